Source: an optimization exercise on an open RTL-to-GDS flow (aim: small area, a short achievable clock period and few clock cycles). Production flows keep margins and buffers that such runs may drop.
Where RTL was checked, it was by simulation tests only, not by an equivalence proof against the original.
Order is by start time. A run may have started before the one above it ended, and the first run may already hold edits.
Not every run is shown, and edits may drop behaviour that the tests do not exercise.
Function not checked in run 3: the RTL went through the layout flow alone.
No activity file was given, so power comes from the tool's default toggle rates.

`flow/design.v`:
```
module lenet (
    input wire clk,
    input wire rst_n,
    input wire compute_start,
    output reg compute_finish,
    input wire [31:0] scale_CONV1,
    input wire [31:0] scale_CONV2,
    input wire [31:0] scale_CONV3,
    input wire [31:0] scale_FC1,
    input wire [31:0] scale_FC2,
    output reg [ 3:0] sram_weight_wea0,
    output reg [15:0] sram_weight_addr0,
    output reg [31:0] sram_weight_wdata0,
    input wire [31:0] sram_weight_rdata0,
    output reg [ 3:0] sram_weight_wea1,
    output reg [15:0] sram_weight_addr1,
    output reg [31:0] sram_weight_wdata1,
    input wire [31:0] sram_weight_rdata1,
    output reg [ 3:0] sram_act_wea0,
    output reg [15:0] sram_act_addr0,
    output reg [31:0] sram_act_wdata0,
    input wire [31:0] sram_act_rdata0,
    output reg [ 3:0] sram_act_wea1,
    output reg [15:0] sram_act_addr1,
    output reg [31:0] sram_act_wdata1,
    input wire [31:0] sram_act_rdata1
);
    reg [2:0] state, next_state;
    wire load_done, layer_done, do_store;
    wire [8*8-1:0] in_act;  
    wire [10*8-1:0] weight;  
    wire [8*8-1:0] out_act;  
    reg [9:0] scale;
    wire [7:0] wea;
    wire [9:0] load_act_addr0, load_act_addr1, store_act_addr0, store_act_addr1;
    reg in_rst_n;
    reg in_compute_start;
    reg out_compute_finish;
    reg [9:0] in_scale_CONV1, in_scale_CONV2, in_scale_CONV3, in_scale_FC1;
    wire [13:0] out_sram_weight_addr0, out_sram_weight_addr1;
    reg [31:0] in_sram_weight_rdata0, in_sram_weight_rdata1;
    wire [3:0] out_sram_act_wea0, out_sram_act_wea1;
    reg [9:0] out_sram_act_addr0, out_sram_act_addr1;
    wire [31:0] out_sram_act_wdata0, out_sram_act_wdata1;
    reg [31:0] in_sram_act_rdata0, in_sram_act_rdata1;
    always @(posedge clk) begin
        in_rst_n <= rst_n;
        in_compute_start <= compute_start;
        in_scale_CONV1 <= scale_CONV1;
        in_scale_CONV2 <= scale_CONV2;
        in_scale_CONV3 <= scale_CONV3;
        in_scale_FC1 <= scale_FC1;
        in_sram_weight_rdata0 <= sram_weight_rdata0;
        in_sram_weight_rdata1 <= sram_weight_rdata1;
        in_sram_act_rdata0 <= sram_act_rdata0;
        in_sram_act_rdata1 <= sram_act_rdata1;
        compute_finish <= out_compute_finish;
        sram_weight_wea0 <= 1'b0;  
        sram_weight_addr0 <= out_sram_weight_addr0;
        sram_weight_wdata0 <= 1'b0;  
        sram_weight_wea1 <= 1'b0;  
        sram_weight_addr1 <= out_sram_weight_addr1;
        sram_weight_wdata1 <= 1'b0;  
        sram_act_wea0 <= out_sram_act_wea0;
        sram_act_addr0 <= out_sram_act_addr0;
        sram_act_wdata0 <= out_sram_act_wdata0;
        sram_act_wea1 <= out_sram_act_wea1;
        sram_act_addr1 <= out_sram_act_addr1;
        sram_act_wdata1 <= out_sram_act_wdata1;
    end  
    reg [6*3-1:0] state_delay;  
    reg [5:0] do_store_delay;  
    reg [2:0] layer_done_delay;  
    always @(posedge clk) begin
        if(!in_rst_n) begin
            state_delay <= 1'b0;
            do_store_delay <= 1'b0;
            layer_done_delay <= 1'b0;
        end
        else begin
            state_delay <= {state_delay[14:0], state[2:0]};
            do_store_delay <= {do_store_delay[4:0], do_store};
            layer_done_delay <= {layer_done_delay[1:0], layer_done};
        end
    end
    load_act lda(
        .clk(clk),
        .rst_n(in_rst_n),
        .state(state),
        .stop(do_store_delay[0]),
        .in_act(in_act),
        .load_done(load_done),
        .sram_act_addr0(load_act_addr0), .sram_act_addr1(load_act_addr1),
        .sram_act_rdata0(in_sram_act_rdata0), .sram_act_rdata1(in_sram_act_rdata1)     
    );
    load_weight ldw(
        .clk(clk),
        .rst_n(in_rst_n),
        .state(state),
        .stop(do_store_delay[0]),
        .weight(weight),
        .sram_weight_addr0(out_sram_weight_addr0), .sram_weight_addr1(out_sram_weight_addr1),
        .sram_weight_rdata0(in_sram_weight_rdata0), .sram_weight_rdata1(in_sram_weight_rdata1)    
    );
    layer ly(
        .clk(clk),
        .rst_n(in_rst_n),
        .state(state_delay[17:12]),
        .stop(do_store_delay[5:4]),
        .weight(weight),
        .in_act(in_act),
        .scale(scale),
        .out_act(out_act),
        .wea(wea),
        .do_store(do_store),
        .layer_done(layer_done)
    );
    store sd(
        .clk(clk),
        .rst_n(in_rst_n),
        .state(state_delay[17:15]),
        .do_store(do_store),
        .out_act(out_act),
        .wea(wea),
        .sram_act_wea0(out_sram_act_wea0), .sram_act_wea1(out_sram_act_wea1),
        .sram_act_addr0(store_act_addr0), .sram_act_addr1(store_act_addr1),
        .sram_act_wdata0(out_sram_act_wdata0), .sram_act_wdata1(out_sram_act_wdata1)    
    );
    always @(posedge clk) begin
        if(!in_rst_n) state <= 3'd0;       
        else state <= next_state;        
    end
    always @(*) begin    
        if(do_store_delay[0]) begin  
            out_sram_act_addr0 = store_act_addr0;
            out_sram_act_addr1 = store_act_addr1;
        end
        else begin  
            out_sram_act_addr0 = load_act_addr0;
            out_sram_act_addr1 = load_act_addr1;
        end
        case(state)
            3'd0: begin
                next_state = in_compute_start ? 3'd1 : 3'd0;
                scale = 0;          
            end
            3'd1: begin
                next_state = load_done? 3'd2: 3'd1;   
                scale = in_scale_CONV1;
            end      
            3'd2: begin
                next_state = load_done? 3'd3: 3'd2;  
                scale = in_scale_CONV2;
            end  
            3'd3: begin
                next_state = load_done? 3'd4: 3'd3;   
                scale = in_scale_CONV3;
            end  
            3'd4: begin
                next_state = load_done? 3'd5: 3'd4;    
                scale = in_scale_FC1;
            end  
            3'd5: begin
                next_state = load_done? 3'd7: 3'd5;     
                scale = in_scale_FC1;  
            end  
            default: begin  
                next_state = layer_done_delay[2]? 3'd0: 3'd7;
                scale = 0;
            end
        endcase
        case(state)
            3'd7: out_compute_finish = layer_done_delay[2];
            default: out_compute_finish = 1'b0;    
        endcase
    end
endmodule
module load_act(
    input wire clk,
    input wire rst_n,
    input wire [2:0] state,
    input wire stop,
    output reg [8*8-1:0] in_act,  
    output reg load_done,
    output reg [9:0] sram_act_addr0, sram_act_addr1,
    input wire [31:0] sram_act_rdata0, sram_act_rdata1
);
    reg [3:0] cnt_unit1, next_cnt_unit1;
    reg [6:0] cnt_unit2, next_cnt_unit2;
    reg [9:0] cnt_unit3, next_cnt_unit3;
    reg [13:0] cnt_unit4, next_cnt_unit4;
    reg unit1_bound, unit2_bound, unit3_bound, unit4_bound;
    reg [9:0] act_idx, next_act_idx;
    reg [8*8-1:0] next_in_act;
    reg [9:0] next_act_addr0, next_act_addr1;
    reg next_load_done;
    always @(posedge clk) begin
        if (!rst_n) begin
            cnt_unit1 <= 1'b0;
            cnt_unit2 <= 1'b0;
            cnt_unit3 <= 1'b0;
            cnt_unit4 <= 1'b0;
            act_idx <= 1'b0;
            in_act <= 1'b0;
            sram_act_addr0 <= 16'b0;
            sram_act_addr1 <= 16'b1;
            load_done <= 1'b0;
        end
        else begin
            cnt_unit1 <= next_cnt_unit1;
            cnt_unit2 <= next_cnt_unit2;
            cnt_unit3 <= next_cnt_unit3;
            cnt_unit4 <= next_cnt_unit4;
            act_idx <= next_act_idx;
            in_act <= next_in_act;
            sram_act_addr0 <= next_act_addr0;
            sram_act_addr1 <= next_act_addr1;  
            load_done <= next_load_done; 
        end
    end
    always @(*) begin
        if(!stop) begin
            case(state)
                3'd1: begin
                    unit1_bound = (cnt_unit1 == 4'd6-1);
                    unit2_bound = (cnt_unit2 == 7'd42-1); 
                    unit3_bound = (cnt_unit3 == 10'd588-1); 
                    unit4_bound = (cnt_unit4 == 14'd3528-1); 
                    next_cnt_unit1 = unit1_bound? 1'b0: (cnt_unit1 + 1'b1);
                    next_cnt_unit2 = unit2_bound? 1'b0: (cnt_unit2 + 1'b1);
                    next_cnt_unit3 = unit3_bound? 1'b0: (cnt_unit3 + 1'b1);
                    next_cnt_unit4 = unit4_bound? 1'b0: (cnt_unit4 + 1'b1);
                    if(unit4_bound)
                        next_act_idx = 10'd256;  
                    else begin
                        if(unit3_bound)
                            next_act_idx = 1'b0;  
                        else begin
                            if(unit2_bound)
                                next_act_idx = act_idx + 10'd10;  
                            else
                                next_act_idx = unit1_bound? (act_idx + 1'b1): act_idx;  
                        end        
                    end   
                    next_act_addr0 = act_idx + cnt_unit1*8;  
                    next_act_addr1 = act_idx + cnt_unit1*8 + 1'b1;              
                    next_in_act = {sram_act_rdata1, sram_act_rdata0};   
                    next_load_done = unit4_bound;
                end
                3'd2: begin
                    unit1_bound = (cnt_unit1 == 4'd6-1);
                    unit2_bound = (cnt_unit2 == 7'd108-1);
                    unit3_bound = (cnt_unit3 == 10'd540-1);
                    unit4_bound = (cnt_unit4 == 14'd8640-1);
                    next_cnt_unit1 = unit1_bound? 1'b0: (cnt_unit1 + 1'b1);
                    next_cnt_unit2 = unit2_bound? 1'b0: (cnt_unit2 + 1'b1);
                    next_cnt_unit3 = unit3_bound? 1'b0: (cnt_unit3 + 1'b1);
                    next_cnt_unit4 = unit4_bound? 1'b0: (cnt_unit4 + 1'b1);
                    if(unit4_bound)
                        next_act_idx = 10'd592;  
                    else begin
                        if(unit3_bound) 
                            next_act_idx = 10'd256;  
                        else begin
                            case(cnt_unit2)
                                7'd36-1, 7'd72-1: next_act_idx = act_idx - 10'd280 + 1'b1;  
                                7'd108-1: next_act_idx = act_idx - 10'd280 + 10'd6;  
                                default: next_act_idx = unit1_bound? (act_idx + 10'd56): act_idx;  
                            endcase  
                        end   
                    end
                    next_act_addr0 = act_idx + cnt_unit1*4;  
                    next_act_addr1 = act_idx + cnt_unit1*4 + 1'b1;  
                    next_in_act = {sram_act_rdata1, sram_act_rdata0}; 
                    next_load_done = unit4_bound;
                end
                3'd3: begin
                    unit1_bound = (cnt_unit1 == 4'd5-1);  
                    unit2_bound = (cnt_unit2 == 7'd5-1);  
                    unit3_bound = (cnt_unit3 == 10'd50-1); 
                    unit4_bound = (cnt_unit4 == 14'd6000-1); 
                    next_cnt_unit1 = unit1_bound? 1'b0: (cnt_unit1 + 1'b1);
                    next_cnt_unit2 = unit2_bound? 1'b0: (cnt_unit2 + 1'b1);
                    next_cnt_unit3 = unit3_bound? 1'b0: (cnt_unit3 + 1'b1); 
                    next_cnt_unit4 = unit4_bound? 1'b0: (cnt_unit4 + 1'b1);
                    next_act_idx = unit4_bound? 10'd692: act_idx;  
                    next_act_addr0 = act_idx + cnt_unit3*2;
                    next_act_addr1 = act_idx + cnt_unit3*2 + 1'b1;  
                    next_in_act = {sram_act_rdata1, sram_act_rdata0}; 
                    next_load_done = unit4_bound;
                end
                3'd4: begin
                    unit1_bound = (cnt_unit1 == 4'd15-1);  
                    unit2_bound = (cnt_unit2 == 7'd15-1);  
                    unit3_bound = (cnt_unit3 == 10'd15-1); 
                    unit4_bound = (cnt_unit4 == 14'd1260-1);
                    next_cnt_unit1 = unit1_bound? 1'b0: (cnt_unit1 + 1'b1);
                    next_cnt_unit2 = unit2_bound? 1'b0: (cnt_unit2 + 1'b1);
                    next_cnt_unit3 = unit3_bound? 1'b0: (cnt_unit3 + 1'b1); 
                    next_cnt_unit4 = unit4_bound? 1'b0: (cnt_unit4 + 1'b1);
                    next_act_idx =  unit4_bound? 10'd722: act_idx;  
                    next_act_addr0 = act_idx + cnt_unit3*2;
                    next_act_addr1 = act_idx + cnt_unit3*2 + 1'b1;  
                    next_in_act = {sram_act_rdata1, sram_act_rdata0}; 
                    next_load_done = unit4_bound;
                end
                3'd5: begin
                    unit1_bound = (cnt_unit1 == 4'd11-1);  
                    unit2_bound = (cnt_unit2 == 7'd11-1);  
                    unit3_bound = (cnt_unit3 == 10'd11-1); 
                    unit4_bound = (cnt_unit4 == 14'd110-1);
                    next_cnt_unit1 = unit1_bound? 1'b0: (cnt_unit1 + 1'b1);
                    next_cnt_unit2 = unit2_bound? 1'b0: (cnt_unit2 + 1'b1);
                    next_cnt_unit3 = unit3_bound? 1'b0: (cnt_unit3 + 1'b1); 
                    next_cnt_unit4 = unit4_bound? 1'b0: (cnt_unit4 + 1'b1);
                    next_act_idx = act_idx;
                    next_act_addr0 = act_idx + cnt_unit3*2;
                    next_act_addr1 = act_idx + cnt_unit3*2 + 1'b1;  
                    next_in_act = {sram_act_rdata1, sram_act_rdata0}; 
                    next_load_done = unit4_bound;
                end
                default: begin
                    unit1_bound = 1'b0;
                    unit2_bound = 1'b0;
                    unit3_bound = 1'b0;
                    unit4_bound = 1'b0;
                    next_cnt_unit1 = cnt_unit1;
                    next_cnt_unit2 = cnt_unit2;
                    next_cnt_unit3 = cnt_unit3;
                    next_cnt_unit4 = cnt_unit4;
                    next_act_idx = act_idx;
                    next_act_addr0 = sram_act_addr0;
                    next_act_addr1 = sram_act_addr1;
                    next_in_act = {sram_act_rdata1, sram_act_rdata0};
                    next_load_done = load_done;
                end
            endcase
        end
        else begin
            unit1_bound = 1'b0;
            unit2_bound = 1'b0;
            unit3_bound = 1'b0;
            unit4_bound = 1'b0;
            next_cnt_unit1 = cnt_unit1;
            next_cnt_unit2 = cnt_unit2;
            next_cnt_unit3 = cnt_unit3;
            next_cnt_unit4 = cnt_unit4;
            next_act_idx = act_idx;
            next_act_addr0 = sram_act_addr0;
            next_act_addr1 = sram_act_addr1;
            next_in_act = {sram_act_rdata1, sram_act_rdata0};
            next_load_done = load_done;
        end
    end
endmodule
module load_weight (
    input wire clk,
    input wire rst_n,
    input wire [2:0] state,
    input wire stop,
    output reg [10*8-1:0] weight,  
    output reg [13:0] sram_weight_addr0, sram_weight_addr1,
    input wire [31:0] sram_weight_rdata0, sram_weight_rdata1
);
    reg [3:0] cnt_unit1, next_cnt_unit1;
    reg [5:0] cnt_unit2, next_cnt_unit2;
    reg [12:0] cnt_unit3, next_cnt_unit3;
    reg unit1_bound, unit2_bound, unit3_bound;
    reg [13:0] weight_idx, next_weight_idx;
    reg [10*8-1:0] next_weight;
    reg [13:0] next_weight_addr0, next_weight_addr1;
    always @(posedge clk) begin
        if (!rst_n) begin
            cnt_unit1 <= 1'b0;
            cnt_unit2 <= 1'b0;
            cnt_unit3 <= 1'b0;
            weight_idx <= 1'b0;
            weight <= 1'b0;
            sram_weight_addr0 <= 16'b0;
            sram_weight_addr1 <= 16'b1;
        end
        else begin
            cnt_unit1 <= next_cnt_unit1;
            cnt_unit2 <= next_cnt_unit2;
            cnt_unit3 <= next_cnt_unit3;
            weight_idx <= next_weight_idx;
            weight <= next_weight;
            sram_weight_addr0 <= next_weight_addr0;
            sram_weight_addr1 <= next_weight_addr1;   
        end
    end
    always @(*) begin
        if(!stop) begin
            case(state)
                3'd1: begin
                    unit1_bound = (cnt_unit1 == 4'd6-1);
                    unit2_bound = (cnt_unit2 == 6'd6-1);  
                    unit3_bound = (cnt_unit3 == 13'd588-1); 
                    next_cnt_unit1 = unit1_bound? 1'b0: (cnt_unit1 + 1'b1);
                    next_cnt_unit2 = unit2_bound? 1'b0: (cnt_unit2 + 1'b1);
                    next_cnt_unit3 = unit3_bound? 1'b0: (cnt_unit3 + 1'b1);
                    next_weight_idx = unit3_bound? (weight_idx + 10'd10): weight_idx;  
                    next_weight_addr0 = unit1_bound? sram_weight_addr0: (weight_idx + cnt_unit1*2);  
                    next_weight_addr1 = unit1_bound? sram_weight_addr1: (weight_idx + cnt_unit1*2 + 1'b1);                       
                end 
                3'd2: begin
                    unit1_bound = (cnt_unit1 == 4'd6-1);
                    unit2_bound = (cnt_unit2 == 6'd36-1);
                    unit3_bound = (cnt_unit3 == 13'd540-1);
                    next_cnt_unit1 = unit1_bound? 1'b0: (cnt_unit1 + 1'b1);
                    next_cnt_unit2 = unit2_bound? 1'b0: (cnt_unit2 + 1'b1);
                    next_cnt_unit3 = unit3_bound? 1'b0: (cnt_unit3 + 1'b1);
                    if(unit3_bound)
                        next_weight_idx = weight_idx + 10'd10;  
                    else begin
                        if(unit2_bound)
                            next_weight_idx = weight_idx - 10'd50;  
                        else
                            next_weight_idx = unit1_bound? (weight_idx + 10'd10): weight_idx;  
                    end
                    next_weight_addr0 = unit1_bound? sram_weight_addr0: (weight_idx + cnt_unit1*2);  
                    next_weight_addr1 = unit1_bound? sram_weight_addr1: (weight_idx + cnt_unit1*2 + 1'b1);                           
                end
                3'd3: begin
                    unit1_bound = (cnt_unit1 == 4'd6-1);  
                    unit2_bound = (cnt_unit2 == 6'd6-1);  
                    unit3_bound = (cnt_unit3 == 13'd6000-1);
                    next_cnt_unit1 = unit1_bound? 1'b0: (cnt_unit1 + 1'b1);
                    next_cnt_unit2 = unit2_bound? 1'b0: (cnt_unit2 + 1'b1);
                    next_cnt_unit3 = unit3_bound? 1'b0: (cnt_unit3 + 1'b1);
                    next_weight_idx = unit3_bound? 16'd13020: weight_idx;  
                    next_weight_addr0 = weight_idx + cnt_unit3*2;
                    next_weight_addr1 = weight_idx + cnt_unit3*2 + 1'b1;                           
                end
                3'd4: begin
                    unit1_bound = (cnt_unit1 == 4'd6-1);  
                    unit2_bound = (cnt_unit2 == 6'd6-1);  
                    unit3_bound = (cnt_unit3 == 13'd1260-1);
                    next_cnt_unit1 = unit1_bound? 1'b0: (cnt_unit1 + 1'b1);
                    next_cnt_unit2 = 1'b0;
                    next_cnt_unit3 = unit3_bound? 1'b0: (cnt_unit3 + 1'b1);
                    next_weight_idx = unit3_bound? 16'd15540: weight_idx;  
                    next_weight_addr0 = weight_idx + cnt_unit3*2;
                    next_weight_addr1 = weight_idx + cnt_unit3*2 + 1'b1;                           
                end
                3'd5: begin
                    unit1_bound = (cnt_unit1 == 4'd11-1);
                    unit2_bound = (cnt_unit2 == 6'd1-1);
                    unit3_bound = (cnt_unit3 == 13'd110-1);  
                    next_cnt_unit1 = unit1_bound? 1'b0: (cnt_unit1 + 1'b1);
                    next_cnt_unit2 = unit1_bound? (cnt_unit2 + 1'b1): cnt_unit2;
                    next_cnt_unit3 = unit3_bound? 1'b0: (cnt_unit3 + 1'b1);
                    next_weight_idx = unit1_bound? (weight_idx + 16'd21): weight_idx;
                    next_weight_addr0 = weight_idx + cnt_unit1*2;
                    next_weight_addr1 = unit1_bound? (16'd15750 + cnt_unit2): (weight_idx + cnt_unit1*2 + 1'b1);  
                end
                default: begin
                    unit1_bound = 1'b0;
                    unit2_bound = 1'b0;
                    unit3_bound = 1'b0;
                    next_cnt_unit1 = cnt_unit1;
                    next_cnt_unit2 = cnt_unit2;
                    next_cnt_unit3 = cnt_unit3;
                    next_weight_idx = weight_idx;
                    next_weight_addr0 = sram_weight_addr0;
                    next_weight_addr1 = sram_weight_addr1;
                end
            endcase
        end
        else begin
            unit1_bound = 1'b0;
            unit2_bound = 1'b0;
            unit3_bound = 1'b0;
            next_cnt_unit1 = cnt_unit1;
            next_cnt_unit2 = cnt_unit2;
            next_cnt_unit3 = cnt_unit3;
            next_weight_idx = weight_idx;
            next_weight_addr0 = sram_weight_addr0;
            next_weight_addr1 = sram_weight_addr1;
        end
        case(state)
            3'd1, 3'd2: next_weight = {weight[39:0], sram_weight_rdata1[7:0], sram_weight_rdata0};
            3'd3, 3'd4, 3'd5, 3'd7: next_weight = {16'b0, sram_weight_rdata1, sram_weight_rdata0};
            default: next_weight = weight;
        endcase
    end
endmodule
module layer (
    input wire clk,
    input wire rst_n,
    input wire [5:0] state,  
    input wire [1:0] stop,  
    input wire [10*8-1:0] weight,  
    input wire [8*8-1:0] in_act,  
    input wire [9:0] scale,
    output reg [8*8-1:0] out_act,  
    output reg [7:0] wea,
    output reg do_store,
    output reg layer_done
);
    reg [8:0] cnt_unit1, next_cnt_unit1;
    reg [13:0] cnt_unit2, next_cnt_unit2;
    reg [8*32-1:0] psum;  
    wire [8*32-1:0] next_psum;  
    wire [2*32-1:0] max;  
    wire [2*8-1:0] cur_out_act;  
    reg [8*8-1:0] next_out_act;  
    reg [7:0] next_wea;
    reg next_layer_done, next_do_store;
    mul_iw mul1(  
        .clk(clk),
        .rst_n(rst_n),
        .state(state[2:0]),  
        .stop(stop[0]),
        .psum(psum),  
        .weight(weight),
        .in_act(in_act),
        .next_psum(next_psum)  
    );
    comparator cmp1(  
        .in({psum[191:128], psum[63:0]}),  
        .max(max[31:0])  
    ); 
    comparator cmp2(  
        .in({psum[255:192], psum[127:64]}),  
        .max(max[63:32])  
    );  
    rqc r1(  
        .in(max[31:0]),  
        .scale(scale),
        .out(cur_out_act[7:0])  
    );
    rqc r2(  
        .in(max[63:32]),  
        .scale(scale),
        .out(cur_out_act[15:8])  
    );
    always @(posedge clk) begin
        if(!rst_n) begin
            cnt_unit1 <= 1'b0;
            cnt_unit2 <= 1'b0;
            psum <= 1'b0;
            out_act <= 1'b0;
            wea <= 1'b0;
            do_store <= 1'b0;
            layer_done <= 1'b0;
        end
        else begin
            cnt_unit1 <= next_cnt_unit1;
            cnt_unit2 <= next_cnt_unit2;
            psum <= next_psum;
            out_act <= next_out_act;
            wea <= next_wea;
            do_store <= next_do_store;
            layer_done <= next_layer_done;
        end
    end
    always @(*) begin
        next_out_act = out_act;
        if(!stop[1]) begin
            case(state[5:3])  
                3'd1: begin 
                    next_cnt_unit1 = (cnt_unit1 == 9'd42-1)? 1'b0: (cnt_unit1 + 1'b1);
                    next_cnt_unit2 = (cnt_unit2 == 14'd3528-1)? 1'b0: (cnt_unit2 + 1'b1);
                    case(cnt_unit1)
                        9'd6-1, 9'd30-1: next_out_act = {48'b0, cur_out_act};
                        9'd12-1, 9'd36-1: next_out_act[31:16] = cur_out_act;
                        9'd18-1, 9'd42-1: next_out_act[47:32] = cur_out_act;
                        9'd24-1: next_out_act[63:48] = cur_out_act;
                    endcase
                    next_do_store = (cnt_unit1 == 9'd24-1) | (cnt_unit1 == 9'd42-1);
                    next_layer_done = (cnt_unit2 == 14'd3528-1);
                    next_wea = 8'b1111_1111;
                end
                3'd2: begin
                    next_cnt_unit1 = (cnt_unit1 == 9'd432-1)? 1'b0: (cnt_unit1 + 1'b1);
                    next_cnt_unit2 = (cnt_unit2 == 14'd8640-1)? 1'b0: (cnt_unit2 + 1'b1);
                    case(cnt_unit1)
                        9'd36-1: next_out_act = {48'b0, cur_out_act};
                        9'd72-1: next_out_act[31:16] = cur_out_act;
                        9'd108-1: next_out_act[39:32] = cur_out_act[7:0];
                        9'd144-1: next_out_act = {40'b0, cur_out_act, 8'b0};
                        9'd180-1: next_out_act[39:24] = cur_out_act;
                        9'd216-1: next_out_act[47:40] = cur_out_act[7:0];
                        9'd252-1: next_out_act = {32'b0, cur_out_act, 16'b0};
                        9'd288-1: next_out_act[47:32] = cur_out_act;
                        9'd324-1: next_out_act[55:48] = cur_out_act[7:0];
                        9'd360-1: next_out_act = {24'b0, cur_out_act, 24'b0};
                        9'd396-1: next_out_act[55:40] = cur_out_act;
                        9'd432-1: next_out_act[63:56] = cur_out_act[7:0];
                    endcase
                    case(cnt_unit1)
                        9'd108-1: next_wea = 8'b0001_1111;
                        9'd216-1: next_wea = 8'b0011_1110;
                        9'd324-1: next_wea = 8'b0111_1100;
                        9'd432-1: next_wea = 8'b1111_1000;
                        default: next_wea = 8'b0000_0000;
                    endcase
                    next_do_store = (cnt_unit1 == 9'd108-1) | (cnt_unit1 == 9'd216-1) | (cnt_unit1 == 9'd324-1) | (cnt_unit1 == 9'd432-1);
                    next_layer_done = (cnt_unit2 == 14'd8640-1);
                end
                3'd3: begin
                    next_cnt_unit1 = (cnt_unit1 == 9'd400-1)? 1'b0: (cnt_unit1 + 1'b1);
                    next_cnt_unit2 = (cnt_unit2 == 14'd6000-1)? 1'b0: (cnt_unit2 + 1'b1);
                    case(cnt_unit1)
                        9'd50-1: next_out_act[7:0] = cur_out_act[7:0];
                        9'd100-1: next_out_act[15:8] = cur_out_act[7:0];
                        9'd150-1: next_out_act[23:16] = cur_out_act[7:0];
                        9'd200-1: next_out_act[31:24] = cur_out_act[7:0];
                        9'd250-1: next_out_act[39:32] = cur_out_act[7:0];
                        9'd300-1: next_out_act[47:40] = cur_out_act[7:0];
                        9'd350-1: next_out_act[55:48] = cur_out_act[7:0];
                        9'd400-1: next_out_act[63:56] = cur_out_act[7:0];
                    endcase
                    next_wea = 8'b1111_1111;
                    next_do_store = (cnt_unit1 == 9'd400-1);
                    next_layer_done = (cnt_unit2 == 14'd6000-1);
                end
                3'd4: begin
                    next_cnt_unit1 = ((cnt_unit1 == 9'd120-1) | (cnt_unit2 == 14'd1260-1))? 1'b0: (cnt_unit1 + 1'b1);
                    next_cnt_unit2 = (cnt_unit2 == 14'd1260-1)? 1'b0: (cnt_unit2 + 1'b1);
                    case(cnt_unit1)
                        9'd15-1: next_out_act[7:0] = cur_out_act[7:0];
                        9'd30-1: next_out_act[15:8] = cur_out_act[7:0];
                        9'd45-1: next_out_act[23:16] = cur_out_act[7:0];
                        9'd60-1: next_out_act[31:24] = cur_out_act[7:0];
                        9'd75-1: next_out_act[39:32] = cur_out_act[7:0];
                        9'd90-1: next_out_act[47:40] = cur_out_act[7:0];
                        9'd105-1: next_out_act[55:48] = cur_out_act[7:0];
                        9'd120-1: next_out_act[63:56] = cur_out_act[7:0];
                    endcase
                    next_wea = (cnt_unit2 == 14'd1260-1)? 8'b0000_1111: 8'b1111_1111;
                    next_do_store = (cnt_unit1 == 9'd120-1) | (cnt_unit2 == 14'd1260-1);
                    next_layer_done = (cnt_unit2 == 14'd1260-1);
                end
                3'd5: begin
                    next_cnt_unit1 = (cnt_unit1 == 9'd22-1)? 1'b0: (cnt_unit1 + 1'b1);
                    next_cnt_unit2 = (cnt_unit2 == 14'd110-1)? 1'b0: (cnt_unit2 + 1'b1);
                    case(cnt_unit1)
                        9'd11-2: next_out_act[31:0] = next_psum[31:0];
                        9'd22-2: next_out_act[63:32] = next_psum[31:0];
                    endcase
                    next_wea = 8'b1111_1111;
                    next_do_store = (cnt_unit1 == 9'd22-2);
                    next_layer_done = (cnt_unit2 == 14'd110-2);
                end
                default: begin
                    next_cnt_unit1 = cnt_unit1;
                    next_cnt_unit2 = cnt_unit2;
                    next_do_store = do_store;
                    next_layer_done = layer_done;
                    next_wea = wea;
                end
            endcase
        end
        else begin
            next_cnt_unit1 = cnt_unit1;
            next_cnt_unit2 = cnt_unit2;
            next_do_store = do_store;
            next_layer_done = layer_done;
            next_wea = wea;
        end
    end
endmodule
module mul_iw(
    input wire clk,
    input wire rst_n,
    input wire [2:0] state,
    input wire stop,
    input wire [8*32-1:0] psum,  
    input wire [10*8-1:0] weight,  
    input wire [8*8-1:0] in_act,  
    output reg [8*32-1:0] next_psum  
);
    integer i;
    reg [5:0] cnt_unit1, next_cnt_unit1;
    always @(posedge clk) begin
        if(!rst_n) begin
            cnt_unit1 <= 1'b0;
        end
        else begin
            cnt_unit1 <= next_cnt_unit1;
        end
    end
    always @(*) begin
        if(!stop) begin
            case(state)
                3'd1: next_cnt_unit1 = (cnt_unit1 == 6'd6-1)? 1'b0: (cnt_unit1 + 1'b1);
                3'd2: next_cnt_unit1 = (cnt_unit1 == 6'd36-1)? 1'b0: (cnt_unit1 + 1'b1);
                3'd3: next_cnt_unit1 = (cnt_unit1 == 6'd50-1)? 1'b0: (cnt_unit1 + 1'b1);
                3'd4: next_cnt_unit1 = (cnt_unit1 == 6'd15-1)? 1'b0: (cnt_unit1 + 1'b1);
                3'd5: next_cnt_unit1 = (cnt_unit1 == 6'd11-1)? 1'b0: (cnt_unit1 + 1'b1);
                default: next_cnt_unit1 = cnt_unit1;
            endcase
            case(state)
                3'd1, 3'd2: begin
                    case(cnt_unit1)
                        6'd0: begin
                            for(i = 0; i < 4; i = i+1) begin
                                next_psum[i*32 +: 32] = ($signed(in_act[i*8 +: 8])*$signed(weight[7:0]) + $signed(in_act[(i+1)*8 +: 8])*$signed(weight[15:8])) + 
                                                        ($signed(in_act[(i+2)*8 +: 8])*$signed(weight[23:16]) + $signed(in_act[(i+3)*8 +: 8])*$signed(weight[31:24])) + 
                                                        $signed(in_act[(i+4)*8 +: 8])*$signed(weight[39:32]);
                            end
                            next_psum[32*8-1:32*4] = 1'b0;
                        end
                        6'd6, 6'd12, 6'd18, 6'd24, 6'd30: begin
                            for(i = 0; i < 4; i = i+1) begin
                                next_psum[i*32 +: 32] = ($signed(in_act[i*8 +: 8])*$signed(weight[7:0]) + $signed(in_act[(i+1)*8 +: 8])*$signed(weight[15:8])) + 
                                                        ($signed(in_act[(i+2)*8 +: 8])*$signed(weight[23:16]) + $signed(in_act[(i+3)*8 +: 8])*$signed(weight[31:24])) + 
                                                        $signed(in_act[(i+4)*8 +: 8])*$signed(weight[39:32]) + $signed(psum[i*32 +: 32]);
                            end
                            next_psum[32*8-1:32*4] = psum[32*8-1:32*4];
                        end
                        6'd5, 6'd11, 6'd17, 6'd23, 6'd29, 6'd35: begin
                            next_psum[32*4-1:0] = psum[32*4-1:0];
                            for(i = 0; i < 4; i = i+1) begin
                                next_psum[(i+4)*32 +: 32] = ($signed(in_act[i*8 +: 8])*$signed(weight[47:40]) + $signed(in_act[(i+1)*8 +: 8])*$signed(weight[55:48])) + 
                                                            ($signed(in_act[(i+2)*8 +: 8])*$signed(weight[63:56]) + $signed(in_act[(i+3)*8 +: 8])*$signed(weight[71:64])) + 
                                                            $signed(in_act[(i+4)*8 +: 8])*$signed(weight[79:72]) + $signed(psum[(i+4)*32 +: 32]);
                            end
                        end
                        default: begin
                            for(i = 0; i < 4; i = i+1) begin
                                next_psum[i*32 +: 32] = ($signed(in_act[i*8 +: 8])*$signed(weight[7:0]) + $signed(in_act[(i+1)*8 +: 8])*$signed(weight[15:8])) + 
                                                        ($signed(in_act[(i+2)*8 +: 8])*$signed(weight[23:16]) + $signed(in_act[(i+3)*8 +: 8])*$signed(weight[31:24])) + 
                                                        $signed(in_act[(i+4)*8 +: 8])*$signed(weight[39:32]) + $signed(psum[i*32 +: 32]);
                            end
                            for(i = 0; i < 4; i = i+1) begin
                                next_psum[(i+4)*32 +: 32] = ($signed(in_act[i*8 +: 8])*$signed(weight[47:40]) + $signed(in_act[(i+1)*8 +: 8])*$signed(weight[55:48])) + 
                                                            ($signed(in_act[(i+2)*8 +: 8])*$signed(weight[63:56]) + $signed(in_act[(i+3)*8 +: 8])*$signed(weight[71:64])) + 
                                                            $signed(in_act[(i+4)*8 +: 8])*$signed(weight[79:72]) + $signed(psum[(i+4)*32 +: 32]);
                            end
                        end
                    endcase
                end
                3'd3, 3'd4: begin
                    next_psum[255:32] = 1'b0;
                    case(cnt_unit1)
                        6'd0: begin
                            next_psum[31:0] = (($signed(in_act[7:0])*$signed(weight[7:0]) + $signed(in_act[15:8])*$signed(weight[15:8])) +
                                            ($signed(in_act[23:16])*$signed(weight[23:16]) + $signed(in_act[31:24])*$signed(weight[31:24]))) + 
                                            (($signed(in_act[39:32])*$signed(weight[39:32]) + $signed(in_act[47:40])*$signed(weight[47:40])) + 
                                            ($signed(in_act[55:48])*$signed(weight[55:48]) + $signed(in_act[63:56])*$signed(weight[63:56])));
                        end
                        default: begin
                            next_psum[31:0] = (($signed(in_act[7:0])*$signed(weight[7:0]) + $signed(in_act[15:8])*$signed(weight[15:8])) +
                                            ($signed(in_act[23:16])*$signed(weight[23:16]) + $signed(in_act[31:24])*$signed(weight[31:24]))) + 
                                            (($signed(in_act[39:32])*$signed(weight[39:32]) + $signed(in_act[47:40])*$signed(weight[47:40])) + 
                                            ($signed(in_act[55:48])*$signed(weight[55:48]) + $signed(in_act[63:56])*$signed(weight[63:56]))) +
                                            $signed(psum[31:0]);
                        end
                    endcase
                end
                3'd5: begin
                    next_psum[255:32] = 1'b0;
                    case(cnt_unit1)
                        6'd0: begin
                            next_psum[31:0] = (($signed(in_act[7:0])*$signed(weight[7:0]) + $signed(in_act[15:8])*$signed(weight[15:8])) +
                                            ($signed(in_act[23:16])*$signed(weight[23:16]) + $signed(in_act[31:24])*$signed(weight[31:24]))) + 
                                            (($signed(in_act[39:32])*$signed(weight[39:32]) + $signed(in_act[47:40])*$signed(weight[47:40])) + 
                                            ($signed(in_act[55:48])*$signed(weight[55:48]) + $signed(in_act[63:56])*$signed(weight[63:56])));
                        end
                        6'd11-1: begin  
                            next_psum[31:0] = (($signed(in_act[7:0])*$signed(weight[7:0]) + $signed(in_act[15:8])*$signed(weight[15:8])) +
                                            ($signed(in_act[23:16])*$signed(weight[23:16]) + $signed(in_act[31:24])*$signed(weight[31:24]))) +
                                            $signed(psum[31:0]) + $signed(weight[63:32]);
                        end
                        default: begin
                            next_psum[31:0] = (($signed(in_act[7:0])*$signed(weight[7:0]) + $signed(in_act[15:8])*$signed(weight[15:8])) +
                                            ($signed(in_act[23:16])*$signed(weight[23:16]) + $signed(in_act[31:24])*$signed(weight[31:24]))) + 
                                            (($signed(in_act[39:32])*$signed(weight[39:32]) + $signed(in_act[47:40])*$signed(weight[47:40])) + 
                                            ($signed(in_act[55:48])*$signed(weight[55:48]) + $signed(in_act[63:56])*$signed(weight[63:56]))) +
                                            $signed(psum[31:0]);
                        end
                    endcase
                end
                default: next_psum = psum;
            endcase
        end
        else begin
            next_psum = psum;
            next_cnt_unit1 = cnt_unit1;
        end
    end
endmodule
module comparator(  
    input wire [4*32-1:0] in,  
    output reg [31:0] max  
);  
    always @(*) begin
        if($signed(in[31:0]) > $signed(in[63:32])) begin
            if($signed(in[95:64]) > $signed(in[127:96]))
                max = ($signed(in[31:0]) > $signed(in[95:64]))? $signed(in[31:0]): $signed(in[95:64]);
            else
                max = ($signed(in[31:0]) > $signed(in[127:96]))? $signed(in[31:0]): $signed(in[127:96]);
        end
        else begin
            if($signed(in[95:64]) > $signed(in[127:96]))
                max = ($signed(in[63:32]) > $signed(in[95:64]))? $signed(in[63:32]): $signed(in[95:64]);
            else
                max = ($signed(in[63:32]) > $signed(in[127:96]))? $signed(in[63:32]): $signed(in[127:96]);
        end
    end
endmodule
module rqc(  
    input wire [31:0] in,  
    input [9:0] scale,
    output reg [7:0] out  
);
    reg [31:0] quant;
    always @(*) begin
        if($signed(in) > 0) begin  
            quant = ($signed(scale) * $signed(in)) >>> 16;  
            out = (quant > 32'h7f)? 8'h7f: quant[7:0];  
        end
        else begin
            quant = 32'b0;
            out = 8'b0;
        end
    end
endmodule
module store(
    input wire clk,
    input wire rst_n,
    input wire [2:0] state,
    input wire do_store,
    input wire [8*8-1:0] out_act,  
    input wire [7:0] wea,
    output reg [3:0] sram_act_wea0, sram_act_wea1,
    output reg [9:0] sram_act_addr0, sram_act_addr1,
    output reg [31:0] sram_act_wdata0, sram_act_wdata1
);
    reg [3:0] next_act_wea0, next_act_wea1;
    reg [9:0] next_act_addr0, next_act_addr1;
    reg [31:0] next_sram_act_wdata0, next_sram_act_wdata1;
    always @(posedge clk) begin
        if(!rst_n) begin
            sram_act_wea0 <= 4'b0;
            sram_act_wea1 <= 4'b0;
            sram_act_addr0 <= 16'd0; 
            sram_act_addr1 <= 16'd0;
            sram_act_wdata0 <= 32'b0;
            sram_act_wdata1 <= 32'b0;
        end
        else begin
            sram_act_wea0 <= next_act_wea0;
            sram_act_wea1 <= next_act_wea1;
            sram_act_addr0 <= next_act_addr0; 
            sram_act_addr1 <= next_act_addr1; 
            sram_act_wdata0 <= next_sram_act_wdata0;
            sram_act_wdata1 <= next_sram_act_wdata1;
        end
    end
    always @(*) begin
        if(do_store) begin
            next_act_wea0 = wea[3:0];
            next_act_wea1 = wea[7:4]; 
            next_sram_act_wdata0 = out_act[31:0];
            next_sram_act_wdata1 = out_act[63:32];
            case(state)
                3'd1, 3'd3, 3'd4: begin                 
                    next_act_addr0 = sram_act_addr0 + 2'd2;
                    next_act_addr1 = sram_act_addr1 + 2'd2;      
                end
                3'd2: begin
                    case(wea) 
                        8'b0001_1111: begin
                            next_act_addr0 = sram_act_addr0 + 2'd2;
                            next_act_addr1 = sram_act_addr1 + 2'd2; 
                        end
                        default: begin
                            next_act_addr0 = sram_act_addr0 + 2'd1;
                            next_act_addr1 = sram_act_addr1 + 2'd1; 
                        end
                    endcase                   
                end
                3'd5: begin
                    if(sram_act_addr0 == 16'd742) begin  
                        next_act_addr0 = sram_act_addr0 + 2'd1;
                        next_act_addr1 = sram_act_addr1 + 2'd1; 
                    end
                    else begin
                        next_act_addr0 = sram_act_addr0 + 2'd2;
                        next_act_addr1 = sram_act_addr1 + 2'd2; 
                    end
                end
                default: begin                   
                    next_act_addr0 = sram_act_addr0;
                    next_act_addr1 = sram_act_addr1; 
                end
            endcase
        end
        else begin
            next_act_wea0 = 4'b0;
            next_act_wea1 = 4'b0;
            next_sram_act_wdata0 = 1'b0;
            next_sram_act_wdata1 = 1'b0;
            next_act_addr0 = (state == 3'd0)? 16'd256-2: sram_act_addr0;
            next_act_addr1 = (state == 3'd0)? 16'd257-2: sram_act_addr1;
        end
    end
endmodule
```
`flow/run.sh`:
```
#!/bin/bash
# synth_recipe.tcl (not shown) runs the flow's synth.tcl, then flattens the netlist and writes it again
# the make line also repeats each setting of config.mk as NAME=value (left out here)
make -C /OpenROAD-flow-scripts/flow DESIGN_CONFIG=/design/flow/config.mk WORK_HOME=/design/flow/orfs CLKGATE_MAP_FILE= SYNTH_SCRIPT=/design/flow/synth_recipe.tcl finish
```
`flow/config.mk`:
```
export PLATFORM = sky130hd
export DESIGN_NAME = lenet
export DESIGN_NICKNAME = lenet
export VERILOG_FILES = /design/flow/design.v
export SDC_FILE = /design/flow/constraint.sdc
export NUM_CORES = 4
export LEC_CHECK = 0
export CAP_MARGIN = 20
export CORE_MARGIN = 2
export CORE_UTILIZATION = 40
export SLEW_MARGIN = 20
```
`flow/constraint.sdc`:
```
create_clock -name core_clock -period 14.0 [get_ports {clk}]
set_input_delay 2.8000 -clock core_clock [delete_from_list [all_inputs] [get_ports {clk}]]
set_output_delay 2.8000 -clock core_clock [all_outputs]
set_load 0.01 [all_outputs]
```
==> results of run 1 <==
## critical path: cells and delay by family, from the launching register on
kind	cells	cell delay, ns
AO/OA/AOI/OAI	21	3.53
XOR/XNOR	3	0.56
adder cells (fa/ha/maj)	14	5.90
buffers and inverters	14	1.94
flip-flops	1	0.41
AND/OR/NAND/NOR	5	0.97
## final timing paths
kind	start	endpoint	slack, ns	cells past startpoint
max reg2reg	lda.in_act[11]	ly.out_act[62]	0.57	57
min	sd.sram_act_wdata0[28]	sram_act_wdata0[28]	0.32	0
min reg2reg	sd.sram_act_wdata0[28]	sram_act_wdata0[28]	0.32	0
max	lda.in_act[11]	ly.out_act[62]	0.57	57
## state kept, by name, indices dropped and copies added, names as in the netlist, 13 cells and up
register and flops:
sram_act_wdata0 32, ldw.cnt_unit3 13, lda.cnt_unit4 14, ldw.weight_idx 14, sd.sram_act_wdata1 32, ly.cnt_unit2 14
ly.out_act 64, ldw.weight 80, state_delay 18, in_sram_act_rdata0 32, sd.sram_act_wdata0 32, sram_weight_addr0 14
sram_act_wdata1 32, in_sram_act_rdata1 32, ldw.sram_weight_addr0 14, in_sram_weight_rdata0 32, ldw.sram_weight_addr1 14, ly.psum 256
lda.in_act 64, sram_weight_addr1 14, in_sram_weight_rdata1 32
## repair_timing
| action | CTS | global route |
|---|---|---|
| setup endpoints to repair | 4 | 24 |
| setup buffers | 0 | 2 |
| pin swaps | 0 | 23 |
| endpoints found under the hold margin | 0 | 0 |
| cloned | 0 | 0 |
| gates resized for setup | 3 | 73 |
## synth_stat cells (103+ instances only)
master | count | share of area (%)
nand3_1 | 222 | 0.54
nand2b_1 | 327 | 0.99
nor2_1 | 1229 | 2.2
and3_1 | 141 | 0.42
xnor2_1 | 695 | 2.9
fa_1 | 3855 | 37
o21ai_0 | 677 | 1.6
nor2b_1 | 103 | 0.31
a21oi_1 | 969 | 2.3
nor3_1 | 239 | 0.58
and2_1 | 1530 | 4.6
a21o_1 | 221 | 0.80
dfxtp_1 | 1047 | 10
a211oi_1 | 103 | 0.37
xor2_1 | 253 | 1.1
clkbuf_1 | 940 | 1.7
o21bai_1 | 149 | 0.54
inv_1 | 4602 | 8.3
nand4_1 | 125 | 0.38
a22oi_1 | 186 | 0.67
nand2_1 | 2187 | 4.0
ha_1 | 2113 | 13
## layout make-up
class / count / area [µm²] / share of cell area, %
Multi-Input combinational cell: 16707 / 166100 / 73.49
Sequential cell: 1047 / 21150 / 9.362
Inverter: 4607 / 17300 / 7.657
Tap cell: 6916 / 8653 / 3.830
Timing Repair Buffer: 929 / 7925 / 3.507
Clock buffer: 188 / 4023 / 1.780
Clock inverter: 64 / 783.3 / 0.3466
Antenna cell: 25 / 62.56 / 0.02769
## cell families after synthesis
kind of cell / after synthesis / synth area share, %
flops: 1047 / 10.09
buf+inv: 5698 / 10.49
simple gates: 6368 / 14.91
mux: 100 / 0.5164
xor+xnor: 960 / 4.125
fa+ha+maj: 5968 / 49.89
other cells: 1 / 0.001806
compound gates: 3223 / 9.971
## through the flow
| step | utilization [%] | hold slack, ns |
|---|---|---|
| after CTS | 43.62 | 0.3200 |
| after global routing | 43.70 | 0.3285 |
| after detailed placement | 42.68 | 0.3121 |
| final | 43.71 | 0.3237 |
| after global placement | 42.68 | 0.3122 |
| after floorplan | - | 0.3096 |
## metal layers
metal	vias up	global-route usage, %
met5	-	0
met3	1282	6.716
met4	24	13.75
met2	6818	41.88
li1	73195	-
met1	82156	37.72
==> run summary, run 1 <==
# TYPE chip_impl_metric gauge
chip_impl_info{name="run_status",value="timing/DRC/antenna clean"} 1
chip_impl_metric{name="worst_ep_required_time",unit="ns"} 14.80
chip_impl_info{name="final_common_cell",value="inv_1"} 1
chip_impl_metric{name="vias_per_cell",unit=""} 5.363
chip_impl_metric{name="synth_area",unit="µm²"} 207700
chip_impl_info{name="holdCritPathClass",value="reg2reg"} 1
chip_impl_info{name="cts_tree",value="yes"} 1
chip_impl_metric{name="layout.filler_cells",unit=""} 50560
chip_impl_metric{name="clk_path_buf_depth",unit=""} 4
chip_impl_info{name="cp-start-kind",value="flip-flop"} 1
chip_impl_metric{name="grt_pass1_wl",unit="mm"} 1099
chip_impl_metric{name="io_buffers",unit=""} 291
chip_impl_metric{name="grt_antenna_before_repair",unit=""} 42
chip_impl_metric{name="fin_crit",unit="ns"} 13.43
chip_impl_metric{name="final_cells",unit=""} 30483
chip_impl_metric{name="drt-pass1-iter-count",unit=""} 10
chip_impl_metric{name="ys_warn_count",unit=""} 8
chip_impl_metric{name="grt_overflow_total",unit=""} 0
chip_impl_metric{name="met3_length",unit="mm"} 69.59
chip_impl_metric{name="die_height",unit="µm"} 724.5
chip_impl_metric{name="detail_route.drc_violations",unit=""} 0
chip_impl_metric{name="critical_path_peak_fanout",unit=""} 26
chip_impl_info{name="maxUsedRoutingLayer",value="met5"} 1
chip_impl_metric{name="worst_path_largest_cell_delay",unit="ns"} 0.55
chip_impl_metric{name="initial_utilization",unit="%"} 40.17
chip_impl_info{name="layout_common_cells",value="inv_1 (4,602), fa_1 (3,854), nand2_1 (2,182)"} 1
chip_impl_metric{name="areaGrowthSynthToFinish",unit="%"} 8.809
chip_impl_metric{name="max_cap_violations",unit=""} 0
chip_impl_metric{name="finalHoldViolations",unit=""} 0
chip_impl_metric{name="synth_async_sr_flop_share",unit="%"} 0
chip_impl_info{name="timing.critical_path.mode_cell",value="fa_1"} 1
chip_impl_metric{name="ios",unit=""} 500
chip_impl_metric{name="number_of_register_bits_inferred_by_synthesis",unit=""} 1047
chip_impl_metric{name="detail-route-antenna-nets",unit=""} 0
chip_impl_metric{name="placedInstanceArea",unit="µm²"} 220700
chip_impl_metric{name="timing.setup.tns",unit="ns"} 0
chip_impl_metric{name="worstSkewPairLatency",unit="ns"} 0.93
chip_impl_metric{name="worst_slew_margin_rel",unit="%"} 8.470
chip_impl_metric{name="post_place_setup_slack",unit="ns"} -0.1986
chip_impl_info{name="dominantRegCellSynth",value="dfxtp_1"} 1
chip_impl_metric{name="fmax",unit="GHz"} 0.07448
chip_impl_metric{name="globalplace.congestion",unit=""} 0.9736
chip_impl_metric{name="worst_ep_arrival_time",unit="ns"} 14.22
chip_impl_metric{name="final-setup-viol-count",unit=""} 0
chip_impl_metric{name="detailedRoute.firstIterationViolations",unit=""} 13867
chip_impl_metric{name="die_footprint",unit="µm²"} 524900
chip_impl_info{name="worst-setup-path-type",value="reg2reg"} 1
chip_impl_metric{name="cts_max_level",unit=""} 4
chip_impl_metric{name="synthesis.instances",unit=""} 23365
chip_impl_metric{name="final_min_period_over_clock_period",unit="%"} 95.90
chip_impl_metric{name="num_rows",unit=""} 264
chip_impl_metric{name="core_region_area",unit="µm²"} 516900
chip_impl_metric{name="track_usage",unit="%"} 27.92
chip_impl_metric{name="clk_pin_slew",unit="ns"} 0.06
chip_impl_info{name="clockRootBuffer",value="clkbuf_16"} 1
chip_impl_metric{name="chipWidth",unit="µm"} 724.5
chip_impl_metric{name="post_route_skew",unit="ns"} 0.1176
chip_impl_metric{name="grt_max_degree",unit=""} 89
chip_impl_metric{name="worstMarginPinSlew",unit="ns"} 1.373
chip_impl_metric{name="cts_buffers",unit=""} 144
chip_impl_metric{name="synth_sequential_area_ratio",unit="%"} 10.09
chip_impl_metric{name="via_count",unit=""} 163475
chip_impl_metric{name="wl_met1",unit="mm"} 308.7
chip_impl_metric{name="routed_wirelength",unit="mm"} 733.8
chip_impl_metric{name="wire_length_on_met2",unit="mm"} 310.4
chip_impl_metric{name="cts_hold_buffers",unit=""} 0
chip_impl_metric{name="synth.distinct_cells",unit=""} 105
chip_impl_metric{name="synth_enable_flop_cells",unit=""} 0
chip_impl_metric{name="finalNetCount",unit=""} 29695
chip_impl_info{name="timing.critical_path.to_type",value="flip-flop"} 1
chip_impl_metric{name="postSynthAreaPerCell",unit="µm²"} 8.888
chip_impl_metric{name="place.detailed.instances",unit=""} 30203
chip_impl_metric{name="clock_sink_count",unit=""} 1047
chip_impl_info{name="cp_slowest_cell",value="fa_1"} 1
chip_impl_metric{name="wl_per_cell",unit="µm"} 24.07
chip_impl_metric{name="final_max_slew_viol_count",unit=""} 0
chip_impl_metric{name="first_global_vias",unit=""} 167405
chip_impl_metric{name="final_layout_size_suffix_gt1_share",unit="%"} 5.203
chip_impl_metric{name="timing.final.ws_setup",unit="ns"} 0.5739
chip_impl_metric{name="detail_placement_hpwl",unit="mm"} 589.3
chip_impl_metric{name="postLayoutCellArea",unit="µm²"} 226000
Testbench counts, summed over its fixed seeds: cycles 475,968.
Power of run 1 is not shown: the default activity estimate is doubtful for this run.
==> run 2, diff against run 1 <==
==> flow/design.v (replaced) <==
module lenet (
    input wire clk,
    input wire rst_n,
    input wire compute_start,
    output reg compute_finish,
    input wire [31:0] scale_CONV1,
    input wire [31:0] scale_CONV2,
    input wire [31:0] scale_CONV3,
    input wire [31:0] scale_FC1,
    input wire [31:0] scale_FC2,
    output wire [ 3:0] sram_weight_wea0,
    output wire [15:0] sram_weight_addr0,
    output wire [31:0] sram_weight_wdata0,
    input wire [31:0] sram_weight_rdata0,
    output wire [ 3:0] sram_weight_wea1,
    output wire [15:0] sram_weight_addr1,
    output wire [31:0] sram_weight_wdata1,
    input wire [31:0] sram_weight_rdata1,
    output reg [ 3:0] sram_act_wea0,
    output wire [15:0] sram_act_addr0,
    output wire [31:0] sram_act_wdata0,
    input wire [31:0] sram_act_rdata0,
    output reg [ 3:0] sram_act_wea1,
    output wire [15:0] sram_act_addr1,
    output wire [31:0] sram_act_wdata1,
    input wire [31:0] sram_act_rdata1
);
    reg rst_q, start_q;
    always @(posedge clk) begin
        rst_q <= rst_n;
        start_q <= compute_start;
    end
    reg s_idle, s_c1, s_c2, s_c3, s_f1, s_f2, s_done;
    wire conv = s_c1 | s_c2;
    wire dense = s_c3 | s_f1 | s_f2;
    reg running;            
    reg wr_req;             
    wire issue = running & ~wr_req;
    reg [2:0] r;  reg r_e;        
    reg [2:0] c;  reg c_e;        
    reg dy;                       
    reg [2:0] j;  reg j_e;        
    reg [3:0] py; reg py_e;       
    reg [3:0] f;  reg f_e;        
    reg [5:0] k;  reg k_e;        
    reg [6:0] n;  reg n_e;        
    reg k_e1;                     
    wire grp_e = r_e & c_e;                   
    wire conv_last = grp_e & dy & j_e & py_e & f_e;
    wire at_last = conv ? conv_last : (k_e & n_e);
    reg [9:0] ap, ap1;      
    reg [9:0] rb;           
    reg [13:0] wa0, wa1;    
    reg [13:0] wb, wb1;     
    reg [13:0] bpa;         
    reg [9:0] aa0, aa1;     
    reg q_n;                
    reg t1v, t1f, t1l, t1d, t1g, t1q, t1a, t1b;
    reg t2v, t2f, t2l, t2d, t2g, t2q, t2a, t2b;
    reg t3v, t3f, t3l, t3d, t3g, t3a;
    reg t4v, t4f, t4l, t4d, t4g;
    reg t5v, t5d, t5g;
    reg go;                 
    reg [3:0] rq_cnt;
    wire pipe_empty = ~(t1v | t2v | t3v | t4v | t5v | go | (rq_cnt != 4'd0) | wr_req);
    reg [11:0] wptr, wptr1;
    reg rq_g;               
    wire [2:0] r_n = r_e ? 3'd0 : r + 3'd1;
    wire [2:0] c_n = c_e ? 3'd0 : c + 3'd1;
    wire [2:0] j_n = j_e ? 3'd0 : j + 3'd1;
    wire [3:0] py_n = py_e ? 4'd0 : py + 4'd1;
    wire [5:0] k_n = k_e ? 6'd0 : k + 6'd1;
    reg [5:0] k_last;
    always @(*) begin
        if (s_c3) k_last = 6'd49;
        else if (s_f1) k_last = 6'd14;
        else k_last = 6'd10;
    end
    always @(posedge clk) begin
        if (!rst_q) begin
            {s_c1, s_c2, s_c3, s_f1, s_f2, s_done} <= 6'd0;
            s_idle <= 1'b1;
            running <= 1'b0;
            compute_finish <= 1'b0;
            t1v <= 1'b0;
        end else begin
            t1v <= 1'b0;
            if (issue & at_last) running <= 1'b0;
            if (issue & ~at_last) begin
                t1v <= 1'b1;
                t1a <= 1'b0;
                t1b <= 1'b0;
                t1q <= 1'b0;
                if (conv) begin
                    r <= r_n;
                    r_e <= (r_n == 3'd4);
                    t1f <= grp_e;
                    t1l <= (r == 3'd3) & c_e;
                    wa0 <= wa0 + 14'd2;
                    wa1 <= wa1 + 14'd2;
                    if (!r_e) begin
                        ap <= ap + (s_c1 ? 10'd8 : 10'd4); aa0 <= ap + (s_c1 ? 10'd8 : 10'd4);
                        ap1 <= ap1 + (s_c1 ? 10'd8 : 10'd4); aa1 <= ap1 + (s_c1 ? 10'd8 : 10'd4);
                        if (q_n) begin
                            t1q <= 1'b1;
                            if (r == 3'd1) wa1 <= wa1 + 14'd4;
                            if (r == 3'd3) wa1 <= wa1;
                        end
                    end else if (!c_e) begin
                        c <= c_n;
                        c_e <= (c_n == 3'd5);
                        ap <= ap + 10'd40; aa0 <= ap + 10'd40;
                        ap1 <= ap1 + 10'd40; aa1 <= ap1 + 10'd40;
                    end else begin
                        c <= 3'd0;
                        c_e <= s_c1;
                        dy <= ~dy;
                        wa0 <= wb;
                        wa1 <= wb1;
                        if (!dy) begin
                            ap <= rb + (s_c1 ? 10'd8 : 10'd4); aa0 <= rb + (s_c1 ? 10'd8 : 10'd4);
                            ap1 <= rb + (s_c1 ? 10'd9 : 10'd5); aa1 <= rb + (s_c1 ? 10'd9 : 10'd5);
                        end else begin
                            j <= j_n;
                            j_e <= s_c1 ? (j_n == 3'd6) : (j_n == 3'd2);
                            if (!j_e) begin
                                rb <= rb + 10'd1;
                                ap <= rb + 10'd1; aa0 <= rb + 10'd1;
                                ap1 <= rb + 10'd2; aa1 <= rb + 10'd2;
                            end else begin
                                py <= py_n;
                                py_e <= s_c1 ? (py_n == 4'd13) : (py_n == 4'd4);
                                if (!py_e) begin
                                    rb <= rb + (s_c1 ? 10'd10 : 10'd6);
                                    ap <= rb + (s_c1 ? 10'd10 : 10'd6); aa0 <= rb + (s_c1 ? 10'd10 : 10'd6);
                                    ap1 <= rb + (s_c1 ? 10'd11 : 10'd7); aa1 <= rb + (s_c1 ? 10'd11 : 10'd7);
                                end else begin
                                    rb <= s_c1 ? 10'd0 : 10'd256;
                                    ap <= s_c1 ? 10'd0 : 10'd256; aa0 <= s_c1 ? 10'd0 : 10'd256;
                                    ap1 <= s_c1 ? 10'd1 : 10'd257; aa1 <= s_c1 ? 10'd1 : 10'd257;
                                    f <= f + 4'd1;
                                    f_e <= s_c1 ? (f == 4'd4) : (f == 4'd14);
                                    wa0 <= wa0 + 14'd2;
                                    wa1 <= wa1 + 14'd2;
                                    wb <= wa0 + 14'd2;
                                    wb1 <= wa1 + 14'd2;
                                end
                            end
                        end
                    end
                    q_n <= s_c2 & f_e & py_e & j_e & dy & c_e & ((r_n == 3'd1) | (r_n == 3'd2) | (r_n == 3'd3));
                end else begin
                    k <= k_n;
                    k_e <= k_e1;
                    k_e1 <= (k_n == k_last - 6'd1);
                    t1f <= k_e;
                    t1l <= k_e1;
                    wa0 <= wa0 + 14'd2;
                    wa1 <= wa1 + 14'd2;
                    ap <= ap + 10'd2; aa0 <= ap + 10'd2;
                    ap1 <= ap1 + 10'd2; aa1 <= ap1 + 10'd2;
                    if (k_e1 & s_f2) begin
                        wa1 <= bpa;
                        bpa <= bpa + 14'd1;
                        t1a <= 1'b1;
                        t1b <= 1'b1;
                    end
                    if (k_e) begin
                        n <= n + 7'd1;
                        n_e <= s_c3 ? (n == 7'd118) : s_f1 ? (n == 7'd82) : (n == 7'd8);
                        ap <= s_c3 ? 10'd592 : s_f1 ? 10'd692 : 10'd722; aa0 <= s_c3 ? 10'd592 : s_f1 ? 10'd692 : 10'd722;
                        ap1 <= s_c3 ? 10'd593 : s_f1 ? 10'd693 : 10'd723; aa1 <= s_c3 ? 10'd593 : s_f1 ? 10'd693 : 10'd723;
                        if (s_f2) begin
                            wa0 <= wa0 + 14'd1;
                            wa1 <= wa0 + 14'd2;
                        end
                    end
                end
                t1d <= conv & (grp_e ? ~dy : dy);
                t1g <= conv & (grp_e & dy ? (s_c1 ? (j_n == 3'd6) : (j_n == 3'd2)) : j_e);
            end
            if (wr_req) begin
                aa0 <= wptr[11:2];
                aa1 <= s_c1 ? wptr[11:2] : wptr1[11:2];
            end
            if (!running && pipe_empty && !s_done) begin
                if (s_idle & ~start_q) begin
                end else if (s_f2) begin
                    s_f2 <= 1'b0;
                    s_done <= 1'b1;
                    compute_finish <= 1'b1;
                end else begin
                    {s_c1, s_c2, s_c3, s_f1, s_f2} <= {s_idle, s_c1, s_c2, s_c3, s_f1};
                    s_idle <= 1'b0;
                    running <= 1'b1;
                    r <= 3'd0; r_e <= 1'b0;
                    c <= 3'd0; c_e <= s_idle;
                    dy <= 1'b0;
                    j <= 3'd0; j_e <= 1'b0;
                    py <= 4'd0; py_e <= 1'b0;
                    f <= 4'd0; f_e <= 1'b0;
                    k <= 6'd0; k_e <= 1'b0;
                    k_e1 <= 1'b0;
                    n <= 7'd0; n_e <= 1'b0;
                    q_n <= 1'b0;
                    bpa <= 14'd15750;
                    if (s_idle) begin
                        wa0 <= 14'd0; wa1 <= 14'd1; wb <= 14'd0; wb1 <= 14'd1;
                    end else begin
                        wa0 <= wa0 + 14'd2; wa1 <= wa0 + 14'd3;
                        wb <= wa0 + 14'd2; wb1 <= wa0 + 14'd3;
                    end
                    if (s_idle) begin ap <= 10'd0; aa0 <= 10'd0; ap1 <= 10'd1; aa1 <= 10'd1; rb <= 10'd0; end
                    else if (s_c1) begin ap <= 10'd256; aa0 <= 10'd256; ap1 <= 10'd257; aa1 <= 10'd257; rb <= 10'd256; end
                    else if (s_c2) begin ap <= 10'd592; aa0 <= 10'd592; ap1 <= 10'd593; aa1 <= 10'd593; end
                    else if (s_c3) begin ap <= 10'd692; aa0 <= 10'd692; ap1 <= 10'd693; aa1 <= 10'd693; end
                    else begin ap <= 10'd722; aa0 <= 10'd722; ap1 <= 10'd723; aa1 <= 10'd723; end
                    t1v <= 1'b1;
                    t1f <= 1'b1;
                    t1l <= 1'b0;
                    t1d <= 1'b0;
                    t1g <= 1'b0;
                    t1q <= 1'b0;
                    t1a <= 1'b0;
                    t1b <= s_c2;             
                end
            end
        end
    end
    reg conv1_w, conv2_w, fc2_w;
    always @(posedge clk) begin
        if (!rst_q) begin
            sram_act_wea0 <= 4'd0;
            sram_act_wea1 <= 4'd0;
        end else begin
            sram_act_wea0 <= 4'd0;
            sram_act_wea1 <= 4'd0;
            if (wr_req) begin
                if (s_c1) begin
                    sram_act_wea0 <= wptr[1] ? 4'b1100 : 4'b0011;
                    sram_act_wea1 <= rq_g ? 4'b1100 : 4'b0000;
                end else if (s_f2) begin
                    sram_act_wea0 <= 4'b1111;
                end else begin
                    sram_act_wea0 <= 4'b0001 << wptr[1:0];
                    sram_act_wea1 <= (s_c2 & ~rq_g) ? (4'b0001 << wptr1[1:0]) : 4'b0000;
                end
            end
        end
    end
    assign sram_weight_wea0 = 4'd0;
    assign sram_weight_wea1 = 4'd0;
    assign sram_weight_wdata0 = 32'd0;
    assign sram_weight_wdata1 = 32'd0;
    assign sram_weight_addr0 = {2'b00, wa0};
    assign sram_weight_addr1 = {2'b00, wa1};
    assign sram_act_addr0 = {6'd0, aa0};
    assign sram_act_addr1 = {6'd0, aa1};
    reg [7:0] A0, A1, A2, A3, A4, A5, A6, A7;   
    reg [7:0] W0, W1, W2, W3, W4;               
    reg [7:0] V2, V3, V4;                       
    reg lane3_zero;                             
    wire [63:0] ab = {sram_act_rdata1, sram_act_rdata0};
    wire [63:0] wbt = {sram_weight_rdata1, sram_weight_rdata0};
    always @(posedge clk) begin
        t2v <= t1v & rst_q; t2f <= t1f; t2l <= t1l; t2d <= t1d; t2g <= t1g;
        t2q <= t1q; t2a <= t1a; t2b <= t1b;
        t3v <= t2v & rst_q; t3f <= t2f; t3l <= t2l; t3d <= t2d; t3g <= t2g; t3a <= t2a;
        t4v <= t3v & rst_q; t4f <= t3f; t4l <= t3l; t4d <= t3d; t4g <= t3g;
        A0 <= ab[7:0];
        A1 <= ab[15:8];
        A2 <= ab[23:16];
        A3 <= ab[31:24];
        A4 <= t2a ? 8'd0 : ab[39:32];
        A5 <= t2b ? 8'd0 : ab[47:40];
        A6 <= t2b ? 8'd0 : ab[55:48];
        A7 <= t2b ? 8'd0 : ab[63:56];
        W0 <= t2q ? wbt[47:40] : wbt[7:0];
        W1 <= t2q ? wbt[55:48] : wbt[15:8];
        W2 <= t2q ? wbt[63:56] : wbt[23:16];
        W3 <= t2q ? 8'd0 : wbt[31:24];
        W4 <= t2q ? 8'd0 : wbt[39:32];
        V2 <= dense ? wbt[47:40] : t2q ? wbt[63:56] : wbt[23:16];
        V3 <= dense ? wbt[55:48] : t2q ? 8'd0 : wbt[31:24];
        V4 <= dense ? wbt[63:56] : t2q ? 8'd0 : wbt[39:32];
        lane3_zero <= dense;
    end
    wire [7:0] V0 = lane3_zero ? 8'd0 : W0;
    wire [7:0] V1 = lane3_zero ? 8'd0 : W1;
    wire [23:0] p0r0, p0r1, p0r2, p0r3, p1r0, p1r1, p1r2, p1r3;
    wire [23:0] p2r0, p2r1, p2r2, p2r3, p3r0, p3r1, p3r2, p3r3;
    csa5 m0 (.a0(A0), .w0(W0), .a1(A1), .w1(W1), .a2(A2), .w2(W2), .a3(A3), .w3(W3), .a4(A4), .w4(W4),
             .r0(p0r0), .r1(p0r1), .r2(p0r2), .r3(p0r3));
    csa5 m1 (.a0(A1), .w0(W0), .a1(A2), .w1(W1), .a2(A3), .w2(W2), .a3(A4), .w3(W3), .a4(A5), .w4(W4),
             .r0(p1r0), .r1(p1r1), .r2(p1r2), .r3(p1r3));
    csa5 m2 (.a0(A2), .w0(W0), .a1(A3), .w1(W1), .a2(A4), .w2(W2), .a3(A5), .w3(W3), .a4(A6), .w4(W4),
             .r0(p2r0), .r1(p2r1), .r2(p2r2), .r3(p2r3));
    csa5 m3 (.a0(A3), .w0(V0), .a1(A4), .w1(V1), .a2(A5), .w2(V2), .a3(A6), .w3(V3), .a4(A7), .w4(V4),
             .r0(p3r0), .r1(p3r1), .r2(p3r2), .r3(p3r3));
    reg [23:0] R00, R01, R02, R03, R10, R11, R12, R13, R20, R21, R22, R23, R30, R31, R32, R33;
    always @(posedge clk) begin
        R00 <= p0r0; R01 <= p0r1; R02 <= p0r2; R03 <= p0r3;
        R10 <= p1r0; R11 <= p1r1; R12 <= p1r2; R13 <= p1r3;
        R20 <= p2r0; R21 <= p2r1; R22 <= p2r2; R23 <= p2r3;
        R30 <= p3r0; R31 <= p3r1; R32 <= p3r2; R33 <= p3r3;
    end
    reg signed [23:0] acc0, acc1, acc2, acc3;
    wire [23:0] ai0 = t4f ? 24'd0 : acc0;
    wire [23:0] ai1 = t4f ? 24'd0 : acc1;
    wire [23:0] ai2 = t4f ? 24'd0 : acc2;
    wire [23:0] ai3 = t4f ? 24'd0 : acc3;
    wire [23:0] s0, c0, s1, c1, s2, c2, s3, c3;
    csa_acc x0 (.acc(ai0), .r0(R00), .r1(R01), .r2(R02), .r3(R03), .s(s0), .c(c0));
    csa_acc x1 (.acc(ai1), .r0(R10), .r1(R11), .r2(R12), .r3(R13), .s(s1), .c(c1));
    csa_acc x2 (.acc(ai2), .r0(R20), .r1(R21), .r2(R22), .r3(R23), .s(s2), .c(c2));
    csa_acc x3 (.acc(ai3), .r0(R30), .r1(R31), .r2(R32), .r3(R33), .s(s3), .c(c3));
    always @(posedge clk) begin
        t5v <= t4v & t4l & rst_q;
        t5d <= t4d;
        t5g <= t4g;
        if (t4v) begin
            acc0 <= s0 + c0;
            acc1 <= s1 + c1;
            acc2 <= s2 + c2;
            acc3 <= s3 + c3;
        end
    end
    reg signed [23:0] pp0, pp1, m1r, rq_m;
    wire signed [23:0] h0 = (acc0 > acc1) ? acc0 : acc1;
    wire signed [23:0] h1 = (acc2 > acc3) ? acc2 : acc3;
    wire signed [23:0] v0 = (pp0 > h0) ? pp0 : h0;
    wire signed [23:0] v1 = (pp1 > h1) ? pp1 : h1;
    wire signed [23:0] dsum = acc0 + acc3;
    wire signed [23:0] mv0 = conv ? v0 : dsum;
    wire mv0_pos = ~mv0[23] & (|mv0[22:0]);
    wire mv1_pos = ~v1[23] & (|v1[22:0]);
    wire [23:0] m0_new = (s_f2 | mv0_pos) ? mv0 : 24'sd0;
    always @(posedge clk) begin
        go <= 1'b0;
        if (t5v) begin
            if (conv & ~t5d) begin
                pp0 <= h0;
                pp1 <= h1;
            end else begin
                go <= rst_q;
                rq_g <= t5g;
                m1r <= mv1_pos ? v1 : 24'sd0;
            end
        end
    end
    reg [9:0] scale;
    wire scale_next = (wptr == 12'd2364) | (wptr == 12'd2767) | (wptr == 12'd2887);
    always @(posedge clk) begin
        if (s_c1 & ~scale_next) scale <= scale_CONV1[9:0];
        else if ((s_c1 & scale_next) | (s_c2 & ~scale_next)) scale <= scale_CONV2[9:0];
        else if ((s_c2 & scale_next) | (s_c3 & ~scale_next)) scale <= scale_CONV3[9:0];
        else scale <= scale_FC1[9:0];
    end
    reg [31:0] rq_acc;
    reg [12:0] sh;          
    reg [7:0] q0;
    reg [31:0] wd0;
    reg [7:0] wd1;
    wire [31:0] M = {{8{rq_m[23]}}, rq_m};
    function [32:0] bsel;   
        input [2:0] d;
        input [31:0] x;
        reg neg, two, one;
        begin
            neg = d[2] & ~(d[1] & d[0]);
            two = (d == 3'b011) | (d == 3'b100);
            one = d[1] ^ d[0];
            bsel = {neg, (two ? {x[30:0], 1'b0} : one ? x : 32'd0) ^ {32{neg}}};
        end
    endfunction
    wire [32:0] bh = bsel(sh[12:10], M);
    wire [32:0] bl = bsel(sh[10:8], M);
    wire first_step = (rq_cnt == 4'd1) | (rq_cnt == 4'd5);
    wire [31:0] rq_base = s_f2 ? rq_acc : first_step ? 32'd0 : {rq_acc[27:0], 4'd0};
    wire [31:0] rq_x1 = s_f2 ? M : {bh[29:0], 2'b00};
    wire [31:0] rq_x2 = s_f2 ? 32'd0 : bl[31:0];
    wire [31:0] rq_ci = s_f2 ? 32'd0 : {29'd0, bh[32], 1'b0, bl[32]};
    wire [31:0] rq_sum = rq_base + rq_x1 + rq_x2 + rq_ci;
    wire [7:0] qbyte = (rq_acc[31:23] != 9'd0) ? 8'h7f : {1'b0, rq_acc[22:16]};
    always @(posedge clk) begin
        if (!rst_q) begin
            rq_cnt <= 4'd0;
            wr_req <= 1'b0;
        end else begin
            if (wr_req) wr_req <= 1'b0;
            if (t3a) rq_acc <= {V4, V3, V2, W4};
            if (t5v & ~(conv & ~t5d)) rq_m <= m0_new;
            if (go) begin
                sh <= {scale[9], scale[9], scale, 1'b0};
                if (s_f2) rq_cnt <= 4'd9;
                else rq_cnt <= 4'd1;
            end else if (rq_cnt != 4'd0) begin
                rq_cnt <= rq_cnt + 4'd1;
                sh <= {sh[8:0], 4'd0};
                rq_acc <= rq_sum;
                if (rq_cnt == 4'd4) begin
                    q0 <= qbyte;
                    wd0 <= {4{qbyte}};
                    if (conv) begin
                        rq_m <= m1r;
                        sh <= {scale[9], scale[9], scale, 1'b0};
                    end else begin
                        rq_cnt <= 4'd0;
                        wr_req <= 1'b1;
                    end
                end
                if (rq_cnt == 4'd8) begin
                    rq_cnt <= 4'd0;
                    wr_req <= 1'b1;
                    if (s_c1) wd0 <= {qbyte, q0, qbyte, q0};
                end
                if (rq_cnt == 4'd9) rq_cnt <= 4'd10;
                if (rq_cnt == 4'd10) begin
                    wd0 <= rq_acc;
                    rq_cnt <= 4'd0;
                    wr_req <= 1'b1;
                end
            end
        end
    end
    always @(posedge clk) if (rq_cnt == 4'd8) wd1 <= s_c1 ? 8'd0 : qbyte;
    assign sram_act_wdata0 = wd0;
    assign sram_act_wdata1 = {4{wd1}};
    always @(posedge clk) begin
        if (!rst_q) begin
            wptr <= 12'd1024;
            wptr1 <= 12'd1025;
        end else if (wr_req) begin
            if (s_c1) begin
                wptr <= wptr + (rq_g ? 12'd4 : 12'd2);
                wptr1 <= wptr1 + (rq_g ? 12'd4 : 12'd2);
            end else if (s_c2 & ~rq_g) begin
                wptr <= wptr + 12'd2;
                wptr1 <= wptr1 + 12'd2;
            end else if (s_f2) begin
                wptr <= wptr + 12'd4;
                wptr1 <= wptr1 + 12'd4;
            end else begin
                wptr <= wptr + 12'd1;
                wptr1 <= wptr1 + 12'd1;
            end
        end
    end
endmodule
module csa5 (
    input wire [7:0] a0, w0, a1, w1, a2, w2, a3, w3, a4, w4,
    output wire [23:0] r0, r1, r2, r3
);
    wire p1 = (a0[0] & w0[0]) ^ (a1[0] & w1[0]) ^ (a2[0] & w2[0]);
    wire p2 = ((a0[0] & w0[0]) & (a1[0] & w1[0])) | ((a0[0] & w0[0]) & (a2[0] & w2[0])) | ((a1[0] & w1[0]) & (a2[0] & w2[0]));
    wire p3 = (a0[0] & w0[1]) ^ (a0[1] & w0[0]) ^ (a1[0] & w1[1]);
    wire p4 = ((a0[0] & w0[1]) & (a0[1] & w0[0])) | ((a0[0] & w0[1]) & (a1[0] & w1[1])) | ((a0[1] & w0[0]) & (a1[0] & w1[1]));
    wire p5 = (a1[1] & w1[0]) ^ (a2[0] & w2[1]) ^ (a2[1] & w2[0]);
    wire p6 = ((a1[1] & w1[0]) & (a2[0] & w2[1])) | ((a1[1] & w1[0]) & (a2[1] & w2[0])) | ((a2[0] & w2[1]) & (a2[1] & w2[0]));
    wire p7 = (a3[0] & w3[1]) ^ (a3[1] & w3[0]) ^ (a4[0] & w4[1]);
    wire p8 = ((a3[0] & w3[1]) & (a3[1] & w3[0])) | ((a3[0] & w3[1]) & (a4[0] & w4[1])) | ((a3[1] & w3[0]) & (a4[0] & w4[1]));
    wire p9 = (a0[0] & w0[2]) ^ (a0[1] & w0[1]) ^ (a0[2] & w0[0]);
    wire p10 = ((a0[0] & w0[2]) & (a0[1] & w0[1])) | ((a0[0] & w0[2]) & (a0[2] & w0[0])) | ((a0[1] & w0[1]) & (a0[2] & w0[0]));
    wire p11 = (a1[0] & w1[2]) ^ (a1[1] & w1[1]) ^ (a1[2] & w1[0]);
    wire p12 = ((a1[0] & w1[2]) & (a1[1] & w1[1])) | ((a1[0] & w1[2]) & (a1[2] & w1[0])) | ((a1[1] & w1[1]) & (a1[2] & w1[0]));
    wire p13 = (a2[0] & w2[2]) ^ (a2[1] & w2[1]) ^ (a2[2] & w2[0]);
    wire p14 = ((a2[0] & w2[2]) & (a2[1] & w2[1])) | ((a2[0] & w2[2]) & (a2[2] & w2[0])) | ((a2[1] & w2[1]) & (a2[2] & w2[0]));
    wire p15 = (a3[0] & w3[2]) ^ (a3[1] & w3[1]) ^ (a3[2] & w3[0]);
    wire p16 = ((a3[0] & w3[2]) & (a3[1] & w3[1])) | ((a3[0] & w3[2]) & (a3[2] & w3[0])) | ((a3[1] & w3[1]) & (a3[2] & w3[0]));
    wire p17 = (a4[0] & w4[2]) ^ (a4[1] & w4[1]) ^ (a4[2] & w4[0]);
    wire p18 = ((a4[0] & w4[2]) & (a4[1] & w4[1])) | ((a4[0] & w4[2]) & (a4[2] & w4[0])) | ((a4[1] & w4[1]) & (a4[2] & w4[0]));
    wire p19 = (a0[0] & w0[3]) ^ (a0[1] & w0[2]) ^ (a0[2] & w0[1]);
    wire p20 = ((a0[0] & w0[3]) & (a0[1] & w0[2])) | ((a0[0] & w0[3]) & (a0[2] & w0[1])) | ((a0[1] & w0[2]) & (a0[2] & w0[1]));
    wire p21 = (a0[3] & w0[0]) ^ (a1[0] & w1[3]) ^ (a1[1] & w1[2]);
    wire p22 = ((a0[3] & w0[0]) & (a1[0] & w1[3])) | ((a0[3] & w0[0]) & (a1[1] & w1[2])) | ((a1[0] & w1[3]) & (a1[1] & w1[2]));
    wire p23 = (a1[2] & w1[1]) ^ (a1[3] & w1[0]) ^ (a2[0] & w2[3]);
    wire p24 = ((a1[2] & w1[1]) & (a1[3] & w1[0])) | ((a1[2] & w1[1]) & (a2[0] & w2[3])) | ((a1[3] & w1[0]) & (a2[0] & w2[3]));
    wire p25 = (a2[1] & w2[2]) ^ (a2[2] & w2[1]) ^ (a2[3] & w2[0]);
    wire p26 = ((a2[1] & w2[2]) & (a2[2] & w2[1])) | ((a2[1] & w2[2]) & (a2[3] & w2[0])) | ((a2[2] & w2[1]) & (a2[3] & w2[0]));
    wire p27 = (a3[0] & w3[3]) ^ (a3[1] & w3[2]) ^ (a3[2] & w3[1]);
    wire p28 = ((a3[0] & w3[3]) & (a3[1] & w3[2])) | ((a3[0] & w3[3]) & (a3[2] & w3[1])) | ((a3[1] & w3[2]) & (a3[2] & w3[1]));
    wire p29 = (a3[3] & w3[0]) ^ (a4[0] & w4[3]) ^ (a4[1] & w4[2]);
    wire p30 = ((a3[3] & w3[0]) & (a4[0] & w4[3])) | ((a3[3] & w3[0]) & (a4[1] & w4[2])) | ((a4[0] & w4[3]) & (a4[1] & w4[2]));
    wire p31 = (a4[2] & w4[1]) ^ (a4[3] & w4[0]);
    wire p32 = (a4[2] & w4[1]) & (a4[3] & w4[0]);
    wire p33 = (a0[0] & w0[4]) ^ (a0[1] & w0[3]) ^ (a0[2] & w0[2]);
    wire p34 = ((a0[0] & w0[4]) & (a0[1] & w0[3])) | ((a0[0] & w0[4]) & (a0[2] & w0[2])) | ((a0[1] & w0[3]) & (a0[2] & w0[2]));
    wire p35 = (a0[3] & w0[1]) ^ (a0[4] & w0[0]) ^ (a1[0] & w1[4]);
    wire p36 = ((a0[3] & w0[1]) & (a0[4] & w0[0])) | ((a0[3] & w0[1]) & (a1[0] & w1[4])) | ((a0[4] & w0[0]) & (a1[0] & w1[4]));
    wire p37 = (a1[1] & w1[3]) ^ (a1[2] & w1[2]) ^ (a1[3] & w1[1]);
    wire p38 = ((a1[1] & w1[3]) & (a1[2] & w1[2])) | ((a1[1] & w1[3]) & (a1[3] & w1[1])) | ((a1[2] & w1[2]) & (a1[3] & w1[1]));
    wire p39 = (a1[4] & w1[0]) ^ (a2[0] & w2[4]) ^ (a2[1] & w2[3]);
    wire p40 = ((a1[4] & w1[0]) & (a2[0] & w2[4])) | ((a1[4] & w1[0]) & (a2[1] & w2[3])) | ((a2[0] & w2[4]) & (a2[1] & w2[3]));
    wire p41 = (a2[2] & w2[2]) ^ (a2[3] & w2[1]) ^ (a2[4] & w2[0]);
    wire p42 = ((a2[2] & w2[2]) & (a2[3] & w2[1])) | ((a2[2] & w2[2]) & (a2[4] & w2[0])) | ((a2[3] & w2[1]) & (a2[4] & w2[0]));
    wire p43 = (a3[0] & w3[4]) ^ (a3[1] & w3[3]) ^ (a3[2] & w3[2]);
    wire p44 = ((a3[0] & w3[4]) & (a3[1] & w3[3])) | ((a3[0] & w3[4]) & (a3[2] & w3[2])) | ((a3[1] & w3[3]) & (a3[2] & w3[2]));
    wire p45 = (a3[3] & w3[1]) ^ (a3[4] & w3[0]) ^ (a4[0] & w4[4]);
    wire p46 = ((a3[3] & w3[1]) & (a3[4] & w3[0])) | ((a3[3] & w3[1]) & (a4[0] & w4[4])) | ((a3[4] & w3[0]) & (a4[0] & w4[4]));
    wire p47 = (a4[1] & w4[3]) ^ (a4[2] & w4[2]) ^ (a4[3] & w4[1]);
    wire p48 = ((a4[1] & w4[3]) & (a4[2] & w4[2])) | ((a4[1] & w4[3]) & (a4[3] & w4[1])) | ((a4[2] & w4[2]) & (a4[3] & w4[1]));
    wire p49 = (a0[0] & w0[5]) ^ (a0[1] & w0[4]) ^ (a0[2] & w0[3]);
    wire p50 = ((a0[0] & w0[5]) & (a0[1] & w0[4])) | ((a0[0] & w0[5]) & (a0[2] & w0[3])) | ((a0[1] & w0[4]) & (a0[2] & w0[3]));
    wire p51 = (a0[3] & w0[2]) ^ (a0[4] & w0[1]) ^ (a0[5] & w0[0]);
    wire p52 = ((a0[3] & w0[2]) & (a0[4] & w0[1])) | ((a0[3] & w0[2]) & (a0[5] & w0[0])) | ((a0[4] & w0[1]) & (a0[5] & w0[0]));
    wire p53 = (a1[0] & w1[5]) ^ (a1[1] & w1[4]) ^ (a1[2] & w1[3]);
    wire p54 = ((a1[0] & w1[5]) & (a1[1] & w1[4])) | ((a1[0] & w1[5]) & (a1[2] & w1[3])) | ((a1[1] & w1[4]) & (a1[2] & w1[3]));
    wire p55 = (a1[3] & w1[2]) ^ (a1[4] & w1[1]) ^ (a1[5] & w1[0]);
    wire p56 = ((a1[3] & w1[2]) & (a1[4] & w1[1])) | ((a1[3] & w1[2]) & (a1[5] & w1[0])) | ((a1[4] & w1[1]) & (a1[5] & w1[0]));
    wire p57 = (a2[0] & w2[5]) ^ (a2[1] & w2[4]) ^ (a2[2] & w2[3]);
    wire p58 = ((a2[0] & w2[5]) & (a2[1] & w2[4])) | ((a2[0] & w2[5]) & (a2[2] & w2[3])) | ((a2[1] & w2[4]) & (a2[2] & w2[3]));
    wire p59 = (a2[3] & w2[2]) ^ (a2[4] & w2[1]) ^ (a2[5] & w2[0]);
    wire p60 = ((a2[3] & w2[2]) & (a2[4] & w2[1])) | ((a2[3] & w2[2]) & (a2[5] & w2[0])) | ((a2[4] & w2[1]) & (a2[5] & w2[0]));
    wire p61 = (a3[0] & w3[5]) ^ (a3[1] & w3[4]) ^ (a3[2] & w3[3]);
    wire p62 = ((a3[0] & w3[5]) & (a3[1] & w3[4])) | ((a3[0] & w3[5]) & (a3[2] & w3[3])) | ((a3[1] & w3[4]) & (a3[2] & w3[3]));
    wire p63 = (a3[3] & w3[2]) ^ (a3[4] & w3[1]) ^ (a3[5] & w3[0]);
    wire p64 = ((a3[3] & w3[2]) & (a3[4] & w3[1])) | ((a3[3] & w3[2]) & (a3[5] & w3[0])) | ((a3[4] & w3[1]) & (a3[5] & w3[0]));
    wire p65 = (a4[0] & w4[5]) ^ (a4[1] & w4[4]) ^ (a4[2] & w4[3]);
    wire p66 = ((a4[0] & w4[5]) & (a4[1] & w4[4])) | ((a4[0] & w4[5]) & (a4[2] & w4[3])) | ((a4[1] & w4[4]) & (a4[2] & w4[3]));
    wire p67 = (a4[3] & w4[2]) ^ (a4[4] & w4[1]) ^ (a4[5] & w4[0]);
    wire p68 = ((a4[3] & w4[2]) & (a4[4] & w4[1])) | ((a4[3] & w4[2]) & (a4[5] & w4[0])) | ((a4[4] & w4[1]) & (a4[5] & w4[0]));
    wire p69 = (a0[0] & w0[6]) ^ (a0[1] & w0[5]) ^ (a0[2] & w0[4]);
    wire p70 = ((a0[0] & w0[6]) & (a0[1] & w0[5])) | ((a0[0] & w0[6]) & (a0[2] & w0[4])) | ((a0[1] & w0[5]) & (a0[2] & w0[4]));
    wire p71 = (a0[3] & w0[3]) ^ (a0[4] & w0[2]) ^ (a0[5] & w0[1]);
    wire p72 = ((a0[3] & w0[3]) & (a0[4] & w0[2])) | ((a0[3] & w0[3]) & (a0[5] & w0[1])) | ((a0[4] & w0[2]) & (a0[5] & w0[1]));
    wire p73 = (a0[6] & w0[0]) ^ (a1[0] & w1[6]) ^ (a1[1] & w1[5]);
    wire p74 = ((a0[6] & w0[0]) & (a1[0] & w1[6])) | ((a0[6] & w0[0]) & (a1[1] & w1[5])) | ((a1[0] & w1[6]) & (a1[1] & w1[5]));
    wire p75 = (a1[2] & w1[4]) ^ (a1[3] & w1[3]) ^ (a1[4] & w1[2]);
    wire p76 = ((a1[2] & w1[4]) & (a1[3] & w1[3])) | ((a1[2] & w1[4]) & (a1[4] & w1[2])) | ((a1[3] & w1[3]) & (a1[4] & w1[2]));
    wire p77 = (a1[5] & w1[1]) ^ (a1[6] & w1[0]) ^ (a2[0] & w2[6]);
    wire p78 = ((a1[5] & w1[1]) & (a1[6] & w1[0])) | ((a1[5] & w1[1]) & (a2[0] & w2[6])) | ((a1[6] & w1[0]) & (a2[0] & w2[6]));
    wire p79 = (a2[1] & w2[5]) ^ (a2[2] & w2[4]) ^ (a2[3] & w2[3]);
    wire p80 = ((a2[1] & w2[5]) & (a2[2] & w2[4])) | ((a2[1] & w2[5]) & (a2[3] & w2[3])) | ((a2[2] & w2[4]) & (a2[3] & w2[3]));
    wire p81 = (a2[4] & w2[2]) ^ (a2[5] & w2[1]) ^ (a2[6] & w2[0]);
    wire p82 = ((a2[4] & w2[2]) & (a2[5] & w2[1])) | ((a2[4] & w2[2]) & (a2[6] & w2[0])) | ((a2[5] & w2[1]) & (a2[6] & w2[0]));
    wire p83 = (a3[0] & w3[6]) ^ (a3[1] & w3[5]) ^ (a3[2] & w3[4]);
    wire p84 = ((a3[0] & w3[6]) & (a3[1] & w3[5])) | ((a3[0] & w3[6]) & (a3[2] & w3[4])) | ((a3[1] & w3[5]) & (a3[2] & w3[4]));
    wire p85 = (a3[3] & w3[3]) ^ (a3[4] & w3[2]) ^ (a3[5] & w3[1]);
    wire p86 = ((a3[3] & w3[3]) & (a3[4] & w3[2])) | ((a3[3] & w3[3]) & (a3[5] & w3[1])) | ((a3[4] & w3[2]) & (a3[5] & w3[1]));
    wire p87 = (a3[6] & w3[0]) ^ (a4[0] & w4[6]) ^ (a4[1] & w4[5]);
    wire p88 = ((a3[6] & w3[0]) & (a4[0] & w4[6])) | ((a3[6] & w3[0]) & (a4[1] & w4[5])) | ((a4[0] & w4[6]) & (a4[1] & w4[5]));
    wire p89 = (a4[2] & w4[4]) ^ (a4[3] & w4[3]) ^ (a4[4] & w4[2]);
    wire p90 = ((a4[2] & w4[4]) & (a4[3] & w4[3])) | ((a4[2] & w4[4]) & (a4[4] & w4[2])) | ((a4[3] & w4[3]) & (a4[4] & w4[2]));
    wire p91 = (a4[5] & w4[1]) ^ (a4[6] & w4[0]);
    wire p92 = (a4[5] & w4[1]) & (a4[6] & w4[0]);
    wire p93 = (a0[1] & w0[6]) ^ (a0[2] & w0[5]) ^ (a0[3] & w0[4]);
    wire p94 = ((a0[1] & w0[6]) & (a0[2] & w0[5])) | ((a0[1] & w0[6]) & (a0[3] & w0[4])) | ((a0[2] & w0[5]) & (a0[3] & w0[4]));
    wire p95 = (a0[4] & w0[3]) ^ (a0[5] & w0[2]) ^ (a0[6] & w0[1]);
    wire p96 = ((a0[4] & w0[3]) & (a0[5] & w0[2])) | ((a0[4] & w0[3]) & (a0[6] & w0[1])) | ((a0[5] & w0[2]) & (a0[6] & w0[1]));
    wire p97 = (a1[1] & w1[6]) ^ (a1[2] & w1[5]) ^ (a1[3] & w1[4]);
    wire p98 = ((a1[1] & w1[6]) & (a1[2] & w1[5])) | ((a1[1] & w1[6]) & (a1[3] & w1[4])) | ((a1[2] & w1[5]) & (a1[3] & w1[4]));
    wire p99 = (a1[4] & w1[3]) ^ (a1[5] & w1[2]) ^ (a1[6] & w1[1]);
    wire p100 = ((a1[4] & w1[3]) & (a1[5] & w1[2])) | ((a1[4] & w1[3]) & (a1[6] & w1[1])) | ((a1[5] & w1[2]) & (a1[6] & w1[1]));
    wire p101 = (a2[1] & w2[6]) ^ (a2[2] & w2[5]) ^ (a2[3] & w2[4]);
    wire p102 = ((a2[1] & w2[6]) & (a2[2] & w2[5])) | ((a2[1] & w2[6]) & (a2[3] & w2[4])) | ((a2[2] & w2[5]) & (a2[3] & w2[4]));
    wire p103 = (a2[4] & w2[3]) ^ (a2[5] & w2[2]) ^ (a2[6] & w2[1]);
    wire p104 = ((a2[4] & w2[3]) & (a2[5] & w2[2])) | ((a2[4] & w2[3]) & (a2[6] & w2[1])) | ((a2[5] & w2[2]) & (a2[6] & w2[1]));
    wire p105 = (a3[1] & w3[6]) ^ (a3[2] & w3[5]) ^ (a3[3] & w3[4]);
    wire p106 = ((a3[1] & w3[6]) & (a3[2] & w3[5])) | ((a3[1] & w3[6]) & (a3[3] & w3[4])) | ((a3[2] & w3[5]) & (a3[3] & w3[4]));
    wire p107 = (a3[4] & w3[3]) ^ (a3[5] & w3[2]) ^ (a3[6] & w3[1]);
    wire p108 = ((a3[4] & w3[3]) & (a3[5] & w3[2])) | ((a3[4] & w3[3]) & (a3[6] & w3[1])) | ((a3[5] & w3[2]) & (a3[6] & w3[1]));
    wire p109 = (a4[1] & w4[6]) ^ (a4[2] & w4[5]) ^ (a4[3] & w4[4]);
    wire p110 = ((a4[1] & w4[6]) & (a4[2] & w4[5])) | ((a4[1] & w4[6]) & (a4[3] & w4[4])) | ((a4[2] & w4[5]) & (a4[3] & w4[4]));
    wire p111 = (a4[4] & w4[3]) ^ (a4[5] & w4[2]) ^ (a4[6] & w4[1]);
    wire p112 = ((a4[4] & w4[3]) & (a4[5] & w4[2])) | ((a4[4] & w4[3]) & (a4[6] & w4[1])) | ((a4[5] & w4[2]) & (a4[6] & w4[1]));
    wire p113 = ~(a0[0] & w0[7]) ^ ~(a0[7] & w0[0]) ^ ~(a1[0] & w1[7]);
    wire p114 = (~(a0[0] & w0[7]) & ~(a0[7] & w0[0])) | (~(a0[0] & w0[7]) & ~(a1[0] & w1[7])) | (~(a0[7] & w0[0]) & ~(a1[0] & w1[7]));
    wire p115 = ~(a1[7] & w1[0]) ^ ~(a2[0] & w2[7]) ^ ~(a2[7] & w2[0]);
    wire p116 = (~(a1[7] & w1[0]) & ~(a2[0] & w2[7])) | (~(a1[7] & w1[0]) & ~(a2[7] & w2[0])) | (~(a2[0] & w2[7]) & ~(a2[7] & w2[0]));
    wire p117 = ~(a3[0] & w3[7]) ^ ~(a3[7] & w3[0]) ^ ~(a4[0] & w4[7]);
    wire p118 = (~(a3[0] & w3[7]) & ~(a3[7] & w3[0])) | (~(a3[0] & w3[7]) & ~(a4[0] & w4[7])) | (~(a3[7] & w3[0]) & ~(a4[0] & w4[7]));
    wire p119 = 1'b1 ^ (a0[2] & w0[6]) ^ (a0[3] & w0[5]);
    wire p120 = (1'b1 & (a0[2] & w0[6])) | (1'b1 & (a0[3] & w0[5])) | ((a0[2] & w0[6]) & (a0[3] & w0[5]));
    wire p121 = (a0[4] & w0[4]) ^ (a0[5] & w0[3]) ^ (a0[6] & w0[2]);
    wire p122 = ((a0[4] & w0[4]) & (a0[5] & w0[3])) | ((a0[4] & w0[4]) & (a0[6] & w0[2])) | ((a0[5] & w0[3]) & (a0[6] & w0[2]));
    wire p123 = (a1[2] & w1[6]) ^ (a1[3] & w1[5]) ^ (a1[4] & w1[4]);
    wire p124 = ((a1[2] & w1[6]) & (a1[3] & w1[5])) | ((a1[2] & w1[6]) & (a1[4] & w1[4])) | ((a1[3] & w1[5]) & (a1[4] & w1[4]));
    wire p125 = (a1[5] & w1[3]) ^ (a1[6] & w1[2]) ^ (a2[2] & w2[6]);
    wire p126 = ((a1[5] & w1[3]) & (a1[6] & w1[2])) | ((a1[5] & w1[3]) & (a2[2] & w2[6])) | ((a1[6] & w1[2]) & (a2[2] & w2[6]));
    wire p127 = (a2[3] & w2[5]) ^ (a2[4] & w2[4]) ^ (a2[5] & w2[3]);
    wire p128 = ((a2[3] & w2[5]) & (a2[4] & w2[4])) | ((a2[3] & w2[5]) & (a2[5] & w2[3])) | ((a2[4] & w2[4]) & (a2[5] & w2[3]));
    wire p129 = (a2[6] & w2[2]) ^ (a3[2] & w3[6]) ^ (a3[3] & w3[5]);
    wire p130 = ((a2[6] & w2[2]) & (a3[2] & w3[6])) | ((a2[6] & w2[2]) & (a3[3] & w3[5])) | ((a3[2] & w3[6]) & (a3[3] & w3[5]));
    wire p131 = (a3[4] & w3[4]) ^ (a3[5] & w3[3]) ^ (a3[6] & w3[2]);
    wire p132 = ((a3[4] & w3[4]) & (a3[5] & w3[3])) | ((a3[4] & w3[4]) & (a3[6] & w3[2])) | ((a3[5] & w3[3]) & (a3[6] & w3[2]));
    wire p133 = (a4[2] & w4[6]) ^ (a4[3] & w4[5]) ^ (a4[4] & w4[4]);
    wire p134 = ((a4[2] & w4[6]) & (a4[3] & w4[5])) | ((a4[2] & w4[6]) & (a4[4] & w4[4])) | ((a4[3] & w4[5]) & (a4[4] & w4[4]));
    wire p135 = (a4[5] & w4[3]) ^ (a4[6] & w4[2]) ^ ~(a0[1] & w0[7]);
    wire p136 = ((a4[5] & w4[3]) & (a4[6] & w4[2])) | ((a4[5] & w4[3]) & ~(a0[1] & w0[7])) | ((a4[6] & w4[2]) & ~(a0[1] & w0[7]));
    wire p137 = ~(a0[7] & w0[1]) ^ ~(a1[1] & w1[7]) ^ ~(a1[7] & w1[1]);
    wire p138 = (~(a0[7] & w0[1]) & ~(a1[1] & w1[7])) | (~(a0[7] & w0[1]) & ~(a1[7] & w1[1])) | (~(a1[1] & w1[7]) & ~(a1[7] & w1[1]));
    wire p139 = ~(a2[1] & w2[7]) ^ ~(a2[7] & w2[1]) ^ ~(a3[1] & w3[7]);
    wire p140 = (~(a2[1] & w2[7]) & ~(a2[7] & w2[1])) | (~(a2[1] & w2[7]) & ~(a3[1] & w3[7])) | (~(a2[7] & w2[1]) & ~(a3[1] & w3[7]));
    wire p141 = ~(a3[7] & w3[1]) ^ ~(a4[1] & w4[7]) ^ ~(a4[7] & w4[1]);
    wire p142 = (~(a3[7] & w3[1]) & ~(a4[1] & w4[7])) | (~(a3[7] & w3[1]) & ~(a4[7] & w4[1])) | (~(a4[1] & w4[7]) & ~(a4[7] & w4[1]));
    wire p143 = (a0[3] & w0[6]) ^ (a0[4] & w0[5]) ^ (a0[5] & w0[4]);
    wire p144 = ((a0[3] & w0[6]) & (a0[4] & w0[5])) | ((a0[3] & w0[6]) & (a0[5] & w0[4])) | ((a0[4] & w0[5]) & (a0[5] & w0[4]));
    wire p145 = (a0[6] & w0[3]) ^ (a1[3] & w1[6]) ^ (a1[4] & w1[5]);
    wire p146 = ((a0[6] & w0[3]) & (a1[3] & w1[6])) | ((a0[6] & w0[3]) & (a1[4] & w1[5])) | ((a1[3] & w1[6]) & (a1[4] & w1[5]));
    wire p147 = (a1[5] & w1[4]) ^ (a1[6] & w1[3]) ^ (a2[3] & w2[6]);
    wire p148 = ((a1[5] & w1[4]) & (a1[6] & w1[3])) | ((a1[5] & w1[4]) & (a2[3] & w2[6])) | ((a1[6] & w1[3]) & (a2[3] & w2[6]));
    wire p149 = (a2[4] & w2[5]) ^ (a2[5] & w2[4]) ^ (a2[6] & w2[3]);
    wire p150 = ((a2[4] & w2[5]) & (a2[5] & w2[4])) | ((a2[4] & w2[5]) & (a2[6] & w2[3])) | ((a2[5] & w2[4]) & (a2[6] & w2[3]));
    wire p151 = (a3[3] & w3[6]) ^ (a3[4] & w3[5]) ^ (a3[5] & w3[4]);
    wire p152 = ((a3[3] & w3[6]) & (a3[4] & w3[5])) | ((a3[3] & w3[6]) & (a3[5] & w3[4])) | ((a3[4] & w3[5]) & (a3[5] & w3[4]));
    wire p153 = (a3[6] & w3[3]) ^ (a4[3] & w4[6]) ^ (a4[4] & w4[5]);
    wire p154 = ((a3[6] & w3[3]) & (a4[3] & w4[6])) | ((a3[6] & w3[3]) & (a4[4] & w4[5])) | ((a4[3] & w4[6]) & (a4[4] & w4[5]));
    wire p155 = (a4[5] & w4[4]) ^ (a4[6] & w4[3]) ^ ~(a0[2] & w0[7]);
    wire p156 = ((a4[5] & w4[4]) & (a4[6] & w4[3])) | ((a4[5] & w4[4]) & ~(a0[2] & w0[7])) | ((a4[6] & w4[3]) & ~(a0[2] & w0[7]));
    wire p157 = ~(a0[7] & w0[2]) ^ ~(a1[2] & w1[7]) ^ ~(a1[7] & w1[2]);
    wire p158 = (~(a0[7] & w0[2]) & ~(a1[2] & w1[7])) | (~(a0[7] & w0[2]) & ~(a1[7] & w1[2])) | (~(a1[2] & w1[7]) & ~(a1[7] & w1[2]));
    wire p159 = ~(a2[2] & w2[7]) ^ ~(a2[7] & w2[2]) ^ ~(a3[2] & w3[7]);
    wire p160 = (~(a2[2] & w2[7]) & ~(a2[7] & w2[2])) | (~(a2[2] & w2[7]) & ~(a3[2] & w3[7])) | (~(a2[7] & w2[2]) & ~(a3[2] & w3[7]));
    wire p161 = ~(a3[7] & w3[2]) ^ ~(a4[2] & w4[7]) ^ ~(a4[7] & w4[2]);
    wire p162 = (~(a3[7] & w3[2]) & ~(a4[2] & w4[7])) | (~(a3[7] & w3[2]) & ~(a4[7] & w4[2])) | (~(a4[2] & w4[7]) & ~(a4[7] & w4[2]));
    wire p163 = 1'b1 ^ (a0[4] & w0[6]) ^ (a0[5] & w0[5]);
    wire p164 = (1'b1 & (a0[4] & w0[6])) | (1'b1 & (a0[5] & w0[5])) | ((a0[4] & w0[6]) & (a0[5] & w0[5]));
    wire p165 = (a0[6] & w0[4]) ^ (a1[4] & w1[6]) ^ (a1[5] & w1[5]);
    wire p166 = ((a0[6] & w0[4]) & (a1[4] & w1[6])) | ((a0[6] & w0[4]) & (a1[5] & w1[5])) | ((a1[4] & w1[6]) & (a1[5] & w1[5]));
    wire p167 = (a1[6] & w1[4]) ^ (a2[4] & w2[6]) ^ (a2[5] & w2[5]);
    wire p168 = ((a1[6] & w1[4]) & (a2[4] & w2[6])) | ((a1[6] & w1[4]) & (a2[5] & w2[5])) | ((a2[4] & w2[6]) & (a2[5] & w2[5]));
    wire p169 = (a2[6] & w2[4]) ^ (a3[4] & w3[6]) ^ (a3[5] & w3[5]);
    wire p170 = ((a2[6] & w2[4]) & (a3[4] & w3[6])) | ((a2[6] & w2[4]) & (a3[5] & w3[5])) | ((a3[4] & w3[6]) & (a3[5] & w3[5]));
    wire p171 = (a3[6] & w3[4]) ^ (a4[4] & w4[6]) ^ (a4[5] & w4[5]);
    wire p172 = ((a3[6] & w3[4]) & (a4[4] & w4[6])) | ((a3[6] & w3[4]) & (a4[5] & w4[5])) | ((a4[4] & w4[6]) & (a4[5] & w4[5]));
    wire p173 = (a4[6] & w4[4]) ^ ~(a0[3] & w0[7]) ^ ~(a0[7] & w0[3]);
    wire p174 = ((a4[6] & w4[4]) & ~(a0[3] & w0[7])) | ((a4[6] & w4[4]) & ~(a0[7] & w0[3])) | (~(a0[3] & w0[7]) & ~(a0[7] & w0[3]));
    wire p175 = ~(a1[3] & w1[7]) ^ ~(a1[7] & w1[3]) ^ ~(a2[3] & w2[7]);
    wire p176 = (~(a1[3] & w1[7]) & ~(a1[7] & w1[3])) | (~(a1[3] & w1[7]) & ~(a2[3] & w2[7])) | (~(a1[7] & w1[3]) & ~(a2[3] & w2[7]));
    wire p177 = ~(a2[7] & w2[3]) ^ ~(a3[3] & w3[7]) ^ ~(a3[7] & w3[3]);
    wire p178 = (~(a2[7] & w2[3]) & ~(a3[3] & w3[7])) | (~(a2[7] & w2[3]) & ~(a3[7] & w3[3])) | (~(a3[3] & w3[7]) & ~(a3[7] & w3[3]));
    wire p179 = ~(a4[3] & w4[7]) ^ ~(a4[7] & w4[3]);
    wire p180 = ~(a4[3] & w4[7]) & ~(a4[7] & w4[3]);
    wire p181 = (a0[5] & w0[6]) ^ (a0[6] & w0[5]) ^ (a1[5] & w1[6]);
    wire p182 = ((a0[5] & w0[6]) & (a0[6] & w0[5])) | ((a0[5] & w0[6]) & (a1[5] & w1[6])) | ((a0[6] & w0[5]) & (a1[5] & w1[6]));
    wire p183 = (a1[6] & w1[5]) ^ (a2[5] & w2[6]) ^ (a2[6] & w2[5]);
    wire p184 = ((a1[6] & w1[5]) & (a2[5] & w2[6])) | ((a1[6] & w1[5]) & (a2[6] & w2[5])) | ((a2[5] & w2[6]) & (a2[6] & w2[5]));
    wire p185 = (a3[5] & w3[6]) ^ (a3[6] & w3[5]) ^ (a4[5] & w4[6]);
    wire p186 = ((a3[5] & w3[6]) & (a3[6] & w3[5])) | ((a3[5] & w3[6]) & (a4[5] & w4[6])) | ((a3[6] & w3[5]) & (a4[5] & w4[6]));
    wire p187 = (a4[6] & w4[5]) ^ ~(a0[4] & w0[7]) ^ ~(a0[7] & w0[4]);
    wire p188 = ((a4[6] & w4[5]) & ~(a0[4] & w0[7])) | ((a4[6] & w4[5]) & ~(a0[7] & w0[4])) | (~(a0[4] & w0[7]) & ~(a0[7] & w0[4]));
    wire p189 = ~(a1[4] & w1[7]) ^ ~(a1[7] & w1[4]) ^ ~(a2[4] & w2[7]);
    wire p190 = (~(a1[4] & w1[7]) & ~(a1[7] & w1[4])) | (~(a1[4] & w1[7]) & ~(a2[4] & w2[7])) | (~(a1[7] & w1[4]) & ~(a2[4] & w2[7]));
    wire p191 = ~(a2[7] & w2[4]) ^ ~(a3[4] & w3[7]) ^ ~(a3[7] & w3[4]);
    wire p192 = (~(a2[7] & w2[4]) & ~(a3[4] & w3[7])) | (~(a2[7] & w2[4]) & ~(a3[7] & w3[4])) | (~(a3[4] & w3[7]) & ~(a3[7] & w3[4]));
    wire p193 = ~(a4[4] & w4[7]) ^ ~(a4[7] & w4[4]);
    wire p194 = ~(a4[4] & w4[7]) & ~(a4[7] & w4[4]);
    wire p195 = (a0[6] & w0[6]) ^ (a1[6] & w1[6]) ^ (a2[6] & w2[6]);
    wire p196 = ((a0[6] & w0[6]) & (a1[6] & w1[6])) | ((a0[6] & w0[6]) & (a2[6] & w2[6])) | ((a1[6] & w1[6]) & (a2[6] & w2[6]));
    wire p197 = (a3[6] & w3[6]) ^ (a4[6] & w4[6]) ^ ~(a0[5] & w0[7]);
    wire p198 = ((a3[6] & w3[6]) & (a4[6] & w4[6])) | ((a3[6] & w3[6]) & ~(a0[5] & w0[7])) | ((a4[6] & w4[6]) & ~(a0[5] & w0[7]));
    wire p199 = ~(a0[7] & w0[5]) ^ ~(a1[5] & w1[7]) ^ ~(a1[7] & w1[5]);
    wire p200 = (~(a0[7] & w0[5]) & ~(a1[5] & w1[7])) | (~(a0[7] & w0[5]) & ~(a1[7] & w1[5])) | (~(a1[5] & w1[7]) & ~(a1[7] & w1[5]));
    wire p201 = ~(a2[5] & w2[7]) ^ ~(a2[7] & w2[5]) ^ ~(a3[5] & w3[7]);
    wire p202 = (~(a2[5] & w2[7]) & ~(a2[7] & w2[5])) | (~(a2[5] & w2[7]) & ~(a3[5] & w3[7])) | (~(a2[7] & w2[5]) & ~(a3[5] & w3[7]));
    wire p203 = ~(a3[7] & w3[5]) ^ ~(a4[5] & w4[7]) ^ ~(a4[7] & w4[5]);
    wire p204 = (~(a3[7] & w3[5]) & ~(a4[5] & w4[7])) | (~(a3[7] & w3[5]) & ~(a4[7] & w4[5])) | (~(a4[5] & w4[7]) & ~(a4[7] & w4[5]));
    wire p205 = ~(a0[6] & w0[7]) ^ ~(a0[7] & w0[6]) ^ ~(a1[6] & w1[7]);
    wire p206 = (~(a0[6] & w0[7]) & ~(a0[7] & w0[6])) | (~(a0[6] & w0[7]) & ~(a1[6] & w1[7])) | (~(a0[7] & w0[6]) & ~(a1[6] & w1[7]));
    wire p207 = ~(a1[7] & w1[6]) ^ ~(a2[6] & w2[7]) ^ ~(a2[7] & w2[6]);
    wire p208 = (~(a1[7] & w1[6]) & ~(a2[6] & w2[7])) | (~(a1[7] & w1[6]) & ~(a2[7] & w2[6])) | (~(a2[6] & w2[7]) & ~(a2[7] & w2[6]));
    wire p209 = ~(a3[6] & w3[7]) ^ ~(a3[7] & w3[6]) ^ ~(a4[6] & w4[7]);
    wire p210 = (~(a3[6] & w3[7]) & ~(a3[7] & w3[6])) | (~(a3[6] & w3[7]) & ~(a4[6] & w4[7])) | (~(a3[7] & w3[6]) & ~(a4[6] & w4[7]));
    wire p211 = (a0[7] & w0[7]) ^ (a1[7] & w1[7]) ^ (a2[7] & w2[7]);
    wire p212 = ((a0[7] & w0[7]) & (a1[7] & w1[7])) | ((a0[7] & w0[7]) & (a2[7] & w2[7])) | ((a1[7] & w1[7]) & (a2[7] & w2[7]));
    wire p213 = (a3[7] & w3[7]) ^ (a4[7] & w4[7]);
    wire p214 = (a3[7] & w3[7]) & (a4[7] & w4[7]);
    wire p215 = (a4[1] & w4[0]) ^ p2 ^ p3;
    wire p216 = ((a4[1] & w4[0]) & p2) | ((a4[1] & w4[0]) & p3) | (p2 & p3);
    wire p217 = p4 ^ p6 ^ p8;
    wire p218 = (p4 & p6) | (p4 & p8) | (p6 & p8);
    wire p219 = p11 ^ p13 ^ p15;
    wire p220 = (p11 & p13) | (p11 & p15) | (p13 & p15);
    wire p221 = p17 ^ p9;
    wire p222 = p17 & p9;
    wire p223 = p31 ^ p10 ^ p12;
    wire p224 = (p31 & p10) | (p31 & p12) | (p10 & p12);
    wire p225 = p14 ^ p16 ^ p18;
    wire p226 = (p14 & p16) | (p14 & p18) | (p16 & p18);
    wire p227 = p19 ^ p21 ^ p23;
    wire p228 = (p19 & p21) | (p19 & p23) | (p21 & p23);
    wire p229 = p25 ^ p27 ^ p29;
    wire p230 = (p25 & p27) | (p25 & p29) | (p27 & p29);
    wire p231 = (a4[4] & w4[0]) ^ p32 ^ p20;
    wire p232 = ((a4[4] & w4[0]) & p32) | ((a4[4] & w4[0]) & p20) | (p32 & p20);
    wire p233 = p22 ^ p24 ^ p26;
    wire p234 = (p22 & p24) | (p22 & p26) | (p24 & p26);
    wire p235 = p28 ^ p30 ^ p33;
    wire p236 = (p28 & p30) | (p28 & p33) | (p30 & p33);
    wire p237 = p35 ^ p37 ^ p39;
    wire p238 = (p35 & p37) | (p35 & p39) | (p37 & p39);
    wire p239 = p41 ^ p43 ^ p45;
    wire p240 = (p41 & p43) | (p41 & p45) | (p43 & p45);
    wire p241 = p34 ^ p36 ^ p38;
    wire p242 = (p34 & p36) | (p34 & p38) | (p36 & p38);
    wire p243 = p40 ^ p42 ^ p44;
    wire p244 = (p40 & p42) | (p40 & p44) | (p42 & p44);
    wire p245 = p46 ^ p48 ^ p49;
    wire p246 = (p46 & p48) | (p46 & p49) | (p48 & p49);
    wire p247 = p51 ^ p53 ^ p55;
    wire p248 = (p51 & p53) | (p51 & p55) | (p53 & p55);
    wire p249 = p57 ^ p59 ^ p61;
    wire p250 = (p57 & p59) | (p57 & p61) | (p59 & p61);
    wire p251 = p63 ^ p65 ^ p67;
    wire p252 = (p63 & p65) | (p63 & p67) | (p65 & p67);
    wire p253 = p91 ^ p50 ^ p52;
    wire p254 = (p91 & p50) | (p91 & p52) | (p50 & p52);
    wire p255 = p54 ^ p56 ^ p58;
    wire p256 = (p54 & p56) | (p54 & p58) | (p56 & p58);
    wire p257 = p60 ^ p62 ^ p64;
    wire p258 = (p60 & p62) | (p60 & p64) | (p62 & p64);
    wire p259 = p66 ^ p68 ^ p69;
    wire p260 = (p66 & p68) | (p66 & p69) | (p68 & p69);
    wire p261 = p71 ^ p73 ^ p75;
    wire p262 = (p71 & p73) | (p71 & p75) | (p73 & p75);
    wire p263 = p77 ^ p79 ^ p81;
    wire p264 = (p77 & p79) | (p77 & p81) | (p79 & p81);
    wire p265 = p83 ^ p85 ^ p87;
    wire p266 = (p83 & p85) | (p83 & p87) | (p85 & p87);
    wire p267 = ~(a4[7] & w4[0]) ^ p92 ^ p70;
    wire p268 = (~(a4[7] & w4[0]) & p92) | (~(a4[7] & w4[0]) & p70) | (p92 & p70);
    wire p269 = p72 ^ p74 ^ p76;
    wire p270 = (p72 & p74) | (p72 & p76) | (p74 & p76);
    wire p271 = p78 ^ p80 ^ p82;
    wire p272 = (p78 & p80) | (p78 & p82) | (p80 & p82);
    wire p273 = p84 ^ p86 ^ p88;
    wire p274 = (p84 & p86) | (p84 & p88) | (p86 & p88);
    wire p275 = p90 ^ p101 ^ p103;
    wire p276 = (p90 & p101) | (p90 & p103) | (p101 & p103);
    wire p277 = p105 ^ p107 ^ p109;
    wire p278 = (p105 & p107) | (p105 & p109) | (p107 & p109);
    wire p279 = p111 ^ p113 ^ p115;
    wire p280 = (p111 & p113) | (p111 & p115) | (p113 & p115);
    wire p281 = p117 ^ p93 ^ p95;
    wire p282 = (p117 & p93) | (p117 & p95) | (p93 & p95);
    wire p283 = p97 ^ p99;
    wire p284 = p97 & p99;
    wire p285 = p100 ^ p102 ^ p104;
    wire p286 = (p100 & p102) | (p100 & p104) | (p102 & p104);
    wire p287 = p106 ^ p108 ^ p110;
    wire p288 = (p106 & p108) | (p106 & p110) | (p108 & p110);
    wire p289 = p112 ^ p114 ^ p116;
    wire p290 = (p112 & p114) | (p112 & p116) | (p114 & p116);
    wire p291 = p118 ^ p94 ^ p96;
    wire p292 = (p118 & p94) | (p118 & p96) | (p94 & p96);
    wire p293 = p98 ^ p119 ^ p121;
    wire p294 = (p98 & p119) | (p98 & p121) | (p119 & p121);
    wire p295 = p123 ^ p125 ^ p127;
    wire p296 = (p123 & p125) | (p123 & p127) | (p125 & p127);
    wire p297 = p129 ^ p131 ^ p133;
    wire p298 = (p129 & p131) | (p129 & p133) | (p131 & p133);
    wire p299 = p135 ^ p137 ^ p139;
    wire p300 = (p135 & p137) | (p135 & p139) | (p137 & p139);
    wire p301 = p120 ^ p122 ^ p124;
    wire p302 = (p120 & p122) | (p120 & p124) | (p122 & p124);
    wire p303 = p126 ^ p128 ^ p130;
    wire p304 = (p126 & p128) | (p126 & p130) | (p128 & p130);
    wire p305 = p132 ^ p134 ^ p136;
    wire p306 = (p132 & p134) | (p132 & p136) | (p134 & p136);
    wire p307 = p138 ^ p140 ^ p142;
    wire p308 = (p138 & p140) | (p138 & p142) | (p140 & p142);
    wire p309 = p143 ^ p145 ^ p147;
    wire p310 = (p143 & p145) | (p143 & p147) | (p145 & p147);
    wire p311 = p149 ^ p151 ^ p153;
    wire p312 = (p149 & p151) | (p149 & p153) | (p151 & p153);
    wire p313 = p155 ^ p157 ^ p159;
    wire p314 = (p155 & p157) | (p155 & p159) | (p157 & p159);
    wire p315 = p179 ^ p144 ^ p146;
    wire p316 = (p179 & p144) | (p179 & p146) | (p144 & p146);
    wire p317 = p148 ^ p150 ^ p152;
    wire p318 = (p148 & p150) | (p148 & p152) | (p150 & p152);
    wire p319 = p154 ^ p156 ^ p158;
    wire p320 = (p154 & p156) | (p154 & p158) | (p156 & p158);
    wire p321 = p160 ^ p162 ^ p163;
    wire p322 = (p160 & p162) | (p160 & p163) | (p162 & p163);
    wire p323 = p165 ^ p167 ^ p169;
    wire p324 = (p165 & p167) | (p165 & p169) | (p167 & p169);
    wire p325 = p171 ^ p173 ^ p175;
    wire p326 = (p171 & p173) | (p171 & p175) | (p173 & p175);
    wire p327 = p180 ^ p193 ^ p164;
    wire p328 = (p180 & p193) | (p180 & p164) | (p193 & p164);
    wire p329 = p166 ^ p168 ^ p170;
    wire p330 = (p166 & p168) | (p166 & p170) | (p168 & p170);
    wire p331 = p172 ^ p174 ^ p176;
    wire p332 = (p172 & p174) | (p172 & p176) | (p174 & p176);
    wire p333 = p178 ^ p181 ^ p183;
    wire p334 = (p178 & p181) | (p178 & p183) | (p181 & p183);
    wire p335 = p185 ^ p187 ^ p189;
    wire p336 = (p185 & p187) | (p185 & p189) | (p187 & p189);
    wire p337 = p194 ^ p182 ^ p184;
    wire p338 = (p194 & p182) | (p194 & p184) | (p182 & p184);
    wire p339 = p186 ^ p188 ^ p190;
    wire p340 = (p186 & p188) | (p186 & p190) | (p188 & p190);
    wire p341 = p192 ^ p195 ^ p197;
    wire p342 = (p192 & p195) | (p192 & p197) | (p195 & p197);
    wire p343 = p199 ^ p201 ^ p203;
    wire p344 = (p199 & p201) | (p199 & p203) | (p201 & p203);
    wire p345 = ~(a4[7] & w4[6]) ^ p196 ^ p198;
    wire p346 = (~(a4[7] & w4[6]) & p196) | (~(a4[7] & w4[6]) & p198) | (p196 & p198);
    wire p347 = p200 ^ p202 ^ p204;
    wire p348 = (p200 & p202) | (p200 & p204) | (p202 & p204);
    wire p349 = p205 ^ p207 ^ p209;
    wire p350 = (p205 & p207) | (p205 & p209) | (p207 & p209);
    wire p351 = p213 ^ p206 ^ p208;
    wire p352 = (p213 & p206) | (p213 & p208) | (p206 & p208);
    wire p353 = p210 ^ p211;
    wire p354 = p210 & p211;
    wire p355 = 1'b1 ^ p214 ^ p212;
    wire p356 = (1'b1 & p214) | (1'b1 & p212) | (p214 & p212);
    wire p357 = p222 ^ p218 ^ p223;
    wire p358 = (p222 & p218) | (p222 & p223) | (p218 & p223);
    wire p359 = p225 ^ p220 ^ p227;
    wire p360 = (p225 & p220) | (p225 & p227) | (p220 & p227);
    wire p361 = p47 ^ p224 ^ p226;
    wire p362 = (p47 & p224) | (p47 & p226) | (p224 & p226);
    wire p363 = p231 ^ p233 ^ p228;
    wire p364 = (p231 & p233) | (p231 & p228) | (p233 & p228);
    wire p365 = p230 ^ p235 ^ p237;
    wire p366 = (p230 & p235) | (p230 & p237) | (p235 & p237);
    wire p367 = p232 ^ p234 ^ p241;
    wire p368 = (p232 & p234) | (p232 & p241) | (p234 & p241);
    wire p369 = p243 ^ p236 ^ p238;
    wire p370 = (p243 & p236) | (p243 & p238) | (p236 & p238);
    wire p371 = p240 ^ p245 ^ p247;
    wire p372 = (p240 & p245) | (p240 & p247) | (p245 & p247);
    wire p373 = p249 ^ p251;
    wire p374 = p249 & p251;
    wire p375 = p89 ^ p242 ^ p244;
    wire p376 = (p89 & p242) | (p89 & p244) | (p242 & p244);
    wire p377 = p253 ^ p255 ^ p257;
    wire p378 = (p253 & p255) | (p253 & p257) | (p255 & p257);
    wire p379 = p246 ^ p248 ^ p250;
    wire p380 = (p246 & p248) | (p246 & p250) | (p248 & p250);
    wire p381 = p252 ^ p259 ^ p261;
    wire p382 = (p252 & p259) | (p252 & p261) | (p259 & p261);
    wire p383 = p263 ^ p265;
    wire p384 = p263 & p265;
    wire p385 = p283 ^ p254 ^ p256;
    wire p386 = (p283 & p254) | (p283 & p256) | (p254 & p256);
    wire p387 = p258 ^ p267 ^ p269;
    wire p388 = (p258 & p267) | (p258 & p269) | (p267 & p269);
    wire p389 = p271 ^ p273 ^ p260;
    wire p390 = (p271 & p273) | (p271 & p260) | (p273 & p260);
    wire p391 = p262 ^ p264 ^ p266;
    wire p392 = (p262 & p264) | (p262 & p266) | (p264 & p266);
    wire p393 = p275 ^ p277 ^ p279;
    wire p394 = (p275 & p277) | (p275 & p279) | (p277 & p279);
    wire p395 = p141 ^ p284 ^ p268;
    wire p396 = (p141 & p284) | (p141 & p268) | (p284 & p268);
    wire p397 = p270 ^ p272 ^ p274;
    wire p398 = (p270 & p272) | (p270 & p274) | (p272 & p274);
    wire p399 = p285 ^ p287 ^ p289;
    wire p400 = (p285 & p287) | (p285 & p289) | (p287 & p289);
    wire p401 = p291 ^ p276 ^ p278;
    wire p402 = (p291 & p276) | (p291 & p278) | (p276 & p278);
    wire p403 = p280 ^ p282 ^ p293;
    wire p404 = (p280 & p282) | (p280 & p293) | (p282 & p293);
    wire p405 = p295 ^ p297 ^ p299;
    wire p406 = (p295 & p297) | (p295 & p299) | (p297 & p299);
    wire p407 = p161 ^ p286 ^ p288;
    wire p408 = (p161 & p286) | (p161 & p288) | (p286 & p288);
    wire p409 = p290 ^ p292 ^ p301;
    wire p410 = (p290 & p292) | (p290 & p301) | (p292 & p301);
    wire p411 = p303 ^ p305 ^ p307;
    wire p412 = (p303 & p305) | (p303 & p307) | (p305 & p307);
    wire p413 = p294 ^ p296 ^ p298;
    wire p414 = (p294 & p296) | (p294 & p298) | (p296 & p298);
    wire p415 = p300 ^ p309 ^ p311;
    wire p416 = (p300 & p309) | (p300 & p311) | (p309 & p311);
    wire p417 = p177 ^ p302 ^ p304;
    wire p418 = (p177 & p302) | (p177 & p304) | (p302 & p304);
    wire p419 = p306 ^ p308 ^ p315;
    wire p420 = (p306 & p308) | (p306 & p315) | (p308 & p315);
    wire p421 = p317 ^ p319 ^ p310;
    wire p422 = (p317 & p319) | (p317 & p310) | (p319 & p310);
    wire p423 = p312 ^ p314 ^ p321;
    wire p424 = (p312 & p314) | (p312 & p321) | (p314 & p321);
    wire p425 = p323 ^ p325;
    wire p426 = p323 & p325;
    wire p427 = p191 ^ p316 ^ p318;
    wire p428 = (p191 & p316) | (p191 & p318) | (p316 & p318);
    wire p429 = p320 ^ p327 ^ p329;
    wire p430 = (p320 & p327) | (p320 & p329) | (p327 & p329);
    wire p431 = p331 ^ p322 ^ p324;
    wire p432 = (p331 & p322) | (p331 & p324) | (p322 & p324);
    wire p433 = p326 ^ p333 ^ p335;
    wire p434 = (p326 & p333) | (p326 & p335) | (p333 & p335);
    wire p435 = p328 ^ p330 ^ p332;
    wire p436 = (p328 & p330) | (p328 & p332) | (p330 & p332);
    wire p437 = p337 ^ p339 ^ p334;
    wire p438 = (p337 & p339) | (p337 & p334) | (p339 & p334);
    wire p439 = p336 ^ p341 ^ p343;
    wire p440 = (p336 & p341) | (p336 & p343) | (p341 & p343);
    wire p441 = p338 ^ p340 ^ p345;
    wire p442 = (p338 & p340) | (p338 & p345) | (p340 & p345);
    wire p443 = p347 ^ p342 ^ p344;
    wire p444 = (p347 & p342) | (p347 & p344) | (p342 & p344);
    wire p445 = p353 ^ p346 ^ p348;
    wire p446 = (p353 & p346) | (p353 & p348) | (p346 & p348);
    wire p447 = p351 ^ p350;
    wire p448 = p351 & p350;
    wire p449 = p354 ^ p352 ^ p355;
    wire p450 = (p354 & p352) | (p354 & p355) | (p352 & p355);
    wire p451 = p239 ^ p358 ^ p361;
    wire p452 = (p239 & p358) | (p239 & p361) | (p358 & p361);
    wire p453 = p373 ^ p362 ^ p364;
    wire p454 = (p373 & p362) | (p373 & p364) | (p362 & p364);
    wire p455 = p366 ^ p367 ^ p369;
    wire p456 = (p366 & p367) | (p366 & p369) | (p367 & p369);
    wire p457 = p374 ^ p383 ^ p368;
    wire p458 = (p374 & p383) | (p374 & p368) | (p383 & p368);
    wire p459 = p370 ^ p375 ^ p372;
    wire p460 = (p370 & p375) | (p370 & p372) | (p375 & p372);
    wire p461 = p377 ^ p379 ^ p381;
    wire p462 = (p377 & p379) | (p377 & p381) | (p379 & p381);
    wire p463 = p281 ^ p384 ^ p376;
    wire p464 = (p281 & p384) | (p281 & p376) | (p384 & p376);
    wire p465 = p378 ^ p380 ^ p385;
    wire p466 = (p378 & p380) | (p378 & p385) | (p380 & p385);
    wire p467 = p382 ^ p387 ^ p389;
    wire p468 = (p382 & p387) | (p382 & p389) | (p387 & p389);
    wire p469 = p391 ^ p393;
    wire p470 = p391 & p393;
    wire p471 = p386 ^ p388 ^ p390;
    wire p472 = (p386 & p388) | (p386 & p390) | (p388 & p390);
    wire p473 = p392 ^ p395 ^ p397;
    wire p474 = (p392 & p395) | (p392 & p397) | (p395 & p397);
    wire p475 = p394 ^ p399 ^ p401;
    wire p476 = (p394 & p399) | (p394 & p401) | (p399 & p401);
    wire p477 = p403 ^ p405;
    wire p478 = p403 & p405;
    wire p479 = p313 ^ p396 ^ p398;
    wire p480 = (p313 & p396) | (p313 & p398) | (p396 & p398);
    wire p481 = p400 ^ p402 ^ p407;
    wire p482 = (p400 & p402) | (p400 & p407) | (p402 & p407);
    wire p483 = p404 ^ p406 ^ p409;
    wire p484 = (p404 & p406) | (p404 & p409) | (p406 & p409);
    wire p485 = p411 ^ p413 ^ p415;
    wire p486 = (p411 & p413) | (p411 & p415) | (p413 & p415);
    wire p487 = p425 ^ p408 ^ p410;
    wire p488 = (p425 & p408) | (p425 & p410) | (p408 & p410);
    wire p489 = p412 ^ p414 ^ p417;
    wire p490 = (p412 & p414) | (p412 & p417) | (p414 & p417);
    wire p491 = p416 ^ p419 ^ p421;
    wire p492 = (p416 & p419) | (p416 & p421) | (p419 & p421);
    wire p493 = p426 ^ p418 ^ p420;
    wire p494 = (p426 & p418) | (p426 & p420) | (p418 & p420);
    wire p495 = p422 ^ p427 ^ p424;
    wire p496 = (p422 & p427) | (p422 & p424) | (p427 & p424);
    wire p497 = p429 ^ p431 ^ p433;
    wire p498 = (p429 & p431) | (p429 & p433) | (p431 & p433);
    wire p499 = p428 ^ p430 ^ p432;
    wire p500 = (p428 & p430) | (p428 & p432) | (p430 & p432);
    wire p501 = p435 ^ p434 ^ p437;
    wire p502 = (p435 & p434) | (p435 & p437) | (p434 & p437);
    wire p503 = p349 ^ p436 ^ p438;
    wire p504 = (p349 & p436) | (p349 & p438) | (p436 & p438);
    wire p505 = p440 ^ p441 ^ p443;
    wire p506 = (p440 & p441) | (p440 & p443) | (p441 & p443);
    wire p507 = p447 ^ p442 ^ p444;
    wire p508 = (p447 & p442) | (p447 & p444) | (p442 & p444);
    wire p509 = p454 ^ p457 ^ p456;
    wire p510 = (p454 & p457) | (p454 & p456) | (p457 & p456);
    wire p511 = p469 ^ p458 ^ p463;
    wire p512 = (p469 & p458) | (p469 & p463) | (p458 & p463);
    wire p513 = p460 ^ p465 ^ p462;
    wire p514 = (p460 & p465) | (p460 & p462) | (p465 & p462);
    wire p515 = p464 ^ p470 ^ p477;
    wire p516 = (p464 & p470) | (p464 & p477) | (p470 & p477);
    wire p517 = p466 ^ p468 ^ p471;
    wire p518 = (p466 & p468) | (p466 & p471) | (p468 & p471);
    wire p519 = p473 ^ p475;
    wire p520 = p473 & p475;
    wire p521 = p478 ^ p472 ^ p474;
    wire p522 = (p478 & p472) | (p478 & p474) | (p472 & p474);
    wire p523 = p479 ^ p476 ^ p481;
    wire p524 = (p479 & p476) | (p479 & p481) | (p476 & p481);
    wire p525 = p483 ^ p485;
    wire p526 = p483 & p485;
    wire p527 = p423 ^ p480 ^ p482;
    wire p528 = (p423 & p480) | (p423 & p482) | (p480 & p482);
    wire p529 = p484 ^ p487 ^ p489;
    wire p530 = (p484 & p487) | (p484 & p489) | (p487 & p489);
    wire p531 = p486 ^ p491;
    wire p532 = p486 & p491;
    wire p533 = p488 ^ p490 ^ p493;
    wire p534 = (p488 & p490) | (p488 & p493) | (p490 & p493);
    wire p535 = p492 ^ p495 ^ p497;
    wire p536 = (p492 & p495) | (p492 & p497) | (p495 & p497);
    wire p537 = p439 ^ p494 ^ p496;
    wire p538 = (p439 & p494) | (p439 & p496) | (p494 & p496);
    wire p539 = p499 ^ p498 ^ p501;
    wire p540 = (p499 & p498) | (p499 & p501) | (p498 & p501);
    wire p541 = p500 ^ p502 ^ p503;
    wire p542 = (p500 & p502) | (p500 & p503) | (p502 & p503);
    wire p543 = p445 ^ p504 ^ p506;
    wire p544 = (p445 & p504) | (p445 & p506) | (p504 & p506);
    wire p545 = p448 ^ p446 ^ p449;
    wire p546 = (p448 & p446) | (p448 & p449) | (p446 & p449);
    wire p547 = p519 ^ p512 ^ p515;
    wire p548 = (p519 & p512) | (p519 & p515) | (p512 & p515);
    wire p549 = p520 ^ p516 ^ p525;
    wire p550 = (p520 & p516) | (p520 & p525) | (p516 & p525);
    wire p551 = p518 ^ p521 ^ p523;
    wire p552 = (p518 & p521) | (p518 & p523) | (p521 & p523);
    wire p553 = p531 ^ p522 ^ p526;
    wire p554 = (p531 & p522) | (p531 & p526) | (p522 & p526);
    wire p555 = p524 ^ p527 ^ p529;
    wire p556 = (p524 & p527) | (p524 & p529) | (p527 & p529);
    wire p557 = p532 ^ p528 ^ p530;
    wire p558 = (p532 & p528) | (p532 & p530) | (p528 & p530);
    wire p559 = p533 ^ p535;
    wire p560 = p533 & p535;
    wire p561 = p534 ^ p537 ^ p536;
    wire p562 = (p534 & p537) | (p534 & p536) | (p537 & p536);
    wire p563 = p505 ^ p538 ^ p540;
    wire p564 = (p505 & p538) | (p505 & p540) | (p538 & p540);
    assign r0 = {1'b1, 1'b1, 1'b1, 1'b1, 1'b1, 1'b1, 1'b0, 1'b1, p508, p507, p541, p539, p554, p550, p548, p514, p467, p459, p371, p360, p229, p221, p5, (a3[0] & w3[0])};
    assign r1 = {1'b0, 1'b0, 1'b0, 1'b0, 1'b0, 1'b0, 1'b0, p356, p545, p542, p562, p558, p559, p553, p549, p517, p510, p461, p452, p363, p357, p217, p7, (a4[0] & w4[0])};
    assign r2 = {1'b0, 1'b0, 1'b0, 1'b0, 1'b0, 1'b0, 1'b0, p450, p544, p543, p563, p560, p556, p552, p551, p547, p511, p509, p453, p365, p359, p216, p215, p1};
    assign r3 = {1'b0, 1'b0, 1'b0, 1'b0, 1'b0, 1'b0, 1'b0, p546, 1'b0, p564, 1'b0, p561, p557, p555, 1'b0, 1'b0, p513, 1'b0, p455, p451, 1'b0, p219, 1'b0, 1'b0};
endmodule
module csa_acc (
    input wire [23:0] acc, r0, r1, r2, r3,
    output wire [23:0] s, c
);
    wire q1 = r0[0] ^ r1[0] ^ r2[0];
    wire q2 = (r0[0] & r1[0]) | (r0[0] & r2[0]) | (r1[0] & r2[0]);
    wire q3 = r3[0] ^ acc[0];
    wire q4 = r3[0] & acc[0];
    wire q5 = r0[1] ^ r1[1] ^ r2[1];
    wire q6 = (r0[1] & r1[1]) | (r0[1] & r2[1]) | (r1[1] & r2[1]);
    wire q7 = r3[1] ^ acc[1];
    wire q8 = r3[1] & acc[1];
    wire q9 = r0[2] ^ r1[2] ^ r2[2];
    wire q10 = (r0[2] & r1[2]) | (r0[2] & r2[2]) | (r1[2] & r2[2]);
    wire q11 = r3[2] ^ acc[2];
    wire q12 = r3[2] & acc[2];
    wire q13 = r0[3] ^ r1[3] ^ r2[3];
    wire q14 = (r0[3] & r1[3]) | (r0[3] & r2[3]) | (r1[3] & r2[3]);
    wire q15 = r3[3] ^ acc[3];
    wire q16 = r3[3] & acc[3];
    wire q17 = r0[4] ^ r1[4] ^ r2[4];
    wire q18 = (r0[4] & r1[4]) | (r0[4] & r2[4]) | (r1[4] & r2[4]);
    wire q19 = r3[4] ^ acc[4];
    wire q20 = r3[4] & acc[4];
    wire q21 = r0[5] ^ r1[5] ^ r2[5];
    wire q22 = (r0[5] & r1[5]) | (r0[5] & r2[5]) | (r1[5] & r2[5]);
    wire q23 = r3[5] ^ acc[5];
    wire q24 = r3[5] & acc[5];
    wire q25 = r0[6] ^ r1[6] ^ r2[6];
    wire q26 = (r0[6] & r1[6]) | (r0[6] & r2[6]) | (r1[6] & r2[6]);
    wire q27 = r3[6] ^ acc[6];
    wire q28 = r3[6] & acc[6];
    wire q29 = r0[7] ^ r1[7] ^ r2[7];
    wire q30 = (r0[7] & r1[7]) | (r0[7] & r2[7]) | (r1[7] & r2[7]);
    wire q31 = r3[7] ^ acc[7];
    wire q32 = r3[7] & acc[7];
    wire q33 = r0[8] ^ r1[8] ^ r2[8];
    wire q34 = (r0[8] & r1[8]) | (r0[8] & r2[8]) | (r1[8] & r2[8]);
    wire q35 = r3[8] ^ acc[8];
    wire q36 = r3[8] & acc[8];
    wire q37 = r0[9] ^ r1[9] ^ r2[9];
    wire q38 = (r0[9] & r1[9]) | (r0[9] & r2[9]) | (r1[9] & r2[9]);
    wire q39 = r3[9] ^ acc[9];
    wire q40 = r3[9] & acc[9];
    wire q41 = r0[10] ^ r1[10] ^ r2[10];
    wire q42 = (r0[10] & r1[10]) | (r0[10] & r2[10]) | (r1[10] & r2[10]);
    wire q43 = r3[10] ^ acc[10];
    wire q44 = r3[10] & acc[10];
    wire q45 = r0[11] ^ r1[11] ^ r2[11];
    wire q46 = (r0[11] & r1[11]) | (r0[11] & r2[11]) | (r1[11] & r2[11]);
    wire q47 = r3[11] ^ acc[11];
    wire q48 = r3[11] & acc[11];
    wire q49 = r0[12] ^ r1[12] ^ r2[12];
    wire q50 = (r0[12] & r1[12]) | (r0[12] & r2[12]) | (r1[12] & r2[12]);
    wire q51 = r3[12] ^ acc[12];
    wire q52 = r3[12] & acc[12];
    wire q53 = r0[13] ^ r1[13] ^ r2[13];
    wire q54 = (r0[13] & r1[13]) | (r0[13] & r2[13]) | (r1[13] & r2[13]);
    wire q55 = r3[13] ^ acc[13];
    wire q56 = r3[13] & acc[13];
    wire q57 = r0[14] ^ r1[14] ^ r2[14];
    wire q58 = (r0[14] & r1[14]) | (r0[14] & r2[14]) | (r1[14] & r2[14]);
    wire q59 = r3[14] ^ acc[14];
    wire q60 = r3[14] & acc[14];
    wire q61 = r0[15] ^ r1[15] ^ r2[15];
    wire q62 = (r0[15] & r1[15]) | (r0[15] & r2[15]) | (r1[15] & r2[15]);
    wire q63 = r3[15] ^ acc[15];
    wire q64 = r3[15] & acc[15];
    wire q65 = r0[16] ^ r1[16] ^ r2[16];
    wire q66 = (r0[16] & r1[16]) | (r0[16] & r2[16]) | (r1[16] & r2[16]);
    wire q67 = r3[16] ^ acc[16];
    wire q68 = r3[16] & acc[16];
    wire q69 = r0[17] ^ r1[17] ^ r2[17];
    wire q70 = (r0[17] & r1[17]) | (r0[17] & r2[17]) | (r1[17] & r2[17]);
    wire q71 = r3[17] ^ acc[17];
    wire q72 = r3[17] & acc[17];
    wire q73 = r0[18] ^ r1[18] ^ r2[18];
    wire q74 = (r0[18] & r1[18]) | (r0[18] & r2[18]) | (r1[18] & r2[18]);
    wire q75 = r3[18] ^ acc[18];
    wire q76 = r3[18] & acc[18];
    wire q77 = r0[19] ^ r1[19] ^ r2[19];
    wire q78 = (r0[19] & r1[19]) | (r0[19] & r2[19]) | (r1[19] & r2[19]);
    wire q79 = r3[19] ^ acc[19];
    wire q80 = r3[19] & acc[19];
    wire q81 = r0[20] ^ r1[20] ^ r2[20];
    wire q82 = (r0[20] & r1[20]) | (r0[20] & r2[20]) | (r1[20] & r2[20]);
    wire q83 = r3[20] ^ acc[20];
    wire q84 = r3[20] & acc[20];
    wire q85 = r0[21] ^ r1[21] ^ r2[21];
    wire q86 = (r0[21] & r1[21]) | (r0[21] & r2[21]) | (r1[21] & r2[21]);
    wire q87 = r3[21] ^ acc[21];
    wire q88 = r3[21] & acc[21];
    wire q89 = r0[22] ^ r1[22] ^ r2[22];
    wire q90 = (r0[22] & r1[22]) | (r0[22] & r2[22]) | (r1[22] & r2[22]);
    wire q91 = r3[22] ^ acc[22];
    wire q92 = r3[22] & acc[22];
    wire q93 = r0[23] ^ r1[23] ^ r2[23];
    wire q94 = (r0[23] & r1[23]) | (r0[23] & r2[23]) | (r1[23] & r2[23]);
    wire q95 = r3[23] ^ acc[23];
    wire q96 = r3[23] & acc[23];
    wire q97 = q2 ^ q4 ^ q5;
    wire q98 = (q2 & q4) | (q2 & q5) | (q4 & q5);
    wire q99 = q6 ^ q8 ^ q9;
    wire q100 = (q6 & q8) | (q6 & q9) | (q8 & q9);
    wire q101 = q10 ^ q12 ^ q13;
    wire q102 = (q10 & q12) | (q10 & q13) | (q12 & q13);
    wire q103 = q14 ^ q16 ^ q17;
    wire q104 = (q14 & q16) | (q14 & q17) | (q16 & q17);
    wire q105 = q18 ^ q20 ^ q21;
    wire q106 = (q18 & q20) | (q18 & q21) | (q20 & q21);
    wire q107 = q22 ^ q24 ^ q25;
    wire q108 = (q22 & q24) | (q22 & q25) | (q24 & q25);
    wire q109 = q26 ^ q28 ^ q29;
    wire q110 = (q26 & q28) | (q26 & q29) | (q28 & q29);
    wire q111 = q30 ^ q32 ^ q33;
    wire q112 = (q30 & q32) | (q30 & q33) | (q32 & q33);
    wire q113 = q34 ^ q36 ^ q37;
    wire q114 = (q34 & q36) | (q34 & q37) | (q36 & q37);
    wire q115 = q38 ^ q40 ^ q41;
    wire q116 = (q38 & q40) | (q38 & q41) | (q40 & q41);
    wire q117 = q42 ^ q44 ^ q45;
    wire q118 = (q42 & q44) | (q42 & q45) | (q44 & q45);
    wire q119 = q46 ^ q48 ^ q49;
    wire q120 = (q46 & q48) | (q46 & q49) | (q48 & q49);
    wire q121 = q50 ^ q52 ^ q53;
    wire q122 = (q50 & q52) | (q50 & q53) | (q52 & q53);
    wire q123 = q54 ^ q56 ^ q57;
    wire q124 = (q54 & q56) | (q54 & q57) | (q56 & q57);
    wire q125 = q58 ^ q60 ^ q61;
    wire q126 = (q58 & q60) | (q58 & q61) | (q60 & q61);
    wire q127 = q62 ^ q64 ^ q65;
    wire q128 = (q62 & q64) | (q62 & q65) | (q64 & q65);
    wire q129 = q66 ^ q68 ^ q69;
    wire q130 = (q66 & q68) | (q66 & q69) | (q68 & q69);
    wire q131 = q70 ^ q72 ^ q73;
    wire q132 = (q70 & q72) | (q70 & q73) | (q72 & q73);
    wire q133 = q74 ^ q76 ^ q77;
    wire q134 = (q74 & q76) | (q74 & q77) | (q76 & q77);
    wire q135 = q78 ^ q80 ^ q81;
    wire q136 = (q78 & q80) | (q78 & q81) | (q80 & q81);
    wire q137 = q82 ^ q84 ^ q85;
    wire q138 = (q82 & q84) | (q82 & q85) | (q84 & q85);
    wire q139 = q86 ^ q88 ^ q89;
    wire q140 = (q86 & q88) | (q86 & q89) | (q88 & q89);
    wire q141 = q90 ^ q92 ^ q93;
    wire q142 = (q90 & q92) | (q90 & q93) | (q92 & q93);
    wire q143 = q11 ^ q98 ^ q99;
    wire q144 = (q11 & q98) | (q11 & q99) | (q98 & q99);
    wire q145 = q15 ^ q100 ^ q101;
    wire q146 = (q15 & q100) | (q15 & q101) | (q100 & q101);
    wire q147 = q19 ^ q102 ^ q103;
    wire q148 = (q19 & q102) | (q19 & q103) | (q102 & q103);
    wire q149 = q23 ^ q104 ^ q105;
    wire q150 = (q23 & q104) | (q23 & q105) | (q104 & q105);
    wire q151 = q27 ^ q106 ^ q107;
    wire q152 = (q27 & q106) | (q27 & q107) | (q106 & q107);
    wire q153 = q31 ^ q108 ^ q109;
    wire q154 = (q31 & q108) | (q31 & q109) | (q108 & q109);
    wire q155 = q35 ^ q110 ^ q111;
    wire q156 = (q35 & q110) | (q35 & q111) | (q110 & q111);
    wire q157 = q39 ^ q112 ^ q113;
    wire q158 = (q39 & q112) | (q39 & q113) | (q112 & q113);
    wire q159 = q43 ^ q114 ^ q115;
    wire q160 = (q43 & q114) | (q43 & q115) | (q114 & q115);
    wire q161 = q47 ^ q116 ^ q117;
    wire q162 = (q47 & q116) | (q47 & q117) | (q116 & q117);
    wire q163 = q51 ^ q118 ^ q119;
    wire q164 = (q51 & q118) | (q51 & q119) | (q118 & q119);
    wire q165 = q55 ^ q120 ^ q121;
    wire q166 = (q55 & q120) | (q55 & q121) | (q120 & q121);
    wire q167 = q59 ^ q122 ^ q123;
    wire q168 = (q59 & q122) | (q59 & q123) | (q122 & q123);
    wire q169 = q63 ^ q124 ^ q125;
    wire q170 = (q63 & q124) | (q63 & q125) | (q124 & q125);
    wire q171 = q67 ^ q126 ^ q127;
    wire q172 = (q67 & q126) | (q67 & q127) | (q126 & q127);
    wire q173 = q71 ^ q128 ^ q129;
    wire q174 = (q71 & q128) | (q71 & q129) | (q128 & q129);
    wire q175 = q75 ^ q130 ^ q131;
    wire q176 = (q75 & q130) | (q75 & q131) | (q130 & q131);
    wire q177 = q79 ^ q132 ^ q133;
    wire q178 = (q79 & q132) | (q79 & q133) | (q132 & q133);
    wire q179 = q83 ^ q134 ^ q135;
    wire q180 = (q83 & q134) | (q83 & q135) | (q134 & q135);
    wire q181 = q87 ^ q136 ^ q137;
    wire q182 = (q87 & q136) | (q87 & q137) | (q136 & q137);
    wire q183 = q91 ^ q138 ^ q139;
    wire q184 = (q91 & q138) | (q91 & q139) | (q138 & q139);
    wire q185 = q95 ^ q140 ^ q141;
    wire q186 = (q95 & q140) | (q95 & q141) | (q140 & q141);
    assign s = {q184, q182, q180, q178, q176, q174, q172, q170, q168, q166, q164, q162, q160, q158, q156, q154, q152, q150, q148, q146, q144, q143, q7, q1};
    assign c = {q185, q183, q181, q179, q177, q175, q173, q171, q169, q167, q165, q163, q161, q159, q157, q155, q153, q151, q149, q147, q145, 1'b0, q97, q3};
endmodule
==> run 2 against run 1 <==
Synthesized cell count shrank 60%. Worst hold slack gained 0.0024 ns. Design area shrank 56%. Highest routed layer unchanged. First-iteration DRC count shrank 56%. Count of clock-buffer cells in the layout shrank 31. Maximum frequency grew 110%. Die area shrank 57%. Register-to-register slack gained 7.1 ns. Core utilization grew 0.57 points. Via count shrank 59%. Global-route usage shrank 2.7 points. Worst setup slack gained 7.1 ns.
==> run summary, run 2 <==
# TYPE chip_impl_metric gauge
chip_impl_metric{name="ios",unit=""} 500
chip_impl_metric{name="detailedRoute.firstIterationViolations",unit=""} 6052
chip_impl_metric{name="drt-pass1-iter-count",unit=""} 6
chip_impl_metric{name="chipWidth",unit="µm"} 476.3
chip_impl_metric{name="final_min_period_over_clock_period",unit="%"} 45.36
chip_impl_metric{name="final-setup-viol-count",unit=""} 0
chip_impl_metric{name="ff2ff_setup_slack",unit="ns"} 7.65
chip_impl_metric{name="globalplace.congestion",unit=""} 0.9165
chip_impl_info{name="layout_common_cells",value="inv_1 (1,480), fa_1 (1,248), and2_1 (988)"} 1
chip_impl_metric{name="vias_per_cell",unit=""} 5.403
chip_impl_metric{name="post_route_skew",unit="ns"} 0.03520
chip_impl_info{name="registers_with_the_highest_flip_flop_counts",value="rq_acc: 32 flops, wd0: 32 flops"} 1
chip_impl_metric{name="area_of_the_multi_input_gates",unit="µm²"} 59070
chip_impl_metric{name="number_of_register_bits_inferred_by_synthesis",unit=""} 896
chip_impl_metric{name="final_max_slew_viol_count",unit=""} 0
chip_impl_metric{name="synth_sequential_area_ratio",unit="%"} 25.15
chip_impl_metric{name="grt_overflow_total",unit=""} 0
chip_impl_metric{name="ys_warn_count",unit=""} 1
chip_impl_metric{name="fmax",unit="GHz"} 0.1575
chip_impl_metric{name="synth_area",unit="µm²"} 89220
chip_impl_metric{name="final_layout_size_suffix_gt1_share",unit="%"} 5.243
chip_impl_metric{name="first_global_vias",unit=""} 69286
chip_impl_info{name="timing.critical_path.to_type",value="flip-flop"} 1
chip_impl_metric{name="fin_crit",unit="ns"} 6.350
chip_impl_metric{name="cts_setup_buffers",unit=""} 0
chip_impl_info{name="cp_slowest_cell",value="or4_1"} 1
chip_impl_metric{name="timing.setup.tns",unit="ns"} 0
chip_impl_info{name="final_common_cell",value="inv_1"} 1
chip_impl_info{name="post-synth-top-area-cell",value="fa_1"} 1
chip_impl_metric{name="synth_enable_flop_cells",unit=""} 450
chip_impl_metric{name="grt_antenna_before_repair",unit=""} 22
chip_impl_metric{name="yosysTopAreaCellShare",unit="%"} 28.00
chip_impl_metric{name="cts_buffers",unit=""} 107
chip_impl_info{name="cts_tree",value="yes"} 1
chip_impl_metric{name="worst_ep_arrival_time",unit="ns"} 6.84
chip_impl_metric{name="worstMarginPinSlew",unit="ns"} 1.266
chip_impl_metric{name="ctsResizeCount",unit=""} 0
chip_impl_metric{name="cts_max_level",unit=""} 3
chip_impl_info{name="run_status",value="timing/DRC/antenna clean"} 1
chip_impl_info{name="synth_commonest_cells",value="inv_1 (1,481), fa_1 (1,248), and2_1 (988)"} 1
chip_impl_metric{name="grt_max_degree",unit=""} 73
chip_impl_metric{name="areaGrowthSynthToFinish",unit="%"} 10.21
chip_impl_metric{name="die_footprint",unit="µm²"} 226800
chip_impl_metric{name="finalNetCount",unit=""} 11376
chip_impl_metric{name="synthesis.instances",unit=""} 9294
chip_impl_info{name="worst-setup-path-type",value="reg2reg"} 1
chip_impl_metric{name="detail-route-antenna-nets",unit=""} 0
chip_impl_info{name="grt_setup_unrepaired",value="no"} 1
chip_impl_metric{name="track_usage",unit="%"} 25.20
chip_impl_metric{name="layout.filler_cells",unit=""} 21478
chip_impl_metric{name="routed_wirelength",unit="mm"} 288.9
chip_impl_info{name="synth_most_common_cell",value="inv_1"} 1
chip_impl_metric{name="register_area",unit="µm²"} 22500
chip_impl_metric{name="worst_path_largest_cell_delay",unit="ns"} 0.58
chip_impl_metric{name="detail_placement_hpwl",unit="mm"} 205.9
chip_impl_metric{name="critical_path_peak_fanout",unit=""} 29
chip_impl_metric{name="die_height",unit="µm"} 476.3
chip_impl_metric{name="postSynthAreaPerCell",unit="µm²"} 9.600
chip_impl_metric{name="max_cap_violations",unit=""} 0
chip_impl_metric{name="worstSkewPairLatency",unit="ns"} 0.77
chip_impl_metric{name="cts_hold_buffers",unit=""} 0
chip_impl_info{name="clockRootBuffer",value="clkbuf_16"} 1
chip_impl_metric{name="worst_ep_required_time",unit="ns"} 14.49
chip_impl_info{name="netlist_top_cells_area",value="fa_1 (28%), edfxtp_1 (15%), dfxtp_1 (10%)"} 1
chip_impl_metric{name="worst_slew_margin_rel",unit="%"} 15.51
chip_impl_metric{name="synth_async_sr_flop_share",unit="%"} 0
chip_impl_metric{name="clk_pin_slew",unit="ns"} 0.06
chip_impl_info{name="holdCritPathClass",value="reg2reg"} 1
chip_impl_metric{name="core_region_area",unit="µm²"} 222100
chip_impl_metric{name="num_rows",unit=""} 173
chip_impl_info{name="path_cells",value="ha_1 -> nand4_1 -> or4_1 -> nand3_1 -> o31ai_1 -> a21boi_2 -> buf_4 -> nand2_1 -> o21ai_0 -> inv_1 -> ha_1 -> a211oi_1 -> o21ai_1 -> a211oi_1 -> a21oi_1 -> o41ai_2 -> buf_4 -> nand2_1 -> o211ai_1 -> o22ai_1"} 1
chip_impl_metric{name="clk_path_buf_depth",unit=""} 3
chip_impl_metric{name="synth.distinct_cells",unit=""} 103
chip_impl_metric{name="grt_pass1_wl",unit="mm"} 435.7
chip_impl_info{name="cp-start-kind",value="flip-flop"} 1
chip_impl_metric{name="io_buffers",unit=""} 287
chip_impl_metric{name="finalHoldViolations",unit=""} 0
chip_impl_info{name="dominantRegCellSynth",value="edfxtp_1"} 1
chip_impl_metric{name="wl_per_cell",unit="µm"} 23.23
chip_impl_metric{name="detail_route.drc_violations",unit=""} 0
chip_impl_metric{name="initial_utilization",unit="%"} 40.17
chip_impl_metric{name="via_count",unit=""} 67196
chip_impl_metric{name="clock_sink_count",unit=""} 896
run 2: cell types whose count changed in the layout (fill, tap and decap cells not counted), moves of 542 or more:
cell / change
nor2_1: -750
ha_1: -1619
nand2_1: -1498
inv_1: -3122
fa_1: -2606
and2_1: -542
run 2: worst max-delay path: cells and delay by family (launching register included):
kind	cells	cell delay, ns
flops	1	0.55
compound gates	10	2.66
buf+inv	3	0.89
simple gates	5	1.24
fa+ha+maj	2	0.72
run 2: layer usage:
metal / track usage (%) / wire, µm / vias to the layer above / part of all wire (%)
met5: 0 / 25 / - / 0.0087
met4: 10.22 / 13060 / 4 / 4.5
met3: 5.269 / 26130 / 693 / 9.0
met2: 39.06 / 128200 / 3343 / 44
met1: 34.31 / 121500 / 33569 / 42
li1: - / - / 29587 / -
run 2: area by class of cell:
cell class / count / area share (%)
antenna: 21 / 0.05344
clock buffer: 157 / 3.276
clock inverter: 44 / 0.4148
inverter: 1484 / 5.665
multi-input combinational: 6451 / 60.07
sequential: 896 / 22.88
tap: 2975 / 3.785
timing repair buffer: 409 / 3.864
run 2: path summary, 6_finish.rpt:
check / startpoint / to / cells after the start
hold / removal: t2g / t3g / 0
hold reg to reg: t2g / t3g / 0
setup reg to reg: acc0[23] / rq_m[10] / 20
setup / recovery: acc0[23] / rq_m[10] / 20
run 2: stage by stage:
| step | instance area, µm² | hold WS, ns | std cells | setup WS, ns | util [%] |
|---|---|---|---|---|---|
| CTS | 98230 | 0.3268 | 12413 | 7.360 | 44.23 |
| floorplan | 89570 | 0.3096 | 9386 | 6.270 | - |
| finish | 98340 | 0.3261 | 12437 | 7.650 | 44.28 |
| detailed placement | 94600 | 0.3121 | 12212 | 7.330 | 42.60 |
| global placement | 94600 | 0.3132 | 12212 | 7.398 | 42.60 |
| global route | 98300 | 0.3305 | 12421 | 7.243 | 44.26 |
run 2: cell families (layout without fill, tap and decap cells):
kind of cell	after synthesis	count (layout)	synth area share, %
other	1	114	0.004203
AND/OR/NAND/NOR	2848	2848	16.53
flip-flops	896	896	25.15
buffers and inverters	2039	2094	9.150
multiplexers	176	176	2.094
AO/OA/AOI/OAI	1270	1270	9.003
adder cells (fa/ha/maj)	1736	1736	34.85
XOR/XNOR	328	328	3.220
Testbench counts for the RTL of run 2, summed over its fixed seeds: cycles 690,096.
Power of run 2 is not shown: the default activity estimate is doubtful for this run.
==> run 3, diff against run 2 <==
--- a/flow/design.v
+++ b/flow/design.v
@@ -258,10 +258,11 @@
     assign sram_act_addr1 = {6'd0, aa1};
     reg [7:0] A0, A1, A2, A3, A4, A5, A6, A7;   
     reg [7:0] W0, W1, W2, W3, W4;               
-    reg [7:0] V2, V3, V4;                       
-    reg lane3_zero;                             
+    reg [7:0] V0, V1, V2, V3, V4;               
     wire [63:0] ab = {sram_act_rdata1, sram_act_rdata0};
     wire [63:0] wbt = {sram_weight_rdata1, sram_weight_rdata0};
+    wire [7:0] W0_n = t2q ? wbt[47:40] : wbt[7:0];
+    wire [7:0] W1_n = t2q ? wbt[55:48] : wbt[15:8];
     always @(posedge clk) begin
         t2v <= t1v & rst_q; t2f <= t1f; t2l <= t1l; t2d <= t1d; t2g <= t1g;
         t2q <= t1q; t2a <= t1a; t2b <= t1b;
@@ -275,34 +276,33 @@
         A5 <= t2b ? 8'd0 : ab[47:40];
         A6 <= t2b ? 8'd0 : ab[55:48];
         A7 <= t2b ? 8'd0 : ab[63:56];
-        W0 <= t2q ? wbt[47:40] : wbt[7:0];
-        W1 <= t2q ? wbt[55:48] : wbt[15:8];
+        W0 <= W0_n;
+        W1 <= W1_n;
         W2 <= t2q ? wbt[63:56] : wbt[23:16];
         W3 <= t2q ? 8'd0 : wbt[31:24];
         W4 <= t2q ? 8'd0 : wbt[39:32];
         V2 <= dense ? wbt[47:40] : t2q ? wbt[63:56] : wbt[23:16];
         V3 <= dense ? wbt[55:48] : t2q ? 8'd0 : wbt[31:24];
         V4 <= dense ? wbt[63:56] : t2q ? 8'd0 : wbt[39:32];
-        lane3_zero <= dense;
+        V0 <= dense ? 8'd0 : W0_n;
+        V1 <= dense ? 8'd0 : W1_n;
     end
-    wire [7:0] V0 = lane3_zero ? 8'd0 : W0;
-    wire [7:0] V1 = lane3_zero ? 8'd0 : W1;
-    wire [23:0] p0r0, p0r1, p0r2, p0r3, p1r0, p1r1, p1r2, p1r3;
-    wire [23:0] p2r0, p2r1, p2r2, p2r3, p3r0, p3r1, p3r2, p3r3;
+    wire [23:0] p0r0, p0r1, p0r2, p1r0, p1r1, p1r2;
+    wire [23:0] p2r0, p2r1, p2r2, p3r0, p3r1, p3r2;
     csa5 m0 (.a0(A0), .w0(W0), .a1(A1), .w1(W1), .a2(A2), .w2(W2), .a3(A3), .w3(W3), .a4(A4), .w4(W4),
-             .r0(p0r0), .r1(p0r1), .r2(p0r2), .r3(p0r3));
+             .r0(p0r0), .r1(p0r1), .r2(p0r2));
     csa5 m1 (.a0(A1), .w0(W0), .a1(A2), .w1(W1), .a2(A3), .w2(W2), .a3(A4), .w3(W3), .a4(A5), .w4(W4),
-             .r0(p1r0), .r1(p1r1), .r2(p1r2), .r3(p1r3));
+             .r0(p1r0), .r1(p1r1), .r2(p1r2));
     csa5 m2 (.a0(A2), .w0(W0), .a1(A3), .w1(W1), .a2(A4), .w2(W2), .a3(A5), .w3(W3), .a4(A6), .w4(W4),
-             .r0(p2r0), .r1(p2r1), .r2(p2r2), .r3(p2r3));
+             .r0(p2r0), .r1(p2r1), .r2(p2r2));
     csa5 m3 (.a0(A3), .w0(V0), .a1(A4), .w1(V1), .a2(A5), .w2(V2), .a3(A6), .w3(V3), .a4(A7), .w4(V4),
-             .r0(p3r0), .r1(p3r1), .r2(p3r2), .r3(p3r3));
-    reg [23:0] R00, R01, R02, R03, R10, R11, R12, R13, R20, R21, R22, R23, R30, R31, R32, R33;
+             .r0(p3r0), .r1(p3r1), .r2(p3r2));
+    reg [23:0] R00, R01, R02, R10, R11, R12, R20, R21, R22, R30, R31, R32;
     always @(posedge clk) begin
-        R00 <= p0r0; R01 <= p0r1; R02 <= p0r2; R03 <= p0r3;
-        R10 <= p1r0; R11 <= p1r1; R12 <= p1r2; R13 <= p1r3;
-        R20 <= p2r0; R21 <= p2r1; R22 <= p2r2; R23 <= p2r3;
-        R30 <= p3r0; R31 <= p3r1; R32 <= p3r2; R33 <= p3r3;
+        R00 <= p0r0; R01 <= p0r1; R02 <= p0r2;
+        R10 <= p1r0; R11 <= p1r1; R12 <= p1r2;
+        R20 <= p2r0; R21 <= p2r1; R22 <= p2r2;
+        R30 <= p3r0; R31 <= p3r1; R32 <= p3r2;
     end
     reg signed [23:0] acc0, acc1, acc2, acc3;
     wire [23:0] ai0 = t4f ? 24'd0 : acc0;
@@ -310,10 +310,10 @@
     wire [23:0] ai2 = t4f ? 24'd0 : acc2;
     wire [23:0] ai3 = t4f ? 24'd0 : acc3;
     wire [23:0] s0, c0, s1, c1, s2, c2, s3, c3;
-    csa_acc x0 (.acc(ai0), .r0(R00), .r1(R01), .r2(R02), .r3(R03), .s(s0), .c(c0));
-    csa_acc x1 (.acc(ai1), .r0(R10), .r1(R11), .r2(R12), .r3(R13), .s(s1), .c(c1));
-    csa_acc x2 (.acc(ai2), .r0(R20), .r1(R21), .r2(R22), .r3(R23), .s(s2), .c(c2));
-    csa_acc x3 (.acc(ai3), .r0(R30), .r1(R31), .r2(R32), .r3(R33), .s(s3), .c(c3));
+    csa_acc x0 (.acc(ai0), .r0(R00), .r1(R01), .r2(R02), .s(s0), .c(c0));
+    csa_acc x1 (.acc(ai1), .r0(R10), .r1(R11), .r2(R12), .s(s1), .c(c1));
+    csa_acc x2 (.acc(ai2), .r0(R20), .r1(R21), .r2(R22), .s(s2), .c(c2));
+    csa_acc x3 (.acc(ai3), .r0(R30), .r1(R31), .r2(R32), .s(s3), .c(c3));
     always @(posedge clk) begin
         t5v <= t4v & t4l & rst_q;
         t5d <= t4d;
@@ -326,10 +326,12 @@
         end
     end
     reg signed [23:0] pp0, pp1, m1r, rq_m;
-    wire signed [23:0] h0 = (acc0 > acc1) ? acc0 : acc1;
-    wire signed [23:0] h1 = (acc2 > acc3) ? acc2 : acc3;
-    wire signed [23:0] v0 = (pp0 > h0) ? pp0 : h0;
-    wire signed [23:0] v1 = (pp1 > h1) ? pp1 : h1;
+    wire g01 = acc0 > acc1, gp0 = pp0 > acc0, gp1 = pp0 > acc1;
+    wire g23 = acc2 > acc3, gp2 = pp1 > acc2, gp3 = pp1 > acc3;
+    wire signed [23:0] h0 = g01 ? acc0 : acc1;
+    wire signed [23:0] h1 = g23 ? acc2 : acc3;
+    wire signed [23:0] v0 = (gp0 & gp1) ? pp0 : h0;
+    wire signed [23:0] v1 = (gp2 & gp3) ? pp1 : h1;
     wire signed [23:0] dsum = acc0 + acc3;
     wire signed [23:0] mv0 = conv ? v0 : dsum;
     wire mv0_pos = ~mv0[23] & (|mv0[22:0]);
@@ -356,7 +358,7 @@
         else if ((s_c2 & scale_next) | (s_c3 & ~scale_next)) scale <= scale_CONV3[9:0];
         else scale <= scale_FC1[9:0];
     end
-    reg [31:0] rq_acc;
+    reg [31:0] rq_s, rq_c;
     reg [12:0] sh;          
     reg [7:0] q0;
     reg [31:0] wd0;
@@ -375,35 +377,47 @@
     endfunction
     wire [32:0] bh = bsel(sh[12:10], M);
     wire [32:0] bl = bsel(sh[10:8], M);
-    wire first_step = (rq_cnt == 4'd1) | (rq_cnt == 4'd5);
-    wire [31:0] rq_base = s_f2 ? rq_acc : first_step ? 32'd0 : {rq_acc[27:0], 4'd0};
-    wire [31:0] rq_x1 = s_f2 ? M : {bh[29:0], 2'b00};
-    wire [31:0] rq_x2 = s_f2 ? 32'd0 : bl[31:0];
-    wire [31:0] rq_ci = s_f2 ? 32'd0 : {29'd0, bh[32], 1'b0, bl[32]};
-    wire [31:0] rq_sum = rq_base + rq_x1 + rq_x2 + rq_ci;
-    wire [7:0] qbyte = (rq_acc[31:23] != 9'd0) ? 8'h7f : {1'b0, rq_acc[22:16]};
+    wire [31:0] y0 = {rq_s[27:0], 4'd0};
+    wire [31:0] y1 = {rq_c[27:0], 1'b0, bh[32], 1'b0, bl[32]};
+    wire [31:0] y2 = {bh[29:0], 2'b00};
+    wire [31:0] y3 = bl[31:0];
+    wire [31:0] u_s = y0 ^ y1 ^ y2;
+    wire [31:0] u_c = {((y0 & y1) | (y0 & y2) | (y1 & y2)), 1'b0};
+    wire [31:0] v_s = u_s ^ u_c[31:0] ^ y3;
+    wire [31:0] v_c = {((u_s & u_c[31:0]) | (u_s & y3) | (u_c[31:0] & y3)), 1'b0};
+    wire [31:0] prod = rq_s + rq_c;
+    wire [7:0] qbyte = (prod[31:23] != 9'd0) ? 8'h7f : {1'b0, prod[22:16]};
     always @(posedge clk) begin
         if (!rst_q) begin
             rq_cnt <= 4'd0;
             wr_req <= 1'b0;
         end else begin
             if (wr_req) wr_req <= 1'b0;
-            if (t3a) rq_acc <= {V4, V3, V2, W4};
             if (t5v & ~(conv & ~t5d)) rq_m <= m0_new;
+            if (t3a) rq_s <= {V4, V3, V2, W4};
             if (go) begin
                 sh <= {scale[9], scale[9], scale, 1'b0};
-                if (s_f2) rq_cnt <= 4'd9;
-                else rq_cnt <= 4'd1;
+                if (s_f2) begin
+                    rq_c <= M;
+                    rq_cnt <= 4'd9;
+                end else begin
+                    rq_s <= 32'd0;
+                    rq_c <= 32'd0;
+                    rq_cnt <= 4'd1;
+                end
             end else if (rq_cnt != 4'd0) begin
                 rq_cnt <= rq_cnt + 4'd1;
                 sh <= {sh[8:0], 4'd0};
-                rq_acc <= rq_sum;
+                rq_s <= v_s;
+                rq_c <= v_c;
                 if (rq_cnt == 4'd4) begin
                     q0 <= qbyte;
                     wd0 <= {4{qbyte}};
                     if (conv) begin
                         rq_m <= m1r;
                         sh <= {scale[9], scale[9], scale, 1'b0};
+                        rq_s <= 32'd0;
+                        rq_c <= 32'd0;
                     end else begin
                         rq_cnt <= 4'd0;
                         wr_req <= 1'b1;
@@ -414,9 +428,8 @@
                     wr_req <= 1'b1;
                     if (s_c1) wd0 <= {qbyte, q0, qbyte, q0};
                 end
-                if (rq_cnt == 4'd9) rq_cnt <= 4'd10;
-                if (rq_cnt == 4'd10) begin
-                    wd0 <= rq_acc;
+                if (rq_cnt == 4'd9) begin
+                    wd0 <= prod;
                     rq_cnt <= 4'd0;
                     wr_req <= 1'b1;
                 end
@@ -449,7 +462,7 @@
 endmodule
 module csa5 (
     input wire [7:0] a0, w0, a1, w1, a2, w2, a3, w3, a4, w4,
-    output wire [23:0] r0, r1, r2, r3
+    output wire [23:0] r0, r1, r2
 );
     wire p1 = (a0[0] & w0[0]) ^ (a1[0] & w1[0]) ^ (a2[0] & w2[0]);
     wire p2 = ((a0[0] & w0[0]) & (a1[0] & w1[0])) | ((a0[0] & w0[0]) & (a2[0] & w2[0])) | ((a1[0] & w1[0]) & (a2[0] & w2[0]));
@@ -807,409 +820,346 @@
     wire p354 = p210 & p211;
     wire p355 = 1'b1 ^ p214 ^ p212;
     wire p356 = (1'b1 & p214) | (1'b1 & p212) | (p214 & p212);
-    wire p357 = p222 ^ p218 ^ p223;
-    wire p358 = (p222 & p218) | (p222 & p223) | (p218 & p223);
-    wire p359 = p225 ^ p220 ^ p227;
-    wire p360 = (p225 & p220) | (p225 & p227) | (p220 & p227);
-    wire p361 = p47 ^ p224 ^ p226;
-    wire p362 = (p47 & p224) | (p47 & p226) | (p224 & p226);
-    wire p363 = p231 ^ p233 ^ p228;
-    wire p364 = (p231 & p233) | (p231 & p228) | (p233 & p228);
-    wire p365 = p230 ^ p235 ^ p237;
-    wire p366 = (p230 & p235) | (p230 & p237) | (p235 & p237);
-    wire p367 = p232 ^ p234 ^ p241;
-    wire p368 = (p232 & p234) | (p232 & p241) | (p234 & p241);
-    wire p369 = p243 ^ p236 ^ p238;
-    wire p370 = (p243 & p236) | (p243 & p238) | (p236 & p238);
-    wire p371 = p240 ^ p245 ^ p247;
-    wire p372 = (p240 & p245) | (p240 & p247) | (p245 & p247);
-    wire p373 = p249 ^ p251;
-    wire p374 = p249 & p251;
-    wire p375 = p89 ^ p242 ^ p244;
-    wire p376 = (p89 & p242) | (p89 & p244) | (p242 & p244);
-    wire p377 = p253 ^ p255 ^ p257;
-    wire p378 = (p253 & p255) | (p253 & p257) | (p255 & p257);
-    wire p379 = p246 ^ p248 ^ p250;
-    wire p380 = (p246 & p248) | (p246 & p250) | (p248 & p250);
-    wire p381 = p252 ^ p259 ^ p261;
-    wire p382 = (p252 & p259) | (p252 & p261) | (p259 & p261);
-    wire p383 = p263 ^ p265;
-    wire p384 = p263 & p265;
-    wire p385 = p283 ^ p254 ^ p256;
-    wire p386 = (p283 & p254) | (p283 & p256) | (p254 & p256);
-    wire p387 = p258 ^ p267 ^ p269;
-    wire p388 = (p258 & p267) | (p258 & p269) | (p267 & p269);
-    wire p389 = p271 ^ p273 ^ p260;
-    wire p390 = (p271 & p273) | (p271 & p260) | (p273 & p260);
-    wire p391 = p262 ^ p264 ^ p266;
-    wire p392 = (p262 & p264) | (p262 & p266) | (p264 & p266);
-    wire p393 = p275 ^ p277 ^ p279;
-    wire p394 = (p275 & p277) | (p275 & p279) | (p277 & p279);
-    wire p395 = p141 ^ p284 ^ p268;
-    wire p396 = (p141 & p284) | (p141 & p268) | (p284 & p268);
-    wire p397 = p270 ^ p272 ^ p274;
-    wire p398 = (p270 & p272) | (p270 & p274) | (p272 & p274);
-    wire p399 = p285 ^ p287 ^ p289;
-    wire p400 = (p285 & p287) | (p285 & p289) | (p287 & p289);
-    wire p401 = p291 ^ p276 ^ p278;
-    wire p402 = (p291 & p276) | (p291 & p278) | (p276 & p278);
-    wire p403 = p280 ^ p282 ^ p293;
-    wire p404 = (p280 & p282) | (p280 & p293) | (p282 & p293);
-    wire p405 = p295 ^ p297 ^ p299;
-    wire p406 = (p295 & p297) | (p295 & p299) | (p297 & p299);
-    wire p407 = p161 ^ p286 ^ p288;
-    wire p408 = (p161 & p286) | (p161 & p288) | (p286 & p288);
-    wire p409 = p290 ^ p292 ^ p301;
-    wire p410 = (p290 & p292) | (p290 & p301) | (p292 & p301);
-    wire p411 = p303 ^ p305 ^ p307;
-    wire p412 = (p303 & p305) | (p303 & p307) | (p305 & p307);
-    wire p413 = p294 ^ p296 ^ p298;
-    wire p414 = (p294 & p296) | (p294 & p298) | (p296 & p298);
-    wire p415 = p300 ^ p309 ^ p311;
-    wire p416 = (p300 & p309) | (p300 & p311) | (p309 & p311);
-    wire p417 = p177 ^ p302 ^ p304;
-    wire p418 = (p177 & p302) | (p177 & p304) | (p302 & p304);
-    wire p419 = p306 ^ p308 ^ p315;
-    wire p420 = (p306 & p308) | (p306 & p315) | (p308 & p315);
-    wire p421 = p317 ^ p319 ^ p310;
-    wire p422 = (p317 & p319) | (p317 & p310) | (p319 & p310);
-    wire p423 = p312 ^ p314 ^ p321;
-    wire p424 = (p312 & p314) | (p312 & p321) | (p314 & p321);
-    wire p425 = p323 ^ p325;
-    wire p426 = p323 & p325;
-    wire p427 = p191 ^ p316 ^ p318;
-    wire p428 = (p191 & p316) | (p191 & p318) | (p316 & p318);
-    wire p429 = p320 ^ p327 ^ p329;
-    wire p430 = (p320 & p327) | (p320 & p329) | (p327 & p329);
-    wire p431 = p331 ^ p322 ^ p324;
-    wire p432 = (p331 & p322) | (p331 & p324) | (p322 & p324);
-    wire p433 = p326 ^ p333 ^ p335;
-    wire p434 = (p326 & p333) | (p326 & p335) | (p333 & p335);
-    wire p435 = p328 ^ p330 ^ p332;
-    wire p436 = (p328 & p330) | (p328 & p332) | (p330 & p332);
-    wire p437 = p337 ^ p339 ^ p334;
-    wire p438 = (p337 & p339) | (p337 & p334) | (p339 & p334);
-    wire p439 = p336 ^ p341 ^ p343;
-    wire p440 = (p336 & p341) | (p336 & p343) | (p341 & p343);
-    wire p441 = p338 ^ p340 ^ p345;
-    wire p442 = (p338 & p340) | (p338 & p345) | (p340 & p345);
-    wire p443 = p347 ^ p342 ^ p344;
-    wire p444 = (p347 & p342) | (p347 & p344) | (p342 & p344);
-    wire p445 = p353 ^ p346 ^ p348;
-    wire p446 = (p353 & p346) | (p353 & p348) | (p346 & p348);
-    wire p447 = p351 ^ p350;
-    wire p448 = p351 & p350;
-    wire p449 = p354 ^ p352 ^ p355;
-    wire p450 = (p354 & p352) | (p354 & p355) | (p352 & p355);
-    wire p451 = p239 ^ p358 ^ p361;
-    wire p452 = (p239 & p358) | (p239 & p361) | (p358 & p361);
-    wire p453 = p373 ^ p362 ^ p364;
-    wire p454 = (p373 & p362) | (p373 & p364) | (p362 & p364);
-    wire p455 = p366 ^ p367 ^ p369;
-    wire p456 = (p366 & p367) | (p366 & p369) | (p367 & p369);
-    wire p457 = p374 ^ p383 ^ p368;
-    wire p458 = (p374 & p383) | (p374 & p368) | (p383 & p368);
-    wire p459 = p370 ^ p375 ^ p372;
-    wire p460 = (p370 & p375) | (p370 & p372) | (p375 & p372);
-    wire p461 = p377 ^ p379 ^ p381;
-    wire p462 = (p377 & p379) | (p377 & p381) | (p379 & p381);
-    wire p463 = p281 ^ p384 ^ p376;
-    wire p464 = (p281 & p384) | (p281 & p376) | (p384 & p376);
-    wire p465 = p378 ^ p380 ^ p385;
-    wire p466 = (p378 & p380) | (p378 & p385) | (p380 & p385);
-    wire p467 = p382 ^ p387 ^ p389;
-    wire p468 = (p382 & p387) | (p382 & p389) | (p387 & p389);
-    wire p469 = p391 ^ p393;
-    wire p470 = p391 & p393;
-    wire p471 = p386 ^ p388 ^ p390;
-    wire p472 = (p386 & p388) | (p386 & p390) | (p388 & p390);
-    wire p473 = p392 ^ p395 ^ p397;
-    wire p474 = (p392 & p395) | (p392 & p397) | (p395 & p397);
-    wire p475 = p394 ^ p399 ^ p401;
-    wire p476 = (p394 & p399) | (p394 & p401) | (p399 & p401);
-    wire p477 = p403 ^ p405;
-    wire p478 = p403 & p405;
-    wire p479 = p313 ^ p396 ^ p398;
-    wire p480 = (p313 & p396) | (p313 & p398) | (p396 & p398);
-    wire p481 = p400 ^ p402 ^ p407;
-    wire p482 = (p400 & p402) | (p400 & p407) | (p402 & p407);
-    wire p483 = p404 ^ p406 ^ p409;
-    wire p484 = (p404 & p406) | (p404 & p409) | (p406 & p409);
-    wire p485 = p411 ^ p413 ^ p415;
-    wire p486 = (p411 & p413) | (p411 & p415) | (p413 & p415);
-    wire p487 = p425 ^ p408 ^ p410;
-    wire p488 = (p425 & p408) | (p425 & p410) | (p408 & p410);
-    wire p489 = p412 ^ p414 ^ p417;
-    wire p490 = (p412 & p414) | (p412 & p417) | (p414 & p417);
-    wire p491 = p416 ^ p419 ^ p421;
-    wire p492 = (p416 & p419) | (p416 & p421) | (p419 & p421);
-    wire p493 = p426 ^ p418 ^ p420;
-    wire p494 = (p426 & p418) | (p426 & p420) | (p418 & p420);
-    wire p495 = p422 ^ p427 ^ p424;
-    wire p496 = (p422 & p427) | (p422 & p424) | (p427 & p424);
-    wire p497 = p429 ^ p431 ^ p433;
-    wire p498 = (p429 & p431) | (p429 & p433) | (p431 & p433);
-    wire p499 = p428 ^ p430 ^ p432;
-    wire p500 = (p428 & p430) | (p428 & p432) | (p430 & p432);
-    wire p501 = p435 ^ p434 ^ p437;
-    wire p502 = (p435 & p434) | (p435 & p437) | (p434 & p437);
-    wire p503 = p349 ^ p436 ^ p438;
-    wire p504 = (p349 & p436) | (p349 & p438) | (p436 & p438);
-    wire p505 = p440 ^ p441 ^ p443;
-    wire p506 = (p440 & p441) | (p440 & p443) | (p441 & p443);
-    wire p507 = p447 ^ p442 ^ p444;
-    wire p508 = (p447 & p442) | (p447 & p444) | (p442 & p444);
-    wire p509 = p454 ^ p457 ^ p456;
-    wire p510 = (p454 & p457) | (p454 & p456) | (p457 & p456);
-    wire p511 = p469 ^ p458 ^ p463;
-    wire p512 = (p469 & p458) | (p469 & p463) | (p458 & p463);
-    wire p513 = p460 ^ p465 ^ p462;
-    wire p514 = (p460 & p465) | (p460 & p462) | (p465 & p462);
-    wire p515 = p464 ^ p470 ^ p477;
-    wire p516 = (p464 & p470) | (p464 & p477) | (p470 & p477);
-    wire p517 = p466 ^ p468 ^ p471;
-    wire p518 = (p466 & p468) | (p466 & p471) | (p468 & p471);
-    wire p519 = p473 ^ p475;
-    wire p520 = p473 & p475;
-    wire p521 = p478 ^ p472 ^ p474;
-    wire p522 = (p478 & p472) | (p478 & p474) | (p472 & p474);
-    wire p523 = p479 ^ p476 ^ p481;
-    wire p524 = (p479 & p476) | (p479 & p481) | (p476 & p481);
-    wire p525 = p483 ^ p485;
-    wire p526 = p483 & p485;
-    wire p527 = p423 ^ p480 ^ p482;
-    wire p528 = (p423 & p480) | (p423 & p482) | (p480 & p482);
-    wire p529 = p484 ^ p487 ^ p489;
-    wire p530 = (p484 & p487) | (p484 & p489) | (p487 & p489);
-    wire p531 = p486 ^ p491;
-    wire p532 = p486 & p491;
-    wire p533 = p488 ^ p490 ^ p493;
-    wire p534 = (p488 & p490) | (p488 & p493) | (p490 & p493);
-    wire p535 = p492 ^ p495 ^ p497;
-    wire p536 = (p492 & p495) | (p492 & p497) | (p495 & p497);
-    wire p537 = p439 ^ p494 ^ p496;
-    wire p538 = (p439 & p494) | (p439 & p496) | (p494 & p496);
-    wire p539 = p499 ^ p498 ^ p501;
-    wire p540 = (p499 & p498) | (p499 & p501) | (p498 & p501);
-    wire p541 = p500 ^ p502 ^ p503;
-    wire p542 = (p500 & p502) | (p500 & p503) | (p502 & p503);
-    wire p543 = p445 ^ p504 ^ p506;
-    wire p544 = (p445 & p504) | (p445 & p506) | (p504 & p506);
-    wire p545 = p448 ^ p446 ^ p449;
-    wire p546 = (p448 & p446) | (p448 & p449) | (p446 & p449);
-    wire p547 = p519 ^ p512 ^ p515;
-    wire p548 = (p519 & p512) | (p519 & p515) | (p512 & p515);
-    wire p549 = p520 ^ p516 ^ p525;
-    wire p550 = (p520 & p516) | (p520 & p525) | (p516 & p525);
-    wire p551 = p518 ^ p521 ^ p523;
-    wire p552 = (p518 & p521) | (p518 & p523) | (p521 & p523);
-    wire p553 = p531 ^ p522 ^ p526;
-    wire p554 = (p531 & p522) | (p531 & p526) | (p522 & p526);
-    wire p555 = p524 ^ p527 ^ p529;
-    wire p556 = (p524 & p527) | (p524 & p529) | (p527 & p529);
-    wire p557 = p532 ^ p528 ^ p530;
-    wire p558 = (p532 & p528) | (p532 & p530) | (p528 & p530);
-    wire p559 = p533 ^ p535;
-    wire p560 = p533 & p535;
-    wire p561 = p534 ^ p537 ^ p536;
-    wire p562 = (p534 & p537) | (p534 & p536) | (p537 & p536);
-    wire p563 = p505 ^ p538 ^ p540;
-    wire p564 = (p505 & p538) | (p505 & p540) | (p538 & p540);
-    assign r0 = {1'b1, 1'b1, 1'b1, 1'b1, 1'b1, 1'b1, 1'b0, 1'b1, p508, p507, p541, p539, p554, p550, p548, p514, p467, p459, p371, p360, p229, p221, p5, (a3[0] & w3[0])};
-    assign r1 = {1'b0, 1'b0, 1'b0, 1'b0, 1'b0, 1'b0, 1'b0, p356, p545, p542, p562, p558, p559, p553, p549, p517, p510, p461, p452, p363, p357, p217, p7, (a4[0] & w4[0])};
-    assign r2 = {1'b0, 1'b0, 1'b0, 1'b0, 1'b0, 1'b0, 1'b0, p450, p544, p543, p563, p560, p556, p552, p551, p547, p511, p509, p453, p365, p359, p216, p215, p1};
-    assign r3 = {1'b0, 1'b0, 1'b0, 1'b0, 1'b0, 1'b0, 1'b0, p546, 1'b0, p564, 1'b0, p561, p557, p555, 1'b0, 1'b0, p513, 1'b0, p455, p451, 1'b0, p219, 1'b0, 1'b0};
+    wire p357 = p221 ^ p217 ^ p216;
+    wire p358 = (p221 & p217) | (p221 & p216) | (p217 & p216);
+    wire p359 = p222 ^ p218 ^ p223;
+    wire p360 = (p222 & p218) | (p222 & p223) | (p218 & p223);
+    wire p361 = p225 ^ p220 ^ p227;
+    wire p362 = (p225 & p220) | (p225 & p227) | (p220 & p227);
+    wire p363 = p47 ^ p224 ^ p226;
+    wire p364 = (p47 & p224) | (p47 & p226) | (p224 & p226);
+    wire p365 = p231 ^ p233 ^ p228;
+    wire p366 = (p231 & p233) | (p231 & p228) | (p233 & p228);
+    wire p367 = p230 ^ p235 ^ p237;
+    wire p368 = (p230 & p235) | (p230 & p237) | (p235 & p237);
+    wire p369 = p232 ^ p234 ^ p241;
+    wire p370 = (p232 & p234) | (p232 & p241) | (p234 & p241);
+    wire p371 = p243 ^ p236 ^ p238;
+    wire p372 = (p243 & p236) | (p243 & p238) | (p236 & p238);
+    wire p373 = p240 ^ p245 ^ p247;
+    wire p374 = (p240 & p245) | (p240 & p247) | (p245 & p247);
+    wire p375 = p249 ^ p251;
+    wire p376 = p249 & p251;
+    wire p377 = p89 ^ p242 ^ p244;
+    wire p378 = (p89 & p242) | (p89 & p244) | (p242 & p244);
+    wire p379 = p253 ^ p255 ^ p257;
+    wire p380 = (p253 & p255) | (p253 & p257) | (p255 & p257);
+    wire p381 = p246 ^ p248 ^ p250;
+    wire p382 = (p246 & p248) | (p246 & p250) | (p248 & p250);
+    wire p383 = p252 ^ p259 ^ p261;
+    wire p384 = (p252 & p259) | (p252 & p261) | (p259 & p261);
+    wire p385 = p263 ^ p265;
+    wire p386 = p263 & p265;
+    wire p387 = p283 ^ p254 ^ p256;
+    wire p388 = (p283 & p254) | (p283 & p256) | (p254 & p256);
+    wire p389 = p258 ^ p267 ^ p269;
+    wire p390 = (p258 & p267) | (p258 & p269) | (p267 & p269);
+    wire p391 = p271 ^ p273 ^ p260;
+    wire p392 = (p271 & p273) | (p271 & p260) | (p273 & p260);
+    wire p393 = p262 ^ p264 ^ p266;
+    wire p394 = (p262 & p264) | (p262 & p266) | (p264 & p266);
+    wire p395 = p275 ^ p277 ^ p279;
+    wire p396 = (p275 & p277) | (p275 & p279) | (p277 & p279);
+    wire p397 = p141 ^ p284 ^ p268;
+    wire p398 = (p141 & p284) | (p141 & p268) | (p284 & p268);
+    wire p399 = p270 ^ p272 ^ p274;
+    wire p400 = (p270 & p272) | (p270 & p274) | (p272 & p274);
+    wire p401 = p285 ^ p287 ^ p289;
+    wire p402 = (p285 & p287) | (p285 & p289) | (p287 & p289);
+    wire p403 = p291 ^ p276 ^ p278;
+    wire p404 = (p291 & p276) | (p291 & p278) | (p276 & p278);
+    wire p405 = p280 ^ p282 ^ p293;
+    wire p406 = (p280 & p282) | (p280 & p293) | (p282 & p293);
+    wire p407 = p295 ^ p297 ^ p299;
+    wire p408 = (p295 & p297) | (p295 & p299) | (p297 & p299);
+    wire p409 = p161 ^ p286 ^ p288;
+    wire p410 = (p161 & p286) | (p161 & p288) | (p286 & p288);
+    wire p411 = p290 ^ p292 ^ p301;
+    wire p412 = (p290 & p292) | (p290 & p301) | (p292 & p301);
+    wire p413 = p303 ^ p305 ^ p307;
+    wire p414 = (p303 & p305) | (p303 & p307) | (p305 & p307);
+    wire p415 = p294 ^ p296 ^ p298;
+    wire p416 = (p294 & p296) | (p294 & p298) | (p296 & p298);
+    wire p417 = p300 ^ p309 ^ p311;
+    wire p418 = (p300 & p309) | (p300 & p311) | (p309 & p311);
+    wire p419 = p177 ^ p302 ^ p304;
+    wire p420 = (p177 & p302) | (p177 & p304) | (p302 & p304);
+    wire p421 = p306 ^ p308 ^ p315;
+    wire p422 = (p306 & p308) | (p306 & p315) | (p308 & p315);
+    wire p423 = p317 ^ p319 ^ p310;
+    wire p424 = (p317 & p319) | (p317 & p310) | (p319 & p310);
+    wire p425 = p312 ^ p314 ^ p321;
+    wire p426 = (p312 & p314) | (p312 & p321) | (p314 & p321);
+    wire p427 = p323 ^ p325;
+    wire p428 = p323 & p325;
+    wire p429 = p191 ^ p316 ^ p318;
+    wire p430 = (p191 & p316) | (p191 & p318) | (p316 & p318);
+    wire p431 = p320 ^ p327 ^ p329;
+    wire p432 = (p320 & p327) | (p320 & p329) | (p327 & p329);
+    wire p433 = p331 ^ p322 ^ p324;
+    wire p434 = (p331 & p322) | (p331 & p324) | (p322 & p324);
+    wire p435 = p326 ^ p333 ^ p335;
+    wire p436 = (p326 & p333) | (p326 & p335) | (p333 & p335);
+    wire p437 = p328 ^ p330 ^ p332;
+    wire p438 = (p328 & p330) | (p328 & p332) | (p330 & p332);
+    wire p439 = p337 ^ p339 ^ p334;
+    wire p440 = (p337 & p339) | (p337 & p334) | (p339 & p334);
+    wire p441 = p336 ^ p341 ^ p343;
+    wire p442 = (p336 & p341) | (p336 & p343) | (p341 & p343);
+    wire p443 = p338 ^ p340 ^ p345;
+    wire p444 = (p338 & p340) | (p338 & p345) | (p340 & p345);
+    wire p445 = p347 ^ p342 ^ p344;
+    wire p446 = (p347 & p342) | (p347 & p344) | (p342 & p344);
+    wire p447 = p353 ^ p346 ^ p348;
+    wire p448 = (p353 & p346) | (p353 & p348) | (p346 & p348);
+    wire p449 = p351 ^ p350;
+    wire p450 = p351 & p350;
+    wire p451 = p354 ^ p352 ^ p355;
+    wire p452 = (p354 & p352) | (p354 & p355) | (p352 & p355);
+    wire p453 = p229 ^ p358 ^ p359;
+    wire p454 = (p229 & p358) | (p229 & p359) | (p358 & p359);
+    wire p455 = p239 ^ p360 ^ p363;
+    wire p456 = (p239 & p360) | (p239 & p363) | (p360 & p363);
+    wire p457 = p362 ^ p365 ^ p367;
+    wire p458 = (p362 & p365) | (p362 & p367) | (p365 & p367);
+    wire p459 = p375 ^ p364 ^ p366;
+    wire p460 = (p375 & p364) | (p375 & p366) | (p364 & p366);
+    wire p461 = p368 ^ p369 ^ p371;
+    wire p462 = (p368 & p369) | (p368 & p371) | (p369 & p371);
+    wire p463 = p376 ^ p385 ^ p370;
+    wire p464 = (p376 & p385) | (p376 & p370) | (p385 & p370);
+    wire p465 = p372 ^ p377 ^ p374;
+    wire p466 = (p372 & p377) | (p372 & p374) | (p377 & p374);
+    wire p467 = p379 ^ p381 ^ p383;
+    wire p468 = (p379 & p381) | (p379 & p383) | (p381 & p383);
+    wire p469 = p281 ^ p386 ^ p378;
+    wire p470 = (p281 & p386) | (p281 & p378) | (p386 & p378);
+    wire p471 = p380 ^ p382 ^ p387;
+    wire p472 = (p380 & p382) | (p380 & p387) | (p382 & p387);
+    wire p473 = p384 ^ p389 ^ p391;
+    wire p474 = (p384 & p389) | (p384 & p391) | (p389 & p391);
+    wire p475 = p393 ^ p395;
+    wire p476 = p393 & p395;
+    wire p477 = p388 ^ p390 ^ p392;
+    wire p478 = (p388 & p390) | (p388 & p392) | (p390 & p392);
+    wire p479 = p394 ^ p397 ^ p399;
+    wire p480 = (p394 & p397) | (p394 & p399) | (p397 & p399);
+    wire p481 = p396 ^ p401 ^ p403;
+    wire p482 = (p396 & p401) | (p396 & p403) | (p401 & p403);
+    wire p483 = p405 ^ p407;
+    wire p484 = p405 & p407;
+    wire p485 = p313 ^ p398 ^ p400;
+    wire p486 = (p313 & p398) | (p313 & p400) | (p398 & p400);
+    wire p487 = p402 ^ p404 ^ p409;
+    wire p488 = (p402 & p404) | (p402 & p409) | (p404 & p409);
+    wire p489 = p406 ^ p408 ^ p411;
+    wire p490 = (p406 & p408) | (p406 & p411) | (p408 & p411);
+    wire p491 = p413 ^ p415 ^ p417;
+    wire p492 = (p413 & p415) | (p413 & p417) | (p415 & p417);
+    wire p493 = p427 ^ p410 ^ p412;
+    wire p494 = (p427 & p410) | (p427 & p412) | (p410 & p412);
+    wire p495 = p414 ^ p416 ^ p419;
+    wire p496 = (p414 & p416) | (p414 & p419) | (p416 & p419);
+    wire p497 = p418 ^ p421 ^ p423;
+    wire p498 = (p418 & p421) | (p418 & p423) | (p421 & p423);
+    wire p499 = p428 ^ p420 ^ p422;
+    wire p500 = (p428 & p420) | (p428 & p422) | (p420 & p422);
+    wire p501 = p424 ^ p429 ^ p426;
+    wire p502 = (p424 & p429) | (p424 & p426) | (p429 & p426);
+    wire p503 = p431 ^ p433 ^ p435;
+    wire p504 = (p431 & p433) | (p431 & p435) | (p433 & p435);
+    wire p505 = p430 ^ p432 ^ p434;
+    wire p506 = (p430 & p432) | (p430 & p434) | (p432 & p434);
+    wire p507 = p437 ^ p436 ^ p439;
+    wire p508 = (p437 & p436) | (p437 & p439) | (p436 & p439);
+    wire p509 = p349 ^ p438 ^ p440;
+    wire p510 = (p349 & p438) | (p349 & p440) | (p438 & p440);
+    wire p511 = p442 ^ p443 ^ p445;
+    wire p512 = (p442 & p443) | (p442 & p445) | (p443 & p445);
+    wire p513 = p449 ^ p444 ^ p446;
+    wire p514 = (p449 & p444) | (p449 & p446) | (p444 & p446);
+    wire p515 = p450 ^ p448 ^ p451;
+    wire p516 = (p450 & p448) | (p450 & p451) | (p448 & p451);
+    wire p517 = 1'b1 ^ p356 ^ p452;
+    wire p518 = (1'b1 & p356) | (1'b1 & p452) | (p356 & p452);
+    wire p519 = p373 ^ p456 ^ p459;
+    wire p520 = (p373 & p456) | (p373 & p459) | (p456 & p459);
+    wire p521 = p460 ^ p463 ^ p462;
+    wire p522 = (p460 & p463) | (p460 & p462) | (p463 & p462);
+    wire p523 = p465 ^ p467;
+    wire p524 = p465 & p467;
+    wire p525 = p475 ^ p464 ^ p469;
+    wire p526 = (p475 & p464) | (p475 & p469) | (p464 & p469);
+    wire p527 = p466 ^ p471 ^ p468;
+    wire p528 = (p466 & p471) | (p466 & p468) | (p471 & p468);
+    wire p529 = p470 ^ p476 ^ p483;
+    wire p530 = (p470 & p476) | (p470 & p483) | (p476 & p483);
+    wire p531 = p472 ^ p474 ^ p477;
+    wire p532 = (p472 & p474) | (p472 & p477) | (p474 & p477);
+    wire p533 = p479 ^ p481;
+    wire p534 = p479 & p481;
+    wire p535 = p484 ^ p478 ^ p480;
+    wire p536 = (p484 & p478) | (p484 & p480) | (p478 & p480);
+    wire p537 = p485 ^ p482 ^ p487;
+    wire p538 = (p485 & p482) | (p485 & p487) | (p482 & p487);
+    wire p539 = p489 ^ p491;
+    wire p540 = p489 & p491;
+    wire p541 = p425 ^ p486 ^ p488;
+    wire p542 = (p425 & p486) | (p425 & p488) | (p486 & p488);
+    wire p543 = p490 ^ p493 ^ p495;
+    wire p544 = (p490 & p493) | (p490 & p495) | (p493 & p495);
+    wire p545 = p492 ^ p497;
+    wire p546 = p492 & p497;
+    wire p547 = p494 ^ p496 ^ p499;
+    wire p548 = (p494 & p496) | (p494 & p499) | (p496 & p499);
+    wire p549 = p498 ^ p501 ^ p503;
+    wire p550 = (p498 & p501) | (p498 & p503) | (p501 & p503);
+    wire p551 = p441 ^ p500 ^ p502;
+    wire p552 = (p441 & p500) | (p441 & p502) | (p500 & p502);
+    wire p553 = p505 ^ p504 ^ p507;
+    wire p554 = (p505 & p504) | (p505 & p507) | (p504 & p507);
+    wire p555 = p506 ^ p508 ^ p509;
+    wire p556 = (p506 & p508) | (p506 & p509) | (p508 & p509);
+    wire p557 = p447 ^ p510 ^ p512;
+    wire p558 = (p447 & p510) | (p447 & p512) | (p510 & p512);
+    wire p559 = p473 ^ p524 ^ p522;
+    wire p560 = (p473 & p524) | (p473 & p522) | (p524 & p522);
+    wire p561 = p533 ^ p526 ^ p529;
+    wire p562 = (p533 & p526) | (p533 & p529) | (p526 & p529);
+    wire p563 = p528 ^ p531;
+    wire p564 = p528 & p531;
+    wire p565 = p534 ^ p530 ^ p539;
+    wire p566 = (p534 & p530) | (p534 & p539) | (p530 & p539);
+    wire p567 = p532 ^ p535 ^ p537;
+    wire p568 = (p532 & p535) | (p532 & p537) | (p535 & p537);
+    wire p569 = p545 ^ p536 ^ p540;
+    wire p570 = (p545 & p536) | (p545 & p540) | (p536 & p540);
+    wire p571 = p538 ^ p541 ^ p543;
+    wire p572 = (p538 & p541) | (p538 & p543) | (p541 & p543);
+    wire p573 = p546 ^ p542 ^ p544;
+    wire p574 = (p546 & p542) | (p546 & p544) | (p542 & p544);
+    wire p575 = p547 ^ p549;
+    wire p576 = p547 & p549;
+    wire p577 = p548 ^ p551 ^ p550;
+    wire p578 = (p548 & p551) | (p548 & p550) | (p551 & p550);
+    wire p579 = p511 ^ p552 ^ p554;
+    wire p580 = (p511 & p552) | (p511 & p554) | (p552 & p554);
+    wire p581 = p513 ^ p556 ^ p557;
+    wire p582 = (p513 & p556) | (p513 & p557) | (p556 & p557);
+    wire p583 = p514 ^ p515 ^ p558;
+    wire p584 = (p514 & p515) | (p514 & p558) | (p515 & p558);
+    wire p585 = p564 ^ p562 ^ p565;
+    wire p586 = (p564 & p562) | (p564 & p565) | (p562 & p565);
+    wire p587 = p566 ^ p569 ^ p568;
+    wire p588 = (p566 & p569) | (p566 & p568) | (p569 & p568);
+    wire p589 = p570 ^ p575 ^ p572;
+    wire p590 = (p570 & p575) | (p570 & p572) | (p575 & p572);
+    wire p591 = p553 ^ p574 ^ p576;
+    wire p592 = (p553 & p574) | (p553 & p576) | (p574 & p576);
+    wire p593 = p555 ^ p578 ^ p579;
+    wire p594 = (p555 & p578) | (p555 & p579) | (p578 & p579);
+    assign r0 = {1'b1, 1'b1, 1'b1, 1'b1, 1'b1, 1'b1, p518, p516, p582, p580, p592, p577, p573, p571, p567, p563, p525, p523, p458, p454, p361, p219, p5, (a3[0] & w3[0])};
+    assign r1 = {1'b0, 1'b0, 1'b0, 1'b0, 1'b0, 1'b0, 1'b0, p517, p583, p581, p593, p590, p588, p586, p585, p560, p527, p520, p461, p455, p453, p357, p7, (a4[0] & w4[0])};
+    assign r2 = {1'b0, 1'b0, 1'b0, 1'b0, 1'b0, 1'b0, 1'b0, p584, 1'b0, p594, 1'b0, p591, p589, p587, 1'b0, p561, p559, p521, p519, p457, 1'b0, 1'b0, p215, p1};
 endmodule
 module csa_acc (
-    input wire [23:0] acc, r0, r1, r2, r3,
+    input wire [23:0] acc, r0, r1, r2,
     output wire [23:0] s, c
 );
     wire q1 = r0[0] ^ r1[0] ^ r2[0];
     wire q2 = (r0[0] & r1[0]) | (r0[0] & r2[0]) | (r1[0] & r2[0]);
-    wire q3 = r3[0] ^ acc[0];
-    wire q4 = r3[0] & acc[0];
-    wire q5 = r0[1] ^ r1[1] ^ r2[1];
-    wire q6 = (r0[1] & r1[1]) | (r0[1] & r2[1]) | (r1[1] & r2[1]);
-    wire q7 = r3[1] ^ acc[1];
-    wire q8 = r3[1] & acc[1];
-    wire q9 = r0[2] ^ r1[2] ^ r2[2];
-    wire q10 = (r0[2] & r1[2]) | (r0[2] & r2[2]) | (r1[2] & r2[2]);
-    wire q11 = r3[2] ^ acc[2];
-    wire q12 = r3[2] & acc[2];
-    wire q13 = r0[3] ^ r1[3] ^ r2[3];
-    wire q14 = (r0[3] & r1[3]) | (r0[3] & r2[3]) | (r1[3] & r2[3]);
-    wire q15 = r3[3] ^ acc[3];
-    wire q16 = r3[3] & acc[3];
-    wire q17 = r0[4] ^ r1[4] ^ r2[4];
-    wire q18 = (r0[4] & r1[4]) | (r0[4] & r2[4]) | (r1[4] & r2[4]);
-    wire q19 = r3[4] ^ acc[4];
-    wire q20 = r3[4] & acc[4];
-    wire q21 = r0[5] ^ r1[5] ^ r2[5];
-    wire q22 = (r0[5] & r1[5]) | (r0[5] & r2[5]) | (r1[5] & r2[5]);
-    wire q23 = r3[5] ^ acc[5];
-    wire q24 = r3[5] & acc[5];
-    wire q25 = r0[6] ^ r1[6] ^ r2[6];
-    wire q26 = (r0[6] & r1[6]) | (r0[6] & r2[6]) | (r1[6] & r2[6]);
-    wire q27 = r3[6] ^ acc[6];
-    wire q28 = r3[6] & acc[6];
-    wire q29 = r0[7] ^ r1[7] ^ r2[7];
-    wire q30 = (r0[7] & r1[7]) | (r0[7] & r2[7]) | (r1[7] & r2[7]);
-    wire q31 = r3[7] ^ acc[7];
-    wire q32 = r3[7] & acc[7];
-    wire q33 = r0[8] ^ r1[8] ^ r2[8];
-    wire q34 = (r0[8] & r1[8]) | (r0[8] & r2[8]) | (r1[8] & r2[8]);
-    wire q35 = r3[8] ^ acc[8];
-    wire q36 = r3[8] & acc[8];
-    wire q37 = r0[9] ^ r1[9] ^ r2[9];
-    wire q38 = (r0[9] & r1[9]) | (r0[9] & r2[9]) | (r1[9] & r2[9]);
-    wire q39 = r3[9] ^ acc[9];
-    wire q40 = r3[9] & acc[9];
-    wire q41 = r0[10] ^ r1[10] ^ r2[10];
-    wire q42 = (r0[10] & r1[10]) | (r0[10] & r2[10]) | (r1[10] & r2[10]);
-    wire q43 = r3[10] ^ acc[10];
-    wire q44 = r3[10] & acc[10];
-    wire q45 = r0[11] ^ r1[11] ^ r2[11];
-    wire q46 = (r0[11] & r1[11]) | (r0[11] & r2[11]) | (r1[11] & r2[11]);
-    wire q47 = r3[11] ^ acc[11];
-    wire q48 = r3[11] & acc[11];
-    wire q49 = r0[12] ^ r1[12] ^ r2[12];
-    wire q50 = (r0[12] & r1[12]) | (r0[12] & r2[12]) | (r1[12] & r2[12]);
-    wire q51 = r3[12] ^ acc[12];
-    wire q52 = r3[12] & acc[12];
-    wire q53 = r0[13] ^ r1[13] ^ r2[13];
-    wire q54 = (r0[13] & r1[13]) | (r0[13] & r2[13]) | (r1[13] & r2[13]);
-    wire q55 = r3[13] ^ acc[13];
-    wire q56 = r3[13] & acc[13];
-    wire q57 = r0[14] ^ r1[14] ^ r2[14];
-    wire q58 = (r0[14] & r1[14]) | (r0[14] & r2[14]) | (r1[14] & r2[14]);
-    wire q59 = r3[14] ^ acc[14];
-    wire q60 = r3[14] & acc[14];
-    wire q61 = r0[15] ^ r1[15] ^ r2[15];
-    wire q62 = (r0[15] & r1[15]) | (r0[15] & r2[15]) | (r1[15] & r2[15]);
-    wire q63 = r3[15] ^ acc[15];
-    wire q64 = r3[15] & acc[15];
-    wire q65 = r0[16] ^ r1[16] ^ r2[16];
-    wire q66 = (r0[16] & r1[16]) | (r0[16] & r2[16]) | (r1[16] & r2[16]);
-    wire q67 = r3[16] ^ acc[16];
-    wire q68 = r3[16] & acc[16];
-    wire q69 = r0[17] ^ r1[17] ^ r2[17];
-    wire q70 = (r0[17] & r1[17]) | (r0[17] & r2[17]) | (r1[17] & r2[17]);
-    wire q71 = r3[17] ^ acc[17];
-    wire q72 = r3[17] & acc[17];
-    wire q73 = r0[18] ^ r1[18] ^ r2[18];
-    wire q74 = (r0[18] & r1[18]) | (r0[18] & r2[18]) | (r1[18] & r2[18]);
-    wire q75 = r3[18] ^ acc[18];
-    wire q76 = r3[18] & acc[18];
-    wire q77 = r0[19] ^ r1[19] ^ r2[19];
-    wire q78 = (r0[19] & r1[19]) | (r0[19] & r2[19]) | (r1[19] & r2[19]);
-    wire q79 = r3[19] ^ acc[19];
-    wire q80 = r3[19] & acc[19];
-    wire q81 = r0[20] ^ r1[20] ^ r2[20];
-    wire q82 = (r0[20] & r1[20]) | (r0[20] & r2[20]) | (r1[20] & r2[20]);
-    wire q83 = r3[20] ^ acc[20];
-    wire q84 = r3[20] & acc[20];
-    wire q85 = r0[21] ^ r1[21] ^ r2[21];
-    wire q86 = (r0[21] & r1[21]) | (r0[21] & r2[21]) | (r1[21] & r2[21]);
-    wire q87 = r3[21] ^ acc[21];
-    wire q88 = r3[21] & acc[21];
-    wire q89 = r0[22] ^ r1[22] ^ r2[22];
-    wire q90 = (r0[22] & r1[22]) | (r0[22] & r2[22]) | (r1[22] & r2[22]);
-    wire q91 = r3[22] ^ acc[22];
-    wire q92 = r3[22] & acc[22];
-    wire q93 = r0[23] ^ r1[23] ^ r2[23];
-    wire q94 = (r0[23] & r1[23]) | (r0[23] & r2[23]) | (r1[23] & r2[23]);
-    wire q95 = r3[23] ^ acc[23];
-    wire q96 = r3[23] & acc[23];
-    wire q97 = q2 ^ q4 ^ q5;
-    wire q98 = (q2 & q4) | (q2 & q5) | (q4 & q5);
-    wire q99 = q6 ^ q8 ^ q9;
-    wire q100 = (q6 & q8) | (q6 & q9) | (q8 & q9);
-    wire q101 = q10 ^ q12 ^ q13;
-    wire q102 = (q10 & q12) | (q10 & q13) | (q12 & q13);
-    wire q103 = q14 ^ q16 ^ q17;
-    wire q104 = (q14 & q16) | (q14 & q17) | (q16 & q17);
-    wire q105 = q18 ^ q20 ^ q21;
-    wire q106 = (q18 & q20) | (q18 & q21) | (q20 & q21);
-    wire q107 = q22 ^ q24 ^ q25;
-    wire q108 = (q22 & q24) | (q22 & q25) | (q24 & q25);
-    wire q109 = q26 ^ q28 ^ q29;
-    wire q110 = (q26 & q28) | (q26 & q29) | (q28 & q29);
-    wire q111 = q30 ^ q32 ^ q33;
-    wire q112 = (q30 & q32) | (q30 & q33) | (q32 & q33);
-    wire q113 = q34 ^ q36 ^ q37;
-    wire q114 = (q34 & q36) | (q34 & q37) | (q36 & q37);
-    wire q115 = q38 ^ q40 ^ q41;
-    wire q116 = (q38 & q40) | (q38 & q41) | (q40 & q41);
-    wire q117 = q42 ^ q44 ^ q45;
-    wire q118 = (q42 & q44) | (q42 & q45) | (q44 & q45);
-    wire q119 = q46 ^ q48 ^ q49;
-    wire q120 = (q46 & q48) | (q46 & q49) | (q48 & q49);
-    wire q121 = q50 ^ q52 ^ q53;
-    wire q122 = (q50 & q52) | (q50 & q53) | (q52 & q53);
-    wire q123 = q54 ^ q56 ^ q57;
-    wire q124 = (q54 & q56) | (q54 & q57) | (q56 & q57);
-    wire q125 = q58 ^ q60 ^ q61;
-    wire q126 = (q58 & q60) | (q58 & q61) | (q60 & q61);
-    wire q127 = q62 ^ q64 ^ q65;
-    wire q128 = (q62 & q64) | (q62 & q65) | (q64 & q65);
-    wire q129 = q66 ^ q68 ^ q69;
-    wire q130 = (q66 & q68) | (q66 & q69) | (q68 & q69);
-    wire q131 = q70 ^ q72 ^ q73;
-    wire q132 = (q70 & q72) | (q70 & q73) | (q72 & q73);
-    wire q133 = q74 ^ q76 ^ q77;
-    wire q134 = (q74 & q76) | (q74 & q77) | (q76 & q77);
-    wire q135 = q78 ^ q80 ^ q81;
-    wire q136 = (q78 & q80) | (q78 & q81) | (q80 & q81);
-    wire q137 = q82 ^ q84 ^ q85;
-    wire q138 = (q82 & q84) | (q82 & q85) | (q84 & q85);
-    wire q139 = q86 ^ q88 ^ q89;
-    wire q140 = (q86 & q88) | (q86 & q89) | (q88 & q89);
-    wire q141 = q90 ^ q92 ^ q93;
-    wire q142 = (q90 & q92) | (q90 & q93) | (q92 & q93);
-    wire q143 = q11 ^ q98 ^ q99;
-    wire q144 = (q11 & q98) | (q11 & q99) | (q98 & q99);
-    wire q145 = q15 ^ q100 ^ q101;
-    wire q146 = (q15 & q100) | (q15 & q101) | (q100 & q101);
-    wire q147 = q19 ^ q102 ^ q103;
-    wire q148 = (q19 & q102) | (q19 & q103) | (q102 & q103);
-    wire q149 = q23 ^ q104 ^ q105;
-    wire q150 = (q23 & q104) | (q23 & q105) | (q104 & q105);
-    wire q151 = q27 ^ q106 ^ q107;
-    wire q152 = (q27 & q106) | (q27 & q107) | (q106 & q107);
-    wire q153 = q31 ^ q108 ^ q109;
-    wire q154 = (q31 & q108) | (q31 & q109) | (q108 & q109);
-    wire q155 = q35 ^ q110 ^ q111;
-    wire q156 = (q35 & q110) | (q35 & q111) | (q110 & q111);
-    wire q157 = q39 ^ q112 ^ q113;
-    wire q158 = (q39 & q112) | (q39 & q113) | (q112 & q113);
-    wire q159 = q43 ^ q114 ^ q115;
-    wire q160 = (q43 & q114) | (q43 & q115) | (q114 & q115);
-    wire q161 = q47 ^ q116 ^ q117;
-    wire q162 = (q47 & q116) | (q47 & q117) | (q116 & q117);
-    wire q163 = q51 ^ q118 ^ q119;
-    wire q164 = (q51 & q118) | (q51 & q119) | (q118 & q119);
-    wire q165 = q55 ^ q120 ^ q121;
-    wire q166 = (q55 & q120) | (q55 & q121) | (q120 & q121);
-    wire q167 = q59 ^ q122 ^ q123;
-    wire q168 = (q59 & q122) | (q59 & q123) | (q122 & q123);
-    wire q169 = q63 ^ q124 ^ q125;
-    wire q170 = (q63 & q124) | (q63 & q125) | (q124 & q125);
-    wire q171 = q67 ^ q126 ^ q127;
-    wire q172 = (q67 & q126) | (q67 & q127) | (q126 & q127);
-    wire q173 = q71 ^ q128 ^ q129;
-    wire q174 = (q71 & q128) | (q71 & q129) | (q128 & q129);
-    wire q175 = q75 ^ q130 ^ q131;
-    wire q176 = (q75 & q130) | (q75 & q131) | (q130 & q131);
-    wire q177 = q79 ^ q132 ^ q133;
-    wire q178 = (q79 & q132) | (q79 & q133) | (q132 & q133);
-    wire q179 = q83 ^ q134 ^ q135;
-    wire q180 = (q83 & q134) | (q83 & q135) | (q134 & q135);
-    wire q181 = q87 ^ q136 ^ q137;
-    wire q182 = (q87 & q136) | (q87 & q137) | (q136 & q137);
-    wire q183 = q91 ^ q138 ^ q139;
-    wire q184 = (q91 & q138) | (q91 & q139) | (q138 & q139);
-    wire q185 = q95 ^ q140 ^ q141;
-    wire q186 = (q95 & q140) | (q95 & q141) | (q140 & q141);
-    assign s = {q184, q182, q180, q178, q176, q174, q172, q170, q168, q166, q164, q162, q160, q158, q156, q154, q152, q150, q148, q146, q144, q143, q7, q1};
-    assign c = {q185, q183, q181, q179, q177, q175, q173, q171, q169, q167, q165, q163, q161, q159, q157, q155, q153, q151, q149, q147, q145, 1'b0, q97, q3};
+    wire q3 = r0[1] ^ r1[1] ^ r2[1];
+    wire q4 = (r0[1] & r1[1]) | (r0[1] & r2[1]) | (r1[1] & r2[1]);
+    wire q5 = r0[2] ^ r1[2] ^ r2[2];
+    wire q6 = (r0[2] & r1[2]) | (r0[2] & r2[2]) | (r1[2] & r2[2]);
+    wire q7 = r0[3] ^ r1[3] ^ r2[3];
+    wire q8 = (r0[3] & r1[3]) | (r0[3] & r2[3]) | (r1[3] & r2[3]);
+    wire q9 = r0[4] ^ r1[4] ^ r2[4];
+    wire q10 = (r0[4] & r1[4]) | (r0[4] & r2[4]) | (r1[4] & r2[4]);
+    wire q11 = r0[5] ^ r1[5] ^ r2[5];
+    wire q12 = (r0[5] & r1[5]) | (r0[5] & r2[5]) | (r1[5] & r2[5]);
+    wire q13 = r0[6] ^ r1[6] ^ r2[6];
+    wire q14 = (r0[6] & r1[6]) | (r0[6] & r2[6]) | (r1[6] & r2[6]);
+    wire q15 = r0[7] ^ r1[7] ^ r2[7];
+    wire q16 = (r0[7] & r1[7]) | (r0[7] & r2[7]) | (r1[7] & r2[7]);
+    wire q17 = r0[8] ^ r1[8] ^ r2[8];
+    wire q18 = (r0[8] & r1[8]) | (r0[8] & r2[8]) | (r1[8] & r2[8]);
+    wire q19 = r0[9] ^ r1[9] ^ r2[9];
+    wire q20 = (r0[9] & r1[9]) | (r0[9] & r2[9]) | (r1[9] & r2[9]);
+    wire q21 = r0[10] ^ r1[10] ^ r2[10];
+    wire q22 = (r0[10] & r1[10]) | (r0[10] & r2[10]) | (r1[10] & r2[10]);
+    wire q23 = r0[11] ^ r1[11] ^ r2[11];
+    wire q24 = (r0[11] & r1[11]) | (r0[11] & r2[11]) | (r1[11] & r2[11]);
+    wire q25 = r0[12] ^ r1[12] ^ r2[12];
+    wire q26 = (r0[12] & r1[12]) | (r0[12] & r2[12]) | (r1[12] & r2[12]);
+    wire q27 = r0[13] ^ r1[13] ^ r2[13];
+    wire q28 = (r0[13] & r1[13]) | (r0[13] & r2[13]) | (r1[13] & r2[13]);
+    wire q29 = r0[14] ^ r1[14] ^ r2[14];
+    wire q30 = (r0[14] & r1[14]) | (r0[14] & r2[14]) | (r1[14] & r2[14]);
+    wire q31 = r0[15] ^ r1[15] ^ r2[15];
+    wire q32 = (r0[15] & r1[15]) | (r0[15] & r2[15]) | (r1[15] & r2[15]);
+    wire q33 = r0[16] ^ r1[16] ^ r2[16];
+    wire q34 = (r0[16] & r1[16]) | (r0[16] & r2[16]) | (r1[16] & r2[16]);
+    wire q35 = r0[17] ^ r1[17] ^ r2[17];
+    wire q36 = (r0[17] & r1[17]) | (r0[17] & r2[17]) | (r1[17] & r2[17]);
+    wire q37 = r0[18] ^ r1[18] ^ r2[18];
+    wire q38 = (r0[18] & r1[18]) | (r0[18] & r2[18]) | (r1[18] & r2[18]);
+    wire q39 = r0[19] ^ r1[19] ^ r2[19];
+    wire q40 = (r0[19] & r1[19]) | (r0[19] & r2[19]) | (r1[19] & r2[19]);
+    wire q41 = r0[20] ^ r1[20] ^ r2[20];
+    wire q42 = (r0[20] & r1[20]) | (r0[20] & r2[20]) | (r1[20] & r2[20]);
+    wire q43 = r0[21] ^ r1[21] ^ r2[21];
+    wire q44 = (r0[21] & r1[21]) | (r0[21] & r2[21]) | (r1[21] & r2[21]);
+    wire q45 = r0[22] ^ r1[22] ^ r2[22];
+    wire q46 = (r0[22] & r1[22]) | (r0[22] & r2[22]) | (r1[22] & r2[22]);
+    wire q47 = r0[23] ^ r1[23] ^ r2[23];
+    wire q48 = (r0[23] & r1[23]) | (r0[23] & r2[23]) | (r1[23] & r2[23]);
+    wire q49 = q2 ^ q3 ^ acc[1];
+    wire q50 = (q2 & q3) | (q2 & acc[1]) | (q3 & acc[1]);
+    wire q51 = q4 ^ q5 ^ acc[2];
+    wire q52 = (q4 & q5) | (q4 & acc[2]) | (q5 & acc[2]);
+    wire q53 = q6 ^ q7 ^ acc[3];
+    wire q54 = (q6 & q7) | (q6 & acc[3]) | (q7 & acc[3]);
+    wire q55 = q8 ^ q9 ^ acc[4];
+    wire q56 = (q8 & q9) | (q8 & acc[4]) | (q9 & acc[4]);
+    wire q57 = q10 ^ q11 ^ acc[5];
+    wire q58 = (q10 & q11) | (q10 & acc[5]) | (q11 & acc[5]);
+    wire q59 = q12 ^ q13 ^ acc[6];
+    wire q60 = (q12 & q13) | (q12 & acc[6]) | (q13 & acc[6]);
+    wire q61 = q14 ^ q15 ^ acc[7];
+    wire q62 = (q14 & q15) | (q14 & acc[7]) | (q15 & acc[7]);
+    wire q63 = q16 ^ q17 ^ acc[8];
+    wire q64 = (q16 & q17) | (q16 & acc[8]) | (q17 & acc[8]);
+    wire q65 = q18 ^ q19 ^ acc[9];
+    wire q66 = (q18 & q19) | (q18 & acc[9]) | (q19 & acc[9]);
+    wire q67 = q20 ^ q21 ^ acc[10];
+    wire q68 = (q20 & q21) | (q20 & acc[10]) | (q21 & acc[10]);
+    wire q69 = q22 ^ q23 ^ acc[11];
+    wire q70 = (q22 & q23) | (q22 & acc[11]) | (q23 & acc[11]);
+    wire q71 = q24 ^ q25 ^ acc[12];
+    wire q72 = (q24 & q25) | (q24 & acc[12]) | (q25 & acc[12]);
+    wire q73 = q26 ^ q27 ^ acc[13];
+    wire q74 = (q26 & q27) | (q26 & acc[13]) | (q27 & acc[13]);
+    wire q75 = q28 ^ q29 ^ acc[14];
+    wire q76 = (q28 & q29) | (q28 & acc[14]) | (q29 & acc[14]);
+    wire q77 = q30 ^ q31 ^ acc[15];
+    wire q78 = (q30 & q31) | (q30 & acc[15]) | (q31 & acc[15]);
+    wire q79 = q32 ^ q33 ^ acc[16];
+    wire q80 = (q32 & q33) | (q32 & acc[16]) | (q33 & acc[16]);
+    wire q81 = q34 ^ q35 ^ acc[17];
+    wire q82 = (q34 & q35) | (q34 & acc[17]) | (q35 & acc[17]);
+    wire q83 = q36 ^ q37 ^ acc[18];
+    wire q84 = (q36 & q37) | (q36 & acc[18]) | (q37 & acc[18]);
+    wire q85 = q38 ^ q39 ^ acc[19];
+    wire q86 = (q38 & q39) | (q38 & acc[19]) | (q39 & acc[19]);
+    wire q87 = q40 ^ q41 ^ acc[20];
+    wire q88 = (q40 & q41) | (q40 & acc[20]) | (q41 & acc[20]);
+    wire q89 = q42 ^ q43 ^ acc[21];
+    wire q90 = (q42 & q43) | (q42 & acc[21]) | (q43 & acc[21]);
+    wire q91 = q44 ^ q45 ^ acc[22];
+    wire q92 = (q44 & q45) | (q44 & acc[22]) | (q45 & acc[22]);
+    wire q93 = q46 ^ q47 ^ acc[23];
+    wire q94 = (q46 & q47) | (q46 & acc[23]) | (q47 & acc[23]);
+    assign s = {q92, q90, q88, q86, q84, q82, q80, q78, q76, q74, q72, q70, q68, q66, q64, q62, q60, q58, q56, q54, q52, q50, q49, q1};
+    assign c = {q93, q91, q89, q87, q85, q83, q81, q79, q77, q75, q73, q71, q69, q67, q65, q63, q61, q59, q57, q55, q53, q51, 1'b0, acc[0]};
 endmodule
--- a/flow/config.mk
+++ b/flow/config.mk
@@ -5,7 +5,7 @@
 export SDC_FILE = /design/flow/constraint.sdc
 export NUM_CORES = 4
 export LEC_CHECK = 0
-export CAP_MARGIN = 20
+export CAP_MARGIN = 80
 export CORE_MARGIN = 2
 export CORE_UTILIZATION = 40
-export SLEW_MARGIN = 20
+export SLEW_MARGIN = 80
==> run 3 against run 2 <==
Still clean on timing, DRC and antenna. Design area grew 8.1%. Area after synthesis grew 0.56%. Core utilization grew 3.5 points. Critical path type unchanged. Critical endpoint is now acc3[23]. Highest routed layer unchanged.
==> run summary, run 3 <==
# TYPE chip_impl_metric gauge
chip_impl_metric{name="routed_wirelength",unit="mm"} 298.8
chip_impl_info{name="synth_commonest_cells",value="inv_1 (1,417), fa_1 (1,270), and2_1 (1,005)"} 1
chip_impl_metric{name="grt_pass1_wl",unit="mm"} 452.9
chip_impl_metric{name="grt_antenna_before_repair",unit=""} 32
chip_impl_info{name="worst-setup-path-type",value="reg2reg"} 1
chip_impl_metric{name="reg2regPathDepth",unit=""} 21
chip_impl_metric{name="first_global_vias",unit=""} 72710
chip_impl_metric{name="chipWidth",unit="µm"} 477.6
chip_impl_metric{name="gr-usage-met2",unit="%"} 40.82
chip_impl_metric{name="fin_crit",unit="ns"} 5.765
chip_impl_metric{name="initial_utilization",unit="%"} 40.32
chip_impl_metric{name="die_height",unit="µm"} 477.6
chip_impl_metric{name="number_of_register_bits_inferred_by_synthesis",unit=""} 895
chip_impl_info{name="dominantRegCellSynth",value="edfxtp_1"} 1
chip_impl_metric{name="max_cap_violations",unit=""} 0
chip_impl_metric{name="cts_buffers",unit=""} 107
chip_impl_metric{name="post_synth_fa_ha_maj_area_fraction",unit="%"} 34.84
chip_impl_info{name="holdCritPathClass",value="reg2reg"} 1
chip_impl_metric{name="critical_path_peak_fanout",unit=""} 41
chip_impl_metric{name="fmax",unit="GHz"} 0.1734
chip_impl_metric{name="clk_path_buf_depth",unit=""} 3
chip_impl_info{name="cp-start-kind",value="flip-flop"} 1
chip_impl_metric{name="fin_worst_hold_slack",unit="ns"} 0.2902
chip_impl_metric{name="detail-route-antenna-nets",unit=""} 0
chip_impl_metric{name="synth.area.mux_share",unit="%"} 2.103
chip_impl_metric{name="cts_hold_buffers",unit=""} 0
chip_impl_metric{name="cts_setup_buffers",unit=""} 0
chip_impl_info{name="layout_common_cells",value="inv_1 (1,402), fa_1 (1,262), and2_1 (1,004)"} 1
chip_impl_metric{name="worst_ep_arrival_time",unit="ns"} 6.36
chip_impl_metric{name="vias_per_cell",unit=""} 5.423
chip_impl_metric{name="finalNetCount",unit=""} 11730
chip_impl_metric{name="via_count",unit=""} 69336
chip_impl_info{name="global_route.peak_usage_layer",value="met2"} 1
chip_impl_metric{name="synth_async_sr_flop_share",unit="%"} 0
chip_impl_metric{name="grt_max_degree",unit=""} 45
chip_impl_metric{name="wl_per_cell",unit="µm"} 23.37
chip_impl_metric{name="synth_sequential_area_ratio",unit="%"} 25.35
chip_impl_metric{name="worst_hold_path.num_cells",unit=""} 0
chip_impl_metric{name="final_max_slew_viol_count",unit=""} 0
chip_impl_metric{name="synth_simple_gate_area_share",unit="%"} 17.05
chip_impl_metric{name="final-setup-viol-count",unit=""} 0
chip_impl_metric{name="ios",unit=""} 500
chip_impl_metric{name="post_place_setup_slack",unit="ns"} 8.174
chip_impl_info{name="run_status",value="timing/DRC/antenna clean"} 1
chip_impl_metric{name="timing.setup.tns",unit="ns"} 0
chip_impl_metric{name="ff2ff_setup_slack",unit="ns"} 8.23
chip_impl_metric{name="final_layout_size_suffix_gt1_share",unit="%"} 12.33
chip_impl_metric{name="globalplace.congestion",unit=""} 0.9284
chip_impl_metric{name="cts_max_level",unit=""} 3
chip_impl_metric{name="drt-pass1-iter-count",unit=""} 6
chip_impl_metric{name="synthesis.instances",unit=""} 9268
chip_impl_info{name="final_common_cell",value="inv_1"} 1
chip_impl_metric{name="synth_area",unit="µm²"} 89720
chip_impl_info{name="cts_tree",value="yes"} 1
chip_impl_metric{name="yosysTopAreaCellShare",unit="%"} 28.34
chip_impl_metric{name="grt.met1_usage",unit="%"} 35.20
chip_impl_info{name="netlist_top_cells_area",value="fa_1 (28%), edfxtp_1 (16%), dfxtp_1 (9.2%)"} 1
chip_impl_metric{name="num_rows",unit=""} 173
chip_impl_metric{name="ctsResizeCount",unit=""} 0
chip_impl_metric{name="areaGrowthSynthToFinish",unit="%"} 18.50
chip_impl_metric{name="post_route_skew",unit="ns"} 0.07338
chip_impl_metric{name="detail_route.drc_violations",unit=""} 0
chip_impl_metric{name="grt_util_met3",unit="%"} 5.329
chip_impl_metric{name="synth_enable_flop_cells",unit=""} 482
chip_impl_metric{name="track_usage",unit="%"} 26.09
chip_impl_metric{name="detailedRoute.firstIterationViolations",unit=""} 6068
chip_impl_info{name="registers_with_the_highest_flip_flop_counts",value="rq_c: 32 flops, rq_s: 32 flops, wd0: 32 flops"} 1
chip_impl_metric{name="timing.final.ws_setup",unit="ns"} 8.235
chip_impl_metric{name="postSynthAreaPerCell",unit="µm²"} 9.681
chip_impl_metric{name="worst_ep_required_time",unit="ns"} 14.59
chip_impl_metric{name="final_min_period_over_clock_period",unit="%"} 41.18
chip_impl_metric{name="worstSkewPairLatency",unit="ns"} 0.82
chip_impl_info{name="synth_most_common_cell",value="inv_1"} 1
chip_impl_info{name="clockRootBuffer",value="clkbuf_16"} 1
chip_impl_metric{name="synth-xor-area-share",unit="%"} 3.277
chip_impl_metric{name="clock_sink_count",unit=""} 895
chip_impl_metric{name="grt_overflow_total",unit=""} 0
chip_impl_metric{name="detail_placement_hpwl",unit="mm"} 228.5
chip_impl_metric{name="post-route-util",unit="%"} 47.78
chip_impl_metric{name="die_footprint",unit="µm²"} 228100
chip_impl_metric{name="io_buffers",unit=""} 287
chip_impl_metric{name="finalHoldViolations",unit=""} 0
chip_impl_metric{name="core_region_area",unit="µm²"} 222500
chip_impl_info{name="timing.critical_path.to_type",value="flip-flop"} 1
chip_impl_info{name="post-synth-top-area-cell",value="fa_1"} 1
chip_impl_info{name="grt_setup_unrepaired",value="no"} 1
chip_impl_metric{name="synth_compound_gate_area_share",unit="%"} 8.627
chip_impl_info{name="combinational_family_with_the_most_area_after_synthesis",value="adder cells"} 1
chip_impl_metric{name="synth.distinct_cells",unit=""} 102
chip_impl_metric{name="clk_pin_slew",unit="ns"} 0.06
chip_impl_metric{name="ys_warn_count",unit=""} 1
[run 3: final cells by class]
class                   count  area, µm²
diodes                     14      35.03
clock buffers             153       3293
clock inverters            49      444.2
fillers                 20754     116200
inverters                1417       5331
multi-input cells        6494      61750
flip-flops and latches    895      23050
well taps                2975       3722
repair buffers            788       8692
[run 3: logic make-up after synthesis]
kind of cell,count (synthesis)
adders and majority gates,1736
DFF,895
AOI/OAI and AO/OA,1221
muxes,180
xor gates and xnor gates,334
and+or+nand+nor,2930
buffers and inverters,1971
other,1
[run 3: worst paths after layout]
| check | from | endpoint |
|---|---|---|
| setup / recovery | t4f | acc3[23] |
| hold / removal | t3l | t4l |
| hold reg to reg | t3l | t4l |
| setup reg to reg | t4f | acc3[23] |
[run 3: per-stage QoR]
| stage | instance area (µm²) | instances |
|---|---|---|
| floorplan | 90070 | 9360 |
| global placement | 95160 | 12187 |
| detailed placement | 101500 | 12527 |
| CTS | 105200 | 12729 |
| global route | 106300 | 12774 |
| finish | 106300 | 12785 |
[run 3: critical path, cell delays in order (launching register included)]
cell and delay, ns:
dfxtp_2 0.33, buf_8 0.25, buf_8 0.25, buf_16 0.20, nor2_1 0.09, fa_1 0.49, ha_1 0.34, a31oi_2 0.19
nor2b_1 0.08, o21ai_1 0.19, a21oi_1 0.13, nor4_2 0.19, clkdlybuf4s25_1 0.36, o31ai_4 0.11, o41ai_2 0.21, clkdlybuf4s50_1 0.57
clkdlybuf4s50_1 0.52, o21ai_2 0.11, o211a_1 0.24, o21a_1 0.20, o2111a_1 0.24, a211oi_1 0.24
[run 3: routing by layer]
metal | up-vias | routed length (µm)
met1 | 34891 | 124500
met2 | 3240 | 134600
li1 | 30430 | -
met4 | 16 | 14050
met3 | 759 | 25520
met5 | - | 97
Power of run 3 is not shown: the default activity estimate is doubtful for this run.
==> run 4, diff against run 3 <==
--- a/flow/design.v
+++ b/flow/design.v
@@ -48,11 +48,10 @@
     wire grp_e = r_e & c_e;                   
     wire conv_last = grp_e & dy & j_e & py_e & f_e;
     wire at_last = conv ? conv_last : (k_e & n_e);
-    reg [9:0] ap, ap1;      
+    reg [9:0] ap;           
     reg [9:0] rb;           
     reg [13:0] wa0, wa1;    
-    reg [13:0] wb, wb1;     
-    reg [13:0] bpa;         
+    reg [13:0] wb;          
     reg [9:0] aa0, aa1;     
     reg q_n;                
     reg t1v, t1f, t1l, t1d, t1g, t1q, t1a, t1b;
@@ -63,7 +62,7 @@
     reg go;                 
     reg [3:0] rq_cnt;
     wire pipe_empty = ~(t1v | t2v | t3v | t4v | t5v | go | (rq_cnt != 4'd0) | wr_req);
-    reg [11:0] wptr, wptr1;
+    reg [11:0] wptr;
     reg rq_g;               
     wire [2:0] r_n = r_e ? 3'd0 : r + 3'd1;
     wire [2:0] c_n = c_e ? 3'd0 : c + 3'd1;
@@ -76,6 +75,35 @@
         else if (s_f1) k_last = 6'd14;
         else k_last = 6'd10;
     end
+    wire st_r  = conv & ~r_e;                   
+    wire st_c  = conv & r_e & ~c_e;             
+    wire st_g  = conv & grp_e;                  
+    wire st_dy = st_g & ~dy;                    
+    wire st_j  = st_g & dy & ~j_e;              
+    wire st_py = st_g & dy & j_e & ~py_e;       
+    wire st_f  = st_g & dy & j_e & py_e;        
+    wire st_n  = dense & k_e;                   
+    reg [9:0] dlt, dlt1;
+    always @(*) begin
+        if (st_c) begin dlt = 10'd40; dlt1 = 10'd41; end
+        else if (st_j) begin dlt = 10'd1; dlt1 = 10'd2; end
+        else if (st_py) begin dlt = s_c1 ? 10'd10 : 10'd6; dlt1 = s_c1 ? 10'd11 : 10'd7; end
+        else if (conv) begin dlt = s_c1 ? 10'd8 : 10'd4; dlt1 = s_c1 ? 10'd9 : 10'd5; end
+        else begin dlt = 10'd2; dlt1 = 10'd3; end
+    end
+    wire [9:0] apb = (st_dy | st_j | st_py) ? rb : ap;
+    wire [9:0] apsum = apb + dlt;
+    wire [9:0] apsum1 = apb + dlt1;
+    wire [9:0] lbase = s_c3 ? 10'd592 : s_f1 ? 10'd692 : 10'd722;
+    wire [9:0] ap_nx = st_f ? (s_c1 ? 10'd0 : 10'd256) : st_n ? lbase : apsum;
+    wire [9:0] lbase1 = s_c3 ? 10'd593 : s_f1 ? 10'd693 : 10'd723;
+    wire [9:0] ap1_nx = st_f ? (s_c1 ? 10'd1 : 10'd257) : st_n ? lbase1 : apsum1;
+    wire [13:0] wsum = wa0 + ((s_f2 & k_e) ? 14'd1 : 14'd2);
+    wire [13:0] wa0_nx = (st_g & ~st_f) ? wb : wsum;
+    wire q3 = q_n & ((r == 3'd1) | (r == 3'd2));
+    wire fc2_bias = s_f2 & k_e1;
+    wire [13:0] wa1_nx = fc2_bias ? (14'd15750 + {7'd0, n}) : (st_g & ~st_f) ? (wb + 14'd1) : (wa0 + ((s_f2 & k_e) ? 14'd2 : q3 ? 14'd5 : 14'd3));
+    wire [11:0] wptr_p1 = wptr + 12'd1;
     always @(posedge clk) begin
         if (!rst_q) begin
             {s_c1, s_c2, s_c3, s_f1, s_f2, s_done} <= 6'd0;
@@ -83,70 +111,48 @@
             running <= 1'b0;
             compute_finish <= 1'b0;
             t1v <= 1'b0;
+            t1f <= 1'b0;
         end else begin
             t1v <= 1'b0;
+            t1f <= 1'b0;
             if (issue & at_last) running <= 1'b0;
             if (issue & ~at_last) begin
                 t1v <= 1'b1;
-                t1a <= 1'b0;
-                t1b <= 1'b0;
-                t1q <= 1'b0;
+                t1a <= fc2_bias;
+                t1b <= fc2_bias;
+                t1q <= conv & q_n;
+                ap <= ap_nx;
+                aa0 <= ap_nx;
+                aa1 <= ap1_nx;
+                wa0 <= wa0_nx;
+                wa1 <= wa1_nx;
+                if (st_j | st_py | st_f) rb <= ap_nx;
+                if (st_f) wb <= wsum;
                 if (conv) begin
                     r <= r_n;
                     r_e <= (r_n == 3'd4);
                     t1f <= grp_e;
                     t1l <= (r == 3'd3) & c_e;
-                    wa0 <= wa0 + 14'd2;
-                    wa1 <= wa1 + 14'd2;
-                    if (!r_e) begin
-                        ap <= ap + (s_c1 ? 10'd8 : 10'd4); aa0 <= ap + (s_c1 ? 10'd8 : 10'd4);
-                        ap1 <= ap1 + (s_c1 ? 10'd8 : 10'd4); aa1 <= ap1 + (s_c1 ? 10'd8 : 10'd4);
-                        if (q_n) begin
-                            t1q <= 1'b1;
-                            if (r == 3'd1) wa1 <= wa1 + 14'd4;
-                            if (r == 3'd3) wa1 <= wa1;
-                        end
-                    end else if (!c_e) begin
+                    if (st_c) begin
                         c <= c_n;
                         c_e <= (c_n == 3'd5);
-                        ap <= ap + 10'd40; aa0 <= ap + 10'd40;
-                        ap1 <= ap1 + 10'd40; aa1 <= ap1 + 10'd40;
-                    end else begin
+                    end
+                    if (st_g) begin
                         c <= 3'd0;
                         c_e <= s_c1;
                         dy <= ~dy;
-                        wa0 <= wb;
-                        wa1 <= wb1;
-                        if (!dy) begin
-                            ap <= rb + (s_c1 ? 10'd8 : 10'd4); aa0 <= rb + (s_c1 ? 10'd8 : 10'd4);
-                            ap1 <= rb + (s_c1 ? 10'd9 : 10'd5); aa1 <= rb + (s_c1 ? 10'd9 : 10'd5);
-                        end else begin
-                            j <= j_n;
-                            j_e <= s_c1 ? (j_n == 3'd6) : (j_n == 3'd2);
-                            if (!j_e) begin
-                                rb <= rb + 10'd1;
-                                ap <= rb + 10'd1; aa0 <= rb + 10'd1;
-                                ap1 <= rb + 10'd2; aa1 <= rb + 10'd2;
-                            end else begin
-                                py <= py_n;
-                                py_e <= s_c1 ? (py_n == 4'd13) : (py_n == 4'd4);
-                                if (!py_e) begin
-                                    rb <= rb + (s_c1 ? 10'd10 : 10'd6);
-                                    ap <= rb + (s_c1 ? 10'd10 : 10'd6); aa0 <= rb + (s_c1 ? 10'd10 : 10'd6);
-                                    ap1 <= rb + (s_c1 ? 10'd11 : 10'd7); aa1 <= rb + (s_c1 ? 10'd11 : 10'd7);
-                                end else begin
-                                    rb <= s_c1 ? 10'd0 : 10'd256;
-                                    ap <= s_c1 ? 10'd0 : 10'd256; aa0 <= s_c1 ? 10'd0 : 10'd256;
-                                    ap1 <= s_c1 ? 10'd1 : 10'd257; aa1 <= s_c1 ? 10'd1 : 10'd257;
-                                    f <= f + 4'd1;
-                                    f_e <= s_c1 ? (f == 4'd4) : (f == 4'd14);
-                                    wa0 <= wa0 + 14'd2;
-                                    wa1 <= wa1 + 14'd2;
-                                    wb <= wa0 + 14'd2;
-                                    wb1 <= wa1 + 14'd2;
-                                end
-                            end
-                        end
+                    end
+                    if (st_j | st_py | st_f) begin
+                        j <= j_n;
+                        j_e <= s_c1 ? (j_n == 3'd6) : (j_n == 3'd2);
+                    end
+                    if (st_py | st_f) begin
+                        py <= py_n;
+                        py_e <= s_c1 ? (py_n == 4'd13) : (py_n == 4'd4);
+                    end
+                    if (st_f) begin
+                        f <= f + 4'd1;
+                        f_e <= s_c1 ? (f == 4'd4) : (f == 4'd14);
                     end
                     q_n <= s_c2 & f_e & py_e & j_e & dy & c_e & ((r_n == 3'd1) | (r_n == 3'd2) | (r_n == 3'd3));
                 end else begin
@@ -155,25 +161,9 @@
                     k_e1 <= (k_n == k_last - 6'd1);
                     t1f <= k_e;
                     t1l <= k_e1;
-                    wa0 <= wa0 + 14'd2;
-                    wa1 <= wa1 + 14'd2;
-                    ap <= ap + 10'd2; aa0 <= ap + 10'd2;
-                    ap1 <= ap1 + 10'd2; aa1 <= ap1 + 10'd2;
-                    if (k_e1 & s_f2) begin
-                        wa1 <= bpa;
-                        bpa <= bpa + 14'd1;
-                        t1a <= 1'b1;
-                        t1b <= 1'b1;
-                    end
                     if (k_e) begin
                         n <= n + 7'd1;
                         n_e <= s_c3 ? (n == 7'd118) : s_f1 ? (n == 7'd82) : (n == 7'd8);
-                        ap <= s_c3 ? 10'd592 : s_f1 ? 10'd692 : 10'd722; aa0 <= s_c3 ? 10'd592 : s_f1 ? 10'd692 : 10'd722;
-                        ap1 <= s_c3 ? 10'd593 : s_f1 ? 10'd693 : 10'd723; aa1 <= s_c3 ? 10'd593 : s_f1 ? 10'd693 : 10'd723;
-                        if (s_f2) begin
-                            wa0 <= wa0 + 14'd1;
-                            wa1 <= wa0 + 14'd2;
-                        end
                     end
                 end
                 t1d <= conv & (grp_e ? ~dy : dy);
@@ -181,7 +171,7 @@
             end
             if (wr_req) begin
                 aa0 <= wptr[11:2];
-                aa1 <= s_c1 ? wptr[11:2] : wptr1[11:2];
+                aa1 <= s_c1 ? wptr[11:2] : wptr_p1[11:2];
             end
             if (!running && pipe_empty && !s_done) begin
                 if (s_idle & ~start_q) begin
@@ -203,18 +193,14 @@
                     k_e1 <= 1'b0;
                     n <= 7'd0; n_e <= 1'b0;
                     q_n <= 1'b0;
-                    bpa <= 14'd15750;
-                    if (s_idle) begin
-                        wa0 <= 14'd0; wa1 <= 14'd1; wb <= 14'd0; wb1 <= 14'd1;
-                    end else begin
-                        wa0 <= wa0 + 14'd2; wa1 <= wa0 + 14'd3;
-                        wb <= wa0 + 14'd2; wb1 <= wa0 + 14'd3;
-                    end
-                    if (s_idle) begin ap <= 10'd0; aa0 <= 10'd0; ap1 <= 10'd1; aa1 <= 10'd1; rb <= 10'd0; end
-                    else if (s_c1) begin ap <= 10'd256; aa0 <= 10'd256; ap1 <= 10'd257; aa1 <= 10'd257; rb <= 10'd256; end
-                    else if (s_c2) begin ap <= 10'd592; aa0 <= 10'd592; ap1 <= 10'd593; aa1 <= 10'd593; end
-                    else if (s_c3) begin ap <= 10'd692; aa0 <= 10'd692; ap1 <= 10'd693; aa1 <= 10'd693; end
-                    else begin ap <= 10'd722; aa0 <= 10'd722; ap1 <= 10'd723; aa1 <= 10'd723; end
+                    wa0 <= s_idle ? 14'd0 : wsum;
+                    wb <= s_idle ? 14'd0 : wsum;
+                    wa1 <= s_idle ? 14'd1 : wsum + 14'd1;
+                    if (s_idle) begin ap <= 10'd0; aa0 <= 10'd0; aa1 <= 10'd1; rb <= 10'd0; end
+                    else if (s_c1) begin ap <= 10'd256; aa0 <= 10'd256; aa1 <= 10'd257; rb <= 10'd256; end
+                    else if (s_c2) begin ap <= 10'd592; aa0 <= 10'd592; aa1 <= 10'd593; end
+                    else if (s_c3) begin ap <= 10'd692; aa0 <= 10'd692; aa1 <= 10'd693; end
+                    else begin ap <= 10'd722; aa0 <= 10'd722; aa1 <= 10'd723; end
                     t1v <= 1'b1;
                     t1f <= 1'b1;
                     t1l <= 1'b0;
@@ -227,7 +213,6 @@
             end
         end
     end
-    reg conv1_w, conv2_w, fc2_w;
     always @(posedge clk) begin
         if (!rst_q) begin
             sram_act_wea0 <= 4'd0;
@@ -243,7 +228,7 @@
                     sram_act_wea0 <= 4'b1111;
                 end else begin
                     sram_act_wea0 <= 4'b0001 << wptr[1:0];
-                    sram_act_wea1 <= (s_c2 & ~rq_g) ? (4'b0001 << wptr1[1:0]) : 4'b0000;
+                    sram_act_wea1 <= (s_c2 & ~rq_g) ? (4'b0001 << wptr_p1[1:0]) : 4'b0000;
                 end
             end
         end
@@ -268,14 +253,14 @@
         t2q <= t1q; t2a <= t1a; t2b <= t1b;
         t3v <= t2v & rst_q; t3f <= t2f; t3l <= t2l; t3d <= t2d; t3g <= t2g; t3a <= t2a;
         t4v <= t3v & rst_q; t4f <= t3f; t4l <= t3l; t4d <= t3d; t4g <= t3g;
-        A0 <= ab[7:0];
-        A1 <= ab[15:8];
-        A2 <= ab[23:16];
-        A3 <= ab[31:24];
-        A4 <= t2a ? 8'd0 : ab[39:32];
-        A5 <= t2b ? 8'd0 : ab[47:40];
-        A6 <= t2b ? 8'd0 : ab[55:48];
-        A7 <= t2b ? 8'd0 : ab[63:56];
+        A0 <= t2v ? ab[7:0] : 8'd0;
+        A1 <= t2v ? ab[15:8] : 8'd0;
+        A2 <= t2v ? ab[23:16] : 8'd0;
+        A3 <= t2v ? ab[31:24] : 8'd0;
+        A4 <= (t2v & ~t2a) ? ab[39:32] : 8'd0;
+        A5 <= (t2v & ~t2b) ? ab[47:40] : 8'd0;
+        A6 <= (t2v & ~t2b) ? ab[55:48] : 8'd0;
+        A7 <= (t2v & ~t2b) ? ab[63:56] : 8'd0;
         W0 <= W0_n;
         W1 <= W1_n;
         W2 <= t2q ? wbt[63:56] : wbt[23:16];
@@ -318,12 +303,10 @@
         t5v <= t4v & t4l & rst_q;
         t5d <= t4d;
         t5g <= t4g;
-        if (t4v) begin
-            acc0 <= s0 + c0;
-            acc1 <= s1 + c1;
-            acc2 <= s2 + c2;
-            acc3 <= s3 + c3;
-        end
+        acc0 <= s0 + c0;
+        acc1 <= s1 + c1;
+        acc2 <= s2 + c2;
+        acc3 <= s3 + c3;
     end
     reg signed [23:0] pp0, pp1, m1r, rq_m;
     wire g01 = acc0 > acc1, gp0 = pp0 > acc0, gp1 = pp0 > acc1;
@@ -440,24 +423,8 @@
     assign sram_act_wdata0 = wd0;
     assign sram_act_wdata1 = {4{wd1}};
     always @(posedge clk) begin
-        if (!rst_q) begin
-            wptr <= 12'd1024;
-            wptr1 <= 12'd1025;
-        end else if (wr_req) begin
-            if (s_c1) begin
-                wptr <= wptr + (rq_g ? 12'd4 : 12'd2);
-                wptr1 <= wptr1 + (rq_g ? 12'd4 : 12'd2);
-            end else if (s_c2 & ~rq_g) begin
-                wptr <= wptr + 12'd2;
-                wptr1 <= wptr1 + 12'd2;
-            end else if (s_f2) begin
-                wptr <= wptr + 12'd4;
-                wptr1 <= wptr1 + 12'd4;
-            end else begin
-                wptr <= wptr + 12'd1;
-                wptr1 <= wptr1 + 12'd1;
-            end
-        end
+        if (!rst_q) wptr <= 12'd1024;
+        else if (wr_req) wptr <= wptr + ((s_c1 & rq_g) | s_f2 ? 12'd4 : (s_c1 | (s_c2 & ~rq_g)) ? 12'd2 : 12'd1);
     end
 endmodule
 module csa5 (
==> flow/config.mk (replaced) <==
export PLATFORM = sky130hd
export DESIGN_NAME = lenet
export DESIGN_NICKNAME = lenet
export VERILOG_FILES = /design/flow/design.v
export SDC_FILE = /design/flow/constraint.sdc
export NUM_CORES = 4
export LEC_CHECK = 0
export CAP_MARGIN = 20
export CORE_MARGIN = 2
export CORE_UTILIZATION = 65
export PLACE_DENSITY = 0.75
export SLEW_MARGIN = 20
==> run 4 against run 3 <==
Via count decreased by 8.8%. Global-route usage up 13 points. Design area is 14% lower. Synthesized cell count is 6.4% lower. Worst hold slack lost 0.015 ns. Critical path depth shrank 4. Die area is 42% lower. Maximum frequency is 4.5% higher. Area after synthesis shrank 6.3%. Count of clock-buffer cells in the layout is 20 lower. Critical endpoint is now acc1[23]. Non-clock buffer count decreased by 393. Final cell count fell by 17%. Still clean on timing, DRC and antenna.
==> run summary, run 4 <==
# TYPE chip_impl_metric gauge
chip_impl_info{name="run_status",value="timing/DRC/antenna clean"} 1
chip_impl_metric{name="core_region_area",unit="µm²"} 128000
chip_impl_info{name="timing.hold.worst_endpoint",value="t4l"} 1
chip_impl_info{name="post-synth-top-area-cell",value="fa_1"} 1
chip_impl_metric{name="grt_max_degree",unit=""} 163
chip_impl_metric{name="p_clk_share",unit="%"} 13.4
chip_impl_info{name="holdCritPathClass",value="reg2reg"} 1
chip_impl_metric{name="worst_hold_path.num_cells",unit=""} 0
chip_impl_metric{name="worst_ep_arrival_time",unit="ns"} 6.19
chip_impl_metric{name="fmax",unit="GHz"} 0.1812
chip_impl_metric{name="synth.distinct_cells",unit=""} 92
chip_impl_info{name="clockRootBuffer",value="clkbuf_16"} 1
chip_impl_info{name="cts_tree",value="yes"} 1
chip_impl_metric{name="ios",unit=""} 500
chip_impl_metric{name="ctsResizeCount",unit=""} 0
chip_impl_info{name="layout_common_cells",value="inv_1 (1,488), fa_1 (1,269), and2_1 (1,094)"} 1
chip_impl_metric{name="reg2regPathDepth",unit=""} 17
chip_impl_metric{name="detail_route.drc_violations",unit=""} 0
chip_impl_metric{name="vias_per_cell",unit=""} 5.954
chip_impl_metric{name="worst_path_largest_cell_delay",unit="ns"} 0.63
chip_impl_metric{name="cts_hold_buffers",unit=""} 0
chip_impl_info{name="critical_path.top_delay_family",value="compound AO/OA/AOI/OAI gates"} 1
chip_impl_metric{name="track_usage",unit="%"} 38.91
chip_impl_metric{name="power.density",unit="nW/µm²"} 221.0
chip_impl_metric{name="final_min_period_over_clock_period",unit="%"} 39.42
chip_impl_metric{name="final_max_slew_viol_count",unit=""} 0
chip_impl_metric{name="critical_path_buf_inv_count",unit=""} 2
chip_impl_info{name="hp-start",value="t3l"} 1
chip_impl_metric{name="ff2ff_setup_slack",unit="ns"} 8.48
chip_impl_metric{name="areaGrowthSynthToFinish",unit="%"} 9.005
chip_impl_metric{name="power_frac_seq",unit="%"} 22.7
chip_impl_metric{name="post_route_skew",unit="ns"} 0.06134
chip_impl_metric{name="comb_power_share",unit="%"} 64.0
chip_impl_metric{name="synth_enable_flop_cells",unit=""} 347
chip_impl_metric{name="chipWidth",unit="µm"} 363.6
chip_impl_metric{name="clk_pin_slew",unit="ns"} 0.06
chip_impl_metric{name="post-route-util",unit="%"} 71.57
chip_impl_info{name="synth_commonest_cells",value="inv_1 (1,488), fa_1 (1,269), and2_1 (1,094)"} 1
chip_impl_metric{name="detail-route-antenna-nets",unit=""} 0
chip_impl_metric{name="wl_per_cell",unit="µm"} 23.88
chip_impl_metric{name="netSwitchingPower",unit="µW"} 9760
chip_impl_metric{name="p_int",unit="µW"} 10490
chip_impl_metric{name="finalHoldViolations",unit=""} 0
chip_impl_metric{name="synth_area",unit="µm²"} 84040
chip_impl_metric{name="drt-pass1-iter-count",unit=""} 9
chip_impl_metric{name="max_cap_violations",unit=""} 0
chip_impl_metric{name="grt_pass1_wl",unit="mm"} 386.7
chip_impl_info{name="path_cells",value="buf_4 -> buf_4 -> nor2_1 -> fa_1 -> ha_1 -> a31oi_1 -> o21bai_1 -> a211o_1 -> a2111oi_0 -> o31ai_1 -> o211ai_1 -> a311oi_1 -> o21ai_1 -> nand2b_1 -> a21o_1 -> a21oi_1 -> xor2_1"} 1
chip_impl_metric{name="fin_crit",unit="ns"} 5.519
chip_impl_metric{name="detail_placement_hpwl",unit="mm"} 179.6
chip_impl_metric{name="worst_ep_required_time",unit="ns"} 14.67
chip_impl_metric{name="design_power_total",unit="µW"} 20250
chip_impl_metric{name="cts_buffers",unit=""} 97
chip_impl_metric{name="initial_utilization",unit="%"} 65.65
chip_impl_info{name="registers_with_the_highest_flip_flop_counts",value="rq_c: 32 flops, rq_s: 32 flops, wd0: 32 flops"} 1
chip_impl_metric{name="die_footprint",unit="µm²"} 132200
chip_impl_metric{name="clock_sink_count",unit=""} 845
chip_impl_metric{name="timing.setup.tns",unit="ns"} 0
chip_impl_metric{name="finalNetCount",unit=""} 10794
chip_impl_info{name="netlist_top_cells_area",value="fa_1 (30%), edfxtp_1 (12%), dfxtp_1 (12%)"} 1
chip_impl_info{name="timing.critical_path.mode_cell",value="buf_4"} 1
chip_impl_metric{name="synth_async_sr_flop_share",unit="%"} 0
chip_impl_metric{name="synthesis.instances",unit=""} 8678
chip_impl_metric{name="final-setup-viol-count",unit=""} 0
chip_impl_metric{name="final_cells",unit=""} 10616
chip_impl_metric{name="number_of_register_bits_inferred_by_synthesis",unit=""} 845
chip_impl_metric{name="grt_overflow_total",unit=""} 0
chip_impl_info{name="timing.critical_path.to_type",value="flip-flop"} 1
chip_impl_info{name="dominantRegCellSynth",value="dfxtp_1"} 1
chip_impl_info{name="worst-setup-path-type",value="reg2reg"} 1
chip_impl_info{name="grt_setup_unrepaired",value="no"} 1
chip_impl_metric{name="cts_setup_buffers",unit=""} 0
chip_impl_metric{name="synth_sequential_area_ratio",unit="%"} 24.26
chip_impl_metric{name="critical_path_peak_fanout",unit=""} 50
chip_impl_info{name="final_common_cell",value="inv_1"} 1
chip_impl_metric{name="cts_max_level",unit=""} 3
chip_impl_info{name="synth_most_common_cell",value="inv_1"} 1
chip_impl_info{name="cp-start-kind",value="flip-flop"} 1
chip_impl_info{name="crit-reg2reg-launch",value="t4f"} 1
chip_impl_metric{name="first_global_vias",unit=""} 65667
chip_impl_metric{name="peakVddDrop",unit="µV"} 208.1
chip_impl_metric{name="leakagePower",unit="µW"} 0.04140
chip_impl_metric{name="globalplace.congestion",unit=""} 0.9554
chip_impl_metric{name="final_layout_size_suffix_gt1_share",unit="%"} 4.624
chip_impl_metric{name="ys_warn_count",unit=""} 1
chip_impl_metric{name="num_rows",unit=""} 131
chip_impl_metric{name="worstMarginPinSlew",unit="ns"} 1.223
chip_impl_metric{name="yosysTopAreaCellShare",unit="%"} 30.23
chip_impl_metric{name="grt_antenna_before_repair",unit=""} 13
chip_impl_metric{name="postSynthAreaPerCell",unit="µm²"} 9.685
chip_impl_metric{name="worstSkewPairLatency",unit="ns"} 0.75
chip_impl_metric{name="power.share.switching",unit="%"} 48.20
chip_impl_metric{name="detailedRoute.firstIterationViolations",unit=""} 7005
chip_impl_metric{name="routed_wirelength",unit="mm"} 253.5
chip_impl_metric{name="die_height",unit="µm"} 363.6
chip_impl_metric{name="place.detailed.instances",unit=""} 10414
chip_impl_info{name="reg2reg_to",value="acc1[23]"} 1
chip_impl_metric{name="via_count",unit=""} 63204
chip_impl_metric{name="io_buffers",unit=""} 287
chip_impl_info{name="cp_slowest_cell",value="dfxtp_2"} 1
chip_impl_metric{name="worst_slew_margin_rel",unit="%"} 18.47
chip_impl_metric{name="clk_path_buf_depth",unit=""} 3
-- run 4: cell types whose count changed after synthesis, moves of 43 or more --
cell      before   now
edfxtp_1     482   347
nor2_1       473   352
o21ai_0      320   209
nand2_1      713   603
and2_1      1005  1094
dfxtp_1      413   498
nand3_1      168    91
inv_1       1417  1488
clkbuf_1     405   341
o21ai_1        4    47
-- run 4: cells by family (layout without fill, tap and decap cells) --
family	count (synthesis)	count (layout)	share of synthesized area, %
muxes	156	156	1.949
buffers and inverters	1967	2064	9.303
adders and majority gates	1718	1718	36.91
xor gates and xnor gates	265	265	2.762
DFF	845	845	24.26
other	1	113	0.004462
and+or+nand+nor	2669	2669	16.84
AOI/OAI and AO/OA	1057	1057	7.966
-- run 4: power by group through the flow --
| stage | Clock, µW | Sequential (µW) | Combinational [µW] |
|---|---|---|---|
| floorplan | 0 | 4100 | 9260 |
| global placement | 0 | 4570 | 12300 |
| detailed placement | 0 | 4600 | 12700 |
| CTS | 2730 | 4550 | 12800 |
| global route | 2820 | 4630 | 14400 |
| finish | 2700 | 4590 | 13000 |
-- run 4: how the worst max path moves through the flow --
stage	startpoint	endpoint	slack [ns]	depth (start not counted)
after floorplan	rst_q	rq_c[0]	6.39	2
after global placement	t4f	acc1[23]	8.59	17
after detailed placement	t4f	acc1[23]	8.54	17
after CTS	t4f	acc1[23]	8.49	17
after global routing	t4f	acc1[23]	8.04	17
final	t4f	acc1[23]	8.48	17
-- run 4: final cells by class --
cell class	instances	area, µm²
multi-input cells	5958	56290
fillers	9723	36400
flip-flops and latches	845	20430
inverters	1488	5585
repair buffers	395	3704
clock buffers	133	2831
well taps	1729	2163
clock inverters	48	561.8
diodes	20	50.05
-- run 4: routing by layer --
layer  share of wire (%)  global-route usage (%)  vias to the layer above
li1                    -                       -                    27429
met1                  37                   49.82                    31085
met2                  46                   61.15                     3769
met3                  11                   10.07                      919
met4                 5.9                   20.48                        2
met5              0.0051                       0                        -
-- run 4: stage by stage --
stage	area (µm²)	setup slack (ns)	hold WS, ns
after floorplan	84390	6.390	0.3096
after global placement	88130	8.588	0.3130
after detailed placement	88130	8.537	0.3142
after CTS	91530	8.488	0.2699
after global routing	91570	8.038	0.2878
final	91610	8.481	0.2748
Testbench counts for the RTL of run 4, summed over its fixed seeds: cycles 690,072.
==> run 5, diff against run 4 <==
--- a/flow/config.mk
+++ b/flow/config.mk
@@ -5,8 +5,8 @@
 export SDC_FILE = /design/flow/constraint.sdc
 export NUM_CORES = 4
 export LEC_CHECK = 0
-export CAP_MARGIN = 20
+export CAP_MARGIN = 80
 export CORE_MARGIN = 2
 export CORE_UTILIZATION = 65
 export PLACE_DENSITY = 0.75
-export SLEW_MARGIN = 20
+export SLEW_MARGIN = 80
==> run 5 against run 4 <==
Via count grew 2.3%. Combinational power grew 12%. Final cell count is 2.0% higher. Highest routed layer unchanged. Core utilization increased by 4.1 points. Sequential power is 2% lower. Synthesized cell count unchanged. Die area stayed put. Sequential share of layout area is 0.91 points lower. Design area is 5.7% higher. Area after synthesis is the same.
==> run summary, run 5 <==
# TYPE chip_impl_metric gauge
chip_impl_info{name="clockRootBuffer",value="clkbuf_16"} 1
chip_impl_metric{name="drt-pass1-iter-count",unit=""} 6
chip_impl_metric{name="finalNetCount",unit=""} 11003
chip_impl_metric{name="synth_sequential_area_ratio",unit="%"} 24.26
chip_impl_info{name="worst-setup-path-type",value="reg2reg"} 1
chip_impl_metric{name="grt_overflow_total",unit=""} 0
chip_impl_metric{name="netSwitchingPower",unit="µW"} 10450
chip_impl_metric{name="worst_hold_path.num_cells",unit=""} 0
chip_impl_metric{name="globalplace.congestion",unit=""} 0.9554
chip_impl_info{name="hp-start",value="t4d"} 1
chip_impl_metric{name="comb_power_share",unit="%"} 66.7
chip_impl_info{name="run_status",value="timing/DRC/antenna clean"} 1
chip_impl_metric{name="final_max_slew_viol_count",unit=""} 0
chip_impl_metric{name="postSynthAreaPerCell",unit="µm²"} 9.685
chip_impl_info{name="post-synth-top-area-cell",value="fa_1"} 1
chip_impl_info{name="timing.critical_path.to_type",value="flip-flop"} 1
chip_impl_metric{name="layout.filler_cells",unit=""} 8846
chip_impl_metric{name="synthesis.instances",unit=""} 8678
chip_impl_info{name="registers_with_the_highest_flip_flop_counts",value="rq_c: 32 flops, rq_s: 32 flops, wd0: 32 flops"} 1
chip_impl_metric{name="ff2ff_setup_slack",unit="ns"} 8.63
chip_impl_metric{name="detail-route-antenna-nets",unit=""} 0
chip_impl_metric{name="worstSkewPairLatency",unit="ns"} 0.77
chip_impl_metric{name="detailedRoute.firstIterationViolations",unit=""} 6471
chip_impl_metric{name="num_rows",unit=""} 131
chip_impl_metric{name="synth_area",unit="µm²"} 84040
chip_impl_metric{name="reg2regPathDepth",unit=""} 20
chip_impl_info{name="reg2reg_to",value="acc2[20]"} 1
chip_impl_info{name="cts_tree",value="yes"} 1
chip_impl_metric{name="clock_sink_count",unit=""} 845
chip_impl_info{name="grt_setup_unrepaired",value="no"} 1
chip_impl_metric{name="post_route_skew",unit="ns"} 0.05955
chip_impl_metric{name="vias_per_cell",unit=""} 5.976
chip_impl_metric{name="chipWidth",unit="µm"} 363.6
chip_impl_metric{name="register_area",unit="µm²"} 20710
chip_impl_metric{name="track_usage",unit="%"} 39.59
chip_impl_metric{name="timing.setup.tns",unit="ns"} 0
chip_impl_metric{name="final-setup-viol-count",unit=""} 0
chip_impl_metric{name="io_buffers",unit=""} 287
chip_impl_metric{name="area_of_the_multi_input_gates",unit="µm²"} 58150
chip_impl_metric{name="power.share.switching",unit="%"} 48.00
chip_impl_metric{name="yosysTopAreaCellShare",unit="%"} 30.23
chip_impl_metric{name="p_clk_share",unit="%"} 12.6
chip_impl_metric{name="grt_pass1_wl",unit="mm"} 394.0
chip_impl_metric{name="design_power_total",unit="µW"} 21770
chip_impl_info{name="layout_common_cells",value="inv_1 (1,483), fa_1 (1,266), and2_1 (1,091)"} 1
chip_impl_metric{name="ios",unit=""} 500
chip_impl_metric{name="peakVddDrop",unit="µV"} 215.1
chip_impl_metric{name="cts_max_level",unit=""} 3
chip_impl_metric{name="worst_ep_arrival_time",unit="ns"} 5.96
chip_impl_metric{name="fmax",unit="GHz"} 0.1863
chip_impl_metric{name="cts_hold_buffers",unit=""} 0
chip_impl_info{name="crit-reg2reg-launch",value="t4f"} 1
chip_impl_metric{name="initial_utilization",unit="%"} 65.65
chip_impl_metric{name="wl_per_cell",unit="µm"} 24.02
chip_impl_info{name="holdCritPathClass",value="reg2reg"} 1
chip_impl_info{name="dominantRegCellSynth",value="dfxtp_1"} 1
chip_impl_info{name="final_common_cell",value="inv_1"} 1
chip_impl_metric{name="via_count",unit=""} 64686
chip_impl_info{name="synth_commonest_cells",value="inv_1 (1,488), fa_1 (1,269), and2_1 (1,094)"} 1
chip_impl_metric{name="routed_wirelength",unit="mm"} 260.0
chip_impl_metric{name="number_of_register_bits_inferred_by_synthesis",unit=""} 845
chip_impl_metric{name="grt_max_degree",unit=""} 52
chip_impl_metric{name="areaGrowthSynthToFinish",unit="%"} 15.24
chip_impl_metric{name="die_height",unit="µm"} 363.6
chip_impl_metric{name="detail_placement_hpwl",unit="mm"} 191.1
chip_impl_metric{name="ctsResizeCount",unit=""} 0
chip_impl_metric{name="synth.distinct_cells",unit=""} 92
chip_impl_metric{name="detail_route.drc_violations",unit=""} 0
chip_impl_metric{name="die_footprint",unit="µm²"} 132200
chip_impl_metric{name="first_global_vias",unit=""} 67241
chip_impl_metric{name="synth_enable_flop_cells",unit=""} 347
chip_impl_metric{name="leakagePower",unit="µW"} 0.04323
chip_impl_metric{name="worst_ep_required_time",unit="ns"} 14.59
chip_impl_metric{name="max_cap_violations",unit=""} 0
chip_impl_info{name="synth_most_common_cell",value="inv_1"} 1
chip_impl_metric{name="timing.final.ws_setup",unit="ns"} 8.634
chip_impl_metric{name="cts_buffers",unit=""} 98
chip_impl_metric{name="ys_warn_count",unit=""} 1
chip_impl_metric{name="power.density",unit="nW/µm²"} 224.8
chip_impl_metric{name="post_place_setup_slack",unit="ns"} 8.827
chip_impl_metric{name="p_int",unit="µW"} 11320
chip_impl_metric{name="fin_crit",unit="ns"} 5.366
chip_impl_metric{name="synth_async_sr_flop_share",unit="%"} 0
chip_impl_metric{name="grt_antenna_before_repair",unit=""} 12
chip_impl_metric{name="finalHoldViolations",unit=""} 0
chip_impl_metric{name="clk_path_buf_depth",unit=""} 3
chip_impl_metric{name="power_frac_seq",unit="%"} 20.7
chip_impl_info{name="cp-start-kind",value="flip-flop"} 1
chip_impl_info{name="timing.hold.worst_endpoint",value="t5d"} 1
chip_impl_metric{name="cts_setup_buffers",unit=""} 0
chip_impl_metric{name="core_region_area",unit="µm²"} 128000
chip_impl_metric{name="final_min_period_over_clock_period",unit="%"} 38.33
chip_impl_info{name="netlist_top_cells_area",value="fa_1 (30%), edfxtp_1 (12%), dfxtp_1 (12%)"} 1
chip_impl_metric{name="clk_pin_slew",unit="ns"} 0.06
chip_impl_metric{name="final_layout_size_suffix_gt1_share",unit="%"} 10.46
chip_impl_metric{name="critical_path_peak_fanout",unit=""} 30
-- run 5: metrics by stage --
stage	hold slack [ns]	std cells	cell area, µm²	util (%)
after floorplan	0.3096	8770	84390	-
after global placement	0.3130	10414	88130	68.85
after detailed placement	0.3136	10579	92160	72.00
after CTS	0.3272	10765	95580	74.67
after global routing	0.3284	10810	96810	75.63
final	0.3261	10825	96850	75.66
-- run 5: worst max-delay path by stage --
stage / slack (ns) / endpoint / startpoint
after floorplan: 6.39 / rq_c[0] / rst_q
after global placement: 8.59 / acc1[23] / t4f
after detailed placement: 8.83 / acc2[20] / t4f
after CTS: 8.77 / acc2[20] / t4f
after global routing: 8.43 / acc2[20] / t4f
final: 8.63 / acc2[20] / t4f
-- run 5: critical path, cell delays in order, from the launching register on --
cell and delay, ns:
dfxtp_4 0.38, buf_6 0.19, buf_4 0.28, buf_8 0.22, buf_12 0.21, nor2_1 0.09, fa_1 0.47, ha_1 0.34
a21o_1 0.20, a21oi_1 0.22, o21bai_1 0.09, a21oi_1 0.24, o21bai_1 0.14, a41oi_1 0.35, a21oi_2 0.13, a41o_1 0.30
o41ai_2 0.22, clkdlybuf4s50_1 0.60, o21ai_2 0.11, or2_1 0.24, xor2_1 0.15
-- run 5: kinds of logic after synthesis --
kind of cell	synth area share, %
buffers and inverters	9.303
other	0.004462
adders and majority gates	36.91
DFF	24.26
xor gates and xnor gates	2.762
AOI/OAI and AO/OA	7.966
and+or+nand+nor	16.84
muxes	1.949
-- run 5: area by class of cell --
class / instances / area share, %
sequential: 845 / 21.38
clock buffer: 137 / 2.894
antenna: 16 / 0.04134
clock inverter: 49 / 0.6369
inverter: 1488 / 5.772
multi-input combinational: 5958 / 60.04
tap: 1729 / 2.234
timing repair buffer: 603 / 6.998
-- run 5: routing by layer --
layer / GRT usage [%] / wire, µm / vias to the layer above
met4: 21.49 / 16580 / 6
met3: 10.88 / 29410 / 1060
met5: 0.5810 / 131 / -
met1: 49.41 / 94600 / 31868
met2: 62.81 / 119300 / 3900
li1: - / - / 27852
-- run 5: power by group through the flow --
stage / Sequential (µW) / Combinational [µW] / Clock (µW)
detailed placement: 4530 / 13700 / 0
global route: 4550 / 16000 / 2860
CTS: 4480 / 13800 / 2760
floorplan: 4100 / 9260 / 0
finish: 4500 / 14500 / 2740
global placement: 4570 / 12300 / 0
==> run 6, diff against run 5 <==
--- a/flow/design.v
+++ b/flow/design.v
@@ -57,7 +57,8 @@
     reg t1v, t1f, t1l, t1d, t1g, t1q, t1a, t1b;
     reg t2v, t2f, t2l, t2d, t2g, t2q, t2a, t2b;
     reg t3v, t3f, t3l, t3d, t3g, t3a;
-    reg t4v, t4f, t4l, t4d, t4g;
+    reg t4v, t4l, t4d, t4g;
+    reg clr0, clr1, clr2, clr3;   
     reg t5v, t5d, t5g;
     reg go;                 
     reg [3:0] rq_cnt;
@@ -252,7 +253,7 @@
         t2v <= t1v & rst_q; t2f <= t1f; t2l <= t1l; t2d <= t1d; t2g <= t1g;
         t2q <= t1q; t2a <= t1a; t2b <= t1b;
         t3v <= t2v & rst_q; t3f <= t2f; t3l <= t2l; t3d <= t2d; t3g <= t2g; t3a <= t2a;
-        t4v <= t3v & rst_q; t4f <= t3f; t4l <= t3l; t4d <= t3d; t4g <= t3g;
+        t4v <= t3v & rst_q; t4l <= t3l; t4d <= t3d; t4g <= t3g;
         A0 <= t2v ? ab[7:0] : 8'd0;
         A1 <= t2v ? ab[15:8] : 8'd0;
         A2 <= t2v ? ab[23:16] : 8'd0;
@@ -290,10 +291,16 @@
         R30 <= p3r0; R31 <= p3r1; R32 <= p3r2;
     end
     reg signed [23:0] acc0, acc1, acc2, acc3;
-    wire [23:0] ai0 = t4f ? 24'd0 : acc0;
-    wire [23:0] ai1 = t4f ? 24'd0 : acc1;
-    wire [23:0] ai2 = t4f ? 24'd0 : acc2;
-    wire [23:0] ai3 = t4f ? 24'd0 : acc3;
+    always @(posedge clk) begin
+        clr0 <= t3f;
+        clr1 <= t3f | dense;
+        clr2 <= t3f | dense | (s_c2 & t3g);
+        clr3 <= t3f | (s_c2 & t3g);
+    end
+    wire [23:0] ai0 = clr0 ? 24'd0 : acc0;
+    wire [23:0] ai1 = clr1 ? 24'd0 : acc1;
+    wire [23:0] ai2 = clr2 ? 24'd0 : acc2;
+    wire [23:0] ai3 = clr3 ? 24'd0 : acc3;
     wire [23:0] s0, c0, s1, c1, s2, c2, s3, c3;
     csa_acc x0 (.acc(ai0), .r0(R00), .r1(R01), .r2(R02), .s(s0), .c(c0));
     csa_acc x1 (.acc(ai1), .r0(R10), .r1(R11), .r2(R12), .s(s1), .c(c1));
--- a/flow/config.mk
+++ b/flow/config.mk
@@ -5,8 +5,8 @@
 export SDC_FILE = /design/flow/constraint.sdc
 export NUM_CORES = 4
 export LEC_CHECK = 0
-export CAP_MARGIN = 80
+export CAP_MARGIN = 20
 export CORE_MARGIN = 2
 export CORE_UTILIZATION = 65
 export PLACE_DENSITY = 0.75
-export SLEW_MARGIN = 80
+export SLEW_MARGIN = 20
==> run 6 against run 5 <==
Flip-flop and latch count is 3 higher. Still clean. Clock power is 3% higher. Critical endpoint is now R01[9]. Area after synthesis hardly changed. Clock skew is 0.015 ns lower. Largest cell class unchanged.
==> run summary, run 6 <==
# TYPE chip_impl_metric gauge
chip_impl_metric{name="worst_ep_arrival_time",unit="ns"} 5.70
chip_impl_metric{name="io_buffers",unit=""} 287
chip_impl_metric{name="fin_crit",unit="ns"} 5.017
chip_impl_metric{name="worst_ep_required_time",unit="ns"} 14.69
chip_impl_metric{name="track_usage",unit="%"} 38.74
chip_impl_metric{name="cts_hold_buffers",unit=""} 0
chip_impl_metric{name="peakVddDrop",unit="µV"} 194.9
chip_impl_metric{name="p_int",unit="µW"} 10820
chip_impl_info{name="holdCritPathClass",value="reg2reg"} 1
chip_impl_metric{name="netSwitchingPower",unit="µW"} 9993
chip_impl_metric{name="detailedRoute.firstIterationViolations",unit=""} 6185
chip_impl_metric{name="die_height",unit="µm"} 363.5
chip_impl_info{name="hp-start",value="t3d"} 1
chip_impl_metric{name="final-setup-viol-count",unit=""} 0
chip_impl_metric{name="timing.final.ws_setup",unit="ns"} 8.983
chip_impl_info{name="synth_commonest_cells",value="inv_1 (1,465), fa_1 (1,269), and2_1 (1,085)"} 1
chip_impl_metric{name="finalHoldViolations",unit=""} 0
chip_impl_info{name="grt_setup_unrepaired",value="no"} 1
chip_impl_metric{name="synth_area",unit="µm²"} 84010
chip_impl_info{name="final_common_cell",value="inv_1"} 1
chip_impl_metric{name="routed_wirelength",unit="mm"} 252.0
chip_impl_metric{name="ios",unit=""} 500
chip_impl_metric{name="num_rows",unit=""} 131
chip_impl_metric{name="power_frac_seq",unit="%"} 22.8
chip_impl_metric{name="synthesis.instances",unit=""} 8650
chip_impl_info{name="reg2reg_to",value="R01[9]"} 1
chip_impl_info{name="worst-setup-path-type",value="reg2reg"} 1
chip_impl_metric{name="drt-pass1-iter-count",unit=""} 8
chip_impl_metric{name="grt_overflow_total",unit=""} 0
chip_impl_metric{name="place.detailed.instances",unit=""} 10311
chip_impl_metric{name="fin_worst_hold_slack",unit="ns"} 0.3253
chip_impl_metric{name="cts_max_level",unit=""} 3
chip_impl_metric{name="max_cap_violations",unit=""} 0
chip_impl_metric{name="timing.setup.tns",unit="ns"} 0
chip_impl_info{name="netlist_top_cells_area",value="fa_1 (30%), edfxtp_1 (12%), dfxtp_1 (12%)"} 1
chip_impl_metric{name="detail-route-antenna-nets",unit=""} 0
chip_impl_metric{name="synth_enable_flop_cells",unit=""} 347
chip_impl_info{name="post-synth-top-area-cell",value="fa_1"} 1
chip_impl_info{name="timing.hold.worst_endpoint",value="t4d"} 1
chip_impl_metric{name="areaGrowthSynthToFinish",unit="%"} 8.976
chip_impl_metric{name="yosysTopAreaCellShare",unit="%"} 30.24
chip_impl_info{name="registers_with_the_highest_flip_flop_counts",value="rq_c: 32 flops, rq_s: 32 flops, wd0: 32 flops"} 1
chip_impl_metric{name="final_max_slew_viol_count",unit=""} 0
chip_impl_metric{name="postSynthAreaPerCell",unit="µm²"} 9.712
chip_impl_metric{name="reg2regPathDepth",unit=""} 12
chip_impl_metric{name="grt_antenna_before_repair",unit=""} 12
chip_impl_metric{name="ys_warn_count",unit=""} 1
chip_impl_info{name="dominantRegCellSynth",value="dfxtp_1"} 1
chip_impl_metric{name="synth.distinct_cells",unit=""} 87
chip_impl_metric{name="synth_async_sr_flop_share",unit="%"} 0
chip_impl_metric{name="number_of_register_bits_inferred_by_synthesis",unit=""} 848
chip_impl_metric{name="detail_placement_hpwl",unit="mm"} 179.7
chip_impl_metric{name="post_route_skew",unit="ns"} 0.04422
chip_impl_metric{name="final_cells",unit=""} 10510
chip_impl_info{name="run_status",value="timing/DRC/antenna clean"} 1
chip_impl_metric{name="finalNetCount",unit=""} 10759
chip_impl_metric{name="power.density",unit="nW/µm²"} 227.4
chip_impl_metric{name="clk_pin_slew",unit="ns"} 0.06
chip_impl_info{name="timing.critical_path.to_type",value="flip-flop"} 1
chip_impl_metric{name="vias_per_cell",unit=""} 6.004
chip_impl_info{name="cp-start-kind",value="flip-flop"} 1
chip_impl_metric{name="synth_sequential_area_ratio",unit="%"} 24.34
chip_impl_metric{name="wl_per_cell",unit="µm"} 23.98
chip_impl_metric{name="cts_setup_buffers",unit=""} 0
chip_impl_metric{name="die_footprint",unit="µm²"} 132100
chip_impl_metric{name="cts_buffers",unit=""} 98
chip_impl_info{name="cts_tree",value="yes"} 1
chip_impl_metric{name="ff2ff_setup_slack",unit="ns"} 8.98
chip_impl_info{name="layout_common_cells",value="inv_1 (1,465), fa_1 (1,269), and2_1 (1,085)"} 1
chip_impl_info{name="crit-reg2reg-launch",value="A3[5]"} 1
chip_impl_metric{name="comb_power_share",unit="%"} 63.6
chip_impl_metric{name="clk_path_buf_depth",unit=""} 3
chip_impl_metric{name="chipWidth",unit="µm"} 363.5
chip_impl_metric{name="worstSkewPairLatency",unit="ns"} 0.75
chip_impl_metric{name="grt_max_degree",unit=""} 73
chip_impl_metric{name="via_count",unit=""} 63097
chip_impl_metric{name="core_region_area",unit="µm²"} 127800
chip_impl_metric{name="p_clk_share",unit="%"} 13.5
chip_impl_metric{name="power.share.switching",unit="%"} 48.01
chip_impl_metric{name="initial_utilization",unit="%"} 65.71
chip_impl_metric{name="critical_path_peak_fanout",unit=""} 32
chip_impl_metric{name="final_layout_size_suffix_gt1_share",unit="%"} 5.027
chip_impl_metric{name="clock_sink_count",unit=""} 848
chip_impl_metric{name="globalplace.congestion",unit=""} 0.9537
chip_impl_metric{name="layout.filler_cells",unit=""} 9723
chip_impl_metric{name="worstMarginPinSlew",unit="ns"} 1.192
chip_impl_metric{name="post_place_setup_slack",unit="ns"} 9.059
chip_impl_metric{name="worst_slew_margin_rel",unit="%"} 20.56
chip_impl_metric{name="ctsResizeCount",unit=""} 0
chip_impl_info{name="clockRootBuffer",value="clkbuf_16"} 1
chip_impl_metric{name="grt_pass1_wl",unit="mm"} 384.4
chip_impl_metric{name="worst_hold_path.num_cells",unit=""} 0
chip_impl_metric{name="detail_route.drc_violations",unit=""} 0
chip_impl_metric{name="leakagePower",unit="µW"} 0.04157
chip_impl_metric{name="fmax",unit="GHz"} 0.1993
chip_impl_metric{name="first_global_vias",unit=""} 65679
chip_impl_metric{name="final_min_period_over_clock_period",unit="%"} 35.84
chip_impl_info{name="synth_most_common_cell",value="inv_1"} 1
[run 6: cell count changes in the layout (fill, tap and decap cells not counted), sizes merged, moves of 28 or more]
| cell | before | now |
|---|---|---|
| a21oi | 306 | 352 |
| nor2 | 352 | 392 |
| clkbuf | 163 | 133 |
| buf | 267 | 103 |
| inv | 1496 | 1468 |
[run 6: kinds of logic after synthesis]
| logic type | after synthesis | share of synthesized area (%) |
|---|---|---|
| buffers and inverters | 1947 | 9.247 |
| and+or+nand+nor | 2634 | 16.54 |
| muxes | 163 | 2.052 |
| AOI/OAI and AO/OA | 1074 | 8.132 |
| xor gates and xnor gates | 265 | 2.763 |
| other | 1 | 0.004464 |
| adders and majority gates | 1718 | 36.93 |
| DFF | 848 | 24.34 |
[run 6: final cells by class]
| type | count | area, µm² | area share (%) |
|---|---|---|---|
| inverter | 1465 | 5499 | 6.006 |
| tap | 1662 | 2079 | 2.271 |
| sequential | 848 | 20480 | 22.37 |
| timing repair buffer | 390 | 3654 | 3.991 |
| clock buffer | 133 | 2968 | 3.242 |
| multi-input combinational | 5947 | 56260 | 61.45 |
| clock inverter | 50 | 573.1 | 0.6259 |
| antenna | 15 | 37.54 | 0.04100 |
[run 6: through the flow]
stage / util [%] / power, µW / cell area [µm²]
after floorplan: - / 13640 / 84360
after global placement: 68.79 / 17260 / 87940
after detailed placement: 68.79 / 17700 / 87940
after CTS: 71.56 / 20630 / 91480
after global routing: 71.59 / 22550 / 91530
final: 71.61 / 20820 / 91550
[run 6: routing by layer]
layer	up-vias	share of wire (%)	global-route usage (%)
li1	27360	-	-
met1	31109	37	49.47
met2	3706	45	60.79
met3	914	11	9.776
met4	8	6.3	21.24
met5	-	0.019	0
[run 6: critical path, cell delays in order, from the launching register on]
cell     delay, ns
dfxtp_2       1.10
and2_1        0.29
fa_1          0.39
inv_1         0.09
fa_1          0.47
fa_1          0.53
fa_1          0.56
inv_1         0.05
ha_1          0.30
inv_1         0.06
fa_1          0.54
inv_1         0.05
fa_1          0.52
[run 6: power by group through the flow]
stage	Clock, µW	Combinational [µW]	Sequential [µW]
6_report	2820	13200	4750
5_1_grt	2940	14800	4800
4_1_cts	2840	13100	4710
3_5_place_dp	0	13000	4750
3_3_place_gp	0	12500	4730
2_1_floorplan	0	9470	4170
[run 6: worst max path at each step]
stage,from,to,cells after the start
detailed placement,A3[5],R01[9],12
floorplan,rst_q,rq_c[0],2
global placement,A3[5],R01[9],12
CTS,A3[5],R01[9],12
finish,A3[5],R01[9],12
global route,clr3,acc3[22],14
Testbench counts for the RTL of run 6, summed over its fixed seeds: cycles 690,072.
==> run 7, diff against run 6 <==
--- a/flow/config.mk
+++ b/flow/config.mk
@@ -8,5 +8,6 @@
 export CAP_MARGIN = 20
 export CORE_MARGIN = 2
 export CORE_UTILIZATION = 65
+export CTS_BUF_LIST = sky130_fd_sc_hd__clkbuf_8
 export PLACE_DENSITY = 0.75
 export SLEW_MARGIN = 20
==> run 7 against run 6 <==
Die area stayed put. Critical endpoint is now R00[13]. Synthesized cell count did not move. Clock skew increased by 0.040 ns. Via count is essentially flat. Design area down 0.55%. Combinational power is essentially flat. Worst hold slack gained 0.0018 ns.
==> run summary, run 7 <==
# TYPE chip_impl_metric gauge
chip_impl_metric{name="worst_ep_arrival_time",unit="ns"} 5.74
chip_impl_metric{name="synth_async_sr_flop_share",unit="%"} 0
chip_impl_metric{name="synth.distinct_cells",unit=""} 87
chip_impl_metric{name="io_buffers",unit=""} 287
chip_impl_metric{name="power.density",unit="nW/µm²"} 223.6
chip_impl_metric{name="grt_antenna_before_repair",unit=""} 18
chip_impl_metric{name="layout.filler_cells",unit=""} 9859
chip_impl_metric{name="netSwitchingPower",unit="µW"} 9957
chip_impl_info{name="run_status",value="timing/DRC/antenna clean"} 1
chip_impl_metric{name="detail_route.drc_violations",unit=""} 0
chip_impl_metric{name="leakagePower",unit="µW"} 0.04157
chip_impl_info{name="synth_most_common_cell",value="inv_1"} 1
chip_impl_metric{name="fin_crit",unit="ns"} 5.006
chip_impl_metric{name="fin_worst_hold_slack",unit="ns"} 0.3270
chip_impl_metric{name="p_int",unit="µW"} 10400
chip_impl_metric{name="power.share.switching",unit="%"} 48.92
chip_impl_info{name="grt_setup_unrepaired",value="no"} 1
chip_impl_info{name="cts_tree",value="yes"} 1
chip_impl_info{name="timing.critical_path.to_type",value="flip-flop"} 1
chip_impl_metric{name="num_rows",unit=""} 131
chip_impl_metric{name="drt-pass1-iter-count",unit=""} 8
chip_impl_metric{name="core_region_area",unit="µm²"} 127800
chip_impl_metric{name="detail_placement_hpwl",unit="mm"} 179.7
chip_impl_metric{name="initial_utilization",unit="%"} 65.71
chip_impl_metric{name="post_route_skew",unit="ns"} 0.08375
chip_impl_metric{name="power_frac_seq",unit="%"} 23.3
chip_impl_info{name="worst-setup-path-type",value="reg2reg"} 1
chip_impl_metric{name="ctsResizeCount",unit=""} 0
chip_impl_info{name="cp-start-kind",value="flip-flop"} 1
chip_impl_metric{name="synth_area",unit="µm²"} 84010
chip_impl_metric{name="worst_ep_required_time",unit="ns"} 14.73
chip_impl_metric{name="p_clk_share",unit="%"} 11.7
chip_impl_metric{name="final_max_slew_viol_count",unit=""} 0
chip_impl_metric{name="wl_per_cell",unit="µm"} 23.68
chip_impl_metric{name="grt_pass1_wl",unit="mm"} 383.3
chip_impl_metric{name="clk_pin_slew",unit="ns"} 0.06
chip_impl_metric{name="vias_per_cell",unit=""} 5.955
chip_impl_metric{name="postSynthAreaPerCell",unit="µm²"} 9.712
chip_impl_metric{name="detailedRoute.firstIterationViolations",unit=""} 6099
chip_impl_info{name="dominantRegCellSynth",value="dfxtp_1"} 1
chip_impl_metric{name="finalNetCount",unit=""} 10812
chip_impl_metric{name="yosysTopAreaCellShare",unit="%"} 30.24
chip_impl_metric{name="detail-route-antenna-nets",unit=""} 0
chip_impl_metric{name="synthesis.instances",unit=""} 8650
chip_impl_metric{name="critical_path_peak_fanout",unit=""} 16
chip_impl_metric{name="cts_max_level",unit=""} 4
chip_impl_metric{name="routed_wirelength",unit="mm"} 250.9
chip_impl_metric{name="final_layout_size_suffix_gt1_share",unit="%"} 5.580
chip_impl_info{name="registers_with_the_highest_flip_flop_counts",value="rq_c: 32 flops, rq_s: 32 flops, wd0: 32 flops"} 1
chip_impl_metric{name="first_global_vias",unit=""} 65840
chip_impl_info{name="synth_commonest_cells",value="inv_1 (1,465), fa_1 (1,269), and2_1 (1,085)"} 1
chip_impl_info{name="post-synth-top-area-cell",value="fa_1"} 1
chip_impl_metric{name="final-setup-viol-count",unit=""} 0
chip_impl_metric{name="track_usage",unit="%"} 38.69
chip_impl_info{name="layout_common_cells",value="inv_1 (1,508), fa_1 (1,269), and2_1 (1,085)"} 1
chip_impl_metric{name="synth_sequential_area_ratio",unit="%"} 24.34
chip_impl_metric{name="die_height",unit="µm"} 363.5
chip_impl_metric{name="grt_max_degree",unit=""} 73
chip_impl_metric{name="cts_buffers",unit=""} 150
chip_impl_metric{name="max_cap_violations",unit=""} 0
chip_impl_metric{name="ios",unit=""} 500
chip_impl_metric{name="area_of_the_multi_input_gates",unit="µm²"} 56250
chip_impl_info{name="netlist_top_cells_area",value="fa_1 (30%), edfxtp_1 (12%), dfxtp_1 (12%)"} 1
chip_impl_metric{name="ys_warn_count",unit=""} 1
chip_impl_metric{name="cts_hold_buffers",unit=""} 0
chip_impl_metric{name="via_count",unit=""} 63109
chip_impl_metric{name="clk_path_buf_depth",unit=""} 3
chip_impl_metric{name="worstMarginPinSlew",unit="ns"} 1.229
chip_impl_metric{name="register_area",unit="µm²"} 20480
chip_impl_metric{name="cts_setup_buffers",unit=""} 0
chip_impl_metric{name="worst_slew_margin_rel",unit="%"} 18.10
chip_impl_metric{name="fmax",unit="GHz"} 0.1998
chip_impl_metric{name="final_min_period_over_clock_period",unit="%"} 35.76
chip_impl_info{name="final_common_cell",value="inv_1"} 1
chip_impl_info{name="clockRootBuffer",value="clkbuf_8"} 1
chip_impl_metric{name="areaGrowthSynthToFinish",unit="%"} 8.382
chip_impl_info{name="holdCritPathClass",value="reg2reg"} 1
chip_impl_metric{name="grt_overflow_total",unit=""} 0
chip_impl_metric{name="comb_power_share",unit="%"} 64.9
chip_impl_metric{name="die_footprint",unit="µm²"} 132100
chip_impl_metric{name="timing.setup.tns",unit="ns"} 0
chip_impl_metric{name="globalplace.congestion",unit=""} 0.9537
chip_impl_metric{name="finalHoldViolations",unit=""} 0
chip_impl_metric{name="worstSkewPairLatency",unit="ns"} 0.95
chip_impl_metric{name="synth_enable_flop_cells",unit=""} 347
chip_impl_metric{name="chipWidth",unit="µm"} 363.5
chip_impl_metric{name="number_of_register_bits_inferred_by_synthesis",unit=""} 848
chip_impl_metric{name="peakVddDrop",unit="µV"} 196.7
chip_impl_metric{name="clock_sink_count",unit=""} 848
## run 7: changes by cell type in the layout (fill, tap and decap cells not counted), moves of 4 or more
cell / delta
bufinv_16: -6
clkbuf_1: -9
clkbuf_16: -109
clkbuf_8: +166
diode_2: -4
inv_1: +43
inv_6: +4
## run 7: power groups by stage
stage | combinational (µW) | clock [µW] | sequential (µW)
floorplan | 9470 | 0 | 4170
global placement | 12500 | 0 | 4730
detailed placement | 13000 | 0 | 4750
CTS | 13100 | 2420 | 4700
global route | 14800 | 2520 | 4800
finish | 13200 | 2390 | 4750
## run 7: kinds of logic after synthesis
family / Yosys count / synth area share (%)
AO/OA/AOI/OAI: 1074 / 8.132
AND/OR/NAND/NOR: 2634 / 16.54
XOR/XNOR: 265 / 2.763
multiplexers: 163 / 2.052
other: 1 / 0.004464
adder cells (fa/ha/maj): 1718 / 36.93
buffers and inverters: 1947 / 9.247
flip-flops: 848 / 24.34
## run 7: through the flow
| step | util [%] | power [µW] | setup slack (ns) | instances | cell area, µm² |
|---|---|---|---|---|---|
| 2_1_floorplan | - | 13640 | 6.748 | 8742 | 84360 |
| 3_3_place_gp | 68.79 | 17260 | 9.090 | 10311 | 87940 |
| 3_5_place_dp | 68.79 | 17700 | 9.059 | 10311 | 87940 |
| 4_1_cts | 71.17 | 20200 | 9.034 | 10584 | 90990 |
| 5_1_grt | 71.21 | 22120 | 8.866 | 10592 | 91040 |
| 6_report | 71.22 | 20360 | 8.994 | 10597 | 91050 |
## run 7: worst max-delay path, cell delays in order (launching register included)
cell and delay [ns]:
dfxtp_1 1.01, and2_1 0.26, fa_1 0.45, fa_1 0.54, inv_1 0.05, fa_1 0.54, inv_1 0.06, fa_1 0.53
fa_1 0.55, inv_1 0.04, ha_1 0.20, fa_1 0.55
## run 7: worst paths after layout
kind,start,to,slack (ns),cells after the start
max reg2reg,A1[4],R00[13],8.99,11
min reg2reg,t2f,t3f,0.33,0
max,A1[4],R00[13],8.99,11
min,t2f,t3f,0.33,0
## run 7: final cells by class
| cell class | count | share of cell area, % |
|---|---|---|
| flip-flops and latches | 848 | 22.50 |
| clock inverters | 92 | 0.6129 |
| diodes | 11 | 0.03023 |
| multi-input cells | 5947 | 61.78 |
| well taps | 1662 | 2.284 |
| inverters | 1465 | 6.039 |
| repair buffers | 391 | 4.025 |
| clock buffers | 181 | 2.736 |
## run 7: metal layers
metal,routed length (µm),global-route usage (%),up-vias
met5,46,0,-
met4,15710,21.63,6
met1,93950,49.81,31014
met3,28290,9.786,945
met2,112900,60.07,3688
li1,-,-,27456
==> run 8, diff against run 7 <==
==> flow/config.mk (replaced) <==
export PLATFORM = sky130hd
export DESIGN_NAME = lenet
export DESIGN_NICKNAME = lenet
export VERILOG_FILES = /design/flow/design.v
export SDC_FILE = /design/flow/constraint.sdc
export NUM_CORES = 4
export LEC_CHECK = 0
export CAP_MARGIN = 45
export CORE_MARGIN = 2
export CORE_UTILIZATION = 65
export PLACE_DENSITY = 0.75
export SLEW_MARGIN = 45
==> run 8 against run 7 <==
Via count up 0.44%. Core utilization is 0.52 points higher. First-iteration DRC count fell by 1.9%. Largest power group unchanged. Power increased by 2.6%. Sequential share of layout area fell by 0.091 points.
==> run summary, run 8 <==
# TYPE chip_impl_metric gauge
chip_impl_metric{name="drt-pass1-iter-count",unit=""} 6
chip_impl_metric{name="detail_route.drc_violations",unit=""} 0
chip_impl_metric{name="detail-route-antenna-nets",unit=""} 0
chip_impl_metric{name="first_global_vias",unit=""} 65826
chip_impl_info{name="holdCritPathClass",value="reg2reg"} 1
chip_impl_metric{name="chipWidth",unit="µm"} 363.5
chip_impl_info{name="clockRootBuffer",value="clkbuf_16"} 1
chip_impl_metric{name="ys_warn_count",unit=""} 1
chip_impl_metric{name="worstMarginPinSlew",unit="ns"} 0.8597
chip_impl_metric{name="synthesis.instances",unit=""} 8650
chip_impl_metric{name="synth_enable_flop_cells",unit=""} 347
chip_impl_metric{name="final_max_slew_viol_count",unit=""} 0
chip_impl_info{name="layout_common_cells",value="inv_1 (1,464), fa_1 (1,269), and2_1 (1,085)"} 1
chip_impl_metric{name="core_region_area",unit="µm²"} 127800
chip_impl_metric{name="worst_ep_required_time",unit="ns"} 14.60
chip_impl_metric{name="peakVddDrop",unit="µV"} 197.4
chip_impl_metric{name="clock_sink_count",unit=""} 848
chip_impl_metric{name="die_height",unit="µm"} 363.5
chip_impl_info{name="dominantRegCellSynth",value="dfxtp_1"} 1
chip_impl_metric{name="number_of_register_bits_inferred_by_synthesis",unit=""} 848
chip_impl_metric{name="power.density",unit="nW/µm²"} 227.6
chip_impl_metric{name="clk_pin_slew",unit="ns"} 0.06
chip_impl_metric{name="leakagePower",unit="µW"} 0.04162
chip_impl_metric{name="final_layout_size_suffix_gt1_share",unit="%"} 5.430
chip_impl_metric{name="grt_pass1_wl",unit="mm"} 384.4
chip_impl_metric{name="num_rows",unit=""} 131
chip_impl_metric{name="place.detailed.instances",unit=""} 10315
chip_impl_metric{name="yosysTopAreaCellShare",unit="%"} 30.24
chip_impl_metric{name="die_footprint",unit="µm²"} 132100
chip_impl_info{name="cp-start-kind",value="flip-flop"} 1
chip_impl_metric{name="final_min_period_over_clock_period",unit="%"} 34.20
chip_impl_metric{name="design_power_total",unit="µW"} 20880
chip_impl_info{name="post-synth-top-area-cell",value="fa_1"} 1
chip_impl_info{name="grt_setup_unrepaired",value="no"} 1
chip_impl_metric{name="layout.filler_cells",unit=""} 9624
chip_impl_metric{name="grt_antenna_before_repair",unit=""} 11
chip_impl_metric{name="detail_placement_hpwl",unit="mm"} 180.4
chip_impl_metric{name="synth_async_sr_flop_share",unit="%"} 0
chip_impl_metric{name="routed_wirelength",unit="mm"} 252.4
chip_impl_metric{name="worstSkewPairLatency",unit="ns"} 0.74
chip_impl_info{name="worst-setup-path-type",value="reg2reg"} 1
chip_impl_info{name="reg2reg_to",value="R01[9]"} 1
chip_impl_metric{name="timing.setup.tns",unit="ns"} 0
chip_impl_metric{name="vias_per_cell",unit=""} 6.027
chip_impl_metric{name="track_usage",unit="%"} 38.77
chip_impl_info{name="run_status",value="timing/DRC/antenna clean"} 1
chip_impl_metric{name="ff2ff_setup_slack",unit="ns"} 9.21
chip_impl_metric{name="globalplace.congestion",unit=""} 0.9537
chip_impl_metric{name="worst_hold_path.num_cells",unit=""} 0
chip_impl_metric{name="cts_hold_buffers",unit=""} 0
chip_impl_info{name="cts_tree",value="yes"} 1
chip_impl_metric{name="final-setup-viol-count",unit=""} 0
chip_impl_metric{name="register_area",unit="µm²"} 20550
chip_impl_metric{name="io_buffers",unit=""} 287
chip_impl_metric{name="cts_max_level",unit=""} 3
chip_impl_metric{name="finalNetCount",unit=""} 10763
chip_impl_metric{name="detailedRoute.firstIterationViolations",unit=""} 5982
chip_impl_metric{name="ios",unit=""} 500
chip_impl_metric{name="initial_utilization",unit="%"} 65.71
chip_impl_metric{name="fmax",unit="GHz"} 0.2088
chip_impl_metric{name="synth_area",unit="µm²"} 84010
chip_impl_metric{name="cts_setup_buffers",unit=""} 0
chip_impl_metric{name="cts_buffers",unit=""} 99
chip_impl_metric{name="critical_path_peak_fanout",unit=""} 33
chip_impl_metric{name="wl_per_cell",unit="µm"} 23.99
chip_impl_metric{name="synth_sequential_area_ratio",unit="%"} 24.34
chip_impl_metric{name="ctsResizeCount",unit=""} 0
chip_impl_metric{name="worst_ep_arrival_time",unit="ns"} 5.39
chip_impl_metric{name="grt_overflow_total",unit=""} 0
chip_impl_info{name="final_common_cell",value="inv_1"} 1
chip_impl_metric{name="clk_path_buf_depth",unit=""} 3
chip_impl_info{name="synth_most_common_cell",value="inv_1"} 1
chip_impl_metric{name="placedInstanceArea",unit="µm²"} 88100
chip_impl_metric{name="postSynthAreaPerCell",unit="µm²"} 9.712
chip_impl_metric{name="reg2regPathDepth",unit=""} 12
chip_impl_metric{name="grt_max_degree",unit=""} 73
chip_impl_metric{name="final_cells",unit=""} 10517
chip_impl_metric{name="worst_slew_margin_rel",unit="%"} 42.61
chip_impl_metric{name="fin_crit",unit="ns"} 4.789
chip_impl_metric{name="area_of_the_multi_input_gates",unit="µm²"} 56300
chip_impl_info{name="timing.critical_path.to_type",value="flip-flop"} 1
chip_impl_info{name="synth_commonest_cells",value="inv_1 (1,465), fa_1 (1,269), and2_1 (1,085)"} 1
chip_impl_metric{name="areaGrowthSynthToFinish",unit="%"} 9.174
chip_impl_metric{name="finalHoldViolations",unit=""} 0
chip_impl_metric{name="postLayoutCellArea",unit="µm²"} 91720
chip_impl_info{name="netlist_top_cells_area",value="fa_1 (30%), edfxtp_1 (12%), dfxtp_1 (12%)"} 1
chip_impl_info{name="crit-reg2reg-launch",value="A4[4]"} 1
chip_impl_metric{name="via_count",unit=""} 63387
chip_impl_metric{name="synth.distinct_cells",unit=""} 87
chip_impl_info{name="hp-start",value="t3d"} 1
chip_impl_metric{name="max_cap_violations",unit=""} 0
chip_impl_info{name="timing.hold.worst_endpoint",value="t4d"} 1
chip_impl_metric{name="post_route_skew",unit="ns"} 0.03837
chip_impl_info{name="registers_with_the_highest_flip_flop_counts",value="rq_c: 32 flops, rq_s: 32 flops, wd0: 32 flops"} 1
run 8: critical path, cell delays in order, from the launching register on:
cell and delay (ns):
dfxtp_2 0.31, buf_4 0.51, nand2_1 0.17, fa_1 0.53, fa_1 0.55, fa_1 0.53, fa_1 0.56, inv_1 0.05
ha_1 0.29, inv_1 0.06, fa_1 0.53, inv_1 0.05, fa_1 0.45
run 8: through the flow:
step / setup slack [ns] / utilization, % / hold slack (ns)
final: 9.211 / 71.74 / 0.3246
after global routing: 8.873 / 71.71 / 0.3300
after CTS: 9.215 / 71.69 / 0.3253
after detailed placement: 9.235 / 68.91 / 0.3146
after global placement: 9.090 / 68.79 / 0.3122
after floorplan: 6.748 / - / 0.3096
run 8: worst max path at each step:
| stage | end | startpoint | slack (ns) |
|---|---|---|---|
| after global placement | R01[9] | A3[5] | 9.09 |
| after detailed placement | R01[9] | A4[4] | 9.24 |
| after global routing | wd0[26] | rq_s[0] | 8.87 |
| final | R01[9] | A4[4] | 9.21 |
| after CTS | R01[9] | A4[4] | 9.21 |
| after floorplan | rq_c[0] | rst_q | 6.75 |
run 8: cell type report:
type                       count  share of cell area (%)
clock inverter                71                  0.8976
tap                         1662                   2.267
antenna                       15                 0.04092
multi-input combinational   5947                   61.38
sequential                   848                   22.40
timing repair buffer         393                   4.037
clock buffer                 116                   2.978
inverter                    1465                   5.995
run 8: layer usage:
| metal | part of all wire [%] | GRT usage [%] |
|---|---|---|
| met3 | 11 | 9.599 |
| met5 | 0.027 | 0 |
| met2 | 45 | 60.78 |
| met4 | 6.1 | 20.97 |
| met1 | 38 | 49.82 |
run 8: cells by family (layout without fill, tap and decap cells):
| logic type | count (synthesis) | in the layout | share of synthesized area (%) |
|---|---|---|---|
| adders and majority gates | 1718 | 1718 | 36.93 |
| buffers and inverters | 1947 | 2045 | 9.247 |
| other | 1 | 108 | 0.004464 |
| and+or+nand+nor | 2634 | 2634 | 16.54 |
| muxes | 163 | 163 | 2.052 |
| AOI/OAI and AO/OA | 1074 | 1074 | 8.132 |
| xor gates and xnor gates | 265 | 265 | 2.763 |
| DFF | 848 | 848 | 24.34 |
run 8: power by group:
group / switching, µW / leakage, µW / total (µW) / internal (µW)
Clock: 1170 / 0.00175 / 2840 / 1670
Sequential: 1070 / 0.00749 / 4750 / 3680
Combinational: 7800 / 0.0324 / 13300 / 5490
Total: 10000 / 0.0416 / 20900 / 10800
==> run 9, diff against run 8 <==
--- a/flow/config.mk
+++ b/flow/config.mk
@@ -8,5 +8,6 @@
 export CAP_MARGIN = 45
 export CORE_MARGIN = 2
 export CORE_UTILIZATION = 65
+export CTS_BUF_LIST = sky130_fd_sc_hd__clkbuf_8
 export PLACE_DENSITY = 0.75
 export SLEW_MARGIN = 45
==> run 9 against run 8 <==
Area after synthesis stayed put. Count of clock-buffer cells in the layout is 70 higher. Flip-flop and latch count stayed put. Critical path depth is 11 lower. Via count is 0.23% lower. Worst setup slack worse by 0.10 ns. Global-route usage hardly changed. Critical path type is now reg2out. Critical endpoint is now sram_weight_addr0[7]. Largest cell class unchanged. Largest power group unchanged. Highest routed layer unchanged.
==> run summary, run 9 <==
# TYPE chip_impl_metric gauge
chip_impl_metric{name="post_synth_fa_ha_maj_area_fraction",unit="%"} 36.93
chip_impl_metric{name="io_buffers",unit=""} 287
chip_impl_metric{name="post_route_skew",unit="ns"} 0.08425
chip_impl_metric{name="chipWidth",unit="µm"} 363.5
chip_impl_info{name="synth_most_common_cell",value="inv_1"} 1
chip_impl_metric{name="via_count",unit=""} 63242
chip_impl_metric{name="power.density",unit="nW/µm²"} 224.0
chip_impl_metric{name="detailedRoute.firstIterationViolations",unit=""} 5967
chip_impl_info{name="layout_common_cells",value="inv_1 (1,496), fa_1 (1,269), and2_1 (1,085)"} 1
chip_impl_metric{name="fmax",unit="GHz"} 0.2045
chip_impl_metric{name="p_int",unit="µW"} 10460
chip_impl_metric{name="cts_setup_buffers",unit=""} 0
chip_impl_metric{name="detail_placement_hpwl",unit="mm"} 180.4
chip_impl_metric{name="power_frac_seq",unit="%"} 23.2
chip_impl_info{name="worst-setup-path-type",value="reg2out"} 1
chip_impl_info{name="timing.critical_path.to_type",value="output pin"} 1
chip_impl_metric{name="num_rows",unit=""} 131
chip_impl_metric{name="areaGrowthSynthToFinish",unit="%"} 8.697
chip_impl_metric{name="yosysTopAreaCellShare",unit="%"} 30.24
chip_impl_info{name="path_cells",value="clkdlybuf4s50_1"} 1
chip_impl_metric{name="clock_sink_count",unit=""} 848
chip_impl_metric{name="synth-xor-area-share",unit="%"} 2.763
chip_impl_info{name="cp_slowest_cell",value="clkdlybuf4s50_1"} 1
chip_impl_metric{name="finalHoldViolations",unit=""} 0
chip_impl_metric{name="synth.area.mux_share",unit="%"} 2.052
chip_impl_metric{name="worstSkewPairLatency",unit="ns"} 0.95
chip_impl_metric{name="postLayoutCellArea",unit="µm²"} 91320
chip_impl_metric{name="initial_utilization",unit="%"} 65.71
chip_impl_info{name="clockRootBuffer",value="clkbuf_8"} 1
chip_impl_metric{name="timing.final.ws_setup",unit="ns"} 9.109
chip_impl_metric{name="routed_wirelength",unit="mm"} 251.5
chip_impl_metric{name="grt_max_degree",unit=""} 73
chip_impl_info{name="post-synth-top-area-cell",value="fa_1"} 1
chip_impl_metric{name="leakagePower",unit="µW"} 0.04163
chip_impl_info{name="netlist_top_cells_area",value="fa_1 (30%), edfxtp_1 (12%), dfxtp_1 (12%)"} 1
chip_impl_metric{name="critical_path_buf_inv_count",unit=""} 1
chip_impl_metric{name="final_cells",unit=""} 10605
chip_impl_metric{name="ys_warn_count",unit=""} 1
chip_impl_metric{name="final_layout_size_suffix_gt1_share",unit="%"} 6.044
chip_impl_metric{name="cts_buffers",unit=""} 152
chip_impl_info{name="cp-start-kind",value="flip-flop"} 1
chip_impl_metric{name="synth_compound_gate_area_share",unit="%"} 8.132
chip_impl_metric{name="clk_path_buf_depth",unit=""} 3
chip_impl_info{name="combinational_family_with_the_most_area_after_synthesis",value="adder cells"} 1
chip_impl_metric{name="drt-pass1-iter-count",unit=""} 6
chip_impl_metric{name="post_place_setup_slack",unit="ns"} 9.235
chip_impl_info{name="grt_setup_unrepaired",value="no"} 1
chip_impl_metric{name="critical_path_peak_fanout",unit=""} 11
chip_impl_info{name="final_common_cell",value="inv_1"} 1
chip_impl_metric{name="synth_async_sr_flop_share",unit="%"} 0
chip_impl_metric{name="clk_pin_slew",unit="ns"} 0.07
chip_impl_metric{name="ios",unit=""} 500
chip_impl_metric{name="fin_crit",unit="ns"} 4.891
chip_impl_metric{name="timing.setup.tns",unit="ns"} 0
chip_impl_metric{name="detail_route.drc_violations",unit=""} 0
chip_impl_info{name="dominantRegCellSynth",value="dfxtp_1"} 1
chip_impl_metric{name="ctsResizeCount",unit=""} 0
chip_impl_metric{name="power.share.switching",unit="%"} 48.86
chip_impl_metric{name="grt_overflow_total",unit=""} 0
chip_impl_info{name="critical_path.top_delay_family",value="buffers and inverters"} 1
chip_impl_metric{name="grt_pass1_wl",unit="mm"} 383.4
chip_impl_metric{name="die_height",unit="µm"} 363.5
chip_impl_metric{name="synth_area",unit="µm²"} 84010
chip_impl_metric{name="worst_ep_required_time",unit="ns"} 11.20
chip_impl_metric{name="place.detailed.instances",unit=""} 10315
chip_impl_metric{name="final_max_slew_viol_count",unit=""} 0
chip_impl_metric{name="postSynthAreaPerCell",unit="µm²"} 9.712
chip_impl_metric{name="netSwitchingPower",unit="µW"} 9997
chip_impl_metric{name="synth_simple_gate_area_share",unit="%"} 16.54
chip_impl_info{name="holdCritPathClass",value="reg2reg"} 1
chip_impl_metric{name="final_min_period_over_clock_period",unit="%"} 34.93
chip_impl_metric{name="comb_power_share",unit="%"} 64.7
chip_impl_metric{name="final-setup-viol-count",unit=""} 0
chip_impl_metric{name="die_footprint",unit="µm²"} 132100
chip_impl_metric{name="number_of_register_bits_inferred_by_synthesis",unit=""} 848
chip_impl_metric{name="worstMarginPinSlew",unit="ns"} 0.8653
chip_impl_metric{name="wl_per_cell",unit="µm"} 23.71
chip_impl_metric{name="p_clk_share",unit="%"} 12.1
chip_impl_metric{name="placedInstanceArea",unit="µm²"} 88100
chip_impl_metric{name="core_region_area",unit="µm²"} 127800
chip_impl_info{name="run_status",value="timing/DRC/antenna clean"} 1
chip_impl_metric{name="cts_max_level",unit=""} 4
chip_impl_metric{name="grt_antenna_before_repair",unit=""} 10
chip_impl_metric{name="ff2ff_setup_slack",unit="ns"} 9.14
chip_impl_metric{name="vias_per_cell",unit=""} 5.963
chip_impl_metric{name="synthesis.instances",unit=""} 8650
chip_impl_metric{name="globalplace.congestion",unit=""} 0.9537
chip_impl_metric{name="peakVddDrop",unit="µV"} 198.8
chip_impl_metric{name="first_global_vias",unit=""} 65981
chip_impl_metric{name="finalNetCount",unit=""} 10816
chip_impl_info{name="registers_with_the_highest_flip_flop_counts",value="rq_c: 32 flops, rq_s: 32 flops, wd0: 32 flops"} 1
chip_impl_metric{name="design_power_total",unit="µW"} 20460
chip_impl_metric{name="synth_enable_flop_cells",unit=""} 347
chip_impl_metric{name="cts_hold_buffers",unit=""} 0
chip_impl_metric{name="max_cap_violations",unit=""} 0
chip_impl_metric{name="worst_ep_arrival_time",unit="ns"} 2.09
chip_impl_metric{name="track_usage",unit="%"} 38.74
chip_impl_info{name="synth_commonest_cells",value="inv_1 (1,465), fa_1 (1,269), and2_1 (1,085)"} 1
chip_impl_metric{name="worst_path_largest_cell_delay",unit="ns"} 0.61
chip_impl_info{name="cts_tree",value="yes"} 1
chip_impl_metric{name="synth_sequential_area_ratio",unit="%"} 24.34
chip_impl_metric{name="worst_slew_margin_rel",unit="%"} 42.12
chip_impl_metric{name="detail-route-antenna-nets",unit=""} 0
chip_impl_metric{name="synth.distinct_cells",unit=""} 87
run 9: cell counts after synthesis:
Identical to the previous run, type by type.
run 9: final timing paths:
kind / from / end / cells past startpoint
min: t3d / t4d / 0
min reg2reg: t3d / t4d / 0
max reg2reg: A4[4] / R01[9] / 12
max: wa0[7] / sram_weight_addr0[7] / 1
run 9: area by class of cell:
| type | count | area [µm²] |
|---|---|---|
| clock inverter | 95 | 608.1 |
| antenna | 9 | 22.52 |
| timing repair buffer | 393 | 3702 |
| inverter | 1465 | 5499 |
| fill | 9726 | 36530 |
| sequential | 848 | 20550 |
| multi-input combinational | 5947 | 56300 |
| clock buffer | 186 | 2560 |
| tap | 1662 | 2079 |
run 9: power groups by stage:
stage / clock network (µW) / registers, µW / logic [µW]
5_1_grt: 2600 / 4800 / 14800
3_3_place_gp: 0 / 4730 / 12500
3_5_place_dp: 0 / 4750 / 13000
6_report: 2470 / 4760 / 13200
4_1_cts: 2500 / 4710 / 13100
2_1_floorplan: 0 / 4170 / 9470
run 9: per-layer routing:
layer | track usage (%) | share of wire [%] | wire [µm] | vias up
met5 | 0 | 0.0052 | 13 | -
met4 | 21.36 | 6.3 | 15740 | 2
met3 | 10.21 | 11 | 28300 | 946
met2 | 60.27 | 45 | 113100 | 3771
met1 | 49.61 | 38 | 94350 | 31061
li1 | - | - | - | 27462
run 9: cell families after synthesis:
| family | after synthesis |
|---|---|
| simple gates | 2634 |
| buf+inv | 1947 |
| fa+ha+maj | 1718 |
| compound gates | 1074 |
| flops | 848 |
| xor+xnor | 265 |
| mux | 163 |
| other cells | 1 |
run 9: stage by stage:
| stage | utilization (%) | hold slack [ns] |
|---|---|---|
| after global placement | 68.79 | 0.3122 |
| final | 71.43 | 0.3290 |
| after global routing | 71.42 | 0.3313 |
| after detailed placement | 68.91 | 0.3146 |
| after floorplan | - | 0.3096 |
| after CTS | 71.38 | 0.3282 |
==> run 10, diff against run 9 <==
--- a/flow/config.mk
+++ b/flow/config.mk
@@ -10,4 +10,4 @@
 export CORE_UTILIZATION = 65
 export CTS_BUF_LIST = sky130_fd_sc_hd__clkbuf_8
 export PLACE_DENSITY = 0.75
-export SLEW_MARGIN = 45
+export SLEW_MARGIN = 65
==> run 10 against run 9 <==
Critical path depth unchanged. Global-route usage up 0.13 points. Maximum frequency decreased by 0.96%. Largest cell class unchanged. Clock skew fell by 0.017 ns. Largest power group unchanged.
==> run summary, run 10 <==
# TYPE chip_impl_metric gauge
chip_impl_metric{name="place.detailed.instances",unit=""} 10331
chip_impl_metric{name="worst_path_largest_cell_delay",unit="ns"} 0.62
chip_impl_metric{name="worst_ep_arrival_time",unit="ns"} 2.14
chip_impl_metric{name="areaGrowthSynthToFinish",unit="%"} 9.737
chip_impl_metric{name="synth.area.mux_share",unit="%"} 2.052
chip_impl_metric{name="via_count",unit=""} 63446
chip_impl_metric{name="die_footprint",unit="µm²"} 132100
chip_impl_info{name="timing.critical_path.to_type",value="output pin"} 1
chip_impl_metric{name="drt-pass1-iter-count",unit=""} 6
chip_impl_info{name="synth_most_common_cell",value="inv_1"} 1
chip_impl_metric{name="post_place_setup_slack",unit="ns"} 9.287
chip_impl_metric{name="post_synth_fa_ha_maj_area_fraction",unit="%"} 36.93
chip_impl_metric{name="clock_sink_count",unit=""} 848
chip_impl_metric{name="globalplace.congestion",unit=""} 0.9537
chip_impl_metric{name="final_max_slew_viol_count",unit=""} 0
chip_impl_info{name="path_cells",value="clkdlybuf4s50_1"} 1
chip_impl_metric{name="io_buffers",unit=""} 287
chip_impl_info{name="netlist_top_cells_area",value="fa_1 (30%), edfxtp_1 (12%), dfxtp_1 (12%)"} 1
chip_impl_metric{name="first_global_vias",unit=""} 66160
chip_impl_metric{name="wl_per_cell",unit="µm"} 23.68
chip_impl_metric{name="power.density",unit="nW/µm²"} 223.5
chip_impl_metric{name="cts_setup_buffers",unit=""} 0
chip_impl_metric{name="grt_max_degree",unit=""} 73
chip_impl_info{name="post-synth-top-area-cell",value="fa_1"} 1
chip_impl_metric{name="ctsResizeCount",unit=""} 0
chip_impl_metric{name="timing.setup.tns",unit="ns"} 0
chip_impl_metric{name="synth_enable_flop_cells",unit=""} 347
chip_impl_info{name="grt_setup_unrepaired",value="no"} 1
chip_impl_metric{name="max_cap_violations",unit=""} 0
chip_impl_metric{name="ys_warn_count",unit=""} 1
chip_impl_info{name="holdCritPathClass",value="reg2reg"} 1
chip_impl_metric{name="initial_utilization",unit="%"} 65.71
chip_impl_info{name="clockRootBuffer",value="clkbuf_8"} 1
chip_impl_metric{name="vias_per_cell",unit=""} 5.970
chip_impl_metric{name="yosysTopAreaCellShare",unit="%"} 30.24
chip_impl_metric{name="ios",unit=""} 500
chip_impl_info{name="worst-setup-path-type",value="reg2out"} 1
chip_impl_metric{name="final_cells",unit=""} 10628
chip_impl_info{name="synth_commonest_cells",value="inv_1 (1,465), fa_1 (1,269), and2_1 (1,085)"} 1
chip_impl_metric{name="layout.filler_cells",unit=""} 9657
chip_impl_metric{name="synth-xor-area-share",unit="%"} 2.763
chip_impl_metric{name="post_route_skew",unit="ns"} 0.06730
chip_impl_metric{name="synth_area",unit="µm²"} 84010
chip_impl_metric{name="die_height",unit="µm"} 363.5
chip_impl_metric{name="grt_overflow_total",unit=""} 0
chip_impl_metric{name="leakagePower",unit="µW"} 0.04196
chip_impl_metric{name="fin_crit",unit="ns"} 4.938
chip_impl_metric{name="routed_wirelength",unit="mm"} 251.6
chip_impl_metric{name="final_layout_size_suffix_gt1_share",unit="%"} 7.156
chip_impl_metric{name="synth_async_sr_flop_share",unit="%"} 0
chip_impl_info{name="run_status",value="timing/DRC/antenna clean"} 1
chip_impl_metric{name="core_region_area",unit="µm²"} 127800
chip_impl_metric{name="synthesis.instances",unit=""} 8650
chip_impl_metric{name="finalHoldViolations",unit=""} 0
chip_impl_metric{name="cts_max_level",unit=""} 4
chip_impl_metric{name="synth_simple_gate_area_share",unit="%"} 16.54
chip_impl_metric{name="cts_hold_buffers",unit=""} 0
chip_impl_metric{name="critical_path_peak_fanout",unit=""} 11
chip_impl_metric{name="worst_slew_margin_rel",unit="%"} 62.22
chip_impl_metric{name="finalNetCount",unit=""} 10840
chip_impl_metric{name="final_min_period_over_clock_period",unit="%"} 35.27
chip_impl_metric{name="worstSkewPairLatency",unit="ns"} 0.95
chip_impl_metric{name="track_usage",unit="%"} 38.87
chip_impl_metric{name="synth.distinct_cells",unit=""} 87
chip_impl_metric{name="detailedRoute.firstIterationViolations",unit=""} 6112
chip_impl_info{name="cts_tree",value="yes"} 1
chip_impl_metric{name="detail_placement_hpwl",unit="mm"} 182.0
chip_impl_metric{name="detail-route-antenna-nets",unit=""} 0
chip_impl_info{name="final_common_cell",value="inv_1"} 1
chip_impl_metric{name="worstMarginPinSlew",unit="ns"} 0.5668
chip_impl_metric{name="clk_pin_slew",unit="ns"} 0.06
chip_impl_metric{name="ff2ff_setup_slack",unit="ns"} 9.25
chip_impl_metric{name="cts_buffers",unit=""} 154
chip_impl_metric{name="chipWidth",unit="µm"} 363.5
chip_impl_metric{name="num_rows",unit=""} 131
chip_impl_metric{name="timing.final.ws_setup",unit="ns"} 9.062
chip_impl_metric{name="critical_path_buf_inv_count",unit=""} 1
chip_impl_metric{name="number_of_register_bits_inferred_by_synthesis",unit=""} 848
chip_impl_metric{name="final-setup-viol-count",unit=""} 0
chip_impl_metric{name="fmax",unit="GHz"} 0.2025
chip_impl_metric{name="synth_sequential_area_ratio",unit="%"} 24.34
chip_impl_info{name="dominantRegCellSynth",value="dfxtp_1"} 1
chip_impl_info{name="combinational_family_with_the_most_area_after_synthesis",value="adder cells"} 1
chip_impl_metric{name="clk_path_buf_depth",unit=""} 3
chip_impl_metric{name="synth_compound_gate_area_share",unit="%"} 8.132
chip_impl_metric{name="detail_route.drc_violations",unit=""} 0
chip_impl_metric{name="worst_ep_required_time",unit="ns"} 11.20
chip_impl_info{name="cp_slowest_cell",value="clkdlybuf4s50_1"} 1
chip_impl_info{name="layout_common_cells",value="inv_1 (1,513), fa_1 (1,269), and2_1 (1,084)"} 1
chip_impl_info{name="registers_with_the_highest_flip_flop_counts",value="rq_c: 32 flops, rq_s: 32 flops, wd0: 32 flops"} 1
chip_impl_metric{name="postSynthAreaPerCell",unit="µm²"} 9.712
chip_impl_metric{name="grt_pass1_wl",unit="mm"} 384.9
chip_impl_info{name="cp-start-kind",value="flip-flop"} 1
chip_impl_metric{name="peakVddDrop",unit="µV"} 208.2
chip_impl_metric{name="grt_antenna_before_repair",unit=""} 14
chip_impl_info{name="critical_path.top_delay_family",value="buffers and inverters"} 1
-- run 10: changes by cell type in the layout (fill, tap and decap cells not counted), sizes merged --
| cell | delta |
|---|---|
| buf | +21 |
| inv | +16 |
| clkbuf | +3 |
| clkinv | -14 |
| bufinv | -2 |
| clkinvlp | -1 |
-- run 10: stage by stage --
step                total power (µW)  instance area (µm²)  util [%]  hold WS, ns
finish                         20600                92190     72.11       0.3207
floorplan                      13640                84360         -       0.3096
detailed placement             17870                88810     69.46       0.3136
CTS                            20380                91930     71.91       0.3238
global route                   22430                92180     72.10       0.3259
global placement               17260                87940     68.79       0.3122
-- run 10: logic make-up (layout without fill, tap and decap cells) --
| kind of cell | Yosys count | after routing |
|---|---|---|
| AOI/OAI and AO/OA | 1074 | 1074 |
| xor gates and xnor gates | 265 | 265 |
| adders and majority gates | 1718 | 1718 |
| buffers and inverters | 1947 | 2162 |
| DFF | 848 | 848 |
| muxes | 163 | 163 |
| other | 1 | 102 |
| and+or+nand+nor | 2634 | 2634 |
-- run 10: power by group --
group	switching (µW)	internal [µW]	leakage [µW]
Combinational	7890	5590	0.0327
Sequential	1030	3680	0.00750
Clock	1140	1280	0.00179
-- run 10: final cells by class --
cell class	instances	area, µm²	area share [%]
antenna	9	22.52	0.02443
clock buffer	188	2587	2.807
clock inverter	94	536.8	0.5822
timing repair buffer	415	4207	4.563
inverter	1465	5502	5.967
tap	1662	2079	2.256
multi-input combinational	5947	56630	61.43
sequential	848	20630	22.37
-- run 10: layer usage --
metal	vias up	part of all wire, %	GRT usage [%]
li1	27523	-	-
met2	3685	45	60.33
met3	968	11	10.69
met4	4	6.4	21.02
met1	31266	37	49.76
met5	-	0.010	0
-- run 10: path summary, 6_finish.rpt --
path                              from                   end  cells after the start
worst max register to register   W0[4]               R00[13]                     13
worst min-delay path               t4g                   t5g                      0
worst min register to register     t4g                   t5g                      0
worst max-delay path            wa0[7]  sram_weight_addr0[7]                      1
==> run 11, diff against run 10 <==
--- a/flow/design.v
+++ b/flow/design.v
@@ -33,9 +33,7 @@
     reg s_idle, s_c1, s_c2, s_c3, s_f1, s_f2, s_done;
     wire conv = s_c1 | s_c2;
     wire dense = s_c3 | s_f1 | s_f2;
-    reg running;            
     reg wr_req;             
-    wire issue = running & ~wr_req;
     reg [2:0] r;  reg r_e;        
     reg [2:0] c;  reg c_e;        
     reg dy;                       
@@ -48,23 +46,28 @@
     wire grp_e = r_e & c_e;                   
     wire conv_last = grp_e & dy & j_e & py_e & f_e;
     wire at_last = conv ? conv_last : (k_e & n_e);
-    reg [9:0] ap;           
+    reg [9:0] ap, ap1;      
+    reg [13:0] pw0, pw1;    
+    reg nvld;               
+    reg nf, nl, nd, ng, nq, na, nb;
     reg [9:0] rb;           
     reg [13:0] wa0, wa1;    
     reg [13:0] wb;          
     reg [9:0] aa0, aa1;     
     reg q_n;                
-    reg t1v, t1f, t1l, t1d, t1g, t1q, t1a, t1b;
-    reg t2v, t2f, t2l, t2d, t2g, t2q, t2a, t2b;
-    reg t3v, t3f, t3l, t3d, t3g, t3a;
-    reg t4v, t4l, t4d, t4g;
+    reg t1v, t1f, t1l, t1d, t1g, t1q, t1a, t1b, t1z;    
+    reg t2v, t2f, t2l, t2d, t2g, t2q, t2a, t2b, t2z;
+    reg t3v, t3f, t3l, t3d, t3g, t3a, t3z;
+    reg t4v, t4l, t4d, t4g, t4z;
     reg clr0, clr1, clr2, clr3;   
-    reg t5v, t5d, t5g;
+    reg t5v, t5d, t5g, t5z;
     reg go;                 
     reg [3:0] rq_cnt;
-    wire pipe_empty = ~(t1v | t2v | t3v | t4v | t5v | go | (rq_cnt != 4'd0) | wr_req);
+    reg fin;                
+    wire pipe_empty = ~(t1v | t2v | t3v | t4v | t5v | go | (rq_cnt != 4'd0) | fin | wr_req);
     reg [11:0] wptr;
     reg rq_g;               
+    reg rq_z;               
     wire [2:0] r_n = r_e ? 3'd0 : r + 3'd1;
     wire [2:0] c_n = c_e ? 3'd0 : c + 3'd1;
     wire [2:0] j_n = j_e ? 3'd0 : j + 3'd1;
@@ -99,41 +102,48 @@
     wire [9:0] ap_nx = st_f ? (s_c1 ? 10'd0 : 10'd256) : st_n ? lbase : apsum;
     wire [9:0] lbase1 = s_c3 ? 10'd593 : s_f1 ? 10'd693 : 10'd723;
     wire [9:0] ap1_nx = st_f ? (s_c1 ? 10'd1 : 10'd257) : st_n ? lbase1 : apsum1;
-    wire [13:0] wsum = wa0 + ((s_f2 & k_e) ? 14'd1 : 14'd2);
+    wire [13:0] wsum = pw0 + ((s_f2 & k_e) ? 14'd1 : 14'd2);
     wire [13:0] wa0_nx = (st_g & ~st_f) ? wb : wsum;
     wire q3 = q_n & ((r == 3'd1) | (r == 3'd2));
     wire fc2_bias = s_f2 & k_e1;
-    wire [13:0] wa1_nx = fc2_bias ? (14'd15750 + {7'd0, n}) : (st_g & ~st_f) ? (wb + 14'd1) : (wa0 + ((s_f2 & k_e) ? 14'd2 : q3 ? 14'd5 : 14'd3));
+    wire [13:0] wa1_nx = fc2_bias ? (14'd15750 + {7'd0, n}) : (st_g & ~st_f) ? (wb + 14'd1) : (pw0 + ((s_f2 & k_e) ? 14'd2 : q3 ? 14'd5 : 14'd3));
     wire [11:0] wptr_p1 = wptr + 12'd1;
+    wire issue = nvld & ~wr_req;
     always @(posedge clk) begin
         if (!rst_q) begin
             {s_c1, s_c2, s_c3, s_f1, s_f2, s_done} <= 6'd0;
             s_idle <= 1'b1;
-            running <= 1'b0;
+            nvld <= 1'b0;
             compute_finish <= 1'b0;
             t1v <= 1'b0;
             t1f <= 1'b0;
         end else begin
             t1v <= 1'b0;
             t1f <= 1'b0;
-            if (issue & at_last) running <= 1'b0;
-            if (issue & ~at_last) begin
+            wa0 <= pw0;
+            wa1 <= pw1;
+            aa0 <= ap;
+            aa1 <= ap1;
+            if (issue) begin
                 t1v <= 1'b1;
-                t1a <= fc2_bias;
-                t1b <= fc2_bias;
-                t1q <= conv & q_n;
+                t1f <= nf; t1l <= nl; t1d <= nd; t1g <= ng; t1q <= nq; t1a <= na; t1b <= nb; t1z <= at_last;
+            end
+            if (issue & at_last) nvld <= 1'b0;
+            if (issue & ~at_last) begin
+                na <= fc2_bias;
+                nb <= fc2_bias;
+                nq <= conv & q_n;
                 ap <= ap_nx;
-                aa0 <= ap_nx;
-                aa1 <= ap1_nx;
-                wa0 <= wa0_nx;
-                wa1 <= wa1_nx;
+                ap1 <= ap1_nx;
+                pw0 <= wa0_nx;
+                pw1 <= wa1_nx;
                 if (st_j | st_py | st_f) rb <= ap_nx;
                 if (st_f) wb <= wsum;
                 if (conv) begin
                     r <= r_n;
                     r_e <= (r_n == 3'd4);
-                    t1f <= grp_e;
-                    t1l <= (r == 3'd3) & c_e;
+                    nf <= grp_e;
+                    nl <= (r == 3'd3) & c_e;
                     if (st_c) begin
                         c <= c_n;
                         c_e <= (c_n == 3'd5);
@@ -160,21 +170,21 @@
                     k <= k_n;
                     k_e <= k_e1;
                     k_e1 <= (k_n == k_last - 6'd1);
-                    t1f <= k_e;
-                    t1l <= k_e1;
+                    nf <= k_e;
+                    nl <= k_e1;
                     if (k_e) begin
                         n <= n + 7'd1;
                         n_e <= s_c3 ? (n == 7'd118) : s_f1 ? (n == 7'd82) : (n == 7'd8);
                     end
                 end
-                t1d <= conv & (grp_e ? ~dy : dy);
-                t1g <= conv & (grp_e & dy ? (s_c1 ? (j_n == 3'd6) : (j_n == 3'd2)) : j_e);
+                nd <= conv & (grp_e ? ~dy : dy);
+                ng <= conv & (grp_e & dy ? (s_c1 ? (j_n == 3'd6) : (j_n == 3'd2)) : j_e);
             end
             if (wr_req) begin
                 aa0 <= wptr[11:2];
                 aa1 <= s_c1 ? wptr[11:2] : wptr_p1[11:2];
             end
-            if (!running && pipe_empty && !s_done) begin
+            if (!nvld && pipe_empty && !s_done) begin
                 if (s_idle & ~start_q) begin
                 end else if (s_f2) begin
                     s_f2 <= 1'b0;
@@ -183,7 +193,7 @@
                 end else begin
                     {s_c1, s_c2, s_c3, s_f1, s_f2} <= {s_idle, s_c1, s_c2, s_c3, s_f1};
                     s_idle <= 1'b0;
-                    running <= 1'b1;
+                    nvld <= 1'b1;
                     r <= 3'd0; r_e <= 1'b0;
                     c <= 3'd0; c_e <= s_idle;
                     dy <= 1'b0;
@@ -194,22 +204,21 @@
                     k_e1 <= 1'b0;
                     n <= 7'd0; n_e <= 1'b0;
                     q_n <= 1'b0;
-                    wa0 <= s_idle ? 14'd0 : wsum;
-                    wb <= s_idle ? 14'd0 : wsum;
-                    wa1 <= s_idle ? 14'd1 : wsum + 14'd1;
-                    if (s_idle) begin ap <= 10'd0; aa0 <= 10'd0; aa1 <= 10'd1; rb <= 10'd0; end
-                    else if (s_c1) begin ap <= 10'd256; aa0 <= 10'd256; aa1 <= 10'd257; rb <= 10'd256; end
-                    else if (s_c2) begin ap <= 10'd592; aa0 <= 10'd592; aa1 <= 10'd593; end
-                    else if (s_c3) begin ap <= 10'd692; aa0 <= 10'd692; aa1 <= 10'd693; end
-                    else begin ap <= 10'd722; aa0 <= 10'd722; aa1 <= 10'd723; end
-                    t1v <= 1'b1;
-                    t1f <= 1'b1;
-                    t1l <= 1'b0;
-                    t1d <= 1'b0;
-                    t1g <= 1'b0;
-                    t1q <= 1'b0;
-                    t1a <= 1'b0;
-                    t1b <= s_c2;             
+                    pw0 <= s_idle ? 14'd0 : wa0 + 14'd2;
+                    wb <= s_idle ? 14'd0 : wa0 + 14'd2;
+                    pw1 <= s_idle ? 14'd1 : wa0 + 14'd3;
+                    if (s_idle) begin ap <= 10'd0; ap1 <= 10'd1; rb <= 10'd0; end
+                    else if (s_c1) begin ap <= 10'd256; ap1 <= 10'd257; rb <= 10'd256; end
+                    else if (s_c2) begin ap <= 10'd592; ap1 <= 10'd593; end
+                    else if (s_c3) begin ap <= 10'd692; ap1 <= 10'd693; end
+                    else begin ap <= 10'd722; ap1 <= 10'd723; end
+                    nf <= 1'b1;
+                    nl <= 1'b0;
+                    nd <= 1'b0;
+                    ng <= 1'b0;
+                    nq <= 1'b0;
+                    na <= 1'b0;
+                    nb <= s_c2;              
                 end
             end
         end
@@ -245,15 +254,17 @@
     reg [7:0] A0, A1, A2, A3, A4, A5, A6, A7;   
     reg [7:0] W0, W1, W2, W3, W4;               
     reg [7:0] V0, V1, V2, V3, V4;               
+    reg [7:0] B1, B2, B3, B4, B5, B6;           
+    reg [7:0] U0, U1, U2, U3, U4;               
     wire [63:0] ab = {sram_act_rdata1, sram_act_rdata0};
     wire [63:0] wbt = {sram_weight_rdata1, sram_weight_rdata0};
     wire [7:0] W0_n = t2q ? wbt[47:40] : wbt[7:0];
     wire [7:0] W1_n = t2q ? wbt[55:48] : wbt[15:8];
     always @(posedge clk) begin
-        t2v <= t1v & rst_q; t2f <= t1f; t2l <= t1l; t2d <= t1d; t2g <= t1g;
+        t2v <= t1v & rst_q; t2f <= t1f; t2l <= t1l; t2d <= t1d; t2g <= t1g; t2z <= t1z;
         t2q <= t1q; t2a <= t1a; t2b <= t1b;
-        t3v <= t2v & rst_q; t3f <= t2f; t3l <= t2l; t3d <= t2d; t3g <= t2g; t3a <= t2a;
-        t4v <= t3v & rst_q; t4l <= t3l; t4d <= t3d; t4g <= t3g;
+        t3v <= t2v & rst_q; t3f <= t2f; t3l <= t2l; t3d <= t2d; t3g <= t2g; t3a <= t2a; t3z <= t2z;
+        t4v <= t3v & rst_q; t4l <= t3l; t4d <= t3d; t4g <= t3g; t4z <= t3z;
         A0 <= t2v ? ab[7:0] : 8'd0;
         A1 <= t2v ? ab[15:8] : 8'd0;
         A2 <= t2v ? ab[23:16] : 8'd0;
@@ -272,14 +283,25 @@
         V4 <= dense ? wbt[63:56] : t2q ? 8'd0 : wbt[39:32];
         V0 <= dense ? 8'd0 : W0_n;
         V1 <= dense ? 8'd0 : W1_n;
+        B1 <= (t2v & conv) ? ab[15:8] : 8'd0;
+        B2 <= (t2v & conv) ? ab[23:16] : 8'd0;
+        B3 <= (t2v & conv) ? ab[31:24] : 8'd0;
+        B4 <= (t2v & conv) ? ab[39:32] : 8'd0;
+        B5 <= (t2v & conv) ? ab[47:40] : 8'd0;
+        B6 <= (t2v & conv) ? ab[55:48] : 8'd0;
+        U0 <= conv ? W0_n : 8'd0;
+        U1 <= conv ? W1_n : 8'd0;
+        U2 <= conv ? (t2q ? wbt[63:56] : wbt[23:16]) : 8'd0;
+        U3 <= (conv & ~t2q) ? wbt[31:24] : 8'd0;
+        U4 <= (conv & ~t2q) ? wbt[39:32] : 8'd0;
     end
     wire [23:0] p0r0, p0r1, p0r2, p1r0, p1r1, p1r2;
     wire [23:0] p2r0, p2r1, p2r2, p3r0, p3r1, p3r2;
     csa5 m0 (.a0(A0), .w0(W0), .a1(A1), .w1(W1), .a2(A2), .w2(W2), .a3(A3), .w3(W3), .a4(A4), .w4(W4),
              .r0(p0r0), .r1(p0r1), .r2(p0r2));
-    csa5 m1 (.a0(A1), .w0(W0), .a1(A2), .w1(W1), .a2(A3), .w2(W2), .a3(A4), .w3(W3), .a4(A5), .w4(W4),
+    csa5 m1 (.a0(B1), .w0(U0), .a1(B2), .w1(U1), .a2(B3), .w2(U2), .a3(B4), .w3(U3), .a4(B5), .w4(U4),
              .r0(p1r0), .r1(p1r1), .r2(p1r2));
-    csa5 m2 (.a0(A2), .w0(W0), .a1(A3), .w1(W1), .a2(A4), .w2(W2), .a3(A5), .w3(W3), .a4(A6), .w4(W4),
+    csa5 m2 (.a0(B2), .w0(U0), .a1(B3), .w1(U1), .a2(B4), .w2(U2), .a3(B5), .w3(U3), .a4(B6), .w4(U4),
              .r0(p2r0), .r1(p2r1), .r2(p2r2));
     csa5 m3 (.a0(A3), .w0(V0), .a1(A4), .w1(V1), .a2(A5), .w2(V2), .a3(A6), .w3(V3), .a4(A7), .w4(V4),
              .r0(p3r0), .r1(p3r1), .r2(p3r2));
@@ -310,6 +332,7 @@
         t5v <= t4v & t4l & rst_q;
         t5d <= t4d;
         t5g <= t4g;
+        t5z <= t4z;
         acc0 <= s0 + c0;
         acc1 <= s1 + c1;
         acc2 <= s2 + c2;
@@ -336,18 +359,14 @@
             end else begin
                 go <= rst_q;
                 rq_g <= t5g;
+                rq_z <= t5z;
                 m1r <= mv1_pos ? v1 : 24'sd0;
             end
         end
     end
-    reg [9:0] scale;
-    wire scale_next = (wptr == 12'd2364) | (wptr == 12'd2767) | (wptr == 12'd2887);
-    always @(posedge clk) begin
-        if (s_c1 & ~scale_next) scale <= scale_CONV1[9:0];
-        else if ((s_c1 & scale_next) | (s_c2 & ~scale_next)) scale <= scale_CONV2[9:0];
-        else if ((s_c2 & scale_next) | (s_c3 & ~scale_next)) scale <= scale_CONV3[9:0];
-        else scale <= scale_FC1[9:0];
-    end
+    wire [9:0] scale = s_c1 ? (rq_z ? scale_CONV2[9:0] : scale_CONV1[9:0]) :
+                       s_c2 ? (rq_z ? scale_CONV3[9:0] : scale_CONV2[9:0]) :
+                       s_c3 ? (rq_z ? scale_FC1[9:0] : scale_CONV3[9:0]) : scale_FC1[9:0];
     reg [31:0] rq_s, rq_c;
     reg [12:0] sh;          
     reg [7:0] q0;
@@ -376,13 +395,16 @@
     wire [31:0] v_s = u_s ^ u_c[31:0] ^ y3;
     wire [31:0] v_c = {((u_s & u_c[31:0]) | (u_s & y3) | (u_c[31:0] & y3)), 1'b0};
     wire [31:0] prod = rq_s + rq_c;
-    wire [7:0] qbyte = (prod[31:23] != 9'd0) ? 8'h7f : {1'b0, prod[22:16]};
+    reg [31:0] rp;
+    wire [7:0] qc = (rp[31:23] != 9'd0) ? 8'h7f : {1'b0, rp[22:16]};
     always @(posedge clk) begin
         if (!rst_q) begin
             rq_cnt <= 4'd0;
             wr_req <= 1'b0;
+            fin <= 1'b0;
         end else begin
             if (wr_req) wr_req <= 1'b0;
+            fin <= 1'b0;
             if (t5v & ~(conv & ~t5d)) rq_m <= m0_new;
             if (t3a) rq_s <= {V4, V3, V2, W4};
             if (go) begin
@@ -401,8 +423,7 @@
                 rq_s <= v_s;
                 rq_c <= v_c;
                 if (rq_cnt == 4'd4) begin
-                    q0 <= qbyte;
-                    wd0 <= {4{qbyte}};
+                    rp <= prod;
                     if (conv) begin
                         rq_m <= m1r;
                         sh <= {scale[9], scale[9], scale, 1'b0};
@@ -410,23 +431,26 @@
                         rq_c <= 32'd0;
                     end else begin
                         rq_cnt <= 4'd0;
-                        wr_req <= 1'b1;
+                        fin <= 1'b1;
                     end
                 end
-                if (rq_cnt == 4'd8) begin
-                    rq_cnt <= 4'd0;
-                    wr_req <= 1'b1;
-                    if (s_c1) wd0 <= {qbyte, q0, qbyte, q0};
-                end
-                if (rq_cnt == 4'd9) begin
-                    wd0 <= prod;
+                if (rq_cnt == 4'd5) q0 <= qc;
+                if ((rq_cnt == 4'd8) | (rq_cnt == 4'd9)) begin
+                    rp <= prod;
                     rq_cnt <= 4'd0;
-                    wr_req <= 1'b1;
+                    fin <= 1'b1;
                 end
             end
+            if (fin) begin
+                wr_req <= 1'b1;
+                if (s_f2) wd0 <= rp;
+                else if (s_c1) wd0 <= {qc, q0, qc, q0};
+                else if (s_c2) wd0 <= {4{q0}};
+                else wd0 <= {4{qc}};
+                wd1 <= s_c2 ? qc : 8'd0;
+            end
         end
     end
-    always @(posedge clk) if (rq_cnt == 4'd8) wd1 <= s_c1 ? 8'd0 : qbyte;
     assign sram_act_wdata0 = wd0;
     assign sram_act_wdata1 = {4{wd1}};
     always @(posedge clk) begin
--- a/flow/config.mk
+++ b/flow/config.mk
@@ -10,4 +10,4 @@
 export CORE_UTILIZATION = 65
 export CTS_BUF_LIST = sky130_fd_sc_hd__clkbuf_8
 export PLACE_DENSITY = 0.75
-export SLEW_MARGIN = 65
+export SLEW_MARGIN = 45
==> run 11 against run 10 <==
Routed wire length increased by 12%. Global-route usage increased by 1.9 points. Worst setup slack got worse by 0.47 ns. Via count increased by 4.6%. Sequential power increased by 4.7%. Worst hold slack got worse by 0.028 ns. Clock skew decreased by 0.015 ns. Largest cell class unchanged. Highest routed layer unchanged.
==> run summary, run 11 <==
# TYPE chip_impl_metric gauge
chip_impl_info{name="final_common_cell",value="inv_1"} 1
chip_impl_metric{name="fmax",unit="GHz"} 0.1850
chip_impl_metric{name="final_min_period_over_clock_period",unit="%"} 38.61
chip_impl_metric{name="detail_placement_hpwl",unit="mm"} 212.9
chip_impl_info{name="layout_common_cells",value="inv_1 (1,503), fa_1 (1,269), and2_1 (1,100)"} 1
chip_impl_metric{name="post_place_setup_slack",unit="ns"} 8.683
chip_impl_metric{name="worst_slew_margin_rel",unit="%"} 36.63
chip_impl_metric{name="synth_area",unit="µm²"} 88750
chip_impl_metric{name="first_global_vias",unit=""} 68677
chip_impl_metric{name="post_route_skew",unit="ns"} 0.05279
chip_impl_metric{name="final_layout_size_suffix_gt1_share",unit="%"} 6.071
chip_impl_metric{name="finalHoldViolations",unit=""} 0
chip_impl_metric{name="track_usage",unit="%"} 40.73
chip_impl_metric{name="worst_ep_required_time",unit="ns"} 14.67
chip_impl_metric{name="synth.distinct_cells",unit=""} 95
chip_impl_info{name="holdCritPathClass",value="reg2reg"} 1
chip_impl_metric{name="clk_path_buf_depth",unit=""} 3
chip_impl_metric{name="num_rows",unit=""} 135
chip_impl_metric{name="grt_pass1_wl",unit="mm"} 420.8
chip_impl_info{name="synth_most_common_cell",value="inv_1"} 1
chip_impl_metric{name="worst_ep_arrival_time",unit="ns"} 6.07
chip_impl_metric{name="chipWidth",unit="µm"} 373.5
chip_impl_metric{name="wl_per_cell",unit="µm"} 25.45
chip_impl_metric{name="detail-route-antenna-nets",unit=""} 0
chip_impl_metric{name="yosysTopAreaCellShare",unit="%"} 28.63
chip_impl_info{name="post-synth-top-area-cell",value="fa_1"} 1
chip_impl_metric{name="drt-pass1-iter-count",unit=""} 8
chip_impl_metric{name="max_cap_violations",unit=""} 0
chip_impl_metric{name="clk_pin_slew",unit="ns"} 0.06
chip_impl_metric{name="synthesis.instances",unit=""} 8903
chip_impl_metric{name="clock_sink_count",unit=""} 1010
chip_impl_info{name="dominantRegCellSynth",value="dfxtp_1"} 1
chip_impl_metric{name="core_region_area",unit="µm²"} 135500
chip_impl_metric{name="finalNetCount",unit=""} 11139
chip_impl_metric{name="cts_max_level",unit=""} 4
chip_impl_metric{name="place.detailed.instances",unit=""} 10731
chip_impl_metric{name="initial_utilization",unit="%"} 65.51
chip_impl_info{name="cts_tree",value="yes"} 1
chip_impl_info{name="synth_commonest_cells",value="inv_1 (1,449), fa_1 (1,269), and2_1 (1,102)"} 1
chip_impl_metric{name="layout.filler_cells",unit=""} 10251
chip_impl_metric{name="grt_max_degree",unit=""} 75
chip_impl_metric{name="register_area",unit="µm²"} 24600
chip_impl_metric{name="cts_hold_buffers",unit=""} 0
chip_impl_metric{name="ctsResizeCount",unit=""} 0
chip_impl_metric{name="timing.final.ws_setup",unit="ns"} 8.595
chip_impl_info{name="netlist_top_cells_area",value="fa_1 (29%), edfxtp_1 (14%), dfxtp_1 (13%)"} 1
chip_impl_metric{name="die_height",unit="µm"} 373.5
chip_impl_metric{name="detail_route.drc_violations",unit=""} 0
chip_impl_metric{name="fin_crit",unit="ns"} 5.405
chip_impl_info{name="run_status",value="timing/DRC/antenna clean"} 1
chip_impl_metric{name="timing.setup.tns",unit="ns"} 0
chip_impl_metric{name="worstMarginPinSlew",unit="ns"} 0.9461
chip_impl_metric{name="synth_async_sr_flop_share",unit="%"} 0
chip_impl_metric{name="cts_buffers",unit=""} 174
chip_impl_metric{name="synth_sequential_area_ratio",unit="%"} 27.59
chip_impl_metric{name="routed_wirelength",unit="mm"} 281.8
chip_impl_info{name="worst-setup-path-type",value="reg2reg"} 1
chip_impl_info{name="clockRootBuffer",value="clkbuf_8"} 1
chip_impl_metric{name="ios",unit=""} 500
chip_impl_metric{name="postSynthAreaPerCell",unit="µm²"} 9.968
chip_impl_metric{name="grt_overflow_total",unit=""} 0
chip_impl_metric{name="final_max_slew_viol_count",unit=""} 0
chip_impl_metric{name="via_count",unit=""} 66368
chip_impl_info{name="timing.critical_path.to_type",value="flip-flop"} 1
chip_impl_metric{name="fin_worst_hold_slack",unit="ns"} 0.2927
chip_impl_metric{name="peakVddDrop",unit="µV"} 201.2
chip_impl_metric{name="final-setup-viol-count",unit=""} 0
chip_impl_metric{name="design_power_total",unit="µW"} 17070
chip_impl_metric{name="cts_setup_buffers",unit=""} 0
chip_impl_metric{name="grt_antenna_before_repair",unit=""} 27
chip_impl_metric{name="number_of_register_bits_inferred_by_synthesis",unit=""} 1010
chip_impl_metric{name="areaGrowthSynthToFinish",unit="%"} 9.034
chip_impl_metric{name="area_of_the_multi_input_gates",unit="µm²"} 57260
chip_impl_metric{name="vias_per_cell",unit=""} 5.994
chip_impl_metric{name="leakagePower",unit="µW"} 0.04351
chip_impl_metric{name="die_footprint",unit="µm²"} 139500
chip_impl_metric{name="critical_path_peak_fanout",unit=""} 18
chip_impl_info{name="grt_setup_unrepaired",value="no"} 1
chip_impl_metric{name="ys_warn_count",unit=""} 1
chip_impl_metric{name="io_buffers",unit=""} 287
chip_impl_metric{name="synth_enable_flop_cells",unit=""} 426
chip_impl_metric{name="globalplace.congestion",unit=""} 1.027
chip_impl_info{name="cp-start-kind",value="flip-flop"} 1
chip_impl_metric{name="power.density",unit="nW/µm²"} 176.4
chip_impl_metric{name="detailedRoute.firstIterationViolations",unit=""} 6066
chip_impl_metric{name="worstSkewPairLatency",unit="ns"} 0.95
chip_impl_metric{name="final_cells",unit=""} 11072
## run 11: power breakdown
| part | leakage (µW) | internal, µW | switching, µW |
|---|---|---|---|
| sequential | 0.00882 | 3960 | 970 |
| clock | 0.00205 | 1460 | 1330 |
| combinational | 0.0326 | 3720 | 5630 |
| total | 0.0435 | 9140 | 7930 |
## run 11: final cells by class
cell class	count	area share, %
multi-input combinational	6117	59.18
antenna	18	0.04655
clock buffer	204	2.902
tap	1781	2.303
clock inverter	117	0.8107
sequential	1010	25.43
timing repair buffer	376	3.715
inverter	1449	5.621
## run 11: critical path: stages (launching register included)
cell and delay, ns:
dfxtp_1 0.57, inv_1 0.12, ha_1 0.32, nand4_1 0.22, or4_1 0.57, nor3_1 0.27
nor3_1 0.10, mux2i_2 0.30, or3_1 0.45, buf_4 0.37, mux2_2 0.37, o21ai_0 0.35
nand2_1 0.10, nand4b_1 0.22, o41ai_4 0.37, buf_4 0.31, o31ai_1 0.11
## run 11: per-stage QoR
| step | util (%) | instance area [µm²] |
|---|---|---|
| after floorplan | - | 89090 |
| after global placement | 68.50 | 92790 |
| after detailed placement | 68.69 | 93050 |
| after CTS | 71.34 | 96650 |
| after global routing | 71.41 | 96730 |
| final | 71.43 | 96760 |
## run 11: path summary, 6_finish.rpt
| check | startpoint | endpoint | slack, ns | depth (start not counted) |
|---|---|---|---|---|
| worst max-delay path | acc0[10] | rq_m[3] | 8.59 | 16 |
| worst min-delay path | t1f | t2f | 0.29 | 0 |
| worst max register to register | acc0[10] | rq_m[3] | 8.59 | 16 |
| worst min register to register | t1f | t2f | 0.29 | 0 |
## run 11: per-layer routing
metal  up-vias  track usage [%]  share of wire [%]
met5         -                0              0.020
met4         8            25.09                7.1
met1     32762            50.95                 37
met2      3947            63.32                 45
li1      28616                -                  -
met3      1035            11.01                 11
## run 11: cell families (layout without fill, tap and decap cells)
logic type,Yosys count,after routing,synth area share (%)
AND/OR/NAND/NOR,2823,2823,16.79
adder cells (fa/ha/maj),1720,1720,34.98
flip-flops,1010,1010,27.59
AO/OA/AOI/OAI,1033,1033,7.413
other,1,111,0.004226
multiplexers,153,153,1.798
buffers and inverters,1868,2146,8.514
XOR/XNOR,295,295,2.911
Testbench counts for the RTL of run 11, summed over its fixed seeds: cycles 690,312.
==> run 12, diff against run 11 <==
==> flow/design.v: back to that of run 6 <==
--- a/flow/config.mk
+++ b/flow/config.mk
@@ -7,7 +7,7 @@
 export LEC_CHECK = 0
 export CAP_MARGIN = 45
 export CORE_MARGIN = 2
-export CORE_UTILIZATION = 65
+export CORE_UTILIZATION = 72
 export CTS_BUF_LIST = sky130_fd_sc_hd__clkbuf_8
-export PLACE_DENSITY = 0.75
+export PLACE_DENSITY = 0.82
 export SLEW_MARGIN = 45
==> run 12 against run 11 <==
Still clean. Sequential share of layout area fell by 2.9 points. Routed wire length is 9.9% lower. Global-route usage grew 2.4 points. Worst hold slack improved by 0.029 ns. Sequential power is 4.3% lower. Critical endpoint is now aa1[8].
==> run summary, run 12 <==
# TYPE chip_impl_metric gauge
chip_impl_info{name="run_status",value="timing/DRC/antenna clean"} 1
chip_impl_metric{name="worst_slew_margin_rel",unit="%"} 42.05
chip_impl_metric{name="synth_async_sr_flop_share",unit="%"} 0
chip_impl_info{name="timing.critical_path.to_type",value="flip-flop"} 1
chip_impl_info{name="timing.critical_path.mode_cell",value="a21oi_1"} 1
chip_impl_metric{name="synth_sequential_area_ratio",unit="%"} 24.34
chip_impl_metric{name="synth_area",unit="µm²"} 84010
chip_impl_metric{name="number_of_register_bits_inferred_by_synthesis",unit=""} 848
chip_impl_info{name="layout_common_cells",value="inv_1 (1,507), fa_1 (1,269), and2_1 (1,085)"} 1
chip_impl_info{name="synth_most_common_cell",value="inv_1"} 1
chip_impl_info{name="registers_with_the_highest_flip_flop_counts",value="rq_c: 32 flops, rq_s: 32 flops, wd0: 32 flops"} 1
chip_impl_metric{name="max_cap_violations",unit=""} 0
chip_impl_metric{name="leakagePower",unit="µW"} 0.04164
chip_impl_metric{name="die_height",unit="µm"} 345.6
chip_impl_metric{name="clk_pin_slew",unit="ns"} 0.06
chip_impl_metric{name="routed_wirelength",unit="mm"} 254.0
chip_impl_metric{name="peakVddDrop",unit="µV"} 238.7
chip_impl_metric{name="fmax",unit="GHz"} 0.1958
chip_impl_metric{name="num_rows",unit=""} 125
chip_impl_info{name="critical_path.top_delay_family",value="adder cells"} 1
chip_impl_metric{name="wl_per_cell",unit="µm"} 24.25
chip_impl_metric{name="ys_warn_count",unit=""} 1
chip_impl_metric{name="ctsResizeCount",unit=""} 0
chip_impl_metric{name="cts_setup_buffers",unit=""} 0
chip_impl_metric{name="finalHoldViolations",unit=""} 0
chip_impl_info{name="synth_commonest_cells",value="inv_1 (1,465), fa_1 (1,269), and2_1 (1,085)"} 1
chip_impl_info{name="path_cells",value="buf_4 -> nor2_4 -> nor2_1 -> ha_1 -> a21oi_1 -> buf_4 -> mux2_2 -> ha_1 -> inv_1 -> fa_1 -> inv_1 -> a21oi_1 -> o21bai_1 -> a31oi_1 -> nor3_1 -> xor2_1 -> o22ai_1 -> mux2i_1 -> nor2_1 -> a21oi_1 -> o21ai_0"} 1
chip_impl_metric{name="vias_per_cell",unit=""} 6.178
chip_impl_metric{name="timing.final.ws_setup",unit="ns"} 8.893
chip_impl_metric{name="grt_overflow_total",unit=""} 0
chip_impl_metric{name="power.density",unit="nW/µm²"} 227.0
chip_impl_info{name="grt_setup_unrepaired",value="no"} 1
chip_impl_metric{name="initial_utilization",unit="%"} 72.49
chip_impl_metric{name="via_count",unit=""} 64719
chip_impl_metric{name="power_frac_seq",unit="%"} 22.8
chip_impl_info{name="clockRootBuffer",value="clkbuf_8"} 1
chip_impl_metric{name="finalNetCount",unit=""} 10819
chip_impl_info{name="cp-start-kind",value="flip-flop"} 1
chip_impl_metric{name="p_clk_share",unit="%"} 12.0
chip_impl_metric{name="cts_max_level",unit=""} 4
chip_impl_metric{name="post_route_skew",unit="ns"} 0.05935
chip_impl_metric{name="fin_worst_hold_slack",unit="ns"} 0.3214
chip_impl_info{name="netlist_top_cells_area",value="fa_1 (30%), edfxtp_1 (12%), dfxtp_1 (12%)"} 1
chip_impl_metric{name="cts_buffers",unit=""} 150
chip_impl_metric{name="grt_antenna_before_repair",unit=""} 16
chip_impl_metric{name="detail_route.drc_violations",unit=""} 0
chip_impl_metric{name="synth_enable_flop_cells",unit=""} 347
chip_impl_metric{name="critical_path_buf_inv_count",unit=""} 4
chip_impl_metric{name="worst_ep_arrival_time",unit="ns"} 5.74
chip_impl_metric{name="io_buffers",unit=""} 287
chip_impl_metric{name="critical_path_peak_fanout",unit=""} 25
chip_impl_metric{name="chipWidth",unit="µm"} 345.6
chip_impl_metric{name="post-route-util",unit="%"} 78.65
chip_impl_metric{name="ios",unit=""} 500
chip_impl_metric{name="grt_max_degree",unit=""} 63
chip_impl_metric{name="post_place_setup_slack",unit="ns"} 8.990
chip_impl_metric{name="yosysTopAreaCellShare",unit="%"} 30.24
chip_impl_metric{name="core_region_area",unit="µm²"} 115900
chip_impl_metric{name="synth.distinct_cells",unit=""} 87
chip_impl_metric{name="detail-route-antenna-nets",unit=""} 0
chip_impl_metric{name="die_footprint",unit="µm²"} 119400
chip_impl_metric{name="postLayoutCellArea",unit="µm²"} 91150
chip_impl_metric{name="final_max_slew_viol_count",unit=""} 0
chip_impl_metric{name="detail_placement_hpwl",unit="mm"} 180.8
chip_impl_metric{name="p_int",unit="µW"} 10530
chip_impl_metric{name="first_global_vias",unit=""} 67957
chip_impl_metric{name="final_layout_size_suffix_gt1_share",unit="%"} 5.833
chip_impl_metric{name="power.share.switching",unit="%"} 49.11
chip_impl_metric{name="fin_crit",unit="ns"} 5.107
chip_impl_info{name="worst-setup-path-type",value="reg2reg"} 1
chip_impl_info{name="cts_tree",value="yes"} 1
chip_impl_metric{name="areaGrowthSynthToFinish",unit="%"} 8.495
chip_impl_metric{name="worstMarginPinSlew",unit="ns"} 0.8681
chip_impl_metric{name="comb_power_share",unit="%"} 65.2
chip_impl_metric{name="worst_hold_path.num_cells",unit=""} 0
chip_impl_metric{name="synthesis.instances",unit=""} 8650
chip_impl_metric{name="netSwitchingPower",unit="µW"} 10160
chip_impl_info{name="final_common_cell",value="inv_1"} 1
chip_impl_metric{name="grt_pass1_wl",unit="mm"} 389.4
chip_impl_metric{name="cp.depth",unit=""} 21
chip_impl_info{name="dominantRegCellSynth",value="dfxtp_1"} 1
chip_impl_metric{name="cts_hold_buffers",unit=""} 0
chip_impl_metric{name="globalplace.congestion",unit=""} 0.9670
chip_impl_metric{name="clk_path_buf_depth",unit=""} 3
chip_impl_metric{name="clock_sink_count",unit=""} 848
chip_impl_metric{name="drt-pass1-iter-count",unit=""} 6
chip_impl_metric{name="worstSkewPairLatency",unit="ns"} 0.96
chip_impl_metric{name="final_min_period_over_clock_period",unit="%"} 36.48
chip_impl_metric{name="worst_path_largest_cell_delay",unit="ns"} 0.69
chip_impl_metric{name="timing.setup.tns",unit="ns"} 0
chip_impl_info{name="cp_slowest_cell",value="dfxtp_1"} 1
chip_impl_metric{name="reg2regPathDepth",unit=""} 21
chip_impl_metric{name="worst_ep_required_time",unit="ns"} 14.63
chip_impl_metric{name="postSynthAreaPerCell",unit="µm²"} 9.712
chip_impl_info{name="post-synth-top-area-cell",value="fa_1"} 1
chip_impl_metric{name="track_usage",unit="%"} 43.16
chip_impl_metric{name="detailedRoute.firstIterationViolations",unit=""} 6684
chip_impl_metric{name="placedInstanceArea",unit="µm²"} 87920
chip_impl_metric{name="final-setup-viol-count",unit=""} 0
chip_impl_info{name="holdCritPathClass",value="reg2reg"} 1
[run 12: cell types whose count changed after synthesis, moves of 23 or more]
cell,delta
and3_1,-47
clkbuf_1,+75
a211oi_1,-23
edfxtp_1,-79
mux2_2,+23
a21oi_1,+38
dfxtp_1,-83
o31ai_1,-23
nand3_1,-65
[run 12: area by class of cell]
class | instances | area [µm²]
Inverter | 1465 | 5499
Antenna cell | 19 | 47.55
Fill cell | 7704 | 24740
Clock inverter | 92 | 641.9
Clock buffer | 182 | 2505
Timing Repair Buffer | 398 | 3714
Sequential cell | 848 | 20530
Tap cell | 1524 | 1907
Multi-Input combinational cell | 5947 | 56310
[run 12: per-stage QoR]
stage | instances | power (µW)
2_1_floorplan | 8742 | 13640
3_5_place_dp | 10182 | 17810
3_3_place_gp | 10179 | 17180
4_1_cts | 10456 | 20360
5_1_grt | 10461 | 22290
6_report | 10475 | 20690
[run 12: path summary, 6_finish.rpt]
check | startpoint | endpoint | slack [ns]
setup / recovery | s_c1 | aa1[8] | 8.89
hold / removal | t2f | t3f | 0.32
setup reg to reg | s_c1 | aa1[8] | 8.89
hold reg to reg | t2f | t3f | 0.32
[run 12: power groups by stage]
stage	clock network (µW)	registers, µW	logic (µW)
after floorplan	0	4170	9470
after global placement	0	4670	12500
after detailed placement	0	4710	13100
after CTS	2490	4660	13200
after global routing	2590	4750	14900
final	2470	4720	13500
[run 12: per-layer routing]
metal / vias up / share of wire (%) / track usage, % / routed length, µm
met3: 1317 / 12 / 11.99 / 30820
met1: 31456 / 35 / 53.82 / 89500
met5: - / 0.030 / 0 / 76
li1: 27489 / - / - / -
met4: 10 / 7.8 / 27.75 / 19860
met2: 4447 / 45 / 66.71 / 113700
[run 12: logic make-up after synthesis]
logic type / count (synthesis) / share of synthesized area (%)
XOR/XNOR: 265 / 2.763
buffers and inverters: 1947 / 9.247
AO/OA/AOI/OAI: 1074 / 8.132
multiplexers: 163 / 2.052
AND/OR/NAND/NOR: 2634 / 16.54
other: 1 / 0.004464
adder cells (fa/ha/maj): 1718 / 36.93
flip-flops: 848 / 24.34
Testbench counts for the RTL of run 12, summed over its fixed seeds: cycles 690,072.

## port drivers added, routing unchanged
Ports are ideal in the flow. The routed layouts listed here were re-timed in OpenROAD.
Step 1 assumes that a clkbuf_16 drives the clock port and a buf_2 every other input.
Step 2 adds t to the input delays and takes it off the output delays; t is the mean of the earliest and latest rising clock arrival at the registers after step 1. Input paths then give back, and output paths get back, about the clock's delay inside the block.
a / b / c = ideal / step 1 / step 2; a / b = the first two.
run | shift t [ns] | slack for setup (ns) | hold WS [ns] | worst setup path at the end | pins driven straight from the clock port
run 1 | 1.014 | 0.574 / 0.574 / 0.574 | 0.324 / 0.324 / 0.324 | register to register | 1
run 2 | 0.839 | 7.650 / 7.650 / 7.650 | 0.326 / 0.326 / 0.326 | register to register | 1
run 3 | 0.863 | 8.235 / 8.235 / 8.235 | 0.290 / 0.290 / 0.290 | register to register | 1
run 4 | 0.801 | 8.481 / 8.481 / 8.481 | 0.275 / 0.275 / 0.275 | register to register | 1
run 5 | 0.819 | 8.634 / 8.634 / 8.634 | 0.326 / 0.326 / 0.326 | register to register | 1
run 6 | 0.806 | 8.983 / 8.983 / 8.983 | 0.325 / 0.325 / 0.325 | register to register | 1
run 7 | 0.986 | 8.994 / 8.994 / 8.994 | 0.327 / 0.327 / 0.327 | register to register | 1
run 8 | 0.800 | 9.211 / 9.211 / 9.211 | 0.325 / 0.325 / 0.325 | register to register | 1
run 9 | 0.986 | 9.109 / 9.030 / 9.138 | 0.329 / 0.329 / 0.329 | register to register | 1
run 10 | 0.994 | 9.062 / 8.984 / 9.245 | 0.321 / 0.321 / 0.321 | register to register | 1
run 11 | 1.012 | 8.595 / 8.595 / 8.595 | 0.293 / 0.293 / 0.293 | register to register | 1
run 12 | 1.010 | 8.893 / 8.893 / 8.893 | 0.321 / 0.321 / 0.321 | register to register | 1
After both steps every run listed still meets setup and hold.
